Background: an optimization exercise with open tools, aiming at small area and a short achievable clock period. Do not read the settings as production practice.
At most, simulation tests tie the RTL to the original design; equivalence was not proved.
The runs stand in the order in which they began. Some may have run side by side, so a run need not build on the results above it, and the first need not be the original design.
Not every run is shown, and edits may drop behaviour that the tests do not exercise.
Function not checked in runs 2 to 7, 10 to 13, 17, 19, 22, 30 and 31: the RTL went through the layout flow alone.
The clock cells of runs 10 to 41 come from the design's own scripts or RTL, not from TritonCTS.
No driver is modelled on the clock port, so clock power and skew are understated where the tree is cut down; a real chip needs a root buffer or a tree.
Power figures rest on the tool's default switching activity, not on a simulated workload.

==> flow/design.v <==
`timescale 1ns / 1ps
module pooler(
    input         clk,
    input         ce,
    input         master_rst,
    input  [7:0]  data_in,
    output [7:0]  data_out,
    output        valid_op,
    output        end_op
    );
    localparam NP = 13;               
    reg        c0;                    
    reg [3:0]  pc;                    
    reg        r;                     
    reg [3:0]  band;                  
    reg        valid_q, end_q;
    reg [7:0]  m_q;
    reg [7:0]  sr [0:NP-2];
    integer    i;
    wire [7:0] x  = c0 ? m_q : (r ? sr[NP-2] : 8'd0);
    wire [7:0] mx = (data_in > x) ? data_in : x;
    always @(posedge clk) begin
        if (ce)
            m_q <= mx;
        if (ce && !c0) begin
            for (i = NP-2; i > 0; i = i-1)
                sr[i] <= sr[i-1];
            sr[0] <= m_q;
        end
    end
    always @(posedge clk) begin
        if (master_rst) begin
            c0 <= 1'b0; pc <= 4'd0; r <= 1'b0; band <= 4'd0;
            valid_q <= 1'b0; end_q <= 1'b0;
        end else begin
            valid_q <= ce & r & c0;
            end_q   <= ce & r & c0 & (pc == NP-1) & (band == NP-1);
            if (ce) begin
                c0 <= ~c0;
                if (c0) begin
                    if (pc == NP-1) begin
                        pc <= 4'd0;
                        r  <= ~r;
                        if (r)
                            band <= (band == NP-1) ? 4'd0 : band + 4'd1;
                    end else
                        pc <= pc + 4'd1;
                end
            end
        end
    end
    assign data_out = m_q;
    assign valid_op = valid_q;
    assign end_op   = end_q;
endmodule
==> flow/run.sh <==
#!/bin/bash
# synth_recipe.tcl (not shown) runs the flow's synth.tcl, then flattens the netlist and writes it again
# the make line also repeats each setting of config.mk as NAME=value (left out here)
make -C /OpenROAD-flow-scripts/flow DESIGN_CONFIG=/design/flow/config.mk WORK_HOME=/design/flow/orfs CLKGATE_MAP_FILE= SYNTH_SCRIPT=/design/flow/synth_recipe.tcl finish
==> flow/config.mk <==
export PLATFORM = sky130hd
export DESIGN_NAME = pooler
export DESIGN_NICKNAME = pooler
export VERILOG_FILES = /design/flow/design.v
export SDC_FILE = /design/flow/constraint.sdc
export NUM_CORES = 4
export LEC_CHECK = 0
export CAP_MARGIN = 20
export CORE_MARGIN = 2
export CORE_UTILIZATION = 40
export SLEW_MARGIN = 20
==> flow/constraint.sdc <==
create_clock -name core_clock -period 4.5 [get_ports {clk}]
set_input_delay 0.9000 -clock core_clock [delete_from_list [all_inputs] [get_ports {clk}]]
set_output_delay 0.9000 -clock core_clock [all_outputs]
set_load 0.01 [all_outputs]
==> results.json, run 1 <==
{
  "outcome": "finished clean",
  "r2r_start": "c0",
  "synth_area_per_cell_um2": 19.0,
  "syn-cell-area_um2": 4050,
  "irDropWorstVdd_v": 0.000300,
  "finalWeightedCongestion": 0.749,
  "ys_warn_count": 2,
  "path_common_cell": "nor2b_1",
  "synthMostInstantiatedCell": "edfxtp_1",
  "core_um2": 9820,
  "cp-start-kind": "flop",
  "end_kind": "flop",
  "start_util_pct": 41.3,
  "grt_max_degree": 90,
  "nNetsFinal": 274,
  "cts_setup_buffers": 0,
  "path_buf_inv": 0,
  "rows": 36,
  "critPathKind": "reg2reg",
  "crit_fanout": 15,
  "yosysTopAreaCell": "edfxtp_1",
  "async_flop_share_pct": 0,
  "synth_area_leaders": "edfxtp_1 77%, dfxtp_1 5.9%, ha_1 3.7%",
  "hp-class": "reg2reg",
  "dieArea_um2": 10900,
  "antenna_found_initial": 0,
  "drive_gt1_share_pct": 12.9,
  "synth.distinct_cells": 30,
  "reg2reg_to": "m_q[0]",
  "dpl_cell_area_um2": 4440,
  "critical_path_required_ns": 4.76,
  "hold_viol": 0,
  "netlist.area_leader.share_pct": 77.1,
  "postLayoutSetupSlackWorst_ns": 1.49,
  "htree_levels": 4,
  "syn_to_final_growth_pct": 23.5,
  "p_per_area_nw_per_um2": 537,
  "synthesis.nets": 236,
  "ctsHoldBuffers": 0,
  "finalMaxSlewViolations": 0,
  "ctsResizeCount": 0,
  "hold_depth": 0,
  "synth_common_cells": "104 x edfxtp_1, 15 x a21oi_1, 12 x dfxtp_1, 12 x ha_1, 12 x inv_1",
  "power_w": 0.00269,
  "min-delay-start": "sr[8][7]",
  "pre_cts_slack_ns": 1.45,
  "via_per_inst": 4.79,
  "max_freq_mhz": 333,
  "post-route-period-util_pct": 66.8,
  "first_pass_iters": 4,
  "rr_worst_depth": 8,
  "worstPathArrival_ns": 3.26,
  "max_cap_violations": 0,
  "antenna_left": 0,
  "synth_seq_area_share_pct": 83.0,
  "grt_pass1_vias": 1861,
  "die_h_um": 105,
  "numCtsBuffers": 17,
  "p_leak_nw": 1.71,
  "min_period_ns": 3.01,
  "ff2ff_setup_slack_ns": 1.49,
  "synth_edf_count": 104,
  "hpwl_um": 3390,
  "antennaDiodeCount": 0,
  "rsz0062_at_grt": "no",
  "utilization_pct": 51.0,
  "grt-ovfl-total": 0,
  "finalInstanceArea_um2": 5000,
  "crit_chain": "nor2b_1, a22oi_1, ha_1, nor2b_1, o211ai_1, a21oi_1, o22ai_4, mux2_2",
  "io_pins": 21,
  "drt_iter0_drc": 146,
  "clockBufferDepth": 2,
  "clk_pin_slew_ns": 0.05,
  "setup_violations": 0,
  "worst_slew_pin_slew_ns": 0.673,
  "critPathMaxStageDelay_ns": 0.58,
  "critPathSlowestCell": "nor2b_1",
  "finClkSkew_ns": 0.0101,
  "dieWidth_um": 105,
  "ys_ff_latch": 116,
  "max_slew_margin_pct": 55.0,
  "wl_um": 5990,
  "wl_per_cell_um": 15.1,
  "drc": 0,
  "grt_pass1_wl_um": 9540,
  "finalSetupTns_ns": 0,
  "root_buffer": "clkbuf_8",
  "num_vias": 1902,
  "cts_tree": "done",
  "syn_inst": 213,
  "min_to": "sr[9][7]",
  "cp_top_family": "compound AO/OA/AOI/OAI gates",
  "cts_sinks": 116,
  "ys.flop_type": "edfxtp_1",
  "track_usage_pct": 11.9,
  "fill_cells": 828,
  "io_buffers": 20,
  "clkLatencyLatePin_ns": 0.51
}
[flip-flops by register name, indices dropped and copies added (netlist names)]
register	flops
valid_q	1
end_q	1
c0	1
pc	4
sr	96
r	1
band	4
m_q	8
[report_power, final]
group / switching (W) / total [W] / internal (W)
clock: 0.000437 / 0.00127 / 0.000829
combinational: 0.0000644 / 0.000111 / 0.0000466
sequential: 0.0000334 / 0.00131 / 0.00128
[logic make-up (layout without fill, tap and decap cells)]
kind of cell	count (synthesis)	after routing	share of synthesized area, %
flip-flops	116	116	83.0
AO/OA/AOI/OAI	32	32	5.00
AND/OR/NAND/NOR	27	27	4.17
buffers and inverters	15	66	1.39
adder cells (fa/ha/maj)	12	12	3.71
multiplexers	10	10	2.50
XOR/XNOR	1	1	0.216
[layer usage]
metal / vias to the layer above / GRT usage [%] / part of all wire, %
met1: 951 / 16.3 / 51
met5: - / 0 / 0
met2: 37 / 15.7 / 43
met4: 0 / 5.71 / 1.1
met3: 8 / 5.68 / 5.0
li1: 906 / - / -
[cell usage in the layout, fill, tap and decap left out, types with 4 or more instances in the layout]
cell	n
o21ai_0	5
nor2_1	4
inv_1	12
clkinv_2	4
edfxtp_1	104
nand2_1	4
clkdlybuf4s50_1	20
mux2i_1	9
clkbuf_16	16
dfxtp_1	12
a21oi_1	15
ha_1	12
a22oi_1	7
clkinv_1	4
[how the worst max path moves through the flow]
stage	startpoint	to	slack, ns	cells after the start
after floorplan	ce	sr[0][0]	0.66	1
after global placement	data_in[1]	m_q[0]	1.47	7
after global routing	c0	m_q[0]	1.33	8
final	c0	m_q[0]	1.49	8
after CTS	c0	m_q[0]	1.51	8
after detailed placement	data_in[1]	m_q[0]	1.45	7
[final cells by class]
class                   instances  area (um2)  share of cell area (%)
repair buffers                 22         228                    4.55
multi-input cells              82         639                    12.8
clock inverters                13         140                    2.80
well taps                     133         166                    3.33
inverters                      12        45.0                   0.900
clock buffers                  19         422                    8.43
flip-flops and latches        116        3360                    67.2
[per-stage QoR]
stage	cells	hold WS [ns]
after floorplan	213	0.400
after global placement	365	0.401
after detailed placement	365	0.405
after CTS	397	0.414
after global routing	397	0.420
final	397	0.413
==> inputs of run 2 (changes only) <==
--- a/flow/design.v
+++ b/flow/design.v
@@ -14,19 +14,20 @@
     reg        r;                     
     reg [3:0]  band;                  
     reg        valid_q, end_q;
-    reg [7:0]  m_q;
+    reg [7:0]  h;
     reg [7:0]  sr [0:NP-2];
     integer    i;
-    wire [7:0] x  = c0 ? m_q : (r ? sr[NP-2] : 8'd0);
-    wire [7:0] mx = (data_in > x) ? data_in : x;
+    wire       gt  = data_in > h;
+    wire       sel = gt | (~c0 & ~r);  
+    wire [7:0] mx  = sel ? data_in : h;
     always @(posedge clk) begin
-        if (ce)
-            m_q <= mx;
-        if (ce && !c0) begin
+        if (ce && c0) begin
             for (i = NP-2; i > 0; i = i-1)
                 sr[i] <= sr[i-1];
-            sr[0] <= m_q;
-        end
+            sr[0] <= mx;
+            h     <= sr[NP-2];
+        end else if (ce && sel)
+            h <= data_in;
     end
     always @(posedge clk) begin
         if (master_rst) begin
@@ -49,7 +50,7 @@
             end
         end
     end
-    assign data_out = m_q;
+    assign data_out = sr[0];
     assign valid_op = valid_q;
     assign end_op   = end_q;
 endmodule
==> run 2 against run 1 <==
Net effect:
- worst setup slack better by 0.35 ns
- cell area up 0.23%
- critical path depth is 1 lower
- combinational power decreased by 15%
- register-to-register slack improved by 0.79 ns
- largest power group is now the clock network
- clock-buffer cell count rose by 2
==> results.json, run 2 <==
{
  "synth_edf_count": 104,
  "wl_per_cell_um": 14.6,
  "grt_max_degree": 45,
  "rsz0062_at_grt": "no",
  "synth_area_per_cell_um2": 17.6,
  "synth_seq_area_share_pct": 82.4,
  "ys.flop_type": "edfxtp_1",
  "wl_um": 6080,
  "ff2ff_setup_slack_ns": 2.28,
  "clockBufferDepth": 2,
  "hpwl_um": 3560,
  "io_buffers": 20,
  "drc": 0,
  "antenna_left": 0,
  "syn_to_final_growth_pct": 22.9,
  "finalInstanceArea_um2": 5010,
  "p_leak_nw": 1.73,
  "io_pins": 21,
  "first_pass_iters": 4,
  "ys_ff_latch": 116,
  "cts_tree": "done",
  "irDropWorstVdd_v": 0.000257,
  "num_vias": 1946,
  "final_common_cell": "edfxtp_1",
  "clkLatencyLatePin_ns": 0.51,
  "finalMaxSlewViolations": 0,
  "pwr-share-clk_pct": 48.7,
  "crit_fanout": 8,
  "netlist.area_leader.share_pct": 76.5,
  "fill_cells": 854,
  "via_per_inst": 4.68,
  "reg.largest.list": "sr x96, h x8",
  "dpl_cell_area_um2": 4450,
  "htree_levels": 4,
  "min_period_ns": 2.66,
  "setup_violations": 0,
  "hp-class": "reg2reg",
  "rows": 36,
  "critPathKind": "in2reg",
  "worst_slew_pin_slew_ns": 0.524,
  "pre_cts_slack_ns": 1.30,
  "syn_inst": 232,
  "cp_top_family": "simple AND/OR/NAND/NOR gates",
  "dieWidth_um": 105,
  "drive_gt1_share_pct": 14.1,
  "grt_pass1_wl_um": 10200,
  "max_freq_mhz": 376,
  "start_util_pct": 41.6,
  "combinationalPowerShare_pct": 3.6,
  "end_kind": "flop",
  "power.net_switching_w": 0.000510,
  "max_slew_margin_pct": 65.1,
  "seq_power_share_pct": 47.7,
  "post-route-period-util_pct": 59.1,
  "cts_setup_buffers": 0,
  "dieArea_um2": 11000,
  "antennaDiodeCount": 0,
  "nNetsFinal": 293,
  "numCtsBuffers": 17,
  "finClkSkew_ns": 0.0130,
  "ys_warn_count": 2,
  "finalSetupTns_ns": 0,
  "grt_pass1_vias": 1987,
  "drt_iter0_drc": 133,
  "synthMostInstantiatedCell": "edfxtp_1",
  "cts_sinks": 116,
  "synth_common_cells": "104 x edfxtp_1, 29 x nand2_1, 15 x a21oi_1",
  "postLayoutSetupSlackWorst_ns": 1.84,
  "finalWeightedCongestion": 0.734,
  "yosysTopAreaCell": "edfxtp_1",
  "crit_chain": "clkdlybuf4s50_1, ha_1, nand4_1, nor2_1, a21oi_1, nor3_4, mux2_2",
  "top_register": "sr",
  "syn-cell-area_um2": 4080,
  "die_h_um": 105,
  "critPathSlowestCell": "clkdlybuf4s50_1",
  "worstPathArrival_ns": 2.92,
  "synthesis.nets": 255,
  "p_sw_share_pct": 19.5,
  "antenna_found_initial": 0,
  "cp-start-kind": "primary input",
  "track_usage_pct": 12.5,
  "ctsHoldBuffers": 0,
  "async_flop_share_pct": 0,
  "synth.distinct_cells": 27,
  "p_per_area_nw_per_um2": 520,
  "synth_area_leaders": "edfxtp_1 77%, dfxtp_1 5.9%, ha_1 3.7%",
  "max_cap_violations": 0,
  "critPathMaxStageDelay_ns": 0.45,
  "largest_register_ffs": 96,
  "grt-ovfl-total": 0,
  "internal_power_w": 0.00210,
  "outcome": "finished clean",
  "critical_path_required_ns": 4.76,
  "core_um2": 9820,
  "hold_viol": 0,
  "ctsResizeCount": 0,
  "path_buf_inv": 1,
  "root_buffer": "clkbuf_8",
  "clk_pin_slew_ns": 0.05,
  "mostFrequentLayoutCells": "104 x edfxtp_1, 29 x nand2_1, 20 x clkdlybuf4s50_1, 16 x clkbuf_16, 15 x a21oi_1"
}
run 2: metrics by stage:
stage / hold WS (ns) / instances / power (W) / util [%]
after global placement: 0.401 / 384 / 0.00136 / 45.3
after floorplan: 0.400 / 232 / 0.00132 / -
after CTS: 0.415 / 416 / 0.00264 / 51.1
after global routing: 0.420 / 416 / 0.00271 / 51.1
after detailed placement: 0.405 / 384 / 0.00136 / 45.3
final: 0.415 / 416 / 0.00261 / 51.1
run 2: final timing paths:
kind / start / endpoint / cells after the start
worst min register to register: sr[1][0] / sr[2][0] / 0
worst min-delay path: sr[1][0] / sr[2][0] / 0
worst max-delay path: data_in[7] / sr[0][1] / 7
worst max register to register: h[7] / sr[0][1] / 7
run 2: final cells by class:
type,instances,area (um2),share of cell area (%)
clock buffers,21,429,8.56
clock inverters,11,135,2.69
well taps,133,166,3.32
inverters,14,53.8,1.07
repair buffers,22,215,4.29
multi-input cells,99,652,13.0
flip-flops and latches,116,3360,67.1
run 2: logic make-up (layout without fill, tap and decap cells):
family	count (synthesis)	after routing	synth area share [%]
XOR/XNOR	2	2	0.429
AO/OA/AOI/OAI	25	25	3.50
adder cells (fa/ha/maj)	12	12	3.68
flip-flops	116	116	82.4
multiplexers	8	8	2.21
AND/OR/NAND/NOR	52	52	6.16
buffers and inverters	17	68	1.59
run 2: power groups by stage:
| stage | Combinational, W | Clock, W | Sequential, W |
|---|---|---|---|
| floorplan | 0.0000593 | 0 | 0.00126 |
| global placement | 0.0000948 | 0 | 0.00126 |
| detailed placement | 0.0000972 | 0 | 0.00126 |
| CTS | 0.0000974 | 0.00130 | 0.00124 |
| global route | 0.000107 | 0.00135 | 0.00125 |
| finish | 0.0000949 | 0.00127 | 0.00124 |
run 2: worst register-to-register path: stages, from the launching register on:
cell and delay, ns:
edfxtp_1 0.38, inv_1 0.07, ha_1 0.33, nand4_1 0.13, nor2_1 0.16, a21oi_1 0.10
nor3_4 0.43, mux2_2 0.40
run 2: metal layers:
| layer | part of all wire (%) | vias up | global-route usage, % |
|---|---|---|---|
| li1 | - | 952 | - |
| met1 | 51 | 958 | 17.2 |
| met2 | 43 | 27 | 16.7 |
| met3 | 4.0 | 9 | 5.24 |
| met4 | 1.7 | 0 | 6.86 |
| met5 | 0 | - | 0 |
==> inputs of run 3 (changes only) <==
--- a/flow/config.mk
+++ b/flow/config.mk
@@ -8,4 +8,5 @@
 export CAP_MARGIN = 20
 export CORE_MARGIN = 2
 export CORE_UTILIZATION = 40
+export SETUP_SLACK_MARGIN = 2.7
 export SLEW_MARGIN = 20
==> run 3 against run 2 <==
Net effect:
- critical path type unchanged
- worst setup slack better by 0.49 ns
- synthesized area unchanged
- register-to-register slack better by 0.12 ns
- critical path depth up 1
- wire length up 11%
- worst hold slack worse by 0.0023 ns
- via count up 4.9%
- clock-buffer cell count up 1
- fmax up 23%
- clock power up 8%
- combinational power up about 40%
- flip-flop and latch count unchanged
- still clean
- highest routed layer unchanged
==> results.json, run 3 <==
{
  "dp_cells": 383,
  "min-delay-start": "sr[10][1]",
  "synthesis.nets": 255,
  "ctsHoldBuffers": 0,
  "clockBufferDepth": 2,
  "outcome": "finished clean",
  "pwr-share-clk_pct": 49.8,
  "drc": 0,
  "cts_tree": "done",
  "via_per_inst": 4.79,
  "p_leak_nw": 1.88,
  "start_util_pct": 41.6,
  "htree_levels": 4,
  "clk_pin_slew_ns": 0.06,
  "irDropWorstVdd_v": 0.000276,
  "synthMostInstantiatedCell": "edfxtp_1",
  "finClkSkew_ns": 0.00763,
  "num_vias": 2041,
  "clkLatencyLatePin_ns": 0.49,
  "ys_ff_latch": 116,
  "wl_um": 6770,
  "nNetsFinal": 303,
  "syn-cell-area_um2": 4080,
  "syn_to_final_growth_pct": 30.5,
  "internal_power_w": 0.00221,
  "grt_pass1_vias": 2047,
  "cp-start-kind": "primary input",
  "max_slew_margin_pct": 71.6,
  "top_register": "sr",
  "hp-class": "reg2reg",
  "finalInstanceArea_um2": 5320,
  "worst_slew_pin_slew_ns": 0.425,
  "netlist.area_leader.share_pct": 76.5,
  "antennaDiodeCount": 0,
  "rows": 36,
  "synth_edf_count": 104,
  "die_h_um": 105,
  "antenna_found_initial": 0,
  "wl_per_cell_um": 15.9,
  "max_freq_mhz": 461,
  "synth_common_cells": "104 x edfxtp_1, 29 x nand2_1, 15 x a21oi_1",
  "r2r_start": "h[1]",
  "grt_max_degree": 54,
  "crit_chain": "buf_8, ha_4, nor2b_4, o211ai_1, a211oi_2, nor3_4, buf_6, mux2_4",
  "drive_gt1_share_pct": 30.4,
  "dieArea_um2": 11000,
  "synth_area_per_cell_um2": 17.6,
  "seq_power_share_pct": 45.4,
  "finalSetupTns_ns": 0,
  "synth_seq_area_share_pct": 82.4,
  "end_kind": "flop",
  "hold_viol": 0,
  "final_common_cell": "edfxtp_1",
  "worstPathArrival_ns": 2.40,
  "root_buffer": "clkbuf_8",
  "critPathMaxStageDelay_ns": 0.35,
  "crit_fanout": 5,
  "layout.cells.non_filler": 426,
  "grt_pass1_wl_um": 10600,
  "min_period_ns": 2.17,
  "core_um2": 9820,
  "combinationalPowerShare_pct": 4.9,
  "ys.flop_type": "edfxtp_1",
  "critPathSlowestCell": "a211oi_2",
  "p_sw_share_pct": 19.4,
  "critPathKind": "in2reg",
  "ys_warn_count": 2,
  "p_per_area_nw_per_um2": 515,
  "post-route-period-util_pct": 48.2,
  "rsz0062_at_grt": "yes",
  "yosysTopAreaCell": "edfxtp_1",
  "async_flop_share_pct": 0,
  "setup_violations": 0,
  "numCtsBuffers": 17,
  "worstSetupStartpoint": "data_in[1]",
  "fill_cells": 816,
  "power.net_switching_w": 0.000534,
  "finalMaxSlewViolations": 0,
  "io_pins": 21,
  "mostFrequentLayoutCells": "104 x edfxtp_1, 29 x nand2_1, 16 x clkbuf_16, 14 x a21oi_1, 12 x dfxtp_1",
  "critical_path_required_ns": 4.74,
  "reg.largest.list": "sr x96, h x8",
  "synth.distinct_cells": 27,
  "cts_sinks": 116,
  "max_cap_violations": 0,
  "first_pass_iters": 4,
  "dieWidth_um": 105,
  "antenna_left": 0,
  "io_buffers": 20,
  "finalWeightedCongestion": 0.742,
  "dpl_cell_area_um2": 4530,
  "grt-ovfl-total": 0,
  "drt_iter0_drc": 105,
  "largest_register_ffs": 96,
  "hpwl_um": 3610,
  "synth_area_leaders": "edfxtp_1 77%, dfxtp_1 5.9%, ha_1 3.7%",
  "syn_inst": 232,
  "track_usage_pct": 12.9
}
[run 3: cell counts after synthesis]
Identical to the previous run, type by type.
[run 3: worst max-delay path, delay by kind of cell]
family	cells	cell delay, ns
simple gates	2	0.22
mux	1	0.29
compound gates	2	0.47
fa+ha+maj	1	0.26
buf+inv	2	0.25
[run 3: timing repair]
| action | in CTS | in global routing |
|---|---|---|
| hold endpoints to repair | 0 | 0 |
| buffers inserted | 6 | 3 |
| resized for setup | 110 | 6 |
| pin swaps | 12 | 5 |
| gates cloned | 2 | 0 |
| setup endpoints to repair | 139 | 27 |
[run 3: final timing paths]
| kind | end | slack (ns) | depth (start not counted) |
|---|---|---|---|
| max reg2reg | sr[0][2] | 2.40 | 8 |
| max | sr[0][2] | 2.33 | 8 |
| min | sr[11][1] | 0.41 | 0 |
| min reg2reg | sr[11][1] | 0.41 | 0 |
[run 3: area by class of cell]
type	instances	area (um2)	area share, %
inverters	14	78.8	1.48
multi-input cells	99	820	15.4
repair buffers	30	255	4.79
flip-flops and latches	116	3360	63.2
clock inverters	10	155	2.91
clock buffers	22	453	8.51
well taps	133	166	3.13
repair inverters	2	32.5	0.611
[run 3: power by group through the flow]
stage                     logic [W]  registers [W]  clock network (W)
after floorplan           0.0000683        0.00126                  0
after global placement     0.000103        0.00126                  0
after detailed placement   0.000106        0.00126                  0
after CTS                  0.000130        0.00124            0.00139
after global routing       0.000145        0.00125            0.00143
final                      0.000133        0.00124            0.00137
[run 3: logic make-up after synthesis]
group / after synthesis / share of synthesized area [%]
AOI/OAI and AO/OA: 25 / 3.50
xor gates and xnor gates: 2 / 0.429
adders and majority gates: 12 / 3.68
buffers and inverters: 17 / 1.59
DFF: 116 / 82.4
muxes: 8 / 2.21
and+or+nand+nor: 52 / 6.16
[run 3: per-layer routing]
layer / up-vias / share of wire, % / GRT usage, % / wire length (um)
li1: 967 / - / - / -
met1: 1040 / 48 / 17.2 / 3230
met2: 28 / 49 / 19.2 / 3300
met3: 6 / 2.7 / 4.24 / 183
met4: 0 / 0.89 / 6.00 / 60
met5: - / 0 / 0 / 0
[run 3: metrics by stage]
step                      setup WS [ns]  util, %  hold slack, ns  power [W]
after floorplan                    2.02        -           0.400    0.00133
after global placement             1.31     46.1           0.404    0.00137
after detailed placement           1.28     46.1           0.406    0.00137
after CTS                          2.42     53.8           0.414    0.00277
after global routing               2.33     54.2           0.419    0.00283
final                              2.33     54.2           0.413    0.00274
==> inputs of run 4 (changes only) <==
--- a/flow/config.mk
+++ b/flow/config.mk
@@ -8,5 +8,8 @@
 export CAP_MARGIN = 20
 export CORE_MARGIN = 2
 export CORE_UTILIZATION = 40
+export CTS_BUF_LIST = sky130_fd_sc_hd__clkbuf_8
+export CTS_CLUSTER_DIAMETER = 100
+export CTS_CLUSTER_SIZE = 30
 export SETUP_SLACK_MARGIN = 2.7
 export SLEW_MARGIN = 20
==> run 4 against run 3 <==
Net effect:
- die area stayed put
- sequential power about the same
- worst setup slack lost 0.028 ns
- clock skew rose by 0.0025 ns
- clock-buffer cell count is 3 lower
==> results.json, run 4 <==
{
  "setup_violations": 0,
  "seq_power_share_pct": 51.7,
  "cts_tree": "done",
  "p_sw_share_pct": 20.7,
  "ys.flop_type": "edfxtp_1",
  "worstPathArrival_ns": 2.36,
  "rows": 36,
  "combinationalPowerShare_pct": 5.5,
  "dieWidth_um": 105,
  "ys_ff_latch": 116,
  "largest_register_ffs": 96,
  "synth_compound_area_share_pct": 3.50,
  "mostFrequentLayoutCells": "104 x edfxtp_1, 29 x nand2_1, 19 x clkbuf_8, 15 x inv_1, 14 x a21oi_1",
  "num_vias": 2060,
  "irDropWorstVdd_v": 0.000209,
  "finalSetupTns_ns": 0,
  "htree_levels": 4,
  "power.net_switching_w": 0.000498,
  "grt_pass1_wl_um": 10700,
  "io_pins": 21,
  "synth_seq_area_share_pct": 82.4,
  "synth_common_cells": "104 x edfxtp_1, 29 x nand2_1, 15 x a21oi_1",
  "netlist.area_leader.share_pct": 76.5,
  "core_um2": 9820,
  "critical_path_required_ns": 4.66,
  "synth_area_per_cell_um2": 17.6,
  "internal_power_w": 0.00191,
  "synth_mux_area_share_pct": 2.21,
  "hpwl_um": 3610,
  "first_pass_iters": 4,
  "drive_gt1_share_pct": 29.4,
  "syn-cell-area_um2": 4080,
  "synth_area_leaders": "edfxtp_1 77%, dfxtp_1 5.9%, ha_1 3.7%",
  "p_leak_nw": 1.79,
  "layout.cells.non_filler": 422,
  "synthSimpleGateAreaFrac_pct": 6.16,
  "syn_inst": 232,
  "min_period_ns": 2.20,
  "nNetsFinal": 299,
  "wl_per_cell_um": 16.2,
  "die_h_um": 105,
  "dp_cells": 383,
  "post-route-period-util_pct": 48.8,
  "hp-class": "reg2reg",
  "max_slew_margin_pct": 71.1,
  "numCtsBuffers": 17,
  "clkLatencyLatePin_ns": 0.41,
  "crit_fanout": 5,
  "synth_top_family_by_area": "simple AND/OR/NAND/NOR gates",
  "outcome": "finished clean",
  "root_buffer": "clkbuf_8",
  "grt-ovfl-total": 0,
  "pwr-share-clk_pct": 42.8,
  "antenna_found_initial": 0,
  "synth.distinct_cells": 27,
  "rsz0062_at_grt": "yes",
  "end_kind": "flop",
  "synthesis.nets": 255,
  "hold_viol": 0,
  "synth_edf_count": 104,
  "dieArea_um2": 11000,
  "yosysTopAreaCell": "edfxtp_1",
  "max_freq_mhz": 455,
  "cp-start-kind": "primary input",
  "p_per_area_nw_per_um2": 470,
  "start_util_pct": 41.6,
  "top_register": "sr",
  "finClkSkew_ns": 0.0101,
  "wl_um": 6840,
  "finalMaxSlewViolations": 0,
  "synthMostInstantiatedCell": "edfxtp_1",
  "reg.largest.list": "sr x96, h x8",
  "grt_pass1_vias": 2056,
  "synthAdderAreaFrac_pct": 3.68,
  "drt_iter0_drc": 132,
  "max_cap_violations": 0,
  "syn_to_final_growth_pct": 25.3,
  "critPathKind": "in2reg",
  "ctsHoldBuffers": 0,
  "cts_sinks": 116,
  "async_flop_share_pct": 0,
  "track_usage_pct": 13.0,
  "antenna_left": 0,
  "antennaDiodeCount": 0,
  "drc": 0,
  "clockBufferDepth": 2,
  "ys_warn_count": 2,
  "synthXorXnorAreaFrac_pct": 0.429,
  "worst_slew_pin_slew_ns": 0.433,
  "io_buffers": 20,
  "via_per_inst": 4.88,
  "clk_pin_slew_ns": 0.07,
  "finalWeightedCongestion": 0.742,
  "final_common_cell": "edfxtp_1",
  "grt_max_degree": 54
}
run 4: worst paths after layout:
check,start,end,slack [ns],depth (start not counted)
max reg2reg,h[1],sr[0][2],2.42,8
max,data_in[1],sr[0][2],2.30,8
min reg2reg,sr[9][1],sr[10][1],0.42,0
min,sr[9][1],sr[10][1],0.42,0
run 4: kinds of logic (layout without fill, tap and decap cells):
kind of cell,after synthesis,count (layout)
and+or+nand+nor,52,52
AOI/OAI and AO/OA,25,25
muxes,8,8
buffers and inverters,17,74
adders and majority gates,12,12
DFF,116,116
xor gates and xnor gates,2,2
run 4: power groups by stage:
| stage | Clock (W) | Combinational, W | Sequential, W |
|---|---|---|---|
| after floorplan | 0 | 0.0000683 | 0.00126 |
| after global placement | 0 | 0.000103 | 0.00126 |
| after detailed placement | 0 | 0.000106 | 0.00126 |
| after CTS | 0.00105 | 0.000128 | 0.00124 |
| after global routing | 0.00109 | 0.000145 | 0.00125 |
| final | 0.00103 | 0.000131 | 0.00124 |
run 4: through the flow:
| step | setup WS (ns) | instance area (um2) | power, W | hold slack, ns | util (%) |
|---|---|---|---|---|---|
| after floorplan | 2.02 | 4190 | 0.00133 | 0.400 | - |
| after global placement | 1.31 | 4530 | 0.00137 | 0.404 | 46.1 |
| after detailed placement | 1.28 | 4530 | 0.00137 | 0.406 | 46.1 |
| after CTS | 2.33 | 5080 | 0.00242 | 0.415 | 51.7 |
| after global routing | 2.28 | 5110 | 0.00248 | 0.420 | 52.1 |
| final | 2.30 | 5110 | 0.00240 | 0.416 | 52.1 |
run 4: repair_timing:
action,CTS,global route
cloned,1,0
resized for setup,113,6
buffers inserted,5,1
endpoints found under the setup margin,139,25
pin swaps,12,4
run 4: metal layers:
layer  track usage [%]  vias up  routed length, um
met5                 0        -                  0
met1              17.0     1045               3200
met2              19.7       43               3280
li1                  -      958                  -
met4              6.67        0                136
met3              3.87       14                229
run 4: final cells by class:
| type | instances | area, um2 |
|---|---|---|
| tap | 133 | 166 |
| timing repair buffer | 27 | 238 |
| inverter | 14 | 78.8 |
| fill | 845 | 4710 |
| clock buffer | 19 | 262 |
| sequential | 116 | 3360 |
| timing repair inverter | 1 | 16.3 |
| multi-input combinational | 99 | 823 |
| clock inverter | 13 | 166 |
run 4: worst max-delay path, cell delays in order:
cell      delay [ns]
buf_8           0.10
ha_4            0.26
nor2b_4         0.14
o211ai_1        0.13
a211oi_2        0.32
nor3_4          0.07
buf_6           0.15
mux2_4          0.29
==> inputs of run 5 (changes only) <==
--- a/flow/config.mk
+++ b/flow/config.mk
@@ -8,8 +8,8 @@
 export CAP_MARGIN = 20
 export CORE_MARGIN = 2
 export CORE_UTILIZATION = 40
-export CTS_BUF_LIST = sky130_fd_sc_hd__clkbuf_8
-export CTS_CLUSTER_DIAMETER = 100
-export CTS_CLUSTER_SIZE = 30
+export CTS_BUF_LIST = sky130_fd_sc_hd__clkbuf_4 sky130_fd_sc_hd__clkbuf_8
+export CTS_CLUSTER_DIAMETER = 60
+export CTS_CLUSTER_SIZE = 20
 export SETUP_SLACK_MARGIN = 2.7
 export SLEW_MARGIN = 20
==> run 5 against run 4 <==
Net effect:
- still clean
- sequential power is essentially flat
- flip-flop and latch count is the same
- critical path depth is the same
- sequential share of layout area shrank 0.14 points
- worst setup slack lost 0.022 ns
- fmax shrank 0.97%
- register-to-register slack lost 0.03 ns
- synthesized area is the same
- utilization grew 0.11 points
==> results.json, run 5 <==
{
  "ys_warn_count": 2,
  "track_usage_pct": 13.0,
  "wl_um": 6810,
  "cts_tree": "done",
  "min_period_ns": 2.22,
  "syn_inst": 232,
  "critPathKind": "in2reg",
  "ys.flop_type": "edfxtp_1",
  "met3_length_um": 206,
  "synthMostInstantiatedCell": "edfxtp_1",
  "grt_max_degree": 54,
  "htree_levels": 4,
  "grt-ovfl-total": 0,
  "numCtsBuffers": 17,
  "io_buffers": 20,
  "finalWeightedCongestion": 0.742,
  "end_kind": "flop",
  "die_h_um": 105,
  "synth_edf_count": 104,
  "cts_sinks": 116,
  "highest_layer": "met4",
  "antennaDiodeCount": 0,
  "synthesis.nets": 255,
  "mostFrequentLayoutCells": "104 x edfxtp_1, 29 x nand2_1, 19 x clkbuf_8, 14 x a21oi_1",
  "wl_per_cell_um": 16.1,
  "finClkSkew_ns": 0.0104,
  "max_slew_margin_pct": 70.6,
  "rows": 36,
  "core_um2": 9820,
  "via_per_inst": 4.83,
  "wl_met1_um": 3230,
  "antenna_left": 0,
  "max_cap_violations": 0,
  "grt_pass1_vias": 2051,
  "largest_register_ffs": 96,
  "rsz0062_at_grt": "yes",
  "worst_slew_pin_slew_ns": 0.439,
  "p_leak_nw": 1.79,
  "hold_viol": 0,
  "start_util_pct": 41.6,
  "dieWidth_um": 105,
  "dieArea_um2": 11000,
  "setup_violations": 0,
  "drive_gt1_share_pct": 30.4,
  "met2_length_um": 3240,
  "drc": 0,
  "async_flop_share_pct": 0,
  "cp-start-kind": "primary input",
  "finalSetupTns_ns": 0,
  "syn-cell-area_um2": 4080,
  "first_pass_iters": 4,
  "crit_fanout": 5,
  "clockBufferDepth": 2,
  "top_register": "sr",
  "root_buffer": "clkbuf_8",
  "hp-class": "reg2reg",
  "ctsHoldBuffers": 0,
  "synth_area_per_cell_um2": 17.6,
  "antenna_found_initial": 0,
  "yosysTopAreaCell": "edfxtp_1",
  "synth_seq_area_share_pct": 82.4,
  "irDropWorstVdd_v": 0.000209,
  "fill_cells": 846,
  "hpwl_um": 3610,
  "max_freq_mhz": 451,
  "reg.largest.list": "sr x96, h x8",
  "synth.distinct_cells": 27,
  "nNetsFinal": 299,
  "clkLatencyLatePin_ns": 0.41,
  "synth_common_cells": "104 x edfxtp_1, 29 x nand2_1, 15 x a21oi_1",
  "netlist.area_leader.share_pct": 76.5,
  "num_vias": 2038,
  "drt_iter0_drc": 109,
  "critical_path_required_ns": 4.66,
  "post-route-period-util_pct": 49.3,
  "p_per_area_nw_per_um2": 473,
  "grt_pass1_wl_um": 10800,
  "ys_ff_latch": 116,
  "whs_ns": 0.414,
  "finalMaxSlewViolations": 0,
  "clk_pin_slew_ns": 0.07,
  "synth_area_leaders": "edfxtp_1 77%, dfxtp_1 5.9%, ha_1 3.7%",
  "io_pins": 21,
  "syn_to_final_growth_pct": 25.6,
  "final_common_cell": "edfxtp_1",
  "worstPathArrival_ns": 2.38,
  "outcome": "finished clean"
}
run 5: cell count changes in the layout (fill, tap and decap cells not counted), sizes merged:
| cell | delta |
|---|---|
| clkbuf | +3 |
| inv | -3 |
run 5: cell type report:
type | instances | area (um2) | share of cell area (%)
multi-input cells | 99 | 823 | 16.1
clock buffers | 22 | 284 | 5.54
repair buffers | 27 | 238 | 4.64
repair inverters | 1 | 16.3 | 0.317
clock inverters | 10 | 155 | 3.03
well taps | 133 | 166 | 3.25
flip-flops and latches | 116 | 3360 | 65.6
inverters | 14 | 78.8 | 1.54
run 5: what timing repair did:
item,CTS,global route
pin swaps,12,4
gates cloned,1,0
buffers inserted,5,1
resized for setup,113,6
endpoints found under the setup margin,139,25
run 5: logic make-up after synthesis:
group           share of synthesized area [%]
xor+xnor                                0.429
flops                                    82.4
compound gates                           3.50
mux                                      2.21
simple gates                             6.16
fa+ha+maj                                3.68
buf+inv                                  1.59
run 5: worst paths after layout:
check,end,cells past startpoint,from,slack (ns)
hold reg to reg,sr[10][1],0,sr[9][1],0.41
hold / removal,sr[10][1],0,sr[9][1],0.41
setup / recovery,sr[0][2],8,data_in[1],2.28
setup reg to reg,sr[0][2],8,h[1],2.39
run 5: metrics by stage:
step / cells / total power (W) / util, % / worst slack, ns / cell area [um2]
2_1_floorplan: 232 / 0.00133 / - / 2.02 / 4190
4_1_cts: 421 / 0.00244 / 51.8 / 2.33 / 5090
6_report: 422 / 0.00243 / 52.2 / 2.28 / 5120
3_5_place_dp: 383 / 0.00137 / 46.1 / 1.28 / 4530
3_3_place_gp: 383 / 0.00137 / 46.1 / 1.31 / 4530
5_1_grt: 422 / 0.00251 / 52.2 / 2.28 / 5120
run 5: layer usage:
layer  vias to the layer above  GRT usage [%]
met5                         -              0
met4                         0           6.67
met3                        11           3.87
met2                        33           19.7
met1                      1035           17.1
li1                        959              -
run 5: where the power goes:
group | switching [W] | total (W) | internal (W)
logic | 0.0000727 | 0.000131 | 0.0000585
registers | 0.0000182 | 0.00124 | 0.00122
clock network | 0.000404 | 0.00105 | 0.000648
total | 0.000495 | 0.00243 | 0.00193
run 5: worst max-delay path: stages:
cell and delay (ns):
buf_8 0.10, ha_4 0.26, nor2b_4 0.14, o211ai_1 0.14
a211oi_2 0.32, nor3_4 0.07, buf_6 0.15, mux2_4 0.29
==> inputs of run 6 (changes only) <==
--- a/flow/design.v
+++ b/flow/design.v
@@ -1,3 +1,45 @@
+`timescale 1ns / 1ps
+module cmp_l0(input a, input bn, output ng, output np);
+    assign ng = ~(a & bn);
+    assign np = ~(a | bn);
+endmodule
+module cmp_l1(input ngh, input nph, input ngl, input npl, output g, output p);
+    assign g = ~(ngh & (nph | ngl));
+    assign p = ~(nph | npl);
+endmodule
+module cmp_l2(input gh, input ph, input gl, input pl, output ng, output np);
+    assign ng = ~(gh | (ph & gl));
+    assign np = ~(ph & pl);
+endmodule
+module cmp_l3(input ngh, input nph, input ngl, input nforce, output sel);
+    assign sel = ~(ngh & (nph | ngl) & nforce);
+endmodule
+module comparator2(
+    input  [7:0] a,
+    input  [7:0] bn,          
+    input        nforce,      
+    output       sel_a,       
+    output       sel_b);
+    wire [7:0] ng0, np0;
+    wire [3:0] g1, p1;
+    wire [1:0] ng2, np2;
+    genvar i;
+    generate
+        for (i = 0; i < 8; i = i + 1) begin : l0_
+            cmp_l0 u(.a(a[i]), .bn(bn[i]), .ng(ng0[i]), .np(np0[i]));
+        end
+        for (i = 0; i < 4; i = i + 1) begin : l1_
+            cmp_l1 u(.ngh(ng0[2*i+1]), .nph(np0[2*i+1]), .ngl(ng0[2*i]), .npl(np0[2*i]),
+                     .g(g1[i]), .p(p1[i]));
+        end
+        for (i = 0; i < 2; i = i + 1) begin : l2_
+            cmp_l2 u(.gh(g1[2*i+1]), .ph(p1[2*i+1]), .gl(g1[2*i]), .pl(p1[2*i]),
+                     .ng(ng2[i]), .np(np2[i]));
+        end
+    endgenerate
+    cmp_l3 ua(.ngh(ng2[1]), .nph(np2[1]), .ngl(ng2[0]), .nforce(nforce), .sel(sel_a));
+    cmp_l3 ub(.ngh(ng2[1]), .nph(np2[1]), .ngl(ng2[0]), .nforce(nforce), .sel(sel_b));
+endmodule
 `timescale 1ns / 1ps
 module pooler(
     input         clk,
@@ -17,8 +59,8 @@
     reg [7:0]  h;
     reg [7:0]  sr [0:NP-2];
     integer    i;
-    wire       gt  = data_in > h;
-    wire       sel = gt | (~c0 & ~r);  
+    wire       sel, sel_e;            
+    comparator2 cmp(.a(data_in), .bn(~h), .nforce(c0 | r), .sel_a(sel), .sel_b(sel_e));
     wire [7:0] mx  = sel ? data_in : h;
     always @(posedge clk) begin
         if (ce && c0) begin
@@ -26,7 +68,7 @@
                 sr[i] <= sr[i-1];
             sr[0] <= mx;
             h     <= sr[NP-2];
-        end else if (ce && sel)
+        end else if (ce && sel_e)
             h <= data_in;
     end
     always @(posedge clk) begin
--- a/flow/config.mk
+++ b/flow/config.mk
@@ -8,8 +8,9 @@
 export CAP_MARGIN = 20
 export CORE_MARGIN = 2
 export CORE_UTILIZATION = 40
-export CTS_BUF_LIST = sky130_fd_sc_hd__clkbuf_4 sky130_fd_sc_hd__clkbuf_8
-export CTS_CLUSTER_DIAMETER = 60
-export CTS_CLUSTER_SIZE = 20
+export CTS_BUF_LIST = sky130_fd_sc_hd__clkbuf_8
+export CTS_CLUSTER_DIAMETER = 100
+export CTS_CLUSTER_SIZE = 30
 export SETUP_SLACK_MARGIN = 2.7
 export SLEW_MARGIN = 20
+export SYNTH_HIERARCHICAL = 1
==> run 6 against run 5 <==
Net effect:
- still clean
- wire length fell by 2.1%
- via count increased by 4.7%
- die area decreased by 0.59%
- worst setup slack better by 0.32 ns
- worst hold slack worse by 0.0024 ns
- fmax rose by 17%
- power barely moved
- sequential power barely moved
- synthesized area is 0.61% lower
- critical path depth decreased by 7
- critical path type is now reg2out
- largest cell class unchanged
==> results.json, run 6 <==
{
  "crit_chain": "buf_2",
  "worst_slew_pin_slew_ns": 0.466,
  "postLayoutSetupSlackWorst_ns": 2.60,
  "final_common_cell": "edfxtp_1",
  "min_to": "sr[3][0]",
  "mostFrequentLayoutCells": "104 x edfxtp_1, 46 x nand2_1, 17 x clkbuf_8, 14 x buf_2, 13 x inv_1",
  "min-delay-start": "sr[2][0]",
  "ys_warn_count": 8,
  "end_kind": "primary output",
  "cp_num_cells": 1,
  "critical_path_required_ns": 3.60,
  "post-route-period-util_pct": 42.2,
  "num_vias": 2134,
  "rows": 36,
  "core_um2": 9820,
  "outcome": "finished clean",
  "syn_inst": 250,
  "synth_area_per_cell_um2": 16.2,
  "ctsHoldBuffers": 0,
  "io_pins": 21,
  "wl_per_cell_um": 15.0,
  "grt-ovfl-total": 0,
  "max_slew_margin_pct": 68.8,
  "cp_top_family": "flip-flops",
  "antenna_found_initial": 0,
  "hold_viol": 0,
  "cp-start-kind": "flop",
  "synthesis.nets": 265,
  "p_leak_nw": 1.79,
  "track_usage_pct": 12.8,
  "critPathMaxStageDelay_ns": 0.42,
  "critPathKind": "reg2out",
  "max_cap_violations": 0,
  "clk_pin_slew_ns": 0.07,
  "rr_worst_depth": 5,
  "largest_register_ffs": 96,
  "critPathSlowestCell": "edfxtp_1",
  "antenna_left": 0,
  "ff2ff_setup_slack_ns": 2.84,
  "first_pass_iters": 5,
  "pre_cts_slack_ns": 1.28,
  "min_period_ns": 1.90,
  "path_buf_inv": 1,
  "crit_fanout": 2,
  "finalWeightedCongestion": 0.707,
  "drive_gt1_share_pct": 27.9,
  "top_register": "sr",
  "reg2reg_to": "band[3]",
  "max_freq_mhz": 526,
  "clockBufferDepth": 2,
  "htree_levels": 4,
  "hold_depth": 0,
  "start_util_pct": 41.3,
  "setup_violations": 0,
  "hpwl_um": 3560,
  "grt_pass1_wl_um": 10400,
  "finalSetupTns_ns": 0,
  "syn_to_final_growth_pct": 23.7,
  "syn-cell-area_um2": 4060,
  "irDropWorstVdd_v": 0.000260,
  "grt_pass1_vias": 2063,
  "antennaDiodeCount": 0,
  "die_h_um": 105,
  "dieWidth_um": 105,
  "io_buffers": 20,
  "p_per_area_nw_per_um2": 484,
  "wl_um": 6660,
  "dieArea_um2": 11000,
  "drt_iter0_drc": 132,
  "hp-class": "reg2reg",
  "nNetsFinal": 314,
  "finClkSkew_ns": 0.0125,
  "via_per_inst": 4.80,
  "worstPathArrival_ns": 1.00,
  "cts_sinks": 116,
  "finalMaxSlewViolations": 0,
  "fill_cells": 861,
  "drc": 0,
  "power_w": 0.00243,
  "root_buffer": "clkbuf_8",
  "reg.largest.list": "sr x96, h x8",
  "cts_tree": "done",
  "clkLatencyLatePin_ns": 0.42,
  "grt_max_degree": 36,
  "r2r_start": "pc[0]",
  "rsz0062_at_grt": "yes",
  "numCtsBuffers": 17
}
-- run 6: changes by cell type in the layout (fill, tap and decap cells not counted), sizes merged, moves of 3 or more --
| cell | change |
|---|---|
| o21ai | +10 |
| a21oi | -4 |
| inv | +3 |
| nand3 | +4 |
| nor2 | +5 |
| nand2 | +18 |
| ha | -8 |
| mux2 | -8 |
| nor3 | -3 |
-- run 6: stage by stage --
step | cell area [um2] | hold slack (ns) | std cells | util (%)
2_1_floorplan | 4130 | 0.400 | 250 | -
3_3_place_gp | 4460 | 0.401 | 401 | 45.5
3_5_place_dp | 4460 | 0.405 | 401 | 45.5
4_1_cts | 4990 | 0.412 | 443 | 50.8
5_1_grt | 5020 | 0.421 | 445 | 51.1
6_report | 5020 | 0.412 | 445 | 51.1
-- run 6: worst reg2reg max path: stages (launching register included) --
cell	delay, ns
dfxtp_1	0.36
inv_1	0.09
ha_1	0.24
nand3_2	0.20
or4_1	0.55
a21oi_1	0.15
-- run 6: layout make-up --
| cell class | count | area (um2) | area share (%) |
|---|---|---|---|
| clock inverters | 15 | 213 | 4.24 |
| repair inverters | 1 | 8.76 | 0.175 |
| well taps | 133 | 166 | 3.32 |
| flip-flops and latches | 116 | 3360 | 67.1 |
| clock buffers | 17 | 234 | 4.66 |
| repair buffers | 33 | 262 | 5.21 |
| multi-input cells | 117 | 703 | 14.0 |
| inverters | 13 | 65.1 | 1.30 |
-- run 6: timing repair --
item | 4_1_cts | 5_1_grt
cloned | 1 | 1
setup buffers | 9 | 1
pin swaps | 7 | 4
setup endpoints to repair | 136 | 102
resized for setup | 71 | 16
-- run 6: routing by layer --
| metal | up-vias | track usage, % | wire [um] | share of wire (%) |
|---|---|---|---|---|
| met5 | - | 0 | 0 | 0 |
| met4 | 0 | 4.57 | 56 | 0.84 |
| met3 | 6 | 6.05 | 270 | 4.1 |
| met2 | 47 | 19.1 | 3150 | 47 |
| met1 | 1056 | 16.5 | 3180 | 48 |
| li1 | 1025 | - | - | - |
-- run 6: power by group --
group | total [W] | switching (W) | internal, W
logic | 0.000124 | 0.0000799 | 0.0000437
clock network | 0.00106 | 0.000408 | 0.000654
registers | 0.00124 | 0.0000166 | 0.00123
total | 0.00243 | 0.000505 | 0.00192
-- run 6: how the worst max path moves through the flow --
stage / startpoint / slack (ns) / endpoint
after floorplan: data_in[5] / 2.60 / sr[0][2]
after global placement: ce / 1.36 / sr[6][5]
after detailed placement: ce / 1.28 / sr[5][5]
after CTS: sr[0][1] / 2.58 / data_out[1]
after global routing: sr[0][1] / 2.54 / data_out[1]
final: sr[0][0] / 2.60 / data_out[0]
==> inputs of run 7 (changes only) <==
--- a/flow/config.mk
+++ b/flow/config.mk
@@ -11,6 +11,6 @@
 export CTS_BUF_LIST = sky130_fd_sc_hd__clkbuf_8
 export CTS_CLUSTER_DIAMETER = 100
 export CTS_CLUSTER_SIZE = 30
-export SETUP_SLACK_MARGIN = 2.7
+export SETUP_SLACK_MARGIN = 3.0
 export SLEW_MARGIN = 20
 export SYNTH_HIERARCHICAL = 1
==> run 7 against run 6 <==
Net effect:
- utilization increased by 0.82 points
- critical path depth unchanged
- wire length increased by 5.2%
- first-iteration DRC count decreased by 5.3%
- synthesized cell count unchanged
- worst hold slack improved by 0.0077 ns
- power decreased by 5.2%
- register-to-register slack improved by 0.10 ns
- flip-flop and latch count unchanged
- still clean
==> results.json, run 7 <==
{
  "fill_cells": 855,
  "io_pins": 21,
  "drc": 0,
  "post-route-period-util_pct": 42.3,
  "finalMaxSlewViolations": 0,
  "dieWidth_um": 105,
  "grt_max_degree": 56,
  "setup_violations": 0,
  "end_kind": "primary output",
  "track_usage_pct": 14.4,
  "ctsHoldBuffers": 0,
  "nNetsFinal": 313,
  "hpwl_um": 3600,
  "worst_slew_pin_slew_ns": 0.463,
  "critPathMaxStageDelay_ns": 0.42,
  "hold_viol": 0,
  "cp_top_family": "flip-flops",
  "layout.cells.non_filler": 442,
  "rows": 36,
  "max_freq_mhz": 525,
  "largest_register_ffs": 96,
  "max_cap_violations": 0,
  "start_util_pct": 41.3,
  "crit_fanout": 2,
  "dieArea_um2": 11000,
  "worstPathArrival_ns": 1.00,
  "rsz0062_at_grt": "yes",
  "outcome": "finished clean",
  "antenna_left": 0,
  "num_vias": 2149,
  "max_slew_margin_pct": 69.1,
  "ff2ff_setup_slack_ns": 2.94,
  "critical_path_required_ns": 3.60,
  "antennaDiodeCount": 0,
  "antenna_found_initial": 0,
  "clkLatencyLatePin_ns": 0.42,
  "final_common_cell": "edfxtp_1",
  "clockBufferDepth": 2,
  "ys_warn_count": 8,
  "p_per_area_nw_per_um2": 452,
  "grt-ovfl-total": 0,
  "cp-start-kind": "flop",
  "io_buffers": 20,
  "irDropWorstVdd_v": 0.000314,
  "first_pass_iters": 6,
  "cts_sinks": 116,
  "synthesis.nets": 265,
  "wl_um": 7010,
  "top_register": "sr",
  "drt_iter0_drc": 125,
  "syn_to_final_growth_pct": 25.7,
  "critPathSlowestCell": "edfxtp_1",
  "numCtsBuffers": 17,
  "finClkSkew_ns": 0.00614,
  "reg.largest.list": "sr x96, h x8",
  "clk_pin_slew_ns": 0.07,
  "grt_pass1_wl_um": 11400,
  "dp_cells": 399,
  "path_buf_inv": 1,
  "critPathKind": "reg2out",
  "min_period_ns": 1.90,
  "cts_tree": "done",
  "drive_gt1_share_pct": 37.9,
  "via_per_inst": 4.86,
  "crit_chain": "buf_2",
  "synth_area_per_cell_um2": 16.2,
  "wl_per_cell_um": 15.9,
  "htree_levels": 4,
  "finalWeightedCongestion": 0.762,
  "p_leak_nw": 1.79,
  "mostFrequentLayoutCells": "104 x edfxtp_1, 28 x nand2_1, 19 x nand2_2, 17 x clkbuf_8, 12 x o21ai_2",
  "core_um2": 9820,
  "syn-cell-area_um2": 4060,
  "grt_pass1_vias": 2158,
  "syn_inst": 250,
  "finalSetupTns_ns": 0,
  "root_buffer": "clkbuf_8",
  "hp-class": "reg2reg",
  "die_h_um": 105
}
run 7: cell count changes in the layout (fill, tap and decap cells not counted), moves of 3 or more:
cell      before  now
nand2_2        2   19
nand2_1       46   28
buf_6          2    7
o21ai_1        3    0
inv_1         13   10
o21ai_2        4   12
buf_2         14   10
o21ai_0        8    3
clkbuf_2       3    0
inv_2          0    3
run 7: path summary, 6_finish.rpt:
check	from	endpoint	cells past startpoint
setup / recovery	sr[0][0]	data_out[0]	1
hold / removal	sr[2][5]	sr[3][5]	0
setup reg to reg	h[7]	sr[0][4]	7
hold reg to reg	sr[2][5]	sr[3][5]	0
run 7: area by class of cell:
type                            instances  area, um2  share of cell area, %
Tap cell                              133        166                   3.27
Timing Repair inverter                  3       37.5                  0.737
Multi-Input combinational cell        118        842                   16.5
Sequential cell                       116       3370                   66.1
Inverter                               13       65.1                   1.28
Clock inverter                         13        144                   2.82
Timing Repair Buffer                   29        240                   4.71
Clock buffer                           17        234                   4.59
run 7: report_power, final:
group,total [W],switching [W],internal (W)
combinational,0.000143,0.0000927,0.0000498
sequential,0.00125,0.0000181,0.00123
clock,0.000914,0.000384,0.000530
total,0.00230,0.000495,0.00181
run 7: per-stage QoR:
stage	hold slack, ns	power, W	util, %	setup slack [ns]	instance area [um2]
CTS	0.418	0.00232	50.9	2.57	4990
finish	0.420	0.00230	51.9	2.60	5100
global placement	0.401	0.00137	45.8	1.66	4490
detailed placement	0.405	0.00137	45.8	1.58	4490
global route	0.425	0.00240	51.9	2.53	5100
floorplan	0.400	0.00133	-	2.60	4180
run 7: repair_timing:
action,CTS,global route
gates cloned,4,0
pin swaps,18,14
endpoints found under the hold margin,0,0
endpoints found under the setup margin,141,27
resized for setup,118,29
setup buffers,7,2
run 7: metal layers:
metal	vias to the layer above	global-route usage [%]	part of all wire [%]	wire length, um
met5	-	0	0	0
met4	0	6.29	1.1	76
met2	41	19.6	45	3180
li1	1022	-	-	-
met1	1079	19.8	49	3420
met3	7	6.36	4.8	339
==> inputs of run 8 (changes only) <==
--- a/flow/design.v
+++ b/flow/design.v
@@ -53,46 +53,56 @@
     localparam NP = 13;               
     reg        c0;                    
     reg [3:0]  pc;                    
+    reg        pc_last;               
     reg        r;                     
     reg [3:0]  band;                  
+    reg        band_last;             
     reg        valid_q, end_q;
+    reg        shift_q;               
     reg [7:0]  h;
+    reg [7:0]  o;
     reg [7:0]  sr [0:NP-2];
     integer    i;
     wire       sel, sel_e;            
     comparator2 cmp(.a(data_in), .bn(~h), .nforce(c0 | r), .sel_a(sel), .sel_b(sel_e));
-    wire [7:0] mx  = sel ? data_in : h;
     always @(posedge clk) begin
-        if (ce && c0) begin
+        o <= sel ? data_in : h;
+        if (ce && c0)
+            h <= sr[NP-2];
+        else if (ce && sel_e)
+            h <= data_in;
+        if (shift_q) begin
             for (i = NP-2; i > 0; i = i-1)
                 sr[i] <= sr[i-1];
-            sr[0] <= mx;
-            h     <= sr[NP-2];
-        end else if (ce && sel_e)
-            h <= data_in;
+            sr[0] <= o;
+        end
     end
     always @(posedge clk) begin
         if (master_rst) begin
-            c0 <= 1'b0; pc <= 4'd0; r <= 1'b0; band <= 4'd0;
-            valid_q <= 1'b0; end_q <= 1'b0;
+            c0 <= 1'b0; pc <= 4'd0; pc_last <= 1'b0; r <= 1'b0;
+            band <= 4'd0; band_last <= 1'b0;
+            valid_q <= 1'b0; end_q <= 1'b0; shift_q <= 1'b0;
         end else begin
             valid_q <= ce & r & c0;
-            end_q   <= ce & r & c0 & (pc == NP-1) & (band == NP-1);
+            end_q   <= ce & r & c0 & pc_last & band_last;
+            shift_q <= ce & c0;
             if (ce) begin
                 c0 <= ~c0;
                 if (c0) begin
-                    if (pc == NP-1) begin
-                        pc <= 4'd0;
-                        r  <= ~r;
-                        if (r)
-                            band <= (band == NP-1) ? 4'd0 : band + 4'd1;
-                    end else
-                        pc <= pc + 4'd1;
+                    pc      <= pc_last ? 4'd0 : pc + 4'd1;
+                    pc_last <= (pc == NP-2);
+                    if (pc_last) begin
+                        r <= ~r;
+                        if (r) begin
+                            band      <= band_last ? 4'd0 : band + 4'd1;
+                            band_last <= (band == NP-2);
+                        end
+                    end
                 end
             end
         end
     end
-    assign data_out = sr[0];
+    assign data_out = o;
     assign valid_op = valid_q;
     assign end_op   = end_q;
 endmodule
--- a/flow/config.mk
+++ b/flow/config.mk
@@ -11,6 +11,6 @@
 export CTS_BUF_LIST = sky130_fd_sc_hd__clkbuf_8
 export CTS_CLUSTER_DIAMETER = 100
 export CTS_CLUSTER_SIZE = 30
-export SETUP_SLACK_MARGIN = 3.0
+export SETUP_SLACK_MARGIN = 2.8
 export SLEW_MARGIN = 20
 export SYNTH_HIERARCHICAL = 1
==> run 8 against run 7 <==
Net effect:
- still clean on timing, DRC and antenna
- first-iteration DRC count down 14%
- fmax up 5.3%
- non-clock buffer count down 3
- combinational power down 13%
- worst setup slack better by 0.096 ns
- critical path depth unchanged
- final cell count down 2.3%
- cell area up 1.8%
- sequential share of layout area up 3.3 points
==> results.json, run 8 <==
{
  "outcome": "finished clean",
  "end_kind": "primary output",
  "hold_viol": 0,
  "core_um2": 10400,
  "antennaDiodeCount": 0,
  "drc": 0,
  "first_pass_iters": 4,
  "fill_cells": 865,
  "start_util_pct": 41.4,
  "root_buffer": "clkbuf_8",
  "whs_ns": 0.416,
  "antenna_left": 0,
  "p_per_area_nw_per_um2": 467,
  "via_per_inst": 4.66,
  "crit_chain": "buf_6",
  "max_cap_violations": 0,
  "cts_sinks": 127,
  "cp_top_family": "flip-flops",
  "reg2reg_to": "o[3]",
  "critPathSlowestCell": "dfxtp_4",
  "wl_per_cell_um": 14.6,
  "htree_levels": 4,
  "hpwl_um": 3410,
  "rr_worst_depth": 9,
  "rsz0062_at_grt": "yes",
  "critPathKind": "reg2out",
  "path_buf_inv": 1,
  "min-delay-start": "sr[6][1]",
  "largest_register_ffs": 96,
  "dieArea_um2": 11600,
  "finalInstanceArea_um2": 5190,
  "wl_met1_um": 3170,
  "nNetsFinal": 296,
  "io_pins": 21,
  "clkLatencyLatePin_ns": 0.44,
  "worst_slew_pin_slew_ns": 0.560,
  "r2r_start": "h[1]",
  "top_register": "sr",
  "syn_to_final_growth_pct": 20.8,
  "grt_max_degree": 65,
  "cp-start-kind": "flop",
  "synthesis.nets": 257,
  "numCtsBuffers": 17,
  "wl_um": 6320,
  "clockBufferDepth": 2,
  "drt_iter0_drc": 107,
  "finalMaxSlewViolations": 0,
  "ff2ff_setup_slack_ns": 2.89,
  "rows": 37,
  "min_to": "sr[7][1]",
  "antenna_found_initial": 0,
  "setup_violations": 0,
  "track_usage_pct": 12.5,
  "hp-class": "reg2reg",
  "utilization_pct": 50.0,
  "cts_tree": "done",
  "synth_area_per_cell_um2": 17.6,
  "die_h_um": 108,
  "io_buffers": 20,
  "ys_warn_count": 8,
  "final_common_cell": "edfxtp_1",
  "drive_gt1_share_pct": 33.8,
  "met3_length_um": 262,
  "finClkSkew_ns": 0.00992,
  "highest_layer": "met4",
  "crit_fanout": 2,
  "reg.largest.list": "sr x96, h x8, o x8",
  "finalWeightedCongestion": 0.709,
  "clk_pin_slew_ns": 0.08,
  "multi_input_area_um2": 757,
  "seqCellArea_um2": 3600,
  "worstPathArrival_ns": 0.91,
  "met2_length_um": 2770,
  "max_slew_margin_pct": 62.6,
  "max_freq_mhz": 553,
  "post-route-period-util_pct": 40.2,
  "num_vias": 2013,
  "finalSetupTns_ns": 0,
  "dpl_cell_area_um2": 4690,
  "min_period_ns": 1.81,
  "syn_inst": 244,
  "dieWidth_um": 108,
  "power_w": 0.00243,
  "p_leak_nw": 1.79,
  "grt_pass1_wl_um": 10300,
  "critical_path_required_ns": 3.60,
  "irDropWorstVdd_v": 0.000284,
  "grt_pass1_vias": 2004,
  "syn-cell-area_um2": 4300,
  "hold_depth": 0,
  "mostFrequentLayoutCells": "104 x edfxtp_1, 23 x nand2_1, 17 x clkbuf_8, 14 x dfxtp_1, 11 x buf_2",
  "grt-ovfl-total": 0,
  "critPathMaxStageDelay_ns": 0.36
}
==> run 8: timing repair <==
| action | CTS | global route |
|---|---|---|
| pin swaps | 8 | 6 |
| endpoints found under the setup margin | 110 | 23 |
| setup buffers | 3 | 1 |
| cloned | 1 | 0 |
| hold buffers | 0 | 0 |
| gates resized for setup | 108 | 9 |
==> run 8: worst max path at each step <==
stage | slack [ns] | startpoint | depth (start not counted) | end
2_1_floorplan | 2.68 | ce | 4 | band[2]
3_3_place_gp | 1.76 | data_in[6] | 6 | o[4]
3_5_place_dp | 1.75 | data_in[6] | 6 | o[1]
4_1_cts | 2.66 | o[5] | 1 | data_out[5]
5_1_grt | 2.64 | o[5] | 1 | data_out[5]
6_report | 2.69 | o[5] | 1 | data_out[5]
==> run 8: per-stage QoR <==
stage / cells / setup WS [ns]
after floorplan: 244 / 2.68
after global placement: 395 / 1.76
after detailed placement: 395 / 1.75
after CTS: 431 / 2.66
after global routing: 432 / 2.64
final: 432 / 2.69
==> run 8: where the power goes <==
group	internal [W]	total, W	switching, W	leakage [nW]
registers	0.00131	0.00133	0.0000229	1.14
logic	0.0000552	0.000125	0.0000695	0.456
clock network	0.000500	0.000969	0.000469	0.197
==> run 8: layout make-up <==
cell class              count  share of cell area, %
well taps                 136                   3.28
repair buffers             26                   4.60
clock buffers              17                   4.51
inverters                   8                  0.579
clock inverters            15                   3.09
flip-flops and latches    127                   69.4
multi-input cells         103                   14.6
==> run 8: routing by layer <==
layer  GRT usage [%]  vias to the layer above
met5               0                        -
met4            6.96                        0
met3            5.57                       14
met2            16.9                       29
met1            16.6                      980
li1                -                      990
==> run 8: worst reg2reg max path: stages, from the launching register on <==
cell      delay [ns]
edfxtp_1        0.39
inv_1           0.19
nor2_4          0.06
o21ai_2         0.14
a21oi_2         0.10
o211ai_4        0.26
buf_12          0.16
buf_4           0.11
nand2_1         0.04
o21ai_1         0.08
==> inputs of run 9 (changes only) <==
==> flow/flow/run.sh (new file) <==
#!/bin/bash
# Own layout flow: the standard ORFS flow (standard synthesis, floorplan,
# power grid and taps unchanged), with
#  - port buffers of a plain buffer cell instead of a delay cell,
#  - resizing not restricted to the same cell footprint,
#  - clock tree synthesis without dummy loads.
# The make output goes to flow_make.log in the work folder; ORFS keeps each
# step's own log under orfs/logs.
set -euo pipefail
CTS="-sink_clustering_enable -repair_clock_nets -sink_clustering_size 30 -sink_clustering_max_diameter 100 -buf_list sky130_fd_sc_hd__clkbuf_8 -dont_use_dummy_load"
bash standard.sh \
  MATCH_CELL_FOOTPRINT=0 \
  "BUFFER_PORTS_ARGS=-buffer_cell sky130_fd_sc_hd__buf_2" \
  "CTS_ARGS=$CTS" \
  finish > flow_make.log 2>&1
==> flow/standard.sh (new file) <==
#!/bin/bash
# synth_recipe.tcl (not shown) runs the flow's synth.tcl, then flattens the netlist and writes it again
# the make line also repeats each setting of config.mk as NAME=value (left out here)
make -C /OpenROAD-flow-scripts/flow DESIGN_CONFIG=/design/flow/config.mk WORK_HOME=/design/flow/orfs CLKGATE_MAP_FILE= SYNTH_SCRIPT=/design/flow/synth_recipe.tcl "${@:-finish}"
removed: flow/run.sh
==> run 9 against run 8 <==
Net effect:
- still clean
- register-to-register slack better by 0.05 ns
- final cell count down 3.9%
- non-clock buffer count down 2
- clock skew up 0.019 ns
- die area unchanged
- worst hold slack worse by 0.0014 ns
- first-iteration DRC count down 24%
- flip-flop and latch count unchanged
- via count down 1.3%
- cell area down 4.6%
- critical path type unchanged
- critical endpoint is now data_out[3]
- highest routed layer unchanged
==> results.json, run 9 <==
{
  "rows": 37,
  "top_register": "sr",
  "hp-class": "reg2reg",
  "end_kind": "primary output",
  "nNetsFinal": 294,
  "wl_um": 6120,
  "max_freq_mhz": 561,
  "rsz0062_at_grt": "yes",
  "grt-ovfl-total": 0,
  "utilization_pct": 47.8,
  "max_cap_violations": 0,
  "finClkSkew_ns": 0.0293,
  "drt_iter0_drc": 81,
  "setup_violations": 0,
  "crit_fanout": 2,
  "num_vias": 1986,
  "critPathSlowestCell": "dfxtp_4",
  "p_per_area_nw_per_um2": 426,
  "via_per_inst": 4.79,
  "synthesis.nets": 257,
  "reg.largest.list": "sr x96, h x8, o x8",
  "finalSetupTns_ns": 0,
  "worstPathArrival_ns": 0.88,
  "clockBufferDepth": 2,
  "grt_pass1_vias": 2002,
  "ff2ff_setup_slack_ns": 2.94,
  "largest_register_ffs": 96,
  "cp_top_family": "flip-flops",
  "hpwl_um": 3340,
  "core_um2": 10400,
  "first_pass_iters": 4,
  "syn_inst": 244,
  "die_h_um": 108,
  "htree_levels": 4,
  "grt_max_degree": 59,
  "cts_sinks": 127,
  "critPathKind": "reg2out",
  "cts_tree": "done",
  "critPathMaxStageDelay_ns": 0.36,
  "finalMaxSlewViolations": 0,
  "wl_per_cell_um": 14.7,
  "antennaDiodeCount": 0,
  "whs_ns": 0.415,
  "track_usage_pct": 12.0,
  "irDropWorstVdd_v": 0.000202,
  "syn_to_final_growth_pct": 15.3,
  "post-route-period-util_pct": 39.6,
  "ys_warn_count": 8,
  "start_util_pct": 41.4,
  "root_buffer": "clkbuf_8",
  "numCtsBuffers": 17,
  "cp-start-kind": "flop",
  "hold_viol": 0,
  "crit_chain": "buf_6",
  "antenna_found_initial": 0,
  "drive_gt1_share_pct": 28.3,
  "clk_pin_slew_ns": 0.07,
  "fill_cells": 887,
  "path_buf_inv": 1,
  "p_leak_nw": 1.68,
  "clkLatencyLatePin_ns": 0.42,
  "worst_slew_pin_slew_ns": 0.508,
  "dieWidth_um": 108,
  "finalWeightedCongestion": 0.702,
  "drc": 0,
  "outcome": "finished clean",
  "min_period_ns": 1.78,
  "final_common_cell": "edfxtp_1",
  "dieArea_um2": 11600,
  "grt_pass1_wl_um": 10000,
  "synth_area_per_cell_um2": 17.6,
  "max_slew_margin_pct": 66.1,
  "io_buffers": 20,
  "io_pins": 21,
  "critical_path_required_ns": 3.60,
  "mostFrequentLayoutCells": "104 x edfxtp_1, 23 x nand2_1, 17 x clkbuf_8, 13 x dfxtp_1, 11 x buf_2",
  "syn-cell-area_um2": 4300,
  "antenna_left": 0
}
## run 9: where the power goes
part           total, W  leakage [nW]  switching, W  internal [W]
Clock          0.000671         0.122      0.000341      0.000331
Sequential      0.00134          1.14     0.0000252       0.00131
Combinational  0.000103         0.414     0.0000572     0.0000462
## run 9: timing repair
action / in CTS / in global routing
setup buffers: 0 / 3
resized for setup: 19 / 7
gates cloned: 0 / 0
pin swaps: 1 / 2
setup endpoints to repair: 75 / 20
hold buffers: 0 / 0
## run 9: layout make-up
cell class                      instances  area (um2)  share of cell area [%]
Clock buffer                           17         234                    4.72
Inverter                                8        30.0                   0.606
Multi-Input combinational cell        103         708                    14.3
Sequential cell                       127        3610                    72.8
Tap cell                              136         170                    3.44
Timing Repair Buffer                   24         203                    4.09
## run 9: per-layer routing
| metal | up-vias | global-route usage [%] | share of wire [%] |
|---|---|---|---|
| li1 | 971 | - | - |
| met1 | 983 | 16.5 | 52 |
| met5 | - | 0 | 0 |
| met3 | 6 | 5.75 | 4.2 |
| met2 | 26 | 15.4 | 43 |
| met4 | 0 | 6.59 | 0.88 |
## run 9: metrics by stage
stage | total power, W | cells | area (um2) | setup WS, ns
floorplan | 0.00141 | 244 | 4370 | 2.68
global placement | 0.00144 | 395 | 4590 | 2.21
detailed placement | 0.00144 | 395 | 4590 | 2.19
CTS | 0.00214 | 412 | 4890 | 2.68
global route | 0.00220 | 415 | 4950 | 2.66
finish | 0.00211 | 415 | 4950 | 2.72
## run 9: final timing paths
check | cells after the start | to | start
worst min register to register | 0 | sr[1][0] | sr[0][0]
worst max-delay path | 1 | data_out[3] | o[3]
worst min-delay path | 0 | sr[1][0] | sr[0][0]
worst max register to register | 3 | band[2] | c0
## run 9: worst register-to-register path: stages, from the launching register on
cell	delay, ns
dfxtp_1	0.60
nand4_4	0.20
or4b_1	0.56
a21oi_1	0.13
==> inputs of run 10 (changes only) <==
--- a/flow/design.v
+++ b/flow/design.v
@@ -17,9 +17,10 @@
 module comparator2(
     input  [7:0] a,
     input  [7:0] bn,          
-    input        nforce,      
+    input        nforce_a,    
+    input        nforce_b,    
     output       sel_a,       
-    output       sel_b);
+    output       sel_b);      
     wire [7:0] ng0, np0;
     wire [3:0] g1, p1;
     wire [1:0] ng2, np2;
@@ -37,8 +38,45 @@
                      .ng(ng2[i]), .np(np2[i]));
         end
     endgenerate
-    cmp_l3 ua(.ngh(ng2[1]), .nph(np2[1]), .ngl(ng2[0]), .nforce(nforce), .sel(sel_a));
-    cmp_l3 ub(.ngh(ng2[1]), .nph(np2[1]), .ngl(ng2[0]), .nforce(nforce), .sel(sel_b));
+    cmp_l3 ua(.ngh(ng2[1]), .nph(np2[1]), .ngl(ng2[0]), .nforce(nforce_a), .sel(sel_a));
+    cmp_l3 ub(.ngh(ng2[1]), .nph(np2[1]), .ngl(ng2[0]), .nforce(nforce_b), .sel(sel_b));
+endmodule
+`timescale 1ns / 1ps
+module input_mux(
+    input  [7:0] pix,
+    input  [7:0] nxt,
+    input  [7:0] cur,
+    input        ce,
+    input        c0,
+    output [7:0] d);
+    assign d = ce ? (c0 ? nxt : pix) : cur;
+endmodule
+`timescale 1ns / 1ps
+module control_logic2(
+    input        c0,
+    input  [3:0] pc,
+    input        pc_last,
+    input        r,
+    input  [3:0] band,
+    input        band_last,
+    output       c0_n,
+    output [3:0] pc_n,
+    output       pc_last_n,
+    output       r_n,
+    output [3:0] band_n,
+    output       band_last_n,
+    output       valid_n,         
+    output       end_n);          
+    localparam NP = 13;
+    wire wrap = c0 & pc_last;     
+    assign c0_n        = ~c0;
+    assign pc_n        = c0 ? (pc_last ? 4'd0 : pc + 4'd1) : pc;
+    assign pc_last_n   = c0 ? (pc == NP-2) : pc_last;
+    assign r_n         = r ^ wrap;
+    assign band_n      = (wrap & r) ? (band_last ? 4'd0 : band + 4'd1) : band;
+    assign band_last_n = (wrap & r) ? (band == NP-2) : band_last;
+    assign valid_n     = r & c0;
+    assign end_n       = r & wrap & band_last;
 endmodule
 `timescale 1ns / 1ps
 module pooler(
@@ -63,42 +101,39 @@
     reg [7:0]  o;
     reg [7:0]  sr [0:NP-2];
     integer    i;
-    wire       sel, sel_e;            
-    comparator2 cmp(.a(data_in), .bn(~h), .nforce(c0 | r), .sel_a(sel), .sel_b(sel_e));
+    wire       sel, h_en;
+    comparator2 cmp(.a(data_in), .bn(~h), .nforce_a(c0 | r), .nforce_b(~c0 & r),
+                    .sel_a(sel), .sel_b(h_en));
+    wire [7:0] h_d;
+    input_mux hmux(.pix(data_in), .nxt(sr[NP-2]), .cur(h), .ce(ce), .c0(c0), .d(h_d));
     always @(posedge clk) begin
         o <= sel ? data_in : h;
-        if (ce && c0)
-            h <= sr[NP-2];
-        else if (ce && sel_e)
-            h <= data_in;
+        if (h_en)
+            h <= h_d;
         if (shift_q) begin
             for (i = NP-2; i > 0; i = i-1)
                 sr[i] <= sr[i-1];
             sr[0] <= o;
         end
     end
+    wire       c0_n, pc_last_n, r_n, band_last_n, valid_n, end_n;
+    wire [3:0] pc_n, band_n;
+    control_logic2 ctl(
+        .c0(c0), .pc(pc), .pc_last(pc_last), .r(r), .band(band), .band_last(band_last),
+        .c0_n(c0_n), .pc_n(pc_n), .pc_last_n(pc_last_n), .r_n(r_n), .band_n(band_n),
+        .band_last_n(band_last_n), .valid_n(valid_n), .end_n(end_n));
     always @(posedge clk) begin
         if (master_rst) begin
             c0 <= 1'b0; pc <= 4'd0; pc_last <= 1'b0; r <= 1'b0;
             band <= 4'd0; band_last <= 1'b0;
             valid_q <= 1'b0; end_q <= 1'b0; shift_q <= 1'b0;
         end else begin
-            valid_q <= ce & r & c0;
-            end_q   <= ce & r & c0 & pc_last & band_last;
+            valid_q <= ce & valid_n;
+            end_q   <= ce & end_n;
             shift_q <= ce & c0;
             if (ce) begin
-                c0 <= ~c0;
-                if (c0) begin
-                    pc      <= pc_last ? 4'd0 : pc + 4'd1;
-                    pc_last <= (pc == NP-2);
-                    if (pc_last) begin
-                        r <= ~r;
-                        if (r) begin
-                            band      <= band_last ? 4'd0 : band + 4'd1;
-                            band_last <= (band == NP-2);
-                        end
-                    end
-                end
+                c0 <= c0_n; pc <= pc_n; pc_last <= pc_last_n; r <= r_n;
+                band <= band_n; band_last <= band_last_n;
             end
         end
     end
==> flow/flow/run.sh (replaced) <==
#!/bin/bash
# Own layout flow: the standard ORFS flow (standard synthesis,
# floorplan, power grid, taps, placement, routing unchanged), except
#  - port buffers of a plain buffer cell instead of a delay cell,
#  - resizing not restricted to the same cell footprint,
#  - the clock tree built by flow/cts.tcl instead of TritonCTS.
# Each tool's output goes to a log of its own in the work folder; ORFS also
# keeps each step's log under orfs/logs.
set -euo pipefail
KNOBS=(MATCH_CELL_FOOTPRINT=0 "BUFFER_PORTS_ARGS=-buffer_cell sky130_fd_sc_hd__buf_2")
bash standard.sh "${KNOBS[@]}" place > flow_place.log 2>&1
export PLATFORM_DIR=$FLOW_HOME/platforms/sky130hd
export RDIR=orfs/results/sky130hd/pooler/base
export DONT_USE="sky130_fd_sc_hd__probe_p_8 sky130_fd_sc_hd__probec_p_8 sky130_fd_sc_hd__lpflow_*"
export NLEAF=${NLEAF:-4} LEAFBUF=${LEAFBUF:-sky130_fd_sc_hd__clkbuf_16} ROOTBUF=${ROOTBUF:-none}
export SETUP_MARGIN=${SETUP_MARGIN:-2.9}
openroad -no_init -exit flow/cts.tcl > flow_cts.log 2>&1
bash standard.sh "${KNOBS[@]}" finish > flow_finish.log 2>&1
==> flow/flow/cts.tcl (new file) <==
set P $::env(PLATFORM_DIR)
set R $::env(RDIR)
read_db $R/3_place.odb
read_liberty $P/lib/sky130_fd_sc_hd__tt_025C_1v80.lib
read_sdc $R/3_place.sdc
source $P/setRC.tcl
set_dont_use $::env(DONT_USE)

set K $::env(NLEAF)
set LEAF $::env(LEAFBUF)
set ROOT $::env(ROOTBUF)
set db [ord::get_db]
set block [ord::get_db_block]
set clk [$block findNet clk]
set sinks {}
foreach it [$clk getITerms] {
  set bb [[$it getInst] getBBox]
  lappend sinks [list $it [expr {([$bb xMin]+[$bb xMax])/2.0}] [expr {([$bb yMin]+[$bb yMax])/2.0}]]
}
set n [llength $sinks]
puts "clock sinks: $n"
set cx 0; set cy 0
foreach s $sinks { set cx [expr {$cx + [lindex $s 1]}]; set cy [expr {$cy + [lindex $s 2]}] }
set cx [expr {$cx / $n}]; set cy [expr {$cy / $n}]
set sorted [lsort -real -index 3 [lmap s $sinks {list {*}$s [expr {atan2([lindex $s 2]-$cy, [lindex $s 1]-$cx)}]}]]
set cent {}
for {set k 0} {$k < $K} {incr k} {
  set s [lindex $sorted [expr {int(($k + 0.5) * $n / $K)}]]
  lappend cent [list [lindex $s 1] [lindex $s 2]]
}
# balanced k-means: greedy nearest assignment, at most ceil(n/K) per cluster
set cap [expr {int(ceil(double($n) / $K))}]
for {set iter 0} {$iter < 30} {incr iter} {
  set pairs {}
  for {set i 0} {$i < $n} {incr i} {
    set s [lindex $sorted $i]
    for {set k 0} {$k < $K} {incr k} {
      set c [lindex $cent $k]
      lappend pairs [list [expr {abs([lindex $s 1]-[lindex $c 0]) + abs([lindex $s 2]-[lindex $c 1])}] $i $k]
    }
  }
  array unset asg; array unset cnt
  for {set k 0} {$k < $K} {incr k} { set cnt($k) 0 }
  foreach p [lsort -real -index 0 $pairs] {
    lassign $p d i k
    if {[info exists asg($i)] || $cnt($k) >= $cap} continue
    set asg($i) $k; incr cnt($k)
  }
  set new {}
  for {set k 0} {$k < $K} {incr k} {
    set sx 0; set sy 0; set m 0
    for {set i 0} {$i < $n} {incr i} {
      if {$asg($i) == $k} { set s [lindex $sorted $i]; set sx [expr {$sx+[lindex $s 1]}]; set sy [expr {$sy+[lindex $s 2]}]; incr m }
    }
    lappend new [list [expr {$sx/$m}] [expr {$sy/$m}]]
  }
  set cent $new
}
set leafin {}
for {set k 0} {$k < $K} {incr k} {
  set b [odb::dbInst_create $block [$db findMaster $LEAF] "clkbuf_leaf_$k"]
  set c [lindex $cent $k]
  $b setLocation [expr {int([lindex $c 0])}] [expr {int([lindex $c 1])}]
  $b setPlacementStatus PLACED
  set net [odb::dbNet_create $block "clknet_leaf_$k"]
  $net setSigType CLOCK
  [$b findITerm X] connect $net
  for {set i 0} {$i < $n} {incr i} {
    if {$asg($i) == $k} { set it [lindex [lindex $sorted $i] 0]; $it disconnect; $it connect $net }
  }
  lappend leafin [$b findITerm A]
  puts "leaf $k: $cnt($k) sinks at $c"
}
if {$ROOT ne "none"} {
  set sx 0; set sy 0
  foreach c $cent { set sx [expr {$sx+[lindex $c 0]}]; set sy [expr {$sy+[lindex $c 1]}] }
  set b [odb::dbInst_create $block [$db findMaster $ROOT] "clkbuf_root"]
  $b setLocation [expr {int($sx/$K)}] [expr {int($sy/$K)}]
  $b setPlacementStatus PLACED
  set net [odb::dbNet_create $block "clknet_root"]
  $net setSigType CLOCK
  [$b findITerm X] connect $net
  foreach a $leafin { $a connect $net }
  [$b findITerm A] connect $clk
} else {
  foreach a $leafin { $a connect $clk }
}
$clk setSigType CLOCK
global_connect
detailed_placement
set_propagated_clock [all_clocks]
estimate_parasitics -placement
report_clock_latency
puts "after tree: setup [worst_slack -max] hold [worst_slack -min]"
repair_timing -setup_margin $::env(SETUP_MARGIN) -hold_margin 0 -repair_tns 100 -verbose
detailed_placement
check_placement -verbose
estimate_parasitics -placement
puts "after repair: setup [worst_slack -max] hold [worst_slack -min]"
write_db $R/4_1_cts.odb
write_sdc -no_timestamp $R/4_cts.sdc
--- a/flow/config.mk
+++ b/flow/config.mk
@@ -8,9 +8,6 @@
 export CAP_MARGIN = 20
 export CORE_MARGIN = 2
 export CORE_UTILIZATION = 40
-export CTS_BUF_LIST = sky130_fd_sc_hd__clkbuf_8
-export CTS_CLUSTER_DIAMETER = 100
-export CTS_CLUSTER_SIZE = 30
-export SETUP_SLACK_MARGIN = 2.8
+export SETUP_SLACK_MARGIN = 2.9
 export SLEW_MARGIN = 20
 export SYNTH_HIERARCHICAL = 1
==> run 10 against run 9 <==
Net effect:
- still clean
- worst hold slack improved by 0.0015 ns
- critical path depth increased by 5
- combinational power is 46% higher
- synthesized cell count grew 12%
- utilization barely moved
- synthesized area grew 5.2%
- global-route usage fell by 1.6 points
- power fell by 9.5%
- fmax is 1.4% higher
- sequential power hardly changed
- final cell count up 6.7%
- largest cell class unchanged
- largest power group unchanged
==> results.json, run 10 <==
{
  "end_kind": "flop",
  "start_util_pct": 41.3,
  "min_to": "sr[6][7]",
  "setup_violations": 0,
  "ys_warn_count": 9,
  "finalWeightedCongestion": 0.725,
  "first_pass_iters": 4,
  "max_cap_violations": 0,
  "mostFrequentLayoutCells": "104 x edfxtp_1, 23 x nor2_1, 22 x mux2i_1, 12 x dfxtp_1",
  "worstPathArrival_ns": 1.66,
  "clkLatencyLatePin_ns": 0.17,
  "io_buffers": 20,
  "top_register": "sr",
  "rr_worst_depth": 6,
  "wl_um": 6420,
  "nNetsFinal": 319,
  "syn-cell-area_um2": 4520,
  "syn_inst": 274,
  "min_period_ns": 1.76,
  "io_pins": 21,
  "critPathKind": "in2reg",
  "hold_viol": 0,
  "drc": 0,
  "hold_depth": 0,
  "hp-class": "reg2reg",
  "antenna_left": 0,
  "track_usage_pct": 10.4,
  "r2r_start": "h[3]",
  "dieArea_um2": 12200,
  "grt_pass1_wl_um": 10100,
  "dieWidth_um": 110,
  "antennaDiodeCount": 0,
  "final_common_cell": "edfxtp_1",
  "worst_slew_pin_slew_ns": 0.430,
  "irDropWorstVdd_v": 0.000228,
  "fill_cells": 911,
  "finalSetupTns_ns": 0,
  "rows": 38,
  "post-route-period-util_pct": 39.1,
  "grt_max_degree": 97,
  "finalMaxSlewViolations": 0,
  "finClkSkew_ns": 0.0123,
  "grt-ovfl-total": 0,
  "max_slew_margin_pct": 71.3,
  "hpwl_um": 3730,
  "max_freq_mhz": 569,
  "power_w": 0.00191,
  "core_um2": 10900,
  "rsz0062_at_grt": "yes",
  "p_per_area_nw_per_um2": 366,
  "p_leak_nw": 1.86,
  "clk_pin_slew_ns": 0.11,
  "min-delay-start": "sr[5][7]",
  "wl_per_cell_um": 14.5,
  "critical_path_required_ns": 4.40,
  "reg2reg_to": "h[1]",
  "die_h_um": 110,
  "via_per_inst": 4.78,
  "ff2ff_setup_slack_ns": 2.98,
  "drt_iter0_drc": 137,
  "synthesis.nets": 288,
  "reg.largest.list": "sr x96, h x8, o x8",
  "largest_register_ffs": 96,
  "drive_gt1_share_pct": 27.7,
  "grt_pass1_vias": 2019,
  "utilization_pct": 47.7,
  "synth_area_per_cell_um2": 16.5,
  "antenna_found_initial": 0,
  "crit_fanout": 6,
  "outcome": "finished clean",
  "cp-start-kind": "primary input",
  "whs_ns": 0.416,
  "num_vias": 2118,
  "syn_to_final_growth_pct": 15.5
}
-- run 10: cell count changes in the layout (fill, tap and decap cells not counted), sizes merged, moves of 5 or more --
cell / change
mux2: -7
buf: +8
mux2i: +22
nor2b: +5
nor2: +15
clkbuf: -13
and2: +6
nand2: -8
-- run 10: final cells by class --
| class | count | area, um2 | area share [%] |
|---|---|---|---|
| sequential | 127 | 3600 | 69.0 |
| multi-input combinational | 128 | 975 | 18.7 |
| timing repair buffer | 32 | 324 | 6.21 |
| tap | 140 | 175 | 3.35 |
| buffer | 4 | 100 | 1.92 |
| inverter | 12 | 45.0 | 0.863 |
-- run 10: power breakdown --
| group | internal [W] | leakage (nW) | switching, W |
|---|---|---|---|
| combinational | 0.0000659 | 0.662 | 0.0000840 |
| sequential | 0.00131 | 1.14 | 0.0000237 |
| clock | 0.000166 | 0.0493 | 0.000265 |
-- run 10: per-stage QoR --
step | worst slack, ns | area, um2 | std cells
2_1_floorplan | 2.71 | 4580 | 274
3_5_place_dp | 2.24 | 4790 | 427
3_3_place_gp | 2.37 | 4790 | 427
5_1_grt | 2.71 | 5220 | 443
6_report | 2.74 | 5220 | 443
-- run 10: critical path, stage by stage --
cell and delay [ns]:
buf_6 0.10, nor2_4 0.04, o21ai_2 0.19, a21oi_4 0.06
o211ai_4 0.21, buf_12 0.15
-- run 10: routing by layer --
layer / part of all wire [%] / routed length, um / vias to the layer above / GRT usage, %
li1: - / - / 1061 / -
met1: 51 / 3260 / 1036 / 15.8
met2: 44 / 2810 / 17 / 16.4
met3: 4.7 / 300 / 4 / 1.76
met4: 0.79 / 51 / 0 / 0.804
met5: 0 / 0 / - / 0
-- run 10: how the worst max path moves through the flow --
stage               cells after the start        from   end  slack [ns]
global route                            6  data_in[6]  h[1]        2.71
global placement                        6  data_in[1]  o[1]        2.37
detailed placement                      6  data_in[1]  o[3]        2.24
finish                                  6  data_in[3]  h[1]        2.74
floorplan                               7  data_in[5]  o[0]        2.71
==> inputs of run 11 (changes only) <==
--- a/flow/flow/run.sh
+++ b/flow/flow/run.sh
@@ -12,7 +12,7 @@
 export PLATFORM_DIR=$FLOW_HOME/platforms/sky130hd
 export RDIR=orfs/results/sky130hd/pooler/base
 export DONT_USE="sky130_fd_sc_hd__probe_p_8 sky130_fd_sc_hd__probec_p_8 sky130_fd_sc_hd__lpflow_*"
-export NLEAF=${NLEAF:-4} LEAFBUF=${LEAFBUF:-sky130_fd_sc_hd__clkbuf_16} ROOTBUF=${ROOTBUF:-none}
+export NLEAF=${NLEAF:-4} LEAFBUF=${LEAFBUF:-sky130_fd_sc_hd__clkbuf_16} ROOTBUF=${ROOTBUF:-sky130_fd_sc_hd__clkbuf_16}
 export SETUP_MARGIN=${SETUP_MARGIN:-2.9}
 openroad -no_init -exit flow/cts.tcl > flow_cts.log 2>&1
 bash standard.sh "${KNOBS[@]}" finish > flow_finish.log 2>&1
==> run 11 against run 10 <==
Net effect:
- still clean on timing, DRC and antenna
- via count is 0.90% higher
- combinational power rose by 13%
- sequential share of layout area fell by 1.5 points
==> results.json, run 11 <==
{
  "antennaDiodeCount": 0,
  "ys_warn_count": 9,
  "pre_cts_slack_ns": 2.24,
  "hpwl_um": 3730,
  "start_util_pct": 41.3,
  "rows": 38,
  "r2r_start": "h[7]",
  "whs_ns": 0.426,
  "min_period_ns": 1.74,
  "final_common_cell": "edfxtp_1",
  "finalSetupTns_ns": 0,
  "largest_register_ffs": 96,
  "dieArea_um2": 12200,
  "wl_per_cell_um": 14.8,
  "num_vias": 2137,
  "reg.largest.list": "sr x96, h x8, o x8",
  "antenna_found_initial": 0,
  "path_buf_inv": 1,
  "critPathKind": "reg2out",
  "utilization_pct": 48.9,
  "syn_inst": 274,
  "p_per_area_nw_per_um2": 377,
  "groute.layer.met3.usage_pct": 1.76,
  "io_buffers": 20,
  "max_freq_mhz": 575,
  "finClkSkew_ns": 0.00778,
  "antenna_left": 0,
  "cp_num_cells": 1,
  "nNetsFinal": 319,
  "syn-cell-area_um2": 4520,
  "first_pass_iters": 4,
  "drt_iter0_drc": 104,
  "rr_worst_depth": 6,
  "grtUsageMet1_pct": 15.6,
  "critPathSlowestCell": "dfxtp_4",
  "grt-ovfl-total": 0,
  "clk_pin_slew_ns": 0.11,
  "critical_path.endpoint": "data_out[1]",
  "worstPathArrival_ns": 0.84,
  "max_cap_violations": 0,
  "dieWidth_um": 110,
  "wl_um": 6570,
  "end_kind": "primary output",
  "busiest_layer": "met2",
  "top_register": "sr",
  "postLayoutSetupSlackWorst_ns": 2.76,
  "syn_to_final_growth_pct": 18.3,
  "seqCellArea_um2": 3610,
  "reg2reg_to": "h[1]",
  "cp_top_family": "flip-flops",
  "rsz0062_at_grt": "yes",
  "power_w": 0.00202,
  "cp-start-kind": "flop",
  "grt_max_degree": 97,
  "drc": 0,
  "synth_area_per_cell_um2": 16.5,
  "crit_chain": "buf_6",
  "max_slew_margin_pct": 71.2,
  "grt_pass1_wl_um": 10000,
  "clkLatencyLatePin_ns": 0.34,
  "hp-class": "reg2reg",
  "grt_use_met2_pct": 16.2,
  "setup_violations": 0,
  "worst_slew_pin_slew_ns": 0.432,
  "finalMaxSlewViolations": 0,
  "drive_gt1_share_pct": 30.7,
  "synthesis.nets": 288,
  "ff2ff_setup_slack_ns": 2.95,
  "post-route-period-util_pct": 38.6,
  "finalWeightedCongestion": 0.725,
  "mostFrequentLayoutCells": "104 x edfxtp_1, 22 x mux2i_1, 21 x nor2_1, 17 x buf_6, 11 x inv_1",
  "core_um2": 10900,
  "grt_pass1_vias": 2016,
  "crit_fanout": 2,
  "track_usage_pct": 10.4,
  "critPathMaxStageDelay_ns": 0.38,
  "fill_cells": 895,
  "outcome": "finished clean",
  "critical_path_required_ns": 3.60,
  "irDropWorstVdd_v": 0.000225,
  "worstSetupStartpoint": "o[1]",
  "via_per_inst": 4.82,
  "io_pins": 21,
  "hold_viol": 0,
  "p_leak_nw": 1.89,
  "multi_input_area_um2": 1010,
  "die_h_um": 110
}
==> run 11: worst min-delay path by stage <==
stage,startpoint,end,slack [ns],cells past startpoint
floorplan,sr[9][0],sr[10][0],0.40,0
global placement,sr[10][1],sr[11][1],0.40,0
detailed placement,sr[9][4],sr[10][4],0.40,0
global route,sr[1][4],sr[2][4],0.44,0
finish,sr[5][7],sr[6][7],0.43,0
==> run 11: worst register-to-register path, delay by kind of cell, from the launching register on <==
kind | cells | cell delay (ns)
compound gates | 1 | 0.23
buf+inv | 2 | 0.31
flops | 1 | 0.41
simple gates | 3 | 0.33
==> run 11: cell type report <==
| cell class | count | area share [%] |
|---|---|---|
| well taps | 140 | 3.28 |
| inverters | 12 | 0.843 |
| multi-input cells | 128 | 19.0 |
| flip-flops and latches | 127 | 67.5 |
| repair buffers | 31 | 7.05 |
| plain buffers | 5 | 2.34 |
==> run 11: power by group <==
part / internal (W) / switching, W
combinational: 0.0000790 / 0.0000901
sequential: 0.00131 / 0.0000247
clock: 0.000203 / 0.000312
total: 0.00159 / 0.000427
==> run 11: metrics by stage <==
stage          std cells  cell area (um2)
2_1_floorplan        274             4580
3_3_place_gp         427             4790
3_5_place_dp         427             4790
5_1_grt              443             5350
6_report             443             5350
==> run 11: per-layer routing <==
metal  part of all wire [%]  vias to the layer above
li1                       -                     1062
met5                      0                        -
met4                    2.2                        0
met2                     43                       27
met3                    4.9                       11
met1                     50                     1037
==> inputs of run 12 (changes only) <==
--- a/flow/flow/run.sh
+++ b/flow/flow/run.sh
@@ -12,7 +12,7 @@
 export PLATFORM_DIR=$FLOW_HOME/platforms/sky130hd
 export RDIR=orfs/results/sky130hd/pooler/base
 export DONT_USE="sky130_fd_sc_hd__probe_p_8 sky130_fd_sc_hd__probec_p_8 sky130_fd_sc_hd__lpflow_*"
-export NLEAF=${NLEAF:-4} LEAFBUF=${LEAFBUF:-sky130_fd_sc_hd__clkbuf_16} ROOTBUF=${ROOTBUF:-sky130_fd_sc_hd__clkbuf_16}
-export SETUP_MARGIN=${SETUP_MARGIN:-2.9}
+export NLEAF=${NLEAF:-4} LEAFBUF=${LEAFBUF:-sky130_fd_sc_hd__clkbuf_16} ROOTBUF=${ROOTBUF:-none}
+export SETUP_MARGIN=${SETUP_MARGIN:-2.6}
 openroad -no_init -exit flow/cts.tcl > flow_cts.log 2>&1
 bash standard.sh "${KNOBS[@]}" finish > flow_finish.log 2>&1
--- a/flow/config.mk
+++ b/flow/config.mk
@@ -8,6 +8,6 @@
 export CAP_MARGIN = 20
 export CORE_MARGIN = 2
 export CORE_UTILIZATION = 40
-export SETUP_SLACK_MARGIN = 2.9
+export SETUP_SLACK_MARGIN = 2.6
 export SLEW_MARGIN = 20
 export SYNTH_HIERARCHICAL = 1
==> run 12 against run 11 <==
Net effect:
- still clean on timing, DRC and antenna
- synthesized cell count is the same
- global-route usage grew 0.30 points
- cell area fell by 7.5%
- wire length shrank 4.4%
- die area unchanged
- critical path depth rose by 7
- flip-flop and latch count did not move
- largest cell class unchanged
- highest routed layer is now met5
==> results.json, run 12 <==
{
  "max_freq_mhz": 542,
  "end_kind": "flop",
  "power_w": 0.00188,
  "grt-ovfl-total": 0,
  "clkLatencyLatePin_ns": 0.18,
  "p_leak_nw": 1.75,
  "core_um2": 10900,
  "synthesis.nets": 288,
  "cp-start-kind": "primary input",
  "antennaDiodeCount": 0,
  "finalSetupTns_ns": 0,
  "final_common_cell": "edfxtp_1",
  "hold_viol": 0,
  "dieWidth_um": 110,
  "first_pass_iters": 4,
  "finalMaxSlewViolations": 0,
  "wl_um": 6280,
  "finClkSkew_ns": 0.0143,
  "max_cap_violations": 0,
  "max_slew_margin_pct": 55.8,
  "finalWeightedCongestion": 0.752,
  "hpwl_um": 3740,
  "irDropWorstVdd_v": 0.000299,
  "setup_violations": 0,
  "mostFrequentLayoutCells": "104 x edfxtp_1, 27 x nor2_1, 22 x mux2i_1, 21 x dfxtp_1, 16 x buf_2",
  "synth_area_per_cell_um2": 16.5,
  "met3_length_um": 253,
  "syn_inst": 274,
  "clk_pin_slew_ns": 0.11,
  "dieArea_um2": 12200,
  "via_per_inst": 4.83,
  "top_register": "sr",
  "io_buffers": 20,
  "largest_register_ffs": 96,
  "grt_max_degree": 52,
  "critical_path_required_ns": 4.57,
  "drt_iter0_drc": 156,
  "io_pins": 21,
  "wl_per_cell_um": 14.4,
  "grt_pass1_vias": 2011,
  "ys_warn_count": 9,
  "min_period_ns": 1.84,
  "num_vias": 2103,
  "worstPathArrival_ns": 1.92,
  "hp-class": "reg2reg",
  "rsz0062_at_grt": "yes",
  "antenna_left": 0,
  "die_h_um": 110,
  "drive_gt1_share_pct": 18.0,
  "rows": 38,
  "p_per_area_nw_per_um2": 381,
  "worst_slew_pin_slew_ns": 0.663,
  "reg.largest.list": "sr x96, h x8, o x8",
  "syn-cell-area_um2": 4520,
  "post-route-period-util_pct": 41.0,
  "syn_to_final_growth_pct": 9.36,
  "outcome": "finished clean",
  "utilization_pct": 45.2,
  "antenna_found_initial": 1,
  "met2_length_um": 2780,
  "grt_pass1_wl_um": 10300,
  "highest_layer": "met5",
  "pre_cts_slack_ns": 2.11,
  "crit_fanout": 6,
  "track_usage_pct": 10.7,
  "critPathKind": "in2reg",
  "finalInstanceArea_um2": 4940,
  "nNetsFinal": 311,
  "start_util_pct": 41.3,
  "postLayoutSetupSlackWorst_ns": 2.66,
  "dpl_cell_area_um2": 4750,
  "drc": 0,
  "wl_met1_um": 3190
}
## run 12: per-layer routing
layer,track usage (%),up-vias
met5,0,-
met4,0.714,2
met3,1.59,5
met2,16.9,22
met1,16.5,1041
li1,-,1033
## run 12: area by class of cell
type                    count  area [um2]
plain buffers               4         100
fillers                   959        5990
inverters                  12        45.0
multi-input cells         128         876
flip-flops and latches    127        3590
well taps                 140         175
repair buffers             24         155
## run 12: worst max-delay path, stage by stage
cell      delay (ns)
buf_4           0.11
nor2_2          0.04
o21ai_2         0.13
a21oi_2         0.07
buf_6           0.13
o211ai_4        0.27
buf_6           0.17
o21ai_0         0.08
## run 12: through the flow
step,instances,hold slack (ns)
6_report,435,0.421
5_1_grt,435,0.432
3_5_place_dp,428,0.405
3_3_place_gp,428,0.403
2_1_floorplan,274,0.400
## run 12: worst paths after layout
| kind | start | cells after the start | end | slack [ns] |
|---|---|---|---|---|
| min | sr[2][5] | 0 | sr[3][5] | 0.42 |
| max | data_in[1] | 8 | o[1] | 2.66 |
| min reg2reg | sr[2][5] | 0 | sr[3][5] | 0.42 |
| max reg2reg | c0 | 6 | band[3] | 2.79 |
## run 12: report_power, final
part | internal (W) | leakage (nW) | switching, W | total [W]
clock network | 0.000166 | 0.0493 | 0.000274 | 0.000440
logic | 0.0000457 | 0.562 | 0.0000667 | 0.000112
registers | 0.00130 | 1.14 | 0.0000274 | 0.00133
==> inputs of run 13 (changes only) <==
--- a/flow/flow/run.sh
+++ b/flow/flow/run.sh
@@ -13,6 +13,6 @@
 export RDIR=orfs/results/sky130hd/pooler/base
 export DONT_USE="sky130_fd_sc_hd__probe_p_8 sky130_fd_sc_hd__probec_p_8 sky130_fd_sc_hd__lpflow_*"
 export NLEAF=${NLEAF:-4} LEAFBUF=${LEAFBUF:-sky130_fd_sc_hd__clkbuf_16} ROOTBUF=${ROOTBUF:-none}
-export SETUP_MARGIN=${SETUP_MARGIN:-2.6}
+export SETUP_MARGIN=${SETUP_MARGIN:-2.75}
 openroad -no_init -exit flow/cts.tcl > flow_cts.log 2>&1
 bash standard.sh "${KNOBS[@]}" finish > flow_finish.log 2>&1
--- a/flow/config.mk
+++ b/flow/config.mk
@@ -8,6 +8,6 @@
 export CAP_MARGIN = 20
 export CORE_MARGIN = 2
 export CORE_UTILIZATION = 40
-export SETUP_SLACK_MARGIN = 2.6
+export SETUP_SLACK_MARGIN = 2.75
 export SLEW_MARGIN = 20
 export SYNTH_HIERARCHICAL = 1
==> run 13 against run 12 <==
Net effect:
- cell area rose by 3.8%
- register-to-register slack improved by 0.14 ns
- largest power group unchanged
- wire length grew 1.0%
- combinational power increased by about 20%
- sequential share of layout area fell by 2.6 points
- still clean on timing, DRC and antenna
==> results.json, run 13 <==
{
  "core_um2": 10900,
  "synth_area_per_cell_um2": 16.5,
  "drive_gt1_share_pct": 23.2,
  "worst_slew_pin_slew_ns": 0.430,
  "critPathKind": "in2reg",
  "critical_path_required_ns": 4.40,
  "top_register": "sr",
  "dieArea_um2": 12200,
  "cp_top_family": "simple AND/OR/NAND/NOR gates",
  "hold_viol": 0,
  "track_usage_pct": 10.3,
  "setup_violations": 0,
  "critPathMaxStageDelay_ns": 0.23,
  "die_h_um": 110,
  "hpwl_um": 3730,
  "finClkSkew_ns": 0.00802,
  "wl_um": 6350,
  "path_buf_inv": 2,
  "io_buffers": 20,
  "irDropWorstVdd_v": 0.000220,
  "nNetsFinal": 314,
  "grt_pass1_wl_um": 9920,
  "utilization_pct": 46.9,
  "synthesis.nets": 288,
  "r2r_start": "c0",
  "outcome": "finished clean",
  "finalWeightedCongestion": 0.725,
  "drt_iter0_drc": 87,
  "ys_warn_count": 9,
  "dieWidth_um": 110,
  "grt-ovfl-total": 0,
  "antenna_found_initial": 0,
  "wl_per_cell_um": 14.5,
  "min-delay-start": "sr[5][7]",
  "max_freq_mhz": 563,
  "max_slew_margin_pct": 71.3,
  "antennaDiodeCount": 0,
  "clk_pin_slew_ns": 0.11,
  "syn_inst": 274,
  "post-route-period-util_pct": 39.4,
  "p_per_area_nw_per_um2": 370,
  "max_cap_violations": 0,
  "clkLatencyLatePin_ns": 0.17,
  "worstPathArrival_ns": 1.67,
  "critPathSlowestCell": "o211ai_4",
  "crit_chain": "buf_8, nor2_4, nor2_4, nand2_4, o211ai_4, buf_12",
  "finalSetupTns_ns": 0,
  "antenna_left": 0,
  "io_pins": 21,
  "min_period_ns": 1.77,
  "end_kind": "flop",
  "via_per_inst": 4.76,
  "worstSetupStartpoint": "data_in[7]",
  "crit_fanout": 6,
  "drc": 0,
  "grt_max_degree": 97,
  "rsz0062_at_grt": "yes",
  "start_util_pct": 41.3,
  "reg.largest.list": "sr x96, h x8, o x8",
  "mostFrequentLayoutCells": "104 x edfxtp_1, 23 x nor2_1, 22 x mux2i_1, 21 x dfxtp_1",
  "largest_register_ffs": 96,
  "hp-class": "reg2reg",
  "grt_pass1_vias": 1984,
  "first_pass_iters": 4,
  "num_vias": 2084,
  "finalMaxSlewViolations": 0,
  "path_common_cell": "nor2_4",
  "syn-cell-area_um2": 4520,
  "rows": 38,
  "syn_to_final_growth_pct": 13.5,
  "cp-start-kind": "primary input",
  "p_leak_nw": 1.81,
  "final_common_cell": "edfxtp_1"
}
==> run 13: final timing paths <==
path	to	slack, ns	depth (start not counted)
min reg2reg	sr[6][7]	0.42	0
min	sr[6][7]	0.42	0
max	h[1]	2.73	6
max reg2reg	band[3]	2.93	6
==> run 13: per-layer routing <==
layer	global-route usage [%]	wire length, um
met1	15.6	3230
met2	16.0	2760
met3	1.82	276
met4	1.25	82
met5	0	0
==> run 13: cell type report <==
cell class              instances  area [um2]
well taps                     140         175
inverters                      12        45.0
repair buffers                 27         249
flip-flops and latches        127        3590
multi-input cells             128         968
plain buffers                   4         100
fillers                       914        5810
==> run 13: metrics by stage <==
step | setup WS, ns | power [W] | hold slack, ns | cells | cell area, um2
after floorplan | 2.71 | 0.00143 | 0.400 | 274 | 4580
after global placement | 2.37 | 0.00146 | 0.404 | 427 | 4790
after detailed placement | 2.24 | 0.00146 | 0.405 | 427 | 4790
after global routing | 2.69 | 0.00197 | 0.436 | 438 | 5130
final | 2.73 | 0.00190 | 0.422 | 438 | 5130
==> run 13: where the power goes <==
part,total [W],leakage (nW),internal [W],switching (W)
combinational,0.000134,0.619,0.0000559,0.0000785
clock,0.000430,0.0493,0.000166,0.000265
sequential,0.00133,1.14,0.00130,0.0000265
total,0.00190,1.81,0.00153,0.000370
==> inputs of run 14 (changes only) <==
==> flow/design.v: back to that of run 8 <==
--- a/flow/flow/run.sh
+++ b/flow/flow/run.sh
@@ -13,6 +13,6 @@
 export RDIR=orfs/results/sky130hd/pooler/base
 export DONT_USE="sky130_fd_sc_hd__probe_p_8 sky130_fd_sc_hd__probec_p_8 sky130_fd_sc_hd__lpflow_*"
 export NLEAF=${NLEAF:-4} LEAFBUF=${LEAFBUF:-sky130_fd_sc_hd__clkbuf_16} ROOTBUF=${ROOTBUF:-none}
-export SETUP_MARGIN=${SETUP_MARGIN:-2.75}
+export SETUP_MARGIN=${SETUP_MARGIN:-2.8}
 openroad -no_init -exit flow/cts.tcl > flow_cts.log 2>&1
 bash standard.sh "${KNOBS[@]}" finish > flow_finish.log 2>&1
--- a/flow/config.mk
+++ b/flow/config.mk
@@ -8,6 +8,6 @@
 export CAP_MARGIN = 20
 export CORE_MARGIN = 2
 export CORE_UTILIZATION = 40
-export SETUP_SLACK_MARGIN = 2.75
+export SETUP_SLACK_MARGIN = 2.8
 export SLEW_MARGIN = 20
 export SYNTH_HIERARCHICAL = 1
==> run 14 against run 13 <==
Net effect:
- still clean on timing, DRC and antenna
- power decreased by 1.1%
- flip-flop and latch count did not move
- clock skew rose by 0.0053 ns
- first-iteration DRC count is 31% higher
- sequential share of layout area rose by 3.3 points
- worst hold slack better by 0.0065 ns
- fmax shrank 2.4%
- synthesized area down 4.9%
- wire length down 6.5%
- synthesized cell count down 11%
- critical endpoint is now h[7]
==> results.json, run 14 <==
{
  "worst_slew_pin_slew_ns": 0.550,
  "drc": 0,
  "top_register": "sr",
  "finalInstanceArea_um2": 4890,
  "clk_pin_slew_ns": 0.11,
  "setup_violations": 0,
  "first_pass_iters": 4,
  "wl_um": 5930,
  "post-route-period-util_pct": 40.4,
  "hold_viol": 0,
  "irDropWorstVdd_v": 0.000213,
  "min_to": "sr[5][5]",
  "whs_ns": 0.429,
  "synthesis.nets": 257,
  "finalWeightedCongestion": 0.702,
  "hp-class": "reg2reg",
  "cp-start-kind": "primary input",
  "seqCellArea_um2": 3590,
  "drt_iter0_drc": 114,
  "critical_path_required_ns": 4.38,
  "max_cap_violations": 0,
  "rsz0062_at_grt": "yes",
  "rr_worst_depth": 3,
  "reg2reg_to": "pc[2]",
  "io_pins": 21,
  "max_slew_margin_pct": 63.3,
  "num_vias": 1972,
  "p_per_area_nw_per_um2": 383,
  "final_common_cell": "edfxtp_1",
  "rows": 37,
  "crit_fanout": 8,
  "start_util_pct": 41.4,
  "fill_cells": 894,
  "end_kind": "flop",
  "nNetsFinal": 286,
  "finalSetupTns_ns": 0,
  "largest_register_ffs": 96,
  "clkLatencyLatePin_ns": 0.17,
  "antenna_found_initial": 0,
  "min-delay-start": "sr[4][5]",
  "drive_gt1_share_pct": 27.7,
  "dieWidth_um": 108,
  "grt-ovfl-total": 0,
  "synth_area_per_cell_um2": 17.6,
  "wl_per_cell_um": 14.6,
  "outcome": "finished clean",
  "antenna_left": 0,
  "multi_input_area_um2": 766,
  "ff2ff_setup_slack_ns": 2.90,
  "ys_warn_count": 8,
  "r2r_start": "c0",
  "track_usage_pct": 10.2,
  "grt_max_degree": 59,
  "worstPathArrival_ns": 1.70,
  "via_per_inst": 4.85,
  "die_h_um": 108,
  "antennaDiodeCount": 0,
  "dieArea_um2": 11600,
  "utilization_pct": 47.2,
  "finalMaxSlewViolations": 0,
  "syn-cell-area_um2": 4300,
  "grt_pass1_wl_um": 9670,
  "hold_depth": 0,
  "syn_inst": 244,
  "core_um2": 10400,
  "grt_pass1_vias": 1871,
  "critPathKind": "in2reg",
  "mostFrequentLayoutCells": "104 x edfxtp_1, 22 x dfxtp_1, 16 x nand2_1, 12 x buf_2",
  "hpwl_um": 3340,
  "syn_to_final_growth_pct": 13.9,
  "finClkSkew_ns": 0.0134,
  "min_period_ns": 1.82,
  "dpl_cell_area_um2": 4590,
  "io_buffers": 20,
  "p_leak_nw": 1.63,
  "max_freq_mhz": 550,
  "reg.largest.list": "sr x96, h x8, o x8"
}
run 14: final cells by class:
class	count	area share, %
timing repair buffer	29	4.91
sequential	127	73.3
buffer	4	2.05
inverter	8	0.614
tap	136	3.48
multi-input combinational	103	15.6
run 14: how the worst max path moves through the flow:
stage / start / endpoint / cells after the start / slack, ns
6_report: data_in[0] / h[7] / 6 / 2.68
5_1_grt: data_in[5] / o[5] / 9 / 2.64
3_5_place_dp: data_in[6] / o[0] / 6 / 2.19
3_3_place_gp: data_in[6] / o[0] / 6 / 2.21
2_1_floorplan: ce / band[2] / 4 / 2.68
run 14: per-layer routing:
metal / part of all wire, % / GRT usage (%) / vias up
met5: 0 / 0 / -
met4: 0.88 / 1.19 / 0
met3: 3.0 / 0.787 / 4
met2: 45 / 15.5 / 17
met1: 51 / 16.5 / 996
li1: - / - / 955
run 14: metrics by stage:
step                      worst slack (ns)  total power [W]  cells
after global routing                  2.64          0.00195    407
after global placement                2.21          0.00144    395
after detailed placement              2.19          0.00144    395
after floorplan                       2.68          0.00141    244
final                                 2.68          0.00187    407
run 14: worst max-delay path, stage by stage:
cell and delay, ns:
buf_8 0.08, nand2_2 0.04, o21ai_2 0.18, a21oi_4 0.09, o211ai_2 0.18, o21a_4 0.22
run 14: where the power goes:
part,internal (W),switching [W]
sequential,0.00131,0.0000243
combinational,0.0000481,0.0000630
clock,0.000166,0.000267
total,0.00152,0.000355
==> inputs of run 15 (changes only) <==
--- a/flow/flow/run.sh
+++ b/flow/flow/run.sh
@@ -12,7 +12,7 @@
 export PLATFORM_DIR=$FLOW_HOME/platforms/sky130hd
 export RDIR=orfs/results/sky130hd/pooler/base
 export DONT_USE="sky130_fd_sc_hd__probe_p_8 sky130_fd_sc_hd__probec_p_8 sky130_fd_sc_hd__lpflow_*"
-export NLEAF=${NLEAF:-4} LEAFBUF=${LEAFBUF:-sky130_fd_sc_hd__clkbuf_16} ROOTBUF=${ROOTBUF:-none}
+export NLEAF=${NLEAF:-4} LEAFBUF=${LEAFBUF:-sky130_fd_sc_hd__clkbuf_16} ROOTBUF=${ROOTBUF:-sky130_fd_sc_hd__clkbuf_16}
 export SETUP_MARGIN=${SETUP_MARGIN:-2.8}
 openroad -no_init -exit flow/cts.tcl > flow_cts.log 2>&1
 bash standard.sh "${KNOBS[@]}" finish > flow_finish.log 2>&1
==> run 15 against run 14 <==
Net effect:
- worst setup slack better by 0.083 ns
- flip-flop and latch count unchanged
- register-to-register slack better by 0.02 ns
- power up 3.9%
- sequential share of layout area up 0.70 points
- critical endpoint is now data_out[4]
- highest routed layer unchanged
==> results.json, run 15 <==
{
  "ys_warn_count": 8,
  "die_h_um": 108,
  "critPathSlowestCell": "dfxtp_4",
  "wl_um": 5980,
  "cp-start-kind": "flop",
  "critPathMaxStageDelay_ns": 0.38,
  "max_slew_margin_pct": 66.0,
  "antenna_found_initial": 0,
  "p_per_area_nw_per_um2": 399,
  "syn_to_final_growth_pct": 13.5,
  "drt_iter0_drc": 91,
  "critPathKind": "reg2out",
  "synthesis.nets": 257,
  "finClkSkew_ns": 0.0120,
  "drive_gt1_share_pct": 26.2,
  "final_common_cell": "edfxtp_1",
  "syn_inst": 244,
  "hold_viol": 0,
  "grt_pass1_vias": 1854,
  "grt-ovfl-total": 0,
  "via_per_inst": 4.84,
  "synth_area_per_cell_um2": 17.6,
  "irDropWorstVdd_v": 0.000212,
  "largest_register_ffs": 96,
  "mostFrequentLayoutCells": "104 x edfxtp_1, 23 x nand2_1, 13 x dfxtp_1, 11 x buf_6",
  "track_usage_pct": 10.3,
  "num_vias": 1949,
  "hpwl_um": 3340,
  "drc": 0,
  "grt_pass1_wl_um": 9730,
  "io_pins": 21,
  "grt_max_degree": 59,
  "critical_path_required_ns": 3.60,
  "rsz0062_at_grt": "yes",
  "outcome": "finished clean",
  "setup_violations": 0,
  "path_buf_inv": 1,
  "start_util_pct": 41.4,
  "max_cap_violations": 0,
  "syn-cell-area_um2": 4300,
  "cp_top_family": "flip-flops",
  "top_register": "sr",
  "worstPathArrival_ns": 0.83,
  "dieArea_um2": 11600,
  "first_pass_iters": 4,
  "end_kind": "primary output",
  "p_leak_nw": 1.63,
  "crit_chain": "buf_6",
  "min_period_ns": 1.73,
  "postLayoutSetupSlackWorst_ns": 2.77,
  "crit_fanout": 2,
  "dieWidth_um": 108,
  "core_um2": 10400,
  "utilization_pct": 47.0,
  "wl_per_cell_um": 14.8,
  "rows": 37,
  "io_buffers": 20,
  "finalWeightedCongestion": 0.702,
  "finalMaxSlewViolations": 0,
  "pre_cts_slack_ns": 2.19,
  "post-route-period-util_pct": 38.5,
  "max_freq_mhz": 577,
  "hp-class": "reg2reg",
  "clk_pin_slew_ns": 0.11,
  "antennaDiodeCount": 0,
  "worst_slew_pin_slew_ns": 0.509,
  "antenna_left": 0,
  "reg.largest.list": "sr x96, h x8, o x8",
  "finalSetupTns_ns": 0,
  "clkLatencyLatePin_ns": 0.34,
  "nNetsFinal": 282
}
==> run 15: cell type report <==
class / count / area (um2)
fill: 890 / 5490
sequential: 127 / 3610
multi-input combinational: 103 / 721
timing repair buffer: 24 / 221
tap: 136 / 170
buffer: 5 / 125
inverter: 8 / 30.0
==> run 15: worst paths after layout <==
check	from	to	slack, ns	cells after the start
max	o[4]	data_out[4]	2.77	1
min	sr[5][0]	sr[6][0]	0.43	0
max reg2reg	c0	pc[2]	2.92	3
min reg2reg	sr[5][0]	sr[6][0]	0.43	0
==> run 15: metrics by stage <==
stage	total power [W]	hold WS, ns	instance area (um2)	instances
after floorplan	0.00141	0.400	4370	244
final	0.00195	0.430	4880	403
after detailed placement	0.00144	0.405	4590	395
after global placement	0.00144	0.404	4590	395
after global routing	0.00203	0.437	4880	403
==> run 15: routing by layer <==
layer / vias up / global-route usage [%] / share of wire, %
met3: 8 / 1.09 / 2.8
met4: 0 / 1.47 / 1.4
met5: - / 0 / 0
met1: 973 / 16.5 / 52
li1: 946 / - / -
met2: 22 / 15.5 / 44
==> run 15: power breakdown <==
part / internal, W / switching (W)
combinational: 0.0000486 / 0.0000588
clock: 0.000203 / 0.000304
sequential: 0.00131 / 0.0000254
==> inputs of run 16 (changes only) <==
--- a/flow/flow/run.sh
+++ b/flow/flow/run.sh
@@ -13,6 +13,6 @@
 export RDIR=orfs/results/sky130hd/pooler/base
 export DONT_USE="sky130_fd_sc_hd__probe_p_8 sky130_fd_sc_hd__probec_p_8 sky130_fd_sc_hd__lpflow_*"
 export NLEAF=${NLEAF:-4} LEAFBUF=${LEAFBUF:-sky130_fd_sc_hd__clkbuf_16} ROOTBUF=${ROOTBUF:-sky130_fd_sc_hd__clkbuf_16}
-export SETUP_MARGIN=${SETUP_MARGIN:-2.8}
+export SETUP_MARGIN=${SETUP_MARGIN:-3.0}
 openroad -no_init -exit flow/cts.tcl > flow_cts.log 2>&1
 bash standard.sh "${KNOBS[@]}" finish > flow_finish.log 2>&1
==> run 16 against run 15 <==
Net effect:
- sequential power about the same
- combinational power rose by 16%
- via count is 2.4% higher
- utilization is 1.2 points higher
- global-route usage rose by 0.51 points
- register-to-register slack improved by 0.03 ns
- die area did not move
- synthesized area unchanged
- final cell count is 1.5% higher
- flip-flop and latch count did not move
- synthesized cell count unchanged
- clock power about the same
- critical path type unchanged
==> results.json, run 16 <==
{
  "outcome": "finished clean",
  "syn-cell-area_um2": 4300,
  "grt_pass1_wl_um": 10100,
  "io_buffers": 20,
  "die_h_um": 108,
  "hold_viol": 0,
  "hpwl_um": 3340,
  "reg.largest.list": "sr x96, h x8, o x8",
  "rr_worst_depth": 6,
  "p_per_area_nw_per_um2": 393,
  "max_freq_mhz": 577,
  "p_leak_nw": 1.68,
  "worstSetupStartpoint": "o[4]",
  "wl_um": 6270,
  "utilization_pct": 48.2,
  "pwr-share-clk_pct": 25.9,
  "fill_cells": 885,
  "r2r_start": "h[5]",
  "post-route-period-util_pct": 38.5,
  "final_common_cell": "edfxtp_1",
  "io_pins": 21,
  "cp_num_cells": 1,
  "cp_top_family": "flip-flops",
  "critPathKind": "reg2out",
  "mostFrequentLayoutCells": "104 x edfxtp_1, 22 x nand2_1, 13 x buf_6, 12 x dfxtp_1, 10 x buf_4",
  "worstPathArrival_ns": 0.83,
  "drc": 0,
  "hp-class": "reg2reg",
  "max_slew_margin_pct": 73.5,
  "grt-ovfl-total": 0,
  "rsz0062_at_grt": "yes",
  "min_period_ns": 1.73,
  "drive_gt1_share_pct": 28.6,
  "combinationalPowerShare_pct": 6.3,
  "critical_path.endpoint": "data_out[4]",
  "rows": 37,
  "core_um2": 10400,
  "track_usage_pct": 10.8,
  "reg2reg_to": "h[7]",
  "ff2ff_setup_slack_ns": 2.95,
  "grt_pass1_vias": 1952,
  "synth_area_per_cell_um2": 17.6,
  "end_kind": "primary output",
  "syn_inst": 244,
  "pre_cts_slack_ns": 2.19,
  "critical_path_required_ns": 3.60,
  "power.net_switching_w": 0.000395,
  "num_vias": 1996,
  "largest_register_ffs": 96,
  "wl_per_cell_um": 15.3,
  "antenna_found_initial": 1,
  "antenna_left": 0,
  "ys_warn_count": 8,
  "top_register": "sr",
  "finalWeightedCongestion": 0.702,
  "dieArea_um2": 11600,
  "drt_iter0_drc": 92,
  "finalMaxSlewViolations": 0,
  "max_cap_violations": 0,
  "irDropWorstVdd_v": 0.000212,
  "finClkSkew_ns": 0.0119,
  "power_w": 0.00196,
  "synthesis.nets": 257,
  "nNetsFinal": 288,
  "cp-start-kind": "flop",
  "dieWidth_um": 108,
  "start_util_pct": 41.4,
  "path_buf_inv": 1,
  "first_pass_iters": 4,
  "crit_chain": "buf_6",
  "clk_pin_slew_ns": 0.11,
  "finalSetupTns_ns": 0,
  "critPathMaxStageDelay_ns": 0.38,
  "p_sw_share_pct": 20.1,
  "setup_violations": 0,
  "postLayoutSetupSlackWorst_ns": 2.77,
  "dpl_cell_area_um2": 4590,
  "critPathSlowestCell": "dfxtp_4",
  "via_per_inst": 4.88,
  "antennaDiodeCount": 0,
  "crit_fanout": 2,
  "seq_power_share_pct": 67.8,
  "syn_to_final_growth_pct": 16.4,
  "finalInstanceArea_um2": 5000,
  "clkLatencyLatePin_ns": 0.33,
  "worst_slew_pin_slew_ns": 0.398,
  "internal_power_w": 0.00157,
  "grt_max_degree": 59
}
## run 16: changes by cell type in the layout (fill, tap and decap cells not counted), moves of 2 or more
cell,previous run,this run
buf_2,8,3
a21oi_2,2,0
a21oi_4,0,2
buf_4,2,10
buf_6,11,13
## run 16: cell type report
cell class,instances,area (um2),area share (%)
sequential,127,3610,72.2
multi-input combinational,103,751,15.0
buffer,5,125,2.50
timing repair buffer,30,314,6.28
inverter,8,30.0,0.601
tap,136,170,3.40
## run 16: metrics by stage
step,std cells,hold WS [ns]
2_1_floorplan,244,0.400
3_3_place_gp,395,0.404
3_5_place_dp,395,0.405
5_1_grt,409,0.437
6_report,409,0.431
## run 16: worst min-delay path by stage
stage / start / to / slack (ns) / cells after the start
2_1_floorplan: sr[9][0] / sr[10][0] / 0.40 / 0
3_3_place_gp: sr[2][2] / sr[3][2] / 0.40 / 0
3_5_place_dp: sr[10][5] / sr[11][5] / 0.40 / 0
5_1_grt: sr[10][7] / sr[11][7] / 0.44 / 0
6_report: sr[4][5] / sr[5][5] / 0.43 / 0
## run 16: worst register-to-register path, stage by stage, from the launching register on
cell and delay, ns:
edfxtp_1 0.37, inv_1 0.15, nor2_4 0.07, nor2_2 0.16
nand2_4 0.08, o211ai_2 0.19, o21a_4 0.23
## run 16: metal layers
metal / track usage [%] / wire (um) / vias to the layer above
li1: - / - / 958
met1: 16.5 / 3110 / 1006
met2: 16.9 / 2860 / 20
met3: 1.45 / 196 / 10
met4: 1.56 / 89 / 2
met5: 0 / 8 / -
## run 16: power by group through the flow
stage	registers, W	logic, W	clock network (W)
final	0.00133	0.000124	0.000508
after global placement	0.00136	0.0000856	0
after global routing	0.00134	0.000135	0.000571
after detailed placement	0.00136	0.0000871	0
after floorplan	0.00135	0.0000590	0
==> inputs of run 17 (changes only) <==
==> flow/design.v (replaced) <==
`timescale 1ns / 1ps
module cmp_l0(input a, input bn, output ng, output np);
    assign ng = ~(a & bn);
    assign np = ~(a | bn);
endmodule
module cmp_l1(input ngh, input nph, input ngl, input npl, output g, output p);
    assign g = ~(ngh & (nph | ngl));
    assign p = ~(nph | npl);
endmodule
module cmp_l2(input gh, input ph, input gl, input pl, output ng, output np);
    assign ng = ~(gh | (ph & gl));
    assign np = ~(ph & pl);
endmodule
module cmp_l3(input ngh, input nph, input ngl, input nforce, output sel);
    assign sel = ~(ngh & (nph | ngl) & nforce);
endmodule
module comparator2(
    input  [7:0] a,
    input  [7:0] bn,          
    input        nforce_a,    
    input        nforce_b,    
    output       sel_a,       
    output       sel_b);      
    wire [7:0] ng0, np0;
    wire [3:0] g1, p1;
    wire [1:0] ng2, np2;
    genvar i;
    generate
        for (i = 0; i < 8; i = i + 1) begin : l0_
            cmp_l0 u(.a(a[i]), .bn(bn[i]), .ng(ng0[i]), .np(np0[i]));
        end
        for (i = 0; i < 4; i = i + 1) begin : l1_
            cmp_l1 u(.ngh(ng0[2*i+1]), .nph(np0[2*i+1]), .ngl(ng0[2*i]), .npl(np0[2*i]),
                     .g(g1[i]), .p(p1[i]));
        end
        for (i = 0; i < 2; i = i + 1) begin : l2_
            cmp_l2 u(.gh(g1[2*i+1]), .ph(p1[2*i+1]), .gl(g1[2*i]), .pl(p1[2*i]),
                     .ng(ng2[i]), .np(np2[i]));
        end
    endgenerate
    cmp_l3 ua(.ngh(ng2[1]), .nph(np2[1]), .ngl(ng2[0]), .nforce(nforce_a), .sel(sel_a));
    cmp_l3 ub(.ngh(ng2[1]), .nph(np2[1]), .ngl(ng2[0]), .nforce(nforce_b), .sel(sel_b));
endmodule
`timescale 1ns / 1ps
module input_mux(
    input  s,
    input  a,       
    input  b,       
    output y);
    assign y = s ? a : b;
endmodule
`timescale 1ns / 1ps
module control_logic2(
    input        c0,
    input  [3:0] pc,
    input        r,
    input  [3:0] band,
    output       c0_n,
    output [3:0] pc_n,
    output       r_n,
    output [3:0] band_n,
    output       valid_n,         
    output       end_n);          
    localparam NP = 13;
    wire pc_last   = pc == NP-1;
    wire band_last = band == NP-1;
    wire wrap      = c0 & pc_last;    
    assign c0_n    = ~c0;
    assign pc_n    = c0 ? (pc_last ? 4'd0 : pc + 4'd1) : pc;
    assign r_n     = r ^ wrap;
    assign band_n  = (wrap & r) ? (band_last ? 4'd0 : band + 4'd1) : band;
    assign valid_n = r & c0;
    assign end_n   = r & wrap & band_last;
endmodule
`timescale 1ns / 1ps
module pooler(
    input         clk,
    input         ce,
    input         master_rst,
    input  [7:0]  data_in,
    output [7:0]  data_out,
    output        valid_op,
    output        end_op
    );
    localparam NP = 13;               
    reg        c0;                    
    reg [3:0]  pc;                    
    reg        r;                     
    reg [3:0]  band;                  
    reg        valid_q, end_q;
    reg        shift_q;               
    reg [7:0]  h;
    reg [7:0]  o;
    reg [7:0]  sr [0:NP-2];
    integer    i;
    wire       sel_lo, sel_hi, h_take;
    comparator2 cmp(.a(data_in), .bn(~h), .nforce_a(c0 | r), .nforce_b(c0 | r),
                    .sel_a(sel_lo), .sel_b(sel_hi));
    wire [7:0] mx;
    genvar k;
    generate
        for (k = 0; k < 8; k = k + 1) begin : omux_
            input_mux u(.s(k < 4 ? sel_lo : sel_hi), .a(data_in[k]), .b(h[k]), .y(mx[k]));
        end
    endgenerate
    always @(posedge clk) begin
        o <= mx;
        if (ce && c0)
            h <= sr[NP-2];
        else if (ce && sel_hi)
            h <= data_in;
        if (shift_q) begin
            for (i = NP-2; i > 0; i = i-1)
                sr[i] <= sr[i-1];
            sr[0] <= o;
        end
    end
    wire       c0_n, r_n, valid_n, end_n;
    wire [3:0] pc_n, band_n;
    control_logic2 ctl(
        .c0(c0), .pc(pc), .r(r), .band(band),
        .c0_n(c0_n), .pc_n(pc_n), .r_n(r_n), .band_n(band_n),
        .valid_n(valid_n), .end_n(end_n));
    always @(posedge clk) begin
        if (master_rst) begin
            c0 <= 1'b0; pc <= 4'd0; r <= 1'b0; band <= 4'd0;
            valid_q <= 1'b0; end_q <= 1'b0; shift_q <= 1'b0;
        end else begin
            valid_q <= ce & valid_n;
            end_q   <= ce & end_n;
            shift_q <= ce & c0;
            if (ce) begin
                c0 <= c0_n; pc <= pc_n; r <= r_n; band <= band_n;
            end
        end
    end
    assign data_out = o;
    assign valid_op = valid_q;
    assign end_op   = end_q;
endmodule
--- a/flow/flow/run.sh
+++ b/flow/flow/run.sh
@@ -13,6 +13,6 @@
 export RDIR=orfs/results/sky130hd/pooler/base
 export DONT_USE="sky130_fd_sc_hd__probe_p_8 sky130_fd_sc_hd__probec_p_8 sky130_fd_sc_hd__lpflow_*"
 export NLEAF=${NLEAF:-4} LEAFBUF=${LEAFBUF:-sky130_fd_sc_hd__clkbuf_16} ROOTBUF=${ROOTBUF:-sky130_fd_sc_hd__clkbuf_16}
-export SETUP_MARGIN=${SETUP_MARGIN:-3.0}
+export SETUP_MARGIN=${SETUP_MARGIN:-2.8}
 openroad -no_init -exit flow/cts.tcl > flow_cts.log 2>&1
 bash standard.sh "${KNOBS[@]}" finish > flow_finish.log 2>&1
==> run 17 against run 16 <==
Net effect:
- first-iteration DRC count down 6.5%
- via count decreased by 2.7%
- wire length fell by 4.7%
- combinational power is 5% higher
- clock power is 2% lower
- sequential power barely moved
- register-to-register slack worse by 0.11 ns
- critical endpoint is now o[7]
- fmax shrank 0.48%
- clock skew decreased by 0.00083 ns
- final cell count is 2.2% higher
==> results.json, run 17 <==
{
  "finalMaxSlewViolations": 0,
  "antennaDiodeCount": 0,
  "max_freq_mhz": 574,
  "antenna_found_initial": 0,
  "rsz0062_at_grt": "yes",
  "hpwl_um": 3540,
  "cp_top_family": "compound AO/OA/AOI/OAI gates",
  "grt_pass1_wl_um": 9680,
  "largest_register_ffs": 96,
  "syn-cell-area_um2": 4430,
  "grt-ovfl-total": 0,
  "core_um2": 10800,
  "busiest_layer": "met1",
  "synth_area_per_cell_um2": 17.9,
  "syn_inst": 247,
  "wl_um": 5970,
  "first_pass_iters": 4,
  "layout.cells.non_filler": 418,
  "clk_pin_slew_ns": 0.11,
  "hold_viol": 0,
  "grtUsageMet1_pct": 15.8,
  "crit_chain": "buf_8, nor2_4, o21ai_2, a21oi_4, o211ai_4, buf_6, mux2_4",
  "drt_iter0_drc": 86,
  "finClkSkew_ns": 0.0111,
  "drc": 0,
  "reg.largest.list": "sr x96, h x8, o x8",
  "grt_max_degree": 97,
  "clkLatencyLatePin_ns": 0.33,
  "crit_fanout": 4,
  "track_usage_pct": 10.1,
  "top_register": "sr",
  "start_util_pct": 40.9,
  "rows": 38,
  "critPathSlowestCell": "mux2_4",
  "finalSetupTns_ns": 0,
  "critical_path_required_ns": 4.72,
  "max_cap_violations": 0,
  "p_per_area_nw_per_um2": 370,
  "drive_gt1_share_pct": 34.5,
  "critPathKind": "in2reg",
  "nNetsFinal": 296,
  "ys_warn_count": 8,
  "wl_per_cell_um": 14.3,
  "groute.layer.met3.usage_pct": 1.08,
  "pre_cts_slack_ns": 2.29,
  "dieWidth_um": 109,
  "dieArea_um2": 11900,
  "dp_cells": 404,
  "mostFrequentLayoutCells": "104 x edfxtp_1, 16 x mux2_4",
  "postLayoutSetupSlackWorst_ns": 2.76,
  "min_period_ns": 1.74,
  "setup_violations": 0,
  "multi_input_area_um2": 972,
  "critPathMaxStageDelay_ns": 0.31,
  "io_pins": 21,
  "whs_ns": 0.423,
  "syn_to_final_growth_pct": 17.7,
  "num_vias": 1943,
  "hp-class": "reg2reg",
  "irDropWorstVdd_v": 0.000261,
  "final_common_cell": "edfxtp_1",
  "fill_cells": 910,
  "cp-start-kind": "primary input",
  "ff2ff_setup_slack_ns": 2.84,
  "die_h_um": 109,
  "io_buffers": 20,
  "outcome": "finished clean",
  "post-route-period-util_pct": 38.7,
  "grt_use_met2_pct": 15.5,
  "max_slew_margin_pct": 67.0,
  "via_per_inst": 4.65,
  "worst_slew_pin_slew_ns": 0.495,
  "antenna_left": 0,
  "path_buf_inv": 2,
  "worstPathArrival_ns": 1.96,
  "synthesis.nets": 263,
  "p_leak_nw": 1.85,
  "grt_pass1_vias": 1909,
  "end_kind": "flop",
  "seqCellArea_um2": 3570,
  "finalWeightedCongestion": 0.699
}
run 17: cell type report:
cell class / instances / area share (%)
plain buffers: 5 / 2.40
inverters: 14 / 1.01
repair buffers: 29 / 6.14
flip-flops and latches: 125 / 68.4
multi-input cells: 105 / 18.7
well taps: 140 / 3.36
run 17: report_power, final:
| group | internal, W | switching [W] | leakage [nW] |
|---|---|---|---|
| Combinational | 0.0000679 | 0.0000624 | 0.666 |
| Sequential | 0.00128 | 0.0000215 | 1.13 |
| Clock | 0.000203 | 0.000293 | 0.0616 |
| Total | 0.00155 | 0.000377 | 1.85 |
run 17: final timing paths:
path,startpoint,end,cells past startpoint
max,data_in[5],o[7],7
min,sr[0][1],sr[1][1],0
max reg2reg,h[6],o[7],7
min reg2reg,sr[0][1],sr[1][1],0
run 17: metal layers:
metal  vias to the layer above  part of all wire [%]  routed length, um
li1                        968                     -                  -
met2                        20                    43               2560
met4                         0                   1.6                 97
met5                         -                     0                  0
met3                        10                   3.0                182
met1                       945                    52               3130
run 17: through the flow:
step	instance area, um2	util (%)	power (W)
after floorplan	4490	-	0.00139
after global placement	4730	43.7	0.00142
after detailed placement	4730	43.7	0.00142
after global routing	5210	48.1	0.00200
final	5210	48.1	0.00193
==> inputs of run 18 (changes only) <==
==> flow/design.v: back to that of run 8 <==
--- a/flow/config.mk
+++ b/flow/config.mk
@@ -7,7 +7,7 @@
 export LEC_CHECK = 0
 export CAP_MARGIN = 20
 export CORE_MARGIN = 2
-export CORE_UTILIZATION = 40
+export CORE_UTILIZATION = 60
 export SETUP_SLACK_MARGIN = 2.8
 export SLEW_MARGIN = 20
 export SYNTH_HIERARCHICAL = 1
==> run 18 against run 17 <==
Net effect:
- via count is 0.15% lower
- worst setup slack better by 0.022 ns
- still clean
- sequential share of layout area is 5.6 points higher
- clock skew is 0.00093 ns higher
- register-to-register slack better by 0.10 ns
- largest power group unchanged
==> results.json, run 18 <==
{
  "outcome": "finished clean",
  "largest_register_ffs": 96,
  "finalSetupTns_ns": 0,
  "clkLatencyLatePin_ns": 0.33,
  "dieWidth_um": 88.6,
  "nNetsFinal": 282,
  "wl_per_cell_um": 15.7,
  "synth_area_per_cell_um2": 17.6,
  "max_freq_mhz": 581,
  "rows": 30,
  "grtUsageMet1_pct": 23.6,
  "syn-cell-area_um2": 4300,
  "rsz0062_at_grt": "yes",
  "busiest_layer": "met1",
  "fill_cells": 460,
  "cp-start-kind": "flop",
  "die_h_um": 88.6,
  "drc": 0,
  "grt_use_met2_pct": 21.1,
  "finClkSkew_ns": 0.0120,
  "first_pass_iters": 4,
  "hpwl_um": 3350,
  "drive_gt1_share_pct": 27.0,
  "multi_input_area_um2": 744,
  "antenna_found_initial": 0,
  "setup_violations": 0,
  "finalWeightedCongestion": 0.778,
  "grt_pass1_wl_um": 8600,
  "seqCellArea_um2": 3600,
  "worstPathArrival_ns": 0.82,
  "synthesis.nets": 257,
  "worst_slew_pin_slew_ns": 0.505,
  "clk_pin_slew_ns": 0.11,
  "reg.largest.list": "sr x96, h x8, o x8",
  "cp_top_family": "flip-flops",
  "critPathSlowestCell": "dfxtp_2",
  "crit_fanout": 2,
  "drt_iter0_drc": 68,
  "hp-class": "reg2reg",
  "irDropWorstVdd_v": 0.000305,
  "final_common_cell": "edfxtp_1",
  "start_util_pct": 62.6,
  "io_buffers": 20,
  "grt_pass1_vias": 1705,
  "post-route-period-util_pct": 38.2,
  "syn_inst": 244,
  "min_period_ns": 1.72,
  "dpl_cell_area_um2": 4540,
  "num_vias": 1940,
  "antenna_left": 0,
  "crit_chain": "buf_6",
  "groute.layer.met3.usage_pct": 1.59,
  "critPathKind": "reg2out",
  "path_buf_inv": 1,
  "finalInstanceArea_um2": 4870,
  "wl_um": 5690,
  "whs_ns": 0.421,
  "via_per_inst": 5.34,
  "power_w": 0.00195,
  "end_kind": "primary output",
  "critical_path_required_ns": 3.60,
  "syn_to_final_growth_pct": 13.2,
  "p_per_area_nw_per_um2": 400,
  "io_pins": 21,
  "finalMaxSlewViolations": 0,
  "top_register": "sr",
  "critPathMaxStageDelay_ns": 0.38,
  "dieArea_um2": 7850,
  "max_cap_violations": 0,
  "grt-ovfl-total": 0,
  "core_um2": 6870,
  "grt_max_degree": 61,
  "max_slew_margin_pct": 66.4,
  "mostFrequentLayoutCells": "104 x edfxtp_1, 22 x nand2_1, 12 x buf_6, 11 x dfxtp_1, 11 x dfxtp_2",
  "antennaDiodeCount": 0,
  "hold_viol": 0,
  "p_leak_nw": 1.63,
  "ys_warn_count": 8,
  "track_usage_pct": 14.1
}
==> run 18: final cells by class <==
cell class	instances	area share, %
Sequential cell	127	74.0
Multi-Input combinational cell	103	15.3
Timing Repair Buffer	24	5.04
Buffer	5	2.57
Tap cell	96	2.47
Inverter	8	0.617
==> run 18: routing by layer <==
metal	vias up	part of all wire [%]
met2	19	43
met1	967	53
met4	0	1.3
li1	948	-
met3	6	2.7
met5	-	0
==> run 18: power by group <==
| part | switching, W | internal (W) |
|---|---|---|
| registers | 0.0000253 | 0.00131 |
| logic | 0.0000617 | 0.0000525 |
| clock network | 0.000297 | 0.000203 |
| total | 0.000384 | 0.00156 |
==> run 18: final timing paths <==
path,startpoint,endpoint,slack (ns),cells after the start
worst min register to register,sr[10][1],sr[11][1],0.42,0
worst max-delay path,o[0],data_out[0],2.78,1
worst max register to register,shift_q,sr[7][6],2.94,1
worst min-delay path,sr[10][1],sr[11][1],0.42,0
==> run 18: per-stage QoR <==
| step | cells | utilization [%] | setup WS, ns |
|---|---|---|---|
| detailed placement | 355 | 66.0 | 2.26 |
| finish | 363 | 70.8 | 2.78 |
| floorplan | 244 | - | 2.68 |
| global route | 363 | 70.8 | 2.75 |
| global placement | 355 | 66.0 | 2.31 |
==> inputs of run 19 (changes only) <==
--- a/flow/design.v
+++ b/flow/design.v
@@ -17,9 +17,10 @@
 module comparator2(
     input  [7:0] a,
     input  [7:0] bn,          
-    input        nforce,      
+    input        nforce_a,    
+    input        nforce_b,    
     output       sel_a,       
-    output       sel_b);
+    output       sel_b);      
     wire [7:0] ng0, np0;
     wire [3:0] g1, p1;
     wire [1:0] ng2, np2;
@@ -37,8 +38,31 @@
                      .ng(ng2[i]), .np(np2[i]));
         end
     endgenerate
-    cmp_l3 ua(.ngh(ng2[1]), .nph(np2[1]), .ngl(ng2[0]), .nforce(nforce), .sel(sel_a));
-    cmp_l3 ub(.ngh(ng2[1]), .nph(np2[1]), .ngl(ng2[0]), .nforce(nforce), .sel(sel_b));
+    cmp_l3 ua(.ngh(ng2[1]), .nph(np2[1]), .ngl(ng2[0]), .nforce(nforce_a), .sel(sel_a));
+    cmp_l3 ub(.ngh(ng2[1]), .nph(np2[1]), .ngl(ng2[0]), .nforce(nforce_b), .sel(sel_b));
+endmodule
+`timescale 1ns / 1ps
+module control_logic2(
+    input        c0,
+    input  [3:0] pc,
+    input        r,
+    input  [3:0] band,
+    output       c0_n,
+    output [3:0] pc_n,
+    output       r_n,
+    output [3:0] band_n,
+    output       valid_n,         
+    output       end_n);          
+    localparam NP = 13;
+    wire pc_last   = pc == NP-1;
+    wire band_last = band == NP-1;
+    wire wrap      = c0 & pc_last;    
+    assign c0_n    = ~c0;
+    assign pc_n    = c0 ? (pc_last ? 4'd0 : pc + 4'd1) : pc;
+    assign r_n     = r ^ wrap;
+    assign band_n  = (wrap & r) ? (band_last ? 4'd0 : band + 4'd1) : band;
+    assign valid_n = r & c0;
+    assign end_n   = r & wrap & band_last;
 endmodule
 `timescale 1ns / 1ps
 module pooler(
@@ -53,20 +77,20 @@
     localparam NP = 13;               
     reg        c0;                    
     reg [3:0]  pc;                    
-    reg        pc_last;               
     reg        r;                     
     reg [3:0]  band;                  
-    reg        band_last;             
     reg        valid_q, end_q;
     reg        shift_q;               
     reg [7:0]  h;
     reg [7:0]  o;
     reg [7:0]  sr [0:NP-2];
     integer    i;
-    wire       sel, sel_e;            
-    comparator2 cmp(.a(data_in), .bn(~h), .nforce(c0 | r), .sel_a(sel), .sel_b(sel_e));
+    wire       sel, sel_e;
+    comparator2 cmp(.a(data_in), .bn(~h), .nforce_a(c0 | r), .nforce_b(c0 | r),
+                    .sel_a(sel), .sel_b(sel_e));
+    wire [7:0] mx = sel ? data_in : h;
     always @(posedge clk) begin
-        o <= sel ? data_in : h;
+        o <= mx;
         if (ce && c0)
             h <= sr[NP-2];
         else if (ce && sel_e)
@@ -77,28 +101,22 @@
             sr[0] <= o;
         end
     end
+    wire       c0_n, r_n, valid_n, end_n;
+    wire [3:0] pc_n, band_n;
+    control_logic2 ctl(
+        .c0(c0), .pc(pc), .r(r), .band(band),
+        .c0_n(c0_n), .pc_n(pc_n), .r_n(r_n), .band_n(band_n),
+        .valid_n(valid_n), .end_n(end_n));
     always @(posedge clk) begin
         if (master_rst) begin
-            c0 <= 1'b0; pc <= 4'd0; pc_last <= 1'b0; r <= 1'b0;
-            band <= 4'd0; band_last <= 1'b0;
+            c0 <= 1'b0; pc <= 4'd0; r <= 1'b0; band <= 4'd0;
             valid_q <= 1'b0; end_q <= 1'b0; shift_q <= 1'b0;
         end else begin
-            valid_q <= ce & r & c0;
-            end_q   <= ce & r & c0 & pc_last & band_last;
+            valid_q <= ce & valid_n;
+            end_q   <= ce & end_n;
             shift_q <= ce & c0;
             if (ce) begin
-                c0 <= ~c0;
-                if (c0) begin
-                    pc      <= pc_last ? 4'd0 : pc + 4'd1;
-                    pc_last <= (pc == NP-2);
-                    if (pc_last) begin
-                        r <= ~r;
-                        if (r) begin
-                            band      <= band_last ? 4'd0 : band + 4'd1;
-                            band_last <= (band == NP-2);
-                        end
-                    end
-                end
+                c0 <= c0_n; pc <= pc_n; r <= r_n; band <= band_n;
             end
         end
     end
--- a/flow/config.mk
+++ b/flow/config.mk
@@ -7,7 +7,7 @@
 export LEC_CHECK = 0
 export CAP_MARGIN = 20
 export CORE_MARGIN = 2
-export CORE_UTILIZATION = 60
+export CORE_UTILIZATION = 40
 export SETUP_SLACK_MARGIN = 2.8
 export SLEW_MARGIN = 20
 export SYNTH_HIERARCHICAL = 1
==> run 19 against run 18 <==
Net effect:
- sequential power is essentially flat
- flip-flop and latch count is 2 lower
- cell area is 5.2% higher
- still clean
- first-iteration DRC count up 85%
- largest power group unchanged
- global-route usage down 4.1 points
- synthesized area rose by 2.1%
- worst hold slack got worse by 0.0031 ns
- clock skew fell by 0.0015 ns
- critical path type unchanged
- worst setup slack lost 0.010 ns
- sequential share of layout area decreased by 4.3 points
- largest cell class unchanged
- critical endpoint is now data_out[3]
==> results.json, run 19 <==
{
  "outcome": "finished clean",
  "p_leak_nw": 1.80,
  "io_pins": 21,
  "critPathMaxStageDelay_ns": 0.38,
  "min_period_ns": 1.73,
  "finalSetupTns_ns": 0,
  "clk_pin_slew_ns": 0.11,
  "antenna_found_initial": 0,
  "mostFrequentLayoutCells": "104 x edfxtp_1, 17 x nand2_1, 13 x nor2_1, 12 x inv_1, 12 x buf_6",
  "p_per_area_nw_per_um2": 377,
  "wl_um": 6120,
  "track_usage_pct": 10.1,
  "crit_chain": "buf_6",
  "grt-ovfl-total": 0,
  "grt_pass1_vias": 1862,
  "top_register": "sr",
  "dpl_cell_area_um2": 4680,
  "dieArea_um2": 11800,
  "syn-cell-area_um2": 4390,
  "start_util_pct": 40.8,
  "ys_warn_count": 8,
  "worst_slew_pin_slew_ns": 0.471,
  "fill_cells": 922,
  "drt_iter0_drc": 126,
  "synth_area_per_cell_um2": 17.1,
  "setup_violations": 0,
  "largest_register_ffs": 96,
  "post-route-period-util_pct": 38.4,
  "reg.largest.list": "sr x96, h x8, o x8",
  "irDropWorstVdd_v": 0.000266,
  "finalInstanceArea_um2": 5120,
  "hp-class": "reg2reg",
  "path_buf_inv": 1,
  "antenna_left": 0,
  "max_slew_margin_pct": 68.6,
  "finClkSkew_ns": 0.0105,
  "nNetsFinal": 303,
  "grt_max_degree": 97,
  "num_vias": 2005,
  "critical_path_required_ns": 3.60,
  "die_h_um": 109,
  "cp-start-kind": "flop",
  "via_per_inst": 4.72,
  "hpwl_um": 3570,
  "worstPathArrival_ns": 0.83,
  "rsz0062_at_grt": "yes",
  "clkLatencyLatePin_ns": 0.33,
  "critPathSlowestCell": "dfxtp_4",
  "finalWeightedCongestion": 0.739,
  "wl_per_cell_um": 14.4,
  "synthesis.nets": 272,
  "hold_viol": 0,
  "finalMaxSlewViolations": 0,
  "syn_inst": 256,
  "max_freq_mhz": 578,
  "drive_gt1_share_pct": 33.3,
  "first_pass_iters": 4,
  "syn_to_final_growth_pct": 16.7,
  "core_um2": 10700,
  "crit_fanout": 2,
  "drc": 0,
  "critPathKind": "reg2out",
  "final_common_cell": "edfxtp_1",
  "end_kind": "primary output",
  "rows": 38,
  "io_buffers": 20,
  "antennaDiodeCount": 0,
  "grt_pass1_wl_um": 9430,
  "dieWidth_um": 109,
  "max_cap_violations": 0,
  "utilization_pct": 47.6,
  "cp_top_family": "flip-flops"
}
## run 19: changes by cell type in the layout (fill, tap and decap cells not counted), sizes merged, moves of 3 or more
| cell | change |
|---|---|
| mux2i | +10 |
| o21ai | +8 |
| nor2 | +7 |
| inv | +6 |
| a21oi | -4 |
| ha | +3 |
| nand3b | -3 |
## run 19: power by group
part	total (W)	leakage, nW	switching (W)	internal (W)
Sequential	0.00131	1.13	0.0000219	0.00128
Combinational	0.000126	0.608	0.0000660	0.0000599
Clock	0.000499	0.0616	0.000296	0.000203
Total	0.00193	1.80	0.000384	0.00155
## run 19: routing by layer
layer	up-vias	global-route usage [%]	wire length, um
met5	-	0	0
met4	0	0.916	58
met3	6	1.20	206
met2	26	15.9	2700
met1	992	15.6	3150
li1	981	-	-
## run 19: final timing paths
kind,slack (ns),depth (start not counted),from,end
worst max register to register,2.87,7,h[5],h[1]
worst min register to register,0.42,0,sr[9][4],sr[10][4]
worst max-delay path,2.77,1,o[3],data_out[3]
worst min-delay path,0.42,0,sr[9][4],sr[10][4]
## run 19: stage by stage
step	instances	power (W)	setup slack, ns	hold WS [ns]
after floorplan	256	0.00139	2.70	0.400
after global placement	412	0.00142	2.24	0.401
after detailed placement	412	0.00142	2.23	0.405
after global routing	425	0.00201	2.73	0.426
final	425	0.00193	2.77	0.418
## run 19: final cells by class
| cell class | count | area [um2] | share of cell area, % |
|---|---|---|---|
| Sequential cell | 125 | 3570 | 69.7 |
| Multi-Input combinational cell | 113 | 906 | 17.7 |
| Timing Repair Buffer | 28 | 288 | 5.62 |
| Tap cell | 140 | 175 | 3.42 |
| Buffer | 5 | 125 | 2.44 |
| Inverter | 14 | 55.1 | 1.08 |
==> inputs of run 20 (changes only) <==
==> flow/design.v: back to that of run 8 <==
--- a/flow/flow/run.sh
+++ b/flow/flow/run.sh
@@ -15,4 +15,4 @@
 export NLEAF=${NLEAF:-4} LEAFBUF=${LEAFBUF:-sky130_fd_sc_hd__clkbuf_16} ROOTBUF=${ROOTBUF:-sky130_fd_sc_hd__clkbuf_16}
 export SETUP_MARGIN=${SETUP_MARGIN:-2.8}
 openroad -no_init -exit flow/cts.tcl > flow_cts.log 2>&1
-bash standard.sh "${KNOBS[@]}" finish > flow_finish.log 2>&1
+bash standard.sh "${KNOBS[@]}" SETUP_SLACK_MARGIN=3.0 finish > flow_finish.log 2>&1
==> run 20 against run 19 <==
Net effect:
- global-route usage is 0.24 points higher
- clock power rose by 2%
- flip-flop and latch count increased by 2
- fmax decreased by 0.38%
- worst hold slack better by 0.012 ns
- critical path type unchanged
- largest power group unchanged
==> results.json, run 20 <==
{
  "seq_power_share_pct": 67.7,
  "path_buf_inv": 1,
  "p_leak_nw": 1.69,
  "p_per_area_nw_per_um2": 390,
  "ys_warn_count": 8,
  "critPathSlowestCell": "dfxtp_4",
  "power.net_switching_w": 0.000398,
  "dpl_cell_area_um2": 4590,
  "clk_pin_slew_ns": 0.12,
  "syn_inst": 244,
  "internal_power_w": 0.00157,
  "rsz0062_at_grt": "yes",
  "rr_worst_depth": 6,
  "antenna_left": 0,
  "setup_violations": 0,
  "wl_um": 6300,
  "end_kind": "primary output",
  "finalWeightedCongestion": 0.702,
  "via_per_inst": 4.90,
  "p_sw_share_pct": 20.2,
  "grt_max_degree": 59,
  "max_cap_violations": 0,
  "ff2ff_setup_slack_ns": 2.98,
  "max_freq_mhz": 576,
  "irDropWorstVdd_v": 0.000213,
  "num_vias": 2012,
  "first_pass_iters": 4,
  "synth_area_per_cell_um2": 17.6,
  "postLayoutSetupSlackWorst_ns": 2.76,
  "clkLatencyLatePin_ns": 0.34,
  "min_period_ns": 1.74,
  "finClkSkew_ns": 0.0130,
  "largest_register_ffs": 96,
  "dieWidth_um": 108,
  "wl_per_cell_um": 15.3,
  "die_h_um": 108,
  "outcome": "finished clean",
  "grt_pass1_wl_um": 9730,
  "syn_to_final_growth_pct": 17.4,
  "grt-ovfl-total": 0,
  "combinationalPowerShare_pct": 6.4,
  "hold_viol": 0,
  "synthesis.nets": 257,
  "track_usage_pct": 10.3,
  "drc": 0,
  "cp-start-kind": "flop",
  "final_common_cell": "edfxtp_1",
  "io_pins": 21,
  "rows": 37,
  "reg2reg_to": "o[0]",
  "cp_num_cells": 1,
  "io_buffers": 20,
  "drt_iter0_drc": 88,
  "finalSetupTns_ns": 0,
  "finalInstanceArea_um2": 5040,
  "pwr-share-clk_pct": 25.9,
  "critical_path_required_ns": 3.60,
  "critPathMaxStageDelay_ns": 0.38,
  "worstPathArrival_ns": 0.84,
  "start_util_pct": 41.4,
  "r2r_start": "h[6]",
  "worstSetupStartpoint": "o[4]",
  "hpwl_um": 3340,
  "hp-class": "reg2reg",
  "crit_fanout": 2,
  "drive_gt1_share_pct": 32.7,
  "cp_top_family": "flip-flops",
  "worst_slew_pin_slew_ns": 0.399,
  "dieArea_um2": 11600,
  "top_register": "sr",
  "critical_path.endpoint": "data_out[4]",
  "core_um2": 10400,
  "pre_cts_slack_ns": 2.19,
  "nNetsFinal": 290,
  "mostFrequentLayoutCells": "104 x edfxtp_1, 18 x nand2_1, 12 x buf_6, 11 x dfxtp_1",
  "crit_chain": "buf_6",
  "antennaDiodeCount": 0,
  "antenna_found_initial": 0,
  "max_slew_margin_pct": 73.4,
  "reg.largest.list": "sr x96, h x8, o x8",
  "finalMaxSlewViolations": 0,
  "post-route-period-util_pct": 38.6,
  "critPathKind": "reg2out",
  "grt_pass1_vias": 1854,
  "whs_ns": 0.431,
  "syn-cell-area_um2": 4300
}
run 20: changes by cell type in the layout (fill, tap and decap cells not counted), moves of 4 or more:
cell	previous run	this run
inv_1	12	8
nand2_2	7	3
buf_4	4	8
mux2_2	0	8
o21ai_0	8	3
mux2i_1	10	0
mux2_4	8	0
nor2_1	13	7
run 20: worst min path at each step:
stage / startpoint / slack (ns) / cells after the start / endpoint
detailed placement: sr[10][5] / 0.40 / 0 / sr[11][5]
global route: sr[10][7] / 0.44 / 0 / sr[11][7]
floorplan: sr[9][0] / 0.40 / 0 / sr[10][0]
global placement: sr[2][2] / 0.40 / 0 / sr[3][2]
finish: sr[5][0] / 0.43 / 0 / sr[6][0]
run 20: cell type report:
cell class	count	area, um2
Fill cell	882	5330
Timing Repair Buffer	32	330
Tap cell	136	170
Inverter	8	30.0
Sequential cell	127	3610
Multi-Input combinational cell	103	776
Buffer	5	125
run 20: layer usage:
layer	global-route usage, %	wire length, um	vias up
li1	-	-	966
met1	16.5	3180	1016
met2	15.5	2850	22
met3	1.09	179	8
met4	1.47	88	0
met5	0	0	-
run 20: through the flow:
| step | total power, W | util (%) | std cells |
|---|---|---|---|
| 2_1_floorplan | 0.00141 | - | 244 |
| 3_3_place_gp | 0.00144 | 44.2 | 395 |
| 3_5_place_dp | 0.00144 | 44.2 | 395 |
| 5_1_grt | 0.00205 | 48.6 | 411 |
| 6_report | 0.00197 | 48.6 | 411 |
run 20: power by group through the flow:
stage	sequential (W)	combinational, W	clock (W)
6_report	0.00133	0.000126	0.000510
2_1_floorplan	0.00135	0.0000590	0
3_5_place_dp	0.00136	0.0000871	0
3_3_place_gp	0.00136	0.0000856	0
5_1_grt	0.00134	0.000137	0.000571
==> inputs of run 21 (changes only) <==
--- a/flow/flow/run.sh
+++ b/flow/flow/run.sh
@@ -15,4 +15,4 @@
 export NLEAF=${NLEAF:-4} LEAFBUF=${LEAFBUF:-sky130_fd_sc_hd__clkbuf_16} ROOTBUF=${ROOTBUF:-sky130_fd_sc_hd__clkbuf_16}
 export SETUP_MARGIN=${SETUP_MARGIN:-2.8}
 openroad -no_init -exit flow/cts.tcl > flow_cts.log 2>&1
-bash standard.sh "${KNOBS[@]}" SETUP_SLACK_MARGIN=3.0 finish > flow_finish.log 2>&1
+bash standard.sh "${KNOBS[@]}" SETUP_SLACK_MARGIN=3.2 finish > flow_finish.log 2>&1
==> run 21 against run 20 <==
Net effect:
- still clean
- cell area up 3.0%
- sequential power about the same
- combinational power up 13%
- via count up 1.4%
==> results.json, run 21 <==
{
  "outcome": "finished clean",
  "finalMaxSlewViolations": 0,
  "seqCellArea_um2": 3610,
  "setup_violations": 0,
  "fill_cells": 870,
  "max_slew_margin_pct": 73.9,
  "first_pass_iters": 4,
  "largest_register_ffs": 96,
  "p_per_area_nw_per_um2": 383,
  "synth_area_per_cell_um2": 17.6,
  "worstSetupStartpoint": "o[4]",
  "hpwl_um": 3340,
  "r2r_start": "h[6]",
  "max_cap_violations": 0,
  "drive_gt1_share_pct": 38.3,
  "core_um2": 10400,
  "finClkSkew_ns": 0.0131,
  "antenna_found_initial": 0,
  "post-route-period-util_pct": 38.6,
  "crit_chain": "buf_6",
  "rr_worst_depth": 6,
  "ys_warn_count": 8,
  "top_register": "sr",
  "cp_top_family": "flip-flops",
  "num_vias": 2041,
  "syn_inst": 244,
  "rows": 37,
  "via_per_inst": 4.88,
  "max_freq_mhz": 576,
  "hold_depth": 0,
  "io_buffers": 20,
  "critPathMaxStageDelay_ns": 0.38,
  "worst_slew_pin_slew_ns": 0.392,
  "clk_pin_slew_ns": 0.12,
  "synthesis.nets": 257,
  "antenna_left": 0,
  "grt_pass1_wl_um": 9730,
  "final_common_cell": "edfxtp_1",
  "finalSetupTns_ns": 0,
  "antennaDiodeCount": 0,
  "track_usage_pct": 10.3,
  "reg.largest.list": "sr x96, h x8, o x8",
  "p_leak_nw": 1.77,
  "io_pins": 21,
  "wl_um": 6600,
  "multi_input_area_um2": 865,
  "rsz0062_at_grt": "yes",
  "nNetsFinal": 297,
  "utilization_pct": 50.1,
  "drt_iter0_drc": 124,
  "dp_cells": 395,
  "finalWeightedCongestion": 0.702,
  "crit_fanout": 2,
  "critPathKind": "reg2out",
  "cp-start-kind": "flop",
  "grt-ovfl-total": 0,
  "start_util_pct": 41.4,
  "grt_max_degree": 59,
  "hold_viol": 0,
  "min_period_ns": 1.74,
  "irDropWorstVdd_v": 0.000212,
  "syn_to_final_growth_pct": 20.9,
  "mostFrequentLayoutCells": "104 x edfxtp_1, 18 x nand2_1, 13 x buf_6, 12 x buf_4",
  "dieArea_um2": 11600,
  "grt_pass1_vias": 1854,
  "min-delay-start": "sr[5][0]",
  "critPathSlowestCell": "dfxtp_4",
  "path_buf_inv": 1,
  "wl_per_cell_um": 15.8,
  "worstPathArrival_ns": 0.84,
  "end_kind": "primary output",
  "hp-class": "reg2reg",
  "drc": 0,
  "cp_num_cells": 1,
  "syn-cell-area_um2": 4300,
  "critical_path_required_ns": 3.60,
  "die_h_um": 108,
  "clkLatencyLatePin_ns": 0.34,
  "ff2ff_setup_slack_ns": 2.98,
  "dieWidth_um": 108,
  "layout.cells.non_filler": 418
}
-- run 21: cell types whose count changed in the layout (fill, tap and decap cells not counted), sizes merged --
cell   delta
nand2     +1
buf       +6
-- run 21: worst paths after layout --
kind                  to
max reg2reg         o[0]
max          data_out[4]
min reg2reg     sr[6][0]
min             sr[6][0]
-- run 21: per-stage QoR --
step	setup slack, ns	power (W)	cell area [um2]	hold WS [ns]
6_report	2.76	0.00199	5190	0.431
5_1_grt	2.73	0.00206	5190	0.437
3_5_place_dp	2.19	0.00144	4590	0.405
3_3_place_gp	2.21	0.00144	4590	0.404
2_1_floorplan	2.68	0.00141	4370	0.400
-- run 21: cell type report --
| type | instances | area share (%) |
|---|---|---|
| well taps | 136 | 3.28 |
| inverters | 8 | 0.578 |
| repair buffers | 38 | 7.54 |
| multi-input cells | 104 | 16.6 |
| flip-flops and latches | 127 | 69.6 |
| plain buffers | 5 | 2.41 |
-- run 21: per-layer routing --
metal  vias up  routed length [um]  global-route usage (%)
met1      1032                3300                    16.5
met2        20                3040                    15.5
met4         0                  85                    1.47
met5         -                   0                       0
li1        981                   -                       -
met3         8                 174                    1.09
-- run 21: power breakdown --
group / switching (W) / internal, W
clock: 0.000309 / 0.000204
sequential: 0.0000251 / 0.00131
combinational: 0.0000735 / 0.0000681
==> inputs of run 22 (changes only) <==
--- a/flow/design.v
+++ b/flow/design.v
@@ -19,7 +19,8 @@
     input  [7:0] bn,          
     input        nforce,      
     output       sel_a,       
-    output       sel_b);
+    output       sel_b,
+    output       sel_c);
     wire [7:0] ng0, np0;
     wire [3:0] g1, p1;
     wire [1:0] ng2, np2;
@@ -39,6 +40,7 @@
     endgenerate
     cmp_l3 ua(.ngh(ng2[1]), .nph(np2[1]), .ngl(ng2[0]), .nforce(nforce), .sel(sel_a));
     cmp_l3 ub(.ngh(ng2[1]), .nph(np2[1]), .ngl(ng2[0]), .nforce(nforce), .sel(sel_b));
+    cmp_l3 uc(.ngh(ng2[1]), .nph(np2[1]), .ngl(ng2[0]), .nforce(nforce), .sel(sel_c));
 endmodule
 `timescale 1ns / 1ps
 module pooler(
@@ -63,10 +65,12 @@
     reg [7:0]  o;
     reg [7:0]  sr [0:NP-2];
     integer    i;
-    wire       sel, sel_e;            
-    comparator2 cmp(.a(data_in), .bn(~h), .nforce(c0 | r), .sel_a(sel), .sel_b(sel_e));
+    wire       sel_lo, sel_hi, sel_e;  
+    comparator2 cmp(.a(data_in), .bn(~h), .nforce(c0 | r),
+                    .sel_a(sel_lo), .sel_b(sel_hi), .sel_c(sel_e));
     always @(posedge clk) begin
-        o <= sel ? data_in : h;
+        o[3:0] <= sel_lo ? data_in[3:0] : h[3:0];
+        o[7:4] <= sel_hi ? data_in[7:4] : h[7:4];
         if (ce && c0)
             h <= sr[NP-2];
         else if (ce && sel_e)
--- a/flow/flow/run.sh
+++ b/flow/flow/run.sh
@@ -15,4 +15,4 @@
 export NLEAF=${NLEAF:-4} LEAFBUF=${LEAFBUF:-sky130_fd_sc_hd__clkbuf_16} ROOTBUF=${ROOTBUF:-sky130_fd_sc_hd__clkbuf_16}
 export SETUP_MARGIN=${SETUP_MARGIN:-2.8}
 openroad -no_init -exit flow/cts.tcl > flow_cts.log 2>&1
-bash standard.sh "${KNOBS[@]}" SETUP_SLACK_MARGIN=3.2 finish > flow_finish.log 2>&1
+bash standard.sh "${KNOBS[@]}" finish > flow_finish.log 2>&1
==> run 22 against run 21 <==
Net effect:
- clock skew rose by 0.0041 ns
- synthesized area increased by 0.20%
- first-iteration DRC count shrank 9.7%
- power down 0.89%
- register-to-register slack got worse by 0.04 ns
- global-route usage up 0.48 points
- clock power is essentially flat
- utilization is 2.5 points lower
- wire length fell by 4.1%
- critical path type unchanged
- critical endpoint is now data_out[7]
==> results.json, run 22 <==
{
  "rsz0062_at_grt": "yes",
  "fill_cells": 905,
  "p_leak_nw": 1.65,
  "dieArea_um2": 11600,
  "mostFrequentLayoutCells": "104 x edfxtp_1, 23 x nand2_1, 12 x dfxtp_1, 12 x buf_6, 9 x dfxtp_2",
  "synthesis.nets": 257,
  "worst_slew_pin_slew_ns": 0.407,
  "num_vias": 1965,
  "first_pass_iters": 4,
  "p_per_area_nw_per_um2": 399,
  "critical_path_required_ns": 3.60,
  "dieWidth_um": 108,
  "outcome": "finished clean",
  "grt-ovfl-total": 0,
  "antenna_left": 0,
  "critPathKind": "reg2out",
  "drc": 0,
  "antenna_found_initial": 0,
  "finalSetupTns_ns": 0,
  "drive_gt1_share_pct": 27.7,
  "clk_pin_slew_ns": 0.12,
  "grt_max_degree": 51,
  "syn_to_final_growth_pct": 14.7,
  "core_um2": 10400,
  "start_util_pct": 41.5,
  "setup_violations": 0,
  "critPathSlowestCell": "dfxtp_4",
  "finClkSkew_ns": 0.0172,
  "cp_top_family": "flip-flops",
  "io_buffers": 20,
  "power_w": 0.00197,
  "grt_pass1_wl_um": 10200,
  "final_common_cell": "edfxtp_1",
  "hold_depth": 0,
  "wl_per_cell_um": 15.7,
  "cp_num_cells": 1,
  "rows": 37,
  "finalMaxSlewViolations": 0,
  "die_h_um": 108,
  "end_kind": "primary output",
  "syn_inst": 244,
  "wl_um": 6330,
  "hpwl_um": 3600,
  "rr_worst_depth": 6,
  "finalWeightedCongestion": 0.713,
  "nNetsFinal": 282,
  "max_cap_violations": 0,
  "post-route-period-util_pct": 38.7,
  "hp-class": "reg2reg",
  "clkLatencyLatePin_ns": 0.34,
  "path_buf_inv": 1,
  "largest_register_ffs": 96,
  "max_freq_mhz": 574,
  "syn-cell-area_um2": 4310,
  "max_slew_margin_pct": 72.9,
  "crit_chain": "buf_6",
  "min_period_ns": 1.74,
  "hold_viol": 0,
  "critPathMaxStageDelay_ns": 0.38,
  "grt_pass1_vias": 1947,
  "synth_area_per_cell_um2": 17.6,
  "worstPathArrival_ns": 0.84,
  "antennaDiodeCount": 0,
  "top_register": "sr",
  "irDropWorstVdd_v": 0.000251,
  "track_usage_pct": 10.8,
  "ys_warn_count": 8,
  "io_pins": 21,
  "cp-start-kind": "flop",
  "via_per_inst": 4.88,
  "reg.largest.list": "sr x96, h x8, o x8",
  "crit_fanout": 2,
  "drt_iter0_drc": 112
}
run 22: stage by stage:
| stage | utilization (%) | hold WS (ns) | setup slack (ns) | std cells | area (um2) |
|---|---|---|---|---|---|
| floorplan | - | 0.400 | 2.63 | 244 | 4390 |
| global placement | 44.5 | 0.403 | 2.35 | 396 | 4620 |
| detailed placement | 44.5 | 0.405 | 2.34 | 396 | 4620 |
| global route | 47.6 | 0.432 | 2.73 | 403 | 4940 |
| finish | 47.6 | 0.420 | 2.76 | 403 | 4940 |
run 22: worst reg2reg max path: stages (launching register included):
cell and delay, ns:
edfxtp_1 0.38, inv_1 0.15, nor2_4 0.06, o21ai_2 0.17, a21oi_4 0.10, o211ai_2 0.19, o21a_4 0.22
run 22: path summary, 6_finish.rpt:
check | to | slack (ns) | from
hold reg to reg | sr[10][0] | 0.42 | sr[9][0]
hold / removal | sr[10][0] | 0.42 | sr[9][0]
setup reg to reg | h[0] | 2.94 | h[1]
setup / recovery | data_out[7] | 2.76 | o[7]
run 22: metal layers:
metal | global-route usage, % | up-vias | wire length, um | share of wire (%)
met1 | 17.2 | 982 | 3140 | 50
met2 | 16.4 | 24 | 2840 | 45
met3 | 1.33 | 6 | 257 | 4.1
li1 | - | 953 | - | -
met4 | 1.28 | 0 | 91 | 1.4
met5 | 0 | - | 0 | 0
run 22: layout make-up:
type                            count  area [um2]  share of cell area, %
Tap cell                          136         170                   3.44
Multi-Input combinational cell    104         792                   16.0
Sequential cell                   127        3600                   72.9
Inverter                            8        30.0                  0.608
Buffer                              5         125                   2.53
Timing Repair Buffer               23         220                   4.46
run 22: report_power, final:
| part | total (W) | internal [W] | switching, W |
|---|---|---|---|
| Combinational | 0.000123 | 0.0000522 | 0.0000707 |
| Clock | 0.000516 | 0.000204 | 0.000313 |
| Sequential | 0.00133 | 0.00131 | 0.0000225 |
==> inputs of run 23 (changes only) <==
--- a/flow/design.v
+++ b/flow/design.v
@@ -19,8 +19,7 @@
     input  [7:0] bn,          
     input        nforce,      
     output       sel_a,       
-    output       sel_b,
-    output       sel_c);
+    output       sel_b);
     wire [7:0] ng0, np0;
     wire [3:0] g1, p1;
     wire [1:0] ng2, np2;
@@ -40,7 +39,6 @@
     endgenerate
     cmp_l3 ua(.ngh(ng2[1]), .nph(np2[1]), .ngl(ng2[0]), .nforce(nforce), .sel(sel_a));
     cmp_l3 ub(.ngh(ng2[1]), .nph(np2[1]), .ngl(ng2[0]), .nforce(nforce), .sel(sel_b));
-    cmp_l3 uc(.ngh(ng2[1]), .nph(np2[1]), .ngl(ng2[0]), .nforce(nforce), .sel(sel_c));
 endmodule
 `timescale 1ns / 1ps
 module pooler(
@@ -55,26 +53,24 @@
     localparam NP = 13;               
     reg        c0;                    
     reg [3:0]  pc;                    
-    reg        pc_last;               
     reg        r;                     
     reg [3:0]  band;                  
-    reg        band_last;             
     reg        valid_q, end_q;
     reg        shift_q;               
     reg [7:0]  h;
     reg [7:0]  o;
     reg [7:0]  sr [0:NP-2];
     integer    i;
-    wire       sel_lo, sel_hi, sel_e;  
-    comparator2 cmp(.a(data_in), .bn(~h), .nforce(c0 | r),
-                    .sel_a(sel_lo), .sel_b(sel_hi), .sel_c(sel_e));
+    wire       pc_last   = pc[3] & pc[2];
+    wire       band_last = band[3] & band[2];
+    wire       sel, sel_e;            
+    comparator2 cmp(.a(data_in), .bn(~h), .nforce(c0 | r), .sel_a(sel), .sel_b(sel_e));
+    wire       h_en = ce & (c0 | sel_e);
+    wire [7:0] h_d  = c0 ? sr[NP-2] : data_in;
     always @(posedge clk) begin
-        o[3:0] <= sel_lo ? data_in[3:0] : h[3:0];
-        o[7:4] <= sel_hi ? data_in[7:4] : h[7:4];
-        if (ce && c0)
-            h <= sr[NP-2];
-        else if (ce && sel_e)
-            h <= data_in;
+        o <= sel ? data_in : h;
+        if (h_en)
+            h <= h_d;
         if (shift_q) begin
             for (i = NP-2; i > 0; i = i-1)
                 sr[i] <= sr[i-1];
@@ -83,8 +79,7 @@
     end
     always @(posedge clk) begin
         if (master_rst) begin
-            c0 <= 1'b0; pc <= 4'd0; pc_last <= 1'b0; r <= 1'b0;
-            band <= 4'd0; band_last <= 1'b0;
+            c0 <= 1'b0; pc <= 4'd0; r <= 1'b0; band <= 4'd0;
             valid_q <= 1'b0; end_q <= 1'b0; shift_q <= 1'b0;
         end else begin
             valid_q <= ce & r & c0;
@@ -93,14 +88,11 @@
             if (ce) begin
                 c0 <= ~c0;
                 if (c0) begin
-                    pc      <= pc_last ? 4'd0 : pc + 4'd1;
-                    pc_last <= (pc == NP-2);
+                    pc <= pc_last ? 4'd0 : pc + 4'd1;
                     if (pc_last) begin
                         r <= ~r;
-                        if (r) begin
-                            band      <= band_last ? 4'd0 : band + 4'd1;
-                            band_last <= (band == NP-2);
-                        end
+                        if (r)
+                            band <= band_last ? 4'd0 : band + 4'd1;
                     end
                 end
             end
==> run 23 against run 22 <==
Net effect:
- clock skew shrank 0.0055 ns
- synthesized cell count shrank 2.9%
- fmax grew 0.82%
- first-iteration DRC count shrank 37%
- worst hold slack gained 0.0037 ns
- via count shrank 3.8%
- critical endpoint is now data_out[6]
- sequential power is essentially flat
- worst setup slack gained 0.014 ns
- largest power group unchanged
- wire length shrank 8.8%
==> results.json, run 23 <==
{
  "seqCellArea_um2": 3560,
  "clkLatencyLatePin_ns": 0.33,
  "critical_path_required_ns": 3.60,
  "crit_fanout": 2,
  "io_pins": 21,
  "postLayoutSetupSlackWorst_ns": 2.77,
  "critPathKind": "reg2out",
  "outcome": "finished clean",
  "finalSetupTns_ns": 0,
  "cp_num_cells": 1,
  "syn-cell-area_um2": 4200,
  "rr_worst_depth": 1,
  "synthesis.nets": 250,
  "syn_inst": 237,
  "io_buffers": 20,
  "syn_to_final_growth_pct": 14.5,
  "max_cap_violations": 0,
  "hp-class": "reg2reg",
  "met3_length_um": 159,
  "end_kind": "primary output",
  "hold_viol": 0,
  "finalWeightedCongestion": 0.717,
  "dp_cells": 389,
  "wl_um": 5780,
  "hold_depth": 0,
  "drc": 0,
  "layout.cells.non_filler": 399,
  "mostFrequentLayoutCells": "104 x edfxtp_1, 26 x nand2_1, 10 x dfxtp_1, 10 x buf_6",
  "antennaDiodeCount": 0,
  "antenna_found_initial": 0,
  "irDropWorstVdd_v": 0.000251,
  "cp-start-kind": "flop",
  "p_per_area_nw_per_um2": 402,
  "min_to": "sr[5][4]",
  "wl_met1_um": 2790,
  "drt_iter0_drc": 71,
  "grt_pass1_vias": 1855,
  "pre_cts_slack_ns": 2.23,
  "met2_length_um": 2710,
  "grt_pass1_wl_um": 9070,
  "wl_per_cell_um": 14.5,
  "hpwl_um": 3470,
  "die_h_um": 106,
  "rows": 37,
  "post-route-period-util_pct": 38.4,
  "grt_max_degree": 61,
  "max_freq_mhz": 578,
  "finClkSkew_ns": 0.0117,
  "ys_warn_count": 8,
  "grt-ovfl-total": 0,
  "start_util_pct": 40.9,
  "synth_area_per_cell_um2": 17.7,
  "num_vias": 1890,
  "rsz0062_at_grt": "yes",
  "drive_gt1_share_pct": 29.3,
  "reg2reg_to": "sr[10][7]",
  "setup_violations": 0,
  "core_um2": 10300,
  "worstPathArrival_ns": 0.83,
  "crit_chain": "buf_6",
  "critPathMaxStageDelay_ns": 0.38,
  "largest_register_ffs": 96,
  "dieWidth_um": 106,
  "top_register": "sr",
  "dieArea_um2": 11300,
  "whs_ns": 0.424,
  "critPathSlowestCell": "dfxtp_4",
  "nNetsFinal": 278,
  "final_common_cell": "edfxtp_1",
  "via_per_inst": 4.74,
  "ff2ff_setup_slack_ns": 2.94,
  "reg.largest.list": "sr x96, h x8, o x8",
  "clk_pin_slew_ns": 0.11,
  "p_leak_nw": 1.59,
  "worst_slew_pin_slew_ns": 0.515,
  "min-delay-start": "sr[4][4]",
  "finalMaxSlewViolations": 0,
  "antenna_left": 0,
  "path_buf_inv": 1,
  "track_usage_pct": 9.83,
  "cp_top_family": "flip-flops",
  "multi_input_area_um2": 677,
  "highest_layer": "met4",
  "first_pass_iters": 4,
  "r2r_start": "shift_q",
  "fill_cells": 896,
  "max_slew_margin_pct": 65.7,
  "min_period_ns": 1.73
}
[run 23: how the worst max path moves through the flow]
stage	from	end	slack (ns)
after floorplan	data_in[6]	h[0]	2.68
after global placement	data_in[1]	o[5]	2.24
after detailed placement	data_in[1]	o[5]	2.23
after global routing	o[6]	data_out[6]	2.75
final	o[6]	data_out[6]	2.77
[run 23: final cells by class]
class	instances	area share, %
buffer	5	2.60
multi-input combinational	98	14.1
inverter	9	0.703
tap	136	3.54
sequential	125	74.1
timing repair buffer	26	4.95
[run 23: metal layers]
metal / global-route usage [%] / vias to the layer above
li1: - / 926
met1: 13.5 / 933
met2: 17.4 / 22
met3: 0.858 / 9
met4: 1.67 / 0
met5: 0 / -
[run 23: through the flow]
step / power, W / area [um2] / utilization [%]
after detailed placement: 0.00143 / 4500 / 43.8
after global placement: 0.00142 / 4500 / 43.8
final: 0.00193 / 4810 / 46.8
after global routing: 0.00200 / 4810 / 46.8
after floorplan: 0.00139 / 4270 / -
[run 23: where the power goes]
part	switching (W)	internal [W]
Combinational	0.0000620	0.0000532
Clock	0.000298	0.000203
Sequential	0.0000245	0.00129
Total	0.000385	0.00155
==> inputs of run 24 (changes only) <==
--- a/flow/config.mk
+++ b/flow/config.mk
@@ -7,7 +7,8 @@
 export LEC_CHECK = 0
 export CAP_MARGIN = 20
 export CORE_MARGIN = 2
-export CORE_UTILIZATION = 40
+export CORE_UTILIZATION = 55
+export PLACE_DENSITY = 0.7
 export SETUP_SLACK_MARGIN = 2.8
 export SLEW_MARGIN = 20
 export SYNTH_HIERARCHICAL = 1
==> run 24 against run 23 <==
Net effect:
- still clean on timing, DRC and antenna
- power down 0.28%
- flip-flop and latch count unchanged
- critical path depth unchanged
- first-iteration DRC count up 15%
- sequential share of layout area up 0.54 points
- combinational power about the same
- clock power down 2%
- cell area down 0.55%
- synthesized area unchanged
- critical path type unchanged
==> results.json, run 24 <==
{
  "post-route-period-util_pct": 38.3,
  "track_usage_pct": 13.6,
  "hpwl_um": 3300,
  "cp_top_family": "flip-flops",
  "p_leak_nw": 1.59,
  "nNetsFinal": 277,
  "utilization_pct": 65.2,
  "grt_pass1_vias": 1804,
  "max_freq_mhz": 580,
  "rows": 31,
  "die_h_um": 91.4,
  "reg.largest.list": "sr x96, h x8, o x8",
  "rsz0062_at_grt": "yes",
  "io_pins": 21,
  "combinationalPowerShare_pct": 5.9,
  "hold_viol": 0,
  "dieWidth_um": 91.4,
  "power.net_switching_w": 0.000379,
  "r2r_start": "h[7]",
  "worstSetupStartpoint": "o[4]",
  "antenna_left": 0,
  "ys_warn_count": 8,
  "final_common_cell": "edfxtp_1",
  "setup_violations": 0,
  "antenna_found_initial": 0,
  "syn_inst": 237,
  "wl_um": 5720,
  "finalInstanceArea_um2": 4780,
  "dpl_cell_area_um2": 4450,
  "p_sw_share_pct": 19.7,
  "clkLatencyLatePin_ns": 0.33,
  "crit_chain": "buf_6",
  "top_register": "sr",
  "p_per_area_nw_per_um2": 403,
  "via_per_inst": 5.32,
  "drive_gt1_share_pct": 28.2,
  "internal_power_w": 0.00155,
  "irDropWorstVdd_v": 0.000272,
  "syn-cell-area_um2": 4200,
  "worstPathArrival_ns": 0.83,
  "critical_path_required_ns": 3.60,
  "drc": 0,
  "critPathMaxStageDelay_ns": 0.38,
  "crit_fanout": 2,
  "synth_area_per_cell_um2": 17.7,
  "drt_iter0_drc": 82,
  "critPathKind": "reg2out",
  "finalMaxSlewViolations": 0,
  "antennaDiodeCount": 0,
  "max_cap_violations": 0,
  "cp-start-kind": "flop",
  "num_vias": 1919,
  "end_kind": "primary output",
  "largest_register_ffs": 96,
  "grt_pass1_wl_um": 9140,
  "critPathSlowestCell": "dfxtp_4",
  "pwr-share-clk_pct": 25.6,
  "finalSetupTns_ns": 0,
  "worst_slew_pin_slew_ns": 0.691,
  "grt-ovfl-total": 0,
  "syn_to_final_growth_pct": 13.8,
  "start_util_pct": 57.3,
  "outcome": "finished clean",
  "seq_power_share_pct": 68.5,
  "io_buffers": 20,
  "path_buf_inv": 1,
  "first_pass_iters": 4,
  "max_slew_margin_pct": 54.0,
  "whs_ns": 0.418,
  "hp-class": "reg2reg",
  "clk_pin_slew_ns": 0.11,
  "min-delay-start": "sr[5][6]",
  "finClkSkew_ns": 0.0121,
  "synthesis.nets": 250,
  "grt_max_degree": 97,
  "mostFrequentLayoutCells": "104 x edfxtp_1, 26 x nand2_1, 11 x dfxtp_1, 10 x buf_6",
  "core_um2": 7330,
  "wl_per_cell_um": 15.8,
  "min_period_ns": 1.73,
  "finalWeightedCongestion": 0.767,
  "dieArea_um2": 8350
}
==> run 24: area by class of cell <==
type,count,area [um2]
Multi-Input combinational cell,98,691
Tap cell,99,124
Inverter,9,33.8
Sequential cell,125,3570
Timing Repair Buffer,25,238
Buffer,5,125
Fill cell,504,2550
==> run 24: worst paths after layout <==
path                 end  slack [ns]  depth (start not counted)
max          data_out[4]        2.77                          1
min             sr[6][6]        0.42                          0
max reg2reg         h[5]        2.98                          6
min reg2reg     sr[6][6]        0.42                          0
==> run 24: power groups by stage <==
stage               Sequential [W]  Clock (W)  Combinational, W
floorplan                  0.00134          0         0.0000583
global placement           0.00135          0         0.0000777
detailed placement         0.00135          0         0.0000797
global route               0.00132   0.000547          0.000125
finish                     0.00132   0.000493          0.000114
==> run 24: metal layers <==
metal / vias to the layer above / wire [um] / global-route usage [%]
met3: 9 / 166 / 1.16
met4: 0 / 93 / 1.89
met2: 27 / 2570 / 21.2
met5: - / 0 / 0
li1: 926 / - / -
met1: 957 / 2890 / 21.9
==> run 24: stage by stage <==
stage	setup slack [ns]	total power, W	cells
final	2.77	0.00193	361
after detailed placement	2.18	0.00143	351
after global routing	2.75	0.00200	361
after floorplan	2.68	0.00139	237
after global placement	2.23	0.00142	351
==> inputs of run 25 (changes only) <==
--- a/flow/flow/run.sh
+++ b/flow/flow/run.sh
@@ -8,7 +8,7 @@
 # keeps each step's log under orfs/logs.
 set -euo pipefail
 KNOBS=(MATCH_CELL_FOOTPRINT=0 "BUFFER_PORTS_ARGS=-buffer_cell sky130_fd_sc_hd__buf_2")
-bash standard.sh "${KNOBS[@]}" place > flow_place.log 2>&1
+bash standard.sh "${KNOBS[@]}" SETUP_SLACK_MARGIN=0 place > flow_place.log 2>&1
 export PLATFORM_DIR=$FLOW_HOME/platforms/sky130hd
 export RDIR=orfs/results/sky130hd/pooler/base
 export DONT_USE="sky130_fd_sc_hd__probe_p_8 sky130_fd_sc_hd__probec_p_8 sky130_fd_sc_hd__lpflow_*"
--- a/flow/config.mk
+++ b/flow/config.mk
@@ -7,8 +7,7 @@
 export LEC_CHECK = 0
 export CAP_MARGIN = 20
 export CORE_MARGIN = 2
-export CORE_UTILIZATION = 55
-export PLACE_DENSITY = 0.7
+export CORE_UTILIZATION = 40
 export SETUP_SLACK_MARGIN = 2.8
 export SLEW_MARGIN = 20
 export SYNTH_HIERARCHICAL = 1
==> run 25 against run 24 <==
Net effect:
- still clean on timing, DRC and antenna
- cell area is 0.29% higher
- critical path depth is the same
- flip-flop and latch count did not move
- worst hold slack got worse by 0.00053 ns
- clock power hardly changed
- sequential share of layout area decreased by 0.29 points
- first-iteration DRC count increased by 99%
- register-to-register slack lost 0.06 ns
- wire length increased by 3.8%
- largest cell class unchanged
==> results.json, run 25 <==
{
  "finalMaxSlewViolations": 0,
  "antenna_found_initial": 1,
  "end_kind": "primary output",
  "finClkSkew_ns": 0.0116,
  "drive_gt1_share_pct": 28.6,
  "postLayoutSetupSlackWorst_ns": 2.77,
  "antennaDiodeCount": 0,
  "post-route-period-util_pct": 38.5,
  "irDropWorstVdd_v": 0.000231,
  "finalWeightedCongestion": 0.702,
  "max_slew_margin_pct": 65.2,
  "first_pass_iters": 4,
  "clk_pin_slew_ns": 0.11,
  "ys_warn_count": 8,
  "hp-class": "reg2reg",
  "track_usage_pct": 10.2,
  "outcome": "finished clean",
  "crit_fanout": 2,
  "wl_um": 5930,
  "dieArea_um2": 11300,
  "cp-start-kind": "flop",
  "worstPathArrival_ns": 0.83,
  "layout.cells.non_filler": 398,
  "core_um2": 10300,
  "die_h_um": 106,
  "power_w": 0.00193,
  "path_buf_inv": 1,
  "drc": 0,
  "min_period_ns": 1.73,
  "start_util_pct": 40.9,
  "reg.largest.list": "sr x96, h x8, o x8",
  "clkLatencyLatePin_ns": 0.33,
  "pre_cts_slack_ns": 2.12,
  "nNetsFinal": 277,
  "r2r_start": "shift_q",
  "setup_violations": 0,
  "dieWidth_um": 106,
  "io_pins": 21,
  "min-delay-start": "sr[7][4]",
  "hpwl_um": 3490,
  "wl_per_cell_um": 14.9,
  "syn_to_final_growth_pct": 14.2,
  "synth_area_per_cell_um2": 17.7,
  "mostFrequentLayoutCells": "104 x edfxtp_1, 27 x nand2_1, 11 x buf_6, 10 x dfxtp_1, 10 x buf_2",
  "io_buffers": 20,
  "p_per_area_nw_per_um2": 402,
  "multi_input_area_um2": 683,
  "grt_pass1_vias": 1898,
  "critPathMaxStageDelay_ns": 0.38,
  "critPathSlowestCell": "dfxtp_4",
  "max_freq_mhz": 577,
  "p_leak_nw": 1.59,
  "largest_register_ffs": 96,
  "hold_viol": 0,
  "rsz0062_at_grt": "yes",
  "fill_cells": 918,
  "cp_top_family": "flip-flops",
  "rows": 37,
  "num_vias": 1912,
  "critPathKind": "reg2out",
  "via_per_inst": 4.80,
  "antenna_left": 0,
  "synthesis.nets": 250,
  "drt_iter0_drc": 163,
  "crit_chain": "buf_6",
  "dp_cells": 389,
  "critical_path_required_ns": 3.60,
  "top_register": "sr",
  "max_cap_violations": 0,
  "syn-cell-area_um2": 4200,
  "final_common_cell": "edfxtp_1",
  "grt_max_degree": 62,
  "seqCellArea_um2": 3560,
  "worstSetupStartpoint": "o[4]",
  "syn_inst": 237,
  "grt-ovfl-total": 0,
  "dpl_cell_area_um2": 4450,
  "grt_pass1_wl_um": 9380,
  "finalInstanceArea_um2": 4790,
  "finalSetupTns_ns": 0,
  "worst_slew_pin_slew_ns": 0.523
}
==> run 25: report_power, final <==
| group | internal, W | switching, W | total [W] | leakage [nW] |
|---|---|---|---|---|
| Sequential | 0.00129 | 0.0000257 | 0.00132 | 1.13 |
| Combinational | 0.0000524 | 0.0000649 | 0.000117 | 0.399 |
| Clock | 0.000203 | 0.000291 | 0.000493 | 0.0616 |
==> run 25: layout make-up <==
cell class                 count  area share [%]
buffer                         5            2.61
inverter                       9           0.705
sequential                   125            74.4
timing repair buffer          25            4.52
tap                          136            3.55
multi-input combinational     98            14.3
==> run 25: worst paths after layout <==
check	end	slack, ns	cells after the start
setup reg to reg	sr[4][5]	2.92	1
hold reg to reg	sr[8][4]	0.42	0
hold / removal	sr[8][4]	0.42	0
setup / recovery	data_out[4]	2.77	1
==> run 25: per-stage QoR <==
stage / utilization, % / hold slack [ns]
6_report: 46.6 / 0.417
5_1_grt: 46.6 / 0.432
3_5_place_dp: 43.3 / 0.405
3_3_place_gp: 43.3 / 0.402
2_1_floorplan: - / 0.400
==> run 25: metal layers <==
layer / GRT usage [%] / up-vias / share of wire, %
met5: 0 / - / 0
met3: 1.72 / 5 / 4.6
met1: 14.2 / 958 / 50
met4: 1.30 / 0 / 1.2
met2: 17.6 / 26 / 44
li1: - / 923 / -
==> inputs of run 26 (changes only) <==
--- a/flow/flow/run.sh
+++ b/flow/flow/run.sh
@@ -8,11 +8,11 @@
 # keeps each step's log under orfs/logs.
 set -euo pipefail
 KNOBS=(MATCH_CELL_FOOTPRINT=0 "BUFFER_PORTS_ARGS=-buffer_cell sky130_fd_sc_hd__buf_2")
-bash standard.sh "${KNOBS[@]}" SETUP_SLACK_MARGIN=0 place > flow_place.log 2>&1
+bash standard.sh "${KNOBS[@]}" place > flow_place.log 2>&1
 export PLATFORM_DIR=$FLOW_HOME/platforms/sky130hd
 export RDIR=orfs/results/sky130hd/pooler/base
 export DONT_USE="sky130_fd_sc_hd__probe_p_8 sky130_fd_sc_hd__probec_p_8 sky130_fd_sc_hd__lpflow_*"
 export NLEAF=${NLEAF:-4} LEAFBUF=${LEAFBUF:-sky130_fd_sc_hd__clkbuf_16} ROOTBUF=${ROOTBUF:-sky130_fd_sc_hd__clkbuf_16}
-export SETUP_MARGIN=${SETUP_MARGIN:-2.8}
+export SETUP_MARGIN=${SETUP_MARGIN:-2.0}
 openroad -no_init -exit flow/cts.tcl > flow_cts.log 2>&1
 bash standard.sh "${KNOBS[@]}" finish > flow_finish.log 2>&1
--- a/flow/config.mk
+++ b/flow/config.mk
@@ -8,6 +8,6 @@
 export CAP_MARGIN = 20
 export CORE_MARGIN = 2
 export CORE_UTILIZATION = 40
-export SETUP_SLACK_MARGIN = 2.8
+export SETUP_SLACK_MARGIN = 2.0
 export SLEW_MARGIN = 20
 export SYNTH_HIERARCHICAL = 1
==> run 26 against run 25 <==
Net effect:
- flip-flop and latch count did not move
- power fell by 1.5%
- via count fell by 0.16%
- critical path depth rose by 5
- final cell count fell by 1.0%
- global-route usage fell by 0.51 points
==> results.json, run 26 <==
{
  "outcome": "finished clean",
  "multi_input_area_um2": 594,
  "wl_met1_um": 2940,
  "hold_viol": 0,
  "antenna_found_initial": 1,
  "met2_length_um": 2430,
  "seq_power_share_pct": 69.1,
  "ys_warn_count": 8,
  "drc": 0,
  "irDropWorstVdd_v": 0.000264,
  "mostFrequentLayoutCells": "104 x edfxtp_1, 28 x nand2_1, 20 x dfxtp_1, 20 x buf_2, 14 x o21ai_0",
  "fill_cells": 928,
  "first_pass_iters": 4,
  "synthesis.nets": 250,
  "nNetsFinal": 273,
  "max_cap_violations": 0,
  "max_slew_margin_pct": 50.1,
  "dieArea_um2": 11300,
  "antenna_left": 0,
  "wl_um": 5730,
  "rr_worst_depth": 3,
  "largest_register_ffs": 96,
  "min_to": "sr[7][7]",
  "grt_pass1_vias": 1732,
  "met3_length_um": 291,
  "clk_pin_slew_ns": 0.11,
  "via_per_inst": 4.85,
  "grt-ovfl-total": 0,
  "worstSetupStartpoint": "data_in[7]",
  "ff2ff_setup_slack_ns": 2.48,
  "die_h_um": 106,
  "min_period_ns": 2.08,
  "io_pins": 21,
  "finalWeightedCongestion": 0.736,
  "reg.largest.list": "sr x96, h x8, o x8",
  "hp-class": "reg2reg",
  "top_register": "sr",
  "cp-start-kind": "primary input",
  "clkLatencyLatePin_ns": 0.33,
  "dieWidth_um": 106,
  "p_leak_nw": 1.52,
  "post-route-period-util_pct": 46.3,
  "antennaDiodeCount": 0,
  "seqCellArea_um2": 3550,
  "dpl_cell_area_um2": 4450,
  "min-delay-start": "sr[6][7]",
  "grt_max_degree": 56,
  "power.net_switching_w": 0.000376,
  "grt_pass1_wl_um": 8940,
  "combinationalPowerShare_pct": 4.4,
  "wl_per_cell_um": 14.6,
  "r2r_start": "c0",
  "p_per_area_nw_per_um2": 415,
  "track_usage_pct": 9.72,
  "hold_depth": 0,
  "drive_gt1_share_pct": 18.6,
  "finClkSkew_ns": 0.00988,
  "rows": 37,
  "max_freq_mhz": 480,
  "drt_iter0_drc": 124,
  "crit_fanout": 16,
  "synth_area_per_cell_um2": 17.7,
  "final_common_cell": "edfxtp_1",
  "start_util_pct": 40.9,
  "worst_slew_pin_slew_ns": 0.747,
  "num_vias": 1909,
  "finalMaxSlewViolations": 0,
  "end_kind": "flop",
  "syn_to_final_growth_pct": 9.03,
  "whs_ns": 0.422,
  "hpwl_um": 3570,
  "syn-cell-area_um2": 4200,
  "finalSetupTns_ns": 0,
  "critical_path_required_ns": 4.64,
  "syn_inst": 237,
  "rsz0062_at_grt": "no",
  "finalInstanceArea_um2": 4580,
  "worstPathArrival_ns": 2.22,
  "p_sw_share_pct": 19.8,
  "internal_power_w": 0.00152,
  "io_buffers": 20,
  "reg2reg_to": "o[7]",
  "pwr-share-clk_pct": 26.5,
  "critPathKind": "in2reg",
  "core_um2": 10300,
  "setup_violations": 0,
  "highest_layer": "met5"
}
-- run 26: worst max path at each step --
stage            to  slack (ns)  cells past startpoint
6_report       o[7]        2.42                      6
5_1_grt        o[7]        2.27                      3
3_5_place_dp   o[7]        2.10                      6
3_3_place_gp   o[7]        2.07                      6
2_1_floorplan  o[5]        2.57                      6
-- run 26: layout make-up --
| class | instances | area share [%] |
|---|---|---|
| sequential | 125 | 77.5 |
| multi-input combinational | 98 | 13.0 |
| tap | 136 | 3.72 |
| buffer | 5 | 2.73 |
| timing repair buffer | 21 | 2.35 |
| inverter | 9 | 0.738 |
-- run 26: critical path: stages --
cell and delay [ns]:
buf_2 0.11, nor2_1 0.06, nor2_1 0.16, nand2_1 0.11, o211ai_2 0.52, o21ai_0 0.35
-- run 26: layer usage --
metal	up-vias	track usage, %
li1	916	-
met2	40	14.5
met5	-	0
met1	941	15.7
met4	2	0.835
met3	10	1.59
-- run 26: power by group through the flow --
stage	logic [W]	registers (W)	clock network, W
after floorplan	0.0000505	0.00134	0
after global placement	0.0000823	0.00134	0
after detailed placement	0.0000835	0.00134	0
after global routing	0.0000926	0.00132	0.000559
final	0.0000828	0.00131	0.000504
-- run 26: through the flow --
stage          total power (W)  setup slack, ns  util (%)  cells
6_report               0.00190             2.42      44.5    394
5_1_grt                0.00197             2.27      44.5    394
3_5_place_dp           0.00142             2.10      43.3    389
3_3_place_gp           0.00142             2.07      43.3    389
2_1_floorplan          0.00139             2.57         -    237
==> inputs of run 27 (changes only) <==
--- a/flow/flow/run.sh
+++ b/flow/flow/run.sh
@@ -13,6 +13,6 @@
 export RDIR=orfs/results/sky130hd/pooler/base
 export DONT_USE="sky130_fd_sc_hd__probe_p_8 sky130_fd_sc_hd__probec_p_8 sky130_fd_sc_hd__lpflow_*"
 export NLEAF=${NLEAF:-4} LEAFBUF=${LEAFBUF:-sky130_fd_sc_hd__clkbuf_16} ROOTBUF=${ROOTBUF:-sky130_fd_sc_hd__clkbuf_16}
-export SETUP_MARGIN=${SETUP_MARGIN:-2.0}
+export SETUP_MARGIN=${SETUP_MARGIN:-2.6}
 openroad -no_init -exit flow/cts.tcl > flow_cts.log 2>&1
 bash standard.sh "${KNOBS[@]}" finish > flow_finish.log 2>&1
--- a/flow/config.mk
+++ b/flow/config.mk
@@ -8,6 +8,6 @@
 export CAP_MARGIN = 20
 export CORE_MARGIN = 2
 export CORE_UTILIZATION = 40
-export SETUP_SLACK_MARGIN = 2.0
+export SETUP_SLACK_MARGIN = 2.6
 export SLEW_MARGIN = 20
 export SYNTH_HIERARCHICAL = 1
==> run 27 against run 26 <==
Net effect:
- final cell count up 0.51%
- die area unchanged
- largest power group unchanged
- flip-flop and latch count unchanged
- cell area up 1.3%
- clock skew up 0.0020 ns
- sequential power about the same
- register-to-register slack better by 0.41 ns
- first-iteration DRC count up 18%
- via count about the same
- synthesized cell count unchanged
- wire length up 2.1%
==> results.json, run 27 <==
{
  "antenna_left": 0,
  "rows": 37,
  "dp_cells": 388,
  "via_per_inst": 4.82,
  "layout.cells.non_filler": 396,
  "worstPathArrival_ns": 1.92,
  "p_per_area_nw_per_um2": 411,
  "track_usage_pct": 9.90,
  "core_um2": 10300,
  "nNetsFinal": 275,
  "max_cap_violations": 0,
  "hold_viol": 0,
  "mostFrequentLayoutCells": "104 x edfxtp_1, 28 x nand2_1, 20 x buf_2, 19 x dfxtp_1, 13 x nor2_1",
  "r2r_start": "h[7]",
  "critical_path_required_ns": 4.58,
  "finClkSkew_ns": 0.0119,
  "finalWeightedCongestion": 0.777,
  "irDropWorstVdd_v": 0.000194,
  "worst_slew_pin_slew_ns": 0.493,
  "grt_pass1_wl_um": 9130,
  "syn_to_final_growth_pct": 10.4,
  "critPathKind": "in2reg",
  "clkLatencyLatePin_ns": 0.34,
  "end_kind": "flop",
  "post-route-period-util_pct": 40.9,
  "finalMaxSlewViolations": 0,
  "wl_per_cell_um": 14.8,
  "grt-ovfl-total": 0,
  "hpwl_um": 3610,
  "outcome": "finished clean",
  "top_register": "sr",
  "max_slew_margin_pct": 67.1,
  "start_util_pct": 40.9,
  "first_pass_iters": 4,
  "crit_fanout": 8,
  "fill_cells": 907,
  "hold_depth": 0,
  "dieWidth_um": 106,
  "grt_pass1_vias": 1834,
  "max_freq_mhz": 543,
  "clk_pin_slew_ns": 0.11,
  "ff2ff_setup_slack_ns": 2.89,
  "final_common_cell": "edfxtp_1",
  "drc": 0,
  "finalSetupTns_ns": 0,
  "cp-start-kind": "primary input",
  "setup_violations": 0,
  "grt_max_degree": 97,
  "min_to": "sr[8][7]",
  "p_leak_nw": 1.55,
  "synthesis.nets": 250,
  "syn_inst": 237,
  "io_pins": 21,
  "wl_um": 5850,
  "drive_gt1_share_pct": 20.0,
  "hp-class": "reg2reg",
  "die_h_um": 106,
  "reg2reg_to": "h[6]",
  "dieArea_um2": 11300,
  "rr_worst_depth": 6,
  "synth_area_per_cell_um2": 17.7,
  "rsz0062_at_grt": "yes",
  "syn-cell-area_um2": 4200,
  "drt_iter0_drc": 146,
  "reg.largest.list": "sr x96, h x8, o x8",
  "num_vias": 1908,
  "antennaDiodeCount": 0,
  "min_period_ns": 1.84,
  "ys_warn_count": 8,
  "antenna_found_initial": 0,
  "min-delay-start": "sr[7][7]",
  "io_buffers": 20,
  "largest_register_ffs": 96
}
==> run 27: worst max path at each step <==
| stage | startpoint | end | slack [ns] | cells past startpoint |
|---|---|---|---|---|
| after floorplan | data_in[7] | h[0] | 2.61 | 5 |
| after global placement | data_in[7] | o[2] | 2.23 | 6 |
| after detailed placement | data_in[7] | o[2] | 2.17 | 6 |
| after global routing | data_in[7] | o[6] | 2.59 | 9 |
| final | data_in[3] | h[6] | 2.66 | 6 |
==> run 27: critical path: stages <==
cell and delay [ns]:
buf_2 0.12, nor2_1 0.16, nor2_1 0.09, a21oi_2 0.24
o211ai_2 0.12, o21a_2 0.30
==> run 27: routing by layer <==
metal,share of wire [%],GRT usage [%],wire length (um)
met5,0,0,0
met4,0.80,1.02,47
met3,3.7,1.23,218
met2,46,16.9,2690
met1,50,14.2,2900
==> run 27: power breakdown <==
group	internal, W	total [W]	switching [W]
clock	0.000203	0.000504	0.000301
sequential	0.00129	0.00131	0.0000241
combinational	0.0000360	0.0000902	0.0000542
==> run 27: metrics by stage <==
step	total power [W]	cell area, um2	util, %	setup WS (ns)	hold slack, ns
floorplan	0.00139	4200	-	2.61	0.400
global placement	0.00142	4450	43.3	2.23	0.403
detailed placement	0.00142	4450	43.3	2.17	0.405
global route	0.00198	4640	45.1	2.59	0.427
finish	0.00191	4640	45.1	2.66	0.420
==> run 27: cell type report <==
type,instances,area (um2),share of cell area [%]
repair buffers,23,155,3.35
flip-flops and latches,125,3550,76.5
inverters,9,33.8,0.729
plain buffers,5,125,2.70
multi-input cells,98,604,13.0
well taps,136,170,3.67
==> inputs of run 28 (changes only) <==
--- a/flow/flow/run.sh
+++ b/flow/flow/run.sh
@@ -13,6 +13,6 @@
 export RDIR=orfs/results/sky130hd/pooler/base
 export DONT_USE="sky130_fd_sc_hd__probe_p_8 sky130_fd_sc_hd__probec_p_8 sky130_fd_sc_hd__lpflow_*"
 export NLEAF=${NLEAF:-4} LEAFBUF=${LEAFBUF:-sky130_fd_sc_hd__clkbuf_16} ROOTBUF=${ROOTBUF:-sky130_fd_sc_hd__clkbuf_16}
-export SETUP_MARGIN=${SETUP_MARGIN:-2.6}
+export SETUP_MARGIN=${SETUP_MARGIN:-2.9}
 openroad -no_init -exit flow/cts.tcl > flow_cts.log 2>&1
 bash standard.sh "${KNOBS[@]}" finish > flow_finish.log 2>&1
--- a/flow/config.mk
+++ b/flow/config.mk
@@ -8,6 +8,6 @@
 export CAP_MARGIN = 20
 export CORE_MARGIN = 2
 export CORE_UTILIZATION = 40
-export SETUP_SLACK_MARGIN = 2.6
+export SETUP_SLACK_MARGIN = 2.9
 export SLEW_MARGIN = 20
 export SYNTH_HIERARCHICAL = 1
==> run 28 against run 27 <==
Net effect:
- die area stayed put
- final cell count is 0.51% higher
- clock skew is 0.0030 ns higher
- global-route usage hardly changed
- highest routed layer unchanged
- power is 2.1% higher
- cell area is 6.0% higher
- critical path depth is 5 lower
- clock power is 0.8% lower
==> results.json, run 28 <==
{
  "dieArea_um2": 11300,
  "dpl_cell_area_um2": 4500,
  "grt_pass1_wl_um": 9110,
  "reg.largest.list": "sr x96, h x8, o x8",
  "end_kind": "primary output",
  "antenna_found_initial": 0,
  "setup_violations": 0,
  "num_vias": 1910,
  "via_per_inst": 4.80,
  "finalMaxSlewViolations": 0,
  "hpwl_um": 3410,
  "hp-class": "reg2reg",
  "outcome": "finished clean",
  "antenna_left": 0,
  "syn-cell-area_um2": 4200,
  "whs_ns": 0.417,
  "finalWeightedCongestion": 0.722,
  "path_buf_inv": 1,
  "layout.cells.non_filler": 398,
  "ys_warn_count": 8,
  "critPathSlowestCell": "dfxtp_4",
  "min-delay-start": "sr[6][0]",
  "io_pins": 21,
  "critPathKind": "reg2out",
  "grt-ovfl-total": 0,
  "io_buffers": 20,
  "wl_um": 5890,
  "track_usage_pct": 9.86,
  "syn_to_final_growth_pct": 17.1,
  "min_period_ns": 1.73,
  "hold_viol": 0,
  "fill_cells": 894,
  "rsz0062_at_grt": "yes",
  "reg2reg_to": "h[7]",
  "cp_top_family": "flip-flops",
  "antennaDiodeCount": 0,
  "irDropWorstVdd_v": 0.000239,
  "post-route-period-util_pct": 38.5,
  "multi_input_area_um2": 766,
  "max_cap_violations": 0,
  "rr_worst_depth": 6,
  "start_util_pct": 40.9,
  "drc": 0,
  "drt_iter0_drc": 129,
  "drive_gt1_share_pct": 33.2,
  "r2r_start": "h[6]",
  "top_register": "sr",
  "clk_pin_slew_ns": 0.12,
  "finalSetupTns_ns": 0,
  "crit_fanout": 2,
  "core_um2": 10300,
  "die_h_um": 106,
  "worst_slew_pin_slew_ns": 0.503,
  "first_pass_iters": 4,
  "finalInstanceArea_um2": 4920,
  "nNetsFinal": 277,
  "largest_register_ffs": 96,
  "dieWidth_um": 106,
  "synth_area_per_cell_um2": 17.7,
  "crit_chain": "buf_6",
  "max_freq_mhz": 577,
  "synthesis.nets": 250,
  "max_slew_margin_pct": 66.5,
  "dp_cells": 389,
  "grt_pass1_vias": 1846,
  "min_to": "sr[7][0]",
  "final_common_cell": "edfxtp_1",
  "seqCellArea_um2": 3560,
  "syn_inst": 237,
  "hold_depth": 0,
  "p_per_area_nw_per_um2": 396,
  "finClkSkew_ns": 0.0149,
  "wl_per_cell_um": 14.8,
  "p_leak_nw": 1.62,
  "critPathMaxStageDelay_ns": 0.38,
  "worstPathArrival_ns": 0.83,
  "mostFrequentLayoutCells": "104 x edfxtp_1, 19 x nand2_1, 14 x buf_6, 10 x dfxtp_1",
  "cp-start-kind": "flop",
  "ff2ff_setup_slack_ns": 2.98,
  "clkLatencyLatePin_ns": 0.34,
  "rows": 37,
  "critical_path_required_ns": 3.60,
  "power_w": 0.00195,
  "grt_max_degree": 61
}
==> run 28: final cells by class <==
type / count / share of cell area (%)
inverter: 9 / 0.687
tap: 136 / 3.46
buffer: 5 / 2.54
timing repair buffer: 25 / 5.24
multi-input combinational: 98 / 15.6
sequential: 125 / 72.5
==> run 28: worst max path at each step <==
stage	from	to	slack [ns]	depth (start not counted)
final	o[6]	data_out[6]	2.77	1
after global routing	o[6]	data_out[6]	2.74	1
after detailed placement	data_in[1]	o[5]	2.24	6
after global placement	data_in[1]	o[5]	2.24	6
after floorplan	data_in[6]	h[0]	2.68	5
==> run 28: where the power goes <==
| part | leakage (nW) | switching, W | internal (W) |
|---|---|---|---|
| combinational | 0.432 | 0.0000713 | 0.0000604 |
| clock | 0.0616 | 0.000297 | 0.000203 |
| sequential | 1.13 | 0.0000256 | 0.00129 |
| total | 1.62 | 0.000394 | 0.00155 |
==> run 28: stage by stage <==
stage	worst slack [ns]	util, %
6_report	2.77	47.8
5_1_grt	2.74	47.8
3_5_place_dp	2.24	43.8
3_3_place_gp	2.24	43.8
2_1_floorplan	2.68	-
==> run 28: routing by layer <==
metal  up-vias  share of wire, %  GRT usage (%)  routed length, um
li1        925                 -              -                  -
met1       958                51           14.6               3000
met2        20                45           16.3               2630
met3         7               3.1           1.16                182
met4         0               1.3           1.21                 76
met5         -                 0              0                  0
==> inputs of run 29 (changes only) <==
--- a/flow/flow/run.sh
+++ b/flow/flow/run.sh
@@ -13,6 +13,6 @@
 export RDIR=orfs/results/sky130hd/pooler/base
 export DONT_USE="sky130_fd_sc_hd__probe_p_8 sky130_fd_sc_hd__probec_p_8 sky130_fd_sc_hd__lpflow_*"
 export NLEAF=${NLEAF:-4} LEAFBUF=${LEAFBUF:-sky130_fd_sc_hd__clkbuf_16} ROOTBUF=${ROOTBUF:-sky130_fd_sc_hd__clkbuf_16}
-export SETUP_MARGIN=${SETUP_MARGIN:-2.9}
+export SETUP_MARGIN=${SETUP_MARGIN:-2.7}
 openroad -no_init -exit flow/cts.tcl > flow_cts.log 2>&1
 bash standard.sh "${KNOBS[@]}" finish > flow_finish.log 2>&1
--- a/flow/config.mk
+++ b/flow/config.mk
@@ -8,6 +8,6 @@
 export CAP_MARGIN = 20
 export CORE_MARGIN = 2
 export CORE_UTILIZATION = 40
-export SETUP_SLACK_MARGIN = 2.9
+export SETUP_SLACK_MARGIN = 2.7
 export SLEW_MARGIN = 20
 export SYNTH_HIERARCHICAL = 1
==> run 29 against run 28 <==
Net effect:
- worst setup slack worse by 0.050 ns
- first-iteration DRC count down 23%
- flip-flop and latch count unchanged
==> results.json, run 29 <==
{
  "outcome": "finished clean",
  "synthesis.nets": 250,
  "grt-ovfl-total": 0,
  "antenna_left": 0,
  "core_um2": 10300,
  "power_w": 0.00191,
  "rows": 37,
  "finalInstanceArea_um2": 4700,
  "finClkSkew_ns": 0.00681,
  "critical_path_required_ns": 4.71,
  "post-route-period-util_pct": 39.6,
  "dpl_cell_area_um2": 4490,
  "internal_power_w": 0.00153,
  "finalMaxSlewViolations": 0,
  "critPathKind": "in2reg",
  "seq_power_share_pct": 68.7,
  "critPathMaxStageDelay_ns": 0.30,
  "via_per_inst": 4.72,
  "wl_um": 5690,
  "ys_warn_count": 8,
  "io_pins": 21,
  "hold_viol": 0,
  "dieArea_um2": 11300,
  "num_vias": 1872,
  "antennaDiodeCount": 0,
  "cp-start-kind": "primary input",
  "critPathSlowestCell": "o21ai_0",
  "busiest_layer": "met1",
  "grt_max_degree": 97,
  "irDropWorstVdd_v": 0.000233,
  "min_period_ns": 1.78,
  "largest_register_ffs": 96,
  "final_common_cell": "edfxtp_1",
  "drive_gt1_share_pct": 23.8,
  "p_sw_share_pct": 19.8,
  "io_buffers": 20,
  "cp_top_family": "compound AO/OA/AOI/OAI gates",
  "power.net_switching_w": 0.000378,
  "max_cap_violations": 0,
  "dieWidth_um": 106,
  "antenna_found_initial": 0,
  "grtUsageMet1_pct": 15.6,
  "groute.layer.met3.usage_pct": 1.16,
  "die_h_um": 106,
  "syn_to_final_growth_pct": 11.8,
  "pwr-share-clk_pct": 26.1,
  "syn-cell-area_um2": 4200,
  "drt_iter0_drc": 99,
  "clk_pin_slew_ns": 0.11,
  "clkLatencyLatePin_ns": 0.33,
  "utilization_pct": 45.7,
  "grt_use_met2_pct": 15.5,
  "setup_violations": 0,
  "max_slew_margin_pct": 68.2,
  "start_util_pct": 40.9,
  "reg.largest.list": "sr x96, h x8, o x8",
  "top_register": "sr",
  "path_buf_inv": 2,
  "combinationalPowerShare_pct": 5.1,
  "rsz0062_at_grt": "yes",
  "first_pass_iters": 4,
  "wl_per_cell_um": 14.3,
  "synth_area_per_cell_um2": 17.7,
  "worstPathArrival_ns": 1.99,
  "grt_pass1_vias": 1828,
  "finalSetupTns_ns": 0,
  "drc": 0,
  "end_kind": "flop",
  "finalWeightedCongestion": 0.692,
  "whs_ns": 0.431,
  "nNetsFinal": 276,
  "p_leak_nw": 1.56,
  "track_usage_pct": 9.95,
  "hpwl_um": 3300,
  "worst_slew_pin_slew_ns": 0.477,
  "crit_chain": "buf_2, nor2_4, o21ai_2, a21oi_2, o211ai_4, buf_12, o21ai_0",
  "grt_pass1_wl_um": 9250,
  "max_freq_mhz": 561,
  "mostFrequentLayoutCells": "104 x edfxtp_1, 27 x nand2_1, 20 x buf_2, 17 x dfxtp_1, 12 x o21ai_0",
  "syn_inst": 237,
  "hp-class": "reg2reg",
  "p_per_area_nw_per_um2": 407,
  "crit_fanout": 9
}
## run 29: path summary, 6_finish.rpt
path | start | depth (start not counted) | slack (ns) | endpoint
setup / recovery | data_in[5] | 7 | 2.72 | o[0]
hold / removal | sr[7][7] | 0 | 0.43 | sr[8][7]
setup reg to reg | h[5] | 6 | 2.91 | h[4]
hold reg to reg | sr[7][7] | 0 | 0.43 | sr[8][7]
## run 29: per-stage QoR
| step | std cells | setup WS (ns) |
|---|---|---|
| floorplan | 237 | 2.68 |
| global placement | 388 | 2.19 |
| detailed placement | 388 | 2.18 |
| global route | 397 | 2.66 |
| finish | 397 | 2.72 |
## run 29: final cells by class
cell class              instances  area [um2]
repair buffers                 24         163
well taps                     136         170
multi-input cells              98         653
fillers                       892        5580
flip-flops and latches        125        3550
plain buffers                   5         125
inverters                       9        33.8
## run 29: power groups by stage
| stage | Sequential (W) | Combinational [W] | Clock [W] |
|---|---|---|---|
| after floorplan | 0.00134 | 0.0000555 | 0 |
| after global placement | 0.00135 | 0.0000789 | 0 |
| after detailed placement | 0.00135 | 0.0000794 | 0 |
| after global routing | 0.00132 | 0.000108 | 0.000553 |
| final | 0.00131 | 0.0000980 | 0.000499 |
## run 29: routing by layer
metal | vias to the layer above | part of all wire, %
li1 | 918 | -
met1 | 924 | 51
met2 | 25 | 44
met3 | 5 | 3.7
met4 | 0 | 1.1
met5 | - | 0
## run 29: worst register-to-register path, delay by kind of cell (launching register included)
kind	cells	cell delay [ns]
AO/OA/AOI/OAI	2	0.43
buffers and inverters	1	0.14
flip-flops	1	0.38
AND/OR/NAND/NOR	3	0.35
==> inputs of run 30 (changes only) <==
--- a/flow/design.v
+++ b/flow/design.v
@@ -14,31 +14,49 @@
 module cmp_l3(input ngh, input nph, input ngl, input nforce, output sel);
     assign sel = ~(ngh & (nph | ngl) & nforce);
 endmodule
+module cmp_inv(input a, output y);
+    assign y = ~a;
+endmodule
+module cmp_sel(input ng, input nforce, output sel);
+    assign sel = ~(ng & nforce);
+endmodule
 module comparator2(
     input  [7:0] a,
     input  [7:0] bn,          
     input        nforce,      
-    output       sel_a,       
-    output       sel_b);
-    wire [7:0] ng0, np0;
-    wire [3:0] g1, p1;
-    wire [1:0] ng2, np2;
+    output [7:0] sel);
+    wire [7:0] ng0, np0;      
+    wire [6:0] ga, pa;        
+    wire       g7, p7;        
+    wire [5:0] ngb, npb;      
+    wire       ng76, np76;    
     genvar i;
     generate
         for (i = 0; i < 8; i = i + 1) begin : l0_
             cmp_l0 u(.a(a[i]), .bn(bn[i]), .ng(ng0[i]), .np(np0[i]));
         end
-        for (i = 0; i < 4; i = i + 1) begin : l1_
-            cmp_l1 u(.ngh(ng0[2*i+1]), .nph(np0[2*i+1]), .ngl(ng0[2*i]), .npl(np0[2*i]),
-                     .g(g1[i]), .p(p1[i]));
+        for (i = 0; i < 7; i = i + 1) begin : l1_
+            cmp_l1 u(.ngh(ng0[i+1]), .nph(np0[i+1]), .ngl(ng0[i]), .npl(np0[i]),
+                     .g(ga[i]), .p(pa[i]));
         end
-        for (i = 0; i < 2; i = i + 1) begin : l2_
-            cmp_l2 u(.gh(g1[2*i+1]), .ph(p1[2*i+1]), .gl(g1[2*i]), .pl(p1[2*i]),
-                     .ng(ng2[i]), .np(np2[i]));
+        for (i = 0; i < 5; i = i + 1) begin : l2_
+            cmp_l2 u(.gh(ga[i+2]), .ph(pa[i+2]), .gl(ga[i]), .pl(pa[i]),
+                     .ng(ngb[i]), .np(npb[i]));
         end
     endgenerate
-    cmp_l3 ua(.ngh(ng2[1]), .nph(np2[1]), .ngl(ng2[0]), .nforce(nforce), .sel(sel_a));
-    cmp_l3 ub(.ngh(ng2[1]), .nph(np2[1]), .ngl(ng2[0]), .nforce(nforce), .sel(sel_b));
+    cmp_inv ig7(.a(ng0[7]), .y(g7));
+    cmp_inv ip7(.a(np0[7]), .y(p7));
+    cmp_l2  l2_5(.gh(g7), .ph(p7), .gl(ga[5]), .pl(pa[5]), .ng(ngb[5]), .np(npb[5]));
+    cmp_inv ig76(.a(ga[6]), .y(ng76));
+    cmp_inv ip76(.a(pa[6]), .y(np76));
+    cmp_l3 s0(.ngh(ngb[4]), .nph(npb[4]), .ngl(ngb[0]), .nforce(nforce), .sel(sel[0]));
+    cmp_l3 s1(.ngh(ngb[5]), .nph(npb[5]), .ngl(ngb[1]), .nforce(nforce), .sel(sel[1]));
+    cmp_l3 s2(.ngh(ng76),   .nph(np76),   .ngl(ngb[2]), .nforce(nforce), .sel(sel[2]));
+    cmp_l3 s3(.ngh(ng0[7]), .nph(np0[7]), .ngl(ngb[3]), .nforce(nforce), .sel(sel[3]));
+    cmp_sel s4(.ng(ngb[4]), .nforce(nforce), .sel(sel[4]));
+    cmp_sel s5(.ng(ngb[5]), .nforce(nforce), .sel(sel[5]));
+    cmp_l3  s6(.ngh(ng0[7]), .nph(np0[7]), .ngl(ng0[6]), .nforce(nforce), .sel(sel[6]));
+    cmp_sel s7(.ng(ng0[7]), .nforce(nforce), .sel(sel[7]));
 endmodule
 `timescale 1ns / 1ps
 module pooler(
@@ -63,14 +81,20 @@
     integer    i;
     wire       pc_last   = pc[3] & pc[2];
     wire       band_last = band[3] & band[2];
-    wire       sel, sel_e;            
-    comparator2 cmp(.a(data_in), .bn(~h), .nforce(c0 | r), .sel_a(sel), .sel_b(sel_e));
-    wire       h_en = ce & (c0 | sel_e);
+    wire [7:0] sel;
+    comparator2 cmp(.a(data_in), .bn(~h), .nforce(c0 | r), .sel(sel));
+    wire [7:0] h_en = {8{ce}} & ({8{c0}} | sel);
     wire [7:0] h_d  = c0 ? sr[NP-2] : data_in;
+    genvar k;
+    generate
+        for (k = 0; k < 8; k = k + 1) begin : hbit_
+            always @(posedge clk)
+                if (h_en[k])
+                    h[k] <= h_d[k];
+        end
+    endgenerate
     always @(posedge clk) begin
-        o <= sel ? data_in : h;
-        if (h_en)
-            h <= h_d;
+        o <= (sel & data_in) | (~sel & h);
         if (shift_q) begin
             for (i = NP-2; i > 0; i = i-1)
                 sr[i] <= sr[i-1];
--- a/flow/flow/run.sh
+++ b/flow/flow/run.sh
@@ -13,6 +13,6 @@
 export RDIR=orfs/results/sky130hd/pooler/base
 export DONT_USE="sky130_fd_sc_hd__probe_p_8 sky130_fd_sc_hd__probec_p_8 sky130_fd_sc_hd__lpflow_*"
 export NLEAF=${NLEAF:-4} LEAFBUF=${LEAFBUF:-sky130_fd_sc_hd__clkbuf_16} ROOTBUF=${ROOTBUF:-sky130_fd_sc_hd__clkbuf_16}
-export SETUP_MARGIN=${SETUP_MARGIN:-2.7}
+export SETUP_MARGIN=${SETUP_MARGIN:-2.8}
 openroad -no_init -exit flow/cts.tcl > flow_cts.log 2>&1
 bash standard.sh "${KNOBS[@]}" finish > flow_finish.log 2>&1
--- a/flow/config.mk
+++ b/flow/config.mk
@@ -8,6 +8,6 @@
 export CAP_MARGIN = 20
 export CORE_MARGIN = 2
 export CORE_UTILIZATION = 40
-export SETUP_SLACK_MARGIN = 2.7
+export SETUP_SLACK_MARGIN = 2.8
 export SLEW_MARGIN = 20
 export SYNTH_HIERARCHICAL = 1
==> run 30 against run 29 <==
Net effect:
- first-iteration DRC count increased by 53%
- register-to-register slack improved by 0.07 ns
- die area rose by 3.8%
- worst hold slack lost 0.010 ns
- clock power grew 2%
- largest cell class unchanged
- global-route usage grew 0.73 points
- combinational power is 39% higher
==> results.json, run 30 <==
{
  "reg.largest.list": "sr x96, h x8, o x8",
  "track_usage_pct": 10.7,
  "post-route-period-util_pct": 38.7,
  "io_buffers": 20,
  "critical_path_required_ns": 3.60,
  "max_cap_violations": 0,
  "wl_met1_um": 3250,
  "rows": 38,
  "met3_length_um": 278,
  "syn-cell-area_um2": 4370,
  "hp-class": "reg2reg",
  "seqCellArea_um2": 3560,
  "via_per_inst": 4.82,
  "crit_chain": "buf_6",
  "hold_viol": 0,
  "worstPathArrival_ns": 0.84,
  "num_vias": 2074,
  "reg2reg_to": "h[3]",
  "critical_path.endpoint": "data_out[1]",
  "antenna_left": 0,
  "irDropWorstVdd_v": 0.000286,
  "finalMaxSlewViolations": 0,
  "p_leak_nw": 1.66,
  "hpwl_um": 3870,
  "drt_iter0_drc": 151,
  "worstSetupStartpoint": "o[1]",
  "r2r_start": "h[5]",
  "setup_violations": 0,
  "worst_slew_pin_slew_ns": 0.528,
  "final_common_cell": "edfxtp_1",
  "dieWidth_um": 108,
  "wl_per_cell_um": 14.9,
  "drive_gt1_share_pct": 28.4,
  "ff2ff_setup_slack_ns": 2.98,
  "nNetsFinal": 304,
  "top_register": "sr",
  "drc": 0,
  "rsz0062_at_grt": "yes",
  "min_period_ns": 1.74,
  "cp_top_family": "flip-flops",
  "die_h_um": 108,
  "fill_cells": 956,
  "wl_um": 6400,
  "max_slew_margin_pct": 64.8,
  "max_freq_mhz": 575,
  "first_pass_iters": 4,
  "synthesis.nets": 276,
  "critPathSlowestCell": "dfxtp_4",
  "dieArea_um2": 11800,
  "grt_pass1_vias": 1957,
  "finClkSkew_ns": 0.0130,
  "finalSetupTns_ns": 0,
  "dp_cells": 419,
  "start_util_pct": 40.6,
  "ys_warn_count": 8,
  "clk_pin_slew_ns": 0.11,
  "mostFrequentLayoutCells": "104 x edfxtp_1, 27 x nand2_1, 13 x inv_1, 12 x o21ai_0, 10 x dfxtp_1",
  "syn_inst": 263,
  "crit_fanout": 2,
  "grt_pass1_wl_um": 9960,
  "syn_to_final_growth_pct": 14.1,
  "rr_worst_depth": 6,
  "end_kind": "primary output",
  "path_buf_inv": 1,
  "synth_area_per_cell_um2": 16.6,
  "outcome": "finished clean",
  "cp-start-kind": "flop",
  "io_pins": 21,
  "finalWeightedCongestion": 0.737,
  "antenna_found_initial": 1,
  "critPathKind": "reg2out",
  "p_per_area_nw_per_um2": 394,
  "layout.cells.non_filler": 430,
  "met2_length_um": 2780,
  "grt-ovfl-total": 0,
  "clkLatencyLatePin_ns": 0.34,
  "multi_input_area_um2": 838,
  "core_um2": 10700,
  "highest_layer": "met4",
  "largest_register_ffs": 96,
  "critPathMaxStageDelay_ns": 0.38,
  "grt_max_degree": 97,
  "cp_num_cells": 1
}
run 30: cell types whose count changed in the layout (fill, tap and decap cells not counted), sizes merged, moves of 3 or more:
cell,previous run,this run
nand2,28,32
inv,9,13
o211ai,2,5
a21oi,11,15
o21ai,18,21
o21a,1,8
run 30: how the worst min path moves through the flow:
stage | start | endpoint | slack, ns | depth (start not counted)
2_1_floorplan | sr[9][0] | sr[10][0] | 0.40 | 0
3_3_place_gp | sr[4][5] | sr[5][5] | 0.40 | 0
3_5_place_dp | sr[9][2] | sr[10][2] | 0.40 | 0
5_1_grt | sr[9][6] | sr[10][6] | 0.43 | 0
6_report | sr[9][6] | sr[10][6] | 0.42 | 0
run 30: per-stage QoR:
stage	total power, W	hold slack [ns]	utilization [%]	worst slack [ns]	area, um2
floorplan	0.00141	0.400	-	2.71	4420
global placement	0.00145	0.403	43.6	2.40	4680
detailed placement	0.00146	0.405	43.6	2.34	4680
global route	0.00204	0.433	46.3	2.73	4980
finish	0.00196	0.421	46.4	2.76	4980
run 30: final cells by class:
class | count | share of cell area (%)
inverter | 13 | 0.980
multi-input combinational | 121 | 16.8
buffer | 5 | 2.51
tap | 140 | 3.52
timing repair buffer | 25 | 4.55
antenna | 1 | 0.0502
sequential | 125 | 71.6
run 30: metal layers:
layer / up-vias / track usage [%]
met4: 0 / 1.10
met1: 1008 / 17.0
met5: - / 0
met2: 33 / 16.1
met3: 5 / 1.69
li1: 1028 / -
run 30: report_power, final:
group	internal [W]	switching [W]	total [W]
Sequential	0.00129	0.0000271	0.00132
Combinational	0.0000597	0.0000766	0.000136
Clock	0.000203	0.000304	0.000507
==> inputs of run 31 (changes only) <==
--- a/flow/flow/run.sh
+++ b/flow/flow/run.sh
@@ -12,7 +12,7 @@
 export PLATFORM_DIR=$FLOW_HOME/platforms/sky130hd
 export RDIR=orfs/results/sky130hd/pooler/base
 export DONT_USE="sky130_fd_sc_hd__probe_p_8 sky130_fd_sc_hd__probec_p_8 sky130_fd_sc_hd__lpflow_*"
-export NLEAF=${NLEAF:-4} LEAFBUF=${LEAFBUF:-sky130_fd_sc_hd__clkbuf_16} ROOTBUF=${ROOTBUF:-sky130_fd_sc_hd__clkbuf_16}
-export SETUP_MARGIN=${SETUP_MARGIN:-2.8}
+export NLEAF=${NLEAF:-4} LEAFBUF=${LEAFBUF:-sky130_fd_sc_hd__clkbuf_16} ROOTBUF=${ROOTBUF:-none}
+export SETUP_MARGIN=${SETUP_MARGIN:-2.95}
 openroad -no_init -exit flow/cts.tcl > flow_cts.log 2>&1
 bash standard.sh "${KNOBS[@]}" finish > flow_finish.log 2>&1
--- a/flow/config.mk
+++ b/flow/config.mk
@@ -8,6 +8,6 @@
 export CAP_MARGIN = 20
 export CORE_MARGIN = 2
 export CORE_UTILIZATION = 40
-export SETUP_SLACK_MARGIN = 2.8
+export SETUP_SLACK_MARGIN = 2.95
 export SLEW_MARGIN = 20
 export SYNTH_HIERARCHICAL = 1
==> run 31 against run 30 <==
Net effect:
- still clean
- worst hold slack about the same
- first-iteration DRC count shrank 9.3%
- sequential share of layout area shrank 2.4 points
- power fell by 2.5%
- final cell count rose by 1.2%
- synthesized cell count did not move
- critical endpoint is now h[5]
- combinational power increased by 18%
==> results.json, run 31 <==
{
  "outcome": "finished clean",
  "nNetsFinal": 310,
  "min_period_ns": 1.76,
  "grt_pass1_vias": 2086,
  "core_um2": 10700,
  "clk_pin_slew_ns": 0.12,
  "grt_pass1_wl_um": 10500,
  "syn-cell-area_um2": 4370,
  "antennaDiodeCount": 0,
  "synth_area_per_cell_um2": 16.6,
  "max_slew_margin_pct": 56.1,
  "critPathSlowestCell": "o21a_1",
  "wl_um": 6610,
  "die_h_um": 108,
  "clkLatencyLatePin_ns": 0.18,
  "final_common_cell": "edfxtp_1",
  "rsz0062_at_grt": "yes",
  "finClkSkew_ns": 0.0150,
  "synthesis.nets": 276,
  "antenna_left": 0,
  "irDropWorstVdd_v": 0.000255,
  "io_buffers": 20,
  "ys_warn_count": 8,
  "num_vias": 2128,
  "post-route-period-util_pct": 39.2,
  "critPathMaxStageDelay_ns": 0.19,
  "hpwl_um": 3650,
  "wl_per_cell_um": 15.2,
  "critPathKind": "in2reg",
  "finalSetupTns_ns": 0,
  "top_register": "sr",
  "dpl_cell_area_um2": 4700,
  "worstPathArrival_ns": 1.71,
  "drt_iter0_drc": 137,
  "finalInstanceArea_um2": 5160,
  "antenna_found_initial": 0,
  "start_util_pct": 40.6,
  "drc": 0,
  "finalWeightedCongestion": 0.808,
  "first_pass_iters": 4,
  "hp-class": "reg2reg",
  "hold_viol": 0,
  "cp-start-kind": "primary input",
  "fill_cells": 954,
  "mostFrequentLayoutCells": "104 x edfxtp_1, 22 x nand2_1, 14 x buf_6, 13 x inv_1",
  "drive_gt1_share_pct": 33.9,
  "rows": 38,
  "via_per_inst": 4.89,
  "end_kind": "flop",
  "p_per_area_nw_per_um2": 371,
  "syn_to_final_growth_pct": 18.1,
  "dieArea_um2": 11800,
  "setup_violations": 0,
  "p_leak_nw": 1.72,
  "max_cap_violations": 0,
  "syn_inst": 263,
  "reg.largest.list": "sr x96, h x8, o x8",
  "finalMaxSlewViolations": 0,
  "track_usage_pct": 11.2,
  "crit_chain": "buf_8, nor2_4, inv_1, a21oi_2, nand2_1, o21a_1",
  "grt-ovfl-total": 0,
  "worst_slew_pin_slew_ns": 0.659,
  "largest_register_ffs": 96,
  "grt_max_degree": 50,
  "io_pins": 21,
  "critical_path_required_ns": 4.44,
  "max_freq_mhz": 567,
  "crit_fanout": 4,
  "dieWidth_um": 108
}
run 31: changes by cell type in the layout (fill, tap and decap cells not counted), moves of 3 or more:
cell     previous run  this run
o21ai_0            12         8
buf_4               5         9
nand2_2             3         7
nand2_1            27        22
o21ai_4             1         4
buf_8               1         4
buf_2               9         3
buf_6               9        14
run 31: layer usage:
layer | routed length, um | global-route usage [%] | part of all wire (%)
met1 | 3330 | 17.7 | 50
met3 | 236 | 1.45 | 3.6
met5 | 0 | 0 | 0
met4 | 116 | 2.01 | 1.8
met2 | 2940 | 16.7 | 44
run 31: cell type report:
class	instances	area, um2	share of cell area [%]
sequential	125	3570	69.2
multi-input combinational	121	911	17.7
timing repair buffer	32	355	6.89
tap	140	175	3.40
buffer	4	100	1.94
inverter	13	48.8	0.946
run 31: power breakdown:
group	leakage [nW]	internal, W	switching [W]	total (W)
clock	0.0493	0.000166	0.000268	0.000433
combinational	0.546	0.0000757	0.0000855	0.000161
sequential	1.13	0.00129	0.0000275	0.00132
run 31: worst paths after layout:
path              startpoint        to  slack (ns)  cells after the start
hold reg to reg     sr[1][3]  sr[2][3]        0.42                      0
setup / recovery  data_in[7]      h[5]        2.74                      6
hold / removal      sr[1][3]  sr[2][3]        0.42                      0
setup reg to reg        h[3]      h[3]        2.98                      6
run 31: worst max-delay path: cells and delay by family:
kind | cells | cell delay [ns]
compound gates | 2 | 0.37
simple gates | 2 | 0.24
buf+inv | 2 | 0.18
run 31: metrics by stage:
stage          total power, W  utilization, %  setup WS [ns]  hold slack (ns)  std cells
2_1_floorplan         0.00142               -           2.71            0.400        263
3_3_place_gp          0.00146            43.8           2.47            0.401        419
3_5_place_dp          0.00146            43.8           2.45            0.405        419
5_1_grt               0.00199            48.0           2.68            0.437        435
6_report              0.00191            48.0           2.74            0.422        435
==> inputs of run 32 (changes only) <==
==> flow/design.v: back to that of run 23 <==
--- a/flow/flow/run.sh
+++ b/flow/flow/run.sh
@@ -12,7 +12,7 @@
 export PLATFORM_DIR=$FLOW_HOME/platforms/sky130hd
 export RDIR=orfs/results/sky130hd/pooler/base
 export DONT_USE="sky130_fd_sc_hd__probe_p_8 sky130_fd_sc_hd__probec_p_8 sky130_fd_sc_hd__lpflow_*"
-export NLEAF=${NLEAF:-4} LEAFBUF=${LEAFBUF:-sky130_fd_sc_hd__clkbuf_16} ROOTBUF=${ROOTBUF:-none}
-export SETUP_MARGIN=${SETUP_MARGIN:-2.95}
+export NLEAF=${NLEAF:-4} LEAFBUF=${LEAFBUF:-sky130_fd_sc_hd__clkbuf_16} ROOTBUF=${ROOTBUF:-sky130_fd_sc_hd__clkbuf_16}
+export SETUP_MARGIN=${SETUP_MARGIN:-2.8}
 openroad -no_init -exit flow/cts.tcl > flow_cts.log 2>&1
 bash standard.sh "${KNOBS[@]}" finish > flow_finish.log 2>&1
--- a/flow/config.mk
+++ b/flow/config.mk
@@ -8,6 +8,7 @@
 export CAP_MARGIN = 20
 export CORE_MARGIN = 2
 export CORE_UTILIZATION = 40
-export SETUP_SLACK_MARGIN = 2.95
+export PLACE_DENSITY = 0.8
+export SETUP_SLACK_MARGIN = 2.8
 export SLEW_MARGIN = 20
 export SYNTH_HIERARCHICAL = 1
==> run 32 against run 31 <==
Net effect:
- global-route usage shrank 0.55 points
- final cell count shrank 8.7%
- flip-flop and latch count is the same
- wire length shrank 6.1%
- clock skew shrank 0.0020 ns
- sequential power is essentially flat
- register-to-register slack is essentially flat
- sequential share of layout area grew 4.8 points
- clock power grew 17%
- synthesized area shrank 3.8%
- utilization shrank 1.1 points
- combinational power shrank 29%
- highest routed layer unchanged
==> results.json, run 32 <==
{
  "io_pins": 21,
  "ff2ff_setup_slack_ns": 2.99,
  "drive_gt1_share_pct": 28.7,
  "min-delay-start": "sr[10][3]",
  "hold_depth": 0,
  "final_common_cell": "edfxtp_1",
  "outcome": "finished clean",
  "setup_violations": 0,
  "finalWeightedCongestion": 0.798,
  "worst_slew_pin_slew_ns": 0.786,
  "r2r_start": "h[1]",
  "irDropWorstVdd_v": 0.000212,
  "antenna_left": 0,
  "crit_chain": "buf_6",
  "largest_register_ffs": 96,
  "via_per_inst": 4.94,
  "hpwl_um": 3690,
  "synthesis.nets": 250,
  "finClkSkew_ns": 0.0130,
  "max_cap_violations": 0,
  "dieArea_um2": 11300,
  "max_freq_mhz": 580,
  "reg.largest.list": "sr x96, h x8, o x8",
  "grt-ovfl-total": 0,
  "die_h_um": 106,
  "cp_top_family": "flip-flops",
  "wl_per_cell_um": 15.6,
  "clkLatencyLatePin_ns": 0.34,
  "grt_pass1_wl_um": 9670,
  "num_vias": 1961,
  "cp-start-kind": "flop",
  "max_slew_margin_pct": 47.6,
  "critical_path_required_ns": 3.60,
  "antennaDiodeCount": 0,
  "power_w": 0.00194,
  "drt_iter0_drc": 120,
  "critPathSlowestCell": "dfxtp_4",
  "reg2reg_to": "h[7]",
  "track_usage_pct": 10.6,
  "min_to": "sr[11][3]",
  "finalSetupTns_ns": 0,
  "nNetsFinal": 276,
  "p_per_area_nw_per_um2": 402,
  "critPathMaxStageDelay_ns": 0.38,
  "p_leak_nw": 1.59,
  "top_register": "sr",
  "start_util_pct": 40.9,
  "post-route-period-util_pct": 38.3,
  "grt_pass1_vias": 1881,
  "drc": 0,
  "finalMaxSlewViolations": 0,
  "antenna_found_initial": 0,
  "first_pass_iters": 4,
  "syn-cell-area_um2": 4200,
  "worstPathArrival_ns": 0.83,
  "critPathKind": "reg2out",
  "rows": 37,
  "worstSetupStartpoint": "o[4]",
  "end_kind": "primary output",
  "dieWidth_um": 106,
  "hp-class": "reg2reg",
  "mostFrequentLayoutCells": "104 x edfxtp_1, 23 x nand2_1, 11 x dfxtp_1, 10 x buf_6",
  "path_buf_inv": 1,
  "wl_um": 6210,
  "min_period_ns": 1.73,
  "clk_pin_slew_ns": 0.11,
  "syn_inst": 237,
  "rsz0062_at_grt": "yes",
  "core_um2": 10300,
  "synth_area_per_cell_um2": 17.7,
  "hold_viol": 0,
  "grt_max_degree": 97,
  "rr_worst_depth": 6,
  "crit_fanout": 2,
  "ys_warn_count": 8,
  "syn_to_final_growth_pct": 14.8,
  "io_buffers": 20
}
-- run 32: through the flow --
stage / utilization [%] / setup WS [ns] / cells / hold slack, ns / instance area [um2]
floorplan: - / 2.68 / 237 / 0.400 / 4270
global placement: 43.7 / 2.27 / 388 / 0.401 / 4490
detailed placement: 43.7 / 2.23 / 388 / 0.405 / 4490
global route: 46.9 / 2.74 / 397 / 0.430 / 4820
finish: 46.9 / 2.77 / 397 / 0.427 / 4820
-- run 32: cell type report --
class | instances | area [um2]
sequential | 125 | 3560
buffer | 5 | 125
inverter | 9 | 33.8
tap | 136 | 170
timing repair buffer | 24 | 233
multi-input combinational | 98 | 696
fill | 884 | 5460
-- run 32: report_power, final --
group	internal (W)	leakage, nW	total, W	switching, W
logic	0.0000540	0.404	0.000114	0.0000598
registers	0.00129	1.12	0.00132	0.0000299
clock network	0.000203	0.0616	0.000505	0.000301
-- run 32: routing by layer --
metal	GRT usage [%]	wire length, um
met1	15.6	2880
met2	17.9	3000
met3	1.23	257
met4	0.835	71
met5	0	0
-- run 32: worst max-delay path by stage --
stage,end,slack [ns],depth (start not counted)
3_5_place_dp,o[6],2.23,6
3_3_place_gp,o[6],2.27,6
5_1_grt,o[1],2.74,9
2_1_floorplan,h[0],2.68,5
6_report,data_out[4],2.77,1
==> inputs of run 33 (changes only) <==
--- a/flow/config.mk
+++ b/flow/config.mk
@@ -8,7 +8,7 @@
 export CAP_MARGIN = 20
 export CORE_MARGIN = 2
 export CORE_UTILIZATION = 40
-export PLACE_DENSITY = 0.8
+export GPL_TIMING_DRIVEN = 0
 export SETUP_SLACK_MARGIN = 2.8
 export SLEW_MARGIN = 20
 export SYNTH_HIERARCHICAL = 1
==> run 33 against run 32 <==
Net effect:
- sequential share of layout area down 0.51 points
- critical path type is now in2reg
- flip-flop and latch count did not move
- synthesized cell count unchanged
==> results.json, run 33 <==
{
  "outcome": "finished clean",
  "min_period_ns": 1.72,
  "worstPathArrival_ns": 1.81,
  "dieArea_um2": 11300,
  "finClkSkew_ns": 0.0106,
  "hpwl_um": 3410,
  "hp-class": "reg2reg",
  "drt_iter0_drc": 88,
  "syn-cell-area_um2": 4200,
  "finalMaxSlewViolations": 0,
  "worst_slew_pin_slew_ns": 0.618,
  "whs_ns": 0.424,
  "post-route-period-util_pct": 38.3,
  "busiest_layer": "met2",
  "critPathKind": "in2reg",
  "clk_pin_slew_ns": 0.11,
  "grt-ovfl-total": 0,
  "groute.layer.met3.usage_pct": 1.23,
  "dieWidth_um": 106,
  "critical_path_required_ns": 4.59,
  "p_leak_nw": 1.61,
  "pwr-share-clk_pct": 26.0,
  "drive_gt1_share_pct": 29.4,
  "grt_pass1_wl_um": 9280,
  "clkLatencyLatePin_ns": 0.33,
  "grt_max_degree": 97,
  "fill_cells": 902,
  "via_per_inst": 4.77,
  "syn_inst": 237,
  "irDropWorstVdd_v": 0.000205,
  "antenna_left": 0,
  "largest_register_ffs": 96,
  "io_buffers": 19,
  "drc": 0,
  "synth_area_per_cell_um2": 17.7,
  "top_register": "sr",
  "seq_power_share_pct": 67.5,
  "antennaDiodeCount": 0,
  "crit_fanout": 8,
  "end_kind": "flop",
  "nNetsFinal": 280,
  "hold_viol": 0,
  "mostFrequentLayoutCells": "104 x edfxtp_1, 25 x nand2_1, 12 x buf_6, 12 x dfxtp_1",
  "die_h_um": 106,
  "multi_input_area_um2": 693,
  "max_cap_violations": 0,
  "reg.largest.list": "sr x96, h x8, o x8",
  "max_freq_mhz": 581,
  "power_w": 0.00194,
  "start_util_pct": 40.9,
  "wl_per_cell_um": 14.7,
  "finalWeightedCongestion": 0.700,
  "p_sw_share_pct": 20.1,
  "syn_to_final_growth_pct": 15.4,
  "final_common_cell": "edfxtp_1",
  "max_slew_margin_pct": 58.8,
  "grtUsageMet1_pct": 15.6,
  "grt_use_met2_pct": 16.0,
  "first_pass_iters": 4,
  "rows": 37,
  "power.net_switching_w": 0.000389,
  "setup_violations": 0,
  "internal_power_w": 0.00155,
  "p_per_area_nw_per_um2": 400,
  "cp-start-kind": "primary input",
  "track_usage_pct": 10.1,
  "ys_warn_count": 8,
  "finalSetupTns_ns": 0,
  "dpl_cell_area_um2": 4530,
  "finalInstanceArea_um2": 4850,
  "ff2ff_setup_slack_ns": 2.85,
  "seqCellArea_um2": 3560,
  "num_vias": 1913,
  "grt_pass1_vias": 1800,
  "synthesis.nets": 250,
  "combinationalPowerShare_pct": 6.5,
  "wl_um": 5900,
  "rsz0062_at_grt": "yes",
  "antenna_found_initial": 0,
  "core_um2": 10300,
  "io_pins": 21
}
## run 33: worst max-delay path, cell delays in order
cell,delay [ns]
buf_2,0.12
nor2_2,0.11
nor2_2,0.06
a21oi_2,0.21
o211ai_2,0.11
o21a_4,0.28
## run 33: stage by stage
stage | utilization, % | instances | setup slack, ns
finish | 47.2 | 401 | 2.78
global route | 47.2 | 401 | 2.76
detailed placement | 44.1 | 392 | 2.24
global placement | 44.1 | 392 | 2.23
floorplan | - | 237 | 2.68
## run 33: layer usage
| layer | share of wire (%) | routed length (um) | vias to the layer above |
|---|---|---|---|
| met1 | 50 | 2950 | 950 |
| met5 | 0 | 0 | - |
| li1 | - | - | 930 |
| met2 | 45 | 2660 | 26 |
| met3 | 3.7 | 218 | 7 |
| met4 | 1.2 | 73 | 0 |
## run 33: final cells by class
cell class / instances / share of cell area, %
multi-input combinational: 98 / 14.3
tap: 136 / 3.51
inverter: 9 / 0.697
sequential: 125 / 73.4
buffer: 10 / 3.46
timing repair buffer: 23 / 4.62
## run 33: power groups by stage
stage / combinational (W) / clock, W / sequential [W]
global placement: 0.0000928 / 0 / 0.00134
global route: 0.000136 / 0.000566 / 0.00131
finish: 0.000125 / 0.000504 / 0.00131
detailed placement: 0.0000932 / 0 / 0.00134
floorplan: 0.0000583 / 0 / 0.00134
## run 33: final timing paths
check,startpoint,to,cells past startpoint
max reg2reg,c0,h[7],5
min reg2reg,sr[8][6],sr[9][6],0
min,sr[8][6],sr[9][6],0
max,data_in[2],h[7],6
==> inputs of run 34 (changes only) <==
--- a/flow/design.v
+++ b/flow/design.v
@@ -57,20 +57,21 @@
     reg [3:0]  band;                  
     reg        valid_q, end_q;
     reg        shift_q;               
-    reg [7:0]  h;
+    reg [7:0]  hn;                    
+    wire [7:0] h = ~hn;
     reg [7:0]  o;
     reg [7:0]  sr [0:NP-2];
     integer    i;
     wire       pc_last   = pc[3] & pc[2];
     wire       band_last = band[3] & band[2];
     wire       sel, sel_e;            
-    comparator2 cmp(.a(data_in), .bn(~h), .nforce(c0 | r), .sel_a(sel), .sel_b(sel_e));
+    comparator2 cmp(.a(data_in), .bn(hn), .nforce(c0 | r), .sel_a(sel), .sel_b(sel_e));
     wire       h_en = ce & (c0 | sel_e);
     wire [7:0] h_d  = c0 ? sr[NP-2] : data_in;
     always @(posedge clk) begin
         o <= sel ? data_in : h;
         if (h_en)
-            h <= h_d;
+            hn <= ~h_d;
         if (shift_q) begin
             for (i = NP-2; i > 0; i = i-1)
                 sr[i] <= sr[i-1];
--- a/flow/config.mk
+++ b/flow/config.mk
@@ -8,7 +8,6 @@
 export CAP_MARGIN = 20
 export CORE_MARGIN = 2
 export CORE_UTILIZATION = 40
-export GPL_TIMING_DRIVEN = 0
 export SETUP_SLACK_MARGIN = 2.8
 export SLEW_MARGIN = 20
 export SYNTH_HIERARCHICAL = 1
==> run 34 against run 33 <==
Net effect:
- still clean on timing, DRC and antenna
- fmax increased by 0.71%
- sequential share of layout area decreased by 0.65 points
- sequential power about the same
- critical path depth decreased by 5
- flip-flop and latch count unchanged
- via count decreased by 2.0%
- critical endpoint is now data_out[5]
==> results.json, run 34 <==
{
  "clk_pin_slew_ns": 0.12,
  "setup_violations": 0,
  "syn_inst": 229,
  "drive_gt1_share_pct": 28.8,
  "synthesis.nets": 242,
  "io_pins": 21,
  "internal_power_w": 0.00155,
  "crit_chain": "buf_6",
  "dp_cells": 381,
  "combinationalPowerShare_pct": 5.9,
  "clkLatencyLatePin_ns": 0.34,
  "synth_area_per_cell_um2": 18.3,
  "via_per_inst": 4.77,
  "antenna_left": 0,
  "critical_path_required_ns": 3.60,
  "finalWeightedCongestion": 0.661,
  "cp-start-kind": "flop",
  "fill_cells": 894,
  "cp_top_family": "flip-flops",
  "pwr-share-clk_pct": 26.3,
  "p_leak_nw": 1.64,
  "finalSetupTns_ns": 0,
  "whs_ns": 0.420,
  "hold_viol": 0,
  "nNetsFinal": 272,
  "hpwl_um": 3470,
  "hp-class": "reg2reg",
  "num_vias": 1875,
  "highest_layer": "met4",
  "critPathSlowestCell": "dfxtp_2",
  "ys_warn_count": 8,
  "critPathKind": "reg2out",
  "max_slew_margin_pct": 64.1,
  "hold_depth": 0,
  "crit_fanout": 2,
  "largest_register_ffs": 96,
  "mostFrequentLayoutCells": "104 x edfxtp_1, 17 x buf_6, 16 x nand2_1, 13 x mux2i_1, 11 x dfxtp_1",
  "syn-cell-area_um2": 4200,
  "reg.largest.list": "sr x96, hn x8, o x8",
  "final_common_cell": "edfxtp_1",
  "io_buffers": 20,
  "r2r_start": "shift_q",
  "top_register": "sr",
  "layout.cells.non_filler": 393,
  "grt_max_degree": 61,
  "rsz0062_at_grt": "yes",
  "die_h_um": 106,
  "grt_pass1_wl_um": 9560,
  "drt_iter0_drc": 105,
  "drc": 0,
  "first_pass_iters": 4,
  "outcome": "finished clean",
  "grt_pass1_vias": 1871,
  "critPathMaxStageDelay_ns": 0.37,
  "core_um2": 10300,
  "start_util_pct": 40.9,
  "max_freq_mhz": 585,
  "track_usage_pct": 10.3,
  "wl_um": 5910,
  "worstPathArrival_ns": 0.81,
  "max_cap_violations": 0,
  "dieWidth_um": 106,
  "finalMaxSlewViolations": 0,
  "met2_length_um": 2550,
  "power.net_switching_w": 0.000396,
  "syn_to_final_growth_pct": 16.5,
  "antenna_found_initial": 0,
  "worst_slew_pin_slew_ns": 0.539,
  "postLayoutSetupSlackWorst_ns": 2.79,
  "min_to": "sr[10][3]",
  "dieArea_um2": 11300,
  "path_buf_inv": 1,
  "grt-ovfl-total": 0,
  "p_sw_share_pct": 20.3,
  "finClkSkew_ns": 0.0139,
  "min-delay-start": "sr[9][3]",
  "end_kind": "primary output",
  "irDropWorstVdd_v": 0.000307,
  "min_period_ns": 1.71,
  "rows": 37,
  "wl_met1_um": 3100,
  "ff2ff_setup_slack_ns": 2.94,
  "met3_length_um": 183,
  "wl_per_cell_um": 15.0,
  "rr_worst_depth": 1,
  "pre_cts_slack_ns": 2.19,
  "antennaDiodeCount": 0,
  "post-route-period-util_pct": 38.0,
  "seq_power_share_pct": 67.8,
  "reg2reg_to": "sr[11][2]",
  "p_per_area_nw_per_um2": 398
}
run 34: changes by cell type in the layout (fill, tap and decap cells not counted), sizes merged:
| cell | change |
|---|---|
| buf | +1 |
| mux2 | -8 |
| nand2 | -8 |
| clkbuf | -1 |
| o21ai | -8 |
| mux2i | +16 |
run 34: metal layers:
layer / vias to the layer above / global-route usage, %
li1: 909 / -
met1: 942 / 16.2
met2: 17 / 16.1
met3: 7 / 1.23
met4: 0 / 1.21
met5: - / 0
run 34: power groups by stage:
stage               Combinational, W  Clock, W  Sequential (W)
finish                      0.000115  0.000512         0.00132
global route                0.000125  0.000565         0.00133
global placement           0.0000786         0         0.00134
detailed placement         0.0000797         0         0.00134
floorplan                  0.0000527         0         0.00134
run 34: worst max path at each step:
| stage | endpoint | start | cells past startpoint |
|---|---|---|---|
| global placement | o[7] | data_in[5] | 6 |
| finish | data_out[5] | o[5] | 1 |
| floorplan | hn[0] | data_in[6] | 5 |
| detailed placement | o[7] | data_in[1] | 6 |
| global route | data_out[1] | o[1] | 1 |
run 34: area by class of cell:
| cell class | instances | area, um2 | share of cell area, % |
|---|---|---|---|
| Buffer | 5 | 125 | 2.56 |
| Inverter | 9 | 33.8 | 0.691 |
| Multi-Input combinational cell | 90 | 724 | 14.8 |
| Sequential cell | 125 | 3560 | 72.8 |
| Tap cell | 136 | 170 | 3.48 |
| Timing Repair Buffer | 28 | 279 | 5.70 |
run 34: per-stage QoR:
stage	instance area [um2]	total power [W]	utilization, %
after floorplan	4270	0.00139	-
after global placement	4500	0.00142	43.8
after detailed placement	4500	0.00142	43.8
after global routing	4890	0.00202	47.6
final	4890	0.00195	47.6
==> inputs of run 35 (changes only) <==
--- a/flow/design.v
+++ b/flow/design.v
@@ -57,21 +57,20 @@
     reg [3:0]  band;                  
     reg        valid_q, end_q;
     reg        shift_q;               
-    reg [7:0]  hn;                    
-    wire [7:0] h = ~hn;
+    reg [7:0]  h;
     reg [7:0]  o;
     reg [7:0]  sr [0:NP-2];
     integer    i;
     wire       pc_last   = pc[3] & pc[2];
     wire       band_last = band[3] & band[2];
     wire       sel, sel_e;            
-    comparator2 cmp(.a(data_in), .bn(hn), .nforce(c0 | r), .sel_a(sel), .sel_b(sel_e));
+    comparator2 cmp(.a(data_in), .bn(~h), .nforce(c0 | r), .sel_a(sel), .sel_b(sel_e));
     wire       h_en = ce & (c0 | sel_e);
     wire [7:0] h_d  = c0 ? sr[NP-2] : data_in;
     always @(posedge clk) begin
         o <= sel ? data_in : h;
         if (h_en)
-            hn <= ~h_d;
+            h <= h_d;
         if (shift_q) begin
             for (i = NP-2; i > 0; i = i-1)
                 sr[i] <= sr[i-1];
--- a/flow/config.mk
+++ b/flow/config.mk
@@ -5,6 +5,7 @@
 export SDC_FILE = /design/flow/constraint.sdc
 export NUM_CORES = 4
 export LEC_CHECK = 0
+export ABC_AREA = 1
 export CAP_MARGIN = 20
 export CORE_MARGIN = 2
 export CORE_UTILIZATION = 40
==> run 35 against run 34 <==
Net effect:
- final cell count rose by 9.9%
- register-to-register slack improved by 0.10 ns
- synthesized area rose by 0.92%
- clock skew barely moved
- utilization fell by 1.2 points
==> results.json, run 35 <==
{
  "p_sw_share_pct": 20.1,
  "critPathMaxStageDelay_ns": 0.38,
  "final_common_cell": "edfxtp_1",
  "path_buf_inv": 1,
  "top_register": "sr",
  "multi_input_area_um2": 656,
  "wl_met1_um": 2970,
  "end_kind": "primary output",
  "antenna_left": 0,
  "cp-start-kind": "flop",
  "outcome": "finished clean",
  "antennaDiodeCount": 0,
  "fill_cells": 898,
  "hpwl_um": 3430,
  "crit_fanout": 2,
  "finalMaxSlewViolations": 0,
  "grt_pass1_vias": 1826,
  "finClkSkew_ns": 0.0141,
  "seq_power_share_pct": 68.3,
  "power.net_switching_w": 0.000386,
  "max_cap_violations": 0,
  "setup_violations": 0,
  "postLayoutSetupSlackWorst_ns": 2.77,
  "rsz0062_at_grt": "yes",
  "max_freq_mhz": 579,
  "pwr-share-clk_pct": 26.0,
  "grt_max_degree": 97,
  "hp-class": "reg2reg",
  "syn_inst": 272,
  "rows": 37,
  "internal_power_w": 0.00153,
  "reg.largest.list": "sr x96, h x8, o x8",
  "critical_path_required_ns": 3.60,
  "wl_per_cell_um": 13.6,
  "clkLatencyLatePin_ns": 0.33,
  "via_per_inst": 4.56,
  "max_slew_margin_pct": 67.1,
  "met2_length_um": 2620,
  "worst_slew_pin_slew_ns": 0.493,
  "crit_chain": "buf_6",
  "drt_iter0_drc": 92,
  "die_h_um": 107,
  "grt_pass1_wl_um": 9110,
  "finalSetupTns_ns": 0,
  "start_util_pct": 41.0,
  "io_pins": 21,
  "syn_to_final_growth_pct": 13.1,
  "min_period_ns": 1.73,
  "cp_top_family": "flip-flops",
  "first_pass_iters": 4,
  "drc": 0,
  "critPathKind": "reg2out",
  "nNetsFinal": 311,
  "io_buffers": 20,
  "ff2ff_setup_slack_ns": 3.04,
  "p_per_area_nw_per_um2": 401,
  "grt-ovfl-total": 0,
  "synth_area_per_cell_um2": 15.6,
  "dieWidth_um": 107,
  "num_vias": 1969,
  "dieArea_um2": 11400,
  "post-route-period-util_pct": 38.4,
  "syn-cell-area_um2": 4240,
  "worstPathArrival_ns": 0.83,
  "pre_cts_slack_ns": 2.39,
  "ys_warn_count": 8,
  "hold_viol": 0,
  "antenna_found_initial": 0,
  "p_leak_nw": 1.74,
  "wl_um": 5870,
  "clk_pin_slew_ns": 0.11,
  "critPathSlowestCell": "dfxtp_2",
  "finalWeightedCongestion": 0.774,
  "combinationalPowerShare_pct": 5.7,
  "mostFrequentLayoutCells": "104 x edfxtp_1, 56 x nand2_1, 22 x inv_1, 13 x nor2_1",
  "met3_length_um": 208,
  "track_usage_pct": 9.90,
  "highest_layer": "met4",
  "core_um2": 10300,
  "drive_gt1_share_pct": 23.0,
  "synthesis.nets": 285,
  "seqCellArea_um2": 3560,
  "irDropWorstVdd_v": 0.000218,
  "largest_register_ffs": 96
}
==> run 35: cell types whose count changed in the layout (fill, tap and decap cells not counted), sizes merged, moves of 2 or more <==
cell / delta
nand2: +46
inv: +16
mux2i: -16
nor2: +8
buf: -7
a21oi: -4
o21ai: +4
nand4b: -3
nand3: +2
o211ai: -2
==> run 35: area by class of cell <==
cell class	count	share of cell area [%]
flip-flops and latches	125	74.4
inverters	25	1.96
multi-input cells	120	13.7
well taps	136	3.55
plain buffers	5	2.61
repair buffers	21	3.84
==> run 35: final timing paths <==
| path | startpoint | endpoint | depth (start not counted) |
|---|---|---|---|
| worst max-delay path | o[3] | data_out[3] | 1 |
| worst min register to register | sr[9][1] | sr[10][1] | 0 |
| worst max register to register | c0 | h[1] | 7 |
| worst min-delay path | sr[9][1] | sr[10][1] | 0 |
==> run 35: layer usage <==
metal | vias up | track usage, %
li1 | 983 | -
met1 | 959 | 14.8
met2 | 21 | 16.3
met3 | 6 | 1.16
met4 | 0 | 1.02
met5 | - | 0
==> run 35: power by group through the flow <==
stage / combinational, W / clock (W) / sequential (W)
2_1_floorplan: 0.0000594 / 0 / 0.00133
3_3_place_gp: 0.0000876 / 0 / 0.00134
3_5_place_dp: 0.0000883 / 0 / 0.00134
5_1_grt: 0.000124 / 0.000556 / 0.00132
6_report: 0.000110 / 0.000499 / 0.00131
==> run 35: stage by stage <==
step	util, %	power, W	cells	area (um2)	hold slack [ns]
after floorplan	-	0.00139	272	4290	0.400
after global placement	44.0	0.00143	426	4540	0.401
after detailed placement	44.0	0.00143	426	4540	0.405
after global routing	46.4	0.00200	432	4790	0.439
final	46.4	0.00192	432	4790	0.416
==> inputs of run 36 (changes only) <==
--- a/flow/flow/run.sh
+++ b/flow/flow/run.sh
@@ -13,6 +13,6 @@
 export RDIR=orfs/results/sky130hd/pooler/base
 export DONT_USE="sky130_fd_sc_hd__probe_p_8 sky130_fd_sc_hd__probec_p_8 sky130_fd_sc_hd__lpflow_*"
 export NLEAF=${NLEAF:-4} LEAFBUF=${LEAFBUF:-sky130_fd_sc_hd__clkbuf_16} ROOTBUF=${ROOTBUF:-sky130_fd_sc_hd__clkbuf_16}
-export SETUP_MARGIN=${SETUP_MARGIN:-2.8}
+export SETUP_MARGIN=${SETUP_MARGIN:-2.85}
 openroad -no_init -exit flow/cts.tcl > flow_cts.log 2>&1
 bash standard.sh "${KNOBS[@]}" finish > flow_finish.log 2>&1
--- a/flow/config.mk
+++ b/flow/config.mk
@@ -9,6 +9,6 @@
 export CAP_MARGIN = 20
 export CORE_MARGIN = 2
 export CORE_UTILIZATION = 40
-export SETUP_SLACK_MARGIN = 2.8
+export SETUP_SLACK_MARGIN = 2.85
 export SLEW_MARGIN = 20
 export SYNTH_HIERARCHICAL = 1
==> run 36 against run 35 <==
Net effect:
- final cell count up 0.23%
- critical path depth unchanged
- clock skew down 0.00070 ns
- largest power group unchanged
- utilization up 0.58 points
- synthesized area unchanged
- highest routed layer unchanged
- critical path type unchanged
- die area unchanged
- fmax down 0.62%
- critical endpoint unchanged
- still clean on timing, DRC and antenna
==> results.json, run 36 <==
{
  "outcome": "finished clean",
  "setup_violations": 0,
  "wl_per_cell_um": 13.8,
  "antenna_found_initial": 0,
  "postLayoutSetupSlackWorst_ns": 2.76,
  "finClkSkew_ns": 0.0134,
  "largest_register_ffs": 96,
  "syn-cell-area_um2": 4240,
  "finalSetupTns_ns": 0,
  "clk_pin_slew_ns": 0.12,
  "synth_area_per_cell_um2": 15.6,
  "core_um2": 10300,
  "grt_max_degree": 97,
  "clkLatencyLatePin_ns": 0.34,
  "hpwl_um": 3450,
  "finalMaxSlewViolations": 0,
  "max_slew_margin_pct": 59.4,
  "dieArea_um2": 11400,
  "post-route-period-util_pct": 38.6,
  "track_usage_pct": 9.93,
  "p_leak_nw": 1.76,
  "antenna_left": 0,
  "irDropWorstVdd_v": 0.000257,
  "cp_top_family": "flip-flops",
  "worst_slew_pin_slew_ns": 0.610,
  "crit_chain": "buf_6",
  "dieWidth_um": 107,
  "critPathKind": "reg2out",
  "io_buffers": 20,
  "rsz0062_at_grt": "yes",
  "max_freq_mhz": 576,
  "pre_cts_slack_ns": 2.39,
  "ys_warn_count": 8,
  "drive_gt1_share_pct": 23.9,
  "synthesis.nets": 285,
  "max_cap_violations": 0,
  "io_pins": 21,
  "critPathSlowestCell": "dfxtp_4",
  "p_per_area_nw_per_um2": 398,
  "critPathMaxStageDelay_ns": 0.38,
  "rows": 37,
  "hold_viol": 0,
  "die_h_um": 107,
  "min_period_ns": 1.74,
  "hp-class": "reg2reg",
  "wl_um": 5980,
  "multi_input_area_um2": 678,
  "mostFrequentLayoutCells": "104 x edfxtp_1, 57 x nand2_1, 22 x inv_1, 13 x buf_6",
  "grt_pass1_wl_um": 9200,
  "fill_cells": 893,
  "syn_to_final_growth_pct": 14.5,
  "final_common_cell": "edfxtp_1",
  "seqCellArea_um2": 3570,
  "grt-ovfl-total": 0,
  "critical_path_required_ns": 3.60,
  "antennaDiodeCount": 0,
  "start_util_pct": 41.0,
  "drc": 0,
  "finalWeightedCongestion": 0.773,
  "crit_fanout": 2,
  "end_kind": "primary output",
  "cp-start-kind": "flop",
  "num_vias": 2017,
  "via_per_inst": 4.66,
  "top_register": "sr",
  "syn_inst": 272,
  "nNetsFinal": 312,
  "first_pass_iters": 4,
  "worstPathArrival_ns": 0.84,
  "drt_iter0_drc": 94,
  "reg.largest.list": "sr x96, h x8, o x8",
  "path_buf_inv": 1,
  "grt_pass1_vias": 1867
}
-- run 36: worst paths after layout --
path	slack, ns	endpoint	start	cells after the start
max reg2reg	3.04	h[4]	h[2]	9
min reg2reg	0.41	sr[7][3]	sr[6][3]	0
max	2.76	data_out[3]	o[3]	1
min	0.41	sr[7][3]	sr[6][3]	0
-- run 36: power by group --
group | internal, W | switching [W] | total (W)
Sequential | 0.00129 | 0.0000245 | 0.00131
Clock | 0.000203 | 0.000299 | 0.000502
Combinational | 0.0000477 | 0.0000691 | 0.000117
-- run 36: worst reg2reg max path: stages (launching register included) --
cell,delay [ns]
edfxtp_1,0.37
inv_1,0.14
nand2_1,0.10
o21ai_2,0.15
a21oi_2,0.05
inv_1,0.05
nand2_1,0.05
nand2_1,0.07
nand2_2,0.06
nand2_4,0.13
-- run 36: layout make-up --
type	instances	area share, %
sequential	125	73.5
multi-input combinational	121	14.0
timing repair buffer	21	4.46
tap	136	3.51
buffer	5	2.58
inverter	25	1.93
-- run 36: metrics by stage --
step / cell area [um2] / util [%] / std cells / power [W] / hold WS (ns)
after floorplan: 4290 / - / 272 / 0.00139 / 0.400
after global placement: 4540 / 44.0 / 426 / 0.00143 / 0.401
after detailed placement: 4540 / 44.0 / 426 / 0.00143 / 0.405
after global routing: 4850 / 47.0 / 433 / 0.00201 / 0.437
final: 4850 / 47.0 / 433 / 0.00193 / 0.414
-- run 36: per-layer routing --
layer | vias up | part of all wire (%) | global-route usage, %
met1 | 998 | 51 | 15.2
met3 | 7 | 3.0 | 1.03
met4 | 0 | 2.0 | 1.76
li1 | 988 | - | -
met5 | - | 0 | 0
met2 | 24 | 44 | 15.7
==> inputs of run 37 (changes only) <==
--- a/flow/design.v
+++ b/flow/design.v
@@ -57,20 +57,21 @@
     reg [3:0]  band;                  
     reg        valid_q, end_q;
     reg        shift_q;               
-    reg [7:0]  h;
+    reg [7:0]  hn;                    
+    wire [7:0] h = ~hn;
     reg [7:0]  o;
     reg [7:0]  sr [0:NP-2];
     integer    i;
     wire       pc_last   = pc[3] & pc[2];
     wire       band_last = band[3] & band[2];
     wire       sel, sel_e;            
-    comparator2 cmp(.a(data_in), .bn(~h), .nforce(c0 | r), .sel_a(sel), .sel_b(sel_e));
+    comparator2 cmp(.a(data_in), .bn(hn), .nforce(c0 | r), .sel_a(sel), .sel_b(sel_e));
     wire       h_en = ce & (c0 | sel_e);
     wire [7:0] h_d  = c0 ? sr[NP-2] : data_in;
     always @(posedge clk) begin
         o <= sel ? data_in : h;
         if (h_en)
-            h <= h_d;
+            hn <= ~h_d;
         if (shift_q) begin
             for (i = NP-2; i > 0; i = i-1)
                 sr[i] <= sr[i-1];
--- a/flow/flow/run.sh
+++ b/flow/flow/run.sh
@@ -13,6 +13,6 @@
 export RDIR=orfs/results/sky130hd/pooler/base
 export DONT_USE="sky130_fd_sc_hd__probe_p_8 sky130_fd_sc_hd__probec_p_8 sky130_fd_sc_hd__lpflow_*"
 export NLEAF=${NLEAF:-4} LEAFBUF=${LEAFBUF:-sky130_fd_sc_hd__clkbuf_16} ROOTBUF=${ROOTBUF:-sky130_fd_sc_hd__clkbuf_16}
-export SETUP_MARGIN=${SETUP_MARGIN:-2.85}
+export SETUP_MARGIN=${SETUP_MARGIN:-2.8}
 openroad -no_init -exit flow/cts.tcl > flow_cts.log 2>&1
 bash standard.sh "${KNOBS[@]}" finish > flow_finish.log 2>&1
--- a/flow/config.mk
+++ b/flow/config.mk
@@ -9,6 +9,6 @@
 export CAP_MARGIN = 20
 export CORE_MARGIN = 2
 export CORE_UTILIZATION = 40
-export SETUP_SLACK_MARGIN = 2.85
+export SETUP_SLACK_MARGIN = 2.8
 export SLEW_MARGIN = 20
 export SYNTH_HIERARCHICAL = 1
==> run 37 against run 36 <==
Net effect:
- worst hold slack gained 0.012 ns
- critical path type unchanged
- largest cell class unchanged
- worst setup slack better by 0.014 ns
- combinational power down 21%
- sequential share of layout area grew 1.7 points
- synthesized cell count is 8.8% lower
- highest routed layer unchanged
- still clean on timing, DRC and antenna
- largest power group unchanged
==> results.json, run 37 <==
{
  "clkLatencyLatePin_ns": 0.33,
  "max_slew_margin_pct": 61.4,
  "rows": 37,
  "pwr-share-clk_pct": 26.1,
  "mostFrequentLayoutCells": "104 x edfxtp_1, 34 x nand2_1, 15 x inv_1, 13 x nor2_1, 12 x buf_2",
  "ff2ff_setup_slack_ns": 3.06,
  "p_sw_share_pct": 19.7,
  "syn_inst": 248,
  "seq_power_share_pct": 69.0,
  "final_common_cell": "edfxtp_1",
  "setup_violations": 0,
  "antenna_found_initial": 0,
  "max_cap_violations": 0,
  "core_um2": 10300,
  "internal_power_w": 0.00153,
  "min_to": "sr[11][4]",
  "path_buf_inv": 1,
  "critical_path_required_ns": 3.60,
  "utilization_pct": 46.1,
  "via_per_inst": 4.57,
  "num_vias": 1869,
  "critPathKind": "reg2out",
  "crit_fanout": 2,
  "worstPathArrival_ns": 0.82,
  "r2r_start": "c0",
  "nNetsFinal": 288,
  "track_usage_pct": 9.71,
  "clk_pin_slew_ns": 0.11,
  "power.net_switching_w": 0.000376,
  "antenna_left": 0,
  "grt-ovfl-total": 0,
  "dieArea_um2": 11300,
  "combinationalPowerShare_pct": 4.8,
  "finalSetupTns_ns": 0,
  "cp_top_family": "flip-flops",
  "synth_area_per_cell_um2": 16.9,
  "hold_depth": 0,
  "hold_viol": 0,
  "synthesis.nets": 261,
  "drc": 0,
  "cp_num_cells": 1,
  "outcome": "finished clean",
  "rr_worst_depth": 7,
  "p_leak_nw": 1.66,
  "critPathMaxStageDelay_ns": 0.37,
  "max_freq_mhz": 580,
  "drt_iter0_drc": 94,
  "rsz0062_at_grt": "yes",
  "wl_per_cell_um": 13.7,
  "cp-start-kind": "flop",
  "drive_gt1_share_pct": 23.4,
  "syn_to_final_growth_pct": 12.7,
  "hpwl_um": 3310,
  "wl_um": 5590,
  "start_util_pct": 40.9,
  "die_h_um": 106,
  "reg.largest.list": "sr x96, hn x8, o x8",
  "hp-class": "reg2reg",
  "top_register": "sr",
  "end_kind": "primary output",
  "finalWeightedCongestion": 0.762,
  "irDropWorstVdd_v": 0.000305,
  "min_period_ns": 1.72,
  "p_per_area_nw_per_um2": 403,
  "worstSetupStartpoint": "o[1]",
  "dieWidth_um": 106,
  "finalMaxSlewViolations": 0,
  "io_pins": 21,
  "critPathSlowestCell": "dfxtp_4",
  "post-route-period-util_pct": 38.3,
  "finClkSkew_ns": 0.00899,
  "antennaDiodeCount": 0,
  "crit_chain": "buf_6",
  "grt_pass1_vias": 1792,
  "worst_slew_pin_slew_ns": 0.579,
  "first_pass_iters": 4,
  "grt_max_degree": 97,
  "ys_warn_count": 8,
  "syn-cell-area_um2": 4200,
  "io_buffers": 20,
  "min-delay-start": "sr[10][4]",
  "grt_pass1_wl_um": 9030,
  "reg2reg_to": "hn[4]",
  "largest_register_ffs": 96
}
run 37: changes by cell type in the layout (fill, tap and decap cells not counted), sizes merged:
cell / previous run / this run
mux2i: 0 / 8
nand2: 67 / 42
buf: 21 / 22
inv: 25 / 17
run 37: worst max-delay path by stage:
stage	end	slack (ns)
2_1_floorplan	hn[0]	2.78
3_3_place_gp	o[4]	2.42
3_5_place_dp	o[7]	2.46
5_1_grt	data_out[1]	2.74
6_report	data_out[1]	2.78
run 37: worst register-to-register path, stage by stage (launching register included):
cell,delay [ns]
dfxtp_2,0.56
inv_1,0.18
nand2_1,0.13
nand2_1,0.05
inv_1,0.05
nand2_1,0.05
nand2_2,0.08
nand2_4,0.10
run 37: power by group through the flow:
stage	logic [W]	registers, W	clock network (W)
floorplan	0.0000505	0.00134	0
detailed placement	0.0000749	0.00135	0
global placement	0.0000746	0.00134	0
global route	0.000104	0.00132	0.000561
finish	0.0000922	0.00132	0.000499
run 37: area by class of cell:
type | count | area, um2
Multi-Input combinational cell | 104 | 628
Inverter | 17 | 63.8
Timing Repair Buffer | 22 | 185
Fill cell | 904 | 5540
Buffer | 5 | 125
Tap cell | 136 | 170
Sequential cell | 125 | 3560
run 37: per-stage QoR:
step | power (W) | instance area, um2 | instances | setup WS, ns | hold WS, ns
6_report | 0.00191 | 4730 | 409 | 2.78 | 0.427
5_1_grt | 0.00199 | 4730 | 409 | 2.74 | 0.422
3_5_place_dp | 0.00142 | 4500 | 402 | 2.46 | 0.405
3_3_place_gp | 0.00142 | 4500 | 402 | 2.42 | 0.404
2_1_floorplan | 0.00139 | 4260 | 248 | 2.78 | 0.400
run 37: routing by layer:
layer | wire [um] | share of wire (%) | global-route usage, % | vias up
li1 | - | - | - | 931
met1 | 2800 | 50 | 14.6 | 913
met2 | 2470 | 44 | 15.5 | 20
met3 | 233 | 4.2 | 1.41 | 5
met4 | 89 | 1.6 | 1.30 | 0
met5 | 0 | 0 | 0 | -
==> inputs of run 38 (changes only) <==
--- a/flow/flow/run.sh
+++ b/flow/flow/run.sh
@@ -13,6 +13,6 @@
 export RDIR=orfs/results/sky130hd/pooler/base
 export DONT_USE="sky130_fd_sc_hd__probe_p_8 sky130_fd_sc_hd__probec_p_8 sky130_fd_sc_hd__lpflow_*"
 export NLEAF=${NLEAF:-4} LEAFBUF=${LEAFBUF:-sky130_fd_sc_hd__clkbuf_16} ROOTBUF=${ROOTBUF:-sky130_fd_sc_hd__clkbuf_16}
-export SETUP_MARGIN=${SETUP_MARGIN:-2.8}
+export SETUP_MARGIN=${SETUP_MARGIN:-2.7}
 openroad -no_init -exit flow/cts.tcl > flow_cts.log 2>&1
 bash standard.sh "${KNOBS[@]}" finish > flow_finish.log 2>&1
--- a/flow/config.mk
+++ b/flow/config.mk
@@ -9,6 +9,6 @@
 export CAP_MARGIN = 20
 export CORE_MARGIN = 2
 export CORE_UTILIZATION = 40
-export SETUP_SLACK_MARGIN = 2.8
+export SETUP_SLACK_MARGIN = 2.7
 export SLEW_MARGIN = 20
 export SYNTH_HIERARCHICAL = 1
==> run 38 against run 37 <==
Net effect:
- wire length is 6.0% higher
- critical path type unchanged
- highest routed layer unchanged
- sequential power hardly changed
- largest cell class unchanged
- still clean
- register-to-register slack worse by 0.10 ns
==> results.json, run 38 <==
{
  "p_per_area_nw_per_um2": 411,
  "ys_warn_count": 8,
  "rows": 37,
  "syn_to_final_growth_pct": 10.6,
  "grt_pass1_wl_um": 9600,
  "crit_chain": "buf_2",
  "min-delay-start": "sr[6][1]",
  "clkLatencyLatePin_ns": 0.35,
  "largest_register_ffs": 96,
  "min_to": "sr[7][1]",
  "grt_max_degree": 97,
  "critPathMaxStageDelay_ns": 0.38,
  "dpl_cell_area_um2": 4470,
  "end_kind": "primary output",
  "start_util_pct": 40.9,
  "io_buffers": 20,
  "mostFrequentLayoutCells": "104 x edfxtp_1, 36 x nand2_1, 20 x buf_2, 16 x dfxtp_1",
  "nNetsFinal": 287,
  "critical_path_required_ns": 3.60,
  "finClkSkew_ns": 0.0205,
  "track_usage_pct": 10.5,
  "finalWeightedCongestion": 0.718,
  "drt_iter0_drc": 99,
  "core_um2": 10300,
  "final_common_cell": "edfxtp_1",
  "dieArea_um2": 11300,
  "cp_top_family": "flip-flops",
  "antennaDiodeCount": 0,
  "outcome": "finished clean",
  "worstPathArrival_ns": 0.86,
  "synthesis.nets": 261,
  "critPathSlowestCell": "dfxtp_1",
  "num_vias": 1882,
  "crit_fanout": 2,
  "cp-start-kind": "flop",
  "post-route-period-util_pct": 39.1,
  "critPathKind": "reg2out",
  "hold_depth": 0,
  "finalMaxSlewViolations": 0,
  "via_per_inst": 4.61,
  "p_leak_nw": 1.63,
  "die_h_um": 106,
  "wl_um": 5930,
  "drive_gt1_share_pct": 20.2,
  "whs_ns": 0.412,
  "drc": 0,
  "grt-ovfl-total": 0,
  "irDropWorstVdd_v": 0.000230,
  "io_pins": 21,
  "max_freq_mhz": 569,
  "reg.largest.list": "sr x96, hn x8, o x8",
  "finalInstanceArea_um2": 4650,
  "max_cap_violations": 0,
  "hp-class": "reg2reg",
  "hpwl_um": 3480,
  "worst_slew_pin_slew_ns": 0.464,
  "r2r_start": "c0",
  "path_buf_inv": 1,
  "min_period_ns": 1.76,
  "wl_per_cell_um": 14.5,
  "rr_worst_depth": 7,
  "max_slew_margin_pct": 69.1,
  "first_pass_iters": 4,
  "antenna_left": 0,
  "clk_pin_slew_ns": 0.12,
  "syn_inst": 248,
  "dieWidth_um": 106,
  "ff2ff_setup_slack_ns": 2.96,
  "finalSetupTns_ns": 0,
  "rsz0062_at_grt": "no",
  "syn-cell-area_um2": 4200,
  "synth_area_per_cell_um2": 16.9,
  "reg2reg_to": "hn[2]",
  "setup_violations": 0,
  "top_register": "sr",
  "antenna_found_initial": 0,
  "hold_viol": 0,
  "grt_pass1_vias": 1870
}
[run 38: worst max-delay path by stage]
stage                          start          end  slack [ns]  depth (start not counted)
after floorplan           data_in[7]         o[0]        2.70                          9
after global placement    data_in[7]         o[1]        2.28                          8
after detailed placement  data_in[7]         o[1]        2.25                          8
after global routing            o[3]  data_out[3]        2.70                          1
final                           o[3]  data_out[3]        2.74                          1
[run 38: where the power goes]
| part | internal (W) | switching, W | total [W] |
|---|---|---|---|
| logic | 0.0000309 | 0.0000525 | 0.0000834 |
| clock network | 0.000204 | 0.000311 | 0.000514 |
| registers | 0.00129 | 0.0000259 | 0.00131 |
| total | 0.00152 | 0.000389 | 0.00191 |
[run 38: final cells by class]
type | instances | area [um2]
fill | 911 | 5630
buffer | 5 | 125
inverter | 17 | 63.8
sequential | 125 | 3550
timing repair buffer | 21 | 128
tap | 136 | 170
multi-input combinational | 104 | 607
[run 38: metal layers]
| layer | vias up | GRT usage [%] | share of wire (%) |
|---|---|---|---|
| met4 | 0 | 1.67 | 1.9 |
| met3 | 8 | 0.920 | 2.6 |
| met5 | - | 0 | 0 |
| met1 | 927 | 16.0 | 52 |
| met2 | 19 | 16.9 | 44 |
| li1 | 928 | - | - |
[run 38: through the flow]
stage	cells	power [W]	setup slack [ns]	util, %
3_3_place_gp	402	0.00141	2.28	43.5
2_1_floorplan	248	0.00138	2.70	-
3_5_place_dp	402	0.00142	2.25	43.5
6_report	408	0.00191	2.74	45.2
5_1_grt	408	0.00198	2.70	45.2
==> inputs of run 39 (changes only) <==
--- a/flow/flow/run.sh
+++ b/flow/flow/run.sh
@@ -13,6 +13,6 @@
 export RDIR=orfs/results/sky130hd/pooler/base
 export DONT_USE="sky130_fd_sc_hd__probe_p_8 sky130_fd_sc_hd__probec_p_8 sky130_fd_sc_hd__lpflow_*"
 export NLEAF=${NLEAF:-4} LEAFBUF=${LEAFBUF:-sky130_fd_sc_hd__clkbuf_16} ROOTBUF=${ROOTBUF:-sky130_fd_sc_hd__clkbuf_16}
-export SETUP_MARGIN=${SETUP_MARGIN:-2.7}
+export SETUP_MARGIN=${SETUP_MARGIN:-2.65}
 openroad -no_init -exit flow/cts.tcl > flow_cts.log 2>&1
 bash standard.sh "${KNOBS[@]}" finish > flow_finish.log 2>&1
--- a/flow/config.mk
+++ b/flow/config.mk
@@ -9,6 +9,6 @@
 export CAP_MARGIN = 20
 export CORE_MARGIN = 2
 export CORE_UTILIZATION = 40
-export SETUP_SLACK_MARGIN = 2.7
+export SETUP_SLACK_MARGIN = 2.65
 export SLEW_MARGIN = 20
 export SYNTH_HIERARCHICAL = 1
==> run 39 against run 38 <==
Net effect:
- still clean on timing, DRC and antenna
- worst setup slack worse by 0.030 ns
- synthesized area stayed put
- sequential power hardly changed
- die area stayed put
- sequential share of layout area is 0.25 points higher
- flip-flop and latch count stayed put
- clock power is 4.1% lower
- utilization is 0.19 points lower
- critical endpoint is now data_out[6]
- largest power group unchanged
- highest routed layer unchanged
==> results.json, run 39 <==
{
  "max_slew_margin_pct": 59.1,
  "multi_input_area_um2": 591,
  "cp_top_family": "flip-flops",
  "hold_viol": 0,
  "mostFrequentLayoutCells": "104 x edfxtp_1, 36 x nand2_1, 20 x buf_2, 19 x dfxtp_1, 18 x nor2_1",
  "via_per_inst": 4.59,
  "path_buf_inv": 1,
  "largest_register_ffs": 96,
  "dieArea_um2": 11300,
  "irDropWorstVdd_v": 0.000238,
  "grt_pass1_vias": 1763,
  "rows": 37,
  "crit_fanout": 2,
  "worstPathArrival_ns": 0.89,
  "die_h_um": 106,
  "hpwl_um": 3400,
  "syn_to_final_growth_pct": 10.1,
  "finalMaxSlewViolations": 0,
  "io_pins": 21,
  "syn_inst": 248,
  "grt-ovfl-total": 0,
  "antennaDiodeCount": 0,
  "finalSetupTns_ns": 0,
  "critPathMaxStageDelay_ns": 0.40,
  "wl_per_cell_um": 13.8,
  "ys_warn_count": 8,
  "core_um2": 10300,
  "start_util_pct": 40.9,
  "crit_chain": "buf_2",
  "reg.largest.list": "sr x96, hn x8, o x8",
  "outcome": "finished clean",
  "cp-start-kind": "flop",
  "final_common_cell": "edfxtp_1",
  "whs_ns": 0.425,
  "critPathKind": "reg2out",
  "critPathSlowestCell": "dfxtp_1",
  "seqCellArea_um2": 3550,
  "first_pass_iters": 4,
  "dieWidth_um": 106,
  "min_period_ns": 1.79,
  "io_buffers": 20,
  "antenna_left": 0,
  "syn-cell-area_um2": 4200,
  "rsz0062_at_grt": "no",
  "max_freq_mhz": 559,
  "num_vias": 1873,
  "hp-class": "reg2reg",
  "synthesis.nets": 261,
  "setup_violations": 0,
  "end_kind": "primary output",
  "p_per_area_nw_per_um2": 407,
  "track_usage_pct": 9.76,
  "max_cap_violations": 0,
  "nNetsFinal": 287,
  "antenna_found_initial": 0,
  "clkLatencyLatePin_ns": 0.33,
  "finalWeightedCongestion": 0.725,
  "clk_pin_slew_ns": 0.11,
  "drive_gt1_share_pct": 17.6,
  "fill_cells": 924,
  "p_leak_nw": 1.63,
  "finClkSkew_ns": 0.0105,
  "grt_max_degree": 97,
  "synth_area_per_cell_um2": 16.9,
  "drt_iter0_drc": 121,
  "grt_pass1_wl_um": 9010,
  "drc": 0,
  "wl_um": 5630,
  "top_register": "sr",
  "critical_path_required_ns": 3.60,
  "post-route-period-util_pct": 39.7,
  "worst_slew_pin_slew_ns": 0.614
}
run 39: worst paths after layout:
path              cells after the start  startpoint  slack, ns          end
setup / recovery                      1        o[6]       2.71  data_out[6]
hold / removal                        0    sr[7][3]       0.43     sr[8][3]
setup reg to reg                      7          c0       2.99         o[4]
hold reg to reg                       0    sr[7][3]       0.43     sr[8][3]
run 39: through the flow:
step / instances / worst slack, ns / instance area (um2) / total power, W / utilization, %
6_report: 408 / 2.71 / 4630 / 0.00188 / 45.0
5_1_grt: 408 / 2.65 / 4630 / 0.00196 / 45.0
3_5_place_dp: 402 / 2.25 / 4460 / 0.00142 / 43.4
3_3_place_gp: 402 / 2.26 / 4460 / 0.00141 / 43.4
2_1_floorplan: 248 / 2.67 / 4210 / 0.00138 / -
run 39: layout make-up:
class                      instances  share of cell area [%]
sequential                       125                    76.7
timing repair buffer              21                    2.76
multi-input combinational        104                    12.8
inverter                          17                    1.38
tap                              136                    3.68
buffer                             5                    2.70
run 39: routing by layer:
metal / GRT usage, % / up-vias / part of all wire (%)
met5: 0 / - / 0
met4: 1.11 / 0 / 1.3
li1: - / 927 / -
met2: 15.6 / 23 / 45
met1: 15.0 / 916 / 50
met3: 1.10 / 7 / 3.3
run 39: where the power goes:
| part | internal, W | switching, W |
|---|---|---|
| Sequential | 0.00129 | 0.0000266 |
| Clock | 0.000203 | 0.000290 |
| Combinational | 0.0000296 | 0.0000488 |
| Total | 0.00152 | 0.000365 |
==> inputs of run 40 (changes only) <==
--- a/flow/flow/run.sh
+++ b/flow/flow/run.sh
@@ -13,6 +13,6 @@
 export RDIR=orfs/results/sky130hd/pooler/base
 export DONT_USE="sky130_fd_sc_hd__probe_p_8 sky130_fd_sc_hd__probec_p_8 sky130_fd_sc_hd__lpflow_*"
 export NLEAF=${NLEAF:-4} LEAFBUF=${LEAFBUF:-sky130_fd_sc_hd__clkbuf_16} ROOTBUF=${ROOTBUF:-sky130_fd_sc_hd__clkbuf_16}
-export SETUP_MARGIN=${SETUP_MARGIN:-2.65}
+export SETUP_MARGIN=${SETUP_MARGIN:-2.75}
 openroad -no_init -exit flow/cts.tcl > flow_cts.log 2>&1
 bash standard.sh "${KNOBS[@]}" finish > flow_finish.log 2>&1
--- a/flow/config.mk
+++ b/flow/config.mk
@@ -9,6 +9,6 @@
 export CAP_MARGIN = 20
 export CORE_MARGIN = 2
 export CORE_UTILIZATION = 40
-export SETUP_SLACK_MARGIN = 2.65
+export SETUP_SLACK_MARGIN = 2.75
 export SLEW_MARGIN = 20
 export SYNTH_HIERARCHICAL = 1
==> run 40 against run 39 <==
Net effect:
- via count grew 0.21%
- worst hold slack about the same
- wire length is 0.55% lower
- synthesized cell count unchanged
- cell area grew 0.73%
- final cell count unchanged
- first-iteration DRC count shrank 30%
- clock power up 1%
- register-to-register slack got worse by 0.07 ns
- fmax increased by 3.6%
- die area stayed put
- power grew 0.61%
- critical endpoint is now data_out[1]
==> results.json, run 40 <==
{
  "p_leak_nw": 1.64,
  "drc": 0,
  "first_pass_iters": 4,
  "min_period_ns": 1.73,
  "start_util_pct": 40.9,
  "die_h_um": 106,
  "wl_um": 5600,
  "critPathSlowestCell": "dfxtp_1",
  "via_per_inst": 4.60,
  "grt_max_degree": 97,
  "pwr-share-clk_pct": 26.3,
  "nNetsFinal": 287,
  "antennaDiodeCount": 0,
  "syn-cell-area_um2": 4200,
  "drt_iter0_drc": 85,
  "dpl_cell_area_um2": 4490,
  "grt_pass1_vias": 1753,
  "hpwl_um": 3350,
  "irDropWorstVdd_v": 0.000210,
  "seq_power_share_pct": 69.3,
  "io_pins": 21,
  "fill_cells": 908,
  "drive_gt1_share_pct": 21.0,
  "end_kind": "primary output",
  "p_sw_share_pct": 19.7,
  "critPathKind": "reg2out",
  "post-route-period-util_pct": 38.3,
  "max_freq_mhz": 579,
  "ff2ff_setup_slack_ns": 2.92,
  "mostFrequentLayoutCells": "104 x edfxtp_1, 35 x nand2_1, 18 x buf_2, 15 x inv_1, 15 x nor2_1",
  "top_register": "sr",
  "cp-start-kind": "flop",
  "p_per_area_nw_per_um2": 407,
  "power_w": 0.00190,
  "antenna_found_initial": 1,
  "hp-class": "reg2reg",
  "finalSetupTns_ns": 0,
  "outcome": "finished clean",
  "crit_fanout": 2,
  "track_usage_pct": 9.93,
  "dieArea_um2": 11300,
  "path_buf_inv": 1,
  "wl_per_cell_um": 13.7,
  "syn_to_final_growth_pct": 10.9,
  "finalInstanceArea_um2": 4660,
  "reg.largest.list": "sr x96, hn x8, o x8",
  "finalMaxSlewViolations": 0,
  "clk_pin_slew_ns": 0.11,
  "cp_top_family": "flip-flops",
  "grt-ovfl-total": 0,
  "max_slew_margin_pct": 68.2,
  "worst_slew_pin_slew_ns": 0.478,
  "max_cap_violations": 0,
  "dieWidth_um": 106,
  "num_vias": 1877,
  "critical_path_required_ns": 3.60,
  "power.net_switching_w": 0.000373,
  "finClkSkew_ns": 0.00824,
  "core_um2": 10300,
  "io_buffers": 20,
  "synthesis.nets": 261,
  "ys_warn_count": 8,
  "critPathMaxStageDelay_ns": 0.36,
  "rsz0062_at_grt": "yes",
  "hold_viol": 0,
  "finalWeightedCongestion": 0.703,
  "largest_register_ffs": 96,
  "antenna_left": 0,
  "combinationalPowerShare_pct": 4.4,
  "final_common_cell": "edfxtp_1",
  "rows": 37,
  "synth_area_per_cell_um2": 16.9,
  "setup_violations": 0,
  "syn_inst": 248,
  "clkLatencyLatePin_ns": 0.33,
  "grt_pass1_wl_um": 9110,
  "crit_chain": "buf_2",
  "worstPathArrival_ns": 0.83,
  "internal_power_w": 0.00152
}
-- run 40: path summary, 6_finish.rpt --
check / startpoint / endpoint / depth (start not counted)
min reg2reg: sr[6][3] / sr[7][3] / 0
min: sr[6][3] / sr[7][3] / 0
max: o[1] / data_out[1] / 1
max reg2reg: c0 / o[1] / 6
-- run 40: through the flow --
step | cells | hold slack (ns) | utilization [%] | setup slack [ns]
global route | 408 | 0.437 | 45.3 | 2.68
global placement | 402 | 0.400 | 43.7 | 2.42
finish | 408 | 0.426 | 45.3 | 2.77
floorplan | 248 | 0.400 | - | 2.75
detailed placement | 402 | 0.405 | 43.7 | 2.42
-- run 40: per-layer routing --
metal  global-route usage, %  share of wire, %
met4                    1.11               1.4
met2                    15.2                43
met3                    1.66               5.2
met5                       0              0.21
met1                    15.5                50
-- run 40: power by group through the flow --
stage	registers, W	clock network [W]	logic (W)
6_report	0.00131	0.000499	0.0000833
2_1_floorplan	0.00134	0	0.0000493
3_3_place_gp	0.00134	0	0.0000734
5_1_grt	0.00132	0.000556	0.0000948
3_5_place_dp	0.00134	0	0.0000741
-- run 40: layout make-up --
class                      count  area, um2  share of cell area [%]
tap                          136        170                    3.65
sequential                   125       3550                    76.3
multi-input combinational    104        606                    13.0
inverter                      17       63.8                    1.37
timing repair buffer          21        140                    3.01
buffer                         5        125                    2.69
==> inputs of run 41 (changes only) <==
--- a/flow/flow/run.sh
+++ b/flow/flow/run.sh
@@ -13,6 +13,6 @@
 export RDIR=orfs/results/sky130hd/pooler/base
 export DONT_USE="sky130_fd_sc_hd__probe_p_8 sky130_fd_sc_hd__probec_p_8 sky130_fd_sc_hd__lpflow_*"
 export NLEAF=${NLEAF:-4} LEAFBUF=${LEAFBUF:-sky130_fd_sc_hd__clkbuf_16} ROOTBUF=${ROOTBUF:-sky130_fd_sc_hd__clkbuf_16}
-export SETUP_MARGIN=${SETUP_MARGIN:-2.75}
+export SETUP_MARGIN=${SETUP_MARGIN:-2.9}
 openroad -no_init -exit flow/cts.tcl > flow_cts.log 2>&1
 bash standard.sh "${KNOBS[@]}" finish > flow_finish.log 2>&1
==> run 41 against run 40 <==
Net effect:
- combinational power up 14%
- final cell count is 0.25% higher
- wire length grew 1.4%
- clock power hardly changed
- die area did not move
- utilization grew 0.73 points
- via count grew 0.37%
- fmax rose by 0.27%
- register-to-register slack better by 0.10 ns
- worst hold slack is essentially flat
- critical path type unchanged
- largest power group unchanged
==> results.json, run 41 <==
{
  "critPathSlowestCell": "dfxtp_2",
  "max_slew_margin_pct": 56.7,
  "critical_path_required_ns": 3.60,
  "track_usage_pct": 10.1,
  "grt_max_degree": 50,
  "mostFrequentLayoutCells": "104 x edfxtp_1, 35 x nand2_1, 15 x inv_1, 14 x nor2_1, 11 x dfxtp_1",
  "core_um2": 10300,
  "met2_length_um": 2440,
  "clk_pin_slew_ns": 0.11,
  "grt-ovfl-total": 0,
  "cp_top_family": "flip-flops",
  "layout.cells.non_filler": 409,
  "wl_um": 5680,
  "cp-start-kind": "flop",
  "clkLatencyLatePin_ns": 0.33,
  "fill_cells": 904,
  "min_period_ns": 1.72,
  "dieWidth_um": 106,
  "p_leak_nw": 1.66,
  "syn_to_final_growth_pct": 12.7,
  "hp-class": "reg2reg",
  "finalInstanceArea_um2": 4730,
  "critPathKind": "reg2out",
  "setup_violations": 0,
  "wl_per_cell_um": 13.9,
  "highest_layer": "met5",
  "io_buffers": 20,
  "synthesis.nets": 261,
  "die_h_um": 106,
  "crit_fanout": 2,
  "post-route-period-util_pct": 38.2,
  "final_common_cell": "edfxtp_1",
  "reg.largest.list": "sr x96, hn x8, o x8",
  "met3_length_um": 295,
  "synth_area_per_cell_um2": 16.9,
  "p_per_area_nw_per_um2": 404,
  "dieArea_um2": 11300,
  "irDropWorstVdd_v": 0.000214,
  "num_vias": 1884,
  "drive_gt1_share_pct": 23.1,
  "outcome": "finished clean",
  "worst_slew_pin_slew_ns": 0.649,
  "first_pass_iters": 4,
  "rsz0062_at_grt": "no",
  "drt_iter0_drc": 89,
  "finalMaxSlewViolations": 0,
  "pre_cts_slack_ns": 2.42,
  "hold_viol": 0,
  "antenna_found_initial": 1,
  "io_pins": 21,
  "crit_chain": "buf_6",
  "finalWeightedCongestion": 0.703,
  "hpwl_um": 3350,
  "postLayoutSetupSlackWorst_ns": 2.78,
  "dp_cells": 402,
  "via_per_inst": 4.61,
  "nNetsFinal": 288,
  "finClkSkew_ns": 0.00971,
  "antenna_left": 0,
  "worstPathArrival_ns": 0.82,
  "utilization_pct": 46.1,
  "grt_pass1_vias": 1794,
  "dpl_cell_area_um2": 4490,
  "syn-cell-area_um2": 4200,
  "max_freq_mhz": 581,
  "antennaDiodeCount": 0,
  "rows": 37,
  "top_register": "sr",
  "path_buf_inv": 1,
  "start_util_pct": 40.9,
  "max_cap_violations": 0,
  "syn_inst": 248,
  "ys_warn_count": 8,
  "critPathMaxStageDelay_ns": 0.38,
  "wl_met1_um": 2850,
  "largest_register_ffs": 96,
  "finalSetupTns_ns": 0,
  "end_kind": "primary output",
  "drc": 0,
  "grt_pass1_wl_um": 9290
}
run 41: report_power, final:
group / leakage, nW / switching (W) / total (W) / internal (W)
sequential: 1.13 / 0.0000292 / 0.00132 / 0.00129
clock: 0.0616 / 0.000296 / 0.000499 / 0.000203
combinational: 0.473 / 0.0000522 / 0.0000947 / 0.0000425
run 41: stage by stage:
| stage | power, W | hold WS [ns] |
|---|---|---|
| 6_report | 0.00191 | 0.426 |
| 5_1_grt | 0.00198 | 0.437 |
| 3_5_place_dp | 0.00142 | 0.405 |
| 3_3_place_gp | 0.00142 | 0.400 |
| 2_1_floorplan | 0.00138 | 0.400 |
run 41: final timing paths:
check	startpoint	to	slack, ns	cells after the start
worst max register to register	c0	o[6]	3.02	6
worst max-delay path	o[3]	data_out[3]	2.78	1
worst min register to register	sr[7][4]	sr[8][4]	0.43	0
worst min-delay path	sr[7][4]	sr[8][4]	0.43	0
run 41: cell type report:
cell class / count / area [um2] / share of cell area [%]
inverter: 17 / 63.8 / 1.35
sequential: 125 / 3560 / 75.2
buffer: 5 / 125 / 2.64
timing repair buffer: 22 / 190 / 4.02
tap: 136 / 170 / 3.59
multi-input combinational: 104 / 627 / 13.2
run 41: layer usage:
layer,vias to the layer above,GRT usage [%]
met5,-,0
met4,2,1.11
met3,9,1.72
met2,30,16.0
met1,912,15.3
li1,931,-

[static timing again, ports no longer ideal]
The flow's constraints put no driver on any port. The routed layouts listed below were extracted and timed again, unchanged, in two steps. Step 1, drivers: a clkbuf_16 drives clk and a buf_2 each remaining input, both assumed. Step 2 also shifts input and output timing later by t, the mid clock arrival at the registers, as if the neighbouring blocks saw the same clock. Three values: no drivers, after step 1, after step 2; two values: the first two.
run	t, ns	slack for setup (ns)	worst setup path at the end
run 1	0.530	1.495 / 1.495 / 1.439	input to register
run 2	0.532	1.841 / 1.844 / 1.312	input to register
run 3	0.520	2.332 / 2.320 / 1.800	input to register
run 4	0.438	2.304 / 2.289 / 1.852	input to register
run 5	0.438	2.282 / 2.270 / 1.832	input to register
run 6	0.441	2.599 / 2.569 / 2.285	input to register
run 7	0.448	2.596 / 2.563 / 2.424	input to register
run 8	0.461	2.692 / 2.661 / 2.391	input to register
run 9	0.441	2.717 / 2.685 / 2.397	input to register
run 10	0.245	2.741 / 2.750 / 2.504	input to register
run 11	0.375	2.762 / 2.725 / 2.489	input to register
run 12	0.248	2.656 / 2.685 / 2.436	input to register
run 13	0.246	2.725 / 2.743 / 2.497	input to register
run 14	0.243	2.682 / 2.697 / 2.454	input to register
run 15	0.364	2.766 / 2.731 / 2.420	input to register
run 16	0.364	2.766 / 2.731 / 2.435	input to register
run 17	0.361	2.758 / 2.726 / 2.365	input to register
run 18	0.358	2.780 / 2.748 / 2.452	input to register
run 19	0.359	2.770 / 2.738 / 2.427	input to register
run 20	0.366	2.763 / 2.728 / 2.404	input to register
run 21	0.365	2.763 / 2.728 / 2.416	input to register
run 22	0.368	2.757 / 2.724 / 2.401	input to register
run 23	0.363	2.771 / 2.736 / 2.423	input to register
run 24	0.356	2.775 / 2.742 / 2.460	input to register
run 25	0.356	2.768 / 2.735 / 2.458	input to register
run 26	0.356	2.418 / 2.416 / 2.059	input to register
run 27	0.366	2.659 / 2.634 / 2.297	input to register
run 28	0.364	2.767 / 2.734 / 2.459	input to register
run 29	0.358	2.717 / 2.720 / 2.362	input to register
run 30	0.362	2.761 / 2.727 / 2.455	input to register
run 31	0.248	2.737 / 2.771 / 2.523	input to register
run 32	0.362	2.775 / 2.743 / 2.434	input to register
run 33	0.360	2.779 / 2.777 / 2.417	input to register
run 34	0.362	2.791 / 2.757 / 2.423	input to register
run 35	0.360	2.774 / 2.740 / 2.523	input to register
run 36	0.364	2.763 / 2.729 / 2.539	input to register
run 37	0.361	2.776 / 2.742 / 2.530	input to register
run 38	0.371	2.742 / 2.707 / 2.483	input to register
run 39	0.355	2.712 / 2.680 / 2.461	input to register
run 40	0.359	2.774 / 2.741 / 2.431	input to register
run 41	0.359	2.779 / 2.746 / 2.533	input to register
After both steps setup and hold are still met in every run listed. The setup slack of run 3, which loses most, moves by -0.012 ns with the drivers and by -0.532 ns with both steps.
